Background: an optimization exercise with open tools, aiming at small area, a short achievable clock period and few clock cycles per item. Do not read the settings as production practice.
Where RTL was checked, it was by simulation tests only, not by an equivalence proof against the original.
Runs are listed by start time; runs that overlapped did not see each other's results, and the first one shown may already differ from the original design.
Not every run is shown, and edits may drop behaviour that the tests do not exercise.
The RTL of runs 2 to 13, 16 to 31, 38, 39, 41 to 46, 48, 51 to 54 and 62 was laid out without a check of its function.

<file path="flow/config.mk">
export PLATFORM = sky130hd
export DESIGN_NAME = mat_ops_controller
export DESIGN_NICKNAME = mat_ops_controller
export VERILOG_FILES = /design/flow/design.v
export SDC_FILE = /design/flow/constraint.sdc
export NUM_CORES = 4
export LEC_CHECK = 0
export CAP_MARGIN = 20
export CORE_MARGIN = 2
export CORE_UTILIZATION = 40
export PLACE_DENSITY = 0.6
export SLEW_MARGIN = 20
</file>
<file path="flow/constraint.sdc">
create_clock -name core_clock -period 5.0 [get_ports {i_clk}]
set_input_delay 1.0000 -clock core_clock [delete_from_list [all_inputs] [get_ports {i_clk}]]
set_output_delay 1.0000 -clock core_clock [all_outputs]
set_load 0.01 [all_outputs]
</file>
<file path="flow/design.v">
`timescale 1ns / 1ns
module mat_ops_controller #(
	parameter DATA_LEN = 8,
	parameter N = 8,
	parameter ADDRESS_SIZE = 4
)
(
	input                         i_clk,
	input                         i_rstn,
	input   [DATA_LEN*N-1:0]      i_read_data_A,
	output  [ADDRESS_SIZE-1:0]    o_address_A,
	output                        o_wr_en_A,
	output  [DATA_LEN*N-1:0]      o_write_data_A,
	input   [DATA_LEN*N-1:0]      i_read_data_B,
	output  [ADDRESS_SIZE-1:0]    o_address_B,
	output                        o_wr_en_B,
	output  [DATA_LEN*N-1:0]      o_write_data_B,
	output                        o_done
);
	reg        run;
	reg  [2:0] r;
	reg  [3:0] s;
	reg  [1:0] tail;
	reg        run_n;
	reg  [2:0] r_n;
	reg  [3:0] s_n;
	reg  [1:0] tail_n;
	wire start = (i_read_data_A[7:0] == 8'd1);
	always @(*) begin
		run_n  = run;
		r_n    = r;
		s_n    = s;
		tail_n = 2'd0;
		if (run) begin
			if (s == 4'd8) begin
				s_n = 4'd0;
				if (r == 3'd7) begin
					run_n  = 1'b0;
					tail_n = 2'd1;
				end else begin
					r_n = r + 3'd1;
				end
			end else if (r == 3'd0 && s == 4'd1) begin
				s_n = 4'd3;
			end else begin
				s_n = s + 4'd1;
			end
		end else if (tail != 2'd0) begin
			tail_n = tail + 2'd1;
		end else if (start) begin
			run_n = 1'b1;
			r_n   = 3'd0;
			s_n   = 4'd0;
		end
	end
	wire       wr_n   = run_n && (s_n == 4'd2) && (r_n != 3'd0);
	wire [3:0] s_m1   = s_n - 4'd1;
	wire [2:0] k_n    = (s_n < 4'd2) ? s_n[2:0] : s_m1[2:0];
	wire       done_n = (tail_n == 2'd3);
	reg  [3:0] addr_a;
	reg  [3:0] addr_b;
	reg        wr_b;
	reg        done;
	reg        v0;
	reg  [2:0] k0;
	reg        f0;
	always @(posedge i_clk, negedge i_rstn) begin
		if (!i_rstn) begin
			run    <= 1'b0;
			r      <= 3'd0;
			s      <= 4'd0;
			tail   <= 2'd0;
			addr_a <= 4'd0;
			addr_b <= 4'd0;
			wr_b   <= 1'b0;
			done   <= 1'b0;
		end else begin
			run    <= run_n;
			r      <= r_n;
			s      <= s_n;
			tail   <= tail_n;
			addr_a <= run_n ? {1'b1, r_n} : 4'd0;
			addr_b <= done_n ? 4'd15 : (wr_n ? {1'b1, r_n - 3'd1} : {1'b0, k_n});
			wr_b   <= wr_n || done_n;
			done   <= done_n;
		end
	end
	always @(posedge i_clk) begin
		v0 <= run_n && !wr_n;
		k0 <= k_n;
		f0 <= run_n && (s_n == 4'd0);
	end
	reg                  v1;
	reg  [2:0]           k1;
	reg                  f1;
	reg                  f2;
	reg  [7:0]           a2;
	reg  [63:0]          b2;
	reg  [63:0]          acc;
	always @(posedge i_clk) begin
		v1 <= v0;
		k1 <= k0;
		f1 <= f0;
		f2 <= f1;
		a2 <= v1 ? i_read_data_A[8*k1 +: 8] : 8'd0;
		b2 <= i_read_data_B;
	end
	genvar j;
	generate
		for (j = 0; j < N; j = j + 1) begin : LANE
			always @(posedge i_clk)
				acc[8*j +: 8] <= (f2 ? 8'd0 : acc[8*j +: 8]) + a2 * b2[8*j +: 8];
		end
	endgenerate
	assign o_address_A    = addr_a;
	assign o_wr_en_A      = done;
	assign o_write_data_A = {(DATA_LEN*N){1'b0}};
	assign o_address_B    = addr_b;
	assign o_wr_en_B      = wr_b;
	assign o_write_data_B = acc;
	assign o_done         = done;
endmodule
</file>
<file path="flow/run.sh">
#!/bin/bash
# synth_recipe.tcl (not shown) runs the flow's synth.tcl, then flattens the netlist and writes it again
# the make line also repeats each setting of config.mk as NAME=value (left out here)
make -C /OpenROAD-flow-scripts/flow DESIGN_CONFIG=/design/flow/config.mk WORK_HOME=/design/flow/orfs CLKGATE_MAP_FILE= SYNTH_SCRIPT=/design/flow/synth_recipe.tcl finish
</file>
==> notes.md, run 1 <==
The aggregate routed wire length came out at 32600 µm. The die footprint is 36400 µm². The mean number of vias per cell came out at 4.53.

The number of resized instances in the post-cts repair step came out at 0. The area share of the largest cell type after synthesis is 0.211. The width of the chip is about 190 µm. The relative slew slack is 0.316. The number of maximum-capacitance constraint violations came out at 0. The critical path is of the register to register type.

The global routing usage summed across all routing layers came out at 0.191. Counting flops and latches in the post-synthesis netlist gives roughly 170. Dividing the final minimum period by the clock period gives 0.840. The arrival time at the worst endpoint came out at 4580 ps. The die outline height came out at roughly 190 µm. The first global-routing pass estimated roughly 54000 µm of wire. The kind of end point of the critical path is a register. The effective utilization at floorplan is 0.406. The final global-route overflow total is 0. The number of port buffers came out at approximately 200. No sink is reached through more buffers than the 2 on the longest clock path. In this run the remaining antenna-violating nets after routing total 0.

The clock tree skew after final layout is 14.0 ps. The class of the worst hold path is register to register. Once detailed placement completed, the half-perimeter wirelength came to between 20000 and 30000 µm. The number of synthesized flops with an enable pin came out at 0. The share of the Yosys chip area taken by registers is 0.243. The routed via count came out at 9618. The buffer count from post-CTS setup fixing came out at 0.

Setup repair after global routing left no endpoint under its margin. The routed wire length per instance is 15.3 µm. The area of the core region is about 34000 µm². The number of H-tree branching levels came out at 4.

The transition time of the tightest slew-check pin is slightly above 1000 ps. The main flop type after synthesis is dfxtp_1. Compared with the post-synthesis result, the final layout area differs by 20.5%.

For this run, the post-layout net count is about 2100. The final-report hold violation count is 0. The number of buffers inserted during clock tree synthesis is 17. The number of remaining DRC errors came out at 0. The post-synthesis average cell area is between 9 and 10 µm². In the post-synthesis netlist, the biggest area contributors are dfxtp_1 (21%), fa_1 (21%), ha_1 (13%), inv_1 (7.4%), xnor2_1 (7.2%).

The total negative slack for setup checks is 0 ps. Derived from the worst setup path, the maximum achievable clock frequency is about 0.24 GHz. After technology mapping, the gate count stands at approximately 1500. The kind of start point of the critical path is a register. Clock latency on the worst-skew pair, taken at its later pin, is roughly 460 ps. The post-route cell area is around 17000 µm². The run finished with no timing, DRC or antenna violations. Entering global routing, the biggest net connects 35 pins. The data required time at the worst endpoint is roughly 5400 ps. The number of sinks handled by clock tree synthesis is around 170. The number of antenna violations at the first check in global routing is 1. Wire segments on met2 add up to approximately 17000 µm in the final route. The first-pass iteration count of the detailed router is 4. The floorplan has 68 rows. In the final layout, the share of cells above drive strength 1 is 0.0468.

The worst hold slack across all endpoints is between 300 and 400 ps. For this run, the number of Yosys warnings is 1. The instance area at placement is ~16000 µm². The clock period minus final worst setup slack is roughly 4200 ps. The number of distinct library cells after synthesis is 47. The async set or reset register ratio after synthesis came out at 0.109. TritonCTS built the clock tree. Clock-pin slew was measured on the worst setup and hold paths at 70 ps. The number of DRC violations after detailed-routing iteration 0 is about 290. The cell area after technology mapping came out at 14000 µm². Routability-driven placement finished with a final weighted congestion of slightly above 0.8. The detailed-route wire length on metal 1 came out at 13700 µm. The I/O pin total is between 200 and 300. The uppermost layer routed is met5. CTS placed an instance of clkbuf_16 at the clock tree root. The number of hold-repair buffers added at the cts stage came out at 0. dfxtp_1 takes more of the synthesized area than any other cell.

The total inserted antenna cells came out at 0. Setup violations remaining at the end of the flow were counted as 0. The maximum fanout encountered on the critical timing path came out at 18. The via count of the first global-routing pass came to between 10000 and 15000. The routed length on met3 came out at 1810 µm. The final max-slew violation count is 0.
routing by layer:
metal,GRT usage,up-vias
li1,-,4649
met1,0.232,4700
met2,0.338,232
met3,0.0439,35
met4,0.0564,2
met5,0,-
logic make-up (layout without fill, tap and decap cells):
group / Yosys count / after routing / synth area share
AOI/OAI and AO/OA: 53 / 53 / 0.0272
and+or+nand+nor: 396 / 396 / 0.143
other: 1 / 64 / 0.000268
muxes: 26 / 26 / 0.0330
xor gates and xnor gates: 147 / 147 / 0.0921
DFF: 165 / 165 / 0.243
buffers and inverters: 387 / 525 / 0.123
adders and majority gates: 292 / 292 / 0.339
registers in the layout, indices dropped and copies added (netlist names), 2 cells and up:
register and count:
acc 64, b2 64, a2 8, addr_b 4, s 4, addr_a 3
k0 3, k1 3, r 3, tail 2
cell usage after synthesis, drive strengths merged (5+ instances only):
library cell	count
dfxtp	147
xor2	32
mux4	16
nor2	7
dfrtp	18
fa	144
mux2i	9
and2	93
inv	276
a21oi	22
ha	148
buf	76
nand2b	45
clkbuf	35
nor2b	28
nand2	206
a21o	18
xnor2	115
nand3	5
worst paths after layout:
| kind | depth (start not counted) | from | to | slack [ps] |
|---|---|---|---|---|
| worst max-delay path | 14 | a2[4]$_SDFF_PN0_ | acc[15]$_DFF_P_ | 800 |
| worst min-delay path | 0 | k0[1]$_DFF_P_ | k1[1]$_DFF_P_ | 330 |
| worst max register to register | 14 | a2[4]$_SDFF_PN0_ | acc[15]$_DFF_P_ | 800 |
| worst min register to register | 0 | k0[1]$_DFF_P_ | k1[1]$_DFF_P_ | 330 |
| max in group asynchronous | 1 | i_rstn | s[1]$_DFF_PN0_ | 3460 |
| min in group asynchronous | 1 | i_rstn | addr_b[0]$_DFF_PN0_ | 1020 |
critical path, stage by stage (launching register included):
cell and delay (ps):
dfxtp_1 700, buf_4 380, nand2_1 110, fa_1 510, inv_1 50, fa_1 450, ha_1 290, inv_1 50
fa_1 520, fa_1 480, inv_1 70, a21o_1 110, a21oi_1 70, xnor2_1 190, xnor2_1 140
layout make-up:
cell class / instances / area (µm²)
Clock inverter: 15 / 149
Fill cell: 3249 / 17600
Tap cell: 455 / 569
Inverter: 276 / 1040
Multi-Input combinational cell: 978 / 9100
Timing Repair Buffer: 217 / 2160
Sequential cell: 165 / 3400
Clock buffer: 17 / 425
per-stage QoR:
stage | std cells | setup WS (ps) | util
floorplan | 1530 | 762 | -
global placement | 2091 | 787 | 0.472
detailed placement | 2091 | 801 | 0.472
CTS | 2123 | 756 | 0.489
global route | 2123 | 471 | 0.489
finish | 2123 | 799 | 0.489
layout by cell type (no fill, tap or decap), types with 2 or more instances in the layout:
cell,count
a21oi_1,22
mux4_2,16
fa_1,144
conb_1,64
inv_6,9
clkbuf_16,17
dfrtp_1,18
xnor2_1,115
inv_1,276
clkinv_8,2
nor2b_1,28
dfxtp_1,142
buf_12,2
nand3_1,5
inv_8,2
clkdlybuf4s50_1,204
mux2i_1,9
and2_1,91
nand2_1,206
nor4b_4,2
a22oi_2,2
a21o_1,18
dfxtp_2,5
nand2b_1,45
xor2_1,32
ha_1,148
buf_4,11
clkinvlp_4,2
a2bb2oi_1,2
nor3_1,2
nor2_1,7
Testbench counts, summed over its fixed seeds: cycles 28,800, jobs 384.
Power of run 1 is not shown: the default activity estimate is doubtful for this run.
--- run 2: outline of the changes from run 1 ---
flow/design.v: 122 -> 265 lines; modules unchanged: 0
  mat_ops_controller: edited, 121 -> 128 lines, not shown
  mac_lane: new, 136 lines, shown in part
==> module mac_lane as of run 2, first 58 of 136 lines <==
module mac_lane (
	input            i_clk,
	input      [7:0] a,
	input      [7:0] b,
	input            first,
	output reg [7:0] acc
);
	wire [20:0] d;
	reg  [20:0] q;
	wire t1;
	wire t2;
	wire t3;
	wire t4;
	wire t5;
	wire t6;
	wire t7;
	wire t8;
	wire t9;
	wire t10;
	wire t11;
	wire t12;
	wire t13;
	wire t14;
	wire t15;
	wire t16;
	wire t17;
	wire t18;
	wire t19;
	wire t20;
	wire t21;
	wire t22;
	wire t23;
	wire t24;
	wire t25;
	assign t1 = (a[0] & b[6]) ^ (a[1] & b[5]);
	assign t2 = (a[0] & b[6]) & (a[1] & b[5]);
	assign t3 = (a[0] & b[7]) ^ (a[1] & b[6]) ^ (a[2] & b[5]);
	assign t4 = (a[3] & b[4]) ^ (a[4] & b[3]);
	assign t5 = (a[0] & b[4]) ^ (a[1] & b[3]);
	assign t6 = (a[0] & b[4]) & (a[1] & b[3]);
	assign t7 = (a[0] & b[5]) ^ (a[1] & b[4]) ^ (a[2] & b[3]);
	assign t8 = ((a[0] & b[5]) & (a[1] & b[4])) | ((a[0] & b[5]) & (a[2] & b[3])) | ((a[1] & b[4]) & (a[2] & b[3]));
	assign t9 = (a[3] & b[2]) ^ (a[4] & b[1]);
	assign t10 = (a[3] & b[2]) & (a[4] & b[1]);
	assign t11 = t1 ^ (a[2] & b[4]) ^ (a[3] & b[3]);
	assign t12 = (t1 & (a[2] & b[4])) | (t1 & (a[3] & b[3])) | ((a[2] & b[4]) & (a[3] & b[3]));
	assign t13 = (a[4] & b[2]) ^ (a[5] & b[1]) ^ (a[6] & b[0]);
	assign t14 = ((a[4] & b[2]) & (a[5] & b[1])) | ((a[4] & b[2]) & (a[6] & b[0])) | ((a[5] & b[1]) & (a[6] & b[0]));
	assign t15 = t2 ^ t3 ^ t4;
	assign t16 = (a[5] & b[2]) ^ (a[6] & b[1]) ^ (a[7] & b[0]);
	assign t17 = (a[0] & b[3]) ^ (a[1] & b[2]);
	assign t18 = (a[0] & b[3]) & (a[1] & b[2]);
	assign t19 = t5 ^ (a[2] & b[2]) ^ (a[3] & b[1]);
	assign t20 = (t5 & (a[2] & b[2])) | (t5 & (a[3] & b[1])) | ((a[2] & b[2]) & (a[3] & b[1]));
	assign t21 = t6 ^ t7 ^ t9;
	assign t22 = (t6 & t7) | (t6 & t9) | (t7 & t9);
	assign t23 = t8 ^ t10 ^ t11;
	assign t24 = (t8 & t10) | (t8 & t11) | (t10 & t11);
==> run 2 against run 1 <==
Against the previous run:
- worst setup slack gained 890 ps
- die area increased by 23%
- critical endpoint is now addr_b[1]$_DFF_PN0_
- flip-flop and latch count increased by 170
- first-iteration DRC count grew 7.6%
- critical path depth is 5 lower
- register-to-register slack gained 960 ps
- count of clock-buffer cells in the layout up 36
- via count is 11% higher
==> notes.md, run 2 <==
The flow ran to the end and the layout has no timing, DRC or antenna violations. The count of buffers added on input and output ports is slightly above 200. The width of the chip is 212 µm. The number of remaining DRC errors came out at 0. For this block, the initial DRC count from the detailed router was ~310. The kind of start point of the critical path is an input pin. The path with the worst hold slack has its endpoint at f1$_DFF_P_.

The number of buffers inserted during clock tree synthesis is 39. Summing all multi-input logic gate instances after layout gives approximately 9200 µm². For the pin with the worst max-slew slack, the measured transition is between 1000 and 1500 ps. At the worst endpoint, the arrival time is 3740 ps. Counting instances in the post-synthesis netlist gives the leading cell types as dfxtp_1 (316), inv_1 (207), and2_1 (202). Setup repair after global routing left no endpoint under its margin. The critical path class is input pin to register. The flip-flop count of the largest register, all copies and words added came out at between 150 and 200. The fraction of the yosys area taken by sequential cells is 0.394.

The number of standard-cell rows in the floorplan is 76. The worst register-to-register path begins at f3$_DFF_P_. The final-report hold violation count came out at 0.

The final HPWL from detailed placement came out at about 26000 µm. In this run the worst hold path is classified as register to register. The I/O pin total came out at approximately 270. The die is around 210 µm tall.

Along the worst path, the maximum fanout reaches 7. The total of flip-flops plus latches after synthesis is approximately 340. The yosys synthesis warning count came out at 2.

Entering global routing, the biggest net connects 57 pins. Leaving out fill and tap cells, the most frequent cells in the layout are dfxtp_1 (310), inv_1 (207), clkdlybuf4s50_1 (204). The final worst-path cycle share came out at 0.661.

The buffer count from post-CTS setup fixing came out at 0. Sorting the synthesized cells by area gives the leading types as dfxtp_1 (37%), fa_1 (15%), ha_1 (8.4%), and2_1 (7.3%), xnor2_1 (5.8%). The post-synthesis instance total is ~1600. The async set or reset register ratio after synthesis came out at 0.0567. The clock latency of the later-clocked register in the worst-skew pair is between 500 and 600 ps. The clock net in this run drives a total of 335 sinks.

The number of synthesized flops with an enable pin came out at 0. The effective utilization at floorplan came out at 0.403. The clock transition at the registers of the reported paths is around 60 ps. The number of instances on the worst hold path is 0. In the final layout, the registers with the most flip-flops are LANE.u_lane.q: 168 flops, LANE.u_lane.acc: 64 flops, b2: 64 flops.

The data required time at the worst endpoint is 5430 ps. The clock period minus final worst setup slack is about 3300 ps. Counting flops per register, the top entry is LANE.u_lane.q.

The final global-route overflow total is 0. The area growth from synthesis to layout came out at 22.1%. The beginning of the critical path is i_read_data_A[6].

The number of antenna violations at the first check in global routing was 5. The number of resized instances in the post-cts repair step came out at 0. The aggregate routed wire length is 36100 µm. The routed wire length per instance is 15.1 µm. The post-synthesis average cell area is between 10 and 15 µm². The total inserted antenna cells is 0.

STA classifies the critical path endpoint as a register. The highest achievable clock rate is around 0.30 GHz. The via count of the first global-routing pass is 11700. The total number of nets in the final design came out at approximately 2200.

The number of hold-repair buffers added at the cts stage is 0. The cell at the root of the clock tree is clkbuf_16. Between clock sinks in the finished design, the worst skew comes to 14.9 ps. The number of nets with antenna violations after routing is 0. In the synthesized netlist the dominant register cell turns out to be dfxtp_1. Using the TritonRoute via totals, the vias-per-cell ratio works out to about 4.5. The number of cell instances on the worst register-to-register path is 10. The number of distinct library cells after synthesis came out at 52. The filler cells instantiated in the layout total roughly 3900. The critical path ends at addr_b[1]$_DFF_PN0_. The total negative slack for setup checks is 0 ps. The first-pass GRT wire length came out at about 59000 µm. In this run the standard cell core region covers ~43000 µm².

The leading cell type by number of instances after synthesis is dfxtp_1. The worst hold path begins at f0$_DFF_P_.
run 2: cell types whose count changed after synthesis, moves of 32 or more:
cell,delta
nand2_1,-113
and2_1,+111
dfxtp_1,+169
inv_1,-69
nand2b_1,-35
nor2b_1,+43
ha_1,-32
run 2: cells by family (layout without fill, tap and decap cells):
family          Yosys count  after routing  share of synthesized area
fa+ha+maj               244            244                      0.233
compound gates           86             86                     0.0371
flops                   335            335                      0.394
buf+inv                 317            488                     0.0839
simple gates            433            433                      0.141
xor+xnor                163            163                     0.0828
other cells               1             64                   0.000217
mux                      27             27                     0.0276
run 2: cell type report:
cell class | count | share of cell area
Clock buffer | 53 | 0.0538
Clock inverter | 17 | 0.0137
Inverter | 207 | 0.0369
Tap cell | 546 | 0.0324
Timing Repair Buffer | 211 | 0.101
Multi-Input combinational cell | 1017 | 0.439
Sequential cell | 335 | 0.323
run 2: per-layer routing:
metal	vias to the layer above	track usage	routed length, µm
li1	5218	-	-
met1	5099	0.197	15100
met2	242	0.303	18000
met3	67	0.0473	2120
met4	10	0.0488	814
met5	-	0	59
run 2: critical path, stage by stage:
cell and delay [ps]:
clkdlybuf4s50_1 460, nor4b_4 420, a31oi_4 180, a22oi_1 420, inv_1 120, ha_1 250, or3b_4 410, mux2i_2 170
a211o_1 320
run 2: through the flow:
stage          instance area [µm²]  setup WS [ps]  hold slack, ps  std cells  utilization
2_1_floorplan                17500           1670             310       1669            -
3_3_place_gp                 19600           1220             311       2316        0.459
3_5_place_dp                 19600           1110             312       2316        0.459
4_1_cts                      21100           1680             326       2386        0.492
5_1_grt                      21100           1520             328       2386        0.492
6_report                     21100           1690             326       2386        0.492
Power of run 2 is not shown: the default activity estimate is doubtful for this run.
==> run 3, diff against run 2 <==
--- a/flow/design.v
+++ b/flow/design.v
@@ -135,6 +135,6 @@
 	output reg [7:0] acc
 );
-	wire [20:0] d;
-	reg  [20:0] q;
+	wire [14:0] d;
+	reg  [14:0] q;
 	wire t1;
 	wire t2;
@@ -162,4 +162,15 @@
 	wire t24;
 	wire t25;
+	wire t26;
+	wire t27;
+	wire t28;
+	wire t29;
+	wire t30;
+	wire t31;
+	wire t32;
+	wire t33;
+	wire t34;
+	wire t35;
+	wire t36;
 	assign t1 = (a[0] & b[6]) ^ (a[1] & b[5]);
 	assign t2 = (a[0] & b[6]) & (a[1] & b[5]);
@@ -187,25 +198,30 @@
 	assign t24 = (t8 & t10) | (t8 & t11) | (t10 & t11);
 	assign t25 = t12 ^ t14 ^ t15;
+	assign t26 = (a[0] & b[2]) ^ (a[1] & b[1]);
+	assign t27 = (a[0] & b[2]) & (a[1] & b[1]);
+	assign t28 = t17 ^ (a[2] & b[1]) ^ (a[3] & b[0]);
+	assign t29 = (t17 & (a[2] & b[1])) | (t17 & (a[3] & b[0])) | ((a[2] & b[1]) & (a[3] & b[0]));
+	assign t30 = t18 ^ t19 ^ (a[4] & b[0]);
+	assign t31 = (t18 & t19) | (t18 & (a[4] & b[0])) | (t19 & (a[4] & b[0]));
+	assign t32 = t20 ^ t21 ^ (a[5] & b[0]);
+	assign t33 = (t20 & t21) | (t20 & (a[5] & b[0])) | (t21 & (a[5] & b[0]));
+	assign t34 = t22 ^ t23 ^ t13;
+	assign t35 = (t22 & t23) | (t22 & t13) | (t23 & t13);
+	assign t36 = t24 ^ t25 ^ t16;
 	assign d[0] = (a[0] & b[0]);
 	assign d[1] = (a[0] & b[1]);
 	assign d[2] = (a[1] & b[0]);
-	assign d[3] = (a[0] & b[2]);
-	assign d[4] = (a[1] & b[1]);
-	assign d[5] = (a[2] & b[0]);
-	assign d[6] = t17;
-	assign d[7] = (a[2] & b[1]);
-	assign d[8] = (a[3] & b[0]);
-	assign d[9] = t18;
-	assign d[10] = t19;
-	assign d[11] = (a[4] & b[0]);
-	assign d[12] = t20;
-	assign d[13] = t21;
-	assign d[14] = (a[5] & b[0]);
-	assign d[15] = t22;
-	assign d[16] = t23;
-	assign d[17] = t13;
-	assign d[18] = t24;
-	assign d[19] = t25;
-	assign d[20] = t16;
+	assign d[3] = t26;
+	assign d[4] = (a[2] & b[0]);
+	assign d[5] = t27;
+	assign d[6] = t28;
+	assign d[7] = t29;
+	assign d[8] = t30;
+	assign d[9] = t31;
+	assign d[10] = t32;
+	assign d[11] = t33;
+	assign d[12] = t34;
+	assign d[13] = t35;
+	assign d[14] = t36;
 	always @(posedge i_clk)
 		q <= d;
@@ -224,41 +240,19 @@
 	wire u12;
 	wire u13;
-	wire u14;
-	wire u15;
-	wire u16;
-	wire u17;
-	wire u18;
-	wire u19;
-	wire u20;
-	wire u21;
-	wire u22;
-	wire u23;
-	wire u24;
-	assign u1 = g[2] ^ q[3];
-	assign u2 = g[2] & q[3];
-	assign u3 = g[3] ^ q[6] ^ q[7];
-	assign u4 = (g[3] & q[6]) | (g[3] & q[7]) | (q[6] & q[7]);
-	assign u5 = g[4] ^ q[9] ^ q[10];
-	assign u6 = (g[4] & q[9]) | (g[4] & q[10]) | (q[9] & q[10]);
-	assign u7 = g[5] ^ q[12] ^ q[13];
-	assign u8 = (g[5] & q[12]) | (g[5] & q[13]) | (q[12] & q[13]);
-	assign u9 = g[6] ^ q[15] ^ q[16];
-	assign u10 = (g[6] & q[15]) | (g[6] & q[16]) | (q[15] & q[16]);
-	assign u11 = g[7] ^ q[18] ^ q[19];
-	assign u12 = g[1] ^ q[1];
-	assign u13 = g[1] & q[1];
-	assign u14 = u1 ^ q[4] ^ q[5];
-	assign u15 = (u1 & q[4]) | (u1 & q[5]) | (q[4] & q[5]);
-	assign u16 = u2 ^ u3 ^ q[8];
-	assign u17 = (u2 & u3) | (u2 & q[8]) | (u3 & q[8]);
-	assign u18 = u4 ^ u5 ^ q[11];
-	assign u19 = (u4 & u5) | (u4 & q[11]) | (u5 & q[11]);
-	assign u20 = u6 ^ u7 ^ q[14];
-	assign u21 = (u6 & u7) | (u6 & q[14]) | (u7 & q[14]);
-	assign u22 = u8 ^ u9 ^ q[17];
-	assign u23 = (u8 & u9) | (u8 & q[17]) | (u9 & q[17]);
-	assign u24 = u10 ^ u11 ^ q[20];
-	wire [7:0] s0 = {u23 , u21 , u19 , u17 , u15 , u13 , u12 , g[0]};
-	wire [7:0] s1 = {u24 , u22 , u20 , u18 , u16 , u14 , q[2] , q[0]};
+	assign u1 = g[1] ^ q[1];
+	assign u2 = g[1] & q[1];
+	assign u3 = g[2] ^ q[3] ^ q[4];
+	assign u4 = (g[2] & q[3]) | (g[2] & q[4]) | (q[3] & q[4]);
+	assign u5 = g[3] ^ q[5] ^ q[6];
+	assign u6 = (g[3] & q[5]) | (g[3] & q[6]) | (q[5] & q[6]);
+	assign u7 = g[4] ^ q[7] ^ q[8];
+	assign u8 = (g[4] & q[7]) | (g[4] & q[8]) | (q[7] & q[8]);
+	assign u9 = g[5] ^ q[9] ^ q[10];
+	assign u10 = (g[5] & q[9]) | (g[5] & q[10]) | (q[9] & q[10]);
+	assign u11 = g[6] ^ q[11] ^ q[12];
+	assign u12 = (g[6] & q[11]) | (g[6] & q[12]) | (q[11] & q[12]);
+	assign u13 = g[7] ^ q[13] ^ q[14];
+	wire [7:0] s0 = {u12 , u10 , u8 , u6 , u4 , u2 , u1 , g[0]};
+	wire [7:0] s1 = {u13 , u11 , u9 , u7 , u5 , u3 , q[2] , q[0]};
 	always @(posedge i_clk)
 		acc <= s0 + s1;
==> run 3 against run 2 <==
Against the previous run:
- still clean
- critical path depth stayed put
- non-clock buffer count up 3
- area after synthesis down 5.6%
- clock skew decreased by 3.1 ps
- via count shrank 2.6%
- count of clock-buffer cells in the layout down 3
- cell count shrank 1.9%
- wire length down 5.3%
- synthesized cell count down 1.3%
- core utilization is 0.46 points higher
- flip-flop and latch count shrank 48
- critical endpoint is now addr_b[0]$_DFF_PN0_
==> notes.md, run 3 <==
The number of maximum-capacitance constraint violations came out at 0. By area the synthesized netlist is led by dfxtp_1 (33%), fa_1 (16%), ha_1 (8.9%), xnor2_1 (7.5%), and2_1 (6.5%). The number of instances on the worst hold path came out at 0.

The area of the core region is 39900 µm². In this run, synthesis inferred 0 flip-flops with an integrated enable. The number of different library cells used by synthesis comes to 50. The aggregate routed wire length is 34200 µm. Using the TritonRoute via totals, the vias-per-cell ratio works out to about 4.4. At the pin with the least slew margin, the transition time is approximately 1000 ps.

The number of resized instances in the post-cts repair step is 0. The cell at the root of the clock tree is clkbuf_16. The die outline height came out at ~210 µm.

The number of remaining DRC errors came out at 0. The fraction of layout instances using a drive strength above 1 came out at 0.0518. In the final layout, the registers with the most flip-flops are LANE.u_lane.q: 120 flops, LANE.u_lane.acc: 64 flops, b2: 64 flops.

The number of cell instances on the worst register-to-register path is 10. The critical path is of the input pin to register type. For this configuration, the core starts out at a cell density of 0.408. The final route contains about 10000 vias. Of the synthesized area, sequential elements account for 0.359. STA classifies the critical path endpoint as a register.

The capturing point of the worst reg2reg path is LANE[2].u_lane.acc[7]$_DFF_P_. For this run, the top clock speed supported by timing is about 0.29 GHz. The final HPWL from detailed placement is around 25000 µm.

The yosys synthesis warning count came out at 2. The library cell used most frequently in the layout, excluding fill and tap cells, is dfxtp_1. Entering global routing, the biggest net connects 46 pins. The worst-case register-to-register setup slack came out at 1640 ps. Of all flip-flops after synthesis, the portion carrying an async set or reset was 0.0662. The flow ran to the end and the layout has no timing, DRC or antenna violations. The final layout contains ~2200 nets.

TritonCTS built the clock tree. The via count of the first global-routing pass is 11300. The first-pass GRT wire length came out at between 50000 and 60000 µm. The cell with the largest stage delay on the worst path is a22oi_1. The hold path endpoint is f2$_DFF_P_. The share of synthesized area in the top cell type comes to 0.329.

The clock tree skew after final layout came out at approximately 12 ps. The tightest min-delay check is of the register to register type. The congestion estimate from routability-driven global placement came to 0.854. The final worst-path cycle share came out at 0.690. The number of endpoints failing setup at the final stage came out at 0. The global routing usage summed across all routing layers is 0.168.

For this design, the CTS-stage hold fixing added 0 buffers. Sorting the synthesized cells by how often they occur yields dfxtp_1 (268), inv_1 (230), and2_1 (170). The flip-flop count of the largest register, all copies and words added is 120. Setup repair after global routing left no endpoint under its margin. The final max-slew violation count was 0. Pin placement for this block handled 269 I/O pins. The leading cell type by number of instances after synthesis is dfxtp_1. The number of buffers inserted during clock tree synthesis is 34. The number of nets with antenna violations after routing is 0. For the worst setup path, the data required time is roughly 5400 ps. Across all setup checks in the final design, the least slack found is about 1600 ps.

Measured against its own limit, the worst slew margin works out to 0.303. The repair_antennas step left the layout with diodes totalling 0. Summed over all layers, the global routing overflow is 0.

The worst hold path begins at f1$_DFF_P_. The number of DRC violations after detailed-routing iteration 0 came out at around 330. The total negative slack for setup checks came out at 0 ps.

The area growth from synthesis to layout is 21.8%. The number of sinks handled by clock tree synthesis is 287. The maximum fanout encountered on the critical timing path came out at 7. The total of flip-flops plus latches after synthesis is 287.

For this run, the share of the core covered by cells in the final layout is 0.497. The maximum cell stage delay along the critical path is roughly 480 ps. The routed wire length per instance is 14.6 µm. The arrival time at the worst endpoint is ~3900 ps. Summed over all instances, the cell type with the most area after synthesis is dfxtp_1. The worst-case setup slack after placement came out at about 1000 ps.

Counting flops per register, the top entry is LANE.u_lane.q.
[run 3: kinds of logic after synthesis]
| logic type | Yosys count | share of synthesized area |
|---|---|---|
| simple gates | 433 | 0.145 |
| buf+inv | 340 | 0.0939 |
| flops | 287 | 0.359 |
| fa+ha+maj | 244 | 0.246 |
| xor+xnor | 165 | 0.0887 |
| compound gates | 89 | 0.0383 |
| mux | 26 | 0.0290 |
| other cells | 1 | 0.000230 |
[run 3: metal layers]
metal | track usage | routed length [µm]
met1 | 0.206 | 14800
met2 | 0.294 | 16800
met3 | 0.0388 | 2010
met4 | 0.0487 | 604
met5 | 0 | 14
[run 3: layout make-up]
cell class / count / share of cell area
timing repair buffer: 214 / 0.107
inverter: 231 / 0.0437
clock inverter: 12 / 0.00719
multi-input combinational: 1021 / 0.462
tap: 525 / 0.0331
sequential: 287 / 0.295
clock buffer: 50 / 0.0527
[run 3: metrics by stage]
step	hold WS (ps)	std cells	area [µm²]
2_1_floorplan	310	1648	16500
3_3_place_gp	311	2278	18600
3_5_place_dp	312	2278	18600
4_1_cts	321	2340	19800
5_1_grt	334	2340	19800
6_report	322	2340	19800
[run 3: worst max-delay path, delay by kind of cell]
family	cells	cell delay (ps)
xor gates and xnor gates	1	180
adders and majority gates	1	230
and+or+nand+nor	2	850
AOI/OAI and AO/OA	3	1000
buffers and inverters	2	580
[run 3: worst max path at each step]
| stage | startpoint | end |
|---|---|---|
| after global placement | i_read_data_A[3] | addr_b[1]$_DFF_PN0_ |
| after global routing | f3$_DFF_P_ | LANE[4].u_lane.acc[7]$_DFF_P_ |
| after detailed placement | i_read_data_A[3] | addr_b[0]$_DFF_PN0_ |
| final | i_read_data_A[3] | addr_b[0]$_DFF_PN0_ |
| after CTS | f3$_DFF_P_ | LANE[2].u_lane.acc[7]$_DFF_P_ |
| after floorplan | i_read_data_A[3] | addr_b[1]$_DFF_PN0_ |
Power of run 3 is not shown: the default activity estimate is doubtful for this run.
==> run 4, diff against run 3 <==
--- a/flow/config.mk
+++ b/flow/config.mk
@@ -10,3 +10,4 @@
 export CORE_UTILIZATION = 40
 export PLACE_DENSITY = 0.6
+export SETUP_SLACK_MARGIN = 2.0
 export SLEW_MARGIN = 20
==> run 4 against run 3 <==
Against the previous run:
- critical path type unchanged
- worst setup slack better by 570 ps
- core utilization up 0.42 points
- global-route usage up 0.084 points
- wire length up 1.0%
- count of clock-buffer cells in the layout up 1
- worst hold slack worse by 4.0 ps
- clock skew up 10 ps
- critical path depth unchanged
- synthesized cell count unchanged
- first-iteration DRC count down 3.3%
- non-clock buffer count up 5
- still clean
==> notes.md, run 4 <==
Clock-pin slew was measured on the worst setup and hold paths at around 60 ps. The most used routing layer in global routing is met2. The routed via count is between 10000 and 15000.

The post-synthesis instance total came out at 1585. The number of cell instances on the worst register-to-register path came out at 10. The async set or reset register ratio after synthesis is 0.0662.

After clock tree synthesis, the flow added hold-fix buffers numbering 0. The total negative slack for setup checks came out at 0 ps. The worst hold slack across all endpoints is 318 ps. The area fraction in compound gates after synthesis came to 0.0383. For met2 alone, demand over resource in global routing was 0.294. Of all nets on the critical path, the largest fanout is 6. For this run the aggregate overflow at the end of global routing stands at 0. The number of buffers on the longest clock path came out at 3.

The relative slew slack came out at 0.322. The number of synthesized flops with an enable pin came out at 0. Among all flip-flop cells after synthesis, the most frequent one is dfxtp_1. The total number of nets in the final design came out at ~2200. After legalization and detailed placement, the total HPWL measured roughly 25000 µm. The total of flip-flops plus latches after synthesis came out at between 200 and 300. The number of placed instances, taps included came out at approximately 2300. In the final layout, the registers with the most flip-flops are LANE.u_lane.q: 120 flops, LANE.u_lane.acc: 64 flops, b2: 64 flops. In the routed design, unresolved DRC markers number 0. The yosys synthesis warning count came out at 2. The fraction of layout instances using a drive strength above 1 came out at 0.0604.

The final-report hold violation count came out at 0. STA classifies the critical path endpoint as a register. The number of standard-cell rows in the floorplan came out at 73. The fraction of synthesized area in multiplexers is 0.0290.

The number of DRC violations after detailed-routing iteration 0 is 320. In the synthesized netlist, the cells that appear most often are dfxtp_1 (268), inv_1 (230), and2_1 (170). The simple-gate area share of the yosys netlist came out at 0.145. The final estimated routing congestion in global placement came out at approximately 0.8. The number of endpoints failing setup at the final stage came out at 0.

The clock latency of the later-clocked register in the worst-skew pair came out at 520 ps. The I/O pin total came out at about 270. The parity-gate share of the synthesized area counting xor and xnor cells is 0.0887. The tree is rooted in a clkbuf_16. The adder-cell share of the synthesized area came out at 0.246. The core region is 39900 µm². The number of instances on the worst hold path came out at 0. The width of the chip came out at roughly 210 µm. Leaving out fill and tap cells, the most frequent cell in the layout is dfxtp_1.

The area share of the largest cell type after synthesis came out at 0.329. The detailed router used layers up to and including met5. The area growth from synthesis to layout came out at 22.8%. The final max-slew violation count is 0. The routed wire length per instance came out at about 15 µm.

STA classifies the critical path startpoint as an input pin. The number of nets with antenna violations after routing came out at 0. The flow ran to the end and the layout has no timing, DRC or antenna violations. The global routing usage on met3 is 0.0442.

The clock tree skew after final layout came out at 21.8 ps. The aggregate routed wire length came out at 34600 µm. The first-pass GRT wire length came out at around 56000 µm. The largest family of logic cells by synthesized area is adder cells.

The detailed-route wire length on metal 1 is around 15000 µm. The met1 usage came out at 0.207. The worst hold path belongs to the class register to register.

After synthesis, the cell types taking the most area are dfxtp_1 (33%), fa_1 (16%), ha_1 (8.9%), xnor2_1 (7.5%), and2_1 (6.5%). TritonCTS built the clock tree. Based on the critical path, the design can be clocked at up to between 0.3 and 0.4 GHz. After detailed routing, the met3 layer carries 2320 µm of wire. The number of distinct library cells after synthesis is 50.

The fill cell instance count of the final layout is 3626. In the layout the commonest cells are dfxtp_1 (263), inv_1 (230), clkdlybuf4s50_1 (198). The data required time at the worst endpoint came out at between 5000 and 6000 ps. The global routing usage summed across all routing layers came out at 0.169.

The arrival time at the worst endpoint is between 3000 and 4000 ps. At the pin with the least slew margin, the transition time is ~1000 ps. The fraction of the yosys area taken by sequential cells came out at 0.359.
run 4: final timing paths:
check,start,endpoint,slack (ps)
max reg2reg,s[0]$_DFF_PN0_,addr_b[2]$_DFF_PN0_,2200
min in group asynchronous,i_rstn,tail[1]$_DFF_PN0_,1000
max,i_read_data_A[5],addr_b[0]$_DFF_PN0_,2120
max in group asynchronous,i_rstn,r[0]$_DFF_PN0_,3420
min reg2reg,f2$_DFF_P_,f3$_DFF_P_,320
min,f2$_DFF_P_,f3$_DFF_P_,320
run 4: through the flow:
step	worst slack (ps)	cell area, µm²	util
final	2120	20000	0.501
after global placement	1300	18700	0.468
after detailed placement	1240	18700	0.468
after floorplan	2010	16500	-
after global routing	1970	20000	0.501
after CTS	1990	19900	0.499
run 4: critical path: stages:
cell and delay [ps]:
clkdlybuf4s50_1 430, nor2_1 320, a31oi_4 200, a22oi_2 250
inv_1 90, ha_2 190, or3_4 420, xor2_1 180
o22a_1 210
run 4: cell type report:
| class | count | area (µm²) | area share |
|---|---|---|---|
| inverters | 231 | 867 | 0.0434 |
| well taps | 525 | 657 | 0.0329 |
| diodes | 2 | 5.00 | 0.000250 |
| multi-input cells | 1021 | 9210 | 0.461 |
| clock inverters | 11 | 124 | 0.00620 |
| repair buffers | 219 | 2200 | 0.110 |
| clock buffers | 51 | 1070 | 0.0535 |
| flip-flops and latches | 287 | 5860 | 0.293 |
run 4: timing repair:
action / CTS / global route
endpoints found under the hold margin: 0 / 0
pin swaps: 3 / 6
endpoints found under the setup margin: 16 / 25
buffers inserted: 3 / 3
resized for setup: 4 / 17
run 4: cell families (layout without fill, tap and decap cells):
family | Yosys count | count (layout)
buffers and inverters | 340 | 512
flip-flops | 287 | 287
XOR/XNOR | 165 | 165
other | 1 | 66
adder cells (fa/ha/maj) | 244 | 244
AO/OA/AOI/OAI | 89 | 89
multiplexers | 26 | 26
AND/OR/NAND/NOR | 433 | 433
Power of run 4 is not shown: the default activity estimate is doubtful for this run.
==> run 5, diff against run 4 <==
--- a/flow/config.mk
+++ b/flow/config.mk
@@ -10,4 +10,4 @@
 export CORE_UTILIZATION = 40
 export PLACE_DENSITY = 0.6
-export SETUP_SLACK_MARGIN = 2.0
+export SETUP_SLACK_MARGIN = 3.0
 export SLEW_MARGIN = 20
==> run 5 against run 4 <==
Against the previous run:
- first-iteration DRC count grew 36%
- synthesized cell count is the same
- count of clock-buffer cells in the layout shrank 3
- clock skew shrank 9.4 ps
- non-clock buffer count grew 110
- sequential share of layout area shrank 2.9 points
- critical path depth shrank 1
- critical path type is now register to register
- largest cell class unchanged
- highest routed layer unchanged
==> notes.md, run 5 <==
The die outline height is approximately 200 µm. At the later pin of the worst-skew pair, clock insertion delay measures roughly 520 ps. The via count of the first global-routing pass came out at about 12000. The cell area after technology mapping is around 16000 µm². The total inserted antenna cells came out at 0. The area share of the largest cell type after synthesis is 0.329.

The number of distinct library cells after synthesis came out at 50. The register with the most flip-flops in the layout has 120 of them. Yosys instantiated no cell more often than dfxtp_1.

Summed over all failing endpoints, the final setup total negative slack is 0 ps. In the synthesized netlist the dominant register cell turns out to be dfxtp_1. The fraction of layout instances using a drive strength above 1 came out at 0.303. The die footprint is about 42000 µm². The H-tree was split into 2 levels. The global routing stage identified its most utilized layer as met2. The mean number of vias per cell is 4.55. TritonCTS built the clock tree.

The number of maximum-capacitance constraint violations came out at 0. The final-report hold violation count was 0. The number of resized instances in the post-cts repair step came out at approximately 500.

In the layout the commonest cells are dfxtp_1 (203), inv_1 (194), and2_1 (134). The first-pass iteration count of the detailed router is 5. The largest registers in the layout are LANE.u_lane.q: 120 flops, LANE.u_lane.acc: 64 flops, b2: 64 flops. The first-pass GRT wire length is between 60000 and 70000 µm. The commonest cells after synthesis are dfxtp_1 (268), inv_1 (230), and2_1 (170). The most common cell after layout, fill and taps aside is dfxtp_1.

Summed over all layers, the routed wires come to a little over 40000 µm. The number of buffers inserted during clock tree synthesis came out at 34. The final worst-path cycle share is 0.512. The async set or reset register ratio after synthesis is 0.0662. The final global-route overflow total is 0.

The number of buffers on the longest clock path is 3. The number of endpoints failing setup at the final stage came out at 0. For the pin with the worst max-slew slack, the measured transition is 945 ps. The number of synthesized flops with an enable pin is 0. The met1 usage came out at 0.232. The worst setup path is captured at a register. The data required time at the worst endpoint came out at approximately 5400 ps. The flow ran to the end and the layout has no timing, DRC or antenna violations.

The number of DRC violations after detailed-routing iteration 0 came out at between 400 and 500. The met2 usage came out at 0.338. The routed wire length per instance came out at approximately 17 µm. By area the synthesized netlist is led by dfxtp_1 (33%), fa_1 (16%), ha_1 (8.9%), xnor2_1 (7.5%), and2_1 (6.5%). Relative to the synthesized area, the layout overhead comes to 38.0%. The effective utilization at floorplan came out at 0.408. The synthesized design spends more area on one cell type than any other, namely dfxtp_1. In this run the worst path has a maximum fanout of 4. The final HPWL from detailed placement is approximately 26000 µm. The final estimated routing congestion in global placement came out at 0.794. After clock tree synthesis, the clock-pin slew on the worst setup and hold paths is approximately 60 ps.

LANE.u_lane.q holds more flip-flops than any other register. CTS saw 287 sinks. The yosys synthesis warning count came out at 2. Setup repair after global routing could not meet its margin everywhere. The total number of nets in the final design is roughly 2300. The detail route stage leaves a number of antenna-violating nets equal to 0.

The post-synthesis average cell area is 10.3 µm². For this run, the total global-route usage over all layers was measured as 0.194. The number of setup buffers added after CTS is approximately 80. The fraction of the yosys area taken by sequential cells came out at 0.359. The clock tree skew after final layout came out at between 10 and 15 ps. The pin count of the biggest net entering global routing is 33. The routed via count is about 11000.

The number of cell instances on the worst register-to-register path is 8. After detailed routing, the number of remaining DRC violations is 0. The clock period minus final worst setup slack is around 2600 ps.

The number of antenna violations at the first check in global routing is 7. The number of instances on the worst hold path is 0. The number of hold buffers added after CTS was 0. Fill cells in the final layout number 3391. The critical path in this run is classified as register to register.

The area of the core region is between 30000 and 40000 µm². The I/O pin total came out at roughly 270. Input and output buffers added on the ports amount to about 200. The class of the worst hold path is register to register. The number of standard-cell rows in the floorplan came out at between 70 and 80.

After technology mapping, the gate count stands at around 1600. The width of the chip came out at 206 µm. The tree is rooted in a clkbuf_16. The arrival time at the worst endpoint is 2950 ps. The total of flip-flops plus latches after synthesis came out at ~290. STA classifies the critical path startpoint as a register. The final max-slew violation count is 0. In the global route stage, met3 resource usage came out at 0.0442.

The relative slew slack came out at 0.369. The highest achievable clock rate is approximately 0.39 GHz.
[run 5: cell families after synthesis]
group / Yosys count / synth area share
AOI/OAI and AO/OA: 89 / 0.0383
xor gates and xnor gates: 165 / 0.0887
adders and majority gates: 244 / 0.246
buffers and inverters: 340 / 0.0939
DFF: 287 / 0.359
muxes: 26 / 0.0290
other: 1 / 0.000230
and+or+nand+nor: 433 / 0.145
[run 5: worst max-delay path, stage by stage, from the launching register on]
cell     delay (ps)
dfxtp_4         370
buf_8           140
and2_4          140
ha_4            260
inv_2            30
fa_1            470
inv_1            50
fa_2            540
fa_2            440
[run 5: final cells by class]
class                           count  area, µm²  area share
Clock buffer                       48       1030      0.0457
Multi-Input combinational cell   1021      10400       0.463
Timing Repair Buffer              329       3360       0.149
Tap cell                          525        657      0.0292
Clock inverter                     14        224     0.00996
Sequential cell                   287       5940       0.264
Inverter                          231        867      0.0386
[run 5: path summary, 6_finish.rpt]
check	start	endpoint	slack, ps
max	a2[1]$_SDFF_PN0_	LANE[0].u_lane.q[12]$_DFF_P_	2440
min	f2$_DFF_P_	f3$_DFF_P_	320
max reg2reg	a2[1]$_SDFF_PN0_	LANE[0].u_lane.q[12]$_DFF_P_	2440
min reg2reg	f2$_DFF_P_	f3$_DFF_P_	320
max in group asynchronous	i_rstn	s[0]$_DFF_PN0_	3410
min in group asynchronous	i_rstn	addr_a[1]$_DFF_PN0_	980
[run 5: per-stage QoR]
stage	std cells	worst slack (ps)	area, µm²	hold slack, ps	util
after floorplan	1648	2110	17500	309	-
after global placement	2279	1440	19400	311	0.487
after detailed placement	2279	1390	19400	312	0.487
after CTS	2422	2460	21800	324	0.546
after global routing	2455	2360	22500	329	0.563
final	2455	2440	22500	324	0.563
[run 5: metal layers]
layer	share of wire	up-vias
met3	0.060	79
met2	0.49	292
met1	0.42	5416
li1	-	5366
met4	0.031	8
met5	0.0011	-
Power of run 5 is not shown: the default activity estimate is doubtful for this run.
==> run 6, diff against run 5 <==
--- a/flow/design.v
+++ b/flow/design.v
@@ -27,6 +27,8 @@
 	reg  [2:0] tail_n;
 	wire start = (i_read_data_A[7:0] == 8'd1);
+	wire last  = (s == 4'd8) && (r == 3'd7);
+	wire idle  = !run && (tail == 3'd0);
 	always @(*) begin
-		run_n  = run;
+		run_n  = run ? !last : (idle && start);
 		r_n    = r;
 		s_n    = s;
@@ -35,10 +37,5 @@
 			if (s == 4'd8) begin
 				s_n = 4'd0;
-				if (r == 3'd7) begin
-					run_n  = 1'b0;
-					tail_n = 3'd1;
-				end else begin
-					r_n = r + 3'd1;
-				end
+				r_n = r + 3'd1;
 			end else if (r == 3'd0 && s == 4'd2) begin
 				s_n = 4'd4;
@@ -46,13 +43,11 @@
 				s_n = s + 4'd1;
 			end
+			if (last)
+				tail_n = 3'd1;
 		end else if (tail != 3'd0) begin
 			tail_n = (tail == 3'd4) ? 3'd0 : tail + 3'd1;
-		end else if (start) begin
-			run_n = 1'b1;
-			r_n   = 3'd0;
-			s_n   = 4'd0;
 		end
 	end
-	wire       wr_n   = run_n && (s_n == 4'd3) && (r_n != 3'd0);
+	wire       wr_n   = run && (s_n == 4'd3) && (r_n != 3'd0);
 	wire [3:0] s_m1   = s_n - 4'd1;
 	wire [2:0] k_n    = (s_n < 4'd3) ? s_n[2:0] : s_m1[2:0];
@@ -80,5 +75,5 @@
 			s      <= s_n;
 			tail   <= tail_n;
-			addr_a <= run_n ? {1'b1, r_n} : 4'd0;
+			addr_a <= {run_n, r_n};
 			addr_b <= done_n ? 4'd15 : (wr_n ? {1'b1, r_n - 3'd1} : {1'b0, k_n});
 			wr_b   <= wr_n || done_n;
@@ -95,5 +90,4 @@
 	reg                  f1;
 	reg                  f2;
-	reg                  f3;
 	reg  [7:0]           a2;
 	reg  [63:0]          b2;
@@ -104,5 +98,4 @@
 		f1 <= f0;
 		f2 <= f1;
-		f3 <= f2;
 		a2 <= v1 ? i_read_data_A[8*k1 +: 8] : 8'd0;
 		b2 <= i_read_data_B;
@@ -115,5 +108,5 @@
 				.a     (a2),
 				.b     (b2[8*j +: 8]),
-				.first (f3),
+				.first (f2),
 				.acc   (acc[8*j +: 8])
 			);
@@ -135,4 +128,5 @@
 	output reg [7:0] acc
 );
+	reg              first_q;
 	wire [14:0] d;
 	reg  [14:0] q;
@@ -224,7 +218,9 @@
 	assign d[13] = t35;
 	assign d[14] = t36;
-	always @(posedge i_clk)
-		q <= d;
-	wire [7:0] g = first ? 8'd0 : acc;
+	always @(posedge i_clk) begin
+		q       <= d;
+		first_q <= first;
+	end
+	wire [7:0] g = first_q ? 8'd0 : acc;
 	wire u1;
 	wire u2;
==> run 6 against run 5 <==
Against the previous run:
- area after synthesis down 0.44%
- wire length grew 4.2%
- global-route usage increased by 0.83 points
- core utilization increased by 1.9 points
- critical endpoint is now LANE[4].u_lane.q[12]$_DFF_P_
- fmax is 0.54% higher
==> notes.md, run 6 <==
After detailed routing, the average wire length per cell comes to roughly 17 µm. At the pin with the least slew margin, the transition time is roughly 830 ps. The tree is rooted in a clkbuf_16.

The total number of nets in the final design came out at roughly 2300. The number of maximum-capacitance constraint violations is 0. The number of antenna diodes in the final layout is 0. The data required time at the worst endpoint is approximately 5400 ps. In the finished design, the share of the clock period the worst path needs comes to 0.509. Entering global routing, the biggest net connects 41 pins.

Synthesis produced 1586 cells. The yosys synthesis warning count came out at 2. The setup slack after layout came out at 2460 ps. For this configuration, the core starts out at a cell density of 0.406. The number of nets with antenna violations after routing is 0. The clock tree skew after final layout came out at about 12 ps. The number of buffers inserted during clock tree synthesis came out at 34. The signal on the critical path passes through buf_12 -> and2_4 -> ha_4 -> inv_2 -> fa_1 -> inv_2 -> fa_2 -> fa_2. The post-synthesis average cell area is between 10 and 15 µm². The number of standard-cell rows in the floorplan came out at 73. The I/O pin total came out at between 200 and 300.

In this run the critical register-to-register path is captured at LANE[4].u_lane.q[12]$_DFF_P_. Ranked by flip-flop count, first place goes to LANE.u_lane.q. The largest single stage delay on the critical path is 530 ps. The total negative slack for setup checks is 0 ps.

Summed over all layers, the routed wires come to ~43000 µm. The class of the worst hold path is register to register. The number of hold-repair buffers added at the cts stage came out at 0.

TritonCTS built the clock tree. The critical path contains buffers and inverters numbering 3 combined. The mean number of vias per cell is around 4.6.

The via count of the first global-routing pass came to ~12000. The worst register-to-register path begins at a2[0]$_SDFF_PN0_. STA classifies the critical path endpoint as a register. The wire-length estimate of the detail-placed layout is between 20000 and 30000 µm. In this run the horizontal extent of the chip is 205 µm. Buffers placed on the I/O ports in this run total 204. The hold path endpoint is LANE[7].u_lane.first_q$_DFF_P_. The final estimated routing congestion in global placement came out at 0.777.

The number of gates on the worst path with buffers counted came out at 8. The die covers 42200 µm². The number of H-tree branching levels is 2. The maximum fanout encountered on the critical timing path is 6. The number of buffers on the longest clock path is 3. Leaving out fill and tap cells, the most frequent cells in the layout are dfxtp_1 (201), inv_1 (175), nand2_1 (139). For this design, the slowest cell found on the critical path is fa_2.

The cell type contributing the most total cell area after synthesis is dfxtp_1. The startpoint identified for the worst hold timing path is f2$_DFF_P_. The fraction of the yosys area taken by sequential cells came out at 0.356. Counting I/O delays and the setup requirement, the final critical path takes approximately 2500 ps. The area of the core region came out at roughly 40000 µm². The critical path ends at LANE[4].u_lane.q[12]$_DFF_P_. The number of instances on the worst hold path came out at 0. The routed via count is around 11000.

Across every metal layer, demand over resource in global routing totals 0.202. The number of sinks handled by clock tree synthesis is roughly 280. The final-report hold violation count came out at 0.

The final non-filler cell total came out at 2478. Leaving out fill and tap cells, the most frequent cell in the layout is dfxtp_1. The critical path class is register to register. The number of distinct library cells after synthesis is 52. The clock latency of the later-clocked register in the worst-skew pair came out at ~520 ps. In the post-synthesis netlist, the biggest area contributors are dfxtp_1 (33%), fa_1 (16%), ha_1 (9.0%), xnor2_1 (7.5%), and2_1 (6.5%).

Clock-pin slew was measured on the worst setup and hold paths at approximately 60 ps. The number of placed instances, taps included came out at between 2000 and 2500. The register with the most flip-flops in the layout has 120 of them. The cell area after technology mapping came out at between 15000 and 20000 µm². The largest registers in the layout are LANE.u_lane.q: 120 flops, LANE.u_lane.acc: 64 flops, b2: 64 flops. The flow ran to the end and the layout has no timing, DRC or antenna violations. The fraction of layout instances using a drive strength above 1 is 0.362. Tracing the worst setup path back leads to its startpoint at a2[0]$_SDFF_PN0_. Sorting the synthesized cells by how often they occur yields dfxtp_1 (268), inv_1 (223), and2_1 (168).
==> run 6: cell types whose count changed in the layout (fill, tap and decap cells not counted), moves of 15 or more <==
cell,change
nand2b_4,+15
inv_1,-19
nand2b_1,-17
buf_4,+22
ha_1,-27
and2_4,+17
and2_1,-19
ha_4,+31
==> run 6: timing repair <==
action	CTS	global route
gates resized for setup	509	171
pin swaps	105	91
cloned	6	2
endpoints found under the setup margin	207	169
buffers inserted	102	34
==> run 6: final cells by class <==
type,count,area [µm²],area share
clock inverter,17,229,0.00986
timing repair buffer,354,3560,0.153
tap,525,657,0.0283
inverter,223,840,0.0361
clock buffer,45,986,0.0424
multi-input combinational,1030,11100,0.476
sequential,284,5890,0.253
==> run 6: per-stage QoR <==
stage / area (µm²) / utilization / hold WS [ps]
floorplan: 17500 / - / 309
global placement: 19400 / 0.486 / 312
detailed placement: 19400 / 0.486 / 312
CTS: 22100 / 0.554 / 315
global route: 23200 / 0.582 / 328
finish: 23200 / 0.582 / 315
==> run 6: routing by layer <==
layer  vias to the layer above  share of wire  routed length [µm]  GRT usage
met1                      5585           0.40               17400      0.237
met4                         8          0.034                1450     0.0748
li1                       5431              -                   -          -
met2                       300           0.50               21400      0.355
met5                         -         0.0010                  44          0
met3                        93          0.065                2800     0.0519
==> run 6: cell families (layout without fill, tap and decap cells) <==
| logic type | count (synthesis) | count (layout) | share of synthesized area |
|---|---|---|---|
| other | 1 | 64 | 0.000231 |
| multiplexers | 28 | 28 | 0.0299 |
| AND/OR/NAND/NOR | 441 | 441 | 0.146 |
| buffers and inverters | 335 | 639 | 0.0942 |
| adder cells (fa/ha/maj) | 245 | 245 | 0.248 |
| AO/OA/AOI/OAI | 88 | 88 | 0.0368 |
| flip-flops | 284 | 284 | 0.356 |
| XOR/XNOR | 164 | 164 | 0.0886 |
Power of run 6 is not shown: the default activity estimate is doubtful for this run.
--- run 7: outline of the changes from run 6 ---
flow/design.v: 255 -> 246 lines; modules unchanged: 1
  mac_lane: edited, 133 -> 124 lines, shown in part
==> module mac_lane, changes in run 7, first 63 of 194 lines <==
@@ -7,6 +7,18 @@
 );
 	reg              first_q;
-	wire [14:0] d;
-	reg  [14:0] q;
+	wire [19:0] d;
+	reg  [19:0] q;
+	wire neg0 = a[1];
+	wire one0 = a[0] ^ 1'b0;
+	wire two0 = (a[1] & ~a[0] & ~1'b0) | (~a[1] & a[0] & 1'b0);
+	wire neg1 = a[3];
+	wire one1 = a[2] ^ a[1];
+	wire two1 = (a[3] & ~a[2] & ~a[1]) | (~a[3] & a[2] & a[1]);
+	wire neg2 = a[5];
+	wire one2 = a[4] ^ a[3];
+	wire two2 = (a[5] & ~a[4] & ~a[3]) | (~a[5] & a[4] & a[3]);
+	wire neg3 = a[7];
+	wire one3 = a[6] ^ a[5];
+	wire two3 = (a[7] & ~a[6] & ~a[5]) | (~a[7] & a[6] & a[5]);
 	wire t1;
 	wire t2;
@@ -19,81 +31,34 @@
 	wire t9;
 	wire t10;
-	wire t11;
-	wire t12;
-	wire t13;
-	wire t14;
-	wire t15;
-	wire t16;
-	wire t17;
-	wire t18;
-	wire t19;
-	wire t20;
-	wire t21;
-	wire t22;
-	wire t23;
-	wire t24;
-	wire t25;
-	wire t26;
-	wire t27;
-	wire t28;
-	wire t29;
-	wire t30;
-	wire t31;
-	wire t32;
-	wire t33;
-	wire t34;
-	wire t35;
-	wire t36;
-	assign t1 = (a[0] & b[6]) ^ (a[1] & b[5]);
-	assign t2 = (a[0] & b[6]) & (a[1] & b[5]);
-	assign t3 = (a[0] & b[7]) ^ (a[1] & b[6]) ^ (a[2] & b[5]);
-	assign t4 = (a[3] & b[4]) ^ (a[4] & b[3]);
-	assign t5 = (a[0] & b[4]) ^ (a[1] & b[3]);
-	assign t6 = (a[0] & b[4]) & (a[1] & b[3]);
-	assign t7 = (a[0] & b[5]) ^ (a[1] & b[4]) ^ (a[2] & b[3]);
-	assign t8 = ((a[0] & b[5]) & (a[1] & b[4])) | ((a[0] & b[5]) & (a[2] & b[3])) | ((a[1] & b[4]) & (a[2] & b[3]));
-	assign t9 = (a[3] & b[2]) ^ (a[4] & b[1]);
-	assign t10 = (a[3] & b[2]) & (a[4] & b[1]);
-	assign t11 = t1 ^ (a[2] & b[4]) ^ (a[3] & b[3]);
-	assign t12 = (t1 & (a[2] & b[4])) | (t1 & (a[3] & b[3])) | ((a[2] & b[4]) & (a[3] & b[3]));
-	assign t13 = (a[4] & b[2]) ^ (a[5] & b[1]) ^ (a[6] & b[0]);
==> run 7 against run 6 <==
Against the previous run:
- worst setup slack worse by 250 ps
- non-clock buffer count decreased by 9
- synthesized cell count grew 32%
- cell area rose by 8.3%
==> notes.md, run 7 <==
The run finished with no timing, DRC or antenna violations. Final hold analysis gives a worst-case slack of 324 ps. Leaving out fill and tap cells, the most frequent cell in the layout is inv_1.

The total of flip-flops plus latches after synthesis is roughly 300. The setup slack after layout came out at between 2000 and 2500 ps. In the synthesized netlist, the number of instances is around 2100. The clock transition at the registers of the reported paths is approximately 60 ps. For the finished layout, the period the worst path requires is around 2800 ps.

CTS placed an instance of clkbuf_16 at the clock tree root. The non-clock inverter instance count of the final layout is 250. The final max-slew violation count came out at 0. The width of the chip came out at about 220 µm. The routed via count is approximately 15000. The number of buffers on the longest clock path is 3. The worst setup path is launched from a register. The die covers ~48000 µm².

For this run, the share of the core covered by cells in the final layout is 0.553. The synthesized design spends more area on one cell type than any other, namely dfxtp_1. Dividing the final minimum period by the clock period gives 0.560. For hold timing, the worst endpoint is LANE[6].u_lane.first_q$_DFF_P_. Data on the critical path is required at its endpoint by about 5500 ps.

TritonCTS built the clock tree. The instance area at placement came out at approximately 21000 µm². The area growth from synthesis to layout came out at 36.1%.

The initialized floorplan defines between 70 and 80 standard-cell rows. The initial utilization of the core area, before any placement, comes to 0.406. At the pin with the least slew margin, the transition time is around 1200 ps.

The I/O pin total is about 270. The total number of nets in the final design is about 2700. The clock latency of the later-clocked register in the worst-skew pair is 550 ps. The number of clock buffers in the layout came out at 47. Of the total standard cell area in the layout, the sequential portion is 0.244. By area the synthesized netlist is led by dfxtp_1 (30%), fa_1 (8.7%), ha_1 (8.5%), xnor2_1 (8.5%), inv_1 (5.1%).

For this run, the register share of the synthesized area comes to 0.325. The number of hold-repair buffers added at the cts stage is 0. Setup violations remaining at the end of the flow were counted as 0.

The leading cell type by number of instances after synthesis is dfxtp_1. The register area is about 6100 µm². The post-synthesis average cell area is 8.83 µm². Headroom to the max-slew limit came out at 0.231. The final HPWL from detailed placement came out at ~35000 µm. The worst-case setup slack after placement came out at between 1500 and 2000 ps. The arrival time at the worst endpoint came out at 3270 ps. The final non-filler cell total is about 3000. After detailed routing, the average wire length per cell comes to 19.0 µm. The number of port buffers is between 200 and 250. The number of DRC violations after detailed-routing iteration 0 is roughly 930. The async set or reset register ratio after synthesis came out at 0.0541. The fill cell instance count of the final layout is approximately 4000.

In this run the most critical hold path is launched from f2$_DFF_P_. In the final layout, the registers with the most flip-flops are LANE.u_lane.q: 132 flops, LANE.u_lane.acc: 64 flops, b2: 64 flops. The number of synthesized flops with an enable pin came out at 0.

The total area of multi-input combinational cells came out at ~12000 µm². Summing all non-filler instances in the final layout gives an area of 25200 µm². The fraction of layout instances using a drive strength above 1 came out at 0.270.

The relative area of non-clock buffer cells in the final design is 0.155. The worst setup path is of the register to register kind. The main flop type after synthesis is dfxtp_1. The fraction of area in clock buffers and inverters came out at 0.0464.

The cell class with the largest area share is multi-input gates. The first-pass GRT wire length came out at a little over 80000 µm. After detailed routing, the number of vias per cell comes to about 5. In this run the vertical extent of the chip is between 200 and 250 µm. The worst setup path is captured at a register. The register with the most flip-flops in the layout has roughly 130 of them. The number of antenna violations at the first check in global routing is 1.

Setup repair after global routing could not meet its margin everywhere. The maximum fanout encountered on the critical timing path is 5. The total number of tap cells is 600. The number of antenna diodes in the final layout is 0. The final layout contains routed wiring with a total length of about 56000 µm.
[run 7: timing repair]
item | in CTS | in global routing
setup endpoints to repair | 215 | 146
gates resized for setup | 549 | 191
pin swaps | 53 | 89
setup buffers | 82 | 23
gates cloned | 9 | 5
[run 7: worst max path at each step]
stage / start / end / slack, ps / cells after the start
final: LANE[6].u_lane.first_q$_DFF_P_ / LANE[3].u_lane.acc[7]$_DFF_P_ / 2200 / 12
after global routing: LANE[6].u_lane.first_q$_DFF_P_ / LANE[3].u_lane.acc[7]$_DFF_P_ / 2100 / 12
after CTS: LANE[6].u_lane.first_q$_DFF_P_ / LANE[1].u_lane.acc[7]$_DFF_P_ / 2260 / 12
after detailed placement: LANE[6].u_lane.first_q$_DFF_P_ / LANE[6].u_lane.acc[6]$_DFF_P_ / 1860 / 13
after global placement: LANE[6].u_lane.first_q$_DFF_P_ / LANE[6].u_lane.acc[6]$_DFF_P_ / 1910 / 13
after floorplan: LANE[6].u_lane.first_q$_DFF_P_ / LANE[5].u_lane.acc[7]$_DFF_P_ / 2330 / 11
[run 7: metal layers]
metal / share of wire / global-route usage
met5: 0.00020 / 0
met3: 0.074 / 0.0488
met1: 0.42 / 0.284
met2: 0.48 / 0.376
met4: 0.030 / 0.0755
[run 7: worst max-delay path, stage by stage (launching register included)]
cell and delay [ps]:
dfxtp_4 360, buf_4 160, clkbuf_16 170, nor2b_1 180, fa_1 450, inv_1 80
fa_1 420, inv_2 80, ha_4 210, nand2_2 80, o21ai_4 70, o41ai_4 320
xnor2_1 150
[run 7: cells by family (layout without fill, tap and decap cells)]
family,count (synthesis),in the layout,share of synthesized area
buffers and inverters,459,659,0.111
and+or+nand+nor,409,409,0.104
adders and majority gates,252,252,0.197
other,1,64,0.000203
AOI/OAI and AO/OA,437,437,0.137
muxes,29,29,0.0269
xor gates and xnor gates,209,209,0.100
DFF,296,296,0.325
Power of run 7 is not shown: the default activity estimate is doubtful for this run.
==> run 8, diff against run 7 <==
--- a/flow/design.v
+++ b/flow/design.v
@@ -129,6 +129,6 @@
 );
 	reg              first_q;
-	wire [19:0] d;
-	reg  [19:0] q;
+	wire [14:0] d;
+	reg  [14:0] q;
 	wire neg0 = a[1];
 	wire one0 = a[0] ^ 1'b0;
@@ -153,4 +153,15 @@
 	wire t9;
 	wire t10;
+	wire t11;
+	wire t12;
+	wire t13;
+	wire t14;
+	wire t15;
+	wire t16;
+	wire t17;
+	wire t18;
+	wire t19;
+	wire t20;
+	wire t21;
 	assign t1 = (((one0 & b[6]) | (two0 & b[5])) ^ neg0) ^ (((one1 & b[4]) | (two1 & b[3])) ^ neg1);
 	assign t2 = (((one0 & b[6]) | (two0 & b[5])) ^ neg0) & (((one1 & b[4]) | (two1 & b[3])) ^ neg1);
@@ -163,24 +174,30 @@
 	assign t9 = (t1 & (((one2 & b[2]) | (two2 & b[1])) ^ neg2)) | (t1 & (((one3 & b[0]) | (two3 & 1'b0)) ^ neg3)) | ((((one2 & b[2]) | (two2 & b[1])) ^ neg2) & (((one3 & b[0]) | (two3 & 1'b0)) ^ neg3));
 	assign t10 = t2 ^ t3 ^ (((one2 & b[3]) | (two2 & b[2])) ^ neg2);
+	assign t11 = (((one0 & b[2]) | (two0 & b[1])) ^ neg0) ^ (((one1 & b[0]) | (two1 & 1'b0)) ^ neg1);
+	assign t12 = (((one0 & b[2]) | (two0 & b[1])) ^ neg0) & (((one1 & b[0]) | (two1 & 1'b0)) ^ neg1);
+	assign t13 = (((one0 & b[3]) | (two0 & b[2])) ^ neg0) ^ (((one1 & b[1]) | (two1 & b[0])) ^ neg1);
+	assign t14 = (((one0 & b[3]) | (two0 & b[2])) ^ neg0) & (((one1 & b[1]) | (two1 & b[0])) ^ neg1);
+	assign t15 = t4 ^ (((one2 & b[0]) | (two2 & 1'b0)) ^ neg2) ^ neg2;
+	assign t16 = (t4 & (((one2 & b[0]) | (two2 & 1'b0)) ^ neg2)) | (t4 & neg2) | ((((one2 & b[0]) | (two2 & 1'b0)) ^ neg2) & neg2);
+	assign t17 = t5 ^ t6 ^ (((one2 & b[1]) | (two2 & b[0])) ^ neg2);
+	assign t18 = (t5 & t6) | (t5 & (((one2 & b[1]) | (two2 & b[0])) ^ neg2)) | (t6 & (((one2 & b[1]) | (two2 & b[0])) ^ neg2));
+	assign t19 = t7 ^ t8 ^ neg3;
+	assign t20 = (t7 & t8) | (t7 & neg3) | (t8 & neg3);
+	assign t21 = t9 ^ t10 ^ (((one3 & b[1]) | (two3 & b[0])) ^ neg3);
 	assign d[0] = (((one0 & b[0]) | (two0 & 1'b0)) ^ neg0);
 	assign d[1] = neg0;
 	assign d[2] = (((one0 & b[1]) | (two0 & b[0])) ^ neg0);
-	assign d[3] = (((one0 & b[2]) | (two0 & b[1])) ^ neg0);
-	assign d[4] = (((one1 & b[0]) | (two1 & 1'b0)) ^ neg1);
-	assign d[5] = neg1;
-	assign d[6] = (((one0 & b[3]) | (two0 & b[2])) ^ neg0);
-	assign d[7] = (((one1 & b[1]) | (two1 & b[0])) ^ neg1);
-	assign d[8] = t4;
-	assign d[9] = (((one2 & b[0]) | (two2 & 1'b0)) ^ neg2);
-	assign d[10] = neg2;
-	assign d[11] = t5;
-	assign d[12] = t6;
-	assign d[13] = (((one2 & b[1]) | (two2 & b[0])) ^ neg2);
-	assign d[14] = t7;
-	assign d[15] = t8;
-	assign d[16] = neg3;
-	assign d[17] = t9;
-	assign d[18] = t10;
-	assign d[19] = (((one3 & b[1]) | (two3 & b[0])) ^ neg3);
+	assign d[3] = t11;
+	assign d[4] = neg1;
+	assign d[5] = t12;
+	assign d[6] = t13;
+	assign d[7] = t14;
+	assign d[8] = t15;
+	assign d[9] = t16;
+	assign d[10] = t17;
+	assign d[11] = t18;
+	assign d[12] = t19;
+	assign d[13] = t20;
+	assign d[14] = t21;
 	always @(posedge i_clk) begin
 		q       <= d;
@@ -203,43 +220,21 @@
 	wire u14;
 	wire u15;
-	wire u16;
-	wire u17;
-	wire u18;
-	wire u19;
-	wire u20;
-	wire u21;
-	wire u22;
-	wire u23;
-	wire u24;
-	wire u25;
-	wire u26;
-	assign u1 = g[2] ^ q[3];
-	assign u2 = g[2] & q[3];
-	assign u3 = g[3] ^ q[6];
-	assign u4 = g[3] & q[6];
-	assign u5 = g[4] ^ q[8] ^ q[9];
-	assign u6 = (g[4] & q[8]) | (g[4] & q[9]) | (q[8] & q[9]);
-	assign u7 = g[5] ^ q[11] ^ q[12];
-	assign u8 = (g[5] & q[11]) | (g[5] & q[12]) | (q[11] & q[12]);
-	assign u9 = g[6] ^ q[14] ^ q[15];
-	assign u10 = (g[6] & q[14]) | (g[6] & q[15]) | (q[14] & q[15]);
-	assign u11 = g[7] ^ q[17] ^ q[18];
-	assign u12 = g[0] ^ q[0];
-	assign u13 = g[0] & q[0];
-	assign u14 = g[1] ^ q[2];
-	assign u15 = g[1] & q[2];
-	assign u16 = u1 ^ q[4] ^ q[5];
-	assign u17 = (u1 & q[4]) | (u1 & q[5]) | (q[4] & q[5]);
-	assign u18 = u2 ^ u3 ^ q[7];
-	assign u19 = (u2 & u3) | (u2 & q[7]) | (u3 & q[7]);
-	assign u20 = u4 ^ u5 ^ q[10];
-	assign u21 = (u4 & u5) | (u4 & q[10]) | (u5 & q[10]);
-	assign u22 = u6 ^ u7 ^ q[13];
-	assign u23 = (u6 & u7) | (u6 & q[13]) | (u7 & q[13]);
-	assign u24 = u8 ^ u9 ^ q[16];
-	assign u25 = (u8 & u9) | (u8 & q[16]) | (u9 & q[16]);
-	assign u26 = u10 ^ u11 ^ q[19];
-	wire [7:0] s0 = {u25 , u23 , u21 , u19 , u17 , u15 , u13 , u12};
-	wire [7:0] s1 = {u26 , u24 , u22 , u20 , u18 , u16 , u14 , q[1]};
+	assign u1 = g[0] ^ q[0];
+	assign u2 = g[0] & q[0];
+	assign u3 = g[1] ^ q[2];
+	assign u4 = g[1] & q[2];
+	assign u5 = g[2] ^ q[3] ^ q[4];
+	assign u6 = (g[2] & q[3]) | (g[2] & q[4]) | (q[3] & q[4]);
+	assign u7 = g[3] ^ q[5] ^ q[6];
+	assign u8 = (g[3] & q[5]) | (g[3] & q[6]) | (q[5] & q[6]);
+	assign u9 = g[4] ^ q[7] ^ q[8];
+	assign u10 = (g[4] & q[7]) | (g[4] & q[8]) | (q[7] & q[8]);
+	assign u11 = g[5] ^ q[9] ^ q[10];
+	assign u12 = (g[5] & q[9]) | (g[5] & q[10]) | (q[9] & q[10]);
+	assign u13 = g[6] ^ q[11] ^ q[12];
+	assign u14 = (g[6] & q[11]) | (g[6] & q[12]) | (q[11] & q[12]);
+	assign u15 = g[7] ^ q[13] ^ q[14];
+	wire [7:0] s0 = {u14 , u12 , u10 , u8 , u6 , u4 , u2 , u1};
+	wire [7:0] s1 = {u15 , u13 , u11 , u9 , u7 , u5 , u3 , q[1]};
 	always @(posedge i_clk)
 		acc <= s0 + s1;
==> run 8 against run 7 <==
Against the previous run:
- clock skew is 4.7 ps lower
- area after synthesis down 3.9%
- global-route usage rose by 0.20 points
- synthesized cell count shrank 1.3%
- largest cell class unchanged
==> notes.md, run 8 <==
The flow ran to the end and the layout has no timing, DRC or antenna violations. The final estimated routing congestion in global placement came out at slightly above 0.8. The worst-case setup slack after placement came out at between 1500 and 2000 ps. The routed wire length per instance is roughly 19 µm. The cell type contributing the most total cell area after synthesis is dfxtp_1.

Buffers inserted to repair hold after CTS numbered 0. The area of the core region came out at 44000 µm². The most used flip-flop cell after synthesis is dfxtp_1.

The final max-slew violation count came to 0. The largest registers in the layout are LANE.u_lane.q: 106 flops, LANE.u_lane.acc: 64 flops, b2: 64 flops. Leaving out fill and tap cells, the most frequent cell in the layout is a21oi_1. The transition time of the tightest slew-check pin came out at about 1100 ps.

The fraction of layout instances using a drive strength above 1 is 0.311. The clock transition at the registers of the reported paths came out at about 60 ps. The TritonCTS clock tree is yes. The instance area at placement came out at around 20000 µm². The capturing point of the worst reg2reg path is LANE[6].u_lane.q[14]$_DFF_P_.

The clock period minus final worst setup slack is about 2700 ps. The final global-route overflow total came out at 0. Clock tree synthesis selected as its root buffer the cell clkbuf_16.

The number of placed instances, taps included is 2714. The longest clock path from root to sink contains 3 buffers. Entering global routing, the biggest net connects between 80 and 90 pins. In this run the most critical hold path is launched from f2$_DFF_P_. The effective utilization at floorplan is 0.403. The number of antenna violations at the first check in global routing is 6. The post-route cell area is roughly 25000 µm². By area, the combinational part of the netlist is dominated by compound AO/OA/AOI/OAI gates. In the synthesized netlist, the cells that appear most often are a21oi_1 (285), inv_1 (258), dfxtp_1 (254). The number of sinks handled by clock tree synthesis came out at between 200 and 300. The HPWL after detailed placement is between 30000 and 40000 µm. The relative slew slack came out at 0.247. The die covers 46100 µm².

In this run the tool buffered the top-level ports with ~200 buffer cells. The first-pass iteration count of the detailed router came out at 6. Setup repair after global routing could not meet its margin everywhere. The async set or reset register ratio after synthesis came out at 0.0593. The setup path with the least slack is of type register to register.

The most common cell in the synthesized netlist is a21oi_1. The number of cell instances on the worst register-to-register path is 13. Setup violations remaining at the end of the flow were counted as 0. The arrival time at the worst endpoint came out at ~3200 ps.

The width of the chip is between 200 and 250 µm. The startpoint identified for the worst register-to-register timing path is a2[2]$_SDFF_PN0_. The number of synthesized flops with an enable pin is 0. Timing would allow up to 0.377 GHz. The total number of nets in the final design came out at 2652.

The hold path endpoint is LANE[6].u_lane.first_q$_DFF_P_. Buffers inserted during clock tree synthesis total 31. The number of DRC violations after detailed-routing iteration 0 came out at roughly 1300. Across all register-to-register paths, the minimum setup slack is around 2300 ps. Of the total synthesized cell area, the portion taken by AND, OR, NAND and NOR gates is 0.0916. The area fraction in compound gates after synthesis was 0.171.

The data required time at the worst endpoint is roughly 5500 ps. The global routing usage summed across all routing layers came out at 0.226. The number of H-tree branching levels came out at 1. The number of nets with antenna violations after routing came out at 0.

The number of standard-cell rows in the floorplan is 77. The post-synthesis average cell area is roughly 8.6 µm². More flip-flops sit in one register than any other, and that register is LANE.u_lane.q. The aggregate routed wire length came out at about 55000 µm.

STA classifies the critical path endpoint as a register. In the routed layout, each cell is associated on average with a via count of about 5.2. The maximum fanout encountered on the critical timing path is 8. The min-delay analysis places its worst path in the category register to register. In the finished design, the share of the clock period the worst path needs comes to 0.531. The area growth from synthesis to layout came out at 39.3%. On the final layout, the worst hold slack is 322 ps. The parity-gate share of the synthesized area counting xor and xnor cells came out at 0.107.

The adder-cell share of the synthesized area came out at 0.170. The final non-filler cell total came out at approximately 3000.
-- run 8: final cells by class --
cell class | instances | area (µm²)
Fill cell | 3818 | 19300
Multi-Input combinational cell | 1373 | 12100
Sequential cell | 270 | 5620
Timing Repair Buffer | 386 | 4210
Inverter | 262 | 1010
Clock buffer | 46 | 922
Tap cell | 592 | 741
Clock inverter | 8 | 93.8
Timing Repair inverter | 1 | 8.76
Antenna cell | 1 | 2.50
-- run 8: worst max-delay path, cell delays in order (launching register included) --
cell and delay (ps):
dfxtp_4 400, buf_12 150, nor2b_4 130, buf_6 150
nand2_2 50, o21ai_1 80, a21oi_1 90, ha_1 330
fa_2 370, xnor2_2 150, xnor2_1 140, xnor2_1 150
xnor2_1 240, xnor2_1 150
-- run 8: repair_timing --
| action | 4_1_cts | 5_1_grt |
|---|---|---|
| gates cloned | 10 | 7 |
| pin swaps | 100 | 111 |
| endpoints found under the setup margin | 235 | 184 |
| buffers inserted | 109 | 44 |
| gates resized for setup | 599 | 154 |
-- run 8: worst max-delay path by stage --
stage                          start                            to  slack, ps  cells past startpoint
CTS                   b2[51]$_DFF_P_  LANE[6].u_lane.q[14]$_DFF_P_       2380                     12
global placement    a2[3]$_SDFF_PN0_  LANE[0].u_lane.q[12]$_DFF_P_       1640                     10
floorplan           a2[1]$_SDFF_PN0_  LANE[0].u_lane.q[12]$_DFF_P_       2350                     13
global route        a2[2]$_SDFF_PN0_  LANE[6].u_lane.q[14]$_DFF_P_       2240                     13
finish              a2[2]$_SDFF_PN0_  LANE[6].u_lane.q[14]$_DFF_P_       2340                     13
detailed placement  a2[3]$_SDFF_PN0_  LANE[0].u_lane.q[14]$_DFF_P_       1530                     12
-- run 8: per-layer routing --
layer	GRT usage	part of all wire	vias to the layer above
met1	0.291	0.41	7354
met2	0.380	0.48	681
li1	-	-	7215
met4	0.0734	0.029	10
met3	0.0433	0.085	107
met5	0	0.0012	-
Power of run 8 is not shown: the default activity estimate is doubtful for this run.
==> run 9, diff against run 8 <==
==> flow/design.v: back to that of run 6 <==
--- a/flow/config.mk
+++ b/flow/config.mk
@@ -10,4 +10,4 @@
 export CORE_UTILIZATION = 40
 export PLACE_DENSITY = 0.6
-export SETUP_SLACK_MARGIN = 3.0
+export SETUP_SLACK_MARGIN = 2.5
 export SLEW_MARGIN = 20
==> run 9 against run 8 <==
Against the previous run:
- still clean
- worst setup slack got worse by 4.3 ps
- clock skew is 4.5 ps lower
- via count down 30%
- area after synthesis shrank 8.7%
- non-clock buffer count shrank 126
- first-iteration DRC count fell by 71%
- register-to-register slack is essentially flat
- critical path depth is 4 lower
- count of clock-buffer cells in the layout rose by 7
- wire length down 32%
- flip-flop and latch count up 14
- worst hold slack gained 0.96 ps
- critical path type unchanged
- largest cell class unchanged
==> notes.md, run 9 <==
The fill cell instance count of the final layout is around 3600. Counting instances, the worst hold path has a depth of 0. STA puts the critical path data arrival time at 3050 ps. The register area came out at approximately 5800 µm². The fraction of standard cell area in multi-input logic is 0.463. The number of DRC violations after detailed-routing iteration 0 came out at between 300 and 400. The via count of the first global-routing pass is between 10000 and 15000. The post-synthesis instance total came out at around 1600. The transition time of the tightest slew-check pin came out at 990 ps. The aggregate routed wire length is 37700 µm. Clock tree synthesis selected as its root buffer the cell clkbuf_16.

The die outline height is between 200 and 250 µm. The number of endpoints failing setup at the final stage came out at 0. The maximum fanout encountered on the critical timing path is 5. In this run the worst hold path is classified as register to register. The main flop type after synthesis is dfxtp_1. Ranked by total area, the top cell class in this layout is multi-input gates. The number of resized instances in the post-cts repair step came out at just over 60.

In the final layout, the share of cells above drive strength 1 is 0.133. The total number of tap cells came out at ~530. The routed via count came out at ~11000. The clock transition at the registers of the reported paths is approximately 60 ps. The most common cell after layout, fill and taps aside is dfxtp_1.

The worst register-to-register path has a depth of 9. The relative area of non-clock buffer cells in the final design is 0.129. The setup slack after layout came out at approximately 2300 ps. The post-synthesis average cell area is a little over 10 µm². In this run the cell area of the synthesized design comes to about 16000 µm². The die is a little over 200 µm wide. The number of antenna violations at the first check in global routing is 2. The commonest cells after synthesis are dfxtp_1 (268), inv_1 (223), and2_1 (168).

The first-pass iteration count of the detailed router is 4. The area fraction in compound gates after synthesis is 0.0368. The kind of start point of the critical path is a register.

The non-clock inverter instance count of the final layout came out at between 200 and 250. The synthesized design contains 0 enable-type register cells. The async set or reset register ratio after synthesis is 0.0563. The Yosys step of the flow raised 2 warnings. The critical path in this run is classified as register to register.

In this run, CTS created clock tree buffers numbering 34. The die footprint came out at roughly 42000 µm². The effective utilization at floorplan came out at 0.406. The area of the core region is about 40000 µm². a little over 1000 cells are multi-input combinational gates.

Summed over all failing endpoints, the final setup total negative slack is 0 ps. Counting stages on the worst path, the most repeated cell is fa_2. The largest registers in the layout are LANE.u_lane.q: 120 flops, LANE.u_lane.acc: 64 flops, b2: 64 flops. The flow ran to the end and the layout has no timing, DRC or antenna violations. The final estimated routing congestion in global placement is approximately 0.8. The total area of multi-input combinational cells came out at between 9000 and 10000 µm². The total of plain and repair buffers excluding clock buffers came out at 260. TritonCTS built the clock tree. The register with the most flip-flops in the layout has 120 of them. The buffer count from post-CTS setup fixing came out at 31. The number of sinks handled by clock tree synthesis is roughly 280.

The final-report hold violation count came out at 0. Setup repair after global routing could not meet its margin everywhere. After layout, the minimum clock period comes to 2660 ps. The fraction of area in clock buffers and inverters came out at 0.0567. The share of the Yosys chip area taken by registers is 0.356. The number of remaining DRC errors is 0. Summed over all layers, the global routing overflow is 0. After detailed routing, the average wire length per cell comes to around 16 µm. The highest achievable clock rate came out at ~0.38 GHz. Once detail routing completed, the nets flagged for antenna violations numbered 0.

Yosys attributes the largest share of cell area to dfxtp_1 (33%), fa_1 (16%), ha_1 (9.0%), xnor2_1 (7.5%), and2_1 (6.5%). The number of maximum-capacitance constraint violations came out at 0. In this run the deepest clock path goes through 3 buffers. Relative to the synthesized area, the layout overhead comes to 28.3%.

Of the total synthesized cell area, the portion taken by XOR and XNOR cells is 0.0886. The area share of the largest cell type after synthesis is 0.331.
[run 9: cell types whose count changed after synthesis, sizes merged, moves of 43 or more]
cell,delta
fa,+56
a21oi,-257
clkbuf,-58
and2,+166
o21ai,-47
nor2,-43
buf,-52
[run 9: per-layer routing]
layer | track usage | up-vias | share of wire
li1 | - | 5243 | -
met1 | 0.229 | 5187 | 0.43
met2 | 0.315 | 265 | 0.49
met3 | 0.0385 | 55 | 0.058
met4 | 0.0527 | 0 | 0.021
met5 | 0 | - | 0
[run 9: stage by stage]
step | utilization | instance area [µm²] | hold WS, ps | cells
global placement | 0.468 | 18700 | 311 | 2279
global route | 0.521 | 20800 | 323 | 2384
detailed placement | 0.468 | 18700 | 312 | 2279
floorplan | - | 16700 | 310 | 1649
CTS | 0.513 | 20500 | 324 | 2372
finish | 0.521 | 20800 | 323 | 2387
[run 9: final timing paths]
kind	end	from	slack, ps
max in group asynchronous	run$_DFF_PN0_	i_rstn	3450
hold reg to reg	LANE[7].u_lane.first_q$_DFF_P_	f2$_DFF_P_	320
min in group asynchronous	addr_b[1]$_DFF_PN0_	i_rstn	960
setup / recovery	LANE[3].u_lane.q[12]$_DFF_P_	a2[0]$_SDFF_PN0_	2340
setup reg to reg	LANE[3].u_lane.q[12]$_DFF_P_	a2[0]$_SDFF_PN0_	2340
hold / removal	LANE[7].u_lane.first_q$_DFF_P_	f2$_DFF_P_	320
[run 9: logic make-up (layout without fill, tap and decap cells)]
kind of cell | after synthesis | count (layout)
AND/OR/NAND/NOR | 441 | 441
buffers and inverters | 335 | 545
flip-flops | 284 | 284
adder cells (fa/ha/maj) | 245 | 245
XOR/XNOR | 164 | 164
AO/OA/AOI/OAI | 88 | 88
multiplexers | 28 | 28
other | 1 | 67
[run 9: critical path, delay by kind of cell, from the launching register on]
family,cells,cell delay [ps]
adder cells (fa/ha/maj),4,1680
buffers and inverters,4,320
flip-flops,1,390
AND/OR/NAND/NOR,1,130
Power of run 9 is not shown: the default activity estimate is doubtful for this run.
==> run 10, diff against run 9 <==
--- a/flow/design.v
+++ b/flow/design.v
@@ -129,6 +129,6 @@
 );
 	reg              first_q;
-	wire [14:0] d;
-	reg  [14:0] q;
+	wire [20:0] d;
+	reg  [20:0] q;
 	wire t1;
 	wire t2;
@@ -156,15 +156,4 @@
 	wire t24;
 	wire t25;
-	wire t26;
-	wire t27;
-	wire t28;
-	wire t29;
-	wire t30;
-	wire t31;
-	wire t32;
-	wire t33;
-	wire t34;
-	wire t35;
-	wire t36;
 	assign t1 = (a[0] & b[6]) ^ (a[1] & b[5]);
 	assign t2 = (a[0] & b[6]) & (a[1] & b[5]);
@@ -192,30 +181,25 @@
 	assign t24 = (t8 & t10) | (t8 & t11) | (t10 & t11);
 	assign t25 = t12 ^ t14 ^ t15;
-	assign t26 = (a[0] & b[2]) ^ (a[1] & b[1]);
-	assign t27 = (a[0] & b[2]) & (a[1] & b[1]);
-	assign t28 = t17 ^ (a[2] & b[1]) ^ (a[3] & b[0]);
-	assign t29 = (t17 & (a[2] & b[1])) | (t17 & (a[3] & b[0])) | ((a[2] & b[1]) & (a[3] & b[0]));
-	assign t30 = t18 ^ t19 ^ (a[4] & b[0]);
-	assign t31 = (t18 & t19) | (t18 & (a[4] & b[0])) | (t19 & (a[4] & b[0]));
-	assign t32 = t20 ^ t21 ^ (a[5] & b[0]);
-	assign t33 = (t20 & t21) | (t20 & (a[5] & b[0])) | (t21 & (a[5] & b[0]));
-	assign t34 = t22 ^ t23 ^ t13;
-	assign t35 = (t22 & t23) | (t22 & t13) | (t23 & t13);
-	assign t36 = t24 ^ t25 ^ t16;
 	assign d[0] = (a[0] & b[0]);
 	assign d[1] = (a[0] & b[1]);
 	assign d[2] = (a[1] & b[0]);
-	assign d[3] = t26;
-	assign d[4] = (a[2] & b[0]);
-	assign d[5] = t27;
-	assign d[6] = t28;
-	assign d[7] = t29;
-	assign d[8] = t30;
-	assign d[9] = t31;
-	assign d[10] = t32;
-	assign d[11] = t33;
-	assign d[12] = t34;
-	assign d[13] = t35;
-	assign d[14] = t36;
+	assign d[3] = (a[0] & b[2]);
+	assign d[4] = (a[1] & b[1]);
+	assign d[5] = (a[2] & b[0]);
+	assign d[6] = t17;
+	assign d[7] = (a[2] & b[1]);
+	assign d[8] = (a[3] & b[0]);
+	assign d[9] = t18;
+	assign d[10] = t19;
+	assign d[11] = (a[4] & b[0]);
+	assign d[12] = t20;
+	assign d[13] = t21;
+	assign d[14] = (a[5] & b[0]);
+	assign d[15] = t22;
+	assign d[16] = t23;
+	assign d[17] = t13;
+	assign d[18] = t24;
+	assign d[19] = t25;
+	assign d[20] = t16;
 	always @(posedge i_clk) begin
 		q       <= d;
@@ -236,19 +220,41 @@
 	wire u12;
 	wire u13;
-	assign u1 = g[1] ^ q[1];
-	assign u2 = g[1] & q[1];
-	assign u3 = g[2] ^ q[3] ^ q[4];
-	assign u4 = (g[2] & q[3]) | (g[2] & q[4]) | (q[3] & q[4]);
-	assign u5 = g[3] ^ q[5] ^ q[6];
-	assign u6 = (g[3] & q[5]) | (g[3] & q[6]) | (q[5] & q[6]);
-	assign u7 = g[4] ^ q[7] ^ q[8];
-	assign u8 = (g[4] & q[7]) | (g[4] & q[8]) | (q[7] & q[8]);
-	assign u9 = g[5] ^ q[9] ^ q[10];
-	assign u10 = (g[5] & q[9]) | (g[5] & q[10]) | (q[9] & q[10]);
-	assign u11 = g[6] ^ q[11] ^ q[12];
-	assign u12 = (g[6] & q[11]) | (g[6] & q[12]) | (q[11] & q[12]);
-	assign u13 = g[7] ^ q[13] ^ q[14];
-	wire [7:0] s0 = {u12 , u10 , u8 , u6 , u4 , u2 , u1 , g[0]};
-	wire [7:0] s1 = {u13 , u11 , u9 , u7 , u5 , u3 , q[2] , q[0]};
+	wire u14;
+	wire u15;
+	wire u16;
+	wire u17;
+	wire u18;
+	wire u19;
+	wire u20;
+	wire u21;
+	wire u22;
+	wire u23;
+	wire u24;
+	assign u1 = g[2] ^ q[3];
+	assign u2 = g[2] & q[3];
+	assign u3 = g[3] ^ q[6] ^ q[7];
+	assign u4 = (g[3] & q[6]) | (g[3] & q[7]) | (q[6] & q[7]);
+	assign u5 = g[4] ^ q[9] ^ q[10];
+	assign u6 = (g[4] & q[9]) | (g[4] & q[10]) | (q[9] & q[10]);
+	assign u7 = g[5] ^ q[12] ^ q[13];
+	assign u8 = (g[5] & q[12]) | (g[5] & q[13]) | (q[12] & q[13]);
+	assign u9 = g[6] ^ q[15] ^ q[16];
+	assign u10 = (g[6] & q[15]) | (g[6] & q[16]) | (q[15] & q[16]);
+	assign u11 = g[7] ^ q[18] ^ q[19];
+	assign u12 = g[1] ^ q[1];
+	assign u13 = g[1] & q[1];
+	assign u14 = u1 ^ q[4] ^ q[5];
+	assign u15 = (u1 & q[4]) | (u1 & q[5]) | (q[4] & q[5]);
+	assign u16 = u2 ^ u3 ^ q[8];
+	assign u17 = (u2 & u3) | (u2 & q[8]) | (u3 & q[8]);
+	assign u18 = u4 ^ u5 ^ q[11];
+	assign u19 = (u4 & u5) | (u4 & q[11]) | (u5 & q[11]);
+	assign u20 = u6 ^ u7 ^ q[14];
+	assign u21 = (u6 & u7) | (u6 & q[14]) | (u7 & q[14]);
+	assign u22 = u8 ^ u9 ^ q[17];
+	assign u23 = (u8 & u9) | (u8 & q[17]) | (u9 & q[17]);
+	assign u24 = u10 ^ u11 ^ q[20];
+	wire [7:0] s0 = {u23 , u21 , u19 , u17 , u15 , u13 , u12 , g[0]};
+	wire [7:0] s1 = {u24 , u22 , u20 , u18 , u16 , u14 , q[2] , q[0]};
 	always @(posedge i_clk)
 		acc <= s0 + s1;
--- a/flow/config.mk
+++ b/flow/config.mk
@@ -10,4 +10,4 @@
 export CORE_UTILIZATION = 40
 export PLACE_DENSITY = 0.6
-export SETUP_SLACK_MARGIN = 2.5
+export SETUP_SLACK_MARGIN = 3.0
 export SLEW_MARGIN = 20
==> run 10 against run 9 <==
Against the previous run:
- non-clock buffer count is 36 higher
- cell area is 11% higher
- clock skew up 16 ps
- flip-flop and latch count rose by 48
- worst setup slack got worse by 65 ps
- cell count is 2.9% higher
- first-iteration DRC count grew 9.7%
- global-route usage increased by 0.33 points
- wire length rose by 10%
- area after synthesis is 5.5% higher
- register-to-register slack lost 70 ps
==> notes.md, run 10 <==
The flow ran to the end and the layout has no timing, DRC or antenna violations. The number of cell instances on the worst register-to-register path is 11. Synthesis instantiated 53 different standard cells from the library. Summing over every cut layer, the via total after detailed routing is roughly 11000.

The final estimated routing congestion in global placement came out at around 0.80. More flip-flops sit in one register than any other, and that register is LANE.u_lane.q. The maximum fanout encountered on the critical timing path came out at 8.

The die outline height is 211 µm. The total number of nets in the final design is 2265. Dividing the final minimum period by the clock period gives 0.545. In this design, the largest share of critical-path delay is due to adder cells. The area of the core region came out at 42000 µm². The share of synthesized area in the top cell type comes to 0.370.

The class of the worst hold path is register to register. For this design, the sink count on the clock tree is around 330. The relative slew slack came out at 0.418. The number of antenna violations at the first check in global routing came out at 2. The utilization of the core after routing came out at 0.548. Entering global routing, the biggest net connects just over 40 pins. The width of the chip came out at around 210 µm. The number of nets with antenna violations after routing came out at 0. The most used flip-flop cell after synthesis is dfxtp_1.

The kind of start point of the critical path is a register. The total of flip-flops plus latches after synthesis came out at around 330. The post-synthesis average cell area is 10.7 µm². The flip-flop count of the largest register, all copies and words added is 168. Summed over all nets, the half-perimeter wirelength after detailed placement is about 27000 µm. The number of buffers inserted during clock tree synthesis is 39. The largest family of logic cells by synthesized area is adder cells. In the synthesized netlist, the cells that appear most often are dfxtp_1 (316), and2_1 (203), inv_1 (193).

The area growth from synthesis to layout is 34.7%. The number of remaining DRC errors came out at 0. The global routing usage summed across all routing layers is 0.186. The post-synthesis instance total is ~1600.

In the final layout, the registers with the most flip-flops are LANE.u_lane.q: 168 flops, LANE.u_lane.acc: 64 flops, b2: 64 flops. Using the TritonRoute via totals, the vias-per-cell ratio works out to around 4.5. The final max-slew violation count is 0. Sorting the synthesized cells by area gives the leading types as dfxtp_1 (37%), fa_1 (15%), ha_1 (8.6%), and2_1 (7.4%), xnor2_1 (6.4%). The number of standard-cell rows in the floorplan is 75. The final non-filler cell total came out at between 2000 and 2500. The via count of the first global-routing pass was between 10000 and 15000. STA classifies the critical path endpoint as a register. STA puts the critical path data required time at 5420 ps. The fill cell instance count of the final layout is roughly 3600. The fraction of synthesized area in multiplexers is 0.0280. The first-pass iteration count of the detailed router came out at 5. The critical path is of the register to register type. The simple-gate area share of the yosys netlist came out at 0.142. The total overflow left after global routing is 0. The aggregate routed wire length is 41500 µm. Input and output buffers added on the ports amount to around 200.

The number of hold-repair buffers added at the cts stage came out at 0. The final-report hold violation count came out at 0. The H-tree was split into 2 levels. The fraction of layout instances using a drive strength above 1 came out at 0.266. The top cell types in the final layout, fill and taps aside, are dfxtp_1 (245), and2_1 (186), inv_1 (163).

The number of placed instances, taps included came out at ~2300. The clock arrives with about 30 ps of skew. For flop-to-flop paths, the worst setup slack is between 2000 and 2500 ps.

The detailed router finished its first iteration with about 410 violations. The beginning of the worst hold path is f2$_DFF_P_. The clock transition at the registers of the reported paths came out at about 60 ps. The worst register-to-register path ends at LANE[6].u_lane.acc[7]$_DFF_P_.

The adder-cell share of the synthesized area came out at 0.235. Traced cell by cell, the critical path runs through clkbuf_16 -> buf_4 -> nand2b_4 -> fa_1 -> inv_1 -> fa_1 -> ha_4 -> nor2_1 -> nor2_1 -> o41ai_2 -> xnor2_1. The worst hold slack across all endpoints is roughly 320 ps.

The maximum cell stage delay along the critical path came out at around 500 ps. The clock latency of the later-clocked register in the worst-skew pair came out at 560 ps. The first-pass GRT wire length is between 60000 and 70000 µm. Of the synthesized area, sequential elements account for 0.393. The TritonCTS clock tree is yes.
-- run 10: cell types whose count changed after synthesis, moves of 15 or more --
| cell | previous run | this run |
|---|---|---|
| and2_1 | 168 | 203 |
| dfxtp_1 | 268 | 316 |
| inv_1 | 223 | 193 |
| nand2_1 | 147 | 109 |
| nand2b_1 | 42 | 11 |
| nor2b_1 | 33 | 62 |
| xor2_1 | 25 | 40 |
-- run 10: timing repair --
action,4_1_cts,5_1_grt
gates resized for setup,504,79
pin swaps,28,58
cloned,1,3
endpoints found under the setup margin,191,139
setup buffers,48,32
-- run 10: worst max path at each step --
stage / endpoint / slack, ps / from
floorplan: LANE[4].u_lane.acc[7]$_DFF_P_ / 2380 / LANE[7].u_lane.first_q$_DFF_P_
global placement: LANE[7].u_lane.acc[7]$_DFF_P_ / 1780 / LANE[7].u_lane.first_q$_DFF_P_
detailed placement: LANE[7].u_lane.acc[7]$_DFF_P_ / 1730 / LANE[7].u_lane.first_q$_DFF_P_
CTS: LANE[4].u_lane.acc[7]$_DFF_P_ / 2290 / LANE[7].u_lane.first_q$_DFF_P_
global route: LANE[7].u_lane.acc[7]$_DFF_P_ / 2170 / LANE[7].u_lane.first_q$_DFF_P_
finish: LANE[6].u_lane.acc[7]$_DFF_P_ / 2280 / LANE[7].u_lane.first_q$_DFF_P_
-- run 10: final cells by class --
class	count	area, µm²	area share
multi-input combinational	1027	10400	0.450
sequential	332	6840	0.297
timing repair buffer	296	3120	0.136
clock buffer	55	1110	0.0481
inverter	194	728	0.0316
tap	539	674	0.0293
clock inverter	12	196	0.00853
antenna	2	5.00	0.000217
-- run 10: routing by layer --
layer	track usage	vias up	share of wire
met5	0	-	0
met4	0.0515	0	0.019
met3	0.0425	51	0.062
met2	0.317	286	0.49
met1	0.236	5428	0.43
li1	-	5390	-
-- run 10: through the flow --
step / instance area, µm² / setup WS (ps)
after global placement: 20200 / 1780
final: 23000 / 2280
after detailed placement: 20200 / 1730
after global routing: 23000 / 2170
after floorplan: 18200 / 2380
after CTS: 22400 / 2290
Power of run 10 is not shown: the default activity estimate is doubtful for this run.
==> run 11, diff against run 10 <==
==> flow/design.v: back to that of run 6 <==
--- a/flow/config.mk
+++ b/flow/config.mk
@@ -9,5 +9,6 @@
 export CORE_MARGIN = 2
 export CORE_UTILIZATION = 40
+export CTS_BUF_LIST = sky130_fd_sc_hd__clkbuf_4 sky130_fd_sc_hd__clkbuf_8
 export PLACE_DENSITY = 0.6
-export SETUP_SLACK_MARGIN = 3.0
+export SETUP_SLACK_MARGIN = 2.5
 export SLEW_MARGIN = 20
==> run 11 against run 10 <==
Against the previous run:
- non-clock buffer count shrank 36
- cell count is 1.5% lower
- via count decreased by 2.6%
- register-to-register slack better by 30 ps
- synthesized cell count down 0.94%
- still clean
- largest cell class unchanged
- flip-flop and latch count is 48 lower
- fmax increased by 1.3%
- cell area decreased by 10%
==> notes.md, run 11 <==
The run finished with no timing, DRC or antenna violations. The placed instances occupy a cell area of between 15000 and 20000 µm². The synthesized design contains 284 register bits.

Excluding fillers, the count of instances in the completed layout stands at about 2400. In this run the count of I/O pins placed on the die edge is ~270. The first-pass iteration count of the detailed router is 4. The transition time of the tightest slew-check pin is 993 ps.

Buffers placed on the I/O ports in this run total slightly above 200. Yosys instantiated no cell more often than dfxtp_1. The final worst-path cycle share came out at 0.538. The final global-route overflow total came out at 0. The cell area after technology mapping came out at roughly 16000 µm².

The final layout contains routed wiring with a total length of roughly 39000 µm. In this run, post-CTS hold repair placed 0 buffers. The floorplan step set the die width to 205 µm. The wire-length estimate of the detail-placed layout is about 26000 µm. Row generation in the floorplan step produced between 70 and 80 rows. The startpoint of the most critical register-to-register path is a2[0]$_SDFF_PN0_. By startpoint and endpoint, the worst setup path is classified as register to register. The area fraction in compound gates after synthesis came out at 0.0368. The largest total area in the synthesized netlist belongs to dfxtp_1. The yosys synthesis warning count came out at 2. The number of cell instances on the worst register-to-register path is 9. The most critical setup path has its startpoint at a2[0]$_SDFF_PN0_.

For this block, the via count after detailed routing is 10900. The number of sinks handled by clock tree synthesis is about 280. STA classifies the critical path endpoint as a register.

No sink is reached through more buffers than the 3 on the longest clock path. The number of distinct library cells after synthesis came out at 52. The number of endpoints failing setup at the final stage is 0. The tool flagged a number of max-cap violations equal to 0.

The area growth from synthesis to layout came out at 28.0%. The data required time at the worst endpoint came out at 5470 ps. The fraction of synthesized area in multiplexers is 0.0299. The largest register by flop count is LANE.u_lane.q. The clock transition at the registers of the reported paths came out at 60 ps. The number of H-tree branching levels is 2. In this run the worst hold path is classified as register to register. In this run, synthesis inferred 0 flip-flops with an integrated enable.

After detailed routing, the number of remaining DRC violations is 0. The mean number of vias per cell is 4.49. By count the netlist is led by dfxtp_1 (268), inv_1 (223), and2_1 (168).

The pin count of the biggest net entering global routing came out at 28. The library cell used most frequently in the layout, excluding fill and tap cells, is dfxtp_1. The die covers roughly 42000 µm².

The setup slack after layout is ~2300 ps. OpenSTA, run right after detailed placement, puts the worst setup slack at roughly 1800 ps. In this run the critical register-to-register path is captured at LANE[3].u_lane.q[12]$_DFF_P_.

The post-synthesis average cell area came out at 10.2 µm². The main flop type after synthesis is dfxtp_1. The number of placed instances, taps included came out at approximately 2300. In the global route stage, overall resource usage came out at 0.183.

The maximum fanout encountered on the critical timing path is 5. The via count of the first global-routing pass came out at approximately 11000. The number of nets with antenna violations after routing is 0. Of the total synthesized cell area, the portion taken by full adders, half adders and majority gates is 0.248. The first-pass GRT wire length is 58900 µm. By area, the combinational part of the netlist is dominated by adder cells. The area share of the largest cell type after synthesis is 0.331. The number of buffers inserted during clock tree synthesis is 52. The library cells used most frequently in the layout, excluding fill and tap cells, are dfxtp_1 (261), inv_1 (210), and2_1 (152). The post-route cell area came out at about 21000 µm². The number of antenna violations at the first check in global routing came out at 1.

The utilization of the core after routing came out at 0.520. The worst hold slack across all endpoints came out at about 330 ps. The final estimated routing congestion in global placement came out at just under 0.8.

In this run the register-to-register setup slack is 2310 ps. Setup repair after global routing could not meet its margin everywhere. The floorplan step set the die height to about 210 µm. By area the synthesized netlist is led by dfxtp_1 (33%), fa_1 (16%), ha_1 (9.0%), xnor2_1 (7.5%), and2_1 (6.5%). The final-report hold violation count came out at 0.
## run 11: changes by cell type after synthesis, moves of 4 or more
| cell | delta |
|---|---|
| inv_1 | +30 |
| xor2_1 | -15 |
| xnor2_1 | +14 |
| o21ai_0 | +9 |
| and2_1 | -35 |
| o21ai_1 | -10 |
| nand2_1 | +38 |
| dfxtp_1 | -48 |
| nor3_1 | -5 |
| a31oi_1 | -4 |
| nor2b_1 | -29 |
| nand2b_1 | +31 |
## run 11: critical path, stage by stage (launching register included)
cell	delay, ps
dfxtp_4	390
buf_12	140
buf_12	110
and2_4	130
ha_4	260
inv_2	30
fa_1	470
inv_1	50
fa_2	520
fa_2	430
## run 11: worst min path at each step
stage	end	slack, ps	startpoint	depth (start not counted)
after floorplan	LANE[7].u_lane.first_q$_DFF_P_	310	f2$_DFF_P_	0
after global placement	LANE[7].u_lane.first_q$_DFF_P_	310	f2$_DFF_P_	0
after detailed placement	k1[2]$_DFF_P_	310	k0[2]$_DFF_P_	0
after CTS	LANE[7].u_lane.first_q$_DFF_P_	330	f2$_DFF_P_	0
after global routing	LANE[7].u_lane.first_q$_DFF_P_	330	f2$_DFF_P_	0
final	LANE[7].u_lane.first_q$_DFF_P_	330	f2$_DFF_P_	0
## run 11: per-layer routing
| metal | GRT usage | share of wire | routed length, µm |
|---|---|---|---|
| met1 | 0.225 | 0.42 | 16100 |
| met2 | 0.318 | 0.50 | 19200 |
| met3 | 0.0405 | 0.066 | 2540 |
| met4 | 0.0586 | 0.021 | 801 |
| met5 | 0 | 0 | 0 |
## run 11: layout make-up
type / count / area [µm²]
Multi-Input combinational cell: 1030 / 9640
Fill cell: 3661 / 19200
Sequential cell: 284 / 5790
Clock inverter: 19 / 201
Tap cell: 525 / 657
Timing Repair Buffer: 260 / 2620
Antenna cell: 2 / 5.00
Clock buffer: 77 / 985
Inverter: 223 / 837
Power of run 11 is not shown: the default activity estimate is doubtful for this run.
==> run 12, diff against run 11 <==
==> flow/flow/run.sh (new file) <==
#!/bin/bash
# The standard layout (standard.sh, standard synthesis unchanged) with
# the port buffers made from the smallest buffer cell instead of the
# clock-delay buffer that buffer_ports picks by default.
set -euo pipefail
bash standard.sh BUFFER_PORTS_ARGS="-buffer_cell sky130_fd_sc_hd__buf_1" finish > make_finish.log 2>&1
==> flow/standard.sh (new file) <==
#!/bin/bash
# synth_recipe.tcl (not shown) runs the flow's synth.tcl, then flattens the netlist and writes it again
# the make line also repeats each setting of config.mk as NAME=value (left out here)
make -C /OpenROAD-flow-scripts/flow DESIGN_CONFIG=/design/flow/config.mk WORK_HOME=/design/flow/orfs CLKGATE_MAP_FILE= SYNTH_SCRIPT=/design/flow/synth_recipe.tcl "${@:-finish}"
--- a/flow/config.mk
+++ b/flow/config.mk
@@ -9,5 +9,4 @@
 export CORE_MARGIN = 2
 export CORE_UTILIZATION = 40
-export CTS_BUF_LIST = sky130_fd_sc_hd__clkbuf_4 sky130_fd_sc_hd__clkbuf_8
 export PLACE_DENSITY = 0.6
 export SETUP_SLACK_MARGIN = 2.5
removed: flow/run.sh
==> run 12 against run 11 <==
Against the previous run:
- worst setup slack improved by 98 ps
- cell area fell by 6.8%
- wire length fell by 3.6%
- die area is the same
- fmax increased by 3.8%
- count of clock-buffer cells in the layout down 24
- clock skew down 13 ps
- worst hold slack lost 1.2 ps
- cell count decreased by 2.3%
- largest cell class unchanged
==> notes.md, run 12 <==
The final max-slew violation count is 0. The initial utilization of the core area, before any placement, comes to 0.406. After floorplanning, the core was divided into 73 placement rows. The number of synthesized flops with an enable pin is 0. The utilization of the core after routing came out at 0.484. The fraction of synthesized area in multiplexers came out at 0.0299. The post-route cell area came out at slightly below 20000 µm². Of the total synthesized cell area, the portion taken by XOR and XNOR cells is 0.0886. The relative slew slack is 0.376. Setup repair after global routing could not meet its margin everywhere. Across the run, the number of max-cap violations was 0. The total negative slack for setup checks came out at 0 ps. The number of endpoints failing setup at the final stage came out at 0. The largest register by flop count is LANE.u_lane.q. The arrival time at the worst endpoint came out at about 3000 ps. The clock transition at the registers of the reported paths came out at around 50 ps.

Across all layers, the routed design uses around 11000 vias. The final HPWL from detailed placement is between 20000 and 30000 µm. TritonCTS built the clock tree. On the critical path the largest part of the delay comes from adder cells. STA classifies the critical path startpoint as a register.

The number of distinct library cells after synthesis came out at 52. Summed over all layers, the global routing overflow is 0. The simple-gate area share of the yosys netlist came out at 0.146.

The pin count of the biggest net entering global routing is 33. The area growth from synthesis to layout came out at 19.3%. The main flop type after synthesis is dfxtp_1. The number of hold-repair buffers added at the cts stage came out at 0. For this design the top-level I/O count stands at 269. The instance area at placement is around 17000 µm².

In the layout the commonest cells are dfxtp_1 (262), inv_1 (216), buf_1 (204). The mean number of vias per cell is between 4 and 5. Of the post-synthesis cell area, the dominant cell type holds 0.331.

Of the cells placed in the final design, the portion with a size suffix greater than 1 is 0.110. For this block, the routed nets add up to roughly 37000 µm of wire. By area, the combinational part of the netlist is dominated by adder cells. Leaving out fill and tap cells, the most frequent cell in the layout is dfxtp_1.

In the final layout, the registers with the most flip-flops are LANE.u_lane.q: 120 flops, LANE.u_lane.acc: 64 flops, b2: 64 flops. The global routing usage summed across all routing layers is 0.181. In this run the standard cell core region covers between 30000 and 40000 µm². The path class of the tightest hold or removal check is register to register. The congestion estimate from routability-driven global placement came to slightly below 0.8. The cell type contributing the most total cell area after synthesis is dfxtp_1.

In this run the tool buffered the top-level ports with approximately 200 buffer cells. Once detail routing completed, the nets flagged for antenna violations numbered 0. Clock skew on the completed layout was measured at around 17 ps.

In the synthesized netlist, the cells that appear most often are dfxtp_1 (268), inv_1 (223), and2_1 (168). The most numerous cell on the critical path is fa_2. In this run the cell area of the synthesized design comes to about 16000 µm². The adder-cell share of the synthesized area is 0.248. CTS placed an instance of clkbuf_16 at the clock tree root. The maximum fanout encountered on the critical timing path is 6. The fraction of the yosys area taken by sequential cells came out at 0.356. The data required time at the worst endpoint came out at around 5400 ps. The first-pass GRT wire length is between 50000 and 60000 µm. For this design, the slowest cell found on the critical path is fa_2.

The H-tree generated during clock tree synthesis spans 2 levels. The flip-flop count of the largest register, all copies and words added came out at between 100 and 150. The die footprint came out at between 40000 and 50000 µm².

After synthesis the netlist holds a flip-flop and latch count of roughly 280. The number of buffers inserted during clock tree synthesis came out at 34. Of the available clock period, the critical path in the final layout requires 0.518. The highest achievable clock rate is approximately 0.39 GHz. The flow ran to the end and the layout has no timing, DRC or antenna violations. Of all flip-flops after synthesis, the portion carrying an async set or reset was 0.0563. The leading cell type by number of instances after synthesis is dfxtp_1. The clock period minus final worst setup slack came out at between 2000 and 3000 ps. The post-synthesis instance total is between 1500 and 2000.

The via count of the first global-routing pass came out at 11400. Yosys attributes the largest share of cell area to dfxtp_1 (33%), fa_1 (16%), ha_1 (9.0%), xnor2_1 (7.5%), and2_1 (6.5%). After the last flow step, the layout net total stands at ~2200.
## run 12: cell counts after synthesis
No cell type changed its count.
## run 12: repair_timing
action,4_1_cts,5_1_grt
gates cloned,1,0
endpoints found under the setup margin,83,49
pin swaps,19,30
resized for setup,35,44
setup buffers,18,11
## run 12: layout make-up
type	count	area, µm²
Clock buffer	53	1100
Sequential cell	284	5790
Timing Repair Buffer	244	1230
Tap cell	525	657
Multi-Input combinational cell	1030	9590
Clock inverter	6	130
Fill cell	3783	20600
Inverter	223	840
## run 12: kinds of logic after synthesis
| group | after synthesis |
|---|---|
| buffers and inverters | 335 |
| flip-flops | 284 |
| multiplexers | 28 |
| AO/OA/AOI/OAI | 88 |
| AND/OR/NAND/NOR | 441 |
| other | 1 |
| adder cells (fa/ha/maj) | 245 |
| XOR/XNOR | 164 |
## run 12: final timing paths
path,startpoint,endpoint,cells after the start
max,a2[0]$_SDFF_PN0_,LANE[5].u_lane.q[12]$_DFF_P_,8
min,v0$_DFF_P_,v1$_DFF_P_,0
max reg2reg,a2[0]$_SDFF_PN0_,LANE[5].u_lane.q[12]$_DFF_P_,8
min reg2reg,v0$_DFF_P_,v1$_DFF_P_,0
max in group asynchronous,i_rstn,run$_DFF_PN0_,1
min in group asynchronous,i_rstn,addr_b[3]$_DFF_PN0_,1
## run 12: through the flow
step / hold WS [ps] / setup slack (ps) / instances
global route: 331 / 2330 / 2365
floorplan: 310 / 2310 / 1649
CTS: 328 / 2410 / 2354
global placement: 313 / 1910 / 2276
finish: 325 / 2410 / 2365
detailed placement: 313 / 1850 / 2276
## run 12: layer usage
metal,share of wire,track usage
met5,0.00043,0
met1,0.41,0.222
met3,0.060,0.0352
met2,0.50,0.320
met4,0.022,0.0570
Power of run 12 is not shown: the default activity estimate is doubtful for this run.
==> run 13, diff against run 12 <==
--- a/flow/design.v
+++ b/flow/design.v
@@ -223,33 +223,5 @@
 	end
 	wire [7:0] g = first_q ? 8'd0 : acc;
-	wire u1;
-	wire u2;
-	wire u3;
-	wire u4;
-	wire u5;
-	wire u6;
-	wire u7;
-	wire u8;
-	wire u9;
-	wire u10;
-	wire u11;
-	wire u12;
-	wire u13;
-	assign u1 = g[1] ^ q[1];
-	assign u2 = g[1] & q[1];
-	assign u3 = g[2] ^ q[3] ^ q[4];
-	assign u4 = (g[2] & q[3]) | (g[2] & q[4]) | (q[3] & q[4]);
-	assign u5 = g[3] ^ q[5] ^ q[6];
-	assign u6 = (g[3] & q[5]) | (g[3] & q[6]) | (q[5] & q[6]);
-	assign u7 = g[4] ^ q[7] ^ q[8];
-	assign u8 = (g[4] & q[7]) | (g[4] & q[8]) | (q[7] & q[8]);
-	assign u9 = g[5] ^ q[9] ^ q[10];
-	assign u10 = (g[5] & q[9]) | (g[5] & q[10]) | (q[9] & q[10]);
-	assign u11 = g[6] ^ q[11] ^ q[12];
-	assign u12 = (g[6] & q[11]) | (g[6] & q[12]) | (q[11] & q[12]);
-	assign u13 = g[7] ^ q[13] ^ q[14];
-	wire [7:0] s0 = {u12 , u10 , u8 , u6 , u4 , u2 , u1 , g[0]};
-	wire [7:0] s1 = {u13 , u11 , u9 , u7 , u5 , u3 , q[2] , q[0]};
 	always @(posedge i_clk)
-		acc <= s0 + s1;
+		acc <= g + {q[13] , q[11] , q[9] , q[7] , q[5] , q[3] , q[1] , q[0]} + {q[14] , q[12] , q[10] , q[8] , q[6] , q[4] , q[2] , 1'b0};
 endmodule
==> run 13 against run 12 <==
Against the previous run:
- critical path depth unchanged
- wire length down 4.5%
- cell area down 3.7%
- critical path type unchanged
==> notes.md, run 13 <==
The final max-slew violation count came to 0. The kind of start point of the critical path is a register. The critical path class is register to register.

Setup repair after global routing could not meet its margin everywhere. Detailed placement finished with a half-perimeter wire length of 24700 µm. The post-synthesis instance total came out at 1435. The clock transition at the registers of the reported paths came out at approximately 60 ps.

Of all cell types, the one taking the most synthesized area is dfxtp_1. Across every metal layer, demand over resource in global routing totals 0.174. The worst-case register-to-register setup slack is between 2000 and 2500 ps.

In this run, CTS created clock tree buffers numbering 34. The routed layout has approximately 10000 vias. In this run the horizontal extent of the chip is around 200 µm. The first-pass iteration count of the detailed router came out at 4.

The min-delay analysis places its worst path in the category register to register. The area growth from synthesis to layout is 19.3%. The flow ran to the end and the layout has no timing, DRC or antenna violations.

The total of flip-flops plus latches after synthesis is ~280. The multi-input combinational cells in the finished layout cover a total of between 9000 and 10000 µm². More flip-flops sit in one register than any other, and that register is LANE.u_lane.q. For the worst-skew pair, the clock arrives at the later sink with an insertion delay of between 500 and 600 ps. For met1 alone, demand over resource in global routing was 0.216. The final-report hold violation count was 0. The data required time at the worst endpoint came out at about 5400 ps.

In the finished design, the share of the clock period the worst path needs comes to 0.513. The number of distinct library cells after synthesis came out at 52. The Yosys step of the flow raised 2 warnings. The relative slew slack is 0.462. The synthesized netlist occupies a cell area of 15600 µm². The first-pass GRT wire length came out at ~55000 µm. The utilization of the core after routing is 0.483. In this run the worst path has a maximum fanout of 7. TritonCTS built the clock tree. For this run, asynchronously set or reset flops after synthesis account for 0.0563. The aggregate routed wire length came out at roughly 36000 µm. The number of H-tree branching levels came out at 2. In the layout the commonest cells are dfxtp_1 (260), buf_1 (204), and2_1 (163). The final global-route overflow total came out at 0. In the final routing, the length of wire on met1 measures roughly 15000 µm. The routed wire length per instance is 16.0 µm. The main flop type after synthesis is dfxtp_1.

The number of endpoints failing setup at the final stage came out at 0. Clock skew on the completed layout was measured at approximately 25 ps. The global routing usage on met3 came out at 0.0373.

The final estimated routing congestion in global placement came out at 0.786. The floorplan step defined a die boundary enclosing slightly above 40000 µm². Based on the critical path, the design can be clocked at up to between 0.3 and 0.4 GHz.

In this run, the number of DRC markers left after iteration 0 of detailed routing was 321. The effective utilization at floorplan came out at 0.405. The largest registers in the layout are LANE.u_lane.q: 120 flops, LANE.u_lane.acc: 64 flops, b2: 64 flops. The via count of the first global-routing pass came to roughly 11000.

The register with the most flip-flops in the layout has 120 of them. Counting every sink on the clock net gives around 280. The die outline height is 202 µm. The uppermost layer routed is met4. The routed length on met3 came out at 1930 µm.

The initialized floorplan defines 72 standard-cell rows. The number of resized instances in the post-cts repair step is 18. For this run, the register share of the synthesized area comes to 0.369. The number of antenna violations at the first check in global routing came out at 2. The total negative slack for setup checks came out at 0 ps. The worst setup path is captured at a register.

Ranked by total cell area, the synthesized netlist is headed by dfxtp_1 (34%), fa_1 (17%), ha_1 (8.5%), xnor2_1 (7.5%), and2_1 (6.8%). The transition time of the tightest slew-check pin came out at 805 ps. Ranked by instance count, the synthesized netlist is headed by dfxtp_1 (268), and2_1 (169), fa_1 (136).

Counting the fill cells in the layout gives 3615. The fraction of layout instances using a drive strength above 1 came out at 0.131. The number of synthesized flops with an enable pin is 0.

The buffer count from post-CTS setup fixing came out at 16. The mean number of vias per cell is roughly 4.5. The met2 routed wirelength came out at between 15000 and 20000 µm.
-- run 13: changes by cell type in the layout (fill, tap and decap cells not counted), moves of 10 or more --
cell / change
nand2_1: -19
nor2_1: -14
ha_4: -10
nand2b_1: -26
xnor2_1: -10
inv_1: -107
nor2b_1: +16
buf_4: +10
-- run 13: worst max-delay path, cell delays in order (launching register included) --
cell,delay (ps)
dfxtp_4,390
buf_6,150
and2_1,160
ha_4,260
inv_2,30
fa_1,470
inv_1,50
fa_2,530
fa_2,420
-- run 13: logic make-up after synthesis --
kind of cell               Yosys count  share of synthesized area
buffers and inverters              230                     0.0726
and+or+nand+nor                    410                      0.143
other                                1                   0.000240
muxes                               31                     0.0334
DFF                                284                      0.369
adders and majority gates          242                      0.259
AOI/OAI and AO/OA                   82                     0.0352
xor gates and xnor gates           155                     0.0870
-- run 13: per-stage QoR --
step	cells	setup WS, ps	hold slack (ps)	cell area [µm²]
3_3_place_gp	2118	1990	312	16800
3_5_place_dp	2118	1960	312	16800
5_1_grt	2216	2340	328	18600
6_report	2217	2440	326	18600
4_1_cts	2191	2390	324	18200
2_1_floorplan	1498	2310	310	16100
-- run 13: worst paths after layout --
kind,from,endpoint,cells past startpoint
max in group asynchronous,i_rstn,tail[0]$_DFF_PN0_,2
setup reg to reg,a2[1]$_SDFF_PN0_,LANE[0].u_lane.q[12]$_DFF_P_,8
hold / removal,v0$_DFF_P_,v1$_DFF_P_,0
min in group asynchronous,i_rstn,addr_a[1]$_DFF_PN0_,1
hold reg to reg,v0$_DFF_P_,v1$_DFF_P_,0
setup / recovery,a2[1]$_SDFF_PN0_,LANE[0].u_lane.q[12]$_DFF_P_,8
-- run 13: cell type report --
type | instances | share of cell area
antenna | 1 | 0.000134
clock buffer | 45 | 0.0534
clock inverter | 12 | 0.00847
inverter | 116 | 0.0234
multi-input combinational | 984 | 0.498
sequential | 284 | 0.311
tap | 518 | 0.0348
timing repair buffer | 257 | 0.0708
Power of run 13 is not shown: the default activity estimate is doubtful for this run.
==> run 14, diff against run 13 <==
--- a/flow/design.v
+++ b/flow/design.v
@@ -18,39 +18,29 @@
 	output                        o_done
 );
-	reg        run;
+	reg        idle;
+	reg  [8:0] S;
+	reg  [3:0] T;
 	reg  [2:0] r;
-	reg  [3:0] s;
-	reg  [2:0] tail;
-	reg        run_n;
-	reg  [2:0] r_n;
-	reg  [3:0] s_n;
-	reg  [2:0] tail_n;
+	reg  [2:0] wrow;      
 	wire start = (i_read_data_A[7:0] == 8'd1);
-	wire last  = (s == 4'd8) && (r == 3'd7);
-	wire idle  = !run && (tail == 3'd0);
-	always @(*) begin
-		run_n  = run ? !last : (idle && start);
-		r_n    = r;
-		s_n    = s;
-		tail_n = 3'd0;
-		if (run) begin
-			if (s == 4'd8) begin
-				s_n = 4'd0;
-				r_n = r + 3'd1;
-			end else if (r == 3'd0 && s == 4'd2) begin
-				s_n = 4'd4;
-			end else begin
-				s_n = s + 4'd1;
-			end
-			if (last)
-				tail_n = 3'd1;
-		end else if (tail != 3'd0) begin
-			tail_n = (tail == 3'd4) ? 3'd0 : tail + 3'd1;
-		end
-	end
-	wire       wr_n   = run && (s_n == 4'd3) && (r_n != 3'd0);
-	wire [3:0] s_m1   = s_n - 4'd1;
-	wire [2:0] k_n    = (s_n < 4'd3) ? s_n[2:0] : s_m1[2:0];
-	wire       done_n = (tail_n == 3'd4);
+	wire go    = idle && start;
+	wire r0    = (r == 3'd0);
+	wire r7    = (r == 3'd7);
+	wire [8:0] S_n;
+	assign S_n[0] = go || (S[8] && !r7);
+	assign S_n[1] = S[0];
+	assign S_n[2] = S[1];
+	assign S_n[3] = S[2] && !r0;
+	assign S_n[4] = (S[2] && r0) || S[3];
+	assign S_n[8:5] = S[7:4];
+	wire [3:0] T_n = {T[2:0], S[8] && r7};
+	wire       idle_n = (idle && !start) || T[3];
+	wire [2:0] r_n    = S[8] ? r + 3'd1 : r;
+	wire [2:0] wrow_n = S[8] ? r : wrow;
+	wire       run_n  = |S_n;
+	wire       wb_n   = S_n[3] || T_n[3];
+	wire [2:0] k_n    = {S_n[5] | S_n[6] | S_n[7] | S_n[8],
+	                     S_n[2] | S_n[4] | S_n[7] | S_n[8],
+	                     S_n[1] | S_n[4] | S_n[6] | S_n[8]};
 	reg  [3:0] addr_a;
 	reg  [3:0] addr_b;
@@ -58,12 +48,12 @@
 	reg        done;
 	reg        v0;
-	reg  [2:0] k0;
 	reg        f0;
 	always @(posedge i_clk, negedge i_rstn) begin
 		if (!i_rstn) begin
-			run    <= 1'b0;
+			idle   <= 1'b1;
+			S      <= 9'd0;
+			T      <= 4'd0;
 			r      <= 3'd0;
-			s      <= 4'd0;
-			tail   <= 3'd0;
+			wrow   <= 3'd0;
 			addr_a <= 4'd0;
 			addr_b <= 4'd0;
@@ -71,18 +61,19 @@
 			done   <= 1'b0;
 		end else begin
-			run    <= run_n;
+			idle   <= idle_n;
+			S      <= S_n;
+			T      <= T_n;
 			r      <= r_n;
-			s      <= s_n;
-			tail   <= tail_n;
+			wrow   <= wrow_n;
 			addr_a <= {run_n, r_n};
-			addr_b <= done_n ? 4'd15 : (wr_n ? {1'b1, r_n - 3'd1} : {1'b0, k_n});
-			wr_b   <= wr_n || done_n;
-			done   <= done_n;
+			addr_b <= wb_n ? {1'b1, wrow_n} : {1'b0, k_n};
+			wr_b   <= wb_n;
+			done   <= T_n[3];
 		end
 	end
+	wire [2:0] k0 = addr_b[2:0];
 	always @(posedge i_clk) begin
-		v0 <= run_n && !wr_n;
-		k0 <= k_n;
-		f0 <= run_n && (s_n == 4'd0);
+		v0 <= run_n && !S_n[3];
+		f0 <= S_n[0];
 	end
 	reg                  v1;
--- a/flow/config.mk
+++ b/flow/config.mk
@@ -10,4 +10,4 @@
 export CORE_UTILIZATION = 40
 export PLACE_DENSITY = 0.6
-export SETUP_SLACK_MARGIN = 2.5
+export SETUP_SLACK_MARGIN = 3.0
 export SLEW_MARGIN = 20
==> run 14 against run 13 <==
Against the previous run:
- still clean
- critical path depth unchanged
- worst setup slack worse by 27 ps
- cell count up 0.95%
- worst hold slack worse by 1.7 ps
- synthesized cell count down 1.7%
- clock skew about the same
- wire length up 9.0%
- flip-flop and latch count up 6
- register-to-register slack worse by 30 ps
==> notes.md, run 14 <==
The arrival time at the worst endpoint is roughly 3000 ps. The number of synthesized flops with an enable pin is 0. Of the total synthesized cell area, the portion taken by full adders, half adders and majority gates is 0.255. The routed via count is about 10000. The post-synthesis instance total is approximately 1400.

The first-pass iteration count of the detailed router came out at 4. The final max-slew violation count is 0. The pin count of the biggest net entering global routing came out at 28.

The post-synthesis average cell area is about 11 µm². After synthesis, the most frequently instantiated cells are dfxtp_1 (265), and2_1 (169), fa_1 (136), inv_1 (136). In this run the worst setup path terminates at LANE[6].u_lane.q[10]$_DFF_P_. The number of endpoints failing setup at the final stage came out at 0. The worst register-to-register path ends at LANE[6].u_lane.q[10]$_DFF_P_.

STA classifies the critical path startpoint as a register. The number of placed instances, taps included came out at between 2000 and 2500. The area of the core region is between 30000 and 40000 µm². The flip-flop count of the largest register, all copies and words added is between 100 and 150. The clock period minus final worst setup slack came out at 2590 ps. TritonCTS built the clock tree. The largest registers in the layout are LANE.u_lane.q: 120 flops, LANE.u_lane.acc: 64 flops, b2: 64 flops.

The flow ran to the end and the layout has no timing, DRC or antenna violations. The total number of nets in the final design is just over 2000. The width of the chip is ~200 µm. The slowest stage of the critical path belongs to the cell fa_2.

Registers take 6050 µm². The clock latency of the later-clocked register in the worst-skew pair is approximately 520 ps. Counting cells, the worst reg-to-reg path comes to 8. The maximum fanout encountered on the critical timing path came out at 7. The share of the Yosys chip area taken by registers is 0.382.

The area fraction in compound gates after synthesis came to 0.0278. The cell area after technology mapping came out at roughly 16000 µm². The number of sinks handled by clock tree synthesis came out at slightly below 300. Tracing the worst setup path back leads to its startpoint at a2[0]$_SDFF_PN0_.

Across all setup checks in the final design, the least slack found is between 2000 and 2500 ps. The total inserted antenna cells came out at 0. The first-pass GRT wire length is a little over 60000 µm. The async set or reset register ratio after synthesis came out at 0.0862. The worst-case register-to-register setup slack came out at 2410 ps. The number of distinct library cells after synthesis came out at 37.

The yosys synthesis warning count came out at 2. Clock tree synthesis selected as its root buffer the cell clkbuf_16. The number of gates on the worst path with buffers counted is 8.

The final non-filler cell total came out at ~2200. The gate family responsible for the most delay along the worst path is adder cells. The top cell types in the final layout, fill and taps aside, are dfxtp_1 (204), and2_1 (135), buf_1 (131). The parity-gate share of the synthesized area counting xor and xnor cells is 0.0893. The effective utilization at floorplan came out at 0.403.

Summed over all nets, the half-perimeter wirelength after detailed placement is approximately 25000 µm. In the synthesized netlist the dominant register cell turns out to be dfxtp_1. The I/O pin total is approximately 270. The critical path contains buffers and inverters numbering 4 combined. The most common cell in the synthesized netlist is dfxtp_1.

The tool flagged a number of max-cap violations equal to 0. The final estimated routing congestion in global placement is around 0.8. The global routing usage summed across all routing layers is 0.195.

The number of buffers inserted during clock tree synthesis came out at 34. Ranked by total cell area, the synthesized netlist is headed by dfxtp_1 (34%), fa_1 (18%), ha_1 (8.0%), xnor2_1 (7.1%), and2_1 (6.8%). By area, the combinational part of the netlist is dominated by adder cells.

The largest register by flop count is LANE.u_lane.q. STA classifies the critical path endpoint as a register. The startpoint of the most critical register-to-register path is a2[0]$_SDFF_PN0_. The number of instances on the worst hold path is 0. By startpoint and endpoint, the worst setup path is classified as register to register.

The highest achievable clock rate came out at 0.386 GHz. The number of antenna violations at the first check in global routing came out at 2. The number of hold-repair buffers added at the cts stage came out at 0. Of the post-synthesis cell area, the dominant cell type holds 0.342. At the worst endpoint, the required time is between 5000 and 6000 ps. Buffers placed on the I/O ports in this run total between 200 and 250. Compared with the post-synthesis result, the final layout area differs by 29.7%. After detailed routing, the average wire length per cell comes to 17.3 µm.
## run 14: cell count changes after synthesis, sizes merged, moves of 6 or more
cell	before	now
and2b	0	10
nor2	19	6
inv	116	136
dfrtp	16	24
clkbuf	37	27
ha	106	99
o21ai	5	11
o21bai	16	8
## run 14: what timing repair did
item | 4_1_cts | 5_1_grt
cloned | 4 | 1
buffers inserted | 63 | 18
pin swaps | 80 | 71
gates resized for setup | 256 | 122
endpoints found under the setup margin | 202 | 162
## run 14: worst min path at each step
stage                                           endpoint
final                                         v1$_DFF_P_
after global routing      LANE[7].u_lane.first_q$_DFF_P_
after CTS                                     v1$_DFF_P_
after detailed placement                      f1$_DFF_P_
after global placement                        v1$_DFF_P_
after floorplan           LANE[7].u_lane.first_q$_DFF_P_
## run 14: per-stage QoR
stage               cell area [µm²]  hold WS (ps)
finish                        20100           324
global route                  20100           336
CTS                           19500           326
detailed placement            16900           312
global placement              16900           311
floorplan                     16200           309
## run 14: kinds of logic (layout without fill, tap and decap cells)
logic type	after synthesis	in the layout
AO/OA/AOI/OAI	73	73
other	1	64
multiplexers	27	27
XOR/XNOR	153	153
flip-flops	290	290
adder cells (fa/ha/maj)	235	235
buffers and inverters	244	490
AND/OR/NAND/NOR	388	388
## run 14: cell type report
class / count / share of cell area
Clock buffer: 53 / 0.0499
Tap cell: 518 / 0.0322
Inverter: 136 / 0.0254
Timing Repair Buffer: 299 / 0.114
Multi-Input combinational cell: 940 / 0.478
Sequential cell: 290 / 0.300
Clock inverter: 2 / 0.000684
## run 14: routing by layer
| metal | GRT usage | up-vias | wire length [µm] |
|---|---|---|---|
| li1 | - | 4792 | - |
| met2 | 0.343 | 264 | 19200 |
| met5 | 0 | - | 25 |
| met1 | 0.240 | 4949 | 16300 |
| met4 | 0.0648 | 4 | 1320 |
| met3 | 0.0360 | 69 | 1870 |
Testbench counts for the RTL of run 14, summed over its fixed seeds: cycles 29,184, jobs 384.
Power of run 14 is not shown: the default activity estimate is doubtful for this run.
==> run 15, diff against run 14 <==
--- a/flow/config.mk
+++ b/flow/config.mk
@@ -10,4 +10,4 @@
 export CORE_UTILIZATION = 40
 export PLACE_DENSITY = 0.6
-export SETUP_SLACK_MARGIN = 3.0
+export SETUP_SLACK_MARGIN = 2.5
 export SLEW_MARGIN = 20
==> run 15 against run 14 <==
Against the previous run:
- first-iteration DRC count rose by 3.8%
- largest cell class unchanged
- fmax rose by 1.6%
- critical endpoint is now LANE[6].u_lane.q[12]$_DFF_P_
- cell count fell by 1.5%
- core utilization fell by 4.1 points
- die area did not move
- flip-flop and latch count did not move
==> notes.md, run 15 <==
The number of placed instances, taps included came out at 2101. The startpoint of the most critical register-to-register path is a2[0]$_SDFF_PN0_. The number of endpoints failing setup at the final stage is 0. The netlist uses 37 different library cells. The number of buffers on the longest clock path came out at 3. The final HPWL from detailed placement is about 25000 µm. The critical path is of the register to register type. The area share of the largest cell type after synthesis is 0.342.

The routed via count is 9762. The library cells used most frequently in the layout, excluding fill and tap cells, are dfxtp_1 (259), buf_1 (204), and2_1 (155). The final worst-path cycle share came out at 0.510. After synthesis, the cell types taking the most area are dfxtp_1 (34%), fa_1 (18%), ha_1 (8.0%), xnor2_1 (7.1%), and2_1 (6.8%). The worst hold path begins at f0$_DFF_P_. TritonCTS built the clock tree. The total of flip-flops plus latches after synthesis is 290.

The die footprint came out at approximately 40000 µm². On the worst path, the slowest cell contributes a delay of ~520 ps. The area growth from synthesis to layout came out at 19.5%. The width of the chip is between 200 and 250 µm. The first-pass iteration count of the detailed router came out at 4. The first-pass GRT wire length came out at about 55000 µm.

The number of synthesized flops with an enable pin came out at 0. Of the cells placed in the final design, the portion with a size suffix greater than 1 is 0.138. Data arrives at the worst endpoint at just under 3000 ps. STA classifies the critical path startpoint as a register. The data required time at the worst endpoint is about 5400 ps. The critical path starts at a2[0]$_SDFF_PN0_. The final max-slew violation count is 0.

The routed design uses between 15000 and 20000 µm of met2 wire. In this run the count of I/O pins placed on the die edge is around 270. The largest individual stage delay along the critical path comes from the cell fa_2. The maximum fanout encountered on the critical timing path came out at 8. The async set or reset register ratio after synthesis is 0.0862. The number of sinks handled by clock tree synthesis came out at 290. Counting flops per register, the top entry is LANE.u_lane.q. The fraction of the yosys area taken by sequential cells is 0.382.

At the later pin of the worst-skew pair, clock insertion delay measures 510 ps. Signal routing reaches up to met4. Hold repair after CTS inserted 0 buffers. By count the netlist is led by dfxtp_1 (265), and2_1 (169), fa_1 (136), inv_1 (136). The library cell used most frequently in the layout, excluding fill and tap cells, is dfxtp_1.

The flip-flop count of the largest register, all copies and words added is between 100 and 150. The pin count of the biggest net entering global routing is 33. The worst setup path is captured at a register. In this run, CTS created clock tree buffers numbering 34. The run finished with no timing, DRC or antenna violations.

The clock tree skew after final layout came out at 15.5 ps. The worst-case setup slack after placement is around 1900 ps. The clock period minus final worst setup slack came out at around 2600 ps. The leading cell type by number of instances after synthesis is dfxtp_1.

The cell area after technology mapping came out at roughly 16000 µm². In this run the clock root is driven by a clkbuf_16. The final non-filler cell total is between 2000 and 2500. The global routing usage on met3 came out at 0.0352. The global routing usage summed across all routing layers came out at 0.173. The core region is roughly 38000 µm². The total number of nets in the final design came out at about 2000.

The min-delay analysis places its worst path in the category register to register. The mean number of vias per cell came out at 4.43. The number of port buffers is about 200. The setup slack after layout is ~2400 ps. The highest achievable clock rate came out at slightly below 0.4 GHz.

For met1 alone, demand over resource in global routing was 0.214. The post-synthesis average cell area came out at 11.0 µm². From bottom edge to top edge, the die measures 201 µm. The post-synthesis instance total came out at around 1400.

The relative slew slack is 0.454. The effective utilization at floorplan came out at 0.403. The most numerous cell on the critical path is fa_1.

The clock transition at the registers of the reported paths came out at roughly 60 ps. The number of remaining DRC errors came out at 0.
-- run 15: cell counts after synthesis --
Identical to the previous run, type by type.
-- run 15: final cells by class --
| class | count | area [µm²] |
|---|---|---|
| diodes | 1 | 2.50 |
| clock buffers | 46 | 1010 |
| clock inverters | 16 | 148 |
| fillers | 3577 | 19900 |
| inverters | 136 | 510 |
| multi-input cells | 940 | 8910 |
| flip-flops and latches | 290 | 5950 |
| well taps | 518 | 648 |
| repair buffers | 258 | 1350 |
-- run 15: metrics by stage --
step / utilization / instance area [µm²]
2_1_floorplan: - / 15900
3_3_place_gp: 0.434 / 16700
3_5_place_dp: 0.434 / 16700
4_1_cts: 0.473 / 18200
5_1_grt: 0.482 / 18500
6_report: 0.482 / 18500
-- run 15: logic make-up (layout without fill, tap and decap cells) --
group	Yosys count	after routing	share of synthesized area
adder cells (fa/ha/maj)	235	235	0.255
multiplexers	27	27	0.0306
AO/OA/AOI/OAI	73	73	0.0278
buffers and inverters	244	456	0.0778
flip-flops	290	290	0.382
XOR/XNOR	153	153	0.0893
AND/OR/NAND/NOR	388	388	0.136
other	1	65	0.000242
-- run 15: critical path, delay by kind of cell (launching register included) --
family                   cells  cell delay (ps)
adder cells (fa/ha/maj)      4             1640
flip-flops                   1              400
buffers and inverters        3              230
AND/OR/NAND/NOR              1              130
-- run 15: what timing repair did --
action,in CTS,in global routing
setup endpoints to repair,89,44
gates resized for setup,40,45
cloned,0,1
pin swaps,19,60
buffers inserted,22,18
-- run 15: worst paths after layout --
check	endpoint	slack, ps	depth (start not counted)
hold / removal	f1$_DFF_P_	320	0
setup reg to reg	LANE[6].u_lane.q[12]$_DFF_P_	2450	8
min in group asynchronous	addr_b[3]$_DFF_PN0_	450	2
hold reg to reg	f1$_DFF_P_	320	0
max in group asynchronous	idle$_DFF_PN1_	4250	2
setup / recovery	LANE[6].u_lane.q[12]$_DFF_P_	2450	8
Power of run 15 is not shown: the default activity estimate is doubtful for this run.
==> run 16, diff against run 15 <==
==> flow/design.v (replaced) <==
`timescale 1ns / 1ns
module mat_ops_controller #(
	parameter DATA_LEN = 8,
	parameter N = 8,
	parameter ADDRESS_SIZE = 4
)
(
	input                         i_clk,
	input                         i_rstn,
	input   [DATA_LEN*N-1:0]      i_read_data_A,
	output  [ADDRESS_SIZE-1:0]    o_address_A,
	output                        o_wr_en_A,
	output  [DATA_LEN*N-1:0]      o_write_data_A,
	input   [DATA_LEN*N-1:0]      i_read_data_B,
	output  [ADDRESS_SIZE-1:0]    o_address_B,
	output                        o_wr_en_B,
	output  [DATA_LEN*N-1:0]      o_write_data_B,
	output                        o_done
);
	reg        idle;
	reg  [8:0] S;
	reg  [3:0] T;
	reg  [2:0] r;
	reg  [2:0] wrow;      
	wire start = (i_read_data_A[7:0] == 8'd1);
	wire go    = idle && start;
	wire r0    = (r == 3'd0);
	wire r7    = (r == 3'd7);
	wire [8:0] S_n;
	assign S_n[0] = go || (S[8] && !r7);
	assign S_n[1] = S[0];
	assign S_n[2] = S[1];
	assign S_n[3] = S[2] && !r0;
	assign S_n[4] = (S[2] && r0) || S[3];
	assign S_n[8:5] = S[7:4];
	wire [3:0] T_n = {T[2:0], S[8] && r7};
	wire       idle_n = (idle && !start) || T[3];
	wire [2:0] r_n    = S[8] ? r + 3'd1 : r;
	wire [2:0] wrow_n = S[8] ? r : wrow;
	wire       run_n  = |S_n;
	wire       wb_n   = S_n[3] || T_n[3];
	wire [2:0] k_n    = {S_n[5] | S_n[6] | S_n[7] | S_n[8],
	                     S_n[2] | S_n[4] | S_n[7] | S_n[8],
	                     S_n[1] | S_n[4] | S_n[6] | S_n[8]};
	reg  [3:0] addr_a;
	reg  [3:0] addr_b;
	reg        wr_b;
	reg        done;
	reg        v0;
	reg        f0;
	always @(posedge i_clk, negedge i_rstn) begin
		if (!i_rstn) begin
			idle   <= 1'b1;
			S      <= 9'd0;
			T      <= 4'd0;
			r      <= 3'd0;
			wrow   <= 3'd0;
			addr_a <= 4'd0;
			addr_b <= 4'd0;
			wr_b   <= 1'b0;
			done   <= 1'b0;
		end else begin
			idle   <= idle_n;
			S      <= S_n;
			T      <= T_n;
			r      <= r_n;
			wrow   <= wrow_n;
			addr_a <= {run_n, r_n};
			addr_b <= wb_n ? {1'b1, wrow_n} : {1'b0, k_n};
			wr_b   <= wb_n;
			done   <= T_n[3];
		end
	end
	wire [2:0] k0 = addr_b[2:0];
	always @(posedge i_clk) begin
		v0 <= run_n && !S_n[3];
		f0 <= S_n[0];
	end
	reg                  v1;
	reg  [2:0]           k1;
	reg                  f1;
	reg                  f2;
	reg  [11:0]          a2;       
	wire [7:0]           a1 = i_read_data_A[8*k1 +: 8];
	wire [11:0]          a1_enc;
	genvar m;
	generate
		for (m = 0; m < 4; m = m + 1) begin : BOOTH
			wire hi = a1[2*m+1];
			wire md = a1[2*m];
			wire lo = (m == 0) ? 1'b0 : a1[2*m-1];
			assign a1_enc[3*m]   = hi;
			assign a1_enc[3*m+1] = md ^ lo;
			assign a1_enc[3*m+2] = (hi & ~md & ~lo) | (~hi & md & lo);
		end
	endgenerate
	reg  [63:0]          b2;
	wire [63:0]          acc;
	always @(posedge i_clk) begin
		v1 <= v0;
		k1 <= k0;
		f1 <= f0;
		f2 <= f1;
		a2 <= v1 ? a1_enc : 12'd0;
		b2 <= i_read_data_B;
	end
	genvar j;
	generate
		for (j = 0; j < N; j = j + 1) begin : LANE
			mac_lane u_lane (
				.i_clk (i_clk),
				.a     (a2),
				.b     (b2[8*j +: 8]),
				.first (f2),
				.acc   (acc[8*j +: 8])
			);
		end
	endgenerate
	assign o_address_A    = addr_a;
	assign o_wr_en_A      = done;
	assign o_write_data_A = {(DATA_LEN*N){1'b0}};
	assign o_address_B    = addr_b;
	assign o_wr_en_B      = wr_b;
	assign o_write_data_B = acc;
	assign o_done         = done;
endmodule
module mac_lane (
	input            i_clk,
	input      [11:0] a,
	input      [7:0] b,
	input            first,
	output reg [7:0] acc
);
	reg              first_q;
	wire [14:0] d;
	reg  [14:0] q;
	wire neg0 = a[0];
	wire one0 = a[1];
	wire two0 = a[2];
	wire neg1 = a[3];
	wire one1 = a[4];
	wire two1 = a[5];
	wire neg2 = a[6];
	wire one2 = a[7];
	wire two2 = a[8];
	wire neg3 = a[9];
	wire one3 = a[10];
	wire two3 = a[11];
	wire t1;
	wire t2;
	wire t3;
	wire t4;
	wire t5;
	wire t6;
	wire t7;
	wire t8;
	wire t9;
	wire t10;
	wire t11;
	wire t12;
	wire t13;
	wire t14;
	wire t15;
	wire t16;
	wire t17;
	wire t18;
	wire t19;
	wire t20;
	wire t21;
	assign t1 = (((one0 & b[6]) | (two0 & b[5])) ^ neg0) ^ (((one1 & b[4]) | (two1 & b[3])) ^ neg1);
	assign t2 = (((one0 & b[6]) | (two0 & b[5])) ^ neg0) & (((one1 & b[4]) | (two1 & b[3])) ^ neg1);
	assign t3 = (((one0 & b[7]) | (two0 & b[6])) ^ neg0) ^ (((one1 & b[5]) | (two1 & b[4])) ^ neg1);
	assign t4 = (((one0 & b[4]) | (two0 & b[3])) ^ neg0) ^ (((one1 & b[2]) | (two1 & b[1])) ^ neg1);
	assign t5 = (((one0 & b[4]) | (two0 & b[3])) ^ neg0) & (((one1 & b[2]) | (two1 & b[1])) ^ neg1);
	assign t6 = (((one0 & b[5]) | (two0 & b[4])) ^ neg0) ^ (((one1 & b[3]) | (two1 & b[2])) ^ neg1);
	assign t7 = (((one0 & b[5]) | (two0 & b[4])) ^ neg0) & (((one1 & b[3]) | (two1 & b[2])) ^ neg1);
	assign t8 = t1 ^ (((one2 & b[2]) | (two2 & b[1])) ^ neg2) ^ (((one3 & b[0]) | (two3 & 1'b0)) ^ neg3);
	assign t9 = (t1 & (((one2 & b[2]) | (two2 & b[1])) ^ neg2)) | (t1 & (((one3 & b[0]) | (two3 & 1'b0)) ^ neg3)) | ((((one2 & b[2]) | (two2 & b[1])) ^ neg2) & (((one3 & b[0]) | (two3 & 1'b0)) ^ neg3));
	assign t10 = t2 ^ t3 ^ (((one2 & b[3]) | (two2 & b[2])) ^ neg2);
	assign t11 = (((one0 & b[2]) | (two0 & b[1])) ^ neg0) ^ (((one1 & b[0]) | (two1 & 1'b0)) ^ neg1);
	assign t12 = (((one0 & b[2]) | (two0 & b[1])) ^ neg0) & (((one1 & b[0]) | (two1 & 1'b0)) ^ neg1);
	assign t13 = (((one0 & b[3]) | (two0 & b[2])) ^ neg0) ^ (((one1 & b[1]) | (two1 & b[0])) ^ neg1);
	assign t14 = (((one0 & b[3]) | (two0 & b[2])) ^ neg0) & (((one1 & b[1]) | (two1 & b[0])) ^ neg1);
	assign t15 = t4 ^ (((one2 & b[0]) | (two2 & 1'b0)) ^ neg2) ^ neg2;
	assign t16 = (t4 & (((one2 & b[0]) | (two2 & 1'b0)) ^ neg2)) | (t4 & neg2) | ((((one2 & b[0]) | (two2 & 1'b0)) ^ neg2) & neg2);
	assign t17 = t5 ^ t6 ^ (((one2 & b[1]) | (two2 & b[0])) ^ neg2);
	assign t18 = (t5 & t6) | (t5 & (((one2 & b[1]) | (two2 & b[0])) ^ neg2)) | (t6 & (((one2 & b[1]) | (two2 & b[0])) ^ neg2));
	assign t19 = t7 ^ t8 ^ neg3;
	assign t20 = (t7 & t8) | (t7 & neg3) | (t8 & neg3);
	assign t21 = t9 ^ t10 ^ (((one3 & b[1]) | (two3 & b[0])) ^ neg3);
	assign d[0] = (((one0 & b[0]) | (two0 & 1'b0)) ^ neg0);
	assign d[1] = neg0;
	assign d[2] = (((one0 & b[1]) | (two0 & b[0])) ^ neg0);
	assign d[3] = t11;
	assign d[4] = neg1;
	assign d[5] = t12;
	assign d[6] = t13;
	assign d[7] = t14;
	assign d[8] = t15;
	assign d[9] = t16;
	assign d[10] = t17;
	assign d[11] = t18;
	assign d[12] = t19;
	assign d[13] = t20;
	assign d[14] = t21;
	always @(posedge i_clk) begin
		q       <= d;
		first_q <= first;
	end
	wire [7:0] g = first_q ? 8'd0 : acc;
	always @(posedge i_clk)
		acc <= g + {q[13] , q[11] , q[9] , q[7] , q[5] , q[3] , q[2] , q[0]} + {q[14] , q[12] , q[10] , q[8] , q[6] , q[4] , 1'b0 , q[1]};
endmodule
==> run 16 against run 15 <==
Against the previous run:
- worst setup slack better by 84 ps
- non-clock buffer count is 10 lower
- critical path type unchanged
- still clean
- area after synthesis is 4.4% lower
- highest routed layer unchanged
==> notes.md, run 16 <==
The flow ran to the end and the layout has no timing, DRC or antenna violations. The startpoint of the most critical register-to-register path is LANE[7].u_lane.first_q$_DFF_P_. The area of the core region is 36500 µm². The flip-flop count of the largest register, all copies and words added came out at ~110. The die outline height came out at 197 µm.

In the final timing run, aggregate negative setup slack is 0 ps. The sum of buffers and inverters on the critical path came out at 3. Counting instances in the post-synthesis netlist gives the leading cell types as dfxtp_1 (255), xnor2_1 (219), a22oi_1 (128). The total of flip-flops plus latches after synthesis came out at 280. The detailed-route wire length on metal 1 is between 15000 and 20000 µm. The number of port buffers came out at around 200. The number of buffers on the longest clock path is 3.

The first-pass GRT wire length came out at 55900 µm. The die covers ~39000 µm². The I/O pin total is roughly 270. The number of antenna violations at the first check in global routing is 0. The fill cell instance count of the final layout came out at between 3000 and 4000.

Counting flops with an async set or reset pin after synthesis yields a share of 0.0893. The min-delay analysis places its worst path in the category register to register. The area growth from synthesis to layout came out at 18.0%. Clock-pin slew was measured on the worst setup and hold paths at around 60 ps. The number of antenna diodes in the final layout is 0. TritonCTS built the clock tree.

The endpoint identified for the worst register-to-register timing path is LANE[5].u_lane.acc[7]$_DFF_P_. The number of nets with antenna violations after routing came out at 0. The pin count of the biggest net entering global routing is 26. Walking the worst path, the cells encountered are buf_6 -> nand2b_1 -> fa_1 -> inv_1 -> ha_2 -> inv_1 -> fa_2 -> nor2b_2 -> nor3_2 -> o21bai_1 -> a21oi_1 -> xnor2_1. The largest register by flop count is LANE.u_lane.q. Across the run, the number of max-cap violations was 0. In this run the worst setup path begins at LANE[7].u_lane.first_q$_DFF_P_. On the critical path, the stage with the largest delay is an instance of dfxtp_4.

In this run the tightest slew margin relative to its limit is 0.415. The width of the chip came out at 197 µm. The global routing usage summed across all routing layers came out at 0.186. The number of H-tree branching levels is 1. After detailed routing, the number of vias per cell comes to 4.87. The total area of multi-input combinational cells is between 8000 and 9000 µm². The share of the Yosys chip area taken by registers is 0.387. The post-synthesis instance total came out at between 1000 and 1500. The number of synthesized flops with an enable pin came out at 0. After clock tree synthesis, the flow added hold-fix buffers numbering 0.

The data required time at the worst endpoint came out at between 5000 and 6000 ps. The initial utilization of the core area, before any placement, comes to 0.406. In this run the cell area of the synthesized design comes to 14800 µm². Yosys attributes the largest share of cell area to dfxtp_1 (34%), xnor2_1 (13%), fa_1 (11%), ha_1 (8.4%), a22oi_1 (6.5%). STA classifies the critical path startpoint as a register. The routed wire length per instance is ~18 µm. The number of buffers inserted during clock tree synthesis came out at 31. The routed design uses ~2400 µm of met3 wire. The number of standard-cell rows in the floorplan is 70. Summing all flip-flop and latch instances after layout gives between 5000 and 6000 µm².

Setup repair after global routing could not meet its margin everywhere. The number of distinct library cells after synthesis came out at 42. Broken down by cell family, the worst path's largest delay share belongs to adder cells.

The smallest clock period supported by the final layout is computed as about 2500 ps. The post-synthesis average cell area is about 11 µm². Counting every sink on the clock net gives 280.

The routed via count is 10100. The transition time of the tightest slew-check pin came out at 874 ps. The total number of nets in the final design is 1886. For flop-to-flop paths, the worst setup slack is between 2000 and 3000 ps. Leaving out fill and tap cells, the most frequent cells in the layout are dfxtp_1 (241), xnor2_1 (219), buf_1 (204). The worst hold path begins at v0$_DFF_P_. The maximum fanout encountered on the critical timing path is 14. The aggregate routed wire length is ~36000 µm.

The worst setup path is captured at a register. Of the cells placed in the final design, the portion with a size suffix greater than 1 is 0.120. The most critical setup path has its endpoint at LANE[5].u_lane.acc[7]$_DFF_P_. The final-report hold violation count was 0. The worst hold path terminates at v1$_DFF_P_. The cell at the root of the clock tree is clkbuf_16.
[run 16: cell count changes after synthesis, moves of 9 or more]
cell      before  now
nor2_1         6   26
inv_1        136  127
nand2_1      126   38
and2_1       169    3
clkbuf_1      26   35
a22oi_1        0  128
and2b_1       10    0
dfxtp_1      265  255
nand2b_1      12   27
buf_1          2   18
mux2_2         3   14
xnor2_1      126  219
fa_1         136   80
[run 16: cell type report]
cell class                      instances  area share
Multi-Input combinational cell        889       0.471
Sequential cell                       280       0.330
Timing Repair Buffer                  248      0.0745
Clock buffer                           37      0.0474
Tap cell                              468      0.0335
Inverter                              127      0.0277
Clock inverter                         21      0.0153
[run 16: metal layers]
metal | vias to the layer above | global-route usage
met1 | 4861 | 0.235
li1 | 4790 | -
met5 | - | 0
met2 | 363 | 0.328
met4 | 0 | 0.0466
met3 | 57 | 0.0341
[run 16: cell families after synthesis]
kind of cell / count (synthesis) / share of synthesized area
flip-flops: 280 / 0.387
buffers and inverters: 259 / 0.0849
XOR/XNOR: 240 / 0.142
AO/OA/AOI/OAI: 211 / 0.0979
adder cells (fa/ha/maj): 179 / 0.192
AND/OR/NAND/NOR: 160 / 0.0559
multiplexers: 35 / 0.0407
other: 1 / 0.000253
[run 16: repair_timing]
item,4_1_cts,5_1_grt
cloned,1,0
endpoints found under the setup margin,63,30
pin swaps,3,30
resized for setup,23,42
setup buffers,20,10
[run 16: per-stage QoR]
| stage | cells | setup slack [ps] | util | cell area, µm² |
|---|---|---|---|---|
| 2_1_floorplan | 1428 | 2470 | - | 15200 |
| 3_3_place_gp | 1981 | 1890 | 0.432 | 15800 |
| 3_5_place_dp | 1981 | 1820 | 0.432 | 15800 |
| 4_1_cts | 2060 | 2500 | 0.472 | 17200 |
| 5_1_grt | 2070 | 2390 | 0.479 | 17500 |
| 6_report | 2070 | 2530 | 0.479 | 17500 |
Power of run 16 is not shown: the default activity estimate is doubtful for this run.
==> run 17, diff against run 16 <==
==> flow/flow/run.sh (replaced) <==
#!/bin/bash
# The standard layout (standard.sh, standard synthesis unchanged) with
# the port buffers made from the smallest buffer cell instead of the
# clock-delay buffer that buffer_ports picks by default.
set -euo pipefail
bash standard.sh BUFFER_PORTS_ARGS="-buffer_cell sky130_fd_sc_hd__buf_1" RECOVER_POWER=100 finish > make_finish.log 2>&1
==> run 17 against run 16 <==
Against the previous run:
- worst hold slack about the same
- cell count is the same
- area after synthesis unchanged
- critical endpoint is now LANE[0].u_lane.acc[7]$_DFF_P_
- wire length decreased by 0.20%
- synthesized cell count unchanged
- critical path depth down 2
- global-route usage unchanged
- flip-flop and latch count is the same
- via count shrank 0.29%
==> notes.md, run 17 <==
The run finished with no timing, DRC or antenna violations. The first global-routing pass estimated between 50000 and 60000 µm of wire. The critical path class is register to register.

The number of buffers on the longest clock path is 3. Setup repair after global routing could not meet its margin everywhere. At the placement stage, the worst setup path has a slack of between 1500 and 2000 ps. For this run, the register share of the synthesized area comes to 0.387. The tree is rooted in a clkbuf_16. The routed wire length per instance came out at between 15 and 20 µm. The routed via count came out at between 10000 and 15000. The number of resized instances in the post-cts repair step came out at 23. The number of distinct library cells after synthesis came out at 42.

Leaving out fill and tap cells, the most frequent cells in the layout are dfxtp_1 (245), xnor2_1 (219), buf_1 (203). The routed design has 36200 µm of wire. STA classifies the critical path startpoint as a register.

The cell family contributing the most delay on the critical path is buffers and inverters. The repair_antennas step left the layout with diodes totalling 0. The final worst-path cycle share came out at 0.627. For this run, the slowest stage of the critical path takes between 700 and 800 ps. The I/O pin total is between 200 and 300. The most common cell in the synthesized netlist is dfxtp_1.

The core region is 36500 µm². The data required time at the worst endpoint came out at approximately 5500 ps. The worst setup path is captured at a register.

For this design, the CTS-stage hold fixing added 0 buffers. The fill cell instance count of the final layout is between 3000 and 4000. The number of remaining DRC errors is 0. The flip-flop count of the largest register, all copies and words added came out at roughly 110. dfxtp_1 takes more of the synthesized area than any other cell.

Setup violations remaining at the end of the flow were counted as 0. The die outline height came out at roughly 200 µm. Counting instances, the worst hold path has a depth of 0.

The floorplan step defined a die boundary enclosing slightly below 40000 µm². The post-synthesis average cell area is 10.9 µm². The final HPWL from detailed placement came out at between 20000 and 25000 µm.

The number of sinks handled by clock tree synthesis is 280. The count of buffers added on input and output ports is just over 200. The routed design could run at a clock period as short as between 3000 and 4000 ps. For this configuration, the core starts out at a cell density of 0.406. The sum of buffers and inverters on the critical path came out at 2. The clock latency of the later-clocked register in the worst-skew pair is 570 ps.

The cell area that synthesis handed to floorplanning was approximately 15000 µm². The number of standard-cell rows in the floorplan is 70. Max-cap violations in this run came to 0. The number of antenna violations at the first check in global routing came to 0.

The pin count of the biggest net entering global routing is 26. TritonCTS built the clock tree. The area share of the largest cell type after synthesis came out at 0.344. The cell that appears most often on the critical path is nor2b_2.

During synthesis, Yosys emitted a total of 2 warnings. The most common cell after layout, fill and taps aside is dfxtp_1. The beginning of the worst hold path is v0$_DFF_P_. The clock transition at the registers of the reported paths came out at ~60 ps. The number of cell instances on the worst register-to-register path is 10. The buffer count from post-CTS setup fixing came out at 20.

Sorting the synthesized cells by area gives the leading types as dfxtp_1 (34%), xnor2_1 (13%), fa_1 (11%), ha_1 (8.4%), a22oi_1 (6.5%). The first-pass iteration count of the detailed router came out at 6. In the final layout, the registers with the most flip-flops are LANE.u_lane.q: 106 flops, LANE.u_lane.acc: 64 flops, b2: 64 flops. The width of the chip is 197 µm. For the pin with the worst max-slew slack, the measured transition is between 1000 and 1500 ps. The final max-slew violation count came out at 0.

The async set or reset register ratio after synthesis came out at 0.0893. In the routed layout, each cell is associated on average with a via count of between 4 and 5. The via count of the first global-routing pass is roughly 10000. The number of DRC violations after detailed-routing iteration 0 came out at 532.

The synthesized design contains 280 register bits. Global routing finished with a remaining overflow of 0. The class of the worst hold path is register to register.

Measured against its own limit, the worst slew margin works out to 0.124. Counting buffers and inverters, the worst setup path is 10 cells deep. The maximum fanout encountered on the critical timing path is 17.
-- run 17: area by class of cell --
class / instances / area [µm²] / area share
Clock inverter: 21 / 268 / 0.0155
Inverter: 127 / 484 / 0.0280
Tap cell: 468 / 586 / 0.0339
Timing Repair Buffer: 248 / 1220 / 0.0706
Sequential cell: 280 / 5760 / 0.334
Clock buffer: 37 / 830 / 0.0480
Multi-Input combinational cell: 889 / 8120 / 0.470
-- run 17: routing by layer --
| layer | part of all wire | routed length [µm] | vias to the layer above | GRT usage |
|---|---|---|---|---|
| met5 | 0 | 0 | - | 0 |
| met4 | 0.023 | 849 | 0 | 0.0466 |
| met3 | 0.060 | 2170 | 59 | 0.0341 |
| met2 | 0.49 | 17900 | 341 | 0.328 |
| met1 | 0.42 | 15300 | 4853 | 0.235 |
| li1 | - | - | 4789 | - |
-- run 17: kinds of logic (layout without fill, tap and decap cells) --
logic type,after synthesis,count (layout),synth area share
XOR/XNOR,240,240,0.142
adder cells (fa/ha/maj),179,179,0.192
AND/OR/NAND/NOR,160,160,0.0559
other,1,64,0.000253
buffers and inverters,259,433,0.0849
multiplexers,35,35,0.0407
AO/OA/AOI/OAI,211,211,0.0979
flip-flops,280,280,0.387
-- run 17: path summary, 6_finish.rpt --
path | endpoint | slack [ps]
hold reg to reg | v1$_DFF_P_ | 330
hold / removal | v1$_DFF_P_ | 330
setup reg to reg | LANE[0].u_lane.acc[7]$_DFF_P_ | 1870
setup / recovery | LANE[0].u_lane.acc[7]$_DFF_P_ | 1870
min in group asynchronous | wrow[2]$_DFF_PN0_ | 800
max in group asynchronous | S[6]$_DFF_PN0_ | 3430
-- run 17: per-stage QoR --
step,hold WS [ps],cells,utilization,instance area [µm²]
finish,327,2070,0.473,17300
global route,331,2070,0.473,17300
detailed placement,315,1981,0.432,15800
floorplan,310,1428,-,15200
CTS,324,2060,0.472,17200
global placement,311,1981,0.432,15800
Power of run 17 is not shown: the default activity estimate is doubtful for this run.
==> run 18, diff against run 17 <==
==> flow/flow/run.sh (replaced) <==
#!/bin/bash
# The standard layout (standard.sh, standard synthesis unchanged) with
# the port buffers made from the smallest buffer cell instead of the
# clock-delay buffer that buffer_ports picks by default.
set -euo pipefail
bash standard.sh BUFFER_PORTS_ARGS="-buffer_cell sky130_fd_sc_hd__buf_1" finish > make_finish.log 2>&1
--- a/flow/config.mk
+++ b/flow/config.mk
@@ -9,4 +9,5 @@
 export CORE_MARGIN = 2
 export CORE_UTILIZATION = 40
+export CTS_BUF_LIST = sky130_fd_sc_hd__clkbuf_8
 export PLACE_DENSITY = 0.6
 export SETUP_SLACK_MARGIN = 2.5
==> run 18 against run 17 <==
Against the previous run:
- still clean
- synthesized cell count did not move
- worst hold slack worse by 3.0 ps
- via count grew 1.0%
- cell area grew 1.3%
- cell count up 1.4%
- critical path type unchanged
- critical endpoint is now LANE[5].u_lane.acc[7]$_DFF_P_
- largest cell class unchanged
==> notes.md, run 18 <==
The leading cell type by number of instances after synthesis is dfxtp_1. At the worst endpoint, the arrival time is around 2900 ps. The most used flip-flop cell after synthesis is dfxtp_1. The total negative slack for setup checks came out at 0 ps. At the end of the flow, the number of nets in the layout was between 1500 and 2000. The worst hold slack across all endpoints came out at 324 ps.

Leaving out fill and tap cells, the most frequent cell in the layout is dfxtp_1. The routed wire length per instance is around 18 µm. Leaving out fill and tap cells, the most frequent cells in the layout are dfxtp_1 (241), xnor2_1 (219), buf_1 (204).

The capturing point of the worst reg2reg path is LANE[5].u_lane.acc[7]$_DFF_P_. The number of DRC violations after detailed-routing iteration 0 is between 400 and 500. The first-pass GRT wire length is 56600 µm. The sum of buffers and inverters on the critical path came out at 3. The total of flip-flops plus latches after synthesis came out at 280. The I/O pin total came out at roughly 270.

The cell area after technology mapping came out at 14800 µm². The first-pass iteration count of the detailed router is 5. The data required time at the worst endpoint came out at around 5500 ps. Setup repair after global routing could not meet its margin everywhere. The die footprint is ~39000 µm². The fraction of layout instances using a drive strength above 1 is 0.134. The global routing usage summed across all routing layers came out at 0.190. The run finished with no timing, DRC or antenna violations. The signal on the critical path passes through buf_8 -> nand2b_1 -> fa_1 -> inv_1 -> ha_2 -> inv_1 -> fa_2 -> nor2b_2 -> nor3_2 -> o21bai_1 -> a21oi_1 -> xnor2_1. The number of sinks handled by clock tree synthesis came out at between 200 and 300. The clock period minus final worst setup slack is about 2500 ps.

Setup violations remaining at the end of the flow were counted as 0. The final estimated routing congestion in global placement came out at ~0.83. After synthesis, the cell types taking the most area are dfxtp_1 (34%), xnor2_1 (13%), fa_1 (11%), ha_1 (8.4%), a22oi_1 (6.5%). In this run the worst setup path begins at LANE[7].u_lane.first_q$_DFF_P_. The worst hold path begins at f1$_DFF_P_.

The maximum cell stage delay along the critical path came out at about 400 ps. The maximum fanout encountered on the critical timing path is 14. Counting flops per register, the top entry is LANE.u_lane.q. The startpoint identified for the worst register-to-register timing path is LANE[7].u_lane.first_q$_DFF_P_. The number of maximum-capacitance constraint violations is 0. The routed via count is 10100. Dividing the detail-routed via count by the number of cells gives roughly 4.8. The number of antenna violations at the first check in global routing is 0. Derived from the worst setup path, the maximum achievable clock frequency is approximately 0.4 GHz. The hold path endpoint is f2$_DFF_P_. In this run, placement finished with an instance count of 1981. In the finished design, the share of the clock period the worst path needs comes to 0.491.

The area of the core region is approximately 37000 µm². The yosys synthesis warning count is 2. Between clock sinks in the finished design, the worst skew comes to between 15 and 20 ps. The flip-flop count of the largest register, all copies and words added came out at roughly 110.

The final non-filler cell total came out at 2100. Buffers inserted during clock tree synthesis total 49. The async set or reset register ratio after synthesis is 0.0893. The number of nets with antenna violations after routing is 0.

The clock transition at the registers of the reported paths is 60 ps. The effective utilization at floorplan is 0.406. The clock latency of the later-clocked register in the worst-skew pair is roughly 590 ps.

The via count of the first global-routing pass is 10400. The total inserted antenna cells came out at 0. The tree is rooted in a clkbuf_8.

The width of the chip is 197 µm. After synthesis, the netlist uses 42 different library cells. The number of remaining DRC errors is 0. The number of standard-cell rows in the floorplan came out at 70. The transition time of the tightest slew-check pin came out at approximately 900 ps. The relative slew slack came out at 0.396.

The worst hold path passes through 0 cells. In this run the tool buffered the top-level ports with a little over 200 buffer cells. TritonCTS built the clock tree.

The area share of the largest cell type after synthesis is 0.344. The largest total area in the synthesized netlist belongs to dfxtp_1. The class of the worst hold path is register to register. Broken down by cell family, the worst path's largest delay share belongs to adder cells. The final max-slew violation count is 0.
[run 18: changes by cell type in the layout (fill, tap and decap cells not counted), sizes merged, moves of 4 or more]
| cell | delta |
|---|---|
| clkbuf | +23 |
| buf | +8 |
| inv | +7 |
| clkinv | -6 |
| bufinv | -4 |
[run 18: layer usage]
metal / global-route usage / share of wire / vias to the layer above
met5: 0 / 0 / -
met4: 0.0626 / 0.023 / 0
met3: 0.0411 / 0.064 / 71
met2: 0.331 / 0.49 / 343
met1: 0.234 / 0.42 / 4891
li1: - / - / 4839
[run 18: through the flow]
step	setup WS, ps	instance area [µm²]	util
2_1_floorplan	2470	15200	-
3_3_place_gp	1890	15800	0.432
3_5_place_dp	1820	15800	0.432
4_1_cts	2490	17200	0.471
5_1_grt	2360	17500	0.479
6_report	2550	17500	0.479
[run 18: layout make-up]
class,count,area (µm²)
clock buffer,67,922
clock inverter,19,143
fill,3449,19000
inverter,127,484
multi-input combinational,889,8270
sequential,280,5780
tap,468,586
timing repair buffer,250,1320
[run 18: kinds of logic (layout without fill, tap and decap cells)]
group | after synthesis | in the layout | synth area share
multiplexers | 35 | 35 | 0.0407
flip-flops | 280 | 280 | 0.387
buffers and inverters | 259 | 463 | 0.0849
adder cells (fa/ha/maj) | 179 | 179 | 0.192
AO/OA/AOI/OAI | 211 | 211 | 0.0979
XOR/XNOR | 240 | 240 | 0.142
other | 1 | 64 | 0.000253
AND/OR/NAND/NOR | 160 | 160 | 0.0559
[run 18: timing repair]
item                                    in CTS  in global routing
endpoints found under the hold margin        0                  0
cloned                                       1                  1
buffers inserted                            17                 14
gates resized for setup                     26                 38
pin swaps                                    1                 30
hold buffers                                 0                  0
endpoints found under the setup margin      64                 28
[run 18: worst reg2reg max path, stage by stage (launching register included)]
cell and delay [ps]:
dfxtp_4 400, buf_8 170, nand2b_1 170, fa_1 360, inv_1 70, ha_2 180, inv_1 60, fa_2 370
nor2b_2 160, nor3_2 60, o21bai_1 130, a21oi_1 90, xnor2_1 130
Power of run 18 is not shown: the default activity estimate is doubtful for this run.
==> run 19, diff against run 18 <==
--- a/flow/config.mk
+++ b/flow/config.mk
@@ -9,5 +9,7 @@
 export CORE_MARGIN = 2
 export CORE_UTILIZATION = 40
-export CTS_BUF_LIST = sky130_fd_sc_hd__clkbuf_8
+export CTS_BUF_LIST = sky130_fd_sc_hd__clkbuf_4 sky130_fd_sc_hd__clkbuf_8 sky130_fd_sc_hd__clkbuf_16
+export CTS_CLUSTER_DIAMETER = 60
+export CTS_CLUSTER_SIZE = 30
 export PLACE_DENSITY = 0.6
 export SETUP_SLACK_MARGIN = 2.5
==> run 19 against run 18 <==
Against the previous run:
- still clean on timing, DRC and antenna
- core utilization is 0.34 points lower
- critical path depth is the same
- area after synthesis unchanged
- flip-flop and latch count unchanged
- worst setup slack is essentially flat
- worst hold slack gained 5.4 ps
- die area did not move
- via count shrank 1.5%
- global-route usage fell by 0.43 points
- clock skew is 4.0 ps lower
- critical path type unchanged
- critical endpoint unchanged
- highest routed layer unchanged
==> notes.md, run 19 <==
Yosys attributes the largest share of cell area to dfxtp_1 (34%), xnor2_1 (13%), fa_1 (11%), ha_1 (8.4%), a22oi_1 (6.5%). The parity-gate share of the synthesized area counting xor and xnor cells came out at 0.142. The most used flip-flop cell after synthesis is dfxtp_1.

The register with the most flip-flops in the final layout is LANE.u_lane.q. The die covers ~39000 µm². The fill cell instance count of the final layout came out at about 3400. The total of flip-flops plus latches after synthesis is 280. The pin count of the biggest net entering global routing came out at 26. The largest family of logic cells by synthesized area is adder cells. The area growth from synthesis to layout is 17.2%.

Dividing the final minimum period by the clock period gives 0.491. The register area came out at 5780 µm². The final global-route overflow total is 0.

The flow ran to the end and the layout has no timing, DRC or antenna violations. Averaged over all synthesized cells, the footprint is 10.9 µm². The area of the core region is between 30000 and 40000 µm². The number of H-tree branching levels is 1.

Ranked by instance count, the synthesized netlist is headed by dfxtp_1 (255), xnor2_1 (219), a22oi_1 (128). The width of the chip came out at 197 µm. The routed wire length per instance came out at roughly 18 µm.

The biggest area contributor in the post-synthesis netlist is dfxtp_1. In this run the remaining antenna-violating nets after routing total 0. The via count of the first global-routing pass came out at between 10000 and 15000. Data on the critical path arrives at its endpoint at 2900 ps.

The Yosys step of the flow raised 2 warnings. The post-synthesis instance total is 1365. After clock tree synthesis, the clock-pin slew on the worst setup and hold paths is approximately 70 ps. After detailed routing, the number of vias per cell comes to between 4 and 5. The aggregate routed wire length is between 30000 and 40000 µm. The later pin in the worst-skew pair is clocked with a latency of around 560 ps. The total negative slack for setup checks is 0 ps. The effective utilization at floorplan came out at 0.406. The number of endpoints failing setup at the final stage is 0. The kind of end point of the critical path is a register. The area share of the largest cell type after synthesis came out at 0.344. The adder-cell share of the synthesized area came out at 0.192. The routed via count is 9990. The critical path in this run is classified as register to register. In the layout the commonest cells are dfxtp_1 (241), xnor2_1 (219), buf_1 (204). The largest registers in the layout are LANE.u_lane.q: 106 flops, LANE.u_lane.acc: 64 flops, b2: 64 flops. After floorplanning, the core was divided into 70 placement rows.

The most common cell after layout, fill and taps aside is dfxtp_1. The number of sinks handled by clock tree synthesis is 280. The utilization of the core after routing is 0.476. The worst pin sits at a relative slew slack of 0.430. Setup repair after global routing could not meet its margin everywhere. The number of maximum-capacitance constraint violations came out at 0. Buffers inserted during clock tree synthesis total 28. The total area of multi-input combinational cells came out at slightly above 8000 µm². The global routing usage summed across all routing layers is 0.186. For the pin with the worst max-slew slack, the measured transition is approximately 850 ps. The area fraction in compound gates after synthesis is 0.0979. The final-report hold violation count was 0.

The number of antenna violations at the first check in global routing is 0. For this run, the post-layout net count is 1878. STA classifies the critical path startpoint as a register.

The tightest min-delay check is of the register to register type. The fraction of layout instances using a drive strength above 1 came out at 0.118. The number of port buffers came out at a little over 200. The data required time at the worst endpoint came out at 5450 ps.

After the first detailed-routing iteration, the DRC count stood at 560. The async set or reset register ratio after synthesis came out at 0.0893. TritonCTS built the clock tree.

The maximum fanout encountered on the critical timing path is 14. The number of distinct library cells after synthesis is 42. The clock period minus final worst setup slack came out at around 2500 ps. The number of remaining DRC errors came out at 0. The fraction of the yosys area taken by sequential cells is 0.387. The total inserted antenna cells came out at 0. The first-pass iteration count of the detailed router came out at 5. The flip-flop count of the largest register, all copies and words added came out at 106.
run 19: cell counts after synthesis:
No cell type changed its count.
run 19: worst paths after layout:
kind / from / slack [ps] / cells after the start / endpoint
worst max register to register: LANE[7].u_lane.first_q$_DFF_P_ / 2550 / 12 / LANE[5].u_lane.acc[7]$_DFF_P_
max in group asynchronous: i_rstn / 4290 / 2 / idle$_DFF_PN1_
worst max-delay path: LANE[7].u_lane.first_q$_DFF_P_ / 2550 / 12 / LANE[5].u_lane.acc[7]$_DFF_P_
worst min-delay path: f2$_DFF_P_ / 330 / 0 / LANE[7].u_lane.first_q$_DFF_P_
worst min register to register: f2$_DFF_P_ / 330 / 0 / LANE[7].u_lane.first_q$_DFF_P_
min in group asynchronous: i_rstn / 420 / 2 / T[3]$_DFF_PN0_
run 19: final cells by class:
type	count	area share
clock inverters	21	0.0163
repair buffers	243	0.0710
well taps	468	0.0337
inverters	127	0.0279
multi-input cells	889	0.476
clock buffers	31	0.0430
flip-flops and latches	280	0.332
run 19: timing repair:
action | in CTS | in global routing
buffers inserted | 17 | 8
pin swaps | 1 | 26
setup endpoints to repair | 64 | 31
resized for setup | 19 | 47
gates cloned | 1 | 0
hold buffers | 0 | 0
run 19: layer usage:
metal	wire, µm	share of wire	GRT usage
met1	15400	0.43	0.235
met2	17700	0.49	0.329
met3	2260	0.063	0.0299
met4	765	0.021	0.0477
met5	0	0	0
run 19: worst max-delay path, cell delays in order, from the launching register on:
cell      delay [ps]
dfxtp_4          380
buf_12           160
nand2b_4         140
fa_1             350
inv_1             80
ha_2             180
inv_1             60
fa_2             370
nor2b_2          130
nor3_1            70
o21bai_1         170
a21oi_1          100
xnor2_1          130
run 19: stage by stage:
stage	hold slack, ps	std cells	cell area, µm²	worst slack, ps
after floorplan	310	1428	15200	2470
after global placement	311	1981	15800	1890
after detailed placement	315	1981	15800	1820
after CTS	331	2051	17100	2500
after global routing	340	2059	17400	2370
final	330	2059	17400	2550
Power of run 19 is not shown: the default activity estimate is doubtful for this run.
==> run 20, diff against run 19 <==
==> flow/config.mk (replaced) <==
export PLATFORM = sky130hd
export DESIGN_NAME = mat_ops_controller
export DESIGN_NICKNAME = mat_ops_controller
export VERILOG_FILES = /design/flow/design.v
export SDC_FILE = /design/flow/constraint.sdc
export NUM_CORES = 4
export LEC_CHECK = 0
export CAP_MARGIN = 20
export CORE_MARGIN = 2
export CORE_UTILIZATION = 60
export PLACE_DENSITY = 0.75
export SETUP_SLACK_MARGIN = 2.5
export SLEW_MARGIN = 20
==> run 20 against run 19 <==
Against the previous run:
- sequential share of layout area about the same
- clock skew decreased by 1.2 ps
- critical path depth unchanged
- die area decreased by 33%
- register-to-register slack got worse by 60 ps
- flip-flop and latch count unchanged
==> notes.md, run 20 <==
By area the synthesized netlist is led by dfxtp_1 (34%), xnor2_1 (13%), fa_1 (11%), ha_1 (8.4%), a22oi_1 (6.5%). The flow ran to the end and the layout has no timing, DRC or antenna violations. The fraction of layout instances using a drive strength above 1 is 0.119. Data arrives at the worst endpoint at around 3000 ps. For the worst flop-to-flop path, the logic depth is 12. Routability-driven placement finished with a final weighted congestion of 0.899. The number of port buffers came out at approximately 200. The final HPWL from detailed placement is 23200 µm. The area share of the largest cell type after synthesis came out at 0.344.

The worst hold slack across all endpoints is around 320 ps. For the worst-skew pair, the clock arrives at the later sink with an insertion delay of 540 ps. Dividing the final minimum period by the clock period gives 0.502.

In this run the worst setup path begins at LANE[7].u_lane.first_q$_DFF_P_. The maximum fanout encountered on the critical timing path came out at 21. The number of synthesized flops with an enable pin came out at 0. In this run the number of H-tree levels came out at 1. The post-route cell area is 17300 µm². The number of distinct library cells after synthesis came out at 42. The fill cell instance count of the final layout is between 1500 and 2000. The routed via count is just over 10000.

The number of buffers inserted during clock tree synthesis is 28. Setup repair after global routing could not meet its margin everywhere. The via count of the first global-routing pass is approximately 10000.

Counting flops with an async set or reset pin after synthesis yields a share of 0.0893. The clock period minus final worst setup slack is approximately 2500 ps. The number of antenna violations at the first check in global routing is 0. The area of the core region is about 24000 µm². Leaving out fill and tap cells, the most frequent cell in the layout is dfxtp_1. The capturing point of the worst reg2reg path is LANE[5].u_lane.acc[7]$_DFF_P_. The global routing usage summed across all routing layers came out at 0.263. The first-pass GRT wire length came out at ~54000 µm.

The fraction of the yosys area taken by sequential cells is 0.387. The highest achievable clock rate came out at between 0.3 and 0.4 GHz. Summed over all nets, wire length on met2 after detailed routing comes to 17800 µm. The biggest area contributor in the post-synthesis netlist is dfxtp_1. The pin count of the biggest net entering global routing came out at 41.

The worst hold path belongs to the class register to register. STA classifies the critical path endpoint as a register. STA classifies the critical path startpoint as a register. In this run the critical register-to-register path is launched from LANE[7].u_lane.first_q$_DFF_P_. The die is around 160 µm wide. The routed wire length per instance is roughly 18 µm.

The final global-route overflow total came out at 0. The data required time at the worst endpoint is about 5400 ps. The library cells used most frequently in the layout, excluding fill and tap cells, are dfxtp_1 (244), xnor2_1 (219), buf_1 (204). The number of hold-repair buffers added at the cts stage is 0. The final-report hold violation count is 0. The clock transition at the registers of the reported paths came out at ~60 ps. The number of maximum-capacitance constraint violations is 0. The area growth from synthesis to layout came out at 16.8%. Setup violations remaining at the end of the flow were counted as 0.

The number of buffers on the longest clock path came out at 3. The critical path class is register to register. The worst-case setup slack after placement came out at 1840 ps. The number of remaining DRC errors is 0.

The routed length on met3 is around 2100 µm. The number of antenna diodes in the final layout is 0. The final max-slew violation count was 0.

The die footprint is approximately 26000 µm². The cell at the root of the clock tree is clkbuf_16. The buffer count from post-CTS setup fixing is 23. In the post-synthesis netlist, the cell with the most instances is dfxtp_1. The TritonCTS clock tree is yes. The transition time of the tightest slew-check pin is between 800 and 900 ps.

The flip-flop count of the largest register, all copies and words added came out at around 110. The total number of nets in the final design came out at ~1900. The number of standard-cell rows in the floorplan is 57. The aggregate routed wire length came out at about 35000 µm. The register area is between 5000 and 6000 µm². After synthesis, the mean cell area works out to about 11 µm². The clock tree skew after final layout is between 10 and 15 ps.
## run 20: metal layers
| metal | track usage | up-vias |
|---|---|---|
| met1 | 0.311 | 4949 |
| met3 | 0.0393 | 97 |
| met4 | 0.106 | 0 |
| met2 | 0.478 | 402 |
| met5 | 0 | - |
| li1 | - | 4802 |
## run 20: layout make-up
cell class,count,area share
Inverter,127,0.0280
Tap cell,324,0.0234
Clock buffer,42,0.0506
Multi-Input combinational cell,889,0.476
Sequential cell,280,0.333
Clock inverter,9,0.0114
Timing Repair Buffer,258,0.0779
## run 20: critical path, stage by stage, from the launching register on
cell,delay [ps]
dfxtp_4,390
buf_12,160
nand2b_1,160
fa_1,360
inv_1,70
ha_1,170
inv_1,60
fa_2,390
nor2b_2,170
nor3_1,80
o21bai_1,140
a21oi_1,100
xnor2_1,130
## run 20: worst min-delay path by stage
stage | start | endpoint | slack (ps) | cells past startpoint
finish | f1$_DFF_P_ | f2$_DFF_P_ | 320 | 0
global route | f1$_DFF_P_ | f2$_DFF_P_ | 330 | 0
CTS | f1$_DFF_P_ | f2$_DFF_P_ | 320 | 0
detailed placement | f1$_DFF_P_ | f2$_DFF_P_ | 310 | 0
global placement | v0$_DFF_P_ | v1$_DFF_P_ | 310 | 0
floorplan | f2$_DFF_P_ | LANE[7].u_lane.first_q$_DFF_P_ | 310 | 0
## run 20: metrics by stage
stage,utilization,std cells
6_report,0.712,1929
5_1_grt,0.712,1929
4_1_cts,0.699,1913
3_5_place_dp,0.642,1839
3_3_place_gp,0.642,1839
2_1_floorplan,-,1428
## run 20: cell families after synthesis
group                    after synthesis  synth area share
flip-flops                           280             0.387
buffers and inverters                259            0.0849
XOR/XNOR                             240             0.142
AO/OA/AOI/OAI                        211            0.0979
adder cells (fa/ha/maj)              179             0.192
AND/OR/NAND/NOR                      160            0.0559
multiplexers                          35            0.0407
other                                  1          0.000253
Power of run 20 is not shown: the default activity estimate is doubtful for this run.
==> run 21, diff against run 20 <==
--- a/flow/config.mk
+++ b/flow/config.mk
@@ -8,6 +8,6 @@
 export CAP_MARGIN = 20
 export CORE_MARGIN = 2
-export CORE_UTILIZATION = 60
-export PLACE_DENSITY = 0.75
-export SETUP_SLACK_MARGIN = 2.5
+export CORE_UTILIZATION = 40
+export PLACE_DENSITY = 0.6
+export SETUP_SLACK_MARGIN = 2.7
 export SLEW_MARGIN = 20
==> run 21 against run 20 <==
Against the previous run:
- core utilization shrank 22 points
- critical path depth shrank 2
- count of clock-buffer cells in the layout shrank 8
- largest cell class unchanged
- cell count grew 9.3%
- flip-flop and latch count is the same
- non-clock buffer count grew 27
- worst setup slack gained 74 ps
- cell area grew 4.2%
- wire length grew 8.1%
- global-route usage shrank 6.7 points
==> notes.md, run 21 <==
The relative slew slack came out at 0.480. The total overflow left after global routing is 0. The routed wire length per instance came out at about 18 µm. After synthesis the netlist holds a flip-flop and latch count of 280.

The die outline height came out at between 150 and 200 µm. The final max-slew violation count is 0. The arrival time at the worst endpoint came out at ~2900 ps.

The flow ran to the end and the layout has no timing, DRC or antenna violations. The number of standard-cell rows in the floorplan came out at 70. The yosys synthesis warning count is 2. The cell at the root of the clock tree is clkbuf_16. In the layout the commonest cells are dfxtp_1 (240), xnor2_1 (217), buf_1 (204). The cell type contributing the most total cell area after synthesis is dfxtp_1. In this run the horizontal extent of the chip is between 150 and 200 µm. TritonCTS built the clock tree.

The number of hold-repair buffers added at the cts stage came out at 0. The global routing usage summed across all routing layers came out at 0.196. Fill cells in the final layout number 3294. The total negative slack for setup checks came out at 0 ps.

The critical path is of the register to register type. The number of nets with antenna violations after routing came out at 0. The via count of the first global-routing pass is around 11000. STA classifies the critical path startpoint as a register. The number of maximum-capacitance constraint violations came out at 0. The main flop type after synthesis is dfxtp_1. The startpoint of the most critical register-to-register path is LANE[7].u_lane.first_q$_DFF_P_.

The final-report hold violation count is 0. At the pin with the least slew margin, the transition time is between 700 and 800 ps. The path class of the tightest hold or removal check is register to register. The number of buffers on the longest clock path came out at 3. The worst-case register-to-register setup slack is 2560 ps. Along the worst path, the maximum fanout reaches 7. The number of antenna violations at the first check in global routing came out at 3. The clock latency of the later-clocked register in the worst-skew pair is 560 ps. The area growth from synthesis to layout is 21.7%. The cell area that synthesis handed to floorplanning was 14800 µm².

Setup repair after global routing could not meet its margin everywhere. The leading cell type by number of instances after synthesis is dfxtp_1. At the worst endpoint, the required time is ~5500 ps. The I/O pin total is around 270. In the synthesized netlist, the cells that appear most often are dfxtp_1 (255), xnor2_1 (219), a22oi_1 (128).

Port buffering added between 200 and 250 buffers. The die covers about 39000 µm². The clock period minus final worst setup slack came out at roughly 2400 ps.

Of all flip-flops after synthesis, the portion carrying an async set or reset was 0.0893. Following the worst setup path forward leads to its endpoint at LANE[7].u_lane.acc[7]$_DFF_P_. The routed via count came out at between 10000 and 15000. TritonCTS created 31 clock buffers. Yosys attributes the largest share of cell area to dfxtp_1 (34%), xnor2_1 (13%), fa_1 (11%), ha_1 (8.4%), a22oi_1 (6.5%). The worst register-to-register path ends at LANE[7].u_lane.acc[7]$_DFF_P_. The number of sinks handled by clock tree synthesis came out at between 200 and 300. Counting flops per register, the top entry is LANE.u_lane.q. The area of the core region is ~37000 µm². The final estimated routing congestion in global placement is ~0.8. The clock transition at the registers of the reported paths came out at about 60 ps. The fraction of layout instances using a drive strength above 1 came out at 0.172.

Yosys mapped a number of flops with a built-in enable equal to 0. The clock arrives with approximately 11 ps of skew. For this configuration, the core starts out at a cell density of 0.406. The number of cell instances on the worst register-to-register path came out at 10.

The mean number of vias per cell is approximately 4.8. The most common cell after layout, fill and taps aside is dfxtp_1. The number of DRC violations after detailed-routing iteration 0 is 406. Static timing analysis puts the maximum clock frequency at about 0.4 GHz. The total number of nets in the final design is between 1500 and 2000.

The worst hold path passes through 0 cells. The final HPWL from detailed placement is between 20000 and 25000 µm. The pin count of the biggest net entering global routing came out at 30. The flip-flop count of the largest register, all copies and words added came out at between 100 and 150. The aggregate routed wire length came out at approximately 38000 µm. The post-synthesis instance total is about 1400.
## run 21: cell counts after synthesis
Identical to the previous run, type by type.
## run 21: repair_timing
action                     CTS  global route
resized for setup           63            42
cloned                       2             0
pin swaps                   31            52
setup endpoints to repair   94            40
setup buffers               57             8
## run 21: per-stage QoR
stage | instance area [µm²] | util | worst slack (ps) | std cells | hold slack, ps
after floorplan | 15400 | - | 2570 | 1428 | 310
after global placement | 15900 | 0.436 | 1970 | 1982 | 310
after detailed placement | 15900 | 0.436 | 1880 | 1982 | 312
after CTS | 17800 | 0.486 | 2530 | 2098 | 326
after global routing | 18000 | 0.494 | 2430 | 2106 | 331
final | 18000 | 0.494 | 2560 | 2108 | 326
## run 21: cells by family after synthesis
family                     share of synthesized area
DFF                                            0.387
buffers and inverters                         0.0849
xor gates and xnor gates                       0.142
AOI/OAI and AO/OA                             0.0979
adders and majority gates                      0.192
and+or+nand+nor                               0.0559
muxes                                         0.0407
other                                       0.000253
## run 21: final cells by class
class | instances | area (µm²) | area share
inverters | 127 | 484 | 0.0268
diodes | 2 | 5.00 | 0.000277
clock buffers | 34 | 807 | 0.0447
multi-input cells | 889 | 8550 | 0.474
clock inverters | 23 | 216 | 0.0120
well taps | 468 | 586 | 0.0325
flip-flops and latches | 280 | 5780 | 0.320
repair buffers | 285 | 1610 | 0.0895
## run 21: critical path, cell delays in order, from the launching register on
cell	delay (ps)
dfxtp_4	420
buf_12	180
nand2b_4	140
fa_1	490
inv_2	50
fa_2	340
a21o_1	200
a21oi_2	170
o21bai_1	100
a21oi_1	160
xnor2_1	130
## run 21: metal layers
metal,part of all wire,wire (µm),track usage
met1,0.42,15800,0.242
met2,0.48,17900,0.331
met3,0.070,2620,0.0440
met4,0.034,1280,0.0783
met5,0.00029,11,0
Power of run 21 is not shown: the default activity estimate is doubtful for this run.
==> run 22, diff against run 21 <==
--- a/flow/design.v
+++ b/flow/design.v
@@ -162,46 +162,34 @@
 	wire t14;
 	wire t15;
-	wire t16;
-	wire t17;
-	wire t18;
-	wire t19;
-	wire t20;
-	wire t21;
-	assign t1 = (((one0 & b[6]) | (two0 & b[5])) ^ neg0) ^ (((one1 & b[4]) | (two1 & b[3])) ^ neg1);
-	assign t2 = (((one0 & b[6]) | (two0 & b[5])) ^ neg0) & (((one1 & b[4]) | (two1 & b[3])) ^ neg1);
-	assign t3 = (((one0 & b[7]) | (two0 & b[6])) ^ neg0) ^ (((one1 & b[5]) | (two1 & b[4])) ^ neg1);
-	assign t4 = (((one0 & b[4]) | (two0 & b[3])) ^ neg0) ^ (((one1 & b[2]) | (two1 & b[1])) ^ neg1);
-	assign t5 = (((one0 & b[4]) | (two0 & b[3])) ^ neg0) & (((one1 & b[2]) | (two1 & b[1])) ^ neg1);
-	assign t6 = (((one0 & b[5]) | (two0 & b[4])) ^ neg0) ^ (((one1 & b[3]) | (two1 & b[2])) ^ neg1);
-	assign t7 = (((one0 & b[5]) | (two0 & b[4])) ^ neg0) & (((one1 & b[3]) | (two1 & b[2])) ^ neg1);
-	assign t8 = t1 ^ (((one2 & b[2]) | (two2 & b[1])) ^ neg2) ^ (((one3 & b[0]) | (two3 & 1'b0)) ^ neg3);
-	assign t9 = (t1 & (((one2 & b[2]) | (two2 & b[1])) ^ neg2)) | (t1 & (((one3 & b[0]) | (two3 & 1'b0)) ^ neg3)) | ((((one2 & b[2]) | (two2 & b[1])) ^ neg2) & (((one3 & b[0]) | (two3 & 1'b0)) ^ neg3));
-	assign t10 = t2 ^ t3 ^ (((one2 & b[3]) | (two2 & b[2])) ^ neg2);
-	assign t11 = (((one0 & b[2]) | (two0 & b[1])) ^ neg0) ^ (((one1 & b[0]) | (two1 & 1'b0)) ^ neg1);
-	assign t12 = (((one0 & b[2]) | (two0 & b[1])) ^ neg0) & (((one1 & b[0]) | (two1 & 1'b0)) ^ neg1);
-	assign t13 = (((one0 & b[3]) | (two0 & b[2])) ^ neg0) ^ (((one1 & b[1]) | (two1 & b[0])) ^ neg1);
-	assign t14 = (((one0 & b[3]) | (two0 & b[2])) ^ neg0) & (((one1 & b[1]) | (two1 & b[0])) ^ neg1);
-	assign t15 = t4 ^ (((one2 & b[0]) | (two2 & 1'b0)) ^ neg2) ^ neg2;
-	assign t16 = (t4 & (((one2 & b[0]) | (two2 & 1'b0)) ^ neg2)) | (t4 & neg2) | ((((one2 & b[0]) | (two2 & 1'b0)) ^ neg2) & neg2);
-	assign t17 = t5 ^ t6 ^ (((one2 & b[1]) | (two2 & b[0])) ^ neg2);
-	assign t18 = (t5 & t6) | (t5 & (((one2 & b[1]) | (two2 & b[0])) ^ neg2)) | (t6 & (((one2 & b[1]) | (two2 & b[0])) ^ neg2));
-	assign t19 = t7 ^ t8 ^ neg3;
-	assign t20 = (t7 & t8) | (t7 & neg3) | (t8 & neg3);
-	assign t21 = t9 ^ t10 ^ (((one3 & b[1]) | (two3 & b[0])) ^ neg3);
-	assign d[0] = (((one0 & b[0]) | (two0 & 1'b0)) ^ neg0);
-	assign d[1] = neg0;
+	assign t1 = (neg1 & ~(one1 & b[0])) ^ (((one0 & b[3]) | (two0 & b[2])) ^ neg0);
+	assign t2 = (neg1 & ~(one1 & b[0])) & (((one0 & b[3]) | (two0 & b[2])) ^ neg0);
+	assign t3 = (one2 & b[0]) ^ (((one0 & b[4]) | (two0 & b[3])) ^ neg0) ^ (((one1 & b[2]) | (two1 & b[1])) ^ neg1);
+	assign t4 = ((one2 & b[0]) & (((one0 & b[4]) | (two0 & b[3])) ^ neg0)) | ((one2 & b[0]) & (((one1 & b[2]) | (two1 & b[1])) ^ neg1)) | ((((one0 & b[4]) | (two0 & b[3])) ^ neg0) & (((one1 & b[2]) | (two1 & b[1])) ^ neg1));
+	assign t5 = (neg2 & ~(one2 & b[0])) ^ (((one0 & b[5]) | (two0 & b[4])) ^ neg0) ^ (((one1 & b[3]) | (two1 & b[2])) ^ neg1);
+	assign t6 = ((neg2 & ~(one2 & b[0])) & (((one0 & b[5]) | (two0 & b[4])) ^ neg0)) | ((neg2 & ~(one2 & b[0])) & (((one1 & b[3]) | (two1 & b[2])) ^ neg1)) | ((((one0 & b[5]) | (two0 & b[4])) ^ neg0) & (((one1 & b[3]) | (two1 & b[2])) ^ neg1));
+	assign t7 = (((one2 & b[1]) | (two2 & b[0])) ^ neg2) ^ t4;
+	assign t8 = (((one2 & b[1]) | (two2 & b[0])) ^ neg2) & t4;
+	assign t9 = (one3 & b[0]) ^ (((one0 & b[6]) | (two0 & b[5])) ^ neg0) ^ (((one1 & b[4]) | (two1 & b[3])) ^ neg1);
+	assign t10 = ((one3 & b[0]) & (((one0 & b[6]) | (two0 & b[5])) ^ neg0)) | ((one3 & b[0]) & (((one1 & b[4]) | (two1 & b[3])) ^ neg1)) | ((((one0 & b[6]) | (two0 & b[5])) ^ neg0) & (((one1 & b[4]) | (two1 & b[3])) ^ neg1));
+	assign t11 = (((one2 & b[2]) | (two2 & b[1])) ^ neg2) ^ t6 ^ t9;
+	assign t12 = ((((one2 & b[2]) | (two2 & b[1])) ^ neg2) & t6) | ((((one2 & b[2]) | (two2 & b[1])) ^ neg2) & t9) | (t6 & t9);
+	assign t13 = (neg3 & ~(one3 & b[0])) ^ (((one0 & b[7]) | (two0 & b[6])) ^ neg0) ^ (((one1 & b[5]) | (two1 & b[4])) ^ neg1);
+	assign t14 = (((one2 & b[3]) | (two2 & b[2])) ^ neg2) ^ (((one3 & b[1]) | (two3 & b[0])) ^ neg3) ^ t10;
+	assign t15 = t13 ^ t14;
+	assign d[0] = (one0 & b[0]);
+	assign d[1] = (neg0 & ~(one0 & b[0]));
 	assign d[2] = (((one0 & b[1]) | (two0 & b[0])) ^ neg0);
-	assign d[3] = t11;
-	assign d[4] = neg1;
-	assign d[5] = t12;
-	assign d[6] = t13;
-	assign d[7] = t14;
-	assign d[8] = t15;
-	assign d[9] = t16;
-	assign d[10] = t17;
-	assign d[11] = t18;
-	assign d[12] = t19;
-	assign d[13] = t20;
-	assign d[14] = t21;
+	assign d[3] = (one1 & b[0]);
+	assign d[4] = (((one0 & b[2]) | (two0 & b[1])) ^ neg0);
+	assign d[5] = (((one1 & b[1]) | (two1 & b[0])) ^ neg1);
+	assign d[6] = t1;
+	assign d[7] = t2;
+	assign d[8] = t3;
+	assign d[9] = t5;
+	assign d[10] = t7;
+	assign d[11] = t8;
+	assign d[12] = t11;
+	assign d[13] = t12;
+	assign d[14] = t15;
 	always @(posedge i_clk) begin
 		q       <= d;
@@ -209,5 +197,31 @@
 	end
 	wire [7:0] g = first_q ? 8'd0 : acc;
+	wire u1;
+	wire u2;
+	wire u3;
+	wire u4;
+	wire u5;
+	wire u6;
+	wire u7;
+	wire u8;
+	wire u9;
+	wire u10;
+	wire u11;
+	wire u12;
+	wire u13;
+	assign u1 = q[1] ^ q[2];
+	assign u2 = q[1] & q[2];
+	assign u3 = q[3] ^ q[4] ^ g[2];
+	assign u4 = (q[3] & q[4]) | (q[3] & g[2]) | (q[4] & g[2]);
+	assign u5 = q[5] ^ q[6] ^ g[3];
+	assign u6 = (q[5] & q[6]) | (q[5] & g[3]) | (q[6] & g[3]);
+	assign u7 = q[7] ^ q[8] ^ g[4];
+	assign u8 = (q[7] & q[8]) | (q[7] & g[4]) | (q[8] & g[4]);
+	assign u9 = q[9] ^ q[10] ^ g[5];
+	assign u10 = (q[9] & q[10]) | (q[9] & g[5]) | (q[10] & g[5]);
+	assign u11 = q[11] ^ q[12] ^ g[6];
+	assign u12 = (q[11] & q[12]) | (q[11] & g[6]) | (q[12] & g[6]);
+	assign u13 = q[13] ^ q[14] ^ g[7];
 	always @(posedge i_clk)
-		acc <= g + {q[13] , q[11] , q[9] , q[7] , q[5] , q[3] , q[2] , q[0]} + {q[14] , q[12] , q[10] , q[8] , q[6] , q[4] , 1'b0 , q[1]};
+		acc <= {u12 , u10 , u8 , u6 , u4 , u2 , g[1] , q[0]} + {u13 , u11 , u9 , u7 , u5 , u3 , u1 , g[0]};
 endmodule
--- a/flow/config.mk
+++ b/flow/config.mk
@@ -10,4 +10,4 @@
 export CORE_UTILIZATION = 40
 export PLACE_DENSITY = 0.6
-export SETUP_SLACK_MARGIN = 2.7
+export SETUP_SLACK_MARGIN = 2.5
 export SLEW_MARGIN = 20
==> run 22 against run 21 <==
Against the previous run:
- fmax is 0.92% lower
- count of clock-buffer cells in the layout is 10 higher
- sequential share of layout area is 1.4 points higher
- register-to-register slack worse by 20 ps
- wire length is 5.7% lower
- flip-flop and latch count is 14 higher
- highest routed layer unchanged
==> notes.md, run 22 <==
The flow ran to the end and the layout has no timing, DRC or antenna violations. The number of standard-cell rows in the floorplan came out at 72. The number of buffers on the longest clock path came out at 3. The async set or reset register ratio after synthesis came out at 0.0850.

The routed via count came out at ~10000. The initial utilization of the core area, before any placement, comes to 0.403. The data required time at the worst endpoint is 5440 ps.

The final-report hold violation count came to 0. The count of nets left with antenna violations once routing finished came out at 0. The maximum cell stage delay along the critical path is about 480 ps. The yosys synthesis warning count came out at 2. The post-synthesis average cell area is ~11 µm². The min-delay analysis places its worst path in the category register to register.

The leading cell type by number of instances after synthesis is dfxtp_1. The die is 201 µm wide. The total negative slack for setup checks came out at 0 ps. By area the synthesized netlist is led by dfxtp_1 (35%), fa_1 (10%), xnor2_1 (9.6%), ha_1 (6.7%), a22oi_1 (6.2%). The routed wire length per instance is between 15 and 20 µm. The number of buffers inserted during clock tree synthesis is 34. The number of port buffers came out at approximately 200. The number of maximum-capacitance constraint violations is 0. The sum of buffers and inverters on the critical path is 2.

The number of H-tree branching levels came out at 2. The number of hold-repair buffers added at the cts stage came out at 0. In this run, distinct cell masters in the synthesized netlist total 52.

The largest registers in the layout are LANE.u_lane.q: 120 flops, LANE.u_lane.acc: 64 flops, b2: 64 flops. Setup repair after global routing could not meet its margin everywhere. The number of antenna violations at the first check in global routing was 4. The pin count of the biggest net entering global routing is 58.

The worst setup path is captured at a register. The final estimated routing congestion in global placement is ~0.84. Synthesis produced a netlist whose cell count is between 1000 and 1500. The TritonCTS clock tree is yes. The final non-filler cell total is approximately 2200. In this run the count of I/O pins placed on the die edge is between 200 and 300. The final global-route overflow total came out at 0. The most common cell after layout, fill and taps aside is dfxtp_1. The final HPWL from detailed placement came out at around 25000 µm. The top cell types in the final layout, fill and taps aside, are dfxtp_1 (261), buf_1 (204), xnor2_1 (169). For this run, the top clock speed supported by timing is 0.407 GHz.

Of the available clock period, the critical path in the final layout requires 0.492. For the pin with the worst max-slew slack, the measured transition is 965 ps. Clock-pin slew was measured on the worst setup and hold paths at roughly 60 ps. The fraction of the yosys area taken by sequential cells is 0.389. The via count of the first global-routing pass is about 11000. The arrival time at the worst endpoint is about 2900 ps. The final max-slew violation count is 0.

In the final design database the tool counted 1938 nets. The critical path goes through buf_8 -> nand2b_4 -> fa_1 -> inv_1 -> ha_4 -> and3_1 -> a221o_1 -> o41ai_2 -> xor2_1. The area of the core region came out at ~38000 µm².

Among all stages on the critical path, the largest delay is contributed by fa_1. The first-pass GRT wire length is 56100 µm. Measured along the y axis, the die boundary spans ~200 µm. The first-pass iteration count of the detailed router came out at 5. The aggregate routed wire length is 35500 µm. The die covers 40200 µm². In the synthesized netlist, the cells that appear most often are dfxtp_1 (269), xnor2_1 (169), inv_1 (162). The cell sitting at the root of the clock tree is a clkbuf_16. The number of placed instances, taps included came out at roughly 2100. The global routing usage summed across all routing layers came out at 0.175. Yosys mapped a number of flops with a built-in enable equal to 0. The flip-flop count of the largest register, all copies and words added came out at between 100 and 150. For this run, the share of the core covered by cells in the final layout is 0.470. The biggest area contributor in the post-synthesis netlist is dfxtp_1. The main flop type after synthesis is dfxtp_1.

The largest register by flop count is LANE.u_lane.q. The clock arrives with ~22 ps of skew. For this design, the sink count on the clock tree is approximately 290.

Synthesis inferred between 200 and 300 register bits. Setup violations remaining at the end of the flow were counted as 0. The mean number of vias per cell is 4.76.
==> run 22: repair_timing <==
item | in CTS | in global routing
setup endpoints to repair | 51 | 37
pin swaps | 1 | 12
resized for setup | 11 | 33
setup buffers | 4 | 3
==> run 22: cell type report <==
class,count,area (µm²)
clock inverter,14,199
inverter,162,608
timing repair buffer,221,950
multi-input combinational,932,8600
antenna,2,5.00
fill,3628,20300
clock buffer,44,992
sequential,294,6040
tap,518,648
==> run 22: metal layers <==
metal	GRT usage	vias to the layer above	routed length (µm)
met4	0.0593	4	858
met3	0.0390	52	2230
met2	0.301	314	17100
li1	-	5060	-
met5	0	-	27
met1	0.217	4973	15300
==> run 22: cell families after synthesis <==
family	synth area share
flip-flops	0.389
buffers and inverters	0.0897
AND/OR/NAND/NOR	0.0915
AO/OA/AOI/OAI	0.103
XOR/XNOR	0.121
adder cells (fa/ha/maj)	0.171
multiplexers	0.0345
other	0.000243
==> run 22: per-stage QoR <==
stage | setup WS (ps) | instance area [µm²] | hold slack (ps)
2_1_floorplan | 2380 | 15800 | 310
5_1_grt | 2400 | 18000 | 329
6_report | 2540 | 18000 | 323
3_3_place_gp | 1950 | 16500 | 313
3_5_place_dp | 1850 | 16500 | 312
4_1_cts | 2440 | 17800 | 324
==> run 22: final timing paths <==
kind	start	slack, ps	depth (start not counted)	endpoint
worst min-delay path	f2$_DFF_P_	320	0	LANE[7].u_lane.first_q$_DFF_P_
worst min register to register	f2$_DFF_P_	320	0	LANE[7].u_lane.first_q$_DFF_P_
max in group asynchronous	i_rstn	4250	2	idle$_DFF_PN1_
worst max-delay path	LANE[7].u_lane.first_q$_DFF_P_	2540	9	LANE[3].u_lane.acc[7]$_DFF_P_
min in group asynchronous	i_rstn	460	2	addr_a[0]$_DFFE_PN0P_
worst max register to register	LANE[7].u_lane.first_q$_DFF_P_	2540	9	LANE[3].u_lane.acc[7]$_DFF_P_
Power of run 22 is not shown: the default activity estimate is doubtful for this run.
==> run 23, diff against run 22 <==
--- a/flow/design.v
+++ b/flow/design.v
@@ -197,31 +197,5 @@
 	end
 	wire [7:0] g = first_q ? 8'd0 : acc;
-	wire u1;
-	wire u2;
-	wire u3;
-	wire u4;
-	wire u5;
-	wire u6;
-	wire u7;
-	wire u8;
-	wire u9;
-	wire u10;
-	wire u11;
-	wire u12;
-	wire u13;
-	assign u1 = q[1] ^ q[2];
-	assign u2 = q[1] & q[2];
-	assign u3 = q[3] ^ q[4] ^ g[2];
-	assign u4 = (q[3] & q[4]) | (q[3] & g[2]) | (q[4] & g[2]);
-	assign u5 = q[5] ^ q[6] ^ g[3];
-	assign u6 = (q[5] & q[6]) | (q[5] & g[3]) | (q[6] & g[3]);
-	assign u7 = q[7] ^ q[8] ^ g[4];
-	assign u8 = (q[7] & q[8]) | (q[7] & g[4]) | (q[8] & g[4]);
-	assign u9 = q[9] ^ q[10] ^ g[5];
-	assign u10 = (q[9] & q[10]) | (q[9] & g[5]) | (q[10] & g[5]);
-	assign u11 = q[11] ^ q[12] ^ g[6];
-	assign u12 = (q[11] & q[12]) | (q[11] & g[6]) | (q[12] & g[6]);
-	assign u13 = q[13] ^ q[14] ^ g[7];
 	always @(posedge i_clk)
-		acc <= {u12 , u10 , u8 , u6 , u4 , u2 , g[1] , q[0]} + {u13 , u11 , u9 , u7 , u5 , u3 , u1 , g[0]};
+		acc <= g + {q[13] , q[11] , q[9] , q[7] , q[5] , q[3] , q[1] , q[0]} + {q[14] , q[12] , q[10] , q[8] , q[6] , q[4] , q[2] , 1'b0};
 endmodule
==> run 23 against run 22 <==
Against the previous run:
- still clean
- flip-flop and latch count is the same
- synthesized cell count shrank 8.9%
- cell count shrank 7.2%
- die area shrank 4.4%
- clock skew grew 1.3 ps
- area after synthesis shrank 4.5%
- count of clock-buffer cells in the layout grew 2
- critical path depth grew 3
- global-route usage is essentially flat
- non-clock buffer count grew 9
- worst hold slack gained 4.3 ps
- largest cell class unchanged
- highest routed layer unchanged
==> notes.md, run 23 <==
The maximum cell stage delay along the critical path came out at between 400 and 500 ps. The die covers slightly below 40000 µm². The number of endpoints failing setup at the final stage came out at 0.

The number of synthesized flops with an enable pin came out at 0. The transition time of the tightest slew-check pin is between 800 and 900 ps. Among all stages on the critical path, the largest delay is contributed by fa_1. The TritonCTS clock tree is yes. The final-report hold violation count came out at 0. The total of flip-flops plus latches after synthesis came out at just under 300.

The register with the most flip-flops in the layout has 120 of them. The library cell used most frequently in the layout, excluding fill and tap cells, is dfxtp_1. The kind of start point of the critical path is a register. The post-synthesis instance total is 1328. The number of buffers on the longest clock path came out at 3.

The top cell types in the final layout, fill and taps aside, are dfxtp_1 (259), buf_1 (204), xnor2_1 (186). The relative slew slack came out at 0.427. Clock tree synthesis inserted a total of 35 buffers. The global routing usage summed across all routing layers came out at 0.175.

The mean number of vias per cell is approximately 4.8. The critical path goes through buf_12 -> nand2b_4 -> fa_1 -> inv_1 -> ha_2 -> inv_1 -> fa_2 -> nor2b_2 -> nor3_1 -> o21bai_1 -> a21oi_2 -> xnor2_1. Routability-driven placement finished with a final weighted congestion of approximately 0.8.

The largest total area in the synthesized netlist belongs to dfxtp_1. The flow ran to the end and the layout has no timing, DRC or antenna violations. STA classifies the critical path endpoint as a register.

Counting flops with an async set or reset pin after synthesis yields a share of 0.0850. In the finished design, the share of the clock period the worst path needs comes to 0.501. The number of nets with antenna violations after routing is 0. The largest register by flop count is LANE.u_lane.q. The path class of the tightest hold or removal check is register to register. The final HPWL from detailed placement is between 20000 and 25000 µm. The cell at the root of the clock tree is clkbuf_16. Of the post-synthesis cell area, the dominant cell type holds 0.365.

The arrival time at the worst endpoint is roughly 2900 ps. The I/O pin total is 269. The sum of buffers and inverters on the critical path came out at 3. Ranked by instance count, the synthesized netlist is headed by dfxtp_1 (269), xnor2_1 (186), a22oi_1 (128). The number of H-tree branching levels is 2. The utilization of the core after routing came out at 0.472. The number of standard-cell rows in the floorplan came out at 70. The number of DRC violations after detailed-routing iteration 0 is 505. The fraction of layout instances using a drive strength above 1 is 0.0955. The number of distinct library cells after synthesis came out at 45.

The highest achievable clock rate is around 0.40 GHz. The pin count of the biggest net entering global routing came out at between 50 and 60. From left edge to right edge, the die measures 196 µm. The first-pass GRT wire length came out at about 53000 µm. The routed design could run at a clock period as short as 2500 ps.

The total inserted antenna cells is 0. Setup repair after global routing could not meet its margin everywhere. The cell area after technology mapping came out at around 15000 µm². For the worst-skew pair, the clock arrives at the later sink with an insertion delay of around 530 ps.

For this run, the number of Yosys warnings is 2. The routed layout has 9776 vias. The data required time at the worst endpoint is approximately 5400 ps. The number of maximum-capacitance constraint violations came out at 0.

On the critical path the largest part of the delay comes from adder cells. The total number of nets in the final design came out at roughly 1800. The filler cells instantiated in the layout total between 3000 and 4000. The number of remaining DRC errors is 0.

The area of the core region is about 36000 µm². The final max-slew violation count came out at 0. The clock drives 294 sinks. In the final layout, the registers with the most flip-flops are LANE.u_lane.q: 120 flops, LANE.u_lane.acc: 64 flops, b2: 64 flops. The number of hold-repair buffers added at the cts stage is 0. The clock transition at the registers of the reported paths came out at about 60 ps.

dfxtp_1 is the most common cell in the netlist. In the synthesized netlist the dominant register cell turns out to be dfxtp_1. The total negative slack for setup checks is 0 ps. The critical path class is register to register. The initial utilization of the core area, before any placement, comes to 0.405. Before antenna repair, the detailed router went through 5 iterations.
==> run 23: per-stage QoR <==
| step | instances | hold WS (ps) | instance area [µm²] | setup WS [ps] |
|---|---|---|---|---|
| finish | 2029 | 328 | 17200 | 2500 |
| global route | 2029 | 333 | 17200 | 2400 |
| CTS | 2013 | 327 | 16900 | 2360 |
| detailed placement | 1952 | 312 | 15700 | 2260 |
| global placement | 1952 | 313 | 15700 | 2280 |
| floorplan | 1391 | 310 | 15100 | 2470 |
==> run 23: cells by family after synthesis <==
kind of cell    share of synthesized area
compound gates                     0.0995
other cells                      0.000254
flops                               0.407
mux                                0.0349
xor+xnor                            0.125
fa+ha+maj                           0.183
simple gates                       0.0743
buf+inv                            0.0760
==> run 23: final timing paths <==
path	end	startpoint	slack, ps	depth (start not counted)
max	LANE[4].u_lane.acc[7]$_DFF_P_	LANE[7].u_lane.first_q$_DFF_P_	2500	12
min	f2$_DFF_P_	f1$_DFF_P_	330	0
max reg2reg	LANE[4].u_lane.acc[7]$_DFF_P_	LANE[7].u_lane.first_q$_DFF_P_	2500	12
min reg2reg	f2$_DFF_P_	f1$_DFF_P_	330	0
max in group asynchronous	idle$_DFF_PN1_	i_rstn	4260	2
min in group asynchronous	S[8]$_DFF_PN0_	i_rstn	450	2
==> run 23: layer usage <==
layer	GRT usage	vias up	share of wire
li1	-	4664	-
met1	0.216	4741	0.42
met2	0.307	309	0.50
met3	0.0390	58	0.063
met4	0.0508	4	0.020
met5	0	-	0.00073
==> run 23: final cells by class <==
class	count	area (µm²)	area share
inverter	109	409	0.0238
clock buffer	46	998	0.0580
sequential	294	6040	0.351
tap	468	586	0.0340
multi-input combinational	868	7980	0.464
clock inverter	14	148	0.00858
timing repair buffer	230	1040	0.0603
==> run 23: what timing repair did <==
| item | 4_1_cts | 5_1_grt |
|---|---|---|
| setup endpoints to repair | 32 | 32 |
| cloned | 0 | 2 |
| pin swaps | 1 | 16 |
| gates resized for setup | 10 | 32 |
| setup buffers | 1 | 14 |
Power of run 23 is not shown: the default activity estimate is doubtful for this run.
==> run 24, diff against run 23 <==
--- a/flow/config.mk
+++ b/flow/config.mk
@@ -10,4 +10,4 @@
 export CORE_UTILIZATION = 40
 export PLACE_DENSITY = 0.6
-export SETUP_SLACK_MARGIN = 2.5
+export SETUP_SLACK_MARGIN = 2.9
 export SLEW_MARGIN = 20
==> run 24 against run 23 <==
Against the previous run:
- synthesized cell count stayed put
- first-iteration DRC count shrank 11%
- flip-flop and latch count unchanged
- global-route usage rose by 1.6 points
- worst hold slack hardly changed
- sequential share of layout area decreased by 2.1 points
- cell count is 2.4% higher
- clock skew is 5.8 ps lower
- core utilization rose by 3.0 points
- largest cell class unchanged
- cell area is 6.5% higher
- die area did not move
- wire length rose by 6.4%
==> notes.md, run 24 <==
The clock period minus final worst setup slack came out at about 2500 ps. The uppermost layer routed is met4. The flip-flop count of the largest register, all copies and words added came out at 120. By area the synthesized netlist is led by dfxtp_1 (36%), fa_1 (12%), xnor2_1 (11%), a22oi_1 (6.5%), ha_1 (6.4%). Setup repair after global routing could not meet its margin everywhere. The pin count of the biggest net entering global routing came out at 33. For this block, the initial DRC count from the detailed router was roughly 450. The total inserted antenna cells came out at 0. The routed wire length per instance came out at 17.5 µm. After synthesis, the mean cell area works out to between 10 and 15 µm². The number of antenna violations at the first check in global routing came out at 0. The total number of nets in the final design is ~1900.

The transition time of the tightest slew-check pin came out at roughly 570 ps. The area share of the largest cell type after synthesis came out at 0.365. At the worst endpoint, the arrival time is slightly below 3000 ps. The utilization of the core after routing came out at 0.503. The number of distinct library cells after synthesis came out at between 40 and 50. Counting flops with a built-in enable in the synthesized netlist gives 0.

The root buffer cell chosen for the clock tree is clkbuf_16. Summed over all instances, the cell type with the most area after synthesis is dfxtp_1. The fraction of layout instances using a drive strength above 1 is 0.193. The pre-antenna-repair detailed-routing pass consisted of 5 iterations. For this block, the routed nets add up to between 30000 and 40000 µm of wire.

The layout has around 3200 filler cells. The signal on the critical path passes through buf_12 -> nand2b_4 -> fa_2 -> inv_2 -> ha_4 -> inv_2 -> fa_2 -> nor2b_4 -> nor3_4 -> o21bai_1 -> a21oi_1 -> xnor2_1. Detailed routing inserted a total of roughly 10000 vias.

By area, the combinational part of the netlist is dominated by adder cells. In this run the vertical extent of the chip is just under 200 µm. For this run, the slowest stage of the critical path takes around 460 ps. The cell area that synthesis handed to floorplanning was between 10000 and 15000 µm². Broken down by cell family, the worst path's largest delay share belongs to adder cells. The clock transition at the registers of the reported paths came out at 60 ps. The maximum fanout encountered on the critical timing path came out at 6. The number of standard-cell rows in the floorplan is 70. The number of endpoints failing setup at the final stage is 0. The adder-cell share of the synthesized area came out at 0.183. The register area is just over 6000 µm².

The detailed-route wire length on metal 1 is about 16000 µm. The flow ran to the end and the layout has no timing, DRC or antenna violations. Port buffering added ~200 buffers. The sum of buffers and inverters on the critical path came out at 3.

The parity-gate share of the synthesized area counting xor and xnor cells is 0.125. The fraction of the yosys area taken by sequential cells came out at 0.407. The async set or reset register ratio after synthesis came out at 0.0850. For this configuration, the core starts out at a cell density of 0.405. The met2 routed wirelength came out at about 18000 µm.

Leaving out fill and tap cells, the most frequent cell in the layout is dfxtp_1. Global routing finished with a remaining overflow of 0. The yosys synthesis warning count came out at 2. The number of hold-repair buffers added at the cts stage is 0. The area growth from synthesis to layout is 24.1%. The final max-slew violation count was 0. The number of maximum-capacitance constraint violations came out at 0.

The clock drives 294 sinks. At the end of routability-driven placement, the weighted congestion stood at 0.800. For this run, the total global-route usage over all layers was measured as 0.191. The TritonCTS clock tree is yes. The class of the worst hold path is register to register.

After routing, the total negative slack on setup checks comes to 0 ps. The portion of synthesized area spent on multiplexers is 0.0349. The largest registers in the layout are LANE.u_lane.q: 120 flops, LANE.u_lane.acc: 64 flops, b2: 64 flops. The area of the core region is roughly 36000 µm². Counting every instance in the synthesized netlist gives approximately 1300. The main flop type after synthesis is dfxtp_1. In the routed design, unresolved DRC markers number 0. The first-pass GRT wire length came out at between 50000 and 60000 µm. The final HPWL from detailed placement is approximately 23000 µm. Static timing analysis puts the maximum clock frequency at between 0.3 and 0.4 GHz. The total area of multi-input combinational cells is between 8000 and 9000 µm².

Dividing the detail-routed via count by the number of cells gives 4.80. The final-report hold violation count came out at 0.
==> run 24: cell types whose count changed in the layout (fill, tap and decap cells not counted), moves of 10 or more <==
| cell | delta |
|---|---|
| inv_2 | +19 |
| inv_1 | -19 |
| ha_4 | +16 |
| nor2b_4 | +12 |
| buf_6 | +21 |
| buf_1 | -27 |
| o21ai_0 | -10 |
| buf_4 | +14 |
| clkbuf_2 | +17 |
| ha_1 | -11 |
==> run 24: repair_timing <==
action | 4_1_cts | 5_1_grt
cloned | 3 | 0
hold endpoints to repair | 0 | 0
setup buffers | 47 | 13
endpoints found under the setup margin | 111 | 77
gates resized for setup | 103 | 93
pin swaps | 45 | 55
==> run 24: layout make-up <==
type | count | share of cell area
multi-input combinational | 868 | 0.460
sequential | 294 | 0.331
timing repair buffer | 278 | 0.0925
clock buffer | 50 | 0.0558
tap | 468 | 0.0320
inverter | 109 | 0.0223
clock inverter | 11 | 0.00636
==> run 24: routing by layer <==
layer / up-vias / GRT usage
met4: 0 / 0.0598
met2: 304 / 0.327
li1: 4779 / -
met1: 4843 / 0.238
met3: 57 / 0.0444
met5: - / 0
==> run 24: worst paths after layout <==
kind,slack (ps),cells after the start,end,start
max in group asynchronous,4270,2,idle$_DFF_PN1_,i_rstn
worst max register to register,2500,12,LANE[6].u_lane.acc[7]$_DFF_P_,LANE[7].u_lane.first_q$_DFF_P_
worst min register to register,330,0,LANE[7].u_lane.first_q$_DFF_P_,f2$_DFF_P_
worst min-delay path,330,0,LANE[7].u_lane.first_q$_DFF_P_,f2$_DFF_P_
worst max-delay path,2500,12,LANE[6].u_lane.acc[7]$_DFF_P_,LANE[7].u_lane.first_q$_DFF_P_
min in group asynchronous,440,2,addr_b[2]$_DFF_PN0_,i_rstn
==> run 24: per-stage QoR <==
step	worst slack (ps)	instances	hold WS, ps	area, µm²
final	2500	2078	327	18300
after global placement	2020	1954	312	15800
after CTS	2500	2065	329	17900
after detailed placement	1940	1954	312	15800
after global routing	2400	2078	331	18300
after floorplan	2480	1391	310	15200
Power of run 24 is not shown: the default activity estimate is doubtful for this run.
==> run 25, diff against run 24 <==
--- a/flow/config.mk
+++ b/flow/config.mk
@@ -10,4 +10,4 @@
 export CORE_UTILIZATION = 40
 export PLACE_DENSITY = 0.6
-export SETUP_SLACK_MARGIN = 2.9
+export SETUP_SLACK_MARGIN = 2.7
 export SLEW_MARGIN = 20
==> run 25 against run 24 <==
Against the previous run:
- core utilization down 1.8 points
- flip-flop and latch count unchanged
- area after synthesis did not move
- fmax is 1.2% lower
- cell count down 1.4%
- via count fell by 1.2%
- synthesized cell count unchanged
- largest cell class unchanged
==> notes.md, run 25 <==
The flow ran to the end and the layout has no timing, DRC or antenna violations. Summing over every cut layer, the via total after detailed routing is 9861. CTS saw a little under 300 sinks.

The floorplan has 70 rows. The final estimated routing congestion in global placement is 0.821. The number of placed instances, taps included came out at between 1500 and 2000.

Dividing the detail-routed wire length by the instance count gives roughly 17 µm. The post-synthesis average cell area is roughly 11 µm². The clock latency of the later-clocked register in the worst-skew pair is approximately 520 ps. The die outline height came out at 196 µm. The final worst-path cycle share came out at 0.506. Yosys printed 2 warnings. The setup slack after layout is approximately 2500 ps. The global routing usage on met3 is 0.0352. The maximum cell stage delay along the critical path came out at about 440 ps.

After floorplanning, the core was sized to cover 36400 µm². The number of antenna violations at the first check in global routing is 0. The via count of the first global-routing pass came out at a little over 10000. dfxtp_1 is the most common cell in the netlist.

The worst-case register-to-register setup slack came out at roughly 2500 ps. In the layout the commonest cells are dfxtp_1 (258), buf_1 (204), xnor2_1 (186). The async set or reset register ratio after synthesis is 0.0850. The first global-routing pass estimated 53900 µm of wire. The final max-slew violation count came to 0. Sorting the synthesized cells by area gives the leading types as dfxtp_1 (36%), fa_1 (12%), xnor2_1 (11%), a22oi_1 (6.5%), ha_1 (6.4%). The number of port buffers is about 200. The post-route cell area is approximately 18000 µm².

The relative slew slack is 0.547. TritonCTS built the clock tree. The cell type contributing the most total cell area after synthesis is dfxtp_1. The effective utilization at floorplan came out at 0.405. The data required time at the worst endpoint came out at approximately 5400 ps.

The clock passes through at most 3 buffers. The I/O pin total came out at 269. The signal on the critical path passes through buf_12 -> buf_8 -> nand2b_4 -> fa_2 -> inv_2 -> ha_4 -> inv_2 -> fa_2 -> nor2b_4 -> nor3_2 -> o21bai_1 -> a21oi_1 -> xnor2_1. The total of flip-flops plus latches after synthesis came out at a little under 300. The number of nets with antenna violations after routing came out at 0.

The met2 usage came out at 0.321. The clock transition at the registers of the reported paths is roughly 60 ps. The most used flip-flop cell after synthesis is dfxtp_1. At the end of the flow, the number of nets in the layout was around 1900. The kind of start point of the critical path is a register.

Entering global routing, the biggest net connects between 40 and 50 pins. In the final layout, the share of cells above drive strength 1 is 0.126. The largest registers in the layout are LANE.u_lane.q: 120 flops, LANE.u_lane.acc: 64 flops, b2: 64 flops. The largest individual stage delay along the critical path comes from the cell fa_2. The die footprint is between 30000 and 40000 µm². The final HPWL from detailed placement came out at roughly 24000 µm. The maximum fanout encountered on the critical timing path is 5. The aggregate routed wire length is between 30000 and 40000 µm. In this run, synthesis inferred 0 flip-flops with an integrated enable.

Hold is met by roughly 320 ps. The post-synthesis instance total is 1328. The worst setup path is captured at a register. The number of maximum-capacitance constraint violations is 0. The number of buffers inserted during clock tree synthesis is 34. The arrival time at the worst endpoint came out at a little under 3000 ps.

The global routing stage identified its most utilized layer as met2. The worst path needs around 2500 ps of the cycle, external delays included. The number of remaining DRC errors is 0. The utilization of the core after routing is 0.485.

For the pin with the worst max-slew slack, the measured transition is just under 700 ps. The final-report hold violation count was 0. Setup violations remaining at the end of the flow were counted as 0. The final non-filler cell total is about 2000. After detailed placement, the total cell area comes to 15800 µm².

The number of DRC violations after detailed-routing iteration 0 came out at 468. The area growth from synthesis to layout is 19.7%. After routing, the total negative slack on setup checks comes to 0 ps.

The commonest cells after synthesis are dfxtp_1 (269), xnor2_1 (186), a22oi_1 (128). The mean number of vias per cell is slightly below 5.
[run 25: repair_timing]
action,CTS,global route
endpoints found under the setup margin,89,48
resized for setup,45,33
pin swaps,27,37
buffers inserted,25,10
[run 25: area by class of cell]
cell class	instances	area, µm²	share of cell area
Antenna cell	1	2.50	0.000142
Clock buffer	47	1020	0.0579
Clock inverter	12	175	0.00992
Inverter	109	409	0.0232
Multi-Input combinational cell	868	8150	0.461
Sequential cell	294	6050	0.343
Tap cell	468	586	0.0331
Timing Repair Buffer	250	1270	0.0718
[run 25: final timing paths]
kind / startpoint / to / depth (start not counted)
max: LANE[7].u_lane.first_q$_DFF_P_ / LANE[4].u_lane.acc[7]$_DFF_P_ / 13
min: f0$_DFF_P_ / f1$_DFF_P_ / 0
max reg2reg: LANE[7].u_lane.first_q$_DFF_P_ / LANE[4].u_lane.acc[7]$_DFF_P_ / 13
min reg2reg: f0$_DFF_P_ / f1$_DFF_P_ / 0
max in group asynchronous: i_rstn / idle$_DFF_PN1_ / 2
min in group asynchronous: i_rstn / S[8]$_DFF_PN0_ / 2
[run 25: logic make-up (layout without fill, tap and decap cells)]
family | after synthesis | count (layout) | share of synthesized area
adder cells (fa/ha/maj) | 163 | 163 | 0.183
AND/OR/NAND/NOR | 193 | 193 | 0.0743
multiplexers | 27 | 27 | 0.0349
AO/OA/AOI/OAI | 214 | 214 | 0.0995
other | 1 | 65 | 0.000254
flip-flops | 294 | 294 | 0.407
XOR/XNOR | 207 | 207 | 0.125
buffers and inverters | 229 | 418 | 0.0760
[run 25: worst max-delay path: cells and delay by family, from the launching register on]
family	cells	cell delay (ps)
fa+ha+maj	3	950
compound gates	2	250
buf+inv	4	390
simple gates	3	320
flops	1	390
xor+xnor	1	120
[run 25: routing by layer]
metal / vias up / routed length, µm
met5: - / 0
met4: 0 / 785
met3: 51 / 2150
met2: 309 / 17800
met1: 4790 / 15000
li1: 4711 / -
Power of run 25 is not shown: the default activity estimate is doubtful for this run.
==> run 26, diff against run 25 <==
--- a/flow/design.v
+++ b/flow/design.v
@@ -81,5 +81,6 @@
 	reg                  f1;
 	reg                  f2;
-	reg  [11:0]          a2;       
+	reg  [11:0]          a2, a2r;
+	reg                  f3, f3r;
 	wire [7:0]           a1 = i_read_data_A[8*k1 +: 8];
 	wire [11:0]          a1_enc;
@@ -102,6 +103,16 @@
 		f1 <= f0;
 		f2 <= f1;
+		f3 <= f2;
 		a2 <= v1 ? a1_enc : 12'd0;
 		b2 <= i_read_data_B;
+	end
+	always @(posedge i_clk, negedge i_rstn) begin
+		if (!i_rstn) begin
+			f3r <= 1'b0;
+			a2r <= 12'd0;
+		end else begin
+			f3r <= f2;
+			a2r <= v1 ? a1_enc : 12'd0;
+		end
 	end
 	genvar j;
@@ -110,7 +121,7 @@
 			mac_lane u_lane (
 				.i_clk (i_clk),
-				.a     (a2),
+				.a     (j < N/2 ? a2 : a2r),
 				.b     (b2[8*j +: 8]),
-				.first (f2),
+				.first (j < N/2 ? f3 : f3r),
 				.acc   (acc[8*j +: 8])
 			);
@@ -132,5 +143,4 @@
 	output reg [7:0] acc
 );
-	reg              first_q;
 	wire [14:0] d;
 	reg  [14:0] q;
@@ -192,8 +202,7 @@
 	assign d[13] = t12;
 	assign d[14] = t15;
-	always @(posedge i_clk) begin
-		q       <= d;
-		first_q <= first;
-	end
+	always @(posedge i_clk)
+		q <= d;
+	wire first_q = first;
 	wire [7:0] g = first_q ? 8'd0 : acc;
 	always @(posedge i_clk)
--- a/flow/config.mk
+++ b/flow/config.mk
@@ -10,4 +10,4 @@
 export CORE_UTILIZATION = 40
 export PLACE_DENSITY = 0.6
-export SETUP_SLACK_MARGIN = 2.7
+export SETUP_SLACK_MARGIN = 2.8
 export SLEW_MARGIN = 20
==> run 26 against run 25 <==
Against the previous run:
- still clean
- via count shrank 1.0%
- first-iteration DRC count grew 8.8%
- flip-flop and latch count grew 13
- worst setup slack gained 3.9 ps
- count of clock-buffer cells in the layout grew 6
==> notes.md, run 26 <==
The flow ran to the end and the layout has no timing, DRC or antenna violations. The global routing usage summed across all routing layers is 0.173. The number of nets with antenna violations after routing came out at 0. The highest achievable clock rate is between 0.3 and 0.4 GHz. The final max-slew violation count came out at 0. The sum of buffers and inverters on the critical path is 4.

The number of gates on the worst path with buffers counted came out at 12. The post-synthesis instance total is between 1000 and 1500. The mean number of vias per cell is 4.74.

The most common cell after layout, fill and taps aside is dfxtp_1. The maximum fanout encountered on the critical timing path is 7. The largest single stage delay on the critical path is roughly 560 ps. The routed wire length per instance came out at 16.6 µm. The post-synthesis average cell area came out at around 11 µm². From synthesis to final layout, the design area changed by 19.8%. The effective utilization at floorplan is 0.408. The die footprint is ~39000 µm².

The tool flagged a number of max-cap violations equal to 0. The worst-case register-to-register setup slack is about 2500 ps. The register with the most flip-flops in the layout has 120 of them. In the final layout, the share of cells above drive strength 1 is 0.148. The cell area after technology mapping came out at approximately 15000 µm². Summed over all instances, the cell type with the most area after synthesis is dfxtp_1.

Once placement completed, the tool counted placed cells totaling between 1500 and 2000. The async set or reset register ratio after synthesis is 0.124. STA classifies the critical path startpoint as a register. The number of sinks handled by clock tree synthesis came out at about 310. The commonest cells after synthesis are dfxtp_1 (269), xnor2_1 (194), a22oi_1 (126). TritonCTS created 36 clock buffers. The startpoint identified for the worst register-to-register timing path is f3r$_DFF_PN0_.

At the pin with the least slew margin, the transition time is 923 ps. The first-pass iteration count of the detailed router came out at 5. The startpoint identified for the worst hold timing path is v0$_DFF_P_. Yosys instantiated no cell more often than dfxtp_1. The final-report hold violation count came out at 0. The number of DRC violations after detailed-routing iteration 0 came out at a little over 500. The arrival time at the worst endpoint came out at just under 3000 ps. The post-route cell area came out at 18000 µm².

On the critical path, the stage with the largest delay is an instance of dfrtp_4. During synthesis, Yosys emitted a total of 2 warnings. Traced cell by cell, the critical path runs through buf_12 -> nand2b_4 -> fa_2 -> inv_2 -> ha_4 -> inv_2 -> fa_2 -> inv_2 -> a21o_1 -> a21oi_2 -> o21ai_1 -> xnor2_1. The pin count of the biggest net entering global routing came out at 39. In this design, the largest share of critical-path delay is due to adder cells. The number of endpoints failing setup at the final stage came out at 0. The largest registers in the layout are LANE.u_lane.q: 120 flops, LANE.u_lane.acc: 64 flops, b2: 64 flops. The floorplan step defined a core boundary enclosing between 30000 and 40000 µm². The aggregate routed wire length came out at 34300 µm. The total of flip-flops plus latches after synthesis is between 300 and 400. Measured along the y axis, the die boundary spans a little under 200 µm.

During placement, the flow inserted port buffers numbering between 200 and 250. The final HPWL from detailed placement is 24000 µm. The number of H-tree branching levels is 2. The clock transition at the registers of the reported paths is ~60 ps. Clock skew on the completed layout was measured at roughly 18 ps.

The fraction of the yosys area taken by sequential cells is 0.422. The clock period minus final worst setup slack is between 2000 and 3000 ps. The library cells used most frequently in the layout, excluding fill and tap cells, are dfxtp_1 (260), buf_1 (203), xnor2_1 (192). The tree is rooted in a clkbuf_16. At the end of the flow the core is filled with cells to 0.489.

The routed via count is 9762. The main flop type after synthesis is dfxtp_1. The final non-filler cell total is between 2000 and 2500. The final global-route overflow total came out at 0. By startpoint and endpoint, the worst setup path is classified as register to register.

The worst setup path is captured at a register. Adding up every negative setup slack in the final design gives 0 ps. The instance area at placement is around 16000 µm². For hold timing, the worst endpoint is v1$_DFF_P_. The final worst-path cycle share came out at 0.506. The number of remaining DRC errors came out at 0. The number of synthesized flops with an enable pin is 0.
-- run 26: per-layer routing --
metal  up-vias  wire length [µm]  global-route usage
met4         0               815              0.0615
met1      4677             15500               0.227
li1       4728                 -                   -
met3        50              1780              0.0341
met5         -                 0                   0
met2       307             16200               0.286
-- run 26: logic make-up after synthesis --
group / synth area share
DFF: 0.422
xor gates and xnor gates: 0.125
AOI/OAI and AO/OA: 0.0952
other: 0.000250
buffers and inverters: 0.0751
and+or+nand+nor: 0.0700
muxes: 0.0326
adders and majority gates: 0.180
-- run 26: final cells by class --
cell class,instances,area [µm²],area share
Multi-Input combinational cell,861,8190,0.455
Tap cell,468,586,0.0325
Clock inverter,13,183,0.0102
Timing Repair Buffer,251,1220,0.0678
Clock buffer,53,1020,0.0565
Sequential cell,307,6390,0.355
Inverter,108,405,0.0225
-- run 26: per-stage QoR --
step	hold slack, ps	worst slack, ps
after floorplan	310	2530
after global placement	312	2230
after detailed placement	315	2170
after CTS	329	2490
after global routing	336	2410
final	327	2470
-- run 26: how the worst max path moves through the flow --
stage | start | to | slack [ps]
after global routing | f3r$_DFF_PN0_ | LANE[4].u_lane.acc[7]$_DFF_P_ | 2410
after CTS | f3r$_DFF_PN0_ | LANE[5].u_lane.acc[7]$_DFF_P_ | 2490
after floorplan | f3r$_DFF_PN0_ | LANE[5].u_lane.acc[7]$_DFF_P_ | 2530
after global placement | f3r$_DFF_PN0_ | LANE[7].u_lane.acc[7]$_DFF_P_ | 2230
final | f3r$_DFF_PN0_ | LANE[4].u_lane.acc[7]$_DFF_P_ | 2470
after detailed placement | f3r$_DFF_PN0_ | LANE[6].u_lane.acc[7]$_DFF_P_ | 2170
-- run 26: what timing repair did --
item                                    4_1_cts  5_1_grt
endpoints found under the setup margin       98       50
setup buffers                                16       22
hold endpoints to repair                      0        0
pin swaps                                    26       35
resized for setup                            43       58
Power of run 26 is not shown: the default activity estimate is doubtful for this run.
==> run 27, diff against run 26 <==
--- a/flow/config.mk
+++ b/flow/config.mk
@@ -10,4 +10,4 @@
 export CORE_UTILIZATION = 40
 export PLACE_DENSITY = 0.6
-export SETUP_SLACK_MARGIN = 2.8
+export SETUP_SLACK_MARGIN = 2.5
 export SLEW_MARGIN = 20
==> run 27 against run 26 <==
Against the previous run:
- cell area shrank 2.2%
- highest routed layer unchanged
- wire length shrank 3.4%
- critical path depth is the same
- clock skew shrank 2.3 ps
- cell count shrank 1.3%
- via count shrank 0.88%
- die area is the same
==> notes.md, run 27 <==
The area of the core region came out at ~37000 µm². The critical path goes through buf_12 -> nand2b_1 -> fa_1 -> inv_1 -> ha_1 -> inv_1 -> fa_1 -> inv_1 -> a21o_1 -> a21oi_2 -> o21ai_1 -> xnor2_1. The critical path starts at f3$_DFF_P_. In this run the most critical hold path is launched from v0$_DFF_P_. In the final routed layout, each cell accounts on average for about 16 µm.

The maximum cell stage delay along the critical path came out at between 400 and 500 ps. Yosys mapped a number of flops with a built-in enable equal to 0. The final global-route overflow total is 0. By instance count, the cell type seen most on the critical path is inv_1. More flip-flops sit in one register than any other, and that register is LANE.u_lane.q. The number of cell instances on the worst register-to-register path is 12. CTS placed an instance of clkbuf_16 at the clock tree root. The class of the worst hold path is register to register. The arrival time at the worst endpoint is between 2000 and 3000 ps. The kind of start point of the critical path is a register. The global routing usage summed across all routing layers came out at 0.171. The cell area after technology mapping came out at around 15000 µm². In the final timing run, aggregate negative setup slack is 0 ps. The final HPWL from detailed placement is 23900 µm. The clock transition at the registers of the reported paths is 60 ps. The register with the most flip-flops in the layout has 120 of them. The width of the chip is about 200 µm. The number of instances on the worst hold path came out at 0. The relative slew slack came out at 0.360.

The number of buffers inserted during clock tree synthesis came out at 36. The worst path needs around 2500 ps of the cycle, external delays included. The highest achievable clock rate came out at approximately 0.4 GHz. The total of flip-flops plus latches after synthesis is between 300 and 400. Of all cell types, the one taking the most synthesized area is dfxtp_1. Setup violations remaining at the end of the flow were counted as 0. The yosys synthesis warning count is 2. The final max-slew violation count is 0. The mean number of vias per cell came out at about 4.8. In the finished design, the share of the clock period the worst path needs comes to 0.502. The number of maximum-capacitance constraint violations came out at 0. The number of port buffers is around 200.

The post-synthesis average cell area is about 11 µm². The flow ran to the end and the layout has no timing, DRC or antenna violations. The final non-filler cell total came out at slightly above 2000. The fraction of the yosys area taken by sequential cells is 0.422. In the layout the commonest cells are dfxtp_1 (263), buf_1 (203), xnor2_1 (194). The number of standard-cell rows in the floorplan came out at 70. At the end of routability-driven placement, the weighted congestion stood at ~0.78. The first global-routing pass estimated 52100 µm of wire. The number of H-tree branching levels is 2. The transition time of the tightest slew-check pin came out at a little under 1000 ps. No sink is reached through more buffers than the 3 on the longest clock path.

The data required time at the worst endpoint is approximately 5400 ps. Among all flip-flop cells after synthesis, the most frequent one is dfxtp_1. The largest registers in the layout are LANE.u_lane.q: 120 flops, LANE.u_lane.acc: 64 flops, b2: 64 flops.

The final-report hold violation count came to 0. In the synthesized netlist, the number of instances is between 1000 and 1500. The area growth from synthesis to layout is 17.1%. TritonCTS built the clock tree. The worst-case register-to-register setup slack came out at around 2500 ps. The fill cell instance count of the final layout is between 3000 and 4000.

The worst setup path is of the register to register kind. The worst setup path is captured at a register. After detailed routing, the total wire length is between 30000 and 40000 µm. The async set or reset register ratio after synthesis came out at 0.124. The total number of nets in the final design is around 1800. The number of antenna violations at the first check in global routing is 0.

The area share of the largest cell type after synthesis is 0.358. The commonest cells after synthesis are dfxtp_1 (269), xnor2_1 (194), a22oi_1 (126). The first-pass iteration count of the detailed router is 5.

In this run, placement finished with an instance count of roughly 2000. The die covers around 39000 µm². Setup repair after global routing could not meet its margin everywhere. The clock latency of the later-clocked register in the worst-skew pair is between 500 and 600 ps. The clock tree skew after final layout came out at ~15 ps.

The fraction of layout instances using a drive strength above 1 is 0.0958.
run 27: cell counts after synthesis:
No cell type changed its count.
run 27: cell type report:
type | count | area (µm²) | area share
clock buffer | 52 | 1070 | 0.0610
multi-input combinational | 861 | 7920 | 0.450
sequential | 307 | 6350 | 0.361
tap | 468 | 586 | 0.0333
clock inverter | 14 | 253 | 0.0144
timing repair buffer | 224 | 997 | 0.0567
inverter | 108 | 405 | 0.0230
run 27: critical path: cells and delay by family (launching register included):
family | cells | cell delay [ps]
adder cells (fa/ha/maj) | 3 | 1050
flip-flops | 1 | 360
AO/OA/AOI/OAI | 3 | 360
buffers and inverters | 4 | 350
AND/OR/NAND/NOR | 1 | 160
XOR/XNOR | 1 | 140
run 27: per-layer routing:
layer / up-vias / GRT usage / routed length (µm)
met5: - / 0 / 0
met4: 0 / 0.0618 / 805
met3: 48 / 0.0313 / 1850
met2: 315 / 0.284 / 15700
met1: 4646 / 0.223 / 14800
li1: 4667 / - / -
run 27: cell families after synthesis:
group | count (synthesis) | synth area share
buffers and inverters | 229 | 0.0751
adders and majority gates | 163 | 0.180
and+or+nand+nor | 183 | 0.0700
DFF | 307 | 0.422
muxes | 27 | 0.0326
xor gates and xnor gates | 215 | 0.125
AOI/OAI and AO/OA | 209 | 0.0952
other | 1 | 0.000250
run 27: stage by stage:
step                      cell area, µm²  worst slack (ps)  utilization  hold slack [ps]
after floorplan                    15300              2460            -              310
after global placement             16000              2160        0.434              311
after detailed placement           16000              2080        0.434              312
after CTS                          17400              2460        0.473              325
after global routing               17600              2340        0.478              337
final                              17600              2490        0.478              324
run 27: what timing repair did:
action	in CTS	in global routing
setup endpoints to repair	42	25
pin swaps	3	19
setup buffers	4	7
resized for setup	19	27
cloned	1	1
hold buffers	0	0
Power of run 27 is not shown: the default activity estimate is doubtful for this run.
==> run 28, diff against run 27 <==
--- a/flow/design.v
+++ b/flow/design.v
@@ -206,5 +206,31 @@
 	wire first_q = first;
 	wire [7:0] g = first_q ? 8'd0 : acc;
+	wire u1;
+	wire u2;
+	wire u3;
+	wire u4;
+	wire u5;
+	wire u6;
+	wire u7;
+	wire u8;
+	wire u9;
+	wire u10;
+	wire u11;
+	wire u12;
+	wire u13;
+	assign u1 = q[1] ^ q[2];
+	assign u2 = q[1] & q[2];
+	assign u3 = q[3] ^ q[4] ^ g[2];
+	assign u4 = (q[3] & q[4]) | (q[3] & g[2]) | (q[4] & g[2]);
+	assign u5 = q[5] ^ q[6] ^ g[3];
+	assign u6 = (q[5] & q[6]) | (q[5] & g[3]) | (q[6] & g[3]);
+	assign u7 = q[7] ^ q[8] ^ g[4];
+	assign u8 = (q[7] & q[8]) | (q[7] & g[4]) | (q[8] & g[4]);
+	assign u9 = q[9] ^ q[10] ^ g[5];
+	assign u10 = (q[9] & q[10]) | (q[9] & g[5]) | (q[10] & g[5]);
+	assign u11 = q[11] ^ q[12] ^ g[6];
+	assign u12 = (q[11] & q[12]) | (q[11] & g[6]) | (q[12] & g[6]);
+	assign u13 = q[13] ^ q[14] ^ g[7];
 	always @(posedge i_clk)
-		acc <= g + {q[13] , q[11] , q[9] , q[7] , q[5] , q[3] , q[1] , q[0]} + {q[14] , q[12] , q[10] , q[8] , q[6] , q[4] , q[2] , 1'b0};
+		acc <= {u12 , u10 , u8 , u6 , u4 , u2 , g[1] , q[0]} + {u13 , u11 , u9 , u7 , u5 , u3 , u1 , g[0]};
 endmodule
--- a/flow/config.mk
+++ b/flow/config.mk
@@ -10,4 +10,4 @@
 export CORE_UTILIZATION = 40
 export PLACE_DENSITY = 0.6
-export SETUP_SLACK_MARGIN = 2.5
+export SETUP_SLACK_MARGIN = 2.8
 export SLEW_MARGIN = 20
==> run 28 against run 27 <==
Against the previous run:
- still clean on timing, DRC and antenna
- flip-flop and latch count is the same
- non-clock buffer count grew 52
- global-route usage grew 1.5 points
- die area grew 4.7%
- worst setup slack gained 74 ps
- critical endpoint is now LANE[1].u_lane.acc[7]$_DFF_P_
==> notes.md, run 28 <==
The global routing usage summed across all routing layers came out at 0.186. The routed design uses around 1800 µm of met3 wire. The final estimated routing congestion in global placement is ~0.8. TritonCTS built the clock tree. Averaged over all synthesized cells, the footprint is ~11 µm². The width of the chip came out at just over 200 µm.

The clock tree skew after final layout is between 15 and 20 ps. The run finished with no timing, DRC or antenna violations. Setup violations remaining at the end of the flow were counted as 0. The beginning of the worst hold path is f0$_DFF_P_. In this run the worst setup path begins at f3$_DFF_P_.

The arrival time at the worst endpoint is about 2900 ps. The adder-cell share of the synthesized area is 0.168. The clock period minus final worst setup slack came out at approximately 2400 ps. After detailed routing, the total wire length is about 38000 µm. Signal routing reaches up to met4.

The class of the worst hold path is register to register. Before antenna repair, the detailed router went through 5 iterations. The final-report hold violation count is 0.

The first-pass GRT wire length is between 60000 and 70000 µm. The kind of end point of the critical path is a register. The mean number of vias per cell is approximately 4.8. Walking the worst path, the cells encountered are buf_6 -> nand2b_4 -> fa_1 -> inv_2 -> ha_4 -> and3_4 -> a221o_1 -> o41ai_2 -> xnor2_1. The number of standard-cell rows in the floorplan is 72. Setup repair after global routing could not meet its margin everywhere. The area fraction in compound gates after synthesis came out at 0.104. The largest registers in the layout are LANE.u_lane.q: 120 flops, LANE.u_lane.acc: 64 flops, b2: 64 flops.

The synthesized design contains 0 enable-type register cells. Clock-pin slew was measured on the worst setup and hold paths at roughly 60 ps. The area growth from synthesis to layout came out at 25.2%. The tool flagged a number of max-cap violations equal to 0. The total inserted antenna cells is 0.

The transition time of the tightest slew-check pin came out at around 890 ps. The simple-gate area share of the yosys netlist came out at 0.0867. The fraction of synthesized area in multiplexers is 0.0339. The relative slew slack is 0.404.

The detailed router placed around 11000 vias in this run. Counting distinct cell types in the post-synthesis netlist gives 55. The number of remaining DRC errors came out at 0.

The H-tree was split into 2 levels. The share of synthesized area in the top cell type comes to 0.342. The maximum fanout encountered on the critical timing path came out at 5.

In this run the critical register-to-register path is captured at LANE[1].u_lane.acc[7]$_DFF_P_. The cell type contributing the most total cell area after synthesis is dfxtp_1. Counting instances in the post-synthesis netlist gives the leading cell types as dfxtp_1 (269), xnor2_1 (177), inv_1 (158). dfxtp_1 is the most common cell in the netlist. The die footprint came out at 41000 µm². The I/O pin total came out at between 200 and 300. The clock latency of the later-clocked register in the worst-skew pair came out at 540 ps.

Summing every instance area after synthesis gives between 15000 and 20000 µm². The total of flip-flops plus latches after synthesis came out at 307. In the layout the commonest cells are dfxtp_1 (261), buf_1 (202), xnor2_1 (175).

The area of the core region is approximately 39000 µm². In the post-synthesis netlist, the biggest area contributors are dfxtp_1 (34%), fa_1 (10%), xnor2_1 (9.8%), ha_1 (6.6%), a22oi_1 (6.1%). The via count of the first global-routing pass came to about 11000. The library cell used most frequently in the layout, excluding fill and tap cells, is dfxtp_1. The async set or reset register ratio after synthesis is 0.124. The number of cell instances on the worst register-to-register path came out at 9. The number of buffers inserted during clock tree synthesis is 36. The cell with the largest stage delay on the worst path is fa_1. The fraction of the yosys area taken by sequential cells came out at 0.402.

The total number of nets in the final design is roughly 2000. The final global-route overflow total is 0. STA classifies the critical path startpoint as a register. In the synthesized netlist the dominant register cell turns out to be dfxtp_1.

The total negative slack for setup checks came out at 0 ps. Following the worst setup path forward leads to its endpoint at LANE[1].u_lane.acc[7]$_DFF_P_. By area, the combinational part of the netlist is dominated by adder cells. The detailed-route wire length on metal 1 is ~17000 µm. The initial utilization of the core area, before any placement, comes to 0.406. The die outline height came out at just over 200 µm.
## run 28: cell types whose count changed after synthesis, sizes merged, moves of 10 or more
| cell | delta |
|---|---|
| xnor2 | -17 |
| nor3 | +15 |
| nor2b | -11 |
| nand2b | +23 |
| nand3 | +11 |
| xor2 | +16 |
| a21oi | -21 |
| inv | +50 |
| nor2 | +10 |
## run 28: cell type report
class                      instances  area [µm²]
clock buffer                      50        1060
timing repair buffer             276        1510
inverter                         158         596
sequential                       307        6370
multi-input combinational        930        9320
tap                              518         648
clock inverter                    15         193
fill                            3506       19000
## run 28: logic make-up after synthesis
| logic type | after synthesis |
|---|---|
| mux | 27 |
| fa+ha+maj | 163 |
| other cells | 1 |
| simple gates | 238 |
| xor+xnor | 214 |
| compound gates | 224 |
| buf+inv | 284 |
| flops | 307 |
## run 28: repair_timing
action / CTS / global route
gates cloned: 2 / 1
gates resized for setup: 108 / 55
endpoints found under the hold margin: 0 / 0
setup buffers: 37 / 23
pin swaps: 65 / 44
setup endpoints to repair: 84 / 57
hold buffers: 0 / 0
## run 28: layer usage
layer,up-vias,GRT usage
met5,-,0
met4,0,0.0534
met3,59,0.0347
met2,276,0.312
met1,5262,0.244
li1,5202,-
## run 28: metrics by stage
step                      setup slack (ps)  std cells  instance area [µm²]  hold WS, ps   util
final                                 2560       2254                19700          329  0.509
after global routing                  2500       2254                19700          336  0.509
after CTS                             2570       2230                19300          329  0.498
after detailed placement              2200       2126                17200          321  0.444
after global placement                2250       2126                17200          316  0.444
after floorplan                       2510       1521                16500          310      -
## run 28: critical path: cells and delay by family, from the launching register on
family	cells	cell delay, ps
fa+ha+maj	2	760
compound gates	2	610
flops	1	370
simple gates	2	270
buf+inv	2	190
xor+xnor	1	120
Power of run 28 is not shown: the default activity estimate is doubtful for this run.
==> run 29, diff against run 28 <==
--- a/flow/design.v
+++ b/flow/design.v
@@ -219,4 +219,47 @@
 	wire u12;
 	wire u13;
+	wire u14;
+	wire u15;
+	wire u16;
+	wire u17;
+	wire u18;
+	wire u19;
+	wire u20;
+	wire u21;
+	wire u22;
+	wire u23;
+	wire u24;
+	wire u25;
+	wire u26;
+	wire u27;
+	wire u28;
+	wire u29;
+	wire u30;
+	wire u31;
+	wire u32;
+	wire u33;
+	wire u34;
+	wire u35;
+	wire u36;
+	wire u37;
+	wire u38;
+	wire u39;
+	wire u40;
+	wire u41;
+	wire u42;
+	wire u43;
+	wire u44;
+	wire u45;
+	wire u46;
+	wire u47;
+	wire u48;
+	wire u49;
+	wire u50;
+	wire u51;
+	wire u52;
+	wire u53;
+	wire u54;
+	wire u55;
+	wire u56;
 	assign u1 = q[1] ^ q[2];
 	assign u2 = q[1] & q[2];
@@ -232,5 +275,48 @@
 	assign u12 = (q[11] & q[12]) | (q[11] & g[6]) | (q[12] & g[6]);
 	assign u13 = q[13] ^ q[14] ^ g[7];
+	assign u14 = (q[0] & g[0]);
+	assign u15 = (q[0] ^ g[0]);
+	assign u16 = (g[1] & u1);
+	assign u17 = (g[1] ^ u1);
+	assign u18 = (u2 & u3);
+	assign u19 = (u2 ^ u3);
+	assign u20 = (u4 & u5);
+	assign u21 = (u4 ^ u5);
+	assign u22 = (u6 & u7);
+	assign u23 = (u6 ^ u7);
+	assign u24 = (u8 & u9);
+	assign u25 = (u8 ^ u9);
+	assign u26 = (u10 & u11);
+	assign u27 = (u10 ^ u11);
+	assign u28 = (u12 & u13);
+	assign u29 = (u12 ^ u13);
+	assign u30 = u16 | (u17 & u14);
+	assign u31 = u18 | (u19 & u16);
+	assign u32 = u19 & u17;
+	assign u33 = u20 | (u21 & u18);
+	assign u34 = u21 & u19;
+	assign u35 = u22 | (u23 & u20);
+	assign u36 = u23 & u21;
+	assign u37 = u24 | (u25 & u22);
+	assign u38 = u25 & u23;
+	assign u39 = u26 | (u27 & u24);
+	assign u40 = u27 & u25;
+	assign u41 = u28 | (u29 & u26);
+	assign u42 = u29 & u27;
+	assign u43 = u31 | (u32 & u14);
+	assign u44 = u33 | (u34 & u30);
+	assign u45 = u35 | (u36 & u31);
+	assign u46 = u36 & u32;
+	assign u47 = u37 | (u38 & u33);
+	assign u48 = u38 & u34;
+	assign u49 = u39 | (u40 & u35);
+	assign u50 = u40 & u36;
+	assign u51 = u41 | (u42 & u37);
+	assign u52 = u42 & u38;
+	assign u53 = u45 | (u46 & u14);
+	assign u54 = u47 | (u48 & u30);
+	assign u55 = u49 | (u50 & u43);
+	assign u56 = u51 | (u52 & u44);
 	always @(posedge i_clk)
-		acc <= {u12 , u10 , u8 , u6 , u4 , u2 , g[1] , q[0]} + {u13 , u11 , u9 , u7 , u5 , u3 , u1 , g[0]};
+		acc <= {(u29 ^ u55) , (u27 ^ u54) , (u25 ^ u53) , (u23 ^ u44) , (u21 ^ u43) , (u19 ^ u30) , (u17 ^ u14) , u15};
 endmodule
==> run 29 against run 28 <==
Against the previous run:
- critical path type unchanged
- count of clock-buffer cells in the layout is 10 lower
- highest routed layer unchanged
- still clean
- flip-flop and latch count unchanged
- largest cell class unchanged
- worst hold slack got worse by 11 ps
==> notes.md, run 29 <==
The run finished with no timing, DRC or antenna violations. The pin count of the biggest net entering global routing came out at 39. The worst hold slack across all endpoints came out at ~320 ps.

The largest registers in the layout are LANE.u_lane.q: 120 flops, LANE.u_lane.acc: 64 flops, b2: 64 flops. Tracing the worst setup path back leads to its startpoint at f3r$_DFF_PN0_. The number of synthesized flops with an enable pin is 0.

For the final database, setup skew stands at between 30 and 40 ps. Once detail routing completed, the nets flagged for antenna violations numbered 0. The endpoint identified for the worst register-to-register timing path is LANE[4].u_lane.acc[7]$_DFF_P_. The first global-routing pass estimated 57800 µm of wire. The number of port buffers is just over 200.

Pin placement for this block handled 269 I/O pins. In this run the most critical hold path is launched from f2$_DFF_P_. By area the synthesized netlist is led by dfxtp_1 (34%), fa_1 (10%), xnor2_1 (9.5%), ha_1 (6.5%), a22oi_1 (6.0%). The final-report hold violation count was 0.

The area of the core region is 39500 µm². The worst-case register-to-register setup slack came out at between 2000 and 2500 ps. The number of cell instances on the worst register-to-register path is 9.

The final layout contains around 2000 nets. The number of buffers inserted during clock tree synthesis came out at 35. Static timing analysis puts the maximum clock frequency at 0.383 GHz. The hold path endpoint is f3r$_DFF_PN0_. For this run, design rule violations remaining after detail routing come to 0. The routed via count came out at between 10000 and 15000.

TritonCTS built the clock tree. The final max-slew violation count is 0. The post-synthesis average cell area is ~11 µm². The number of standard-cell rows in the floorplan came out at 73.

The die outline height came out at approximately 200 µm. The clock transition at the registers of the reported paths is about 60 ps. The final estimated routing congestion in global placement came out at about 0.8.

Measured along the x axis, the die boundary spans 203 µm. The flip-flop count of the largest register, all copies and words added is 120. More flip-flops sit in one register than any other, and that register is LANE.u_lane.q. Setup repair after global routing could not meet its margin everywhere. The total of flip-flops plus latches after synthesis came out at 307.

STA classifies the critical path startpoint as a register. The final global-route overflow total is 0. The area growth from synthesis to layout is 21.9%. The number of DRC violations after detailed-routing iteration 0 is 438. The global routing usage summed across all routing layers is 0.177. In this run the worst setup path terminates at LANE[4].u_lane.acc[7]$_DFF_P_. In the final layout, the share of cells above drive strength 1 is 0.158. Setup violations remaining at the end of the flow were counted as 0. The final worst-path cycle share came out at 0.522. Among all flip-flop cells after synthesis, the most frequent one is dfxtp_1. Among all cell types in the netlist, the one instantiated most often is dfxtp_1.

The area share of the largest cell type after synthesis is 0.338. The worst hold path belongs to the class register to register. The number of sinks handled by clock tree synthesis came out at 307. The number of H-tree branching levels came out at 2. The routed design could run at a clock period as short as approximately 2600 ps. The data required time at the worst endpoint is 5450 ps.

The die footprint is 41400 µm². The worst setup path is captured at a register. The number of antenna violations at the first check in global routing was 0. The post-synthesis instance total is roughly 1500. The startpoint of the most critical register-to-register path is f3r$_DFF_PN0_. Of all flip-flops after synthesis, the portion carrying an async set or reset was 0.124. The yosys synthesis warning count is 2. The clock latency of the later-clocked register in the worst-skew pair came out at 550 ps. The routed wire length per instance is 16.2 µm.

The number of instances on the worst hold path came out at 0. The fill cell instance count of the final layout came out at roughly 3700. The first detailed-routing pass took 7 iterations. Data arrives at the worst endpoint at between 3000 and 4000 ps.

Leaving out fill and tap cells, the most frequent cell in the layout is dfxtp_1. The cell type contributing the most total cell area after synthesis is dfxtp_1. The fraction of the yosys area taken by sequential cells is 0.398.

The final HPWL from detailed placement came out at around 26000 µm. The number of buffers on the longest clock path is 3. The via count of the first global-routing pass was approximately 11000.

The total negative slack for setup checks is 0 ps. The cell area after technology mapping came out at 15900 µm². The transition time of the tightest slew-check pin is 932 ps. For this configuration, the core starts out at a cell density of 0.403.

Counting instances in the post-synthesis netlist gives the leading cell types as dfxtp_1 (269), inv_1 (184), xnor2_1 (172). The relative slew slack is 0.378. The number of maximum-capacitance constraint violations is 0.

The maximum fanout encountered on the critical timing path came out at 8. Dividing the detail-routed via count by the number of cells gives between 4 and 5. The library cells used most frequently in the layout, excluding fill and tap cells, are dfxtp_1 (259), buf_1 (202), xnor2_1 (170). The cell at the root of the clock tree is clkbuf_16. The aggregate routed wire length is 36500 µm.

The worst setup path is of the register to register kind. The number of distinct library cells after synthesis came out at 52.
-- run 29: per-stage QoR --
step	instance area (µm²)	setup WS, ps	cells	util
floorplan	16800	2400	1544	-
global placement	17500	1830	2151	0.442
detailed placement	17500	1750	2151	0.442
CTS	19200	2430	2244	0.487
global route	19400	2290	2250	0.492
finish	19400	2390	2251	0.492
-- run 29: critical path, cell delays in order (launching register included) --
cell and delay [ps]:
dfrtp_4 500, buf_6 180, nand2b_4 150, fa_1 490, inv_2 40, ha_4 220, and3_1 180, a221o_1 330
o41ai_2 260, xor2_1 170
-- run 29: timing repair --
action / in CTS / in global routing
setup buffers: 30 / 6
endpoints found under the setup margin: 99 / 43
hold buffers: 0 / 0
resized for setup: 74 / 30
pin swaps: 36 / 11
-- run 29: cell type report --
cell class | count | area, µm² | share of cell area
timing repair buffer | 245 | 1200 | 0.0620
inverter | 184 | 693 | 0.0357
multi-input combinational | 926 | 9280 | 0.478
clock inverter | 23 | 283 | 0.0146
tap | 525 | 657 | 0.0338
antenna | 1 | 2.50 | 0.000129
clock buffer | 40 | 915 | 0.0471
sequential | 307 | 6370 | 0.328
-- run 29: layer usage --
layer / GRT usage / wire length [µm] / vias to the layer above
li1: - / - / 5189
met1: 0.226 / 16400 / 5175
met2: 0.307 / 17700 / 264
met3: 0.0334 / 1570 / 55
met4: 0.0485 / 798 / 0
met5: 0 / 0 / -
-- run 29: logic make-up after synthesis --
kind of cell,Yosys count,synth area share
mux,28,0.0360
compound gates,211,0.0986
simple gates,242,0.0890
xor+xnor,218,0.121
other cells,1,0.000236
buf+inv,311,0.0912
fa+ha+maj,163,0.166
flops,307,0.398
Power of run 29 is not shown: the default activity estimate is doubtful for this run.
==> run 30, diff against run 29 <==
--- a/flow/design.v
+++ b/flow/design.v
@@ -82,5 +82,5 @@
 	reg                  f2;
 	reg  [11:0]          a2, a2r;
-	reg                  f3, f3r;
+	reg                  f3, keep3;
 	wire [7:0]           a1 = i_read_data_A[8*k1 +: 8];
 	wire [11:0]          a1_enc;
@@ -104,4 +104,5 @@
 		f2 <= f1;
 		f3 <= f2;
+		keep3 <= !f2;
 		a2 <= v1 ? a1_enc : 12'd0;
 		b2 <= i_read_data_B;
@@ -109,8 +110,6 @@
 	always @(posedge i_clk, negedge i_rstn) begin
 		if (!i_rstn) begin
-			f3r <= 1'b0;
 			a2r <= 12'd0;
 		end else begin
-			f3r <= f2;
 			a2r <= v1 ? a1_enc : 12'd0;
 		end
@@ -119,9 +118,9 @@
 	generate
 		for (j = 0; j < N; j = j + 1) begin : LANE
-			mac_lane u_lane (
+			mac_lane #(.KEEP_LOW(j < N/2 ? 0 : 1)) u_lane (
 				.i_clk (i_clk),
 				.a     (j < N/2 ? a2 : a2r),
 				.b     (b2[8*j +: 8]),
-				.first (j < N/2 ? f3 : f3r),
+				.first (j < N/2 ? f3 : keep3),
 				.acc   (acc[8*j +: 8])
 			);
@@ -136,5 +135,7 @@
 	assign o_done         = done;
 endmodule
-module mac_lane (
+module mac_lane #(
+	parameter KEEP_LOW = 0    
+) (
 	input            i_clk,
 	input      [11:0] a,
@@ -205,5 +206,5 @@
 		q <= d;
 	wire first_q = first;
-	wire [7:0] g = first_q ? 8'd0 : acc;
+	wire [7:0] g = (KEEP_LOW ? !first_q : first_q) ? 8'd0 : acc;
 	wire u1;
 	wire u2;
@@ -219,47 +220,4 @@
 	wire u12;
 	wire u13;
-	wire u14;
-	wire u15;
-	wire u16;
-	wire u17;
-	wire u18;
-	wire u19;
-	wire u20;
-	wire u21;
-	wire u22;
-	wire u23;
-	wire u24;
-	wire u25;
-	wire u26;
-	wire u27;
-	wire u28;
-	wire u29;
-	wire u30;
-	wire u31;
-	wire u32;
-	wire u33;
-	wire u34;
-	wire u35;
-	wire u36;
-	wire u37;
-	wire u38;
-	wire u39;
-	wire u40;
-	wire u41;
-	wire u42;
-	wire u43;
-	wire u44;
-	wire u45;
-	wire u46;
-	wire u47;
-	wire u48;
-	wire u49;
-	wire u50;
-	wire u51;
-	wire u52;
-	wire u53;
-	wire u54;
-	wire u55;
-	wire u56;
 	assign u1 = q[1] ^ q[2];
 	assign u2 = q[1] & q[2];
@@ -275,48 +233,5 @@
 	assign u12 = (q[11] & q[12]) | (q[11] & g[6]) | (q[12] & g[6]);
 	assign u13 = q[13] ^ q[14] ^ g[7];
-	assign u14 = (q[0] & g[0]);
-	assign u15 = (q[0] ^ g[0]);
-	assign u16 = (g[1] & u1);
-	assign u17 = (g[1] ^ u1);
-	assign u18 = (u2 & u3);
-	assign u19 = (u2 ^ u3);
-	assign u20 = (u4 & u5);
-	assign u21 = (u4 ^ u5);
-	assign u22 = (u6 & u7);
-	assign u23 = (u6 ^ u7);
-	assign u24 = (u8 & u9);
-	assign u25 = (u8 ^ u9);
-	assign u26 = (u10 & u11);
-	assign u27 = (u10 ^ u11);
-	assign u28 = (u12 & u13);
-	assign u29 = (u12 ^ u13);
-	assign u30 = u16 | (u17 & u14);
-	assign u31 = u18 | (u19 & u16);
-	assign u32 = u19 & u17;
-	assign u33 = u20 | (u21 & u18);
-	assign u34 = u21 & u19;
-	assign u35 = u22 | (u23 & u20);
-	assign u36 = u23 & u21;
-	assign u37 = u24 | (u25 & u22);
-	assign u38 = u25 & u23;
-	assign u39 = u26 | (u27 & u24);
-	assign u40 = u27 & u25;
-	assign u41 = u28 | (u29 & u26);
-	assign u42 = u29 & u27;
-	assign u43 = u31 | (u32 & u14);
-	assign u44 = u33 | (u34 & u30);
-	assign u45 = u35 | (u36 & u31);
-	assign u46 = u36 & u32;
-	assign u47 = u37 | (u38 & u33);
-	assign u48 = u38 & u34;
-	assign u49 = u39 | (u40 & u35);
-	assign u50 = u40 & u36;
-	assign u51 = u41 | (u42 & u37);
-	assign u52 = u42 & u38;
-	assign u53 = u45 | (u46 & u14);
-	assign u54 = u47 | (u48 & u30);
-	assign u55 = u49 | (u50 & u43);
-	assign u56 = u51 | (u52 & u44);
 	always @(posedge i_clk)
-		acc <= {(u29 ^ u55) , (u27 ^ u54) , (u25 ^ u53) , (u23 ^ u44) , (u21 ^ u43) , (u19 ^ u30) , (u17 ^ u14) , u15};
+		acc <= {u12 , u10 , u8 , u6 , u4 , u2 , g[1] , q[0]} + {u13 , u11 , u9 , u7 , u5 , u3 , u1 , g[0]};
 endmodule
--- a/flow/config.mk
+++ b/flow/config.mk
@@ -10,4 +10,4 @@
 export CORE_UTILIZATION = 40
 export PLACE_DENSITY = 0.6
-export SETUP_SLACK_MARGIN = 2.8
+export SETUP_SLACK_MARGIN = 2.5
 export SLEW_MARGIN = 20
==> run 30 against run 29 <==
Against the previous run:
- synthesized cell count shrank 1.4%
- highest routed layer unchanged
- area after synthesis shrank 1.4%
- cell area shrank 5.7%
- global-route usage shrank 0.58 points
- non-clock buffer count shrank 27
- still clean
==> notes.md, run 30 <==
Traced cell by cell, the critical path runs through buf_12 -> nand2b_1 -> fa_1 -> inv_1 -> ha_4 -> and3_1 -> a221o_1 -> o41ai_2 -> xnor2_1. In this run the clock root is driven by a clkbuf_16. The area of the core region came out at slightly below 40000 µm². The routed via count came out at 10400. The global routing usage summed across all routing layers is 0.171. The number of DRC violations after detailed-routing iteration 0 is 416. The async set or reset register ratio after synthesis came out at 0.121. The mapped netlist covers approximately 16000 µm². Hold repair after CTS inserted 0 buffers. Counting the fill cells in the layout gives around 3600. The die outline height came out at slightly above 200 µm. The main flop type after synthesis is dfxtp_1. The largest total area in the synthesized netlist belongs to dfxtp_1. The global routing usage on met3 is 0.0284. The effective utilization at floorplan is 0.406.

The number of synthesized flops with an enable pin came out at 0. The area share of the largest cell type after synthesis is 0.344. The worst setup path is captured at a register. The worst-case register-to-register setup slack is around 2500 ps. In the final layout, the registers with the most flip-flops are LANE.u_lane.q: 120 flops, LANE.u_lane.acc: 64 flops, b2: 64 flops.

The total of flip-flops plus latches after synthesis is 307. The total inserted antenna cells came out at 0. The transition time of the tightest slew-check pin came out at around 900 ps. Entering global routing, the biggest net connects 38 pins. Setup violations remaining at the end of the flow were counted as 0.

For this run, the detailed router's first-pass iteration total came to 5. By count the netlist is led by dfxtp_1 (270), xnor2_1 (175), inv_1 (159). The worst register-to-register path has a depth of 9. The highest achievable clock rate came out at slightly above 0.4 GHz. The final worst-path cycle share is 0.497. The number of buffers inserted during clock tree synthesis is 36. The routed wire length per instance came out at 16.1 µm. The number of distinct library cells after synthesis is 53. The final-report hold violation count came out at 0.

Of the synthesized area, sequential elements account for 0.403. The fraction of layout instances using a drive strength above 1 is 0.0763. The clock period minus final worst setup slack is 2490 ps. The flip-flop count of the largest register, all copies and words added is between 100 and 150. The met2 usage came out at 0.295. The layer flagged by global routing as most heavily used is met2. The cell with the largest stage delay on the worst path is fa_1. The instance area at placement is roughly 17000 µm². Once routing completed, OpenROAD measured the worst setup slack at 2510 ps.

The number of antenna violations at the first check in global routing is 0. The top cell types in the final layout, fill and taps aside, are dfxtp_1 (264), buf_1 (203), xnor2_1 (175). The class of the worst hold path is register to register.

In this run, placement finished with an instance count of 2128. The count of cells in the finished layout, fillers not included, comes to 2196. Routability-driven placement finished with a final weighted congestion of between 0.7 and 0.8. The post-synthesis average cell area is 10.7 µm². The mean number of vias per cell is roughly 4.7. Setup repair after global routing could not meet its margin everywhere. Once layout is complete, the utilization of the core stands at 0.473. The number of port buffers came out at approximately 200. At the worst endpoint, the required time is 5460 ps. The yosys synthesis warning count came out at 3. The number of buffers on the longest clock path came out at 3. TritonCTS built the clock tree. Data arrives at the worst endpoint at roughly 2900 ps. The first-pass GRT wire length came out at around 56000 µm. In this run the count of I/O pins placed on the die edge is between 200 and 300. The run finished with no timing, DRC or antenna violations. The total area of multi-input combinational cells is roughly 8500 µm². The total negative slack for setup checks is 0 ps. The width of the chip is ~200 µm. The maximum cell stage delay along the critical path came out at about 480 ps. The met1 usage is 0.218. The worst hold slack across all endpoints is around 330 ps. The clock latency of the later-clocked register in the worst-skew pair is between 500 and 600 ps. Headroom to the max-slew limit came out at 0.402.

The final global-route overflow total is 0.
[run 30: critical path: cells and delay by family (launching register included)]
family                     cells  cell delay [ps]
DFF                            1              380
buffers and inverters          2              210
xor gates and xnor gates       1              150
adders and majority gates      2              710
AOI/OAI and AO/OA              2              690
and+or+nand+nor                2              290
[run 30: final cells by class]
type,instances,share of cell area
tap,518,0.0354
timing repair buffer,218,0.0513
multi-input combinational,932,0.463
sequential,307,0.347
inverter,159,0.0326
clock inverter,15,0.0118
clock buffer,47,0.0589
[run 30: layer usage]
layer	vias to the layer above	wire (µm)	part of all wire
li1	5103	-	-
met2	259	17100	0.48
met3	56	1640	0.046
met1	4992	15800	0.45
met5	-	0	0
met4	0	847	0.024
[run 30: timing repair]
item	CTS	global route
buffers inserted	0	4
resized for setup	12	25
cloned	0	2
endpoints found under the setup margin	46	41
pin swaps	0	8
[run 30: worst max-delay path by stage]
stage | end | slack [ps] | depth (start not counted)
after detailed placement | LANE[0].u_lane.acc[7]$_DFF_P_ | 2030 | 8
after CTS | LANE[0].u_lane.acc[7]$_DFF_P_ | 2490 | 8
after global routing | LANE[0].u_lane.acc[7]$_DFF_P_ | 2420 | 9
after floorplan | LANE[0].u_lane.acc[7]$_DFF_P_ | 2490 | 10
final | LANE[0].u_lane.acc[7]$_DFF_P_ | 2510 | 9
after global placement | LANE[0].u_lane.acc[7]$_DFF_P_ | 2060 | 8
[run 30: kinds of logic after synthesis]
family | Yosys count | synth area share
flip-flops | 307 | 0.403
buffers and inverters | 285 | 0.0861
AND/OR/NAND/NOR | 242 | 0.0847
AO/OA/AOI/OAI | 222 | 0.104
XOR/XNOR | 214 | 0.119
adder cells (fa/ha/maj) | 163 | 0.168
multiplexers | 27 | 0.0340
other | 1 | 0.000239
Power of run 30 is not shown: the default activity estimate is doubtful for this run.
==> run 31, diff against run 30 <==
--- a/flow/design.v
+++ b/flow/design.v
@@ -207,31 +207,5 @@
 	wire first_q = first;
 	wire [7:0] g = (KEEP_LOW ? !first_q : first_q) ? 8'd0 : acc;
-	wire u1;
-	wire u2;
-	wire u3;
-	wire u4;
-	wire u5;
-	wire u6;
-	wire u7;
-	wire u8;
-	wire u9;
-	wire u10;
-	wire u11;
-	wire u12;
-	wire u13;
-	assign u1 = q[1] ^ q[2];
-	assign u2 = q[1] & q[2];
-	assign u3 = q[3] ^ q[4] ^ g[2];
-	assign u4 = (q[3] & q[4]) | (q[3] & g[2]) | (q[4] & g[2]);
-	assign u5 = q[5] ^ q[6] ^ g[3];
-	assign u6 = (q[5] & q[6]) | (q[5] & g[3]) | (q[6] & g[3]);
-	assign u7 = q[7] ^ q[8] ^ g[4];
-	assign u8 = (q[7] & q[8]) | (q[7] & g[4]) | (q[8] & g[4]);
-	assign u9 = q[9] ^ q[10] ^ g[5];
-	assign u10 = (q[9] & q[10]) | (q[9] & g[5]) | (q[10] & g[5]);
-	assign u11 = q[11] ^ q[12] ^ g[6];
-	assign u12 = (q[11] & q[12]) | (q[11] & g[6]) | (q[12] & g[6]);
-	assign u13 = q[13] ^ q[14] ^ g[7];
 	always @(posedge i_clk)
-		acc <= {u12 , u10 , u8 , u6 , u4 , u2 , g[1] , q[0]} + {u13 , u11 , u9 , u7 , u5 , u3 , u1 , g[0]};
+		acc <= g + {q[13] , q[11] , q[9] , q[7] , q[5] , q[3] , q[1] , q[0]} + {q[14] , q[12] , q[10] , q[8] , q[6] , q[4] , q[2] , 1'b0};
 endmodule
==> run 31 against run 30 <==
Against the previous run:
- first-iteration DRC count increased by 23%
- core utilization barely moved
- highest routed layer unchanged
- register-to-register slack got worse by 50 ps
- largest cell class unchanged
- worst setup slack lost 53 ps
- wire length down 4.3%
- cell area shrank 5.1%
- sequential share of layout area increased by 1.9 points
- non-clock buffer count grew 8
- area after synthesis down 4.6%
- cell count fell by 7.2%
==> notes.md, run 31 <==
The total of flip-flops plus latches after synthesis came out at 307. The library cell used most frequently in the layout, excluding fill and tap cells, is dfxtp_1. The number of synthesized flops with an enable pin came out at 0. The tree is rooted in a clkbuf_16. The clock transition at the registers of the reported paths is approximately 60 ps. The kind of start point of the critical path is a register. The mean number of vias per cell came out at 4.76. The fill cell instance count of the final layout came out at approximately 3400. The most numerous cell on the critical path is buf_4. The first-pass GRT wire length is between 50000 and 60000 µm.

The mapped netlist covers 15000 µm². The number of nets with antenna violations after routing is 0. The flip-flop count of the largest register, all copies and words added came out at between 100 and 150. The beginning of the worst hold path is f1$_DFF_P_.

The floorplan step defined a die boundary enclosing 39000 µm². The final layout contains routed wiring with a total length of 33800 µm. The data required time at the worst endpoint is 5400 ps.

The total negative slack for setup checks is 0 ps. No sink is reached through more buffers than the 3 on the longest clock path. The I/O pin total came out at about 270. The slowest stage of the critical path is the fa_1 cell. The global routing usage summed across all routing layers came out at 0.174.

The yosys synthesis warning count is 3. The path with the worst hold slack has its endpoint at f2$_DFF_P_. The initial utilization of the core area, before any placement, comes to 0.408.

For this run, the register share of the synthesized area comes to 0.423. In this run the vertical extent of the chip is approximately 200 µm. The routed wire length per instance is roughly 17 µm. The class of the worst hold path is register to register. The TritonCTS clock tree is yes. The width of the chip is 197 µm. The number of endpoints failing setup at the final stage is 0.

The area growth from synthesis to layout is 16.0%. In this run the critical register-to-register path is launched from keep3$_DFF_P_. After synthesis, the cell types taking the most area are dfxtp_1 (36%), fa_1 (12%), xnor2_1 (11%), a22oi_1 (6.4%), ha_1 (6.3%). STA classifies the critical path endpoint as a register. The number of DRC violations after detailed-routing iteration 0 came out at a little over 500. In this run the critical register-to-register path is captured at LANE[7].u_lane.acc[7]$_DFF_P_. The area share of the largest cell type after synthesis came out at 0.361. After synthesis, the share of flip-flops with an asynchronous set or reset is 0.121.

The worst hold slack across all endpoints came out at 328 ps. The final max-slew violation count is 0. The number of hold-repair buffers added at the cts stage is 0. Setup repair after global routing could not meet its margin everywhere. The top cell types in the final layout, fill and taps aside, are dfxtp_1 (264), buf_1 (203), xnor2_1 (188). The final HPWL from detailed placement is around 24000 µm. For the worst-skew pair, the clock arrives at the later sink with an insertion delay of between 500 and 600 ps.

The beginning of the critical path is keep3$_DFF_P_. The pin count of the biggest net entering global routing came out at 38. The number of sinks handled by clock tree synthesis came out at ~300.

The post-synthesis instance total came out at 1331. The run finished with no timing, DRC or antenna violations. The leading cell type by number of instances after synthesis is dfxtp_1. The critical path contains buffers and inverters numbering 3 combined. The first-pass iteration count of the detailed router came out at 5. In this run the core area contains 70 standard-cell rows.

Routability-driven placement finished with a final weighted congestion of 0.798. The number of gates on the worst path with buffers counted came out at 11. The transition time of the tightest slew-check pin is approximately 910 ps.

The critical path goes through buf_4 -> buf_4 -> and2_1 -> fa_1 -> inv_1 -> fa_2 -> nor2b_4 -> nor3_2 -> o21bai_1 -> a21oi_2 -> xnor2_1. The setup check on the worst reg-to-reg path leaves a slack of 2460 ps. The final global-route overflow total is 0. In the final layout, the registers with the most flip-flops are LANE.u_lane.q: 120 flops, LANE.u_lane.acc: 64 flops, b2: 64 flops. The number of H-tree branching levels is 2. The number of cell instances on the worst register-to-register path is 11. Derived from the worst setup path, the maximum achievable clock frequency is between 0.3 and 0.4 GHz. The post-synthesis average cell area came out at approximately 11 µm².

The number of remaining DRC errors came out at 0. The relative slew slack came out at 0.395. The total inserted antenna cells is 0. The area of the core region is 36700 µm².
==> run 31: changes by cell type in the layout (fill, tap and decap cells not counted), sizes merged, moves of 10 or more <==
| cell | previous run | this run |
|---|---|---|
| o211ai | 11 | 0 |
| nand2 | 39 | 26 |
| a21oi | 19 | 37 |
| xnor2 | 175 | 190 |
| buf | 214 | 225 |
| inv | 160 | 102 |
| a21boi | 10 | 0 |
| xor2 | 39 | 19 |
| nand3 | 16 | 3 |
| o21ai | 8 | 19 |
==> run 31: repair_timing <==
item	CTS	global route
resized for setup	4	39
setup buffers	5	6
pin swaps	1	16
setup endpoints to repair	36	26
==> run 31: area by class of cell <==
class / instances / area (µm²) / area share
Timing Repair Buffer: 226 / 955 / 0.0550
Sequential cell: 307 / 6350 / 0.366
Tap cell: 468 / 586 / 0.0337
Clock buffer: 53 / 1050 / 0.0603
Multi-Input combinational cell: 871 / 7910 / 0.456
Inverter: 102 / 383 / 0.0221
Clock inverter: 10 / 134 / 0.00771
==> run 31: logic make-up (layout without fill, tap and decap cells) <==
logic type | after synthesis | after routing | share of synthesized area
flip-flops | 307 | 307 | 0.423
buffers and inverters | 216 | 391 | 0.0713
AO/OA/AOI/OAI | 214 | 214 | 0.0981
XOR/XNOR | 209 | 209 | 0.123
AND/OR/NAND/NOR | 194 | 194 | 0.0715
adder cells (fa/ha/maj) | 163 | 163 | 0.180
multiplexers | 27 | 27 | 0.0322
other | 1 | 64 | 0.000251
==> run 31: through the flow <==
stage	area [µm²]	setup slack (ps)	std cells	utilization
finish	17400	2460	2037	0.473
global route	17400	2350	2037	0.473
CTS	17200	2510	2031	0.469
detailed placement	16000	1900	1963	0.435
global placement	16000	1980	1963	0.435
floorplan	15300	2510	1394	-
==> run 31: metal layers <==
layer  share of wire  vias to the layer above  GRT usage
li1                -                     4696          -
met1            0.45                     4646      0.232
met2            0.47                      304      0.287
met3           0.055                       50     0.0302
met4           0.023                        0     0.0602
met5               0                        -          0
Power of run 31 is not shown: the default activity estimate is doubtful for this run.
==> run 32, diff against run 31 <==
--- a/flow/design.v
+++ b/flow/design.v
@@ -19,6 +19,7 @@
 );
 	reg        idle;
+	reg        P;
 	reg  [8:0] S;
-	reg  [3:0] T;
+	reg  [2:0] T;
 	reg  [2:0] r;
 	reg  [2:0] wrow;      
@@ -28,19 +29,19 @@
 	wire r7    = (r == 3'd7);
 	wire [8:0] S_n;
-	assign S_n[0] = go || (S[8] && !r7);
+	assign S_n[0] = P || (S[8] && !r7);
 	assign S_n[1] = S[0];
-	assign S_n[2] = S[1];
-	assign S_n[3] = S[2] && !r0;
-	assign S_n[4] = (S[2] && r0) || S[3];
-	assign S_n[8:5] = S[7:4];
-	wire [3:0] T_n = {T[2:0], S[8] && r7};
-	wire       idle_n = (idle && !start) || T[3];
+	assign S_n[2] = S[1] && !r0;
+	assign S_n[3] = (S[1] && r0) || S[2];
+	assign S_n[8:4] = S[7:3];
+	wire [2:0] T_n = {T[1:0], S[8] && r7};
+	wire       idle_n = (idle && !start) || T[2];
 	wire [2:0] r_n    = S[8] ? r + 3'd1 : r;
 	wire [2:0] wrow_n = S[8] ? r : wrow;
-	wire       run_n  = |S_n;
-	wire       wb_n   = S_n[3] || T_n[3];
+	wire       wb_n   = S_n[2] || T_n[2];
 	wire [2:0] k_n    = {S_n[5] | S_n[6] | S_n[7] | S_n[8],
-	                     S_n[2] | S_n[4] | S_n[7] | S_n[8],
+	                     S_n[3] | S_n[4] | S_n[7] | S_n[8],
 	                     S_n[1] | S_n[4] | S_n[6] | S_n[8]};
+	wire       ra_n   = go || (|S_n[7:0]) || (S_n[8] && !r7);
+	wire [2:0] rowa_n = S_n[8] ? r_n + 3'd1 : r_n;
 	reg  [3:0] addr_a;
 	reg  [3:0] addr_b;
@@ -52,6 +53,7 @@
 		if (!i_rstn) begin
 			idle   <= 1'b1;
+			P      <= 1'b0;
 			S      <= 9'd0;
-			T      <= 4'd0;
+			T      <= 3'd0;
 			r      <= 3'd0;
 			wrow   <= 3'd0;
@@ -62,26 +64,24 @@
 		end else begin
 			idle   <= idle_n;
+			P      <= go;
 			S      <= S_n;
 			T      <= T_n;
 			r      <= r_n;
 			wrow   <= wrow_n;
-			addr_a <= {run_n, r_n};
+			addr_a <= ra_n ? {1'b1, rowa_n} : 4'd0;
 			addr_b <= wb_n ? {1'b1, wrow_n} : {1'b0, k_n};
 			wr_b   <= wb_n;
-			done   <= T_n[3];
+			done   <= T_n[2];
 		end
 	end
 	wire [2:0] k0 = addr_b[2:0];
 	always @(posedge i_clk) begin
-		v0 <= run_n && !S_n[3];
+		v0 <= (|S_n) && !S_n[2];
 		f0 <= S_n[0];
 	end
-	reg                  v1;
-	reg  [2:0]           k1;
 	reg                  f1;
-	reg                  f2;
 	reg  [11:0]          a2, a2r;
-	reg                  f3, keep3;
-	wire [7:0]           a1 = i_read_data_A[8*k1 +: 8];
+	reg                  f2, keep2;
+	wire [7:0]           a1 = i_read_data_A[8*k0 +: 8];
 	wire [11:0]          a1_enc;
 	genvar m;
@@ -96,22 +96,16 @@
 		end
 	endgenerate
-	reg  [63:0]          b2;
 	wire [63:0]          acc;
 	always @(posedge i_clk) begin
-		v1 <= v0;
-		k1 <= k0;
-		f1 <= f0;
-		f2 <= f1;
-		f3 <= f2;
-		keep3 <= !f2;
-		a2 <= v1 ? a1_enc : 12'd0;
-		b2 <= i_read_data_B;
+		f1    <= f0;
+		f2    <= f1;
+		keep2 <= !f1;
+		a2    <= v0 ? a1_enc : 12'd0;
 	end
 	always @(posedge i_clk, negedge i_rstn) begin
-		if (!i_rstn) begin
+		if (!i_rstn)
 			a2r <= 12'd0;
-		end else begin
-			a2r <= v1 ? a1_enc : 12'd0;
-		end
+		else
+			a2r <= v0 ? a1_enc : 12'd0;
 	end
 	genvar j;
@@ -121,6 +115,6 @@
 				.i_clk (i_clk),
 				.a     (j < N/2 ? a2 : a2r),
-				.b     (b2[8*j +: 8]),
-				.first (j < N/2 ? f3 : keep3),
+				.b     (i_read_data_B[8*j +: 8]),
+				.first (j < N/2 ? f2 : keep2),
 				.acc   (acc[8*j +: 8])
 			);
--- a/flow/config.mk
+++ b/flow/config.mk
@@ -10,4 +10,4 @@
 export CORE_UTILIZATION = 40
 export PLACE_DENSITY = 0.6
-export SETUP_SLACK_MARGIN = 2.5
+export SETUP_SLACK_MARGIN = 2.3
 export SLEW_MARGIN = 20
==> run 32 against run 31 <==
Against the previous run:
- cell count is 4.8% lower
- clock skew grew 9.1 ps
- non-clock buffer count shrank 14
- worst setup slack got worse by 40 ps
- cell area is 9.2% lower
- fmax fell by 1.5%
- register-to-register slack got worse by 40 ps
- critical path type unchanged
- critical endpoint is now LANE[1].u_lane.acc[7]$_DFF_P_
==> notes.md, run 32 <==
The run finished with no timing, DRC or antenna violations. Summed over all failing endpoints, the final setup total negative slack is 0 ps. The maximum cell stage delay along the critical path is ~480 ps. The mean number of vias per cell came out at between 4 and 5. The data required time at the worst endpoint came out at approximately 5400 ps. The transition time of the tightest slew-check pin is roughly 870 ps. Counting flops with an async set or reset pin after synthesis yields a share of 0.166. The final-report hold violation count is 0. The clock period minus final worst setup slack came out at 2580 ps.

The worst hold path passes through 0 cells. The number of H-tree branching levels came out at 1. The largest register by flop count is LANE.u_lane.q.

The cell area after technology mapping is 13800 µm². Synthesis instantiated 40 different standard cells from the library. In this design, the largest share of critical-path delay is due to adder cells. The critical path starts at f2$_DFF_P_. The endpoint identified for the worst register-to-register timing path is LANE[1].u_lane.acc[7]$_DFF_P_.

The maximum fanout encountered on the critical timing path is 19. For this run, the top clock speed supported by timing is 0.388 GHz. The arrival time at the worst endpoint is 3010 ps. The number of cell instances on the worst register-to-register path is 11.

The number of antenna violations at the first check in global routing was 1. The post-route cell area came out at roughly 16000 µm². The number of port buffers is between 200 and 250.

In this run the worst hold path is classified as register to register. The post-synthesis average cell area is about 11 µm². No sink is reached through more buffers than the 3 on the longest clock path. On the critical path, the stage with the largest delay is an instance of fa_1. In this run the cell area measured after placement is 14700 µm². The commonest cells after synthesis are dfxtp_1 (201), xnor2_1 (190), a22oi_1 (128).

The critical path goes through buf_8 -> nand2b_1 -> fa_1 -> inv_1 -> ha_1 -> fa_2 -> a21o_1 -> a21oi_2 -> o21bai_1 -> a21oi_2 -> xnor2_1. The most numerous cell type found on the critical path is a21oi_2. The final worst-path cycle share is 0.516. The critical path is of the register to register type. The number of buffers inserted during clock tree synthesis is 28.

The first TritonRoute pass finished after 7 iterations. The final HPWL from detailed placement is 22500 µm. The library cells used most frequently in the layout, excluding fill and tap cells, are buf_1 (203), dfxtp_1 (196), xnor2_1 (190). The beginning of the worst hold path is f0$_DFF_P_. The aggregate routed wire length came out at between 20000 and 30000 µm. The number of buffers and inverters on the critical path is 2. The total number of nets in the final design came out at 1760. dfxtp_1 takes more of the synthesized area than any other cell. The relative slew slack came out at 0.419. Leaving out fill and tap cells, the most frequent cell in the layout is buf_1.

The final global-route overflow total is 0. The leading cell type by number of instances after synthesis is dfxtp_1. After layout, the worst setup slack is about 2400 ps. After clock tree synthesis, the clock-pin slew on the worst setup and hold paths is approximately 60 ps.

Setup repair after global routing could not meet its margin everywhere. The region available for standard cell placement spans between 30000 and 40000 µm². The worst hold path terminates at f1$_DFF_P_. The global routing usage summed across all routing layers is 0.169. The pin count of the biggest net entering global routing is about 40. The via count of the first global-routing pass is a little over 9000. From left edge to right edge, the die measures 189 µm. The number of endpoints failing setup at the final stage came out at 0. In this run, the number of DRC markers left after iteration 0 of detailed routing was 310.

The number of standard-cell rows in the floorplan is 67. The number of synthesized flops with an enable pin is 0. The startpoint of the most critical register-to-register path is f2$_DFF_P_. The effective utilization at floorplan is 0.408. The TritonCTS clock tree is yes.

The area share of the largest cell type after synthesis is 0.293. On the final layout, the worst clock skew is between 20 and 25 ps. The number of nets with antenna violations after routing is 0. In the final layout, the registers with the most flip-flops are LANE.u_lane.q: 120 flops, LANE.u_lane.acc: 64 flops. The number of remaining DRC errors came out at 0. Ranked by total cell area, the synthesized netlist is headed by dfxtp_1 (29%), fa_1 (13%), xnor2_1 (12%), dfrtp_1 (7.1%), a22oi_1 (7.0%). The routed via count came out at about 9100. The kind of end point of the critical path is a register.
==> run 32: changes by cell type in the layout (fill, tap and decap cells not counted), sizes merged, moves of 4 or more <==
| cell | delta |
|---|---|
| dfxtp | -69 |
| clkbuf | -19 |
| buf | -13 |
| inv | +5 |
| diode | +4 |
| o21ai | -4 |
==> run 32: per-layer routing <==
| layer | part of all wire | track usage | vias to the layer above | routed length (µm) |
|---|---|---|---|---|
| met2 | 0.48 | 0.288 | 285 | 14200 |
| met3 | 0.052 | 0.0250 | 55 | 1560 |
| met4 | 0.026 | 0.0593 | 0 | 769 |
| met1 | 0.45 | 0.220 | 4325 | 13300 |
| li1 | - | - | 4484 | - |
| met5 | 0 | 0 | - | 0 |
==> run 32: worst max-delay path by stage <==
stage	end	cells past startpoint
after global routing	LANE[1].u_lane.acc[7]$_DFF_P_	11
after global placement	LANE[2].u_lane.acc[7]$_DFF_P_	12
after CTS	LANE[1].u_lane.acc[7]$_DFF_P_	11
after floorplan	LANE[1].u_lane.acc[7]$_DFF_P_	12
final	LANE[1].u_lane.acc[7]$_DFF_P_	11
after detailed placement	LANE[3].u_lane.acc[7]$_DFF_P_	12
==> run 32: area by class of cell <==
class / count / area [µm²]
Sequential cell: 241 / 5040
Tap cell: 448 / 561
Antenna cell: 4 / 10.0
Multi-Input combinational cell: 877 / 7900
Inverter: 106 / 398
Timing Repair Buffer: 212 / 847
Fill cell: 3227 / 17900
Clock inverter: 17 / 233
Clock buffer: 35 / 778
==> run 32: cells by family (layout without fill, tap and decap cells) <==
family | Yosys count | in the layout | share of synthesized area
AND/OR/NAND/NOR | 198 | 198 | 0.0801
AO/OA/AOI/OAI | 211 | 211 | 0.106
buffers and inverters | 221 | 370 | 0.0791
XOR/XNOR | 212 | 212 | 0.136
adder cells (fa/ha/maj) | 164 | 164 | 0.197
multiplexers | 28 | 28 | 0.0358
other | 1 | 68 | 0.000273
flip-flops | 241 | 241 | 0.365
Testbench counts for the RTL of run 32, summed over its fixed seeds: cycles 29,184, jobs 384.
Power of run 32 is not shown: the default activity estimate is doubtful for this run.
==> run 33, diff against run 32 <==
--- a/flow/config.mk
+++ b/flow/config.mk
@@ -10,4 +10,4 @@
 export CORE_UTILIZATION = 40
 export PLACE_DENSITY = 0.6
-export SETUP_SLACK_MARGIN = 2.3
+export SETUP_SLACK_MARGIN = 2.5
 export SLEW_MARGIN = 20
==> run 33 against run 32 <==
Against the previous run:
- sequential share of layout area fell by 0.53 points
- synthesized cell count did not move
- cell count grew 0.77%
- register-to-register slack gained 120 ps
- fmax is 5.1% higher
- count of clock-buffer cells in the layout increased by 3
- via count rose by 0.40%
- non-clock buffer count grew 18
- global-route usage rose by 0.13 points
- flip-flop and latch count stayed put
- core utilization grew 0.85 points
==> notes.md, run 33 <==
The run finished with no timing, DRC or antenna violations. By count the netlist is led by dfxtp_1 (201), xnor2_1 (190), a22oi_1 (128). The final estimated routing congestion in global placement came out at ~0.82.

TritonCTS created 28 clock buffers. The number of antenna violations at the first check in global routing came out at 1. The clock tree skew after final layout is between 15 and 20 ps.

Entering global routing, the biggest net connects 41 pins. Of the available clock period, the critical path in the final layout requires 0.491. The largest individual stage delay along the critical path comes from the cell fa_1. The beginning of the critical path is keep2$_DFF_P_.

TritonCTS built the clock tree. The worst setup path is launched from a register. The clock latency of the later-clocked register in the worst-skew pair came out at roughly 550 ps. Walking the worst path, the cells encountered are buf_6 -> buf_6 -> and2_4 -> fa_1 -> inv_2 -> fa_2 -> nor2b_2 -> nor3_2 -> o21bai_1 -> a21oi_1 -> xnor2_1. The number of H-tree branching levels is 1. The core region is around 34000 µm². Clock-pin slew was measured on the worst setup and hold paths at roughly 60 ps. The yosys synthesis warning count came out at 3.

Yosys instantiated no cell more often than dfxtp_1. The first-pass GRT wire length is between 40000 and 50000 µm. STA puts the critical path data arrival time at roughly 2900 ps. The root buffer cell chosen for the clock tree is clkbuf_16. The kind of end point of the critical path is a register. The cell type contributing the most total cell area after synthesis is dfxtp_1. In this run the register-to-register setup slack is about 2500 ps.

The number of nets with antenna violations after routing came out at 0. The number of cells on the worst reg-to-reg path is 11. The worst hold path begins at f0$_DFF_P_. In this run, synthesis inferred 0 flip-flops with an integrated enable. The worst hold path terminates at f1$_DFF_P_. The global routing usage summed across all routing layers is 0.170.

The clock period minus final worst setup slack came out at 2450 ps. Across the whole layout, storage elements account for slightly above 5000 µm². The transition time of the tightest slew-check pin came out at 903 ps. The final HPWL from detailed placement came out at 22600 µm. The maximum fanout encountered on the critical timing path came out at 7. The first-pass iteration count of the detailed router is 5.

The number of instances on the worst hold path came out at 0. The total number of nets in the final design came out at between 1500 and 2000. In this run the worst hold path is classified as register to register. The die footprint is about 36000 µm². The highest achievable clock rate is around 0.41 GHz. The die outline height is between 150 and 200 µm. The total area of multi-input combinational cells is 8030 µm². In the synthesized netlist, the number of instances is approximately 1300. The number of remaining DRC errors is 0. Buffers placed on the I/O ports in this run total a little over 200. The routed wire length per instance is roughly 16 µm. In this run, post-CTS hold repair placed 0 buffers. In the synthesized netlist the async set-or-reset flop fraction comes to 0.166.

Post-CTS timing repair inserted 11 buffers for setup. The largest single stage delay on the critical path is ~540 ps. The floorplan step set the die width to 189 µm. In this run the critical register-to-register path is launched from keep2$_DFF_P_.

The final-report hold violation count came out at 0. The flip-flop count of the largest register, all copies and words added is 120. The number of buffers on the longest clock path came out at 3. The worst setup path is of the register to register kind.

The data required time at the worst endpoint came out at approximately 5400 ps. The total negative slack for setup checks came out at 0 ps. The post-synthesis average cell area came out at about 11 µm². Of the cells placed in the final design, the portion with a size suffix greater than 1 is 0.102. In this design, the critical path's most frequently occurring cell is buf_6. The aggregate routed wire length came out at a little over 30000 µm. The final max-slew violation count came to 0. In this run the critical register-to-register path is captured at LANE[7].u_lane.acc[7]$_DFF_P_. Fill cells in the final layout number 3220.

Dividing the detail-routed via count by the number of cells gives about 4.7. The initialized floorplan defines 67 standard-cell rows. Setup repair after global routing could not meet its margin everywhere. Summed over all layers, the global routing overflow is 0.
## run 33: cell types whose count changed in the layout (fill, tap and decap cells not counted), sizes merged
cell,change
clkbuf,+3
diode,-3
bufbuf,+1
bufinv,-1
buf,+17
inv,-1
clkinvlp,-1
## run 33: metrics by stage
step | hold WS [ps] | area (µm²) | instances | setup slack (ps) | util
floorplan | 310 | 14000 | 1339 | 2510 | -
global placement | 317 | 14700 | 1882 | 1930 | 0.436
detailed placement | 325 | 14700 | 1882 | 1830 | 0.436
CTS | 336 | 15900 | 1946 | 2440 | 0.471
global route | 343 | 16100 | 1955 | 2440 | 0.477
finish | 332 | 16100 | 1955 | 2550 | 0.477
## run 33: final cells by class
| type | instances | share of cell area |
|---|---|---|
| diodes | 1 | 0.000156 |
| clock buffers | 38 | 0.0498 |
| repair buffers | 230 | 0.0642 |
| flip-flops and latches | 241 | 0.314 |
| well taps | 448 | 0.0349 |
| clock inverters | 14 | 0.0121 |
| multi-input cells | 877 | 0.500 |
| inverters | 106 | 0.0248 |
## run 33: per-layer routing
metal	vias to the layer above	global-route usage	part of all wire
li1	4515	-	-
met1	4371	0.228	0.45
met2	256	0.286	0.48
met3	44	0.0254	0.048
met4	0	0.0513	0.024
met5	-	0	0
## run 33: critical path: cells and delay by family, from the launching register on
family | cells | cell delay (ps)
adder cells (fa/ha/maj) | 2 | 930
flip-flops | 1 | 380
AND/OR/NAND/NOR | 3 | 340
buffers and inverters | 3 | 310
AO/OA/AOI/OAI | 2 | 220
XOR/XNOR | 1 | 120
## run 33: logic make-up (layout without fill, tap and decap cells)
logic type               count (synthesis)  after routing  synth area share
adder cells (fa/ha/maj)                164            164             0.197
multiplexers                            28             28            0.0358
flip-flops                             241            241             0.365
AO/OA/AOI/OAI                          211            211             0.106
other                                    1             65          0.000273
AND/OR/NAND/NOR                        198            198            0.0801
buffers and inverters                  221            388            0.0791
XOR/XNOR                               212            212             0.136
Power of run 33 is not shown: the default activity estimate is doubtful for this run.
==> run 34, diff against run 33 <==
--- a/flow/design.v
+++ b/flow/design.v
@@ -81,5 +81,5 @@
 	end
 	reg                  f1;
-	reg  [11:0]          a2, a2r;
+	reg  [11:0]          a2;
 	reg                  f2, keep2;
 	wire [7:0]           a1 = i_read_data_A[8*k0 +: 8];
@@ -103,10 +103,4 @@
 		a2    <= v0 ? a1_enc : 12'd0;
 	end
-	always @(posedge i_clk, negedge i_rstn) begin
-		if (!i_rstn)
-			a2r <= 12'd0;
-		else
-			a2r <= v0 ? a1_enc : 12'd0;
-	end
 	genvar j;
 	generate
@@ -114,5 +108,5 @@
 			mac_lane #(.KEEP_LOW(j < N/2 ? 0 : 1)) u_lane (
 				.i_clk (i_clk),
-				.a     (j < N/2 ? a2 : a2r),
+				.a     (a2),
 				.b     (i_read_data_B[8*j +: 8]),
 				.first (j < N/2 ? f2 : keep2),
==> run 34 against run 33 <==
Against the previous run:
- via count grew 1.7%
- critical endpoint is now LANE[1].u_lane.acc[7]$_DFF_P_
- first-iteration DRC count grew 48%
- register-to-register slack gained 50 ps
- worst hold slack lost 3.6 ps
- wire length grew 5.0%
==> notes.md, run 34 <==
The effective utilization at floorplan is 0.406. The gate family responsible for the most delay along the worst path is adder cells. The floorplan has 67 rows. The post-synthesis average cell area is between 10 and 15 µm². Walking the worst path, the cells encountered are buf_8 -> nand2b_1 -> fa_1 -> inv_1 -> ha_2 -> fa_2 -> a21oi_2 -> nor2_1 -> nor2_2 -> o21ai_1 -> xnor2_1. The arrival time at the worst endpoint is approximately 2800 ps. The first-pass iteration count of the detailed router is 5. The total of flip-flops plus latches after synthesis came out at around 230. The mean number of vias per cell is around 4.9. The clock latency of the later-clocked register in the worst-skew pair is 540 ps. The clock tree skew after final layout came out at approximately 24 ps. The area growth from synthesis to layout came out at 14.3%. After clock tree synthesis, the clock-pin slew on the worst setup and hold paths is 60 ps. The fill cell instance count of the final layout is about 3300. CTS built an H-tree with a depth of 1. The number of endpoints failing setup at the final stage came out at 0.

The met1 usage came out at 0.216. The pin count of the biggest net entering global routing is 58. The first-pass GRT wire length came out at 50000 µm. After synthesis, the cell types taking the most area are dfxtp_1 (30%), fa_1 (13%), xnor2_1 (12%), a22oi_1 (7.0%), ha_1 (7.0%). The number of maximum-capacitance constraint violations is 0. The number of gates on the worst path with buffers counted came out at 11. The largest registers in the layout are LANE.u_lane.q: 120 flops, LANE.u_lane.acc: 64 flops, a2: 12 flops.

The data required time at the worst endpoint is around 5400 ps. The routed via count came out at about 9300. The final estimated routing congestion in global placement is 0.790. The floorplan step set the die height to between 150 and 200 µm. The number of placed instances, taps included came out at between 1500 and 2000. The run finished with no timing, DRC or antenna violations. The final non-filler cell total is roughly 1900.

The number of buffers on the longest clock path came out at 3. The transition time of the tightest slew-check pin came out at ~770 ps. The critical path ends at LANE[1].u_lane.acc[7]$_DFF_P_.

The post-synthesis instance total came out at 1266. The capturing point of the worst reg2reg path is LANE[1].u_lane.acc[7]$_DFF_P_. The register with the most flip-flops in the layout has 120 of them. The number of remaining DRC errors is 0. The relative slew slack came out at 0.488. The most common cell after layout, fill and taps aside is buf_1. In the synthesized netlist the async set-or-reset flop fraction comes to 0.122.

The number of cell instances on the worst register-to-register path came out at 11. The cell area after technology mapping came out at about 14000 µm². The final max-slew violation count came out at 0. The path class of the tightest hold or removal check is register to register. In the final layout, the share of cells above drive strength 1 is 0.0740. By count the netlist is led by dfxtp_1 (201), xnor2_1 (189), a22oi_1 (127).

From left edge to right edge, the die measures roughly 190 µm. The number of hold-repair buffers added at the cts stage is 0. The number of synthesized flops with an enable pin came out at 0. The aggregate routed wire length is 32000 µm. Setup repair after global routing could not meet its margin everywhere. The post-route cell area is around 16000 µm².

For hold timing, the worst endpoint is f1$_DFF_P_. The highest achievable clock rate is between 0.4 and 0.5 GHz. The number of distinct library cells after synthesis came out at 45. Across every metal layer, demand over resource in global routing totals 0.177. The cell at the root of the clock tree is clkbuf_16. The yosys synthesis warning count is 3. The critical path class is register to register. Among all flip-flop cells after synthesis, the most frequent one is dfxtp_1. The number of sinks handled by clock tree synthesis is 229. The final global-route overflow total is 0. The number of buffers inserted during clock tree synthesis is 25. The kind of end point of the critical path is a register. The met2 usage is 0.313.

The leading cell type by number of instances after synthesis is dfxtp_1. In the layout the commonest cells are buf_1 (204), dfxtp_1 (192), xnor2_1 (189). In this run the cell area measured after placement is about 14000 µm². At the end of the flow the core is filled with cells to 0.464. The number of antenna violations at the first check in global routing came out at 4. The biggest area contributor in the post-synthesis netlist is dfxtp_1.
run 34: cell count changes in the layout (fill, tap and decap cells not counted), sizes merged, moves of 7 or more:
| cell | before | now |
|---|---|---|
| nor3 | 10 | 3 |
| clkbuf | 38 | 31 |
| nand2 | 23 | 33 |
| dfrtp | 39 | 27 |
| nor2 | 27 | 14 |
| o21bai | 16 | 8 |
run 34: cells by family (layout without fill, tap and decap cells):
group,after synthesis,after routing,share of synthesized area
AND/OR/NAND/NOR,185,185,0.0772
XOR/XNOR,216,216,0.142
AO/OA/AOI/OAI,206,206,0.105
other,1,69,0.000276
multiplexers,28,28,0.0432
adder cells (fa/ha/maj),164,164,0.199
buffers and inverters,237,380,0.0860
flip-flops,229,229,0.347
run 34: area by class of cell:
cell class | instances | area [µm²] | area share
Sequential cell | 229 | 4760 | 0.306
Inverter | 111 | 417 | 0.0268
Clock buffer | 31 | 701 | 0.0450
Tap cell | 448 | 561 | 0.0360
Antenna cell | 5 | 12.5 | 0.000804
Clock inverter | 15 | 154 | 0.00989
Multi-Input combinational cell | 863 | 8000 | 0.514
Timing Repair Buffer | 223 | 947 | 0.0609
run 34: timing repair:
| item | 4_1_cts | 5_1_grt |
|---|---|---|
| resized for setup | 17 | 20 |
| pin swaps | 3 | 13 |
| endpoints found under the setup margin | 63 | 28 |
| buffers inserted | 4 | 6 |
run 34: metrics by stage:
stage          hold WS (ps)  setup WS [ps]
6_report                328           2600
5_1_grt                 336           2460
4_1_cts                 330           2510
3_5_place_dp            316           1950
3_3_place_gp            313           2050
2_1_floorplan           310           2520
run 34: metal layers:
| layer | vias to the layer above | wire length [µm] | share of wire |
|---|---|---|---|
| met4 | 2 | 963 | 0.030 |
| met3 | 62 | 1960 | 0.061 |
| met5 | - | 13 | 0.00041 |
| met2 | 305 | 15800 | 0.49 |
| met1 | 4535 | 13300 | 0.41 |
| li1 | 4440 | - | - |
Testbench counts for the RTL of run 34, summed over its fixed seeds: cycles 29,184, jobs 384.
Power of run 34 is not shown: the default activity estimate is doubtful for this run.
==> run 35, diff against run 34 <==
--- a/flow/config.mk
+++ b/flow/config.mk
@@ -10,4 +10,4 @@
 export CORE_UTILIZATION = 40
 export PLACE_DENSITY = 0.6
-export SETUP_SLACK_MARGIN = 2.5
+export SETUP_SLACK_MARGIN = 2.7
 export SLEW_MARGIN = 20
==> run 35 against run 34 <==
Against the previous run:
- worst setup slack gained 66 ps
- sequential share of layout area is 1.4 points lower
- count of clock-buffer cells in the layout increased by 1
- die area did not move
- clock skew shrank 1.2 ps
- synthesized cell count did not move
- first-iteration DRC count up 0.85%
- non-clock buffer count increased by 24
- area after synthesis did not move
- register-to-register slack gained 70 ps
- critical path type unchanged
- critical endpoint unchanged
- largest cell class unchanged
==> notes.md, run 35 <==
Entering global routing, the biggest net connects between 40 and 50 pins. Routability-driven placement finished with a final weighted congestion of 0.796. Detailed routing inserted a total of between 9000 and 10000 vias. The initialized floorplan defines 67 standard-cell rows.

The class of the worst hold path is register to register. The met2 routed wirelength came out at approximately 16000 µm. In the layout the commonest cells are buf_1 (204), dfxtp_1 (192), xnor2_1 (188). During placement, the flow inserted port buffers numbering 204. The arrival time at the worst endpoint came out at 2760 ps. The final-report hold violation count is 0. Summed over all failing endpoints, the final setup total negative slack is 0 ps. TritonCTS created 26 clock buffers. The number of instances on the worst hold path came out at 0. The Yosys step of the flow raised 3 warnings.

The synthesized design spends more area on one cell type than any other, namely dfxtp_1. After detailed routing, no signal wire sits above met5. For the finished layout, the period the worst path requires is about 2300 ps. Setup slack on the worst reg-to-reg path comes out at between 2000 and 3000 ps. Setup repair after global routing could not meet its margin everywhere. The die is about 190 µm wide. Counting flops and latches in the post-synthesis netlist gives ~230. The via count of the first global-routing pass is 9812.

~270 I/O pins were placed. Measured in cells, the most critical reg-to-reg path has a length of 10. In this run the worst setup path begins at f2$_DFF_P_. The final global-route overflow total came out at 0. By count the netlist is led by dfxtp_1 (201), xnor2_1 (189), a22oi_1 (127). The final max-slew violation count is 0. The register with the most flip-flops in the final layout is LANE.u_lane.q. The sum of buffers and inverters on the critical path came out at 4. After legalization and detailed placement, the total HPWL measured between 20000 and 25000 µm. For this run, the detailed router's first-pass iteration total came to 5.

The number of remaining DRC errors is 0. The final non-filler cell total came out at about 1900. The die outline height is ~190 µm. The fraction of layout instances using a drive strength above 1 is 0.140. The critical path class is register to register. In this design, the stage delay of the slowest critical-path cell is around 480 ps. The number of distinct library cells after synthesis is 45. The number of DRC violations after detailed-routing iteration 0 is 477.

The cell sitting at the root of the clock tree is a clkbuf_16. Once placement finished, the instance area stood at around 15000 µm². For this design, the slowest cell found on the critical path is fa_1. Fill cells in the final layout number between 3000 and 4000. The synthesized design contains 0 enable-type register cells. Of all flip-flops after synthesis, the portion carrying an async set or reset was 0.122.

Following the worst setup path forward leads to its endpoint at LANE[1].u_lane.acc[7]$_DFF_P_. The setup slack after layout is about 2700 ps. The post-synthesis instance total is ~1300. The final worst-path cycle share came out at 0.467.

The effective utilization at floorplan is 0.406. The run finished with no timing, DRC or antenna violations. The post-synthesis average cell area came out at ~11 µm².

Across all hold checks on the routed design, the worst slack comes to 331 ps. The detailed-route wire length on metal 1 came out at about 14000 µm. The area growth from synthesis to layout is 19.9%. The number of antenna violations at the first check in global routing came out at 4. The number of nets with antenna violations after routing came out at 0. The number of sinks handled by clock tree synthesis came out at ~230. OpenSTA, run right after detailed placement, puts the worst setup slack at approximately 2200 ps. The number of maximum-capacitance constraint violations came out at 0. The first-pass GRT wire length is approximately 52000 µm. The maximum fanout encountered on the critical timing path is 16. The routed wire length per instance came out at about 17 µm. The startpoint identified for the worst register-to-register timing path is f2$_DFF_P_.

The data required time at the worst endpoint is between 5000 and 6000 ps. Walking the worst path, the cells encountered are buf_8 -> buf_4 -> buf_12 -> nand2b_1 -> fa_1 -> inv_1 -> ha_1 -> nand2_1 -> o21ai_1 -> xnor2_1. Among all cell types in the netlist, the one instantiated most often is dfxtp_1. The relative slew slack is 0.450.

The number of placed instances, taps included is ~1900. The clock reaches the later pin of the worst-skew pair after ~540 ps.
[run 35: cell counts after synthesis]
No cell type changed its count.
[run 35: what timing repair did]
action	4_1_cts	5_1_grt
setup buffers	16	17
pin swaps	4	48
cloned	0	1
gates resized for setup	30	66
hold buffers	0	0
setup endpoints to repair	71	35
[run 35: worst min-delay path by stage]
stage	from	endpoint	slack [ps]
after floorplan	f0$_DFF_P_	f1$_DFF_P_	310
after global placement	f0$_DFF_P_	f1$_DFF_P_	320
after detailed placement	f0$_DFF_P_	f1$_DFF_P_	310
after CTS	f0$_DFF_P_	f1$_DFF_P_	330
after global routing	f0$_DFF_P_	f1$_DFF_P_	330
final	f0$_DFF_P_	f1$_DFF_P_	330
[run 35: layer usage]
layer  up-vias  GRT usage
li1       4474          -
met1      4563      0.234
met2       342      0.323
met3        55     0.0341
met4         2     0.0553
met5         -          0
[run 35: cell type report]
| type | count | area, µm² | area share |
|---|---|---|---|
| Inverter | 111 | 417 | 0.0256 |
| Clock inverter | 16 | 168 | 0.0103 |
| Antenna cell | 3 | 7.51 | 0.000460 |
| Sequential cell | 229 | 4770 | 0.292 |
| Tap cell | 448 | 561 | 0.0344 |
| Multi-Input combinational cell | 863 | 8420 | 0.516 |
| Timing Repair Buffer | 247 | 1270 | 0.0780 |
| Clock buffer | 32 | 693 | 0.0425 |
[run 35: kinds of logic after synthesis]
family                     count (synthesis)  synth area share
AOI/OAI and AO/OA                        206             0.105
xor gates and xnor gates                 216             0.142
adders and majority gates                164             0.199
buffers and inverters                    237            0.0860
DFF                                      229             0.347
muxes                                     28            0.0432
other                                      1          0.000276
and+or+nand+nor                          185            0.0772
Power of run 35 is not shown: the default activity estimate is doubtful for this run.
==> run 36, diff against run 35 <==
--- a/flow/design.v
+++ b/flow/design.v
@@ -24,10 +24,11 @@
 	reg  [2:0] r;
 	reg  [2:0] wrow;      
+	reg        pa0;       
 	wire start = (i_read_data_A[7:0] == 8'd1);
-	wire go    = idle && start;
+	wire go    = idle && pa0 && start;
 	wire r0    = (r == 3'd0);
 	wire r7    = (r == 3'd7);
 	wire [8:0] S_n;
-	assign S_n[0] = P || (S[8] && !r7);
+	assign S_n[0] = P || (go && addr_a[3]) || (S[8] && !r7);
 	assign S_n[1] = S[0];
 	assign S_n[2] = S[1] && !r0;
@@ -35,5 +36,5 @@
 	assign S_n[8:4] = S[7:3];
 	wire [2:0] T_n = {T[1:0], S[8] && r7};
-	wire       idle_n = (idle && !start) || T[2];
+	wire       idle_n = (idle && !go) || T[2];
 	wire [2:0] r_n    = S[8] ? r + 3'd1 : r;
 	wire [2:0] wrow_n = S[8] ? r : wrow;
@@ -42,5 +43,5 @@
 	                     S_n[3] | S_n[4] | S_n[7] | S_n[8],
 	                     S_n[1] | S_n[4] | S_n[6] | S_n[8]};
-	wire       ra_n   = go || (|S_n[7:0]) || (S_n[8] && !r7);
+	wire       ra_n   = go || (|S_n[7:0]) || (S_n[8] && !r7) || T[2];
 	wire [2:0] rowa_n = S_n[8] ? r_n + 3'd1 : r_n;
 	reg  [3:0] addr_a;
@@ -54,4 +55,5 @@
 			idle   <= 1'b1;
 			P      <= 1'b0;
+			pa0    <= 1'b1;
 			S      <= 9'd0;
 			T      <= 3'd0;
@@ -64,5 +66,6 @@
 		end else begin
 			idle   <= idle_n;
-			P      <= go;
+			P      <= go && !addr_a[3];
+			pa0    <= !addr_a[3];
 			S      <= S_n;
 			T      <= T_n;
--- a/flow/config.mk
+++ b/flow/config.mk
@@ -10,4 +10,4 @@
 export CORE_UTILIZATION = 40
 export PLACE_DENSITY = 0.6
-export SETUP_SLACK_MARGIN = 2.7
+export SETUP_SLACK_MARGIN = 2.5
 export SLEW_MARGIN = 20
==> run 36 against run 35 <==
Against the previous run:
- count of clock-buffer cells in the layout grew 5
- critical path depth is the same
- synthesized cell count shrank 0.87%
- worst hold slack gained 1.0 ps
- wire length shrank 4.7%
- via count shrank 2.0%
- non-clock buffer count shrank 24
==> notes.md, run 36 <==
The global routing usage summed across all routing layers is 0.181. Counting every instance in the synthesized netlist gives 1255. The setup slack after layout is ~2500 ps.

After synthesis, the netlist uses 47 different library cells. The worst-case setup slack after placement came out at around 1900 ps. For this run, the post-layout net count is 1737. The routed layout has around 9200 vias. The fraction of the yosys area taken by sequential cells came out at 0.353.

The kind of end point of the critical path is a register. The data required time at the worst endpoint is between 5000 and 6000 ps. The width of the chip is roughly 190 µm. The final non-filler cell total came out at approximately 1900. The final-report hold violation count came out at 0.

In the synthesized netlist the async set-or-reset flop fraction comes to 0.126. The register area is ~4800 µm². Entering global routing, the biggest net connects 58 pins. From bottom edge to top edge, the die measures approximately 190 µm. The number of standard-cell rows in the floorplan is 67. The fraction of layout instances using a drive strength above 1 came out at 0.0684. In the routed design, unresolved DRC markers number 0.

By area the synthesized netlist is led by dfxtp_1 (30%), fa_1 (13%), xnor2_1 (11%), a22oi_1 (7.1%), ha_1 (7.1%). Among all flip-flop cells after synthesis, the most frequent one is dfxtp_1. For the final routed database, the setup TNS stands at 0 ps. The final max-slew violation count came out at 0. Compared with the post-synthesis result, the final layout area differs by 14.5%.

The final HPWL from detailed placement is about 23000 µm. The total of flip-flops plus latches after synthesis came out at 230. Using the TritonRoute via totals, the vias-per-cell ratio works out to slightly below 5. STA classifies the critical path startpoint as a register. The area share of the largest cell type after synthesis is 0.299.

The tree built by TritonCTS fans out to between 200 and 250 sinks. After clock tree synthesis, the clock-pin slew on the worst setup and hold paths is about 60 ps. The final estimated routing congestion in global placement is 0.818. The largest registers in the layout are LANE.u_lane.q: 120 flops, LANE.u_lane.acc: 64 flops, a2: 12 flops.

The worst path in the final design needs a cycle of 2450 ps, including I/O delays and setup. The first-pass iteration count of the detailed router is 5. The flip-flop count of the largest register, all copies and words added is 120. The total inserted antenna cells came out at 3. The maximum fanout encountered on the critical timing path came out at 8.

The total area of multi-input combinational cells is about 8000 µm². Setup repair after global routing could not meet its margin everywhere. The fraction of area in clock buffers and inverters came out at 0.0575. Measured against its own limit, the worst slew margin works out to 0.498. For this run the aggregate overflow at the end of global routing stands at 0. The non-clock inverter instance count of the final layout came out at 97. The die covers between 30000 and 40000 µm².

The I/O pin total came out at between 200 and 300. For this block, the initial DRC count from the detailed router was ~360. The layout has 37 clock buffers. The transition time of the tightest slew-check pin is 752 ps. The total number of tap cells came out at 448. The highest achievable clock rate is approximately 0.41 GHz. dfxtp_1 takes more of the synthesized area than any other cell.

The cell area that synthesis handed to floorplanning was about 13000 µm². The first-pass GRT wire length is 51100 µm. In this run the clock root is driven by a clkbuf_16.

Of the total standard cell area in the layout, the sequential portion is 0.310. The cell class with the largest area share is multi-input gates. The run finished with no timing, DRC or antenna violations.

The number of port buffers came out at 204. The arrival time at the worst endpoint came out at approximately 2900 ps. The number of antenna violations at the first check in global routing is 5. The number of synthesized flops with an enable pin is 0. The number of buffers inserted during clock tree synthesis came out at 26.

LANE.u_lane.q holds more flip-flops than any other register. Across the run, the number of max-cap violations was 0. At the later pin of the worst-skew pair, clock insertion delay measures 530 ps.

The number of placed instances, taps included is about 1900. The number of endpoints failing setup at the final stage came out at 0. The critical path is of the register to register type.

Measured on the final layout, buffering overhead outside the clock network stands at 0.0620.
-- run 36: cell types whose count changed after synthesis, sizes merged, moves of 5 or more --
cell / before / now
xor2: 24 / 41
inv: 111 / 97
buf: 87 / 82
nand2: 33 / 38
clkbuf: 39 / 44
xnor2: 192 / 175
nand2b: 16 / 11
-- run 36: path summary, 6_finish.rpt --
kind,start,end,slack [ps],cells past startpoint
max,f2$_DFF_P_,LANE[0].u_lane.acc[7]$_DFF_P_,2550,10
min,f0$_DFF_P_,f1$_DFF_P_,330,0
max reg2reg,f2$_DFF_P_,LANE[0].u_lane.acc[7]$_DFF_P_,2550,10
min reg2reg,f0$_DFF_P_,f1$_DFF_P_,330,0
max in group asynchronous,i_rstn,idle$_DFF_PN1_,4230,2
min in group asynchronous,i_rstn,addr_a[2]$_DFF_PN0_,460,2
-- run 36: timing repair --
item                       in CTS  in global routing
pin swaps                       0                  5
hold buffers                    0                  0
buffers inserted                3                  4
gates resized for setup        10                  9
setup endpoints to repair      67                 25
-- run 36: kinds of logic after synthesis --
group                      share of synthesized area
DFF                                            0.353
buffers and inverters                         0.0820
xor gates and xnor gates                       0.142
AOI/OAI and AO/OA                              0.108
and+or+nand+nor                               0.0767
adders and majority gates                      0.202
muxes                                         0.0364
other                                       0.000279
-- run 36: critical path: stages, from the launching register on --
cell and delay [ps]:
dfxtp_4 430, buf_4 220, nor2b_1 80, fa_1 520
inv_1 70, fa_1 450, inv_1 70, a21o_1 110
a21oi_1 100, o21ai_1 190, xnor2_1 90
-- run 36: metrics by stage --
step	util	area (µm²)	hold WS, ps
4_1_cts	0.460	15300	332
3_3_place_gp	0.431	14400	313
3_5_place_dp	0.431	14400	316
5_1_grt	0.462	15400	336
6_report	0.462	15400	332
2_1_floorplan	-	13700	310
-- run 36: layer usage --
metal / track usage / up-vias / part of all wire
met4: 0.0442 / 4 / 0.020
met5: 0 / - / 0.00081
li1: - / 4397 / -
met1: 0.223 / 4472 / 0.41
met3: 0.0379 / 48 / 0.070
met2: 0.325 / 322 / 0.50
Testbench counts for the RTL of run 36, summed over its fixed seeds: cycles 28,808, jobs 384.
Power of run 36 is not shown: the default activity estimate is doubtful for this run.
==> run 37, diff against run 36 <==
--- a/flow/config.mk
+++ b/flow/config.mk
@@ -10,4 +10,4 @@
 export CORE_UTILIZATION = 40
 export PLACE_DENSITY = 0.6
-export SETUP_SLACK_MARGIN = 2.5
+export SETUP_SLACK_MARGIN = 2.4
 export SLEW_MARGIN = 20
==> run 37 against run 36 <==
Against the previous run:
- still clean on timing, DRC and antenna
- register-to-register slack better by 30 ps
- wire length shrank 2.7%
- synthesized cell count is the same
- cell area shrank 0.51%
- count of clock-buffer cells in the layout up 4
- largest cell class unchanged
- flip-flop and latch count stayed put
- via count is 0.14% higher
- die area unchanged
==> notes.md, run 37 <==
The sum of buffers and inverters on the critical path is 1. The number of placed instances, taps included came out at roughly 1900. The run finished with no timing, DRC or antenna violations. The worst setup path is launched from a register. The number of cell instances on the worst register-to-register path is 11. Counting flops with an async set or reset pin after synthesis yields a share of 0.126. The leading cell type by number of instances after synthesis is dfxtp_1. The total of flip-flops plus latches after synthesis is 230.

From left edge to right edge, the die measures between 150 and 200 µm. The largest individual stage delay along the critical path comes from the cell dfrtp_1. The final estimated routing congestion in global placement came out at 0.813.

The maximum fanout encountered on the critical timing path is 16. The sequential fraction of total cell area came out at 0.312. The clock latency of the later-clocked register in the worst-skew pair came out at ~530 ps. A synthesized cell averages between 10 and 15 µm².

The arrival time at the worst endpoint came out at between 1000 and 1500 ps. The first-pass iteration count of the detailed router came out at 5. The clock tree skew after final layout came out at roughly 13 ps.

The fill cell instance count of the final layout came out at between 3000 and 4000. The clock transition at the registers of the reported paths came out at around 60 ps. The largest registers in the layout are LANE.u_lane.q: 120 flops, LANE.u_lane.acc: 64 flops, a2: 12 flops. The final max-slew violation count is 0. The worst-case setup slack after placement came out at around 2000 ps.

The number of endpoints failing setup at the final stage is 0. The detailed router placed slightly above 9000 vias in this run. The maximum cell stage delay along the critical path came out at approximately 720 ps.

The number of port buffers is 204. The register with the most flip-flops in the final layout is LANE.u_lane.q. In the synthesized netlist the dominant register cell turns out to be dfxtp_1. The number of antenna violations at the first check in global routing is 2. Ranked by total cell area, the synthesized netlist is headed by dfxtp_1 (30%), fa_1 (13%), xnor2_1 (11%), a22oi_1 (7.1%), ha_1 (7.1%).

The non-clock inverter instance count of the final layout came out at just under 100. The clock buffers instantiated in the layout total roughly 40. The number of nets with antenna violations after routing came out at 0. After synthesis the cells add up to approximately 13000 µm². The final global-route overflow total came out at 0.

The most common cell after layout, fill and taps aside is buf_1. The first-pass GRT wire length came out at just over 50000 µm. The register area is 4780 µm². The pin count of the biggest net entering global routing came out at 41.

The area growth from synthesis to layout came out at 13.9%. The number of DRC violations after detailed-routing iteration 0 is 470. The fraction of area in clock buffers and inverters came out at 0.0551. The routed wire length per instance is 16.4 µm. The final-report hold violation count came out at 0. The number of standard-cell rows in the floorplan came out at 67. The final non-filler cell total came out at approximately 1900. The kind of end point of the critical path is a primary output.

In this run the critical register-to-register path is captured at LANE[3].u_lane.acc[7]$_DFF_P_. Yosys mapped a number of flops with a built-in enable equal to 0. The total number of sequential cells is 230.

The total number of tap cells is around 450. The die outline height came out at between 150 and 200 µm. The critical path goes through buf_1.

In the layout the commonest cells are buf_1 (204), dfxtp_1 (194), xnor2_1 (173). The aggregate routed wire length is around 31000 µm. The number of buffers on the longest clock path is 3. On the critical path the largest part of the delay comes from flip-flops. The utilization of the core after routing is 0.460. Counting instances in the post-synthesis netlist gives the leading cell types as dfxtp_1 (201), xnor2_1 (173), a22oi_1 (127). The total area of multi-input combinational cells is roughly 7800 µm². The via count of the first global-routing pass is 9855. The fraction of layout instances using a drive strength above 1 came out at 0.0636. The floorplan step defined a core boundary enclosing 33400 µm². The beginning of the worst hold path is f0$_DFF_P_. The total of plain and repair buffers excluding clock buffers came out at roughly 220.

For this run, combinational gates with multiple inputs come to around 870. The number of distinct library cells after synthesis is 47. The number of instances on the worst hold path is 0. The data required time at the worst endpoint is 4000 ps. The global routing usage summed across all routing layers came out at 0.179.
==> run 37: routing by layer <==
| metal | GRT usage | vias to the layer above | wire length, µm |
|---|---|---|---|
| li1 | - | 4394 | - |
| met1 | 0.223 | 4532 | 12900 |
| met2 | 0.326 | 288 | 15800 |
| met3 | 0.0343 | 38 | 2120 |
| met4 | 0.0318 | 4 | 440 |
| met5 | 0 | - | 22 |
==> run 37: how the worst max path moves through the flow <==
stage / start / end / depth (start not counted)
after floorplan: f2$_DFF_P_ / LANE[3].u_lane.acc[7]$_DFF_P_ / 13
after global routing: f2$_DFF_P_ / LANE[1].u_lane.acc[7]$_DFF_P_ / 9
final: addr_b[2]$_DFF_PN0_ / o_address_B[2] / 1
after detailed placement: keep2$_DFF_P_ / LANE[5].u_lane.acc[7]$_DFF_P_ / 10
after CTS: a2[0]$_SDFF_PN0_ / LANE[7].u_lane.q[12]$_DFF_P_ / 4
after global placement: keep2$_DFF_P_ / LANE[7].u_lane.acc[7]$_DFF_P_ / 10
==> run 37: cells by family (layout without fill, tap and decap cells) <==
family | Yosys count | count (layout) | share of synthesized area
AOI/OAI and AO/OA | 208 | 208 | 0.108
adders and majority gates | 164 | 164 | 0.202
buffers and inverters | 223 | 367 | 0.0820
DFF | 230 | 230 | 0.353
and+or+nand+nor | 186 | 186 | 0.0767
muxes | 27 | 27 | 0.0364
xor gates and xnor gates | 216 | 216 | 0.142
other | 1 | 64 | 0.000279
==> run 37: what timing repair did <==
action,CTS,global route
hold buffers,0,0
resized for setup,7,9
setup buffers,0,4
pin swaps,0,0
endpoints found under the setup margin,35,23
endpoints found under the hold margin,0,0
==> run 37: metrics by stage <==
stage	area, µm²	hold slack (ps)
floorplan	13700	310
CTS	15300	333
global placement	14400	314
detailed placement	14400	319
global route	15300	345
finish	15300	330
Power of run 37 is not shown: the default activity estimate is doubtful for this run.
==> run 38, diff against run 37 <==
--- a/flow/design.v
+++ b/flow/design.v
@@ -84,5 +84,5 @@
 	end
 	reg                  f1;
-	reg  [11:0]          a2;
+	reg  [11:0]          a2, a2n;
 	reg                  f2, keep2;
 	wire [7:0]           a1 = i_read_data_A[8*k0 +: 8];
@@ -105,11 +105,12 @@
 		keep2 <= !f1;
 		a2    <= v0 ? a1_enc : 12'd0;
+		a2n   <= v0 ? ~a1_enc : 12'hfff;
 	end
 	genvar j;
 	generate
 		for (j = 0; j < N; j = j + 1) begin : LANE
-			mac_lane #(.KEEP_LOW(j < N/2 ? 0 : 1)) u_lane (
+			mac_lane #(.KEEP_LOW(j < N/2 ? 0 : 1), .A_LOW(j < N/2 ? 0 : 1)) u_lane (
 				.i_clk (i_clk),
-				.a     (a2),
+				.a     (j < N/2 ? a2 : a2n),
 				.b     (i_read_data_B[8*j +: 8]),
 				.first (j < N/2 ? f2 : keep2),
@@ -127,5 +128,6 @@
 endmodule
 module mac_lane #(
-	parameter KEEP_LOW = 0    
+	parameter KEEP_LOW = 0,   
+	parameter A_LOW    = 0    
 ) (
 	input            i_clk,
@@ -137,16 +139,17 @@
 	wire [14:0] d;
 	reg  [14:0] q;
-	wire neg0 = a[0];
-	wire one0 = a[1];
-	wire two0 = a[2];
-	wire neg1 = a[3];
-	wire one1 = a[4];
-	wire two1 = a[5];
-	wire neg2 = a[6];
-	wire one2 = a[7];
-	wire two2 = a[8];
-	wire neg3 = a[9];
-	wire one3 = a[10];
-	wire two3 = a[11];
+	wire [11:0] ad = A_LOW ? ~a : a;
+	wire neg0 = ad[0];
+	wire one0 = ad[1];
+	wire two0 = ad[2];
+	wire neg1 = ad[3];
+	wire one1 = ad[4];
+	wire two1 = ad[5];
+	wire neg2 = ad[6];
+	wire one2 = ad[7];
+	wire two2 = ad[8];
+	wire neg3 = ad[9];
+	wire one3 = ad[10];
+	wire two3 = ad[11];
 	wire t1;
 	wire t2;
--- a/flow/config.mk
+++ b/flow/config.mk
@@ -9,5 +9,8 @@
 export CORE_MARGIN = 2
 export CORE_UTILIZATION = 40
+export CTS_BUF_LIST = sky130_fd_sc_hd__clkbuf_4 sky130_fd_sc_hd__clkbuf_8 sky130_fd_sc_hd__clkbuf_16
+export CTS_CLUSTER_DIAMETER = 60
+export CTS_CLUSTER_SIZE = 30
 export PLACE_DENSITY = 0.6
-export SETUP_SLACK_MARGIN = 2.4
+export SETUP_SLACK_MARGIN = 2.7
 export SLEW_MARGIN = 20
==> run 38 against run 37 <==
Against the previous run:
- core utilization increased by 2.2 points
- flip-flop and latch count is 12 higher
- wire length grew 1.2%
- via count grew 1.8%
- worst hold slack gained 7.1 ps
- cell area is 5.5% higher
- area after synthesis up 1.7%
==> notes.md, run 38 <==
The clock net in this run drives a total of approximately 240 sinks. The instance area at placement came out at approximately 15000 µm². The final HPWL from detailed placement is approximately 23000 µm. The register area came out at ~5000 µm². In the synthesized netlist the dominant register cell turns out to be dfxtp_1. In this run, synthesis inferred 0 flip-flops with an integrated enable. The die outline height is roughly 190 µm. In this run the tool buffered the top-level ports with 204 buffer cells. Setup repair after global routing could not meet its margin everywhere. The cell type contributing the most total cell area after synthesis is dfxtp_1. The number of hold-repair buffers added at the cts stage came out at 0.

The final-report hold violation count is 0. The number of standard-cell rows in the floorplan came out at 67. The maximum fanout encountered on the critical timing path is 6. The data required time at the worst endpoint came out at between 5000 and 6000 ps. The area growth from synthesis to layout came out at 18.2%. Setup total negative slack on the finished layout was measured at 0 ps. The maximum cell stage delay along the critical path is roughly 480 ps. The leading cell type by number of instances after synthesis is dfxtp_1.

The I/O pin total is between 200 and 300. Counting the buffers created by CTS gives 25. Sorting the synthesized cells by area gives the leading types as dfxtp_1 (31%), fa_1 (13%), xnor2_1 (11%), ha_1 (6.9%), dfrtp_1 (4.9%). The worst setup path is captured at a register. The class of the worst hold path is register to register. The fill cell instance count of the final layout came out at between 3000 and 4000. The worst setup path is launched from a register.

The total of flip-flops plus latches after synthesis came out at roughly 240. The number of antenna violations at the first check in global routing was 2. Clock-pin slew was measured on the worst setup and hold paths at 90 ps. The cell area after technology mapping is approximately 14000 µm². The tightest hold path in the finished design has a slack of between 300 and 400 ps. In this run, the number of DRC markers left after iteration 0 of detailed routing was about 360.

The run finished with no timing, DRC or antenna violations. Before antenna repair, the detailed router went through 4 iterations. Routability-driven placement finished with a final weighted congestion of between 0.8 and 0.9.

The yosys synthesis warning count came out at 3. The slowest stage of the critical path is the fa_1 cell. The worst setup path is of the register to register kind. The fraction of layout instances using a drive strength above 1 came out at 0.137. Setup violations remaining at the end of the flow were counted as 0. The effective utilization at floorplan is 0.407. The async set or reset register ratio after synthesis is 0.120.

The number of remaining DRC errors is 0. Static timing analysis puts the maximum clock frequency at approximately 0.42 GHz. Walking the worst path, the cells encountered are buf_12 -> and2_4 -> fa_1 -> ha_2 -> inv_2 -> fa_2 -> inv_2 -> a21o_1 -> a21oi_2 -> o21ai_2 -> xnor2_1. The number of nets with antenna violations after routing is 0. The total area of multi-input combinational cells came out at approximately 8000 µm². The cell count after synthesis came out at roughly 1300. The area of the core region is roughly 34000 µm². Data arrives at the worst endpoint at approximately 2800 ps.

The sum of buffers and inverters on the critical path came out at 3. Dividing the detail-routed wire length by the instance count gives around 16 µm. The final global-route overflow total is 0.

Leaving out fill and tap cells, the most frequent cells in the layout are buf_1 (204), dfxtp_1 (202), xnor2_1 (173). In this run the horizontal extent of the chip is around 190 µm. The final layout contains routed wiring with a total length of 31700 µm. The final max-slew violation count is 0. TritonCTS built the clock tree. The pin count of the biggest net entering global routing came out at 33. Measured in cells, the most critical reg-to-reg path has a length of 11. The number of gates on the worst path with buffers counted came out at 11. The mean number of vias per cell is approximately 4.7.

After layout, the minimum clock period comes to approximately 2400 ps. The share of synthesized area in the top cell type comes to 0.311. The die footprint is about 36000 µm². Between clock sinks in the finished design, the worst skew comes to approximately 18 ps.

The number of H-tree branching levels came out at 1. Yosys mapped the design onto 48 distinct sky130hd cell types. The post-synthesis average cell area came out at around 11 µm². The relative slew slack is 0.545.

The cell at the root of the clock tree is clkbuf_16.
-- run 38: timing repair --
action,CTS,global route
pin swaps,8,36
setup buffers,17,15
endpoints found under the setup margin,86,35
resized for setup,31,45
-- run 38: logic make-up (layout without fill, tap and decap cells) --
| family | count (synthesis) | after routing | share of synthesized area |
|---|---|---|---|
| xor gates and xnor gates | 218 | 218 | 0.140 |
| other | 1 | 66 | 0.000274 |
| DFF | 242 | 242 | 0.365 |
| muxes | 27 | 27 | 0.0358 |
| and+or+nand+nor | 189 | 189 | 0.0729 |
| AOI/OAI and AO/OA | 207 | 207 | 0.0992 |
| adders and majority gates | 164 | 164 | 0.198 |
| buffers and inverters | 253 | 422 | 0.0888 |
-- run 38: final cells by class --
type | instances | share of cell area
multi-input combinational | 869 | 0.495
inverter | 134 | 0.0328
clock buffer | 25 | 0.0387
clock inverter | 20 | 0.0188
antenna | 2 | 0.000309
sequential | 242 | 0.311
tap | 448 | 0.0346
timing repair buffer | 243 | 0.0691
-- run 38: worst paths after layout --
kind | endpoint | startpoint | slack [ps]
hold reg to reg | f1$_DFF_P_ | f0$_DFF_P_ | 340
setup reg to reg | LANE[5].u_lane.acc[7]$_DFF_P_ | keep2$_DFF_P_ | 2640
min in group asynchronous | addr_b[1]$_DFF_PN0_ | i_rstn | 450
hold / removal | f1$_DFF_P_ | f0$_DFF_P_ | 340
setup / recovery | LANE[5].u_lane.acc[7]$_DFF_P_ | keep2$_DFF_P_ | 2640
max in group asynchronous | idle$_DFF_PN1_ | i_rstn | 4240
-- run 38: metrics by stage --
stage / util / cells
after floorplan: - / 1364
after global placement: 0.438 / 1904
after detailed placement: 0.438 / 1904
after CTS: 0.473 / 1966
after global routing: 0.481 / 1982
final: 0.481 / 1983
-- run 38: layer usage --
metal  wire length (µm)  global-route usage  up-vias
met3               1440              0.0200       44
met2              15300               0.313      280
met4                785              0.0490        0
li1                   -                   -     4574
met5                  0                   0        -
met1              14200               0.233     4520
Power of run 38 is not shown: the default activity estimate is doubtful for this run.
==> run 39, diff against run 38 <==
--- a/flow/config.mk
+++ b/flow/config.mk
@@ -13,4 +13,4 @@
 export CTS_CLUSTER_SIZE = 30
 export PLACE_DENSITY = 0.6
-export SETUP_SLACK_MARGIN = 2.7
+export SETUP_SLACK_MARGIN = 2.5
 export SLEW_MARGIN = 20
==> run 39 against run 38 <==
Against the previous run:
- still clean
- cell count down 0.86%
- area after synthesis unchanged
- register-to-register slack worse by 90 ps
- cell area down 2.7%
- fmax down 3.6%
- global-route usage down 0.71 points
- clock skew up 20 ps
- non-clock buffer count down 14
- count of clock-buffer cells in the layout unchanged
- flip-flop and latch count unchanged
- worst setup slack worse by 89 ps
- core utilization down 1.3 points
- critical path type unchanged
==> notes.md, run 39 <==
The relative area of non-clock buffer cells in the final design is 0.0639. The routed via count came out at ~9300. The global routing usage summed across all routing layers came out at 0.171. The library cell used most frequently in the layout, excluding fill and tap cells, is buf_1. The die outline height is between 150 and 200 µm. The area fraction in compound gates after synthesis is 0.0992. The first-pass iteration count of the detailed router is 5. By count the netlist is led by dfxtp_1 (213), xnor2_1 (174), inv_1 (133). The mean number of vias per cell came out at 4.75. From synthesis to final layout, the design area changed by 15.0%.

TritonCTS built the clock tree. The number of DRC violations after detailed-routing iteration 0 is between 400 and 500. The later pin in the worst-skew pair is clocked with a latency of 540 ps.

The fraction of the yosys area taken by sequential cells is 0.365. In the final layout, the registers with the most flip-flops are LANE.u_lane.q: 120 flops, LANE.u_lane.acc: 64 flops. The fraction of layout instances using a drive strength above 1 came out at 0.0856. The kind of end point of the critical path is a register. Counting flops per register, the top entry is LANE.u_lane.q. The parity-gate share of the synthesized area counting xor and xnor cells is 0.140. Averaged over all synthesized cells, the footprint is ~11 µm². The number of antenna diodes in the final layout is 0. The library cells used most frequently in the layout, excluding fill and tap cells, are buf_1 (204), dfxtp_1 (202), xnor2_1 (174). The fraction of standard cell area in multi-input logic is 0.494.

The tightest min-delay check is of the register to register type. The final-report hold violation count came out at 0. The total of plain and repair buffers excluding clock buffers came out at 229. The number of buffers inserted during clock tree synthesis is 24.

The routed wire length per instance is 15.4 µm. In the post-synthesis netlist, the biggest area contributors are dfxtp_1 (31%), fa_1 (13%), xnor2_1 (11%), ha_1 (6.9%), dfrtp_1 (4.9%). The first-pass GRT wire length is 49300 µm. The total area of multi-input combinational cells is between 7000 and 8000 µm².

The effective utilization at floorplan came out at 0.407. The I/O pin total is between 200 and 300. The number of remaining DRC errors came out at 0.

The total number of sequential cells is 242. The critical path is of the register to register type. After synthesis, the largest family of logic cells by area is adder cells.

The number of standard-cell rows in the floorplan is 67. The transition time of the tightest slew-check pin is roughly 780 ps. The cell at the root of the clock tree is clkbuf_16. The fraction of synthesized area in multiplexers is 0.0358.

The flow ran to the end and the layout has no timing, DRC or antenna violations. Of the total synthesized cell area, the portion taken by full adders, half adders and majority gates is 0.198. The total number of tap cells is about 450.

Yosys printed 3 warnings. The leading cell type by number of instances after synthesis is dfxtp_1. Multi-input combinational cells in the finished layout were counted as between 800 and 900. STA puts the critical path data required time at around 5500 ps.

The number of H-tree branching levels is 1. The most used flip-flop cell after synthesis is dfxtp_1. The final global-route overflow total came out at 0. The number of sinks handled by clock tree synthesis came out at about 240. The die is roughly 190 µm wide. The final max-slew violation count is 0.

Timing would allow up to roughly 0.41 GHz. After layout, the inverter instance count without clock inverters stands at 134. The clock tree skew after final layout came out at approximately 38 ps.

The maximum fanout encountered on the critical timing path came out at 10. The fill cell instance count of the final layout is about 3000. The area of the core region is 33600 µm². The relative slew slack is 0.478.

The area share of the largest cell type after synthesis is 0.311. Entering global routing, the biggest net connects 33 pins. The aggregate routed wire length is around 30000 µm.

The final HPWL from detailed placement came out at ~22000 µm. The synthesized design spends more area on one cell type than any other, namely dfxtp_1. The via count of the first global-routing pass is ~9700. Of all flip-flops after synthesis, the portion carrying an async set or reset was 0.120. The number of port buffers came out at 204. The simple-gate area share of the yosys netlist is 0.0729. The fraction of area in clock buffers and inverters is 0.0559.
-- run 39: cell counts after synthesis --
No cell type changed its count.
-- run 39: worst max-delay path, stage by stage, from the launching register on --
cell and delay (ps):
dfxtp_4 410, buf_12 140, nor2b_1 60, fa_1 540
ha_1 190, inv_1 70, fa_1 400, inv_1 70
a21o_1 100, a21oi_1 90, o21ai_1 180, xnor2_1 130
-- run 39: what timing repair did --
| action | 4_1_cts | 5_1_grt |
|---|---|---|
| endpoints found under the hold margin | 0 | 0 |
| setup endpoints to repair | 45 | 38 |
| resized for setup | 17 | 32 |
| gates cloned | 0 | 1 |
| setup buffers | 11 | 6 |
| pin swaps | 3 | 15 |
-- run 39: routing by layer --
layer | vias to the layer above | global-route usage | routed length (µm)
met2 | 311 | 0.297 | 14400
met4 | 0 | 0.0643 | 1050
met5 | - | 0 | 0
li1 | 4539 | - | -
met1 | 4420 | 0.219 | 13100
met3 | 59 | 0.0213 | 1570
-- run 39: worst paths after layout --
path / start / end / slack [ps] / cells after the start
hold reg to reg: f0$_DFF_P_ / f1$_DFF_P_ / 330 / 0
min in group asynchronous: i_rstn / addr_b[1]$_DFF_PN0_ / 440 / 2
setup reg to reg: f2$_DFF_P_ / LANE[0].u_lane.acc[7]$_DFF_P_ / 2550 / 11
hold / removal: f0$_DFF_P_ / f1$_DFF_P_ / 330 / 0
max in group asynchronous: i_rstn / pa0$_DFF_PN1_ / 4250 / 2
setup / recovery: f2$_DFF_P_ / LANE[0].u_lane.acc[7]$_DFF_P_ / 2550 / 11
-- run 39: metrics by stage --
step / instance area (µm²) / util / instances / hold WS, ps / setup slack (ps)
6_report: 15700 / 0.468 / 1966 / 332 / 2550
5_1_grt: 15700 / 0.468 / 1966 / 336 / 2400
4_1_cts: 15600 / 0.464 / 1959 / 334 / 2450
3_5_place_dp: 14600 / 0.434 / 1904 / 314 / 2050
3_3_place_gp: 14600 / 0.434 / 1904 / 310 / 2160
2_1_floorplan: 14000 / - / 1364 / 310 / 2510
Power of run 39 is not shown: the default activity estimate is doubtful for this run.
==> run 40, diff against run 39 <==
--- a/flow/design.v
+++ b/flow/design.v
@@ -84,5 +84,5 @@
 	end
 	reg                  f1;
-	reg  [11:0]          a2, a2n;
+	reg  [11:0]          a2;
 	reg                  f2, keep2;
 	wire [7:0]           a1 = i_read_data_A[8*k0 +: 8];
@@ -105,12 +105,11 @@
 		keep2 <= !f1;
 		a2    <= v0 ? a1_enc : 12'd0;
-		a2n   <= v0 ? ~a1_enc : 12'hfff;
 	end
 	genvar j;
 	generate
 		for (j = 0; j < N; j = j + 1) begin : LANE
-			mac_lane #(.KEEP_LOW(j < N/2 ? 0 : 1), .A_LOW(j < N/2 ? 0 : 1)) u_lane (
+			mac_lane #(.KEEP_LOW(j < N/2 ? 0 : 1)) u_lane (
 				.i_clk (i_clk),
-				.a     (j < N/2 ? a2 : a2n),
+				.a     (a2),
 				.b     (i_read_data_B[8*j +: 8]),
 				.first (j < N/2 ? f2 : keep2),
@@ -128,6 +127,5 @@
 endmodule
 module mac_lane #(
-	parameter KEEP_LOW = 0,   
-	parameter A_LOW    = 0    
+	parameter KEEP_LOW = 0    
 ) (
 	input            i_clk,
@@ -139,17 +137,16 @@
 	wire [14:0] d;
 	reg  [14:0] q;
-	wire [11:0] ad = A_LOW ? ~a : a;
-	wire neg0 = ad[0];
-	wire one0 = ad[1];
-	wire two0 = ad[2];
-	wire neg1 = ad[3];
-	wire one1 = ad[4];
-	wire two1 = ad[5];
-	wire neg2 = ad[6];
-	wire one2 = ad[7];
-	wire two2 = ad[8];
-	wire neg3 = ad[9];
-	wire one3 = ad[10];
-	wire two3 = ad[11];
+	wire neg0 = a[0];
+	wire one0 = a[1];
+	wire two0 = a[2];
+	wire neg1 = a[3];
+	wire one1 = a[4];
+	wire two1 = a[5];
+	wire neg2 = a[6];
+	wire one2 = a[7];
+	wire two2 = a[8];
+	wire neg3 = a[9];
+	wire one3 = a[10];
+	wire two3 = a[11];
 	wire t1;
 	wire t2;
==> run 40 against run 39 <==
Against the previous run:
- still clean on timing, DRC and antenna
- worst hold slack better by 0.84 ps
- wire length up 5.2%
- core utilization shrank 0.99 points
- first-iteration DRC count decreased by 1.0%
- global-route usage increased by 0.79 points
- worst setup slack gained 19 ps
- register-to-register slack improved by 20 ps
- sequential share of layout area down 0.61 points
- area after synthesis is 1.7% lower
- die area shrank 1.7%
- flip-flop and latch count fell by 12
- clock skew shrank 25 ps
- critical path type unchanged
- largest cell class unchanged
- highest routed layer is now met5
==> notes.md, run 40 <==
The flow ran to the end and the layout has no timing, DRC or antenna violations. The tool flagged a number of max-cap violations equal to 0. Walking the worst path, the cells encountered are buf_4 -> nor2b_1 -> fa_1 -> inv_1 -> fa_1 -> inv_1 -> a21o_1 -> a21oi_1 -> o21ai_1 -> xnor2_1.

STA classifies the critical path endpoint as a register. The clock reaches the later pin of the worst-skew pair after 520 ps. The total negative slack for setup checks came out at 0 ps. The worst hold path belongs to the class register to register. The die footprint is ~35000 µm². The die is between 150 and 200 µm wide. Leaving out fill and tap cells, the most frequent cells in the layout are buf_1 (204), dfxtp_1 (193), xnor2_1 (173). The yosys synthesis warning count is 3. Data arrives at the worst endpoint at approximately 2800 ps.

The number of synthesized flops with an enable pin is 0. The fill cell instance count of the final layout is 3200. The net count of the finished layout is roughly 1700. The first-pass GRT wire length came out at ~51000 µm. The critical path in this run is classified as register to register. The maximum fanout encountered on the critical timing path is 8. The async set or reset register ratio after synthesis is 0.126. Counting instances in the post-synthesis netlist gives the leading cell types as dfxtp_1 (201), xnor2_1 (173), a22oi_1 (127). The number of distinct library cells after synthesis came out at between 40 and 50. The flip-flop count of the largest register, all copies and words added is between 100 and 150. The beginning of the critical path is f2$_DFF_P_. The cell type contributing the most total cell area after synthesis is dfxtp_1. The detail route stage leaves a number of antenna-violating nets equal to 0. The cell area after technology mapping is roughly 13000 µm². The number of antenna violations at the first check in global routing is 5. The number of sinks handled by clock tree synthesis came out at 230.

The area growth from synthesis to layout came out at 13.7%. The die outline height came out at around 190 µm. The pin count of the biggest net entering global routing came out at just under 60. The highest achievable clock rate is slightly above 0.4 GHz. The data required time at the worst endpoint came out at around 5400 ps. On the final layout, the worst clock skew is 13.0 ps. The number of buffers on the longest clock path came out at 3.

The clock period minus final worst setup slack is between 2000 and 2500 ps. The final worst-path cycle share came out at 0.487. Measured against its own limit, the worst slew margin works out to 0.512. The main flop type after synthesis is dfxtp_1. Detailed placement finished with a half-perimeter wire length of about 23000 µm. The beginning of the worst hold path is f0$_DFF_P_. The cell with the largest stage delay on the worst path is fa_1. Setup repair after global routing could not meet its margin everywhere. The maximum cell stage delay along the critical path came out at between 500 and 600 ps.

The number of H-tree branching levels is 1. The area share of the largest cell type after synthesis came out at 0.299. The effective utilization at floorplan is 0.403. The routed length on met3 came out at between 2000 and 2500 µm. The first-pass iteration count of the detailed router came out at 5. The kind of start point of the critical path is a register.

The final-report hold violation count is 0. The fraction of layout instances using a drive strength above 1 came out at 0.0680. In the routed layout, each cell is associated on average with a via count of 4.79.

At the pin with the least slew margin, the transition time is 731 ps. The most common cell after layout, fill and taps aside is buf_1. The largest register by flop count is LANE.u_lane.q. The area of the core region came out at 33400 µm².

The final layout contains routed wiring with a total length of ~32000 µm. The final max-slew violation count is 0. The met2 routed wirelength is between 15000 and 20000 µm. The post-synthesis average cell area came out at between 10 and 15 µm².

After technology mapping, the gate count stands at about 1300. After synthesis, the cell types taking the most area are dfxtp_1 (30%), fa_1 (13%), xnor2_1 (11%), a22oi_1 (7.1%), ha_1 (7.1%). The leading cell type by number of instances after synthesis is dfxtp_1. The number of port buffers came out at between 200 and 250. Setup violations remaining at the end of the flow were counted as 0. For this block, wires on met1 add up to between 10000 and 15000 µm. The fraction of the yosys area taken by sequential cells came out at 0.353. The number of DRC violations after detailed-routing iteration 0 came out at a little under 400.

The clock transition at the registers of the reported paths is 70 ps. The number of remaining DRC errors came out at 0.
## run 40: worst paths after layout
path	to	cells past startpoint
worst max-delay path	LANE[0].u_lane.acc[7]$_DFF_P_	10
worst min-delay path	f1$_DFF_P_	0
worst max register to register	LANE[0].u_lane.acc[7]$_DFF_P_	10
worst min register to register	f1$_DFF_P_	0
max in group asynchronous	pa0$_DFF_PN1_	2
min in group asynchronous	addr_a[2]$_DFF_PN0_	2
## run 40: logic make-up after synthesis
| logic type | Yosys count | synth area share |
|---|---|---|
| DFF | 230 | 0.353 |
| buffers and inverters | 223 | 0.0820 |
| xor gates and xnor gates | 216 | 0.142 |
| AOI/OAI and AO/OA | 208 | 0.108 |
| and+or+nand+nor | 186 | 0.0767 |
| adders and majority gates | 164 | 0.202 |
| muxes | 27 | 0.0364 |
| other | 1 | 0.000279 |
## run 40: timing repair
action / in CTS / in global routing
endpoints found under the setup margin: 67 / 24
pin swaps: 0 / 1
buffers inserted: 3 / 4
gates resized for setup: 10 / 7
## run 40: cell type report
type,instances,area (µm²),share of cell area
timing repair buffer,223,956,0.0625
clock inverter,15,156,0.0102
clock buffer,26,622,0.0406
tap,448,561,0.0366
sequential,230,4780,0.313
antenna,4,10.0,0.000654
inverter,97,364,0.0238
multi-input combinational,865,7850,0.513
## run 40: routing by layer
layer / up-vias / global-route usage
li1: 4404 / -
met1: 4401 / 0.222
met2: 289 / 0.320
met3: 43 / 0.0355
met4: 4 / 0.0445
met5: - / 0
## run 40: critical path: cells and delay by family (launching register included)
family,cells,cell delay [ps]
adders and majority gates,2,960
AOI/OAI and AO/OA,3,390
and+or+nand+nor,1,90
xor gates and xnor gates,1,90
buffers and inverters,3,350
DFF,1,430
## run 40: stage by stage
stage	hold WS, ps	util	std cells	area, µm²	setup slack, ps
floorplan	310	-	1318	13700	2470
global placement	313	0.431	1856	14400	1960
detailed placement	316	0.431	1856	14400	1870
CTS	333	0.457	1900	15200	2490
global route	338	0.458	1906	15300	2440
finish	333	0.459	1908	15300	2570
Testbench counts for the RTL of run 40, summed over its fixed seeds: cycles 28,808, jobs 384.
Power of run 40 is not shown: the default activity estimate is doubtful for this run.
==> run 41, diff against run 40 <==
--- a/flow/design.v
+++ b/flow/design.v
@@ -84,6 +84,6 @@
 	end
 	reg                  f1;
-	reg  [11:0]          a2;
-	reg                  f2, keep2;
+	reg  [11:0]          a2, a2n;
+	reg                  f2, keep2, f2r, keep2r;
 	wire [7:0]           a1 = i_read_data_A[8*k0 +: 8];
 	wire [11:0]          a1_enc;
@@ -100,4 +100,13 @@
 	endgenerate
 	wire [63:0]          acc;
+	always @(posedge i_clk, negedge i_rstn) begin
+		if (!i_rstn) begin
+			f2r    <= 1'b0;
+			keep2r <= 1'b1;
+		end else begin
+			f2r    <= f1;
+			keep2r <= !f1;
+		end
+	end
 	always @(posedge i_clk) begin
 		f1    <= f0;
@@ -105,13 +114,14 @@
 		keep2 <= !f1;
 		a2    <= v0 ? a1_enc : 12'd0;
+		a2n   <= v0 ? ~a1_enc : 12'hfff;
 	end
 	genvar j;
 	generate
 		for (j = 0; j < N; j = j + 1) begin : LANE
-			mac_lane #(.KEEP_LOW(j < N/2 ? 0 : 1)) u_lane (
+			mac_lane #(.KEEP_LOW((j / 2) % 2), .A_LOW(j < N/2 ? 0 : 1)) u_lane (
 				.i_clk (i_clk),
-				.a     (a2),
+				.a     (j < N/2 ? a2 : a2n),
 				.b     (i_read_data_B[8*j +: 8]),
-				.first (j < N/2 ? f2 : keep2),
+				.first (j < 2 ? f2 : j < 4 ? keep2 : j < 6 ? f2r : keep2r),
 				.acc   (acc[8*j +: 8])
 			);
@@ -127,5 +137,6 @@
 endmodule
 module mac_lane #(
-	parameter KEEP_LOW = 0    
+	parameter KEEP_LOW = 0,   
+	parameter A_LOW    = 0    
 ) (
 	input            i_clk,
@@ -137,16 +148,17 @@
 	wire [14:0] d;
 	reg  [14:0] q;
-	wire neg0 = a[0];
-	wire one0 = a[1];
-	wire two0 = a[2];
-	wire neg1 = a[3];
-	wire one1 = a[4];
-	wire two1 = a[5];
-	wire neg2 = a[6];
-	wire one2 = a[7];
-	wire two2 = a[8];
-	wire neg3 = a[9];
-	wire one3 = a[10];
-	wire two3 = a[11];
+	wire [11:0] ad = A_LOW ? ~a : a;
+	wire neg0 = ad[0];
+	wire one0 = ad[1];
+	wire two0 = ad[2];
+	wire neg1 = ad[3];
+	wire one1 = ad[4];
+	wire two1 = ad[5];
+	wire neg2 = ad[6];
+	wire one2 = ad[7];
+	wire two2 = ad[8];
+	wire neg3 = ad[9];
+	wire one3 = ad[10];
+	wire two3 = ad[11];
 	wire t1;
 	wire t2;
--- a/flow/config.mk
+++ b/flow/config.mk
@@ -13,4 +13,4 @@
 export CTS_CLUSTER_SIZE = 30
 export PLACE_DENSITY = 0.6
-export SETUP_SLACK_MARGIN = 2.5
+export SETUP_SLACK_MARGIN = 2.7
 export SLEW_MARGIN = 20
==> run 41 against run 40 <==
Against the previous run:
- sequential share of layout area shrank 0.32 points
- critical path depth shrank 1
- register-to-register slack lost 30 ps
==> notes.md, run 41 <==
Timing analysis after detailed placement gives a worst setup slack of 2290 ps. The final-report hold violation count is 0. The number of standard-cell rows in the floorplan is 67. The number of nets with antenna violations after routing came out at 0. The via count of the first global-routing pass came out at between 9000 and 10000. The fraction of layout instances using a drive strength above 1 is 0.157.

Across all hold checks on the routed design, the worst slack comes to 328 ps. TritonCTS built the clock tree. The final worst-path cycle share is 0.492. The synthesized design spends more area on one cell type than any other, namely dfxtp_1. The routed design could run at a clock period as short as 2460 ps. The destination of the critical timing path is LANE[7].u_lane.acc[7]$_DFF_P_. The post-synthesis instance total is about 1300. The async set or reset register ratio after synthesis came out at 0.127.

The number of instances on the worst hold path is 0. The final max-slew violation count is 0. In the synthesized netlist, the cells that appear most often are dfxtp_1 (213), xnor2_1 (170), inv_1 (133).

The number of antenna violations at the first check in global routing came to 0. The library cells used most frequently in the layout, excluding fill and tap cells, are dfxtp_1 (203), buf_1 (203), xnor2_1 (168). In the final layout, the registers with the most flip-flops are LANE.u_lane.q: 120 flops, LANE.u_lane.acc: 64 flops. The first routing iteration left ~480 violations. After synthesis, the cell types taking the most area are dfxtp_1 (31%), fa_1 (13%), xnor2_1 (11%), ha_1 (6.9%), dfrtp_1 (5.1%). Dividing the synthesized area by the synthesized cell count gives 10.5 µm². The flip-flop count of the largest register, all copies and words added came out at between 100 and 150. Setup repair after global routing could not meet its margin everywhere. The worst-case register-to-register setup slack came out at about 2500 ps.

The tree is rooted in a clkbuf_16. The final layout contains ~1800 nets. The maximum fanout encountered on the critical timing path came out at 8.

Between clock sinks in the finished design, the worst skew comes to 18.7 ps. The number of synthesized flops with an enable pin is 0. The data required time at the worst endpoint came out at 5430 ps. The first-pass GRT wire length came out at about 50000 µm. The I/O pin total is 269. The number of endpoints failing setup at the final stage is 0. The pin count of the biggest net entering global routing came out at 33. The width of the chip is between 150 and 200 µm. The worst setup path is launched from a register.

The critical path is of the register to register type. The area of the core region came out at 33700 µm². The run finished with no timing, DRC or antenna violations. The setup slack after layout is ~2500 ps. The number of distinct library cells after synthesis came out at 50.

The mean number of vias per cell is 4.73. The class of the worst hold path is register to register. dfxtp_1 is the most common cell in the netlist.

The main flop type after synthesis is dfxtp_1. The worst register-to-register path ends at LANE[7].u_lane.acc[7]$_DFF_P_. The register with the most flip-flops in the final layout is LANE.u_lane.q. STA puts the critical path data arrival time at roughly 2900 ps.

CTS built an H-tree with a depth of 1. The path with the worst hold slack has its endpoint at f1$_DFF_P_. The total overflow left after global routing is 0. Tracing the worst setup path back leads to its startpoint at keep2r$_DFF_PN1_. The total negative slack for setup checks is 0 ps. For this run, the total global-route usage over all layers was measured as 0.181.

The number of remaining DRC errors came out at 0. The final HPWL from detailed placement is 23500 µm. The post-route cell area came out at roughly 16000 µm². The transition time of the tightest slew-check pin is 804 ps.

The number of cell instances on the worst register-to-register path came out at 9. The fraction of the yosys area taken by sequential cells is 0.366. The clock latency of the later-clocked register in the worst-skew pair is 550 ps. The area share of the largest cell type after synthesis came out at 0.309. The die outline height came out at 190 µm.

The routed layout has approximately 9500 vias. The number of sinks handled by clock tree synthesis is 244. The floorplan step defined a die boundary enclosing 36000 µm². The final layout contains routed wiring with a total length of 32400 µm. The relative slew slack came out at 0.464.

The clock transition at the registers of the reported paths came out at 70 ps.
run 41: cell count changes after synthesis, sizes merged, moves of 7 or more:
| cell | previous run | this run |
|---|---|---|
| a22oi | 127 | 63 |
| and2 | 60 | 41 |
| buf | 82 | 89 |
| clkbuf | 44 | 31 |
| dfxtp | 201 | 213 |
| inv | 97 | 134 |
| nor2 | 14 | 36 |
| o22ai | 1 | 66 |
run 41: layer usage:
| metal | global-route usage | share of wire |
|---|---|---|
| met1 | 0.244 | 0.46 |
| met2 | 0.302 | 0.47 |
| met3 | 0.0242 | 0.051 |
| met4 | 0.0534 | 0.024 |
| met5 | 0 | 0 |
run 41: cell type report:
cell class	count	area, µm²
sequential	244	5090
tap	448	561
fill	3205	17300
clock inverter	22	277
antenna	1	2.50
inverter	134	533
multi-input combinational	876	8080
clock buffer	30	733
timing repair buffer	256	1170
run 41: logic make-up (layout without fill, tap and decap cells):
kind of cell             count (synthesis)  after routing  synth area share
XOR/XNOR                               217            217             0.139
AND/OR/NAND/NOR                        195            195            0.0744
other                                    1             65          0.000272
adder cells (fa/ha/maj)                164            164             0.197
multiplexers                            27             27            0.0356
flip-flops                             244            244             0.366
AO/OA/AOI/OAI                          209            209            0.0990
buffers and inverters                  254            442            0.0885
run 41: worst max-delay path, cell delays in order, from the launching register on:
cell	delay, ps
dfstp_4	690
and2_4	170
fa_1	380
ha_2	200
fa_2	360
a21oi_2	130
nor2_1	50
nor2_1	130
o21ai_1	110
xnor2_1	140
run 41: stage by stage:
step | utilization | instances
after detailed placement | 0.440 | 1912
after global routing | 0.488 | 2010
final | 0.488 | 2011
after global placement | 0.440 | 1912
after floorplan | - | 1374
after CTS | 0.477 | 1982
run 41: what timing repair did:
| action | CTS | global route |
|---|---|---|
| setup buffers | 18 | 28 |
| resized for setup | 38 | 48 |
| pin swaps | 9 | 40 |
| hold buffers | 0 | 0 |
| cloned | 0 | 0 |
| endpoints found under the setup margin | 73 | 33 |
Power of run 41 is not shown: the default activity estimate is doubtful for this run.
==> run 42, diff against run 41 <==
--- a/flow/design.v
+++ b/flow/design.v
@@ -79,11 +79,14 @@
 	end
 	wire [2:0] k0 = addr_b[2:0];
+	reg        h0;
 	always @(posedge i_clk) begin
 		v0 <= (|S_n) && !S_n[2];
 		f0 <= S_n[0];
+		h0 <= (|S_n) && !wb_n && (k_n == 3'd0);
 	end
 	reg                  f1;
 	reg  [11:0]          a2, a2n;
-	reg                  f2, keep2, f2r, keep2r;
+	reg                  f2, keep2;
+	reg                  h1, h2, hkeep2;
 	wire [7:0]           a1 = i_read_data_A[8*k0 +: 8];
 	wire [11:0]          a1_enc;
@@ -100,17 +103,11 @@
 	endgenerate
 	wire [63:0]          acc;
-	always @(posedge i_clk, negedge i_rstn) begin
-		if (!i_rstn) begin
-			f2r    <= 1'b0;
-			keep2r <= 1'b1;
-		end else begin
-			f2r    <= f1;
-			keep2r <= !f1;
-		end
-	end
 	always @(posedge i_clk) begin
 		f1    <= f0;
 		f2    <= f1;
 		keep2 <= !f1;
+		h1    <= h0;
+		h2    <= h1;
+		hkeep2 <= !h1;
 		a2    <= v0 ? a1_enc : 12'd0;
 		a2n   <= v0 ? ~a1_enc : 12'hfff;
@@ -123,5 +120,5 @@
 				.a     (j < N/2 ? a2 : a2n),
 				.b     (i_read_data_B[8*j +: 8]),
-				.first (j < 2 ? f2 : j < 4 ? keep2 : j < 6 ? f2r : keep2r),
+				.first (j < 2 ? f2 : j < 4 ? keep2 : j < 6 ? h2 : hkeep2),
 				.acc   (acc[8*j +: 8])
 			);
==> run 42 against run 41 <==
Against the previous run:
- die area is 0.41% higher
- sequential share of layout area rose by 0.52 points
- critical path depth rose by 1
- still clean on timing, DRC and antenna
- worst setup slack better by 140 ps
- register-to-register slack gained 140 ps
- critical endpoint is now LANE[0].u_lane.acc[7]$_DFF_P_
- non-clock buffer count shrank 5
- cell area down 0.91%
- cell count barely moved
==> notes.md, run 42 <==
The relative slew slack came out at 0.525. The number of distinct library cells after synthesis is 48. The adder-cell share of the synthesized area came out at 0.196. Traced cell by cell, the critical path runs through nor2b_1 -> fa_1 -> ha_1 -> inv_1 -> fa_2 -> inv_1 -> a21o_1 -> a21oi_1 -> o21ai_1 -> xnor2_1.

The parity-gate share of the synthesized area counting xor and xnor cells came out at 0.138. The total number of nets in the final design is between 1500 and 2000. The clock period minus final worst setup slack came out at 2320 ps. In the final layout, the registers with the most flip-flops are LANE.u_lane.q: 120 flops, LANE.u_lane.acc: 64 flops. The number of hold-repair buffers added at the cts stage is 0. The gate family responsible for the most delay along the worst path is adder cells. The number of buffers and inverters on the critical path is 2. The first-pass iteration count of the detailed router is 5. The fraction of the yosys area taken by sequential cells came out at 0.366. The maximum fanout encountered on the critical timing path is 8. In this run the post-CTS setup repair buffer count came out at 24. STA classifies the critical path endpoint as a register. The routed via count came out at 9494. During synthesis, Yosys emitted a total of 5 warnings.

The number of endpoints failing setup at the final stage is 0. The die footprint came out at roughly 36000 µm². Counting stages on the worst path, the most repeated cell is inv_1. The area growth from synthesis to layout came out at 17.7%. The number of antenna violations at the first check in global routing came out at 1. After synthesis the cells add up to roughly 14000 µm². In the post-synthesis netlist, the biggest area contributors are dfxtp_1 (31%), fa_1 (13%), xnor2_1 (11%), ha_1 (6.9%), dfrtp_1 (4.9%). TritonCTS built the clock tree.

0 antenna diodes ended up in the layout. The clock latency of the later-clocked register in the worst-skew pair is 520 ps. The area of the core region came out at 34300 µm².

The pin count of the biggest net entering global routing came out at 33. The number of remaining DRC errors is 0. The cell with the largest stage delay on the worst path is fa_1. Setup repair after global routing could not meet its margin everywhere. In the post-synthesis netlist, the cell with the most instances is dfxtp_1. The final-report hold violation count came out at 0.

Of the total synthesized cell area, the portion taken by AND, OR, NAND and NOR gates is 0.0730. The flow ran to the end and the layout has no timing, DRC or antenna violations. At the pin with the least slew margin, the transition time is between 700 and 800 ps. The number of maximum-capacitance constraint violations came out at 0. Counting every sink on the clock net gives roughly 250. The min-delay analysis places its worst path in the category register to register. The area share of the largest cell type after synthesis is 0.314. Measured against the total synthesized area, the mux share comes to 0.0375. The number of gates resized after CTS was 49. Row generation in the floorplan step produced 68 rows. The maximum cell stage delay along the critical path came out at approximately 480 ps.

The final global-route overflow total came out at 0. The detail route stage leaves a number of antenna-violating nets equal to 0. The number of buffers on the longest clock path is 3. The effective utilization at floorplan came out at 0.404. The cell type contributing the most total cell area after synthesis is dfxtp_1. The clock transition at the registers of the reported paths came out at roughly 80 ps. Yosys mapped a number of flops with a built-in enable equal to 0. For the worst setup path, the data arrival time is approximately 2700 ps. From left edge to right edge, the die measures 190 µm. The post-synthesis average cell area is approximately 10 µm². The area fraction in compound gates after synthesis is 0.0997. The flip-flop count of the largest register, all copies and words added came out at 120.

STA classifies the critical path startpoint as a register. Detailed placement finished with a half-perimeter wire length of about 23000 µm. In the final routed layout, each cell accounts on average for 15.9 µm. The post-synthesis instance total is between 1000 and 1500. Leaving out fill and tap cells, the most frequent cell in the layout is buf_1. For this run, the leading register cell type out of synthesis is dfxtp_1. The total of flip-flops plus latches after synthesis is about 250. The number of DRC violations after detailed-routing iteration 0 is between 300 and 400. The total negative slack for setup checks came out at 0 ps. The via count of the first global-routing pass is 9482.

The worst setup path is of the register to register kind. The final worst-path cycle share is 0.464. The highest achievable clock rate came out at 0.431 GHz.
==> run 42: changes by cell type in the layout (fill, tap and decap cells not counted), sizes merged, moves of 2 or more <==
cell | previous run | this run
a21oi | 36 | 39
nor3 | 3 | 1
clkbuf | 31 | 24
nor2b | 43 | 45
buf | 255 | 250
inv | 144 | 147
clkinvlp | 3 | 0
nor2 | 36 | 39
dfxtp | 213 | 217
==> run 42: path summary, 6_finish.rpt <==
check | slack, ps | cells past startpoint | start | end
max | 2680 | 10 | f2$_DFF_P_ | LANE[0].u_lane.acc[7]$_DFF_P_
min | 340 | 0 | f1$_DFF_P_ | f2$_DFF_P_
max reg2reg | 2680 | 10 | f2$_DFF_P_ | LANE[0].u_lane.acc[7]$_DFF_P_
min reg2reg | 340 | 0 | f1$_DFF_P_ | f2$_DFF_P_
max in group asynchronous | 4220 | 2 | i_rstn | addr_b[1]$_DFF_PN0_
min in group asynchronous | 460 | 2 | i_rstn | addr_a[2]$_DFF_PN0_
==> run 42: metrics by stage <==
step | hold WS (ps) | cells | util | setup WS (ps) | cell area, µm²
2_1_floorplan | 310 | 1382 | - | 2610 | 14300
3_3_place_gp | 320 | 1928 | 0.435 | 2170 | 14900
3_5_place_dp | 333 | 1928 | 0.435 | 2090 | 14900
4_1_cts | 348 | 1993 | 0.468 | 2560 | 16000
5_1_grt | 349 | 2009 | 0.475 | 2570 | 16300
6_report | 344 | 2009 | 0.475 | 2680 | 16300
==> run 42: cell type report <==
cell class	count	area (µm²)
clock inverter	18	256
timing repair buffer	251	1130
multi-input combinational	878	8080
tap	455	569
inverter	138	559
sequential	246	5120
fill	3239	18000
clock buffer	23	576
==> run 42: routing by layer <==
layer	share of wire	track usage	vias up
met5	0.00041	0	-
met4	0.026	0.0483	2
met3	0.053	0.0264	53
met2	0.49	0.307	287
met1	0.44	0.230	4520
li1	-	-	4632
Power of run 42 is not shown: the default activity estimate is doubtful for this run.
==> run 43, diff against run 42 <==
--- a/flow/config.mk
+++ b/flow/config.mk
@@ -13,4 +13,4 @@
 export CTS_CLUSTER_SIZE = 30
 export PLACE_DENSITY = 0.6
-export SETUP_SLACK_MARGIN = 2.7
+export SETUP_SLACK_MARGIN = 2.5
 export SLEW_MARGIN = 20
==> run 43 against run 42 <==
Against the previous run:
- cell area shrank 3.6%
- still clean
- sequential share of layout area grew 1.0 points
- worst setup slack lost 62 ps
- cell count down 1.4%
- area after synthesis did not move
- synthesized cell count unchanged
- die area unchanged
- highest routed layer is now met4
- via count decreased by 1.9%
- largest cell class unchanged
- global-route usage shrank 0.82 points
- register-to-register slack worse by 60 ps
- critical endpoint is now o_address_B[2]
==> notes.md, run 43 <==
The final worst-path cycle share came out at 0.477. The maximum fanout encountered on the critical timing path is 17. The number of H-tree branching levels is 1. The worst setup path is launched from a register. In the final design database the tool counted approximately 1800 nets.

The number of hold-repair buffers added at the cts stage came out at 0. The yosys synthesis warning count came out at 5. The number of instances on the worst hold path came out at 0.

The number of remaining DRC errors came out at 0. The total area of multi-input combinational cells is around 8000 µm². The final-report hold violation count is 0. The final non-filler cell total is around 2000.

The number of antenna violations at the first check in global routing is 0. The register with the most flip-flops in the layout has 120 of them. The most common cell after layout, fill and taps aside is dfxtp_1. The routed via count is ~9300.

Leaving out fill and tap cells, the most frequent cells in the layout are dfxtp_1 (206), buf_1 (204), xnor2_1 (172). The transition time of the tightest slew-check pin is approximately 840 ps. Synthesis produced a netlist whose cell count is 1319. The highest achievable clock rate is approximately 0.42 GHz.

By area, the combinational part of the netlist is dominated by adder cells. The area of the core region came out at between 30000 and 40000 µm². The fill cell instance count of the final layout came out at between 3000 and 4000.

The worst setup path is of the register to primary output kind. The routed wire length per instance is roughly 15 µm. The final max-slew violation count is 0. The most critical setup path has its startpoint at addr_b[2]$_DFF_PN0_. The register with the most flip-flops in the final layout is LANE.u_lane.q.

The number of gates on the worst path with buffers counted came out at 1. The cell type contributing the most total cell area after synthesis is dfxtp_1. The width of the chip came out at 190 µm.

The area share of the largest cell type after synthesis came out at 0.314. The die outline height came out at between 150 and 200 µm. The cell area after technology mapping is ~14000 µm². The maximum cell stage delay along the critical path came out at 650 ps. In this run the remaining antenna-violating nets after routing total 0. The fraction of the yosys area taken by sequential cells is 0.366. In this run, CTS created clock tree buffers numbering 24. The relative slew slack is 0.442. The run finished with no timing, DRC or antenna violations. The first-pass iteration count of the detailed router is 6. The commonest cells after synthesis are dfxtp_1 (217), xnor2_1 (172), inv_1 (137). The I/O pin total came out at between 200 and 300. The initial utilization of the core area, before any placement, comes to 0.404. dfxtp_1 is the most common cell in the netlist. The critical path goes through buf_1. The clock latency of the later-clocked register in the worst-skew pair is about 540 ps. The worst-case register-to-register setup slack is between 2000 and 3000 ps. The cell at the root of the clock tree is clkbuf_16. Summed over all layers, the routed wires come to 30400 µm. The fraction of synthesized area in multiplexers came out at 0.0375. The number of synthesized flops with an enable pin came out at 0.

The number of endpoints failing setup at the final stage is 0. The first global-routing pass estimated 48900 µm of wire. On the critical path the largest part of the delay comes from flip-flops. Of the total synthesized cell area, the portion taken by full adders, half adders and majority gates is 0.196.

The global routing usage summed across all routing layers is 0.169. The number of port buffers came out at roughly 200. The mean number of vias per cell is 4.71. In this run the worst setup path terminates at o_address_B[2].

The fraction of layout instances using a drive strength above 1 is 0.0675. STA classifies the critical path endpoint as a primary output. The total overflow left after global routing is 0. The startpoint identified for the worst register-to-register timing path is keep2$_DFF_P_.

Of the total synthesized cell area, the portion taken by XOR and XNOR cells is 0.138. Subtracting the final worst setup slack from the clock period gives between 2000 and 2500 ps. In the post-synthesis netlist, the biggest area contributors are dfxtp_1 (31%), fa_1 (13%), xnor2_1 (11%), ha_1 (6.9%), dfrtp_1 (4.9%).

The total negative slack for setup checks is 0 ps. Setup repair after global routing could not meet its margin everywhere. The largest registers in the layout are LANE.u_lane.q: 120 flops, LANE.u_lane.acc: 64 flops. The slowest stage of the critical path is the dfrtp_2 cell.
==> run 43: cell counts after synthesis <==
No cell type changed its count.
==> run 43: how the worst min path moves through the flow <==
stage / start / to / slack [ps]
floorplan: f0$_DFF_P_ / f1$_DFF_P_ / 310
global placement: f0$_DFF_P_ / f1$_DFF_P_ / 310
detailed placement: f0$_DFF_P_ / f1$_DFF_P_ / 310
CTS: f0$_DFF_P_ / f1$_DFF_P_ / 330
global route: f0$_DFF_P_ / f1$_DFF_P_ / 340
finish: f0$_DFF_P_ / f1$_DFF_P_ / 330
==> run 43: final cells by class <==
class,instances,area share
Inverter,138,0.0330
Multi-Input combinational cell,878,0.496
Clock buffer,26,0.0403
Timing Repair Buffer,220,0.0564
Clock inverter,17,0.0134
Tap cell,455,0.0362
Sequential cell,246,0.325
==> run 43: stage by stage <==
| stage | area (µm²) | worst slack [ps] | hold slack (ps) |
|---|---|---|---|
| 2_1_floorplan | 14100 | 2540 | 310 |
| 3_3_place_gp | 14800 | 2330 | 313 |
| 3_5_place_dp | 14800 | 2190 | 312 |
| 4_1_cts | 15600 | 2470 | 332 |
| 5_1_grt | 15700 | 2400 | 337 |
| 6_report | 15700 | 2620 | 331 |
==> run 43: kinds of logic after synthesis <==
group / count (synthesis)
buf+inv: 258
flops: 246
xor+xnor: 217
compound gates: 211
simple gates: 193
fa+ha+maj: 164
mux: 29
other cells: 1
==> run 43: metal layers <==
layer / vias up / wire length [µm] / global-route usage
met5: - / 0 / 0
met4: 0 / 935 / 0.0558
met3: 53 / 1690 / 0.0221
met2: 313 / 14200 / 0.284
met1: 4380 / 13500 / 0.224
li1: 4570 / - / -
==> run 43: what timing repair did <==
action                     in CTS  in global routing
setup endpoints to repair      54                 20
hold endpoints to repair        0                  0
pin swaps                       0                  3
buffers inserted                0                  9
resized for setup              17                 12
Power of run 43 is not shown: the default activity estimate is doubtful for this run.
==> run 44, diff against run 43 <==
--- a/flow/config.mk
+++ b/flow/config.mk
@@ -13,4 +13,4 @@
 export CTS_CLUSTER_SIZE = 30
 export PLACE_DENSITY = 0.6
-export SETUP_SLACK_MARGIN = 2.5
+export SETUP_SLACK_MARGIN = 2.6
 export SLEW_MARGIN = 20
==> run 44 against run 43 <==
Against the previous run:
- cell area is 1.7% higher
- global-route usage rose by 0.50 points
- via count is 2.0% higher
- cell count grew 0.86%
- fmax is 0.21% lower
- area after synthesis did not move
- non-clock buffer count rose by 15
- worst setup slack worse by 5.1 ps
- critical path depth rose by 9
- first-iteration DRC count is 10% higher
- still clean on timing, DRC and antenna
- largest cell class unchanged
==> notes.md, run 44 <==
The transition time of the tightest slew-check pin is ~750 ps. The routed length on met3 is about 1800 µm. In the routed design, unresolved DRC markers number 0. The fraction of the yosys area taken by sequential cells came out at 0.366. The clock period minus final worst setup slack came out at roughly 2400 ps. The detailed router placed ~9500 vias in this run. Using the TritonRoute via totals, the vias-per-cell ratio works out to around 4.8.

The biggest area contributor in the post-synthesis netlist is dfxtp_1. For flop-to-flop paths, the worst setup slack is between 2000 and 3000 ps. The number of DRC violations after detailed-routing iteration 0 came out at 444. The main flop type after synthesis is dfxtp_1. Yosys instantiated no cell more often than dfxtp_1. The library cells used most frequently in the layout, excluding fill and tap cells, are dfxtp_1 (206), buf_1 (204), xnor2_1 (172). The buffer count from post-CTS setup fixing came out at 15. The number of standard-cell rows in the floorplan came out at between 60 and 70.

The number of antenna violations at the first check in global routing is 0. The kind of start point of the critical path is a register. The highest achievable clock rate is between 0.4 and 0.5 GHz. The data required time at the worst endpoint came out at 5430 ps.

For this run, the detailed router's first-pass iteration total came to 5. Leaving out fill and tap cells, the most frequent cell in the layout is dfxtp_1. The most used routing layer in global routing is met2. The register with the most flip-flops in the layout has 120 of them. The yosys synthesis warning count came out at 5. The number of port buffers is around 200. In the global route stage, overall resource usage came out at 0.174.

The final max-slew violation count came out at 0. The number of buffers on the longest clock path came out at 3. In this run the vertical extent of the chip is 190 µm. The detail route stage leaves a number of antenna-violating nets equal to 0. The cell area after technology mapping is about 14000 µm².

The met2 usage came out at 0.292. The final worst-path cycle share is 0.478. The fraction of layout instances using a drive strength above 1 came out at 0.0967. The run finished with no timing, DRC or antenna violations. The largest register by flop count is LANE.u_lane.q. The number of endpoints failing setup at the final stage came out at 0. Clock tree synthesis inserted a total of 24 buffers. The number of hold-repair buffers added at the cts stage is 0. TritonCTS built the clock tree.

The tool flagged a number of max-cap violations equal to 0. CTS placed an instance of clkbuf_16 at the clock tree root. In the post-synthesis netlist, the biggest area contributors are dfxtp_1 (31%), fa_1 (13%), xnor2_1 (11%), ha_1 (6.9%), dfrtp_1 (4.9%). Along the worst path, the maximum fanout reaches 6. The aggregate routed wire length is between 30000 and 40000 µm. The largest registers in the layout are LANE.u_lane.q: 120 flops, LANE.u_lane.acc: 64 flops.

Synthesis inferred approximately 250 register bits. The total negative slack for setup checks came out at 0 ps. The width of the chip came out at 190 µm. The arrival time at the worst endpoint came out at 2820 ps. In this run the count of I/O pins placed on the die edge is around 270. The number of synthesized flops with an enable pin came out at 0. The final estimated routing congestion in global placement is between 0.8 and 0.9. In this run, distinct cell masters in the synthesized netlist total 48. The async set or reset register ratio after synthesis is 0.118. The clock latency of the later-clocked register in the worst-skew pair is approximately 540 ps. The wire-length estimate of the detail-placed layout is 22800 µm.

The multi-input combinational cells in the finished layout cover a total of 7890 µm². The global routing usage on met3 is 0.0271. The die footprint is about 36000 µm².

The number of H-tree branching levels is 1. The final-report hold violation count was 0. Counting cells, the worst reg-to-reg path comes to 10. The capturing point of the worst reg2reg path is LANE[0].u_lane.acc[7]$_DFF_P_. The via count of the first global-routing pass is 9615. In the final layout, flip-flops and latches occupy 5110 µm². The beginning of the worst hold path is f0$_DFF_P_. On the final layout, the worst clock skew is about 22 ps. The number of resized instances in the post-cts repair step came out at 24. The relative slew slack is 0.500.

The total number of nets in the final design came out at between 1500 and 2000.
## run 44: cell counts after synthesis
Identical to the previous run, type by type.
## run 44: critical path: stages, from the launching register on
cell and delay [ps]:
dfxtp_4 400, nor2b_1 80, fa_1 550, ha_1 190, inv_1 70, fa_1 410, inv_1 90, a21o_1 130
a21oi_2 80, o21ai_0 200, xnor2_1 90
## run 44: cells by family after synthesis
kind of cell    synth area share
compound gates            0.0997
xor+xnor                   0.138
fa+ha+maj                  0.196
buf+inv                   0.0888
flops                      0.366
mux                       0.0375
other cells             0.000271
simple gates              0.0730
## run 44: stage by stage
stage          hold WS, ps  utilization  setup WS (ps)  instances  cell area [µm²]
3_5_place_dp           313        0.430           2140       1928            14800
3_3_place_gp           313        0.430           2220       1928            14800
2_1_floorplan          310            -           2570       1382            14100
5_1_grt                337        0.466           2470       1996            16000
4_1_cts                333        0.461           2580       1987            15800
6_report               334        0.466           2610       1997            16000
## run 44: worst max path at each step
stage / from / endpoint / slack, ps / cells past startpoint
2_1_floorplan: f2$_DFF_P_ / LANE[1].u_lane.acc[7]$_DFF_P_ / 2570 / 11
6_report: f2$_DFF_P_ / LANE[0].u_lane.acc[7]$_DFF_P_ / 2610 / 10
3_5_place_dp: f2$_DFF_P_ / LANE[0].u_lane.acc[7]$_DFF_P_ / 2140 / 10
3_3_place_gp: hkeep2$_DFF_P_ / LANE[7].u_lane.acc[7]$_DFF_P_ / 2220 / 9
4_1_cts: f2$_DFF_P_ / LANE[0].u_lane.acc[7]$_DFF_P_ / 2580 / 9
5_1_grt: f2$_DFF_P_ / LANE[0].u_lane.acc[7]$_DFF_P_ / 2470 / 10
## run 44: area by class of cell
cell class | instances | area share
clock buffers | 26 | 0.0396
flip-flops and latches | 246 | 0.320
repair buffers | 235 | 0.0633
inverters | 138 | 0.0324
multi-input cells | 878 | 0.493
well taps | 455 | 0.0356
diodes | 1 | 0.000157
clock inverters | 18 | 0.0160
Power of run 44 is not shown: the default activity estimate is doubtful for this run.
==> run 45, diff against run 44 <==
--- a/flow/design.v
+++ b/flow/design.v
@@ -23,5 +23,4 @@
 	reg  [2:0] T;
 	reg  [2:0] r;
-	reg  [2:0] wrow;      
 	reg        pa0;       
 	wire start = (i_read_data_A[7:0] == 8'd1);
@@ -38,5 +37,5 @@
 	wire       idle_n = (idle && !go) || T[2];
 	wire [2:0] r_n    = S[8] ? r + 3'd1 : r;
-	wire [2:0] wrow_n = S[8] ? r : wrow;
+	wire [2:0] wrow_n = r_n - 3'd1;     
 	wire       wb_n   = S_n[2] || T_n[2];
 	wire [2:0] k_n    = {S_n[5] | S_n[6] | S_n[7] | S_n[8],
@@ -59,5 +58,4 @@
 			T      <= 3'd0;
 			r      <= 3'd0;
-			wrow   <= 3'd0;
 			addr_a <= 4'd0;
 			addr_b <= 4'd0;
@@ -71,5 +69,4 @@
 			T      <= T_n;
 			r      <= r_n;
-			wrow   <= wrow_n;
 			addr_a <= ra_n ? {1'b1, rowa_n} : 4'd0;
 			addr_b <= wb_n ? {1'b1, wrow_n} : {1'b0, k_n};
@@ -78,15 +75,13 @@
 		end
 	end
-	wire [2:0] k0 = addr_b[2:0];
-	reg        h0;
+	reg  [2:0] k0;
 	always @(posedge i_clk) begin
+		k0 <= k_n;
 		v0 <= (|S_n) && !S_n[2];
 		f0 <= S_n[0];
-		h0 <= (|S_n) && !wb_n && (k_n == 3'd0);
 	end
 	reg                  f1;
-	reg  [11:0]          a2, a2n;
+	reg  [11:0]          a2;
 	reg                  f2, keep2;
-	reg                  h1, h2, hkeep2;
 	wire [7:0]           a1 = i_read_data_A[8*k0 +: 8];
 	wire [11:0]          a1_enc;
@@ -107,18 +102,14 @@
 		f2    <= f1;
 		keep2 <= !f1;
-		h1    <= h0;
-		h2    <= h1;
-		hkeep2 <= !h1;
 		a2    <= v0 ? a1_enc : 12'd0;
-		a2n   <= v0 ? ~a1_enc : 12'hfff;
 	end
 	genvar j;
 	generate
 		for (j = 0; j < N; j = j + 1) begin : LANE
-			mac_lane #(.KEEP_LOW((j / 2) % 2), .A_LOW(j < N/2 ? 0 : 1)) u_lane (
+			mac_lane #(.KEEP_LOW(j < N/2 ? 0 : 1)) u_lane (
 				.i_clk (i_clk),
-				.a     (j < N/2 ? a2 : a2n),
+				.a     (a2),
 				.b     (i_read_data_B[8*j +: 8]),
-				.first (j < 2 ? f2 : j < 4 ? keep2 : j < 6 ? h2 : hkeep2),
+				.first (j < N/2 ? f2 : keep2),
 				.acc   (acc[8*j +: 8])
 			);
--- a/flow/config.mk
+++ b/flow/config.mk
@@ -13,4 +13,4 @@
 export CTS_CLUSTER_SIZE = 30
 export PLACE_DENSITY = 0.6
-export SETUP_SLACK_MARGIN = 2.6
+export SETUP_SLACK_MARGIN = 2.5
 export SLEW_MARGIN = 20
==> run 45 against run 44 <==
Against the previous run:
- still clean
- first-iteration DRC count down 9.7%
- fmax decreased by 3.9%
- flip-flop and latch count fell by 16
- clock skew fell by 8.1 ps
- worst hold slack better by 2.6 ps
- cell area down 2.7%
- sequential share of layout area down 1.3 points
==> notes.md, run 45 <==
The run finished with no timing, DRC or antenna violations. In this run, the number of DRC markers left after iteration 0 of detailed routing was 401. The routed wire length per instance is about 17 µm. The die outline height is between 150 and 200 µm. The largest register by flop count is LANE.u_lane.q. The parity-gate share of the synthesized area counting xor and xnor cells came out at 0.139.

The final global-route overflow total is 0. The clock period minus final worst setup slack is 2490 ps. Derived from the worst setup path, the maximum achievable clock frequency is roughly 0.40 GHz. Clock tree synthesis inserted a total of 26 buffers. Of the post-synthesis cell area, the dominant cell type holds 0.304. The clock transition at the registers of the reported paths is around 60 ps.

The area fraction in compound gates after synthesis came out at 0.110. The routed via count is 9165. The final estimated routing congestion in global placement came out at about 0.81. The number of antenna violations at the first check in global routing came out at 1. The total number of nets in the final design came out at about 1700. The flip-flop count of the largest register, all copies and words added came out at 120. The TritonCTS clock tree is yes. The adder-cell share of the synthesized area came out at 0.203. The library cells used most frequently in the layout, excluding fill and tap cells, are buf_1 (204), dfxtp_1 (194), xnor2_1 (172). The async set or reset register ratio after synthesis is 0.113.

In the routed design, unresolved DRC markers number 0. The maximum fanout encountered on the critical timing path is 6. The first global-routing pass estimated between 40000 and 50000 µm of wire. The cell type contributing the most total cell area after synthesis is dfxtp_1.

For the worst setup path, the data required time is ~5400 ps. At the pin with the least slew margin, the transition time is ~760 ps. The final max-slew violation count is 0. The worst-case setup slack after placement is between 1500 and 2000 ps. Setup repair after global routing could not meet its margin everywhere.

The worst setup path is of the register to register kind. The number of placed instances, taps included is 1853. Buffers inserted to repair hold after CTS numbered 0.

The worst setup path is launched from a register. In the routed layout, each cell is associated on average with a via count of 4.80. The relative slew slack came out at 0.490. The most used routing layer in global routing is met2.

The longest clock path from root to sink contains 3 buffers. The number of synthesized flops with an enable pin is 0. After synthesis, the largest family of logic cells by area is adder cells. For the final routed database, the setup TNS stands at 0 ps. The clock tree skew after final layout came out at roughly 14 ps.

The number of distinct library cells after synthesis is 50. The HPWL after detailed placement is approximately 22000 µm. Setup violations remaining at the end of the flow were counted as 0. The leading cell type by number of instances after synthesis is dfxtp_1. The total of flip-flops plus latches after synthesis came out at between 200 and 250. The number of maximum-capacitance constraint violations came out at 0. Ranked by instance count, the synthesized netlist is headed by dfxtp_1 (204), xnor2_1 (172), a22oi_1 (128).

The global routing usage on met3 is 0.0289. The global routing usage summed across all routing layers is 0.178. Clock latency on the worst-skew pair, taken at its later pin, is about 530 ps.

The floorplan step defined a core boundary enclosing 33400 µm². The I/O pin total is between 200 and 300. In the synthesized netlist the dominant register cell turns out to be dfxtp_1. After floorplanning, the core was divided into 67 placement rows. In this run the horizontal extent of the chip is ~190 µm. After routing the design area is around 16000 µm². The number of H-tree branching levels came out at 1. The post-synthesis average cell area is roughly 11 µm². The number of nets with antenna violations after routing is 0. Sorting the synthesized cells by area gives the leading types as dfxtp_1 (30%), fa_1 (13%), xnor2_1 (11%), ha_1 (7.2%), a22oi_1 (7.1%).

The via count of the first global-routing pass came out at 9321. Dividing the final minimum period by the clock period gives 0.497. The number of port buffers is roughly 200.

The routed design has 31700 µm of wire. The yosys synthesis warning count came out at 3. The number of resized instances in the post-cts repair step came out at 12. The met1 usage is 0.233. The largest registers in the layout are LANE.u_lane.q: 120 flops, LANE.u_lane.acc: 64 flops, a2: 12 flops.
## run 45: changes by cell type in the layout (fill, tap and decap cells not counted), moves of 8 or more
cell      change
o22ai_1      -65
a22oi_1      +64
inv_1        -48
nand2_1      -16
and2_1       +15
nor2_1       -14
buf_4        -13
dfxtp_1      -12
a21oi_2      -11
a21oi_1       +9
o21ai_0       +8
o21bai_1      +8
## run 45: critical path: stages, from the launching register on
cell,delay [ps]
dfxtp_4,390
buf_4,150
and2_1,150
fa_1,570
inv_1,70
fa_1,460
nor2b_1,160
nor3_1,80
o21bai_1,140
a21oi_1,90
xnor2_1,120
## run 45: kinds of logic after synthesis
logic type               after synthesis
multiplexers                          28
adder cells (fa/ha/maj)              165
flip-flops                           230
buffers and inverters                210
AO/OA/AOI/OAI                        214
other                                  1
XOR/XNOR                             211
AND/OR/NAND/NOR                      187
## run 45: final cells by class
| cell class | instances | area (µm²) |
|---|---|---|
| fillers | 3218 | 17800 |
| clock inverters | 14 | 140 |
| flip-flops and latches | 230 | 4760 |
| inverters | 91 | 342 |
| clock buffers | 33 | 746 |
| multi-input cells | 869 | 8000 |
| well taps | 448 | 561 |
| repair buffers | 226 | 992 |
## run 45: path summary, 6_finish.rpt
check                                                 to  slack [ps]           from  cells past startpoint
max                        LANE[4].u_lane.acc[7]$_DFF_P_        2510  keep2$_DFF_P_                     10
min                                           f1$_DFF_P_         340     f0$_DFF_P_                      0
max reg2reg                LANE[4].u_lane.acc[7]$_DFF_P_        2510  keep2$_DFF_P_                     10
min reg2reg                                   f1$_DFF_P_         340     f0$_DFF_P_                      0
max in group asynchronous                 idle$_DFF_PN1_        4240         i_rstn                      2
min in group asynchronous            addr_a[1]$_DFF_PN0_         440         i_rstn                      2
## run 45: routing by layer
| layer | routed length, µm | part of all wire |
|---|---|---|
| met3 | 1980 | 0.062 |
| met2 | 15200 | 0.48 |
| met5 | 0 | 0 |
| met1 | 14000 | 0.44 |
| met4 | 552 | 0.017 |
Power of run 45 is not shown: the default activity estimate is doubtful for this run.
==> run 46, diff against run 45 <==
--- a/flow/config.mk
+++ b/flow/config.mk
@@ -6,4 +6,5 @@
 export NUM_CORES = 4
 export LEC_CHECK = 0
+export ABC_AREA = 1
 export CAP_MARGIN = 20
 export CORE_MARGIN = 2
==> run 46 against run 45 <==
Against the previous run:
- worst setup slack improved by 59 ps
- critical path depth decreased by 4
- core utilization decreased by 1.5 points
- wire length increased by 24%
- cell area increased by 8.5%
- first-iteration DRC count increased by 89%
- largest cell class unchanged
- highest routed layer is now met5
- critical path type unchanged
- still clean
- global-route usage increased by 2.0 points
- count of clock-buffer cells in the layout decreased by 3
==> notes.md, run 46 <==
The synthesized design contains 230 register bits. The cell at the root of the clock tree is clkbuf_16. The simple-gate area share of the yosys netlist is 0.187. The critical path class is register to register. Summed over all nets, the half-perimeter wirelength after detailed placement is 28800 µm. The later pin in the worst-skew pair is clocked with a latency of ~550 ps. In this run, CTS created clock tree buffers numbering 25. By area the synthesized netlist is led by dfxtp_1 (27%), nand2_1 (12%), fa_1 (12%), xor2_1 (8.6%), inv_1 (8.5%).

Of the cells placed in the final design, the portion with a size suffix greater than 1 is 0.0493. By instance count, the cell type seen most on the critical path is fa_1. The kind of end point of the critical path is a register.

The mean number of vias per cell is between 4 and 5. The number of remaining DRC errors is 0. The met1 usage came out at 0.246. The global routing usage summed across all routing layers is 0.198.

Across the run, the number of max-cap violations was 0. The arrival time at the worst endpoint came out at between 2000 and 3000 ps. The number of placed instances, taps included is between 2000 and 3000. On the critical path, the stage with the largest delay is an instance of fa_1. The congestion estimate from routability-driven global placement came to ~0.86.

The final max-slew violation count came out at 0. The sum of buffers and inverters on the critical path came out at 3. Of the available clock period, the critical path in the final layout requires 0.485.

The number of H-tree branching levels came out at 1. After global routing, the most crowded layer is met2. The routed length on met3 is 3200 µm. The kind of cell with the highest combined delay along the critical path is buffers and inverters. The area fraction in compound gates after synthesis is 0.0631. The fraction of synthesized area in multiplexers came out at 0. The run finished with no timing, DRC or antenna violations. The utilization of the core after routing came out at 0.451. The final global-route overflow total came out at 0. The fill cell instance count of the final layout is 3807. The total number of nets in the final design is around 2400. The async set or reset register ratio after synthesis came out at 0.113.

The share of synthesized area in the top cell type comes to 0.270. The worst hold slack across all endpoints came out at about 350 ps. The aggregate routed wire length came out at 39200 µm. The parity-gate share of the synthesized area counting xor and xnor cells is 0.105. The share of the Yosys chip area taken by registers is 0.314. The die is around 200 µm wide.

The number of buffers on the longest clock path came out at 3. The highest achievable clock rate is between 0.4 and 0.5 GHz. Relative to the synthesized area, the layout overhead comes to 11.6%.

The clock transition at the registers of the reported paths came out at around 70 ps. Setup violations remaining at the end of the flow were counted as 0. The final-report hold violation count came to 0. The yosys synthesis warning count is 3.

The relative slew slack came out at 0.458. Buffers placed on the I/O ports in this run total just over 200. The total negative slack for setup checks is 0 ps.

Across the routed clock network, the largest skew measured is 33.6 ps. The global routing usage on met3 came out at 0.0414. The met2 usage came out at 0.336. In the post-synthesis netlist, the cell with the most instances is nand2_1. By count the netlist is led by nand2_1 (487), inv_1 (344), dfxtp_1 (204). The number of antenna violations at the first check in global routing was 13. The detailed-route wire length on metal 1 is approximately 16000 µm.

In this run the worst hold path is classified as register to register. After detailed routing, no signal wire sits above met5. The largest registers in the layout are LANE.u_lane.q: 120 flops, LANE.u_lane.acc: 64 flops, a2: 12 flops. The post-synthesis instance total came out at between 1500 and 2000.

The floorplan step defined a die boundary enclosing between 30000 and 40000 µm². The area of the core region is 37400 µm². The largest family of logic cells by synthesized area is simple AND/OR/NAND/NOR gates.

The data required time at the worst endpoint is ~5400 ps. The via count of the first global-routing pass was 12000. The effective utilization at floorplan came out at 0.404. Wire segments on met2 add up to 18200 µm in the final route.

The number of sinks handled by clock tree synthesis is 230. The clock period minus final worst setup slack came out at 2430 ps.
## run 46: cell types whose count changed in the layout (fill, tap and decap cells not counted), moves of 88 or more
cell	change
o22ai_1	+88
nand3_1	+101
xnor2_1	-146
nand2_1	+462
xor2_1	+112
inv_1	+253
a22oi_1	-128
## run 46: cell families after synthesis
kind of cell / Yosys count
adders and majority gates: 165
other: 1
DFF: 230
AOI/OAI and AO/OA: 158
and+or+nand+nor: 691
buffers and inverters: 486
xor gates and xnor gates: 178
## run 46: area by class of cell
cell class,instances,area [µm²],area share
Antenna cell,5,12.5,0.000742
Clock buffer,30,676,0.0401
Clock inverter,16,165,0.00979
Inverter,353,1350,0.0799
Multi-Input combinational cell,1256,8330,0.494
Sequential cell,230,4750,0.282
Tap cell,511,639,0.0379
Timing Repair Buffer,223,923,0.0548
Timing Repair inverter,2,15.0,0.000890
## run 46: worst paths after layout
kind                                   from                      endpoint  slack [ps]  cells past startpoint
setup / recovery           a2[3]$_SDFF_PN0_  LANE[6].u_lane.q[12]$_DFF_P_        2570                      6
hold / removal                   f0$_DFF_P_                    f1$_DFF_P_         350                      0
setup reg to reg           a2[3]$_SDFF_PN0_  LANE[6].u_lane.q[12]$_DFF_P_        2570                      6
hold reg to reg                  f0$_DFF_P_                    f1$_DFF_P_         350                      0
max in group asynchronous            i_rstn                 pa0$_DFF_PN1_        4290                      2
min in group asynchronous            i_rstn                S[5]$_DFF_PN0_         420                      2
## run 46: through the flow
| step | cell area (µm²) | setup WS (ps) |
|---|---|---|
| 6_report | 16900 | 2570 |
| 5_1_grt | 16900 | 2470 |
| 4_1_cts | 16800 | 2510 |
| 3_5_place_dp | 15900 | 2030 |
| 3_3_place_gp | 15900 | 2180 |
| 2_1_floorplan | 15300 | 2530 |
## run 46: what timing repair did
action	CTS	global route
setup endpoints to repair	67	26
cloned	2	0
hold buffers	0	0
buffers inserted	4	5
resized for setup	16	7
Power of run 46 is not shown: the default activity estimate is doubtful for this run.
==> run 47, diff against run 46 <==
--- a/flow/design.v
+++ b/flow/design.v
@@ -23,4 +23,5 @@
 	reg  [2:0] T;
 	reg  [2:0] r;
+	reg  [2:0] wrow;      
 	reg        pa0;       
 	wire start = (i_read_data_A[7:0] == 8'd1);
@@ -37,5 +38,5 @@
 	wire       idle_n = (idle && !go) || T[2];
 	wire [2:0] r_n    = S[8] ? r + 3'd1 : r;
-	wire [2:0] wrow_n = r_n - 3'd1;     
+	wire [2:0] wrow_n = S[8] ? r : wrow;
 	wire       wb_n   = S_n[2] || T_n[2];
 	wire [2:0] k_n    = {S_n[5] | S_n[6] | S_n[7] | S_n[8],
@@ -58,4 +59,5 @@
 			T      <= 3'd0;
 			r      <= 3'd0;
+			wrow   <= 3'd0;
 			addr_a <= 4'd0;
 			addr_b <= 4'd0;
@@ -69,4 +71,5 @@
 			T      <= T_n;
 			r      <= r_n;
+			wrow   <= wrow_n;
 			addr_a <= ra_n ? {1'b1, rowa_n} : 4'd0;
 			addr_b <= wb_n ? {1'b1, wrow_n} : {1'b0, k_n};
@@ -75,7 +78,6 @@
 		end
 	end
-	reg  [2:0] k0;
+	wire [2:0] k0 = addr_b[2:0];
 	always @(posedge i_clk) begin
-		k0 <= k_n;
 		v0 <= (|S_n) && !S_n[2];
 		f0 <= S_n[0];
@@ -125,6 +127,5 @@
 endmodule
 module mac_lane #(
-	parameter KEEP_LOW = 0,   
-	parameter A_LOW    = 0    
+	parameter KEEP_LOW = 0    
 ) (
 	input            i_clk,
@@ -136,17 +137,16 @@
 	wire [14:0] d;
 	reg  [14:0] q;
-	wire [11:0] ad = A_LOW ? ~a : a;
-	wire neg0 = ad[0];
-	wire one0 = ad[1];
-	wire two0 = ad[2];
-	wire neg1 = ad[3];
-	wire one1 = ad[4];
-	wire two1 = ad[5];
-	wire neg2 = ad[6];
-	wire one2 = ad[7];
-	wire two2 = ad[8];
-	wire neg3 = ad[9];
-	wire one3 = ad[10];
-	wire two3 = ad[11];
+	wire neg0 = a[0];
+	wire one0 = a[1];
+	wire two0 = a[2];
+	wire neg1 = a[3];
+	wire one1 = a[4];
+	wire two1 = a[5];
+	wire neg2 = a[6];
+	wire one2 = a[7];
+	wire two2 = a[8];
+	wire neg3 = a[9];
+	wire one3 = a[10];
+	wire two3 = a[11];
 	wire t1;
 	wire t2;
--- a/flow/config.mk
+++ b/flow/config.mk
@@ -6,6 +6,5 @@
 export NUM_CORES = 4
 export LEC_CHECK = 0
-export ABC_AREA = 1
-export CAP_MARGIN = 20
+export CAP_MARGIN = 0
 export CORE_MARGIN = 2
 export CORE_UTILIZATION = 40
@@ -15,3 +14,3 @@
 export PLACE_DENSITY = 0.6
 export SETUP_SLACK_MARGIN = 2.5
-export SLEW_MARGIN = 20
+export SLEW_MARGIN = 0
==> run 47 against run 46 <==
Against the previous run:
- flip-flop and latch count unchanged
- cell area down 9.3%
- critical path depth rose by 4
- critical path type unchanged
- largest cell class unchanged
==> notes.md, run 47 <==
The run finished with no timing, DRC or antenna violations. The clock latency of the later-clocked register in the worst-skew pair is roughly 520 ps. The sequential fraction of total cell area came out at 0.313. The number of clock buffers in the layout is 26.

The clock period minus final worst setup slack came out at roughly 2400 ps. In the layout the commonest cells are buf_1 (204), dfxtp_1 (193), xnor2_1 (173). The die is 187 µm tall. The net count of the finished layout is approximately 1700. Among all flip-flop cells after synthesis, the most frequent one is dfxtp_1. The final worst-path cycle share is 0.487. During placement, the flow inserted port buffers numbering 204. The pin count of the biggest net entering global routing came out at 58. The number of maximum-capacitance constraint violations came out at 0. The final max-slew violation count is 0. After synthesis, the cell types taking the most area are dfxtp_1 (30%), fa_1 (13%), xnor2_1 (11%), a22oi_1 (7.1%), ha_1 (7.1%). The number of buffers on the longest clock path came out at 3. The relative area of non-clock buffer cells in the final design came out at 0.0625. Counting every instance in the synthesized netlist gives 1255. The first TritonRoute pass finished after 5 iterations. The routed design has 31800 µm of wire. The arrival time at the worst endpoint came out at 2840 ps.

The met1 usage came out at 0.222. The fraction of layout instances using a drive strength above 1 came out at 0.0680. The final HPWL from detailed placement came out at around 23000 µm. The cell area after technology mapping came out at around 13000 µm².

Ranked by instance count, the synthesized netlist is headed by dfxtp_1 (201), xnor2_1 (173), a22oi_1 (127). Setup repair after global routing could not meet its margin everywhere. The number of antenna violations at the first check in global routing is 5. The routed wire length per instance is about 17 µm. The kind of start point of the critical path is a register. The biggest slice of the area belongs to multi-input gates.

The relative slew slack is 0.512. The register area is ~4800 µm². The clock transition at the registers of the reported paths is around 70 ps. The floorplan step defined a die boundary enclosing between 30000 and 40000 µm². The most common cell after layout, fill and taps aside is buf_1. The register with the most flip-flops in the layout has 120 of them. The multi-input logic cell count is between 800 and 900.

The number of distinct library cells after synthesis is 47. The total area of multi-input combinational cells is roughly 7900 µm². The fraction of standard cell area in multi-input logic came out at 0.513. The final-report hold violation count came out at 0. The area share of the largest cell type after synthesis is 0.299. The fraction of area in clock buffers and inverters is 0.0509. Summed over all layers, the global routing overflow is 0.

For this floorplan the total number of well-tap instances is around 450. In this run the worst path has a maximum fanout of 8. Setup violations remaining at the end of the flow were counted as 0.

The met2 usage is 0.320. The area of the core region came out at about 33000 µm². The floorplan has 67 rows. Using the TritonRoute via totals, the vias-per-cell ratio works out to 4.79. The highest achievable clock rate is ~0.41 GHz. The number of remaining DRC errors is 0. The number of buffers inserted during clock tree synthesis is 23. The clock arrives with 13.0 ps of skew. More flip-flops sit in one register than any other, and that register is LANE.u_lane.q. The number of hold-repair buffers added at the cts stage is 0.

The total inserted antenna cells is 4. The number of H-tree branching levels is 1. The min-delay analysis places its worst path in the category register to register. The global routing usage on met3 is 0.0355. The number of sinks handled by clock tree synthesis came out at 230. The largest registers in the layout are LANE.u_lane.q: 120 flops, LANE.u_lane.acc: 64 flops, a2: 12 flops. In this run the register-to-register setup slack is approximately 2600 ps. In this run the mean area of a mapped cell was roughly 11 µm². The total negative slack for setup checks is 0 ps. The total number of sequential cells came out at 230. Of all cell types, the one taking the most synthesized area is dfxtp_1. The plain and repair buffers instantiated in the layout total approximately 220. The cell at the root of the clock tree is clkbuf_16.
-- run 47: through the flow --
step                      cells  instance area (µm²)  hold WS, ps  utilization  setup WS, ps
final                      1908                15300          333        0.459          2570
after global routing       1906                15300          338        0.458          2440
after CTS                  1900                15200          333        0.457          2490
after detailed placement   1856                14400          316        0.431          1870
after global placement     1856                14400          313        0.431          1960
after floorplan            1318                13700          310            -          2470
-- run 47: cells by family after synthesis --
family	count (synthesis)	synth area share
xor+xnor	216	0.142
mux	27	0.0364
simple gates	186	0.0767
compound gates	208	0.108
buf+inv	223	0.0820
fa+ha+maj	164	0.202
flops	230	0.353
other cells	1	0.000279
-- run 47: worst paths after layout --
check                      startpoint                       endpoint  cells past startpoint
max                        f2$_DFF_P_  LANE[0].u_lane.acc[7]$_DFF_P_                     10
min reg2reg                f0$_DFF_P_                     f1$_DFF_P_                      0
min in group asynchronous      i_rstn            addr_a[2]$_DFF_PN0_                      2
min                        f0$_DFF_P_                     f1$_DFF_P_                      0
max reg2reg                f2$_DFF_P_  LANE[0].u_lane.acc[7]$_DFF_P_                     10
max in group asynchronous      i_rstn                  pa0$_DFF_PN1_                      2
-- run 47: timing repair --
item                                    4_1_cts  5_1_grt
endpoints found under the setup margin       67       24
setup buffers                                 3        4
pin swaps                                     0        1
resized for setup                            10        7
-- run 47: worst max-delay path, stage by stage, from the launching register on --
cell and delay (ps):
dfxtp_4 430, buf_4 220, nor2b_1 90, fa_1 510
inv_1 60, fa_1 450, inv_1 70, a21o_1 110
a21oi_1 100, o21ai_1 180, xnor2_1 90
-- run 47: per-layer routing --
layer | vias to the layer above | routed length [µm] | share of wire
met2 | 289 | 15700 | 0.49
met1 | 4401 | 13400 | 0.42
met5 | - | 26 | 0.00082
met4 | 4 | 646 | 0.020
met3 | 43 | 2010 | 0.063
li1 | 4404 | - | -
Testbench counts for the RTL of run 47, summed over its fixed seeds: cycles 28,808, jobs 384.
Power of run 47 is not shown: the default activity estimate is doubtful for this run.
==> run 48, diff against run 47 <==
--- a/flow/design.v
+++ b/flow/design.v
@@ -23,5 +23,4 @@
 	reg  [2:0] T;
 	reg  [2:0] r;
-	reg  [2:0] wrow;      
 	reg        pa0;       
 	wire start = (i_read_data_A[7:0] == 8'd1);
@@ -38,5 +37,5 @@
 	wire       idle_n = (idle && !go) || T[2];
 	wire [2:0] r_n    = S[8] ? r + 3'd1 : r;
-	wire [2:0] wrow_n = S[8] ? r : wrow;
+	wire [2:0] wrow_n = r_n - 3'd1;     
 	wire       wb_n   = S_n[2] || T_n[2];
 	wire [2:0] k_n    = {S_n[5] | S_n[6] | S_n[7] | S_n[8],
@@ -59,5 +58,4 @@
 			T      <= 3'd0;
 			r      <= 3'd0;
-			wrow   <= 3'd0;
 			addr_a <= 4'd0;
 			addr_b <= 4'd0;
@@ -71,5 +69,4 @@
 			T      <= T_n;
 			r      <= r_n;
-			wrow   <= wrow_n;
 			addr_a <= ra_n ? {1'b1, rowa_n} : 4'd0;
 			addr_b <= wb_n ? {1'b1, wrow_n} : {1'b0, k_n};
@@ -78,12 +75,16 @@
 		end
 	end
-	wire [2:0] k0 = addr_b[2:0];
+	reg  [2:0] k0;
+	reg        h0;
 	always @(posedge i_clk) begin
+		k0 <= k_n;
 		v0 <= (|S_n) && !S_n[2];
 		f0 <= S_n[0];
+		h0 <= (|S_n) && !wb_n && (k_n == 3'd0);
 	end
 	reg                  f1;
-	reg  [11:0]          a2;
+	reg  [11:0]          a2, a2n;
 	reg                  f2, keep2;
+	reg                  h1, h2, hkeep2;
 	wire [7:0]           a1 = i_read_data_A[8*k0 +: 8];
 	wire [11:0]          a1_enc;
@@ -104,14 +105,18 @@
 		f2    <= f1;
 		keep2 <= !f1;
+		h1    <= h0;
+		h2    <= h1;
+		hkeep2 <= !h1;
 		a2    <= v0 ? a1_enc : 12'd0;
+		a2n   <= v0 ? ~a1_enc : 12'hfff;
 	end
 	genvar j;
 	generate
 		for (j = 0; j < N; j = j + 1) begin : LANE
-			mac_lane #(.KEEP_LOW(j < N/2 ? 0 : 1)) u_lane (
+			mac_lane #(.KEEP_LOW((j / 2) % 2), .A_LOW(j < N/2 ? 0 : 1)) u_lane (
 				.i_clk (i_clk),
-				.a     (a2),
+				.a     (j < N/2 ? a2 : a2n),
 				.b     (i_read_data_B[8*j +: 8]),
-				.first (j < N/2 ? f2 : keep2),
+				.first (j < 2 ? f2 : j < 4 ? keep2 : j < 6 ? h2 : hkeep2),
 				.acc   (acc[8*j +: 8])
 			);
@@ -127,5 +132,6 @@
 endmodule
 module mac_lane #(
-	parameter KEEP_LOW = 0    
+	parameter KEEP_LOW = 0,   
+	parameter A_LOW    = 0    
 ) (
 	input            i_clk,
@@ -137,16 +143,17 @@
 	wire [14:0] d;
 	reg  [14:0] q;
-	wire neg0 = a[0];
-	wire one0 = a[1];
-	wire two0 = a[2];
-	wire neg1 = a[3];
-	wire one1 = a[4];
-	wire two1 = a[5];
-	wire neg2 = a[6];
-	wire one2 = a[7];
-	wire two2 = a[8];
-	wire neg3 = a[9];
-	wire one3 = a[10];
-	wire two3 = a[11];
+	wire [11:0] ad = A_LOW ? ~a : a;
+	wire neg0 = ad[0];
+	wire one0 = ad[1];
+	wire two0 = ad[2];
+	wire neg1 = ad[3];
+	wire one1 = ad[4];
+	wire two1 = ad[5];
+	wire neg2 = ad[6];
+	wire one2 = ad[7];
+	wire two2 = ad[8];
+	wire neg3 = ad[9];
+	wire one3 = ad[10];
+	wire two3 = ad[11];
 	wire t1;
 	wire t2;
--- a/flow/config.mk
+++ b/flow/config.mk
@@ -6,5 +6,5 @@
 export NUM_CORES = 4
 export LEC_CHECK = 0
-export CAP_MARGIN = 0
+export CAP_MARGIN = 20
 export CORE_MARGIN = 2
 export CORE_UTILIZATION = 40
@@ -13,4 +13,4 @@
 export CTS_CLUSTER_SIZE = 30
 export PLACE_DENSITY = 0.6
-export SETUP_SLACK_MARGIN = 2.5
-export SLEW_MARGIN = 0
+export SETUP_SLACK_MARGIN = 2.6
+export SLEW_MARGIN = 20
==> run 48 against run 47 <==
Against the previous run:
- still clean
- critical path depth decreased by 1
- non-clock buffer count grew 6
- fmax grew 3.5%
- area after synthesis rose by 2.7%
- register-to-register slack better by 80 ps
- sequential share of layout area is 0.90 points higher
- critical path type unchanged
==> notes.md, run 48 <==
The relative slew slack came out at 0.478. The routed length on met3 is between 1500 and 2000 µm. The first-pass iteration count of the detailed router came out at 5. The data required time at the worst endpoint is about 5400 ps. The cell at the root of the clock tree is clkbuf_16. The clock period minus final worst setup slack came out at 2350 ps. The global routing usage on met3 is 0.0266. The pin count of the biggest net entering global routing came out at 33. The main flop type after synthesis is dfxtp_1.

In the layout the commonest cells are dfxtp_1 (204), buf_1 (204), xnor2_1 (176). Grouping stages by cell kind, the critical path spends the most delay in adder cells. The first-pass GRT wire length is between 40000 and 50000 µm. The beginning of the critical path is keep2$_DFF_P_.

The routed wire length per instance came out at between 15 and 20 µm. The clock latency of the later-clocked register in the worst-skew pair came out at approximately 520 ps. Ranked by flip-flop count, first place goes to LANE.u_lane.q. The final HPWL from detailed placement came out at about 23000 µm. The final max-slew violation count is 0. The area growth from synthesis to layout is 14.5%. TritonCTS built the clock tree.

The width of the chip came out at around 190 µm. The die is about 190 µm tall. The number of distinct library cells after synthesis is between 40 and 50. The worst path meets setup with between 2000 and 3000 ps of slack. The leading cell type by number of instances after synthesis is dfxtp_1. Setup slack on the worst reg-to-reg path comes out at ~2600 ps. In the post-synthesis netlist, the biggest area contributors are dfxtp_1 (32%), fa_1 (13%), xnor2_1 (11%), ha_1 (7.0%), dfrtp_1 (4.3%).

The flip-flop count of the largest register, all copies and words added came out at 120. The startpoint of the most critical register-to-register path is keep2$_DFF_P_. The total of flip-flops plus latches after synthesis came out at 246. The maximum fanout encountered on the critical timing path is 9. The fraction of the yosys area taken by sequential cells is 0.366.

STA classifies the critical path startpoint as a register. The via count of the first global-routing pass came out at between 9000 and 10000. The worst setup path is of the register to register kind. Setup violations remaining at the end of the flow were counted as 0. The number of cell instances on the worst register-to-register path is 9.

The flow ran to the end and the layout has no timing, DRC or antenna violations. Max-cap violations in this run came to 0. The number of remaining DRC errors is 0. Summed over all failing endpoints, the final setup total negative slack is 0 ps. The number of port buffers is between 200 and 250.

The destination of the critical timing path is LANE[2].u_lane.acc[7]$_DFF_P_. Data on the critical path arrives at its endpoint at ~2800 ps. The fill cell instance count of the final layout is about 3300. After synthesis the cells add up to around 14000 µm².

The number of antenna violations at the first check in global routing is 0. The area share of the largest cell type after synthesis is 0.319. The most used routing layer in global routing is met2. The initial utilization of the core area, before any placement, comes to 0.403. In this run, synthesis inferred 0 flip-flops with an integrated enable. For this block, the routed nets add up to roughly 31000 µm of wire. The largest registers in the layout are LANE.u_lane.q: 120 flops, LANE.u_lane.acc: 64 flops. Counting every instance in the synthesized netlist gives roughly 1300.

The fraction of layout instances using a drive strength above 1 is 0.0955. Dividing the synthesized area by the synthesized cell count gives between 10 and 15 µm². The number of gates on the worst path with buffers counted is 9. The final route contains 9459 vias. The maximum cell stage delay along the critical path is 480 ps.

The transition time of the tightest slew-check pin is ~800 ps. The final-report hold violation count came to 0. The commonest cells after synthesis are dfxtp_1 (220), xnor2_1 (177), inv_1 (127). The number of DRC violations after detailed-routing iteration 0 is ~420. The async set or reset register ratio after synthesis came out at 0.106.

The worst setup path is captured at a register. The highest achievable clock rate is between 0.4 and 0.5 GHz. The number of hold-repair buffers added at the cts stage came out at 0. The number of standard-cell rows in the floorplan came out at a little under 70. The instance area at placement is ~15000 µm². dfxtp_1 takes more of the synthesized area than any other cell. The clock transition at the registers of the reported paths came out at 80 ps.
[run 48: changes by cell type after synthesis, moves of 7 or more]
cell      delta
o22ai_1     +65
o21bai_1     +7
clkbuf_1    -16
nor2_1      +26
dfxtp_1     +19
a22oi_1     -63
inv_1       +30
and2_1      -15
nand2b_1    +10
nand2_1     -11
[run 48: what timing repair did]
action	4_1_cts	5_1_grt
pin swaps	1	28
setup endpoints to repair	54	22
gates resized for setup	25	44
setup buffers	12	7
[run 48: cells by family after synthesis]
group | after synthesis | synth area share
flip-flops | 246 | 0.366
buffers and inverters | 243 | 0.0861
AO/OA/AOI/OAI | 221 | 0.105
XOR/XNOR | 214 | 0.136
AND/OR/NAND/NOR | 197 | 0.0767
adder cells (fa/ha/maj) | 165 | 0.197
multiplexers | 27 | 0.0330
other | 1 | 0.000271
[run 48: how the worst min path moves through the flow]
stage,start,endpoint,slack (ps),cells past startpoint
2_1_floorplan,f0$_DFF_P_,f1$_DFF_P_,310,0
3_3_place_gp,f0$_DFF_P_,f1$_DFF_P_,310,0
6_report,f0$_DFF_P_,f1$_DFF_P_,350,0
5_1_grt,T[0]$_DFF_PN0_,T[1]$_DFF_PN0_,370,0
3_5_place_dp,f0$_DFF_P_,f1$_DFF_P_,320,0
4_1_cts,f0$_DFF_P_,f1$_DFF_P_,350,0
[run 48: through the flow]
| step | hold slack [ps] | instances |
|---|---|---|
| 3_3_place_gp | 313 | 1926 |
| 2_1_floorplan | 310 | 1377 |
| 6_report | 348 | 1984 |
| 4_1_cts | 353 | 1977 |
| 5_1_grt | 366 | 1984 |
| 3_5_place_dp | 324 | 1926 |
[run 48: cell type report]
class | instances | area [µm²] | area share
Inverter | 127 | 477 | 0.0301
Sequential cell | 246 | 5090 | 0.322
Multi-Input combinational cell | 888 | 7960 | 0.503
Clock buffer | 23 | 576 | 0.0364
Timing Repair Buffer | 229 | 951 | 0.0601
Tap cell | 455 | 569 | 0.0360
Clock inverter | 16 | 200 | 0.0127
Power of run 48 is not shown: the default activity estimate is doubtful for this run.
==> run 49, diff against run 48 <==
==> flow/design.v: back to that of run 36 <==
--- a/flow/config.mk
+++ b/flow/config.mk
@@ -10,7 +10,7 @@
 export CORE_UTILIZATION = 40
 export CTS_BUF_LIST = sky130_fd_sc_hd__clkbuf_4 sky130_fd_sc_hd__clkbuf_8 sky130_fd_sc_hd__clkbuf_16
-export CTS_CLUSTER_DIAMETER = 60
-export CTS_CLUSTER_SIZE = 30
+export CTS_CLUSTER_DIAMETER = 80
+export CTS_CLUSTER_SIZE = 40
 export PLACE_DENSITY = 0.6
-export SETUP_SLACK_MARGIN = 2.6
+export SETUP_SLACK_MARGIN = 2.5
 export SLEW_MARGIN = 20
==> run 49 against run 48 <==
Against the previous run:
- register-to-register slack lost 50 ps
- count of clock-buffer cells in the layout shrank 7
- via count shrank 3.9%
- first-iteration DRC count shrank 14%
- cell area shrank 5.3%
- die area shrank 2.6%
- non-clock buffer count shrank 6
- sequential share of layout area shrank 0.24 points
- synthesized cell count shrank 4.5%
- worst setup slack lost 53 ps
- cell count shrank 4.7%
- largest cell class unchanged
==> notes.md, run 49 <==
The run finished with no timing, DRC or antenna violations. The via count of the first global-routing pass is 9334. CTS saw 230 sinks. The clock tree skew after final layout came out at about 26 ps. The number of endpoints failing setup at the final stage is 0.

By count the netlist is led by dfxtp_1 (201), xnor2_1 (173), a22oi_1 (127). The first-pass iteration count of the detailed router is 5. The arrival time at the worst endpoint came out at 2820 ps. The area share of the largest cell type after synthesis is 0.299. The TritonCTS clock tree is yes. Leaving out fill and tap cells, the most frequent cell in the layout is buf_1. Yosys attributes the largest share of cell area to dfxtp_1 (30%), fa_1 (13%), xnor2_1 (11%), a22oi_1 (7.1%), ha_1 (7.1%). At the end of routability-driven placement, the weighted congestion stood at 0.818. The post-synthesis average cell area is 10.7 µm². The final-report hold violation count came out at 0. Of the cells placed in the final design, the portion with a size suffix greater than 1 is 0.0563.

After clock tree synthesis, the clock-pin slew on the worst setup and hold paths is approximately 90 ps. The first-pass GRT wire length is between 40000 and 50000 µm. The total negative slack for setup checks is 0 ps. The floorplan has 67 rows. The die outline height is between 150 and 200 µm. The pin count of the biggest net entering global routing is 58. The number of buffers on the longest clock path is 3. CTS built an H-tree with a depth of 1. The routed wire length per instance is about 17 µm. The data required time at the worst endpoint came out at between 5000 and 6000 ps.

The number of maximum-capacitance constraint violations came out at 0. The worst hold path was traced through 0 stages. In the final layout, the registers with the most flip-flops are LANE.u_lane.q: 120 flops, LANE.u_lane.acc: 64 flops, a2: 12 flops.

Detailed placement ended at an HPWL of approximately 23000 µm. In this run, synthesis inferred 0 flip-flops with an integrated enable. The area growth from synthesis to layout came out at 11.3%. The startpoint identified for the worst hold timing path is f0$_DFF_P_.

dfxtp_1 is the most common cell in the netlist. The final max-slew violation count came out at 0. The number of distinct library cells after synthesis came out at 47.

The worst-case register-to-register setup slack is approximately 2600 ps. The number of cell instances on the worst register-to-register path is 9. The I/O pin total came out at 269. The critical path class is register to register.

The buffer count from post-CTS setup fixing is 1. In this run the critical register-to-register path is captured at LANE[7].u_lane.acc[6]$_DFF_P_. The final worst-path cycle share is 0.481. The tightest min-delay check is of the register to register type. The hold path endpoint is f1$_DFF_P_. The number of clock buffers added by TritonCTS is 14. The aggregate routed wire length is approximately 31000 µm. The async set or reset register ratio after synthesis came out at 0.126.

The total number of nets in the final design came out at 1725. The flip-flop count of the largest register, all copies and words added is 120. For this run, design rule violations remaining after detail routing come to 0. The largest register by flop count is LANE.u_lane.q. The clock period minus final worst setup slack is about 2400 ps. The number of nets with antenna violations after routing came out at 0. The cell at the root of the clock tree is clkbuf_16. The highest achievable clock rate came out at ~0.42 GHz.

The relative slew slack came out at 0.504. The number of DRC violations after detailed-routing iteration 0 is 360. Setup repair after global routing could not meet its margin everywhere. The kind of start point of the critical path is a register. The cell type contributing the most total cell area after synthesis is dfxtp_1. After filler insertion, the fill cell instance count of the layout stands at approximately 3200. The total of flip-flops plus latches after synthesis came out at 230. After technology mapping, the gate count stands at 1255. In the final layout, the multi-input gates occupy a little under 8000 µm². In this run the critical register-to-register path is launched from keep2$_DFF_P_. Across the whole layout, storage elements account for between 4000 and 5000 µm².

In this run the worst setup path begins at keep2$_DFF_P_. The number of antenna violations at the first check in global routing was 5. The die footprint came out at roughly 35000 µm². For this configuration, the core starts out at a cell density of 0.403.
==> run 49: changes by cell type after synthesis, sizes merged, moves of 5 or more <==
cell,before,now
a22oi,64,127
nor2,40,14
o22ai,66,1
buf,87,82
nand2b,21,11
o21ai,16,11
inv,127,97
clkbuf,29,44
o21bai,16,9
dfxtp,220,201
a21o,10,15
and2,45,60
nand2,27,38
mux2i,10,4
==> run 49: cell families (layout without fill, tap and decap cells) <==
logic type / count (synthesis) / count (layout) / synth area share
compound gates: 208 / 208 / 0.108
simple gates: 186 / 186 / 0.0767
other cells: 1 / 68 / 0.000279
xor+xnor: 216 / 216 / 0.142
mux: 27 / 27 / 0.0364
buf+inv: 223 / 344 / 0.0820
flops: 230 / 230 / 0.353
fa+ha+maj: 164 / 164 / 0.202
==> run 49: layout make-up <==
cell class | instances | area share
sequential | 230 | 0.319
antenna | 4 | 0.000668
tap | 448 | 0.0374
inverter | 97 | 0.0243
multi-input combinational | 865 | 0.524
timing repair buffer | 223 | 0.0638
clock buffer | 16 | 0.0255
clock inverter | 8 | 0.00551
==> run 49: worst max-delay path, cell delays in order (launching register included) <==
cell and delay [ps]:
dfxtp_4 440, buf_4 210, and2_1 160, fa_1 430, ha_1 280, a21o_1 190, a21oi_1 230, o21bai_1 90
a21oi_1 170, xnor2_1 130
==> run 49: per-layer routing <==
metal,up-vias,GRT usage,routed length [µm]
met4,4,0.0382,590
li1,4369,-,-
met5,-,0,27
met1,4408,0.218,13200
met3,36,0.0330,1870
met2,276,0.316,15700
==> run 49: stage by stage <==
| stage | instances | util | setup WS, ps | hold WS (ps) |
|---|---|---|---|---|
| after floorplan | 1318 | - | 2470 | 310 |
| after detailed placement | 1856 | 0.431 | 1870 | 316 |
| after global placement | 1856 | 0.431 | 1960 | 313 |
| after CTS | 1881 | 0.447 | 2440 | 336 |
| final | 1891 | 0.449 | 2600 | 336 |
| after global routing | 1889 | 0.449 | 2480 | 341 |
Testbench counts for the RTL of run 49, summed over its fixed seeds: cycles 28,808, jobs 384.
Power of run 49 is not shown: the default activity estimate is doubtful for this run.
==> run 50, diff against run 49 <==
--- a/flow/config.mk
+++ b/flow/config.mk
@@ -11,5 +11,5 @@
 export CTS_BUF_LIST = sky130_fd_sc_hd__clkbuf_4 sky130_fd_sc_hd__clkbuf_8 sky130_fd_sc_hd__clkbuf_16
 export CTS_CLUSTER_DIAMETER = 80
-export CTS_CLUSTER_SIZE = 40
+export CTS_CLUSTER_SIZE = 60
 export PLACE_DENSITY = 0.6
 export SETUP_SLACK_MARGIN = 2.5
==> run 50 against run 49 <==
Against the previous run:
- still clean
- flip-flop and latch count unchanged
- synthesized cell count unchanged
- first-iteration DRC count unchanged
- via count did not move
- critical path depth did not move
- critical endpoint unchanged
- highest routed layer unchanged
==> notes.md, run 50 <==
The run finished with no timing, DRC or antenna violations. The fraction of layout instances using a drive strength above 1 is 0.0563. The flip-flop count of the largest register, all copies and words added came out at 120. The pin count of the biggest net entering global routing is between 50 and 60. The critical path class is register to register. The final max-slew violation count is 0. The die covers 35100 µm². In this run the tightest slew margin relative to its limit is 0.504. The maximum fanout encountered on the critical timing path came out at 10.

Sorting the synthesized cells by area gives the leading types as dfxtp_1 (30%), fa_1 (13%), xnor2_1 (11%), a22oi_1 (7.1%), ha_1 (7.1%). The first-pass GRT wire length came out at 49600 µm. The worst hold path belongs to the class register to register. The number of antenna violations at the first check in global routing came to 5. The number of port buffers is 204. The number of H-tree branching levels came out at 1. By count the netlist is led by dfxtp_1 (201), xnor2_1 (173), a22oi_1 (127). The total area of multi-input combinational cells is 7850 µm². The total of flip-flops plus latches after synthesis came out at 230. The post-synthesis average cell area is approximately 11 µm². The final-report hold violation count came to 0. In the routed design, unresolved DRC markers number 0. In the final layout, the registers with the most flip-flops are LANE.u_lane.q: 120 flops, LANE.u_lane.acc: 64 flops, a2: 12 flops.

The clock period minus final worst setup slack is 2400 ps. The highest achievable clock rate came out at about 0.42 GHz. The biggest area contributor in the post-synthesis netlist is dfxtp_1. During synthesis, Yosys emitted a total of 3 warnings. In this run the standard cell core region covers roughly 33000 µm². The clock transition at the registers of the reported paths came out at approximately 90 ps.

Counting the fill cells in the layout gives about 3200. After detailed placement, the total cell area comes to 14400 µm². The most common cell after layout, fill and taps aside is buf_1.

Setup violations remaining at the end of the flow were counted as 0. The mean number of vias per cell is 4.81. The share of the Yosys chip area taken by registers is 0.353.

The number of buffers on the longest clock path came out at 3. The post-route cell area is about 15000 µm². Between clock sinks in the finished design, the worst skew comes to 25.5 ps.

The I/O pin total is ~270. The number of maximum-capacitance constraint violations came out at 0. The number of distinct library cells after synthesis came out at 47. The cell area after technology mapping came out at 13500 µm². The final estimated routing congestion in global placement is 0.818. In the synthesized netlist the dominant register cell turns out to be dfxtp_1.

TritonCTS built the clock tree. The number of buffers inserted during clock tree synthesis came out at 14. Clock tree synthesis selected as its root buffer the cell clkbuf_16. Compared with the post-synthesis result, the final layout area differs by 11.3%. Buffers inserted to repair hold after CTS numbered 0.

In the final layout, flip-flops and latches occupy 4780 µm². The final global-route overflow total came out at 0. In the layout the commonest cells are buf_1 (204), dfxtp_1 (193), xnor2_1 (173). The utilization of the core after routing came out at 0.449. The global routing usage summed across all routing layers came out at 0.176. The number of standard-cell rows in the floorplan came out at 67.

The total number of nets in the final design is ~1700. The data required time at the worst endpoint came out at ~5400 ps. STA classifies the critical path startpoint as a register.

The number of resized instances in the post-cts repair step came out at 11. The width of the chip is 187 µm. The final worst-path cycle share is 0.481. LANE.u_lane.q holds more flip-flops than any other register. The first-pass iteration count of the detailed router came out at 5. The routed via count is around 9100.

The worst hold slack across all endpoints is 336 ps. The total negative slack for setup checks came out at 0 ps. Counting flops with an async set or reset pin after synthesis yields a share of 0.126. At the worst endpoint, the arrival time is roughly 2800 ps.

The worst setup path is captured at a register. The effective utilization at floorplan is 0.403. Measured along the y axis, the die boundary spans about 190 µm. The via count of the first global-routing pass came out at just over 9000.

Setup repair after global routing could not meet its margin everywhere. At the pin with the least slew margin, the transition time is roughly 740 ps. The buffer count from post-CTS setup fixing is 1. After the first detailed-routing iteration, the DRC count stood at between 300 and 400.

The number of synthesized flops with an enable pin is 0. The later pin in the worst-skew pair is clocked with a latency of about 500 ps. The routed wire length per instance is 16.6 µm.

The final HPWL from detailed placement is 22600 µm. The count of nets left with antenna violations once routing finished came out at 0. The post-synthesis instance total is ~1300. The number of sinks handled by clock tree synthesis came out at 230. The aggregate routed wire length came out at 31400 µm. The leading cell type by number of instances after synthesis is dfxtp_1. Of the post-synthesis cell area, the dominant cell type holds 0.299.
run 50: cell counts after synthesis:
No cell type changed its count.
run 50: logic make-up after synthesis:
kind of cell,share of synthesized area
AO/OA/AOI/OAI,0.108
XOR/XNOR,0.142
adder cells (fa/ha/maj),0.202
buffers and inverters,0.0820
flip-flops,0.353
multiplexers,0.0364
other,0.000279
AND/OR/NAND/NOR,0.0767
run 50: per-layer routing:
layer | GRT usage | up-vias | part of all wire
li1 | - | 4369 | -
met1 | 0.218 | 4408 | 0.42
met2 | 0.316 | 276 | 0.50
met3 | 0.0330 | 36 | 0.059
met4 | 0.0382 | 4 | 0.019
met5 | 0 | - | 0.00086
run 50: final timing paths:
check                              startpoint                            end  slack [ps]  depth (start not counted)
worst max register to register  keep2$_DFF_P_  LANE[7].u_lane.acc[6]$_DFF_P_        2600                          9
worst min register to register     f0$_DFF_P_                     f1$_DFF_P_         340                          0
max in group asynchronous              i_rstn                 idle$_DFF_PN1_        4180                          2
min in group asynchronous              i_rstn            addr_a[2]$_DFF_PN0_         510                          2
worst min-delay path               f0$_DFF_P_                     f1$_DFF_P_         340                          0
worst max-delay path            keep2$_DFF_P_  LANE[7].u_lane.acc[6]$_DFF_P_        2600                          9
run 50: worst max-delay path, stage by stage (launching register included):
cell and delay, ps:
dfxtp_4 440, buf_4 210, and2_1 160, fa_1 430, ha_1 280, a21o_1 190
a21oi_1 230, o21bai_1 90, a21oi_1 170, xnor2_1 130
run 50: area by class of cell:
cell class,count,share of cell area
clock inverter,8,0.00551
timing repair buffer,223,0.0638
inverter,97,0.0243
clock buffer,16,0.0255
tap,448,0.0374
sequential,230,0.319
antenna,4,0.000668
multi-input combinational,865,0.524
run 50: metrics by stage:
step / worst slack [ps] / instances
finish: 2600 / 1891
global route: 2480 / 1889
CTS: 2440 / 1881
detailed placement: 1870 / 1856
global placement: 1960 / 1856
floorplan: 2470 / 1318
Power of run 50 is not shown: the default activity estimate is doubtful for this run.
--- run 51: outline of the changes from run 50 ---
flow/design.v: 202 -> 222 lines; modules unchanged: 0
  mat_ops_controller: edited, 126 -> 131 lines, not shown
  mac_lane: edited, 75 -> 90 lines, not shown
--- a/flow/config.mk
+++ b/flow/config.mk
@@ -10,7 +10,7 @@
 export CORE_UTILIZATION = 40
 export CTS_BUF_LIST = sky130_fd_sc_hd__clkbuf_4 sky130_fd_sc_hd__clkbuf_8 sky130_fd_sc_hd__clkbuf_16
-export CTS_CLUSTER_DIAMETER = 80
-export CTS_CLUSTER_SIZE = 60
+export CTS_CLUSTER_DIAMETER = 60
+export CTS_CLUSTER_SIZE = 30
 export PLACE_DENSITY = 0.6
-export SETUP_SLACK_MARGIN = 2.5
+export SETUP_SLACK_MARGIN = 2.6
 export SLEW_MARGIN = 20
==> run 51 against run 50 <==
Against the previous run:
- still clean
- critical path depth grew 1
- area after synthesis is 1.7% higher
- cell count increased by 4.0%
- flip-flop and latch count fell by 8
- highest routed layer unchanged
==> notes.md, run 51 <==
The kind of end point of the critical path is a register. The area share of the largest cell type after synthesis came out at 0.286. The transition time of the tightest slew-check pin is between 700 and 800 ps. The number of buffers inserted during clock tree synthesis is 25. The share of the Yosys chip area taken by registers is 0.334. The number of standard-cell rows in the floorplan is 67.

Each instance of the synthesized netlist takes up on average 10.4 µm². In the post-synthesis netlist, the cell with the most instances is dfxtp_1. The root buffer cell chosen for the clock tree is clkbuf_16. The most numerous cell on the critical path is ha_1. Before CTS, the worst setup slack after placement is ~2200 ps. The TritonCTS clock tree is yes.

By count the netlist is led by dfxtp_1 (196), xnor2_1 (185), inv_1 (120). Of the total synthesized cell area, the portion taken by XOR and XNOR cells is 0.140. STA classifies the critical path startpoint as a register.

The number of buffers on the longest clock path came out at 3. The post-synthesis instance total is about 1300. The post-route cell area is between 15000 and 20000 µm².

The flow ran to the end and the layout has no timing, DRC or antenna violations. The most common cell after layout, fill and taps aside is buf_1. The area growth from synthesis to layout is 13.9%. Setup repair after global routing could not meet its margin everywhere. For this run, the number of standard cells in the final layout without fillers is between 1500 and 2000. The largest single stage delay on the critical path is about 400 ps. In the global route stage, overall resource usage came out at 0.172.

The die outline height came out at ~190 µm. The worst hold slack across all endpoints came out at 329 ps. For this run, the detailed router's first-pass iteration total came to 6. Data on the critical path is required at its endpoint by about 5400 ps. The netlist uses 49 different library cells.

The floorplan step defined a core boundary enclosing ~34000 µm². The arrival time at the worst endpoint came out at around 2800 ps. Traced cell by cell, the critical path runs through buf_4 -> and2_1 -> ha_1 -> ha_1 -> fa_2 -> a21oi_1 -> nor2_1 -> nor2_2 -> o21ai_0 -> xnor2_1. The effective utilization at floorplan is 0.407. In this run the cell area of the synthesized design comes to roughly 14000 µm². The setup slack after layout is 2670 ps. The final-report hold violation count is 0.

The mean number of vias per cell is ~4.8. LANE.u_lane.q holds more flip-flops than any other register. Of the total synthesized cell area, the portion taken by full adders, half adders and majority gates is 0.228. The die footprint is roughly 36000 µm². The number of antenna violations at the first check in global routing came out at 1. Including well taps, the total number of placed cells is 1919. The pin count of the biggest net entering global routing is 33. The min-delay analysis places its worst path in the category register to register. The number of synthesized flops with an enable pin is 0. The slowest stage of the critical path belongs to the cell dfxtp_4. For this run, the top clock speed supported by timing is 0.430 GHz.

In this run, post-CTS hold repair placed 0 buffers. The number of endpoints failing setup at the final stage came out at 0. The synthesized design contains between 200 and 250 register bits. The total number of nets in the final design is 1827. The flip-flop count of the largest register, all copies and words added came out at between 90 and 100.

The width of the chip is ~190 µm. The final HPWL from detailed placement came out at 23100 µm. During I/O placement, the number of pins put on the boundary was roughly 270. After synthesis, the share of flip-flops with an asynchronous set or reset is 0.117.

The number of antenna diodes in the final layout is 0. In the layout the commonest cells are buf_1 (204), xnor2_1 (185), dfxtp_1 (180). At the end of the flow the core is filled with cells to 0.464. The final global-route overflow total is 0. The final worst-path cycle share came out at 0.465. The first-pass GRT wire length is approximately 50000 µm.

The placed instances occupy a cell area of ~15000 µm². The number of sinks handled by clock tree synthesis came out at around 220. The yosys synthesis warning count came out at 5. After synthesis, the share of cell area in mux cells is 0.0361. The final max-slew violation count came out at 0.

Yosys attributes the largest share of cell area to dfxtp_1 (29%), fa_1 (13%), xnor2_1 (12%), ha_1 (10%), dfrtp_1 (4.4%). Once detail routing completed, the nets flagged for antenna violations numbered 0. Among all flip-flop cells after synthesis, the most frequent one is dfxtp_1.
[run 51: cell types whose count changed after synthesis, sizes merged, moves of 9 or more]
| cell | previous run | this run |
|---|---|---|
| clkbuf | 44 | 32 |
| inv | 97 | 121 |
| xnor2 | 175 | 186 |
| xor2 | 41 | 27 |
| o22ai | 1 | 64 |
| and2 | 60 | 44 |
| ha | 76 | 109 |
| nor2b | 48 | 39 |
| a22oi | 127 | 64 |
| nor2 | 14 | 49 |
[run 51: area by class of cell]
class                           count  area, µm²
Inverter                          121        454
Clock buffer                       27        647
Sequential cell                   222       4610
Multi-Input combinational cell    920       8220
Timing Repair Buffer              210        823
Clock inverter                     19        287
Tap cell                          448        561
Fill cell                        3171      18000
[run 51: what timing repair did]
action                                  4_1_cts  5_1_grt
buffers inserted                              0        2
endpoints found under the setup margin       81       32
pin swaps                                     0        1
resized for setup                            14       15
[run 51: final timing paths]
check | cells past startpoint | startpoint | end | slack, ps
max | 10 | hkeep2$_DFF_P_ | LANE[7].u_lane.acc[7]$_DFF_P_ | 2670
min reg2reg | 0 | f0$_DFF_P_ | f1$_DFF_P_ | 330
max reg2reg | 10 | hkeep2$_DFF_P_ | LANE[7].u_lane.acc[7]$_DFF_P_ | 2670
min | 0 | f0$_DFF_P_ | f1$_DFF_P_ | 330
min in group asynchronous | 2 | i_rstn | addr_a[2]$_DFF_PN0_ | 430
max in group asynchronous | 2 | i_rstn | idle$_DFF_PN1_ | 4260
[run 51: per-layer routing]
| metal | vias to the layer above | GRT usage | part of all wire |
|---|---|---|---|
| met2 | 319 | 0.301 | 0.48 |
| li1 | 4600 | - | - |
| met4 | 2 | 0.0448 | 0.021 |
| met5 | - | 0 | 0.00042 |
| met3 | 46 | 0.0256 | 0.057 |
| met1 | 4555 | 0.223 | 0.44 |
[run 51: critical path, delay by kind of cell (launching register included)]
family	cells	cell delay [ps]
fa+ha+maj	3	770
flops	1	400
simple gates	3	370
compound gates	2	310
buf+inv	1	190
xor+xnor	1	150
Power of run 51 is not shown: the default activity estimate is doubtful for this run.
==> run 52, diff against run 51 <==
--- a/flow/design.v
+++ b/flow/design.v
@@ -76,15 +76,12 @@
 	end
 	reg  [2:0] k0;
-	reg        h0;
 	always @(posedge i_clk) begin
 		k0 <= k_n;
 		v0 <= (|S_n) && !S_n[2];
 		f0 <= S_n[0];
-		h0 <= (|S_n) && !wb_n && (k_n == 3'd0);
 	end
 	reg                  f1;
-	reg  [11:0]          a2, a2n;
+	reg  [11:0]          a2;
 	reg                  f2, keep2;
-	reg                  h1, h2, hkeep2;
 	wire [7:0]           a1 = i_read_data_A[8*k0 +: 8];
 	wire [11:0]          a1_enc;
@@ -105,18 +102,14 @@
 		f2    <= f1;
 		keep2 <= !f1;
-		h1    <= h0;
-		h2    <= h1;
-		hkeep2 <= !h1;
 		a2    <= v0 ? a1_enc : 12'd0;
-		a2n   <= v0 ? ~a1_enc : 12'hfff;
 	end
 	genvar j;
 	generate
 		for (j = 0; j < N; j = j + 1) begin : LANE
-			mac_lane #(.KEEP_LOW((j / 2) % 2), .A_LOW(j < N/2 ? 0 : 1)) u_lane (
+			mac_lane #(.KEEP_LOW(j < N/2 ? 0 : 1)) u_lane (
 				.i_clk (i_clk),
-				.a     (j < N/2 ? a2 : a2n),
+				.a     (a2),
 				.b     (i_read_data_B[8*j +: 8]),
-				.first (j < 2 ? f2 : j < 4 ? keep2 : j < 6 ? h2 : hkeep2),
+				.first (j < N/2 ? f2 : keep2),
 				.acc   (acc[8*j +: 8])
 			);
--- a/flow/config.mk
+++ b/flow/config.mk
@@ -10,7 +10,7 @@
 export CORE_UTILIZATION = 40
 export CTS_BUF_LIST = sky130_fd_sc_hd__clkbuf_4 sky130_fd_sc_hd__clkbuf_8 sky130_fd_sc_hd__clkbuf_16
-export CTS_CLUSTER_DIAMETER = 60
-export CTS_CLUSTER_SIZE = 30
+export CTS_CLUSTER_DIAMETER = 80
+export CTS_CLUSTER_SIZE = 40
 export PLACE_DENSITY = 0.6
-export SETUP_SLACK_MARGIN = 2.6
+export SETUP_SLACK_MARGIN = 2.5
 export SLEW_MARGIN = 20
==> run 52 against run 51 <==
Against the previous run:
- cell count fell by 4.6%
- first-iteration DRC count rose by 9.9%
- via count fell by 2.9%
- non-clock buffer count rose by 5
- critical path type unchanged
- critical path depth fell by 1
- cell area fell by 4.0%
- clock skew rose by 9.0 ps
- fmax fell by 4.1%
- core utilization fell by 1.6 points
- worst hold slack improved by 14 ps
- flip-flop and latch count fell by 16
- wire length rose by 0.82%
- largest cell class unchanged
==> notes.md, run 52 <==
The cell with the largest stage delay on the worst path is dfxtp_4. The total of flip-flops plus latches after synthesis came out at slightly above 200. The fill cell instance count of the final layout is roughly 3200. The number of DRC violations after detailed-routing iteration 0 is 443.

Sorting the synthesized cells by area gives the leading types as dfxtp_1 (27%), fa_1 (13%), xnor2_1 (10%), ha_1 (10%), a22oi_1 (7.0%). The average instance in the mapped netlist occupies 10.7 µm². The startpoint identified for the worst register-to-register timing path is f2$_DFF_P_. Across every metal layer, demand over resource in global routing totals 0.172.

The first-pass GRT wire length came out at around 50000 µm. In this run the worst hold path is classified as register to register. The main flop type after synthesis is dfxtp_1.

TritonCTS built the clock tree. The setup slack after layout came out at approximately 2600 ps. The congestion estimate from routability-driven global placement came to about 0.8. Counting stages on the worst path, the most repeated cell is ha_1. The largest register by flop count is LANE.u_lane.q. In this run the cell area measured after placement is roughly 14000 µm².

Port buffering added 204 buffers. The number of cell instances on the worst register-to-register path came out at 9. The worst-case setup slack after placement is 2030 ps. The effective utilization at floorplan came out at 0.406. The final HPWL from detailed placement is 22200 µm. STA puts the critical path data required time at roughly 5400 ps. The number of endpoints failing setup at the final stage is 0. In this design, the largest share of critical-path delay is due to adder cells. The async set or reset register ratio after synthesis is 0.126. The cell area after technology mapping came out at about 14000 µm². The share of synthesized area in the top cell type comes to 0.266.

In the post-synthesis netlist, the cell with the most instances is dfxtp_1. The total number of nets in the final design is between 1500 and 2000. Before antenna repair, the detailed router went through 5 iterations. The sum of buffers and inverters on the critical path came out at 1. In this run the vertical extent of the chip is about 190 µm. The number of sinks handled by clock tree synthesis is a little over 200.

In the final layout, flip-flops and latches occupy roughly 4300 µm². The die footprint is 35400 µm². The fraction of layout instances using a drive strength above 1 is 0.0518. The met2 usage is 0.296.

Entering global routing, the biggest net connects 49 pins. In the synthesized netlist, the cells that appear most often are dfxtp_1 (180), xnor2_1 (159), a22oi_1 (126). Leaving out fill and tap cells, the most frequent cells in the layout are buf_1 (204), dfxtp_1 (170), xnor2_1 (159).

The routed wire length per instance came out at 16.5 µm. The global routing stage identified its most utilized layer as met2. The maximum cell stage delay along the critical path came out at between 400 and 500 ps. In the final layout, the registers with the most flip-flops are LANE.u_lane.q: 96 flops, LANE.u_lane.acc: 64 flops, a2: 12 flops.

The post-synthesis instance total is around 1300. The number of standard-cell rows in the floorplan is 67. The signal on the critical path passes through buf_12 -> nor2b_1 -> ha_1 -> ha_1 -> fa_1 -> a21o_1 -> a21oi_2 -> o31ai_1 -> xor2_1. The region available for standard cell placement spans 33400 µm². The final-report hold violation count came out at 0. The run finished with no timing, DRC or antenna violations. Headroom to the max-slew limit came out at 0.322. The met1 usage came out at 0.225. The aggregate routed wire length is 31000 µm. Leaving out fill and tap cells, the most frequent cell in the layout is buf_1. The number of buffers on the longest clock path came out at 3.

The total negative slack for setup checks is 0 ps. Setup repair after global routing could not meet its margin everywhere. The number of buffers inserted during clock tree synthesis came out at 13. The worst setup path is captured at a register.

Timing would allow up to about 0.41 GHz. The global routing usage on met3 came out at 0.0324. The tree is rooted in a clkbuf_16.

Compared with the post-synthesis result, the final layout area differs by 10.4%. Pin placement for this block handled between 200 and 300 I/O pins. The clock transition at the registers of the reported paths is 90 ps.

The final worst-path cycle share came out at 0.485. The maximum fanout encountered on the critical timing path came out at 15. The routed design could run at a clock period as short as 2430 ps.

The arrival time at the worst endpoint came out at between 2000 and 3000 ps. The clock latency of the later-clocked register in the worst-skew pair came out at 500 ps.
==> run 52: timing repair <==
item,in CTS,in global routing
buffers inserted,2,2
resized for setup,13,11
setup endpoints to repair,77,15
gates cloned,0,1
pin swaps,1,0
==> run 52: logic make-up (layout without fill, tap and decap cells) <==
family                     after synthesis  count (layout)  share of synthesized area
AOI/OAI and AO/OA                      232             232                      0.123
buffers and inverters                  218             319                     0.0810
xor gates and xnor gates               206             206                      0.137
DFF                                    206             206                      0.314
adders and majority gates              197             197                      0.230
and+or+nand+nor                        174             174                     0.0751
muxes                                   30              30                     0.0388
other                                    1              64                   0.000276
==> run 52: cell type report <==
cell class                      count  share of cell area
Clock inverter                      5             0.00301
Tap cell                          448              0.0374
Inverter                           83              0.0208
Clock buffer                       16              0.0245
Multi-Input combinational cell    903               0.566
Timing Repair Buffer              215              0.0621
Sequential cell                   206               0.286
==> run 52: metrics by stage <==
step / cells / hold WS [ps] / utilization
floorplan: 1327 / 310 / -
global placement: 1850 / 316 / 0.431
global route: 1876 / 364 / 0.448
detailed placement: 1850 / 316 / 0.431
finish: 1876 / 342 / 0.448
CTS: 1873 / 339 / 0.445
==> run 52: routing by layer <==
metal	vias to the layer above	share of wire
met2	280	0.48
met1	4442	0.44
met3	33	0.064
li1	4491	-
met4	2	0.016
met5	-	0.00029
==> run 52: how the worst min path moves through the flow <==
stage | start | endpoint | slack, ps | cells past startpoint
after floorplan | f0$_DFF_P_ | f1$_DFF_P_ | 310 | 0
after global placement | f0$_DFF_P_ | f1$_DFF_P_ | 320 | 0
after detailed placement | f0$_DFF_P_ | f1$_DFF_P_ | 320 | 0
after CTS | f0$_DFF_P_ | f1$_DFF_P_ | 340 | 0
after global routing | f0$_DFF_P_ | f1$_DFF_P_ | 360 | 0
final | f0$_DFF_P_ | f1$_DFF_P_ | 340 | 0
Power of run 52 is not shown: the default activity estimate is doubtful for this run.
==> run 53, diff against run 52 <==
--- a/flow/design.v
+++ b/flow/design.v
@@ -76,12 +76,15 @@
 	end
 	reg  [2:0] k0;
+	reg        h0;
 	always @(posedge i_clk) begin
 		k0 <= k_n;
 		v0 <= (|S_n) && !S_n[2];
 		f0 <= S_n[0];
+		h0 <= (|S_n) && !wb_n && (k_n == 3'd0);
 	end
 	reg                  f1;
-	reg  [11:0]          a2;
+	reg  [11:0]          a2, a2n;
 	reg                  f2, keep2;
+	reg                  h1, h2, hkeep2;
 	wire [7:0]           a1 = i_read_data_A[8*k0 +: 8];
 	wire [11:0]          a1_enc;
@@ -102,14 +105,18 @@
 		f2    <= f1;
 		keep2 <= !f1;
+		h1    <= h0;
+		h2    <= h1;
+		hkeep2 <= !h1;
 		a2    <= v0 ? a1_enc : 12'd0;
+		a2n   <= v0 ? ~a1_enc : 12'hfff;
 	end
 	genvar j;
 	generate
 		for (j = 0; j < N; j = j + 1) begin : LANE
-			mac_lane #(.KEEP_LOW(j < N/2 ? 0 : 1)) u_lane (
+			mac_lane #(.KEEP_LOW((j / 2) % 2), .A_LOW(j < N/2 ? 0 : 1)) u_lane (
 				.i_clk (i_clk),
-				.a     (a2),
+				.a     (j < N/2 ? a2 : a2n),
 				.b     (i_read_data_B[8*j +: 8]),
-				.first (j < N/2 ? f2 : keep2),
+				.first (j < 2 ? f2 : j < 4 ? keep2 : j < 6 ? h2 : hkeep2),
 				.acc   (acc[8*j +: 8])
 			);
--- a/flow/config.mk
+++ b/flow/config.mk
@@ -10,7 +10,7 @@
 export CORE_UTILIZATION = 40
 export CTS_BUF_LIST = sky130_fd_sc_hd__clkbuf_4 sky130_fd_sc_hd__clkbuf_8 sky130_fd_sc_hd__clkbuf_16
-export CTS_CLUSTER_DIAMETER = 80
-export CTS_CLUSTER_SIZE = 40
+export CTS_CLUSTER_DIAMETER = 60
+export CTS_CLUSTER_SIZE = 30
 export PLACE_DENSITY = 0.6
-export SETUP_SLACK_MARGIN = 2.5
+export SETUP_SLACK_MARGIN = 2.75
 export SLEW_MARGIN = 20
==> run 53 against run 52 <==
Against the previous run:
- global-route usage barely moved
- first-iteration DRC count rose by 3.8%
- flip-flop and latch count rose by 16
- worst hold slack got worse by 12 ps
- synthesized cell count rose by 4.3%
- clock skew fell by 8.9 ps
- cell count rose by 6.1%
- critical path depth did not move
- still clean on timing, DRC and antenna
- non-clock buffer count rose by 16
==> notes.md, run 53 <==
The flow ran to the end and the layout has no timing, DRC or antenna violations. The routed via count is between 9000 and 10000. The worst setup path is launched from a register. The width of the chip came out at ~190 µm. The library cell used most frequently in the layout, excluding fill and tap cells, is buf_1. The data required time at the worst endpoint is ~5400 ps. The worst setup path is captured at a register.

For the pin with the worst max-slew slack, the measured transition is slightly above 700 ps. dfxtp_1 is the most common cell in the netlist. Max-cap violations in this run came to 0. The clock period minus final worst setup slack is approximately 2200 ps. In the final design database the tool counted 1849 nets.

The initialized floorplan defines between 60 and 70 standard-cell rows. The final worst-path cycle share is 0.441. The number of antenna violations at the first check in global routing is 0. The worst setup path is of the register to register kind. In the final timing run, aggregate negative setup slack is 0 ps. In this run the worst setup path begins at keep2$_DFF_P_. The relative slew slack came out at 0.517. In the routed layout, each cell is associated on average with a via count of roughly 4.8. The floorplan step defined a die boundary enclosing between 30000 and 40000 µm². The final global-route overflow total came out at 0. The global routing usage summed across all routing layers is 0.172. The top cell types in the final layout, fill and taps aside, are buf_1 (201), dfxtp_1 (184), xnor2_1 (184).

Synthesis produced between 1000 and 1500 cells. The destination of the critical timing path is LANE[2].u_lane.acc[7]$_DFF_P_. Counting flops and latches in the post-synthesis netlist gives 222. The number of buffers on the longest clock path is 3. Of the cells placed in the final design, the portion with a size suffix greater than 1 is 0.142. The number of endpoints failing setup at the final stage came out at 0. In this run the critical register-to-register path is launched from keep2$_DFF_P_. The maximum fanout encountered on the critical timing path is 13. The worst-case register-to-register setup slack is ~2800 ps. For this run, the top clock speed supported by timing is between 0.4 and 0.5 GHz.

The number of nets with antenna violations after routing is 0. The startpoint identified for the worst hold timing path is h0$_DFF_P_. Yosys printed 5 warnings. The final-report hold violation count is 0. The routed wire length per instance came out at 15.5 µm.

Hold repair after CTS inserted 0 buffers. The post-synthesis average cell area is 10.4 µm². After synthesis, the cell types taking the most area are dfxtp_1 (29%), fa_1 (13%), xnor2_1 (12%), ha_1 (10%), dfrtp_1 (4.4%).

The number of sinks handled by clock tree synthesis came out at around 220. The worst register-to-register path ends at LANE[2].u_lane.acc[7]$_DFF_P_. In the synthesized netlist the dominant register cell turns out to be dfxtp_1. The synthesized netlist contains between 40 and 50 unique library cells. The largest registers in the layout are LANE.u_lane.q: 96 flops, LANE.u_lane.acc: 64 flops. The I/O pin total came out at between 200 and 300.

The path class of the tightest hold or removal check is register to register. The worst hold path was traced through 0 stages. The hold path endpoint is h1$_DFF_P_. The number of DRC violations after detailed-routing iteration 0 came out at 460. Wires add up to slightly above 30000 µm.

The first detailed-routing pass took 5 iterations. Setup repair after global routing could not meet its margin everywhere. The flip-flop count of the largest register, all copies and words added is 96. The number of synthesized flops with an enable pin is 0. After synthesis, the most frequently instantiated cells are dfxtp_1 (196), xnor2_1 (185), inv_1 (120). The total inserted antenna cells is 0. The arrival time at the worst endpoint is approximately 2600 ps.

The register with the most flip-flops in the final layout is LANE.u_lane.q. Entering global routing, the biggest net connects 33 pins. The final estimated routing congestion in global placement came out at roughly 0.79. The clock transition at the registers of the reported paths is 80 ps. The number of remaining DRC errors came out at 0. In this run the vertical extent of the chip is between 150 and 200 µm. The effective utilization at floorplan is 0.407. The fraction of the yosys area taken by sequential cells is 0.334. Relative to the synthesized area, the layout overhead comes to 18.0%. The synthesized netlist occupies a cell area of roughly 14000 µm². The TritonCTS clock tree is yes.
[run 53: changes by cell type after synthesis, sizes merged, moves of 13 or more]
cell   previous run  this run
inv              83       121
dfxtp           180       196
a22oi           126        64
o21ai             3        16
nor2             15        49
o22ai             0        64
and2             60        44
xor2             42        27
a21o             26         9
nand2            18        40
xnor2           162       186
[run 53: per-stage QoR]
step                      hold slack [ps]  utilization  instance area (µm²)  worst slack, ps  instances
final                                 330        0.481                16200             2790       1990
after global routing                  345        0.481                16200             2660       1990
after CTS                             330        0.476                16000             2760       1982
after detailed placement              312        0.444                14900             2190       1925
after global placement                315        0.444                14900             2230       1925
after floorplan                       310            -                14300             2630       1381
[run 53: final cells by class]
class | count | area (µm²)
Clock buffer | 29 | 697
Clock inverter | 19 | 245
Fill cell | 3126 | 17500
Inverter | 121 | 531
Multi-Input combinational cell | 920 | 8530
Sequential cell | 222 | 4610
Tap cell | 448 | 561
Timing Repair Buffer | 231 | 983
[run 53: logic make-up (layout without fill, tap and decap cells)]
family	count (synthesis)	in the layout	share of synthesized area
buf+inv	239	400	0.0850
flops	222	222	0.334
xor+xnor	215	215	0.140
compound gates	209	209	0.0978
simple gates	207	207	0.0784
fa+ha+maj	197	197	0.228
mux	28	28	0.0361
other cells	1	64	0.000274
[run 53: worst max-delay path, cell delays in order (launching register included)]
cell and delay [ps]:
dfxtp_4 390, and2_1 150, ha_1 290, ha_1 230
fa_1 410, a21oi_1 160, nor2_1 70, nor2_2 120
o21ai_0 130, xnor2_1 140
[run 53: metal layers]
| layer | GRT usage | share of wire | vias up |
|---|---|---|---|
| li1 | - | - | 4656 |
| met1 | 0.229 | 0.44 | 4492 |
| met2 | 0.297 | 0.48 | 315 |
| met3 | 0.0230 | 0.062 | 45 |
| met4 | 0.0424 | 0.020 | 0 |
| met5 | 0 | 0 | - |
[run 53: timing repair]
item / 4_1_cts / 5_1_grt
resized for setup: 23 / 42
setup endpoints to repair: 94 / 37
setup buffers: 9 / 8
endpoints found under the hold margin: 0 / 0
pin swaps: 3 / 7
Power of run 53 is not shown: the default activity estimate is doubtful for this run.
==> run 54, diff against run 53 <==
--- a/flow/design.v
+++ b/flow/design.v
@@ -76,15 +76,12 @@
 	end
 	reg  [2:0] k0;
-	reg        h0;
 	always @(posedge i_clk) begin
 		k0 <= k_n;
 		v0 <= (|S_n) && !S_n[2];
 		f0 <= S_n[0];
-		h0 <= (|S_n) && !wb_n && (k_n == 3'd0);
 	end
 	reg                  f1;
-	reg  [11:0]          a2, a2n;
+	reg  [11:0]          a2;
 	reg                  f2, keep2;
-	reg                  h1, h2, hkeep2;
 	wire [7:0]           a1 = i_read_data_A[8*k0 +: 8];
 	wire [11:0]          a1_enc;
@@ -105,18 +102,14 @@
 		f2    <= f1;
 		keep2 <= !f1;
-		h1    <= h0;
-		h2    <= h1;
-		hkeep2 <= !h1;
 		a2    <= v0 ? a1_enc : 12'd0;
-		a2n   <= v0 ? ~a1_enc : 12'hfff;
 	end
 	genvar j;
 	generate
 		for (j = 0; j < N; j = j + 1) begin : LANE
-			mac_lane #(.KEEP_LOW((j / 2) % 2), .A_LOW(j < N/2 ? 0 : 1)) u_lane (
+			mac_lane #(.KEEP_LOW(j < N/2 ? 0 : 1)) u_lane (
 				.i_clk (i_clk),
-				.a     (j < N/2 ? a2 : a2n),
+				.a     (a2),
 				.b     (i_read_data_B[8*j +: 8]),
-				.first (j < 2 ? f2 : j < 4 ? keep2 : j < 6 ? h2 : hkeep2),
+				.first (j < N/2 ? f2 : keep2),
 				.acc   (acc[8*j +: 8])
 			);
--- a/flow/config.mk
+++ b/flow/config.mk
@@ -10,7 +10,7 @@
 export CORE_UTILIZATION = 40
 export CTS_BUF_LIST = sky130_fd_sc_hd__clkbuf_4 sky130_fd_sc_hd__clkbuf_8 sky130_fd_sc_hd__clkbuf_16
-export CTS_CLUSTER_DIAMETER = 60
-export CTS_CLUSTER_SIZE = 30
+export CTS_CLUSTER_DIAMETER = 80
+export CTS_CLUSTER_SIZE = 40
 export PLACE_DENSITY = 0.6
-export SETUP_SLACK_MARGIN = 2.75
+export SETUP_SLACK_MARGIN = 2.4
 export SLEW_MARGIN = 20
==> run 54 against run 53 <==
Against the previous run:
- worst setup slack got worse by 240 ps
- via count decreased by 3.0%
- critical endpoint is now LANE[7].u_lane.q[9]$_DFF_P_
- area after synthesis decreased by 0.92%
- wire length decreased by 0.73%
- clock skew increased by 8.6 ps
- register-to-register slack got worse by 240 ps
- critical path depth decreased by 4
- sequential share of layout area increased by 0.33 points
- worst hold slack improved by 9.4 ps
- flip-flop and latch count decreased by 16
- cell count decreased by 5.8%
- core utilization decreased by 3.6 points
==> notes.md, run 54 <==
The run finished with no timing, DRC or antenna violations. The number of port buffers came out at roughly 200. The die is between 150 and 200 µm tall. STA classifies the critical path endpoint as a register. Max-cap violations in this run came to 0. The effective utilization at floorplan came out at 0.406. The setup slack after layout came out at roughly 2600 ps.

The register with the most flip-flops in the final layout is LANE.u_lane.q. The clock transition at the registers of the reported paths came out at ~100 ps. In the finished design, the share of the clock period the worst path needs comes to 0.488.

The number of synthesized flops with an enable pin is 0. The number of buffers on the longest clock path came out at 3. The final global-route overflow total came out at 0. The async set or reset register ratio after synthesis is 0.126. The I/O pin total came out at between 200 and 300.

The number of buffers inserted during clock tree synthesis came out at 13. The clock tree skew after final layout came out at 28.7 ps. The final-report hold violation count is 0. The width of the chip came out at between 150 and 200 µm. The kind of start point of the critical path is a register. The post-synthesis average cell area came out at 10.7 µm². The relative slew slack is 0.283. The number of antenna violations at the first check in global routing came out at 0. The register with the most flip-flops in the layout has 96 of them. The fraction of the yosys area taken by sequential cells came out at 0.314.

In this run the standard cell core region covers between 30000 and 40000 µm². The most used flip-flop cell after synthesis is dfxtp_1. The number of distinct library cells after synthesis came out at 50. Data on the critical path arrives at its endpoint at 2820 ps. Yosys printed 3 warnings. The mean number of vias per cell is 4.92. In the layout the commonest cells are buf_1 (204), dfxtp_1 (171), xnor2_1 (159). For the worst-skew pair, the clock arrives at the later sink with an insertion delay of 490 ps. The largest registers in the layout are LANE.u_lane.q: 96 flops, LANE.u_lane.acc: 64 flops, a2: 12 flops. The final max-slew violation count came out at 0. The mapped netlist covers 13600 µm². The final estimated routing congestion in global placement is slightly below 0.8. The global routing usage summed across all routing layers came out at 0.174. Yosys attributes the largest share of cell area to dfxtp_1 (27%), fa_1 (13%), xnor2_1 (10%), ha_1 (10%), a22oi_1 (7.0%). Leaving out fill and tap cells, the most frequent cell in the layout is buf_1. Prior to clock tree synthesis, the placed netlist has a worst setup slack of roughly 2000 ps. For the worst setup path, the data required time is about 5400 ps. The area growth from synthesis to layout came out at 9.53%. Setup repair after global routing left no endpoint under its margin. The number of remaining DRC errors came out at 0. The first-pass GRT wire length came out at between 40000 and 50000 µm.

After detailed routing, the average wire length per cell comes to ~16 µm. The clock period minus final worst setup slack is roughly 2400 ps. The first-pass iteration count of the detailed router came out at 5. The via count of the first global-routing pass is a little under 10000. The highest achievable clock rate came out at a little over 0.4 GHz. The worst hold path belongs to the class register to register. The die footprint came out at around 35000 µm². The critical path in this run is classified as register to register. The final HPWL from detailed placement is between 20000 and 25000 µm.

The detailed router placed between 9000 and 10000 vias in this run. dfxtp_1 takes more of the synthesized area than any other cell. The leading cell type by number of instances after synthesis is dfxtp_1.

The number of DRC violations after detailed-routing iteration 0 is approximately 430. The number of nets with antenna violations after routing is 0. The number of H-tree branching levels is 1. The instance area at placement came out at 14400 µm². The total of flip-flops plus latches after synthesis is 206. The total negative slack for setup checks is 0 ps. The number of sinks handled by clock tree synthesis came out at 206. Entering global routing, the biggest net connects slightly below 60 pins. The post-route cell area is roughly 15000 µm².

By count the netlist is led by dfxtp_1 (180), xnor2_1 (159), a22oi_1 (126). The aggregate routed wire length came out at ~31000 µm. TritonCTS built the clock tree. For this run, the post-layout net count is roughly 1700.
run 54: worst max-delay path, stage by stage, from the launching register on:
cell and delay [ps]:
dfxtp_4 670, buf_4 350, a22oi_1 150, xnor2_1 170, fa_1 570, fa_1 420
run 54: cell families (layout without fill, tap and decap cells):
group           Yosys count  count (layout)  synth area share
mux                      30              30            0.0388
other cells               1              65          0.000276
simple gates            174             174            0.0751
compound gates          232             232             0.123
buf+inv                 218             316            0.0810
xor+xnor                206             206             0.137
flops                   206             206             0.314
fa+ha+maj               197             197             0.230
run 54: final cells by class:
type,count,area [µm²]
Tap cell,448,561
Multi-Input combinational cell,903,8450
Sequential cell,206,4290
Clock buffer,13,325
Timing Repair Buffer,211,835
Fill cell,3207,18600
Inverter,83,312
Clock inverter,9,88.8
Antenna cell,1,2.50
run 54: worst paths after layout:
path	start	to	slack [ps]	depth (start not counted)
worst max-delay path	a2[2]$_SDFF_PN0_	LANE[7].u_lane.q[9]$_DFF_P_	2560	5
worst min-delay path	f0$_DFF_P_	f1$_DFF_P_	340	0
worst max register to register	a2[2]$_SDFF_PN0_	LANE[7].u_lane.q[9]$_DFF_P_	2560	5
worst min register to register	f0$_DFF_P_	f1$_DFF_P_	340	0
max in group asynchronous	i_rstn	pa0$_DFF_PN1_	4210	2
min in group asynchronous	i_rstn	S[6]$_DFF_PN0_	480	2
run 54: repair_timing:
action | in CTS | in global routing
buffers inserted | 0 | 1
endpoints found under the setup margin | 47 | 15
gates resized for setup | 8 | 2
cloned | 0 | 0
run 54: routing by layer:
layer | GRT usage | vias up | part of all wire
li1 | - | 4484 | -
met1 | 0.222 | 4429 | 0.43
met2 | 0.307 | 279 | 0.49
met3 | 0.0307 | 34 | 0.063
met4 | 0.0360 | 0 | 0.015
met5 | 0 | - | 0
run 54: metrics by stage:
stage	std cells	hold WS, ps	util
5_1_grt	1873	342	0.444
3_5_place_dp	1850	316	0.431
6_report	1874	340	0.444
4_1_cts	1872	340	0.443
2_1_floorplan	1327	310	-
3_3_place_gp	1850	314	0.431
Power of run 54 is not shown: the default activity estimate is doubtful for this run.
==> run 55, diff against run 54 <==
--- a/flow/design.v
+++ b/flow/design.v
@@ -24,4 +24,10 @@
 	reg  [2:0] r;
 	reg        pa0;       
+	reg  [3:0] addr_a;
+	reg  [3:0] addr_b;
+	reg        wr_b;
+	reg        done;
+	reg        v0;
+	reg        f0;
 	wire start = (i_read_data_A[7:0] == 8'd1);
 	wire go    = idle && pa0 && start;
@@ -44,10 +50,4 @@
 	wire       ra_n   = go || (|S_n[7:0]) || (S_n[8] && !r7) || T[2];
 	wire [2:0] rowa_n = S_n[8] ? r_n + 3'd1 : r_n;
-	reg  [3:0] addr_a;
-	reg  [3:0] addr_b;
-	reg        wr_b;
-	reg        done;
-	reg        v0;
-	reg        f0;
 	always @(posedge i_clk, negedge i_rstn) begin
 		if (!i_rstn) begin
@@ -76,12 +76,15 @@
 	end
 	reg  [2:0] k0;
+	reg        h0;
 	always @(posedge i_clk) begin
 		k0 <= k_n;
 		v0 <= (|S_n) && !S_n[2];
 		f0 <= S_n[0];
+		h0 <= (|S_n) && !wb_n && (k_n == 3'd0);
 	end
 	reg                  f1;
-	reg  [11:0]          a2;
+	reg  [11:0]          a2, a2n;
 	reg                  f2, keep2;
+	reg                  h1, h2, hkeep2;
 	wire [7:0]           a1 = i_read_data_A[8*k0 +: 8];
 	wire [11:0]          a1_enc;
@@ -102,14 +105,18 @@
 		f2    <= f1;
 		keep2 <= !f1;
+		h1    <= h0;
+		h2    <= h1;
+		hkeep2 <= !h1;
 		a2    <= v0 ? a1_enc : 12'd0;
+		a2n   <= v0 ? ~a1_enc : 12'hfff;
 	end
 	genvar j;
 	generate
 		for (j = 0; j < N; j = j + 1) begin : LANE
-			mac_lane #(.KEEP_LOW(j < N/2 ? 0 : 1)) u_lane (
+			mac_lane #(.KEEP_LOW((j / 2) % 2), .A_LOW(j < N/2 ? 0 : 1)) u_lane (
 				.i_clk (i_clk),
-				.a     (a2),
+				.a     (j < N/2 ? a2 : a2n),
 				.b     (i_read_data_B[8*j +: 8]),
-				.first (j < N/2 ? f2 : keep2),
+				.first (j < 2 ? f2 : j < 4 ? keep2 : j < 6 ? h2 : hkeep2),
 				.acc   (acc[8*j +: 8])
 			);
--- a/flow/config.mk
+++ b/flow/config.mk
@@ -10,7 +10,7 @@
 export CORE_UTILIZATION = 40
 export CTS_BUF_LIST = sky130_fd_sc_hd__clkbuf_4 sky130_fd_sc_hd__clkbuf_8 sky130_fd_sc_hd__clkbuf_16
-export CTS_CLUSTER_DIAMETER = 80
-export CTS_CLUSTER_SIZE = 40
+export CTS_CLUSTER_DIAMETER = 60
+export CTS_CLUSTER_SIZE = 30
 export PLACE_DENSITY = 0.6
-export SETUP_SLACK_MARGIN = 2.4
+export SETUP_SLACK_MARGIN = 2.75
 export SLEW_MARGIN = 20
==> run 55 against run 54 <==
Against the previous run:
- cell area increased by 8.7%
- die area increased by 0.92%
- sequential share of layout area is 0.33 points lower
- critical path depth increased by 4
- still clean on timing, DRC and antenna
- global-route usage fell by 0.12 points
- clock skew fell by 8.6 ps
- area after synthesis up 0.93%
- core utilization up 3.6 points
- critical endpoint is now LANE[2].u_lane.acc[7]$_DFF_P_
==> notes.md, run 55 <==
The run finished with no timing, DRC or antenna violations. The final HPWL from detailed placement came out at between 20000 and 25000 µm. The cell at the root of the clock tree is clkbuf_16. Tracing the worst setup path back leads to its startpoint at keep2$_DFF_P_.

The cell area after technology mapping came out at between 10000 and 15000 µm². The number of placed instances, taps included came out at roughly 1900. Of the total synthesized cell area, the portion taken by XOR and XNOR cells is 0.140. The flip-flop count of the largest register, all copies and words added is 96.

Setup violations remaining at the end of the flow were counted as 0. The number of DRC violations after detailed-routing iteration 0 came out at 460. The clock transition at the registers of the reported paths came out at about 80 ps. Among the stages of the critical path, the cell type that occurs most often is ha_1. Global routing finished with a remaining overflow of 0.

The instance area at placement is around 15000 µm². The largest individual stage delay along the critical path comes from the cell fa_1. The transition time of the tightest slew-check pin is a little over 700 ps. The clock drives approximately 220 sinks. The number of antenna violations at the first check in global routing came out at 0. The final max-slew violation count is 0. The critical path goes through and2_1 -> ha_1 -> ha_1 -> fa_1 -> a21oi_1 -> nor2_1 -> nor2_2 -> o21ai_0 -> xnor2_1.

The TritonCTS clock tree is yes. Entering global routing, the biggest net connects 33 pins. The number of maximum-capacitance constraint violations came out at 0.

The worst setup path is of the register to register kind. In this run the number of cells on the critical path is 9. The area fraction in compound gates after synthesis is 0.0978. The number of nets with antenna violations after routing came out at 0. The endpoint identified for the worst register-to-register timing path is LANE[2].u_lane.acc[7]$_DFF_P_.

The highest achievable clock rate came out at between 0.4 and 0.5 GHz. For this configuration, the core starts out at a cell density of 0.407. The die outline height came out at 189 µm. Ranked by instance count, the synthesized netlist is headed by dfxtp_1 (196), xnor2_1 (185), inv_1 (120). The aggregate routed wire length came out at just over 30000 µm. The worst-case register-to-register setup slack came out at 2790 ps. The total inserted antenna cells came out at 0.

The global routing usage summed across all routing layers came out at 0.172. Counting flops with a built-in enable in the synthesized netlist gives 0. The arrival time at the worst endpoint is about 2600 ps. Of the total synthesized cell area, the portion taken by full adders, half adders and majority gates is 0.228. The data required time at the worst endpoint is ~5400 ps. The first-pass iteration count of the detailed router came out at 5. The post-synthesis instance total came out at 1318. The worst hold slack across all endpoints came out at 330 ps. The most common cell after layout, fill and taps aside is buf_1.

The clock period minus final worst setup slack is about 2200 ps. The main flop type after synthesis is dfxtp_1. Counting flops with an async set or reset pin after synthesis yields a share of 0.117. The via count of the first global-routing pass was 9783. By area the synthesized netlist is led by dfxtp_1 (29%), fa_1 (13%), xnor2_1 (12%), ha_1 (10%), dfrtp_1 (4.4%). The destination of the critical timing path is LANE[2].u_lane.acc[7]$_DFF_P_. The clock latency of the later-clocked register in the worst-skew pair is between 500 and 600 ps.

Grouping stages by cell kind, the critical path spends the most delay in adder cells. The startpoint of the most critical register-to-register path is keep2$_DFF_P_. Setup repair after global routing could not meet its margin everywhere. Summed over all instances, the cell type with the most area after synthesis is dfxtp_1.

The maximum fanout encountered on the critical timing path came out at 13. The die covers 35700 µm². The mean number of vias per cell is about 4.8.

After synthesis, the largest family of logic cells by area is adder cells. In the routed design, unresolved DRC markers number 0. STA classifies the critical path startpoint as a register. LANE.u_lane.q holds more flip-flops than any other register. The simple-gate area share of the yosys netlist came out at 0.0784.

After synthesis, the share of cell area in mux cells is 0.0361. The number of hold-repair buffers added at the cts stage is 0. The area growth from synthesis to layout is 18.0%.

The fraction of the yosys area taken by sequential cells came out at 0.334. In this run, CTS created clock tree buffers numbering 26. For the worst flop-to-flop path, the logic depth is 9. Of the available clock period, the critical path in the final layout requires 0.441. The post-synthesis average cell area came out at between 10 and 15 µm².
run 55: changes by cell type in the layout (fill, tap and decap cells not counted), moves of 17 or more:
cell | previous run | this run
nand2_1 | 18 | 39
a21o_1 | 26 | 9
buf_4 | 5 | 24
xnor2_1 | 159 | 184
a22oi_1 | 126 | 48
and2_1 | 60 | 42
o22ai_1 | 0 | 51
nor2_1 | 15 | 37
run 55: layout make-up:
type                       instances  area [µm²]
timing repair buffer             231         983
fill                            3126       17500
multi-input combinational        920        8530
sequential                       222        4610
clock buffer                      29         697
tap                              448         561
inverter                         121         531
clock inverter                    19         245
run 55: kinds of logic (layout without fill, tap and decap cells):
| group | count (synthesis) | after routing |
|---|---|---|
| adders and majority gates | 197 | 197 |
| other | 1 | 64 |
| buffers and inverters | 239 | 400 |
| AOI/OAI and AO/OA | 209 | 209 |
| DFF | 222 | 222 |
| muxes | 28 | 28 |
| and+or+nand+nor | 207 | 207 |
| xor gates and xnor gates | 215 | 215 |
run 55: how the worst min path moves through the flow:
stage / startpoint / to / slack (ps)
6_report: h0$_DFF_P_ / h1$_DFF_P_ / 330
4_1_cts: h0$_DFF_P_ / h1$_DFF_P_ / 330
3_5_place_dp: h0$_DFF_P_ / h1$_DFF_P_ / 310
3_3_place_gp: h0$_DFF_P_ / h1$_DFF_P_ / 310
5_1_grt: f0$_DFF_P_ / f1$_DFF_P_ / 340
2_1_floorplan: f0$_DFF_P_ / f1$_DFF_P_ / 310
run 55: layer usage:
layer,vias up,part of all wire,track usage
met4,0,0.020,0.0424
met1,4492,0.44,0.229
met2,315,0.48,0.297
met5,-,0,0
li1,4656,-,-
met3,45,0.062,0.0230
run 55: repair_timing:
action,4_1_cts,5_1_grt
endpoints found under the setup margin,94,37
pin swaps,3,7
gates resized for setup,23,42
setup buffers,9,8
Testbench counts for the RTL of run 55, summed over its fixed seeds: cycles 28,808, jobs 384.
Power of run 55 is not shown: the default activity estimate is doubtful for this run.
==> run 56, diff against run 55 <==
--- a/flow/config.mk
+++ b/flow/config.mk
@@ -13,4 +13,4 @@
 export CTS_CLUSTER_SIZE = 30
 export PLACE_DENSITY = 0.6
-export SETUP_SLACK_MARGIN = 2.75
+export SETUP_SLACK_MARGIN = 2.9
 export SLEW_MARGIN = 20
==> run 56 against run 55 <==
Against the previous run:
- still clean on timing, DRC and antenna
- sequential share of layout area down 1.9 points
- first-iteration DRC count fell by 35%
- cell count rose by 1.5%
==> notes.md, run 56 <==
The post-route cell area is about 17000 µm². The number of synthesized flops with an enable pin came out at 0. The number of different library cells used by synthesis comes to just under 50. The beginning of the worst hold path is h0$_DFF_P_. The fraction of the yosys area taken by sequential cells came out at 0.334. The highest achievable clock rate is roughly 0.47 GHz. The post-synthesis instance total is roughly 1300. The effective utilization at floorplan came out at 0.407.

Subtracting the final worst setup slack from the clock period gives about 2100 ps. The fill cell instance count of the final layout is slightly below 3000. In the final layout, the share of cells above drive strength 1 is 0.287. The number of instances on the worst hold path came out at 0. The worst setup path is launched from a register. The global routing usage summed across all routing layers came out at 0.180. Yosys attributes the largest share of cell area to dfxtp_1 (29%), fa_1 (13%), xnor2_1 (12%), ha_1 (10%), dfrtp_1 (4.4%). After clock tree synthesis, the flow added hold-fix buffers numbering 0. The aggregate routed wire length came out at between 30000 and 40000 µm. The setup path with the least slack is of type register to primary output.

The cell type contributing the most total cell area after synthesis is dfxtp_1. Dividing the final minimum period by the clock period gives 0.425. The final-report hold violation count was 0. The floorplan step defined a core boundary enclosing about 34000 µm². The pin count of the biggest net entering global routing came out at 33. A synthesized cell averages 10.4 µm². The relative slew slack came out at 0.599.

The number of antenna violations at the first check in global routing is 0. The run finished with no timing, DRC or antenna violations. In the final layout, the registers with the most flip-flops are LANE.u_lane.q: 96 flops, LANE.u_lane.acc: 64 flops.

Counting both buffers and inverters, the worst setup path holds a total of 1. The flip-flop count of the largest register, all copies and words added is 96. STA puts the critical path data required time at about 4000 ps. The worst-case register-to-register setup slack is slightly below 3000 ps.

The area share of the largest cell type after synthesis is 0.286. The library cells used most frequently in the layout, excluding fill and tap cells, are xnor2_1 (171), dfxtp_1 (169), buf_1 (146). The final HPWL from detailed placement is ~23000 µm. The transition time of the tightest slew-check pin came out at about 600 ps.

The number of DRC violations after detailed-routing iteration 0 came out at slightly below 300. The area growth from synthesis to layout is 27.4%. The clock transition at the registers of the reported paths is 80 ps.

The leading cell type by number of instances after synthesis is dfxtp_1. Broken down by cell family, the worst path's largest delay share belongs to flip-flops. The routed via count came out at 9779. The instance area at placement is about 15000 µm². The final estimated routing congestion in global placement is 0.828. The total number of nets in the final design came out at 1882. The number of remaining DRC errors is 0. After synthesis the cells add up to around 14000 µm². Summed over all layers, the global routing overflow is 0. The number of buffers inserted during clock tree synthesis came out at 23. The first global-routing pass estimated ~52000 µm of wire. For hold timing, the worst endpoint is h1$_DFF_P_. The total negative slack for setup checks is 0 ps. The async set or reset register ratio after synthesis came out at 0.117. The worst register-to-register path ends at LANE[2].u_lane.acc[7]$_DFF_P_.

The yosys synthesis warning count came out at 5. The clock latency of the later-clocked register in the worst-skew pair is ~530 ps. The via count of the first global-routing pass is between 9000 and 10000. The width of the chip came out at between 150 and 200 µm. The number of standard-cell rows in the floorplan is between 60 and 70.

The tightest min-delay check is of the register to register type. The number of buffers on the longest clock path is 3. The number of sinks handled by clock tree synthesis came out at 222. The mean number of vias per cell came out at roughly 4.8. The die covers between 30000 and 40000 µm². The main flop type after synthesis is dfxtp_1. Before antenna repair, the detailed router went through 4 iterations. The maximum fanout encountered on the critical timing path is 4. The arrival time at the worst endpoint came out at 1120 ps. Ranked by instance count, the synthesized netlist is headed by dfxtp_1 (196), xnor2_1 (185), inv_1 (120). The number of cell instances on the worst register-to-register path came out at 8. Synthesis inferred about 220 register bits.
-- run 56: cell counts after synthesis --
Identical to the previous run, type by type.
-- run 56: area by class of cell --
| type | count | area share |
|---|---|---|
| inverter | 121 | 0.0326 |
| tap | 448 | 0.0321 |
| clock inverter | 18 | 0.0147 |
| timing repair buffer | 267 | 0.0836 |
| clock buffer | 24 | 0.0334 |
| multi-input combinational | 920 | 0.537 |
| sequential | 222 | 0.266 |
-- run 56: timing repair --
item	CTS	global route
gates resized for setup	121	161
setup buffers	32	23
endpoints found under the setup margin	134	74
pin swaps	38	83
-- run 56: stage by stage --
stage	setup WS (ps)	hold WS, ps	instances
2_1_floorplan	2630	310	1381
3_3_place_gp	2230	316	1923
3_5_place_dp	2160	313	1923
4_1_cts	2840	319	1997
5_1_grt	2800	326	2020
6_report	2880	316	2020
-- run 56: cell families after synthesis --
kind of cell,count (synthesis),synth area share
mux,28,0.0361
compound gates,209,0.0978
other cells,1,0.000274
buf+inv,239,0.0850
xor+xnor,215,0.140
fa+ha+maj,197,0.228
flops,222,0.334
simple gates,207,0.0784
-- run 56: worst max-delay path by stage --
stage / endpoint / slack, ps / cells after the start
floorplan: LANE[2].u_lane.q[7]$_DFF_P_ / 2630 / 5
global placement: LANE[6].u_lane.q[9]$_DFF_P_ / 2230 / 6
detailed placement: LANE[5].u_lane.q[7]$_DFF_P_ / 2160 / 6
CTS: o_wr_en_A / 2840 / 1
global route: LANE[2].u_lane.acc[7]$_DFF_P_ / 2800 / 9
finish: o_wr_en_A / 2880 / 1
-- run 56: routing by layer --
| layer | global-route usage | part of all wire | up-vias | wire, µm |
|---|---|---|---|---|
| li1 | - | - | 4722 | - |
| met3 | 0.0239 | 0.047 | 37 | 1550 |
| met1 | 0.236 | 0.44 | 4765 | 14400 |
| met2 | 0.315 | 0.50 | 255 | 16400 |
| met5 | 0 | 0 | - | 0 |
| met4 | 0.0412 | 0.018 | 0 | 582 |
Power of run 56 is not shown: the default activity estimate is doubtful for this run.
==> run 57, diff against run 56 <==
--- a/flow/config.mk
+++ b/flow/config.mk
@@ -10,7 +10,7 @@
 export CORE_UTILIZATION = 40
 export CTS_BUF_LIST = sky130_fd_sc_hd__clkbuf_4 sky130_fd_sc_hd__clkbuf_8 sky130_fd_sc_hd__clkbuf_16
-export CTS_CLUSTER_DIAMETER = 60
-export CTS_CLUSTER_SIZE = 30
+export CTS_CLUSTER_DIAMETER = 70
+export CTS_CLUSTER_SIZE = 35
 export PLACE_DENSITY = 0.6
-export SETUP_SLACK_MARGIN = 2.9
+export SETUP_SLACK_MARGIN = 2.75
 export SLEW_MARGIN = 20
==> run 57 against run 56 <==
Against the previous run:
- register-to-register slack got worse by 80 ps
- via count shrank 3.3%
- first-iteration DRC count is 58% higher
- core utilization is 4.3 points lower
- wire length is 5.5% lower
- critical path depth up 4
==> notes.md, run 57 <==
The flow ran to the end and the layout has no timing, DRC or antenna violations. The arrival time at the worst endpoint came out at roughly 2600 ps. By count the netlist is led by dfxtp_1 (196), xnor2_1 (185), inv_1 (120). The longest clock path from root to sink contains 3 buffers. The worst hold path terminates at h1$_DFF_P_. The number of maximum-capacitance constraint violations came out at 0. The startpoint identified for the worst hold timing path is h0$_DFF_P_. In the synthesized netlist the dominant register cell turns out to be dfxtp_1. Grouping stages by cell kind, the critical path spends the most delay in adder cells. The total inserted antenna cells is 0. The fraction of layout instances using a drive strength above 1 came out at 0.140. In this run the critical register-to-register path is captured at LANE[6].u_lane.q[9]$_DFF_P_. The number of hold-repair buffers added at the cts stage came out at 0. The cell with the largest stage delay on the worst path is fa_1. The clock transition at the registers of the reported paths is about 90 ps. Of all nets on the critical path, the largest fanout is 8. The final-report hold violation count came out at 0. The library cells used most frequently in the layout, excluding fill and tap cells, are buf_1 (199), xnor2_1 (184), dfxtp_1 (183). The number of placed instances, taps included came out at ~1900.

The worst path in the final design needs a cycle of about 2200 ps, including I/O delays and setup. The instance area at placement came out at roughly 15000 µm². The die footprint came out at about 36000 µm².

The startpoint identified for the worst register-to-register timing path is a2n[5]$_SDFF_PN1_. The via count of the first global-routing pass was 9732. The pin count of the biggest net entering global routing is 33. The number of DRC violations after detailed-routing iteration 0 came out at between 400 and 500.

The first-pass iteration count of the detailed router is 5. The routed wire length per instance is between 15 and 20 µm. The largest register by flop count is LANE.u_lane.q. The global routing usage on met3 came out at 0.0219. The total negative slack for setup checks is 0 ps. Sorting the synthesized cells by area gives the leading types as dfxtp_1 (29%), fa_1 (13%), xnor2_1 (12%), ha_1 (10%), dfrtp_1 (4.4%). In the synthesized netlist, the number of instances is approximately 1300. The critical path class is input pin to register. In this run the most used layer during global routing was met2.

The relative slew slack came out at 0.508. The filler cells instantiated in the layout total 3135. The final non-filler cell total is about 2000. The sum of buffers and inverters on the critical path is 1.

The tightest min-delay check is of the register to register type. The transition time of the tightest slew-check pin is about 740 ps. The post-route cell area came out at approximately 16000 µm². The number of antenna violations at the first check in global routing is 0. The number of distinct library cells after synthesis came out at 49.

The number of instances on the worst hold path came out at 0. The final HPWL from detailed placement is roughly 23000 µm. STA classifies the critical path startpoint as an input pin.

Across the whole layout, storage elements account for around 4600 µm². Yosys instantiated no cell more often than dfxtp_1. The number of sinks handled by clock tree synthesis came out at 222. The total number of nets in the final design came out at around 1800. The clock tree skew after final layout came out at approximately 27 ps. The yosys synthesis warning count came out at 5.

Detailed routing inserted a total of roughly 9500 vias. The worst-case register-to-register setup slack came out at around 2800 ps. For the worst flop-to-flop path, the logic depth is 4.

The critical path goes through buf_1 -> and2_1 -> nor2b_1 -> fa_1 -> fa_2. The die outline height came out at between 150 and 200 µm. The clock latency of the later-clocked register in the worst-skew pair came out at around 530 ps. The total of flip-flops plus latches after synthesis came out at roughly 220.

In the final layout, the registers with the most flip-flops are LANE.u_lane.q: 96 flops, LANE.u_lane.acc: 64 flops. In the routed design, unresolved DRC markers number 0. The total area of multi-input combinational cells is around 8500 µm². The effective utilization at floorplan came out at 0.407. After floorplanning, the core was divided into 67 placement rows. Setup repair after global routing could not meet its margin everywhere. For the worst setup path, the data required time is 5390 ps. The met2 routed wirelength is about 15000 µm.

Buffers placed on the I/O ports in this run total ~200. The global routing usage summed across all routing layers is 0.172. Signal routing reaches up to met4.
[run 57: how the worst max path moves through the flow]
stage               depth (start not counted)  slack, ps              start                             to
finish                                      5       2820   i_read_data_B[0]    LANE[0].u_lane.q[7]$_DFF_P_
global route                                9       2690         h2$_DFF_P_  LANE[4].u_lane.acc[6]$_DFF_P_
CTS                                         9       2760      keep2$_DFF_P_  LANE[2].u_lane.acc[7]$_DFF_P_
detailed placement                          5       2190  i_read_data_B[16]    LANE[2].u_lane.q[7]$_DFF_P_
global placement                            6       2230  i_read_data_B[60]    LANE[7].u_lane.q[7]$_DFF_P_
floorplan                                   5       2630  i_read_data_B[16]    LANE[2].u_lane.q[7]$_DFF_P_
[run 57: area by class of cell]
class	count	share of cell area
Clock buffer	19	0.0297
Clock inverter	15	0.0173
Inverter	121	0.0331
Multi-Input combinational cell	920	0.533
Sequential cell	222	0.288
Tap cell	448	0.0350
Timing Repair Buffer	234	0.0632
[run 57: through the flow]
stage	hold slack [ps]	util	worst slack [ps]
3_3_place_gp	315	0.444	2230
4_1_cts	332	0.470	2760
3_5_place_dp	312	0.444	2190
5_1_grt	349	0.476	2690
2_1_floorplan	310	-	2630
6_report	336	0.476	2820
[run 57: repair_timing]
item	in CTS	in global routing
gates resized for setup	24	52
pin swaps	3	11
setup endpoints to repair	96	32
buffers inserted	10	10
[run 57: cell families (layout without fill, tap and decap cells)]
group | Yosys count | after routing | synth area share
and+or+nand+nor | 207 | 207 | 0.0784
xor gates and xnor gates | 215 | 215 | 0.140
buffers and inverters | 239 | 389 | 0.0850
muxes | 28 | 28 | 0.0361
other | 1 | 64 | 0.000274
adders and majority gates | 197 | 197 | 0.228
DFF | 222 | 222 | 0.334
AOI/OAI and AO/OA | 209 | 209 | 0.0978
Power of run 57 is not shown: the default activity estimate is doubtful for this run.
==> run 58, diff against run 57 <==
--- a/flow/config.mk
+++ b/flow/config.mk
@@ -10,6 +10,6 @@
 export CORE_UTILIZATION = 40
 export CTS_BUF_LIST = sky130_fd_sc_hd__clkbuf_4 sky130_fd_sc_hd__clkbuf_8 sky130_fd_sc_hd__clkbuf_16
-export CTS_CLUSTER_DIAMETER = 70
-export CTS_CLUSTER_SIZE = 35
+export CTS_CLUSTER_DIAMETER = 80
+export CTS_CLUSTER_SIZE = 40
 export PLACE_DENSITY = 0.6
 export SETUP_SLACK_MARGIN = 2.75
==> run 58 against run 57 <==
Against the previous run:
- worst hold slack improved by 3.4 ps
- die area did not move
- via count fell by 0.20%
- flip-flop and latch count is the same
- wire length about the same
- critical path depth rose by 2
- register-to-register slack lost 20 ps
- clock skew grew 4.1 ps
- area after synthesis is the same
- critical path type unchanged
- largest cell class unchanged
- highest routed layer unchanged
==> notes.md, run 58 <==
The flow ran to the end and the layout has no timing, DRC or antenna violations. Leaving out fill and tap cells, the most frequent cells in the layout are buf_1 (198), xnor2_1 (184), dfxtp_1 (182). The die outline height is 189 µm. Leaving out fill and tap cells, the most frequent cell in the layout is buf_1.

The total number of tap cells is 448. Counting flops and latches in the post-synthesis netlist gives 222. In the final layout, the multi-input gates occupy about 8600 µm². The number of buffers inserted during clock tree synthesis is 15.

The number of antenna violations at the first check in global routing came out at 0. The TritonCTS clock tree is yes. The commonest cells after synthesis are dfxtp_1 (196), xnor2_1 (185), inv_1 (120). The number of remaining DRC errors is 0. For the worst setup path, the data required time is between 5000 and 6000 ps.

The number of buffers on the longest clock path is 3. The fraction of layout instances using a drive strength above 1 came out at 0.138. The instance area at placement is 14900 µm². The highest achievable clock rate is roughly 0.45 GHz.

Of all the cell area in the finished design, the clock network holds 0.0342. The mean number of vias per cell is about 4.8. The maximum fanout encountered on the critical timing path is 5. The total inserted antenna cells came out at 0.

For this block, the initial DRC count from the detailed router was between 400 and 500. The class of the worst hold path is register to register. The final layout contains routed wiring with a total length of 31000 µm. Clock latency on the worst-skew pair, taken at its later pin, is about 510 ps. CTS built an H-tree with a depth of 1. The final max-slew violation count is 0.

The area of the core region is approximately 34000 µm². The synthesized design spends more area on one cell type than any other, namely dfxtp_1. The cell class with the largest area share is multi-input gates. The total number of sequential cells is roughly 220. In this run the remaining antenna-violating nets after routing total 0.

The cell sitting at the root of the clock tree is a clkbuf_16. The effective utilization at floorplan is 0.407. The post-synthesis average cell area is approximately 10 µm².

around 270 I/O pins were placed. Compared with the post-synthesis result, the final layout area differs by 15.6%. The layout contains a multi-input combinational cell count of between 900 and 1000. The width of the chip came out at between 150 and 200 µm. The fraction of standard cell area in multi-input logic came out at 0.541. The final worst-path cycle share came out at 0.441.

Measured on the final layout, buffering overhead outside the clock network stands at 0.0642. In this run, synthesis inferred 0 flip-flops with an integrated enable. The relative slew slack came out at 0.520. Non-clock buffers in the final layout number 233. The transition time of the tightest slew-check pin is 719 ps. The final estimated routing congestion in global placement came out at roughly 0.79. The total negative slack for setup checks is 0 ps.

The async set or reset register ratio after synthesis came out at 0.117. The routed wire length per instance is between 15 and 20 µm. STA classifies the critical path startpoint as an input pin. The die footprint came out at 35700 µm². The detailed router placed between 9000 and 10000 vias in this run. The post-synthesis instance total is around 1300. The fill cell instance count of the final layout is roughly 3200. The first detailed-routing pass ran for 5 iterations. The number of sinks handled by clock tree synthesis came out at around 220. In the final design database the tool counted ~1800 nets. The number of cell instances on the worst register-to-register path came out at 8.

Of the synthesized area, sequential elements account for 0.334. The worst setup path is captured at a register. The clock tree skew after final layout came out at between 30 and 40 ps. The number of maximum-capacitance constraint violations came out at 0.

In this run the cell area of the synthesized design comes to approximately 14000 µm². The register with the most flip-flops in the layout has 96 of them. The final global-route overflow total is 0. In this run the most critical hold path is launched from h0$_DFF_P_. The number of clock buffers in the layout is 15. Of the total standard cell area in the layout, the sequential portion is 0.291. The largest registers in the layout are LANE.u_lane.q: 96 flops, LANE.u_lane.acc: 64 flops. The number of hold-repair buffers added at the cts stage came out at 0.
run 58: changes by cell type in the layout (fill, tap and decap cells not counted), sizes merged:
cell,previous run,this run
bufinv,2,0
clkinvlp,5,4
inv,124,125
clkbuf,24,20
clkinv,5,3
buf,229,228
run 58: what timing repair did:
item                       CTS  global route
hold endpoints to repair     0             0
setup endpoints to repair   98            38
pin swaps                    2             9
cloned                       0             0
resized for setup           23            63
setup buffers                9            10
run 58: cell families (layout without fill, tap and decap cells):
group / Yosys count / count (layout) / synth area share
simple gates: 207 / 207 / 0.0784
mux: 28 / 28 / 0.0361
other cells: 1 / 64 / 0.000274
xor+xnor: 215 / 215 / 0.140
flops: 222 / 222 / 0.334
buf+inv: 239 / 380 / 0.0850
fa+ha+maj: 197 / 197 / 0.228
compound gates: 209 / 209 / 0.0978
run 58: metal layers:
metal,GRT usage,routed length [µm]
met2,0.299,15000
met3,0.0200,1450
met4,0.0382,510
met5,0,0
met1,0.230,14000
run 58: worst paths after layout:
| path | endpoint | slack (ps) |
|---|---|---|
| worst max-delay path | LANE[5].u_lane.q[3]$_DFF_P_ | 2790 |
| worst max register to register | LANE[6].u_lane.acc[7]$_DFF_P_ | 2800 |
| worst min-delay path | h1$_DFF_P_ | 340 |
| min in group asynchronous | S[7]$_DFF_PN0_ | 460 |
| worst min register to register | h1$_DFF_P_ | 340 |
| max in group asynchronous | pa0$_DFF_PN1_ | 4230 |
run 58: worst max-delay path, cell delays in order:
cell and delay [ps]:
buf_1 180, clkinvlp_4 180, buf_4 160, o22ai_1 150, xnor2_1 160, fa_1 470, ha_1 310
run 58: stage by stage:
step / hold slack, ps / utilization / worst slack, ps / instances
2_1_floorplan: 310 / - / 2630 / 1381
3_3_place_gp: 315 / 0.444 / 2230 / 1925
3_5_place_dp: 312 / 0.444 / 2190 / 1925
4_1_cts: 340 / 0.463 / 2660 / 1960
5_1_grt: 352 / 0.471 / 2680 / 1970
6_report: 340 / 0.471 / 2790 / 1970
Power of run 58 is not shown: the default activity estimate is doubtful for this run.
==> run 59, diff against run 58 <==
--- a/flow/config.mk
+++ b/flow/config.mk
@@ -13,4 +13,4 @@
 export CTS_CLUSTER_SIZE = 40
 export PLACE_DENSITY = 0.6
-export SETUP_SLACK_MARGIN = 2.75
+export SETUP_SLACK_MARGIN = 2.85
 export SLEW_MARGIN = 20
==> run 59 against run 58 <==
Against the previous run:
- flip-flop and latch count stayed put
- die area stayed put
- still clean on timing, DRC and antenna
- count of clock-buffer cells in the layout stayed put
- global-route usage is 0.35 points higher
- largest cell class unchanged
- non-clock buffer count is 19 higher
==> notes.md, run 59 <==
The number of buffers on the longest clock path came out at 3. For met2 alone, demand over resource in global routing was 0.302. The kind of start point of the critical path is a register. The class of the worst hold path is register to register.

The clock transition at the registers of the reported paths is roughly 110 ps. The number of endpoints failing setup at the final stage is 0. The leading cell type by number of instances after synthesis is dfxtp_1. The clock drives between 200 and 250 sinks. The first-pass GRT wire length came out at 50600 µm. The cell at the root of the clock tree is clkbuf_16.

The maximum fanout encountered on the critical timing path is 3. The number of port buffers is approximately 200. The commonest cells after synthesis are dfxtp_1 (196), xnor2_1 (185), inv_1 (120). The setup path with the least slack is of type register to primary output. The final layout contains routed wiring with a total length of around 32000 µm. The post-route cell area is 16700 µm². In the post-synthesis netlist, the biggest area contributors are dfxtp_1 (29%), fa_1 (13%), xnor2_1 (12%), ha_1 (10%), dfrtp_1 (4.4%).

The number of maximum-capacitance constraint violations came out at 0. The final global-route overflow total is 0. On the critical path, the stage with the largest delay is an instance of dfrtp_1.

The number of DRC violations after detailed-routing iteration 0 is between 300 and 400. The final max-slew violation count was 0. The main flop type after synthesis is dfxtp_1. The total of flip-flops plus latches after synthesis is around 220. The number of synthesized flops with an enable pin is 0. Leaving out fill and tap cells, the most frequent cell in the layout is dfxtp_1. The mean number of vias per cell is approximately 4.8. The layer flagged by global routing as most heavily used is met2.

The cell area after technology mapping came out at about 14000 µm². The flow ran to the end and the layout has no timing, DRC or antenna violations. Of the post-synthesis cell area, the dominant cell type holds 0.286. The number of antenna violations at the first check in global routing came to 2. Data on the critical path is required at its endpoint by around 4000 ps. In the final routing, the length of wire on met1 measures ~14000 µm.

The effective utilization at floorplan is 0.407. The final-report hold violation count came out at 0. The worst hold slack across all endpoints came out at 343 ps. Broken down by cell family, the worst path's largest delay share belongs to flip-flops. The cell type contributing the most total cell area after synthesis is dfxtp_1. Traced cell by cell, the critical path runs through buf_2. The final HPWL from detailed placement came out at roughly 23000 µm. Headroom to the max-slew limit came out at 0.599. The number of standard-cell rows in the floorplan is 67.

269 I/O pins were placed. The yosys synthesis warning count is 5. The die footprint came out at 35700 µm². The clock latency of the later-clocked register in the worst-skew pair came out at approximately 520 ps. After layout, the minimum clock period comes to ~2100 ps. The width of the chip is ~190 µm. The final worst-path cycle share came out at 0.427. The instance area at placement came out at 15100 µm². In the global route stage, met1 resource usage came out at 0.233. The die outline height came out at 189 µm.

The clock tree skew after final layout is approximately 44 ps. The post-synthesis average cell area is between 10 and 15 µm². The post-synthesis instance total is between 1000 and 1500. The number of H-tree branching levels came out at 1. After the last flow step, the layout net total stands at 1859. The pin count of the biggest net entering global routing came out at 35. Once detail routing completed, the nets flagged for antenna violations numbered 0. The routed wire length per instance is 16.0 µm. In the layout the commonest cells are dfxtp_1 (182), xnor2_1 (177), buf_1 (177). The routed length on met3 came out at ~1600 µm.

The fraction of layout instances using a drive strength above 1 came out at 0.223. The first-pass iteration count of the detailed router is 5. TritonCTS built the clock tree. The async set or reset register ratio after synthesis came out at 0.117. The number of remaining DRC errors is 0.

The number of hold-repair buffers added at the cts stage came out at 0. The global routing usage on met3 is 0.0237. Together, buffers and inverters on the worst path number 1.
[run 59: cell counts after synthesis]
Identical to the previous run, type by type.
[run 59: logic make-up (layout without fill, tap and decap cells)]
family / Yosys count / in the layout / synth area share
adders and majority gates: 197 / 197 / 0.228
and+or+nand+nor: 207 / 207 / 0.0784
AOI/OAI and AO/OA: 209 / 209 / 0.0978
muxes: 28 / 28 / 0.0361
DFF: 222 / 222 / 0.334
buffers and inverters: 239 / 399 / 0.0850
xor gates and xnor gates: 215 / 215 / 0.140
other: 1 / 66 / 0.000274
[run 59: worst paths after layout]
| kind | from | to | slack (ps) | cells after the start |
|---|---|---|---|---|
| setup / recovery | T[2]$_DFF_PN0_ | o_done | 2860 | 1 |
| hold / removal | f0$_DFF_P_ | f1$_DFF_P_ | 340 | 0 |
| setup reg to reg | h2$_DFF_P_ | LANE[4].u_lane.acc[7]$_DFF_P_ | 2880 | 10 |
| hold reg to reg | f0$_DFF_P_ | f1$_DFF_P_ | 340 | 0 |
| max in group asynchronous | i_rstn | pa0$_DFF_PN1_ | 4250 | 2 |
| min in group asynchronous | i_rstn | addr_b[2]$_DFF_PN0_ | 450 | 2 |
[run 59: repair_timing]
| item | 4_1_cts | 5_1_grt |
|---|---|---|
| endpoints found under the setup margin | 121 | 47 |
| gates resized for setup | 51 | 139 |
| pin swaps | 9 | 53 |
| buffers inserted | 17 | 21 |
[run 59: cell type report]
| cell class | count | area [µm²] |
|---|---|---|
| fill | 3115 | 16900 |
| multi-input combinational | 920 | 9080 |
| sequential | 222 | 4620 |
| timing repair buffer | 252 | 1270 |
| inverter | 121 | 564 |
| tap | 448 | 561 |
| clock buffer | 15 | 375 |
| clock inverter | 11 | 189 |
| antenna | 2 | 5.00 |
[run 59: per-stage QoR]
step	instances	setup slack [ps]
after CTS	1968	2750
after detailed placement	1925	2150
after global routing	1990	2750
after floorplan	1381	2630
final	1991	2860
after global placement	1925	2220
Power of run 59 is not shown: the default activity estimate is doubtful for this run.
==> run 60, diff against run 59 <==
--- a/flow/config.mk
+++ b/flow/config.mk
@@ -13,4 +13,4 @@
 export CTS_CLUSTER_SIZE = 40
 export PLACE_DENSITY = 0.6
-export SETUP_SLACK_MARGIN = 2.85
+export SETUP_SLACK_MARGIN = 2.65
 export SLEW_MARGIN = 20
==> run 60 against run 59 <==
Against the previous run:
- worst setup slack got worse by 110 ps
- core utilization fell by 3.9 points
- wire length down 4.7%
- via count shrank 2.7%
- clock skew fell by 18 ps
- area after synthesis unchanged
- critical path depth up 4
- worst hold slack gained 10 ps
- non-clock buffer count is 32 lower
==> notes.md, run 60 <==
The run finished with no timing, DRC or antenna violations. The post-route cell area came out at 15400 µm². Across all register-to-register paths, the minimum setup slack is 2780 ps. The number of maximum-capacitance constraint violations is 0. In this run the critical register-to-register path is captured at LANE[1].u_lane.acc[7]$_DFF_P_. Hold is met by around 350 ps. The maximum cell stage delay along the critical path came out at ~500 ps. The routed via count came out at 9357.

The floorplan has 67 rows. The kind of end point of the critical path is a register. Detailed placement finished with a half-perimeter wire length of ~23000 µm.

Counting flops per register, the top entry is LANE.u_lane.q. The number of buffers inserted during clock tree synthesis came out at 14. The number of buffers on the longest clock path is 3.

The highest achievable clock rate came out at between 0.4 and 0.5 GHz. The total number of nets in the final design is 1826. In the post-synthesis netlist, the biggest area contributors are dfxtp_1 (29%), fa_1 (13%), xnor2_1 (12%), ha_1 (10%), dfrtp_1 (4.4%). The global routing usage summed across all routing layers came out at 0.173. The aggregate routed wire length came out at between 30000 and 40000 µm. Traced cell by cell, the critical path runs through buf_1 -> and2_4 -> nor2b_2 -> fa_1 -> fa_1. The total inserted antenna cells came out at 0. In the final layout, the multi-input gates occupy approximately 8300 µm². The number of endpoints failing setup at the final stage came out at 0. The top cell types in the final layout, fill and taps aside, are buf_1 (203), dfxtp_1 (184), xnor2_1 (184). The clock tree skew after final layout is between 20 and 30 ps. In the finished design, the share of the clock period the worst path needs comes to 0.448. The register with the most flip-flops in the layout has 96 of them. In this run, the number of DRC markers left after iteration 0 of detailed routing was between 500 and 600.

The area share of the largest cell type after synthesis is 0.286. In this run the critical register-to-register path is launched from f2$_DFF_P_. The clock latency of the later-clocked register in the worst-skew pair is between 400 and 500 ps. Global routing finished with a remaining overflow of 0.

TritonCTS built the clock tree. The final-report hold violation count came to 0. The final non-filler cell total came out at just under 2000. The die covers 35700 µm².

The mean number of vias per cell came out at ~4.8. The area growth from synthesis to layout came out at 12.2%. Dividing the detail-routed wire length by the instance count gives between 15 and 20 µm. The most common cell after layout, fill and taps aside is buf_1. Sorting the synthesized cells by how often they occur yields dfxtp_1 (196), xnor2_1 (185), inv_1 (120). The clock transition at the registers of the reported paths came out at ~110 ps. Including well taps, the total number of placed cells is 1923.

The simple-gate area share of the yosys netlist is 0.0784. Fill cells in the final layout number between 3000 and 4000. The async set or reset register ratio after synthesis came out at 0.117.

For this run, design rule violations remaining after detail routing come to 0. For this configuration, the core starts out at a cell density of 0.407. The number of H-tree branching levels came out at 1. The tightest min-delay check is of the register to register type. In this run the horizontal extent of the chip is about 190 µm. At the end of routability-driven placement, the weighted congestion stood at 0.822. Along the worst hold path, the cell count comes to 0.

The worst setup path is of the input pin to register kind. The path with the worst hold slack has its endpoint at h1$_DFF_P_. The via count of the first global-routing pass is 9619.

The clock net in this run drives a total of approximately 220 sinks. For the worst flop-to-flop path, the logic depth is 9. The adder-cell share of the synthesized area is 0.228. Of the post-synthesis cell area, the part taken by muxes is 0.0361. In the synthesized netlist, the number of instances is 1318. The cell sitting at the root of the clock tree is a clkbuf_16. The synthesized design spends more area on one cell type than any other, namely dfxtp_1.

After routing, the total negative slack on setup checks comes to 0 ps. Setup repair after global routing left no endpoint under its margin. Among the stages of the critical path, the cell type that occurs most often is fa_1. The die outline height came out at approximately 190 µm. After synthesis the cells add up to around 14000 µm². The number of synthesized flops with an enable pin came out at 0. The post-synthesis average cell area is just over 10 µm².

The final max-slew violation count came out at 0.
## run 60: cell count changes in the layout (fill, tap and decap cells not counted), moves of 16 or more
cell     previous run  this run
fa_1               65        84
a21oi_2            20         0
buf_1             177       203
fa_2               23         4
a21oi_1            24        44
inv_1              87       103
a22oi_1            38        60
a22oi_2            26         4
buf_4              34        15
ha_4               22         1
ha_1               76       107
## run 60: cells by family after synthesis
family,after synthesis
buffers and inverters,239
muxes,28
adders and majority gates,197
AOI/OAI and AO/OA,209
xor gates and xnor gates,215
and+or+nand+nor,207
other,1
DFF,222
## run 60: final cells by class
class                   count  area share
repair buffers            220      0.0580
well taps                 448      0.0365
clock inverters             7     0.00684
flip-flops and latches    222       0.300
clock buffers              16      0.0249
inverters                 121      0.0321
multi-input cells         920       0.542
## run 60: worst max path at each step
stage | startpoint | endpoint | cells after the start
detailed placement | i_read_data_B[37] | LANE[4].u_lane.q[9]$_DFF_P_ | 6
global route | hkeep2$_DFF_P_ | LANE[6].u_lane.acc[7]$_DFF_P_ | 9
finish | i_read_data_B[16] | LANE[2].u_lane.q[7]$_DFF_P_ | 5
floorplan | i_read_data_B[16] | LANE[2].u_lane.q[7]$_DFF_P_ | 5
CTS | f2$_DFF_P_ | LANE[0].u_lane.acc[7]$_DFF_P_ | 9
global placement | i_read_data_B[37] | LANE[4].u_lane.q[9]$_DFF_P_ | 6
## run 60: per-layer routing
| layer | wire length, µm | up-vias | global-route usage |
|---|---|---|---|
| met4 | 450 | 0 | 0.0352 |
| met1 | 14100 | 4460 | 0.236 |
| met5 | 0 | - | 0 |
| met2 | 14400 | 276 | 0.296 |
| met3 | 1460 | 29 | 0.0215 |
| li1 | - | 4592 | - |
## run 60: repair_timing
item	in CTS	in global routing
pin swaps	0	2
hold buffers	0	0
setup buffers	0	8
resized for setup	15	19
setup endpoints to repair	91	23
## run 60: critical path, delay by kind of cell
| kind | cells | cell delay [ps] |
|---|---|---|
| fa+ha+maj | 2 | 910 |
| buf+inv | 1 | 390 |
| simple gates | 2 | 300 |
Power of run 60 is not shown: the default activity estimate is doubtful for this run.
==> run 61, diff against run 60 <==
--- a/flow/config.mk
+++ b/flow/config.mk
@@ -13,4 +13,4 @@
 export CTS_CLUSTER_SIZE = 40
 export PLACE_DENSITY = 0.6
-export SETUP_SLACK_MARGIN = 2.65
+export SETUP_SLACK_MARGIN = 2.55
 export SLEW_MARGIN = 20
==> run 61 against run 60 <==
Against the previous run:
- cell area shrank 0.55%
- critical path type is now register to register
- still clean
- core utilization shrank 0.25 points
- flip-flop and latch count is the same
- area after synthesis is the same
- first-iteration DRC count shrank 38%
- worst setup slack lost 110 ps
- count of clock-buffer cells in the layout grew 1
- critical path depth grew 5
- die area is the same
- sequential share of layout area grew 0.13 points
==> notes.md, run 61 <==
The final HPWL from detailed placement came out at 23000 µm. The class of the worst hold path is register to register. The clock transition at the registers of the reported paths is approximately 100 ps. The fraction of the yosys area taken by sequential cells is 0.334. The relative slew slack is 0.476. The first global-routing pass estimated between 40000 and 50000 µm of wire. The worst setup path is captured at a register. The routed via count is 9375. The die footprint came out at 35700 µm². The total number of nets in the final design came out at 1822. The number of DRC violations after detailed-routing iteration 0 is 345. The cell sitting at the root of the clock tree is a clkbuf_16. The number of H-tree branching levels came out at 1. The area share of the largest cell type after synthesis came out at 0.286. For this run, the leading register cell type out of synthesis is dfxtp_1. The clock tree skew after final layout is roughly 36 ps. In the final layout, the registers with the most flip-flops are LANE.u_lane.q: 96 flops, LANE.u_lane.acc: 64 flops.

The final-report hold violation count came to 0. The final worst-path cycle share is 0.470. For this run, the slowest stage of the critical path takes between 400 and 500 ps. The pin count of the biggest net entering global routing is 33. STA classifies the critical path startpoint as a register. Relative to the synthesized area, the layout overhead comes to 11.5%.

The final max-slew violation count is 0. In this run, synthesis produced a sequential element count of between 200 and 250. The number of port buffers is between 200 and 250.

For the pin with the worst max-slew slack, the measured transition is around 790 ps. By instance count, the leading cell after synthesis is dfxtp_1. In the final timing run, aggregate negative setup slack is 0 ps. Ranked by total cell area, the synthesized netlist is headed by dfxtp_1 (29%), fa_1 (13%), xnor2_1 (12%), ha_1 (10%), dfrtp_1 (4.4%).

Leaving out fill and tap cells, the most frequent cell in the layout is buf_1. The via count of the first global-routing pass is between 9000 and 10000. The post-synthesis average cell area came out at 10.4 µm². The flip-flop count of the largest register, all copies and words added came out at between 90 and 100.

Based on the critical path, the design can be clocked at up to ~0.43 GHz. From bottom edge to top edge, the die measures 189 µm. The run finished with no timing, DRC or antenna violations. In this run the worst path has a maximum fanout of 9.

The aggregate routed wire length is between 20000 and 30000 µm. Of the cells placed in the final design, the portion with a size suffix greater than 1 is 0.0505. On the critical path, the stage with the largest delay is an instance of fa_1.

The number of remaining DRC errors is 0. The number of antenna violations at the first check in global routing is 0. The width of the chip came out at 189 µm. At the worst endpoint, the arrival time is 2750 ps. The signal on the critical path passes through buf_4 -> and2_1 -> ha_1 -> ha_1 -> fa_1 -> a21oi_1 -> nor2_1 -> nor2_1 -> o21ai_0 -> xnor2_1.

Together, buffers and inverters on the worst path number 1. dfxtp_1 takes more of the synthesized area than any other cell. At the worst endpoint, the required time is 5400 ps. The I/O pin total came out at 269.

The number of buffers inserted during clock tree synthesis came out at 17. The async set or reset register ratio after synthesis is 0.117. The critical path class is register to register. The global routing usage summed across all routing layers came out at 0.169. Synthesis instantiated 49 different standard cells from the library. The number of buffers on the longest clock path came out at 3. The effective utilization at floorplan came out at 0.407. The TritonCTS clock tree is yes. The final estimated routing congestion in global placement is between 0.8 and 0.9. Setup violations remaining at the end of the flow were counted as 0. During synthesis, Yosys emitted a total of 5 warnings.

The total inserted antenna cells came out at 0. Setup repair after global routing could not meet its margin everywhere. The mean number of vias per cell is between 4 and 5.

The area of the core region came out at roughly 34000 µm². The number of nets with antenna violations after routing is 0. The first-pass iteration count of the detailed router came out at 5. The number of hold-repair buffers added at the cts stage came out at 0.

The kind of cell with the highest combined delay along the critical path is adder cells. The library cells used most frequently in the layout, excluding fill and tap cells, are buf_1 (204), xnor2_1 (185), dfxtp_1 (184). The number of maximum-capacitance constraint violations is 0.
-- run 61: cell type report --
cell class,instances,area (µm²)
Tap cell,448,561
Inverter,121,454
Multi-Input combinational cell,920,8190
Clock inverter,13,204
Fill cell,3206,18300
Clock buffer,17,425
Sequential cell,222,4600
Timing Repair Buffer,213,833
-- run 61: what timing repair did --
item	in CTS	in global routing
resized for setup	10	9
setup endpoints to repair	68	26
setup buffers	0	3
-- run 61: path summary, 6_finish.rpt --
path / cells past startpoint / startpoint / slack (ps) / endpoint
min in group asynchronous: 2 / i_rstn / 440 / S[7]$_DFF_PN0_
worst max-delay path: 10 / hkeep2$_DFF_P_ / 2650 / LANE[6].u_lane.acc[7]$_DFF_P_
worst max register to register: 10 / hkeep2$_DFF_P_ / 2650 / LANE[6].u_lane.acc[7]$_DFF_P_
max in group asynchronous: 2 / i_rstn / 4260 / idle$_DFF_PN1_
worst min register to register: 0 / f0$_DFF_P_ / 340 / f1$_DFF_P_
worst min-delay path: 0 / f0$_DFF_P_ / 340 / f1$_DFF_P_
-- run 61: logic make-up after synthesis --
family / Yosys count / share of synthesized area
xor+xnor: 215 / 0.140
flops: 222 / 0.334
fa+ha+maj: 197 / 0.228
simple gates: 207 / 0.0784
mux: 28 / 0.0361
compound gates: 209 / 0.0978
other cells: 1 / 0.000274
buf+inv: 239 / 0.0850
-- run 61: metrics by stage --
step	setup WS (ps)	std cells	util	cell area, µm²	hold slack (ps)
global route	2440	1954	0.454	15300	349
floorplan	2530	1381	-	13900	310
global placement	2280	1921	0.434	14600	318
finish	2650	1954	0.454	15300	340
CTS	2560	1951	0.453	15200	344
detailed placement	2210	1921	0.434	14600	323
-- run 61: metal layers --
metal  GRT usage  up-vias  wire [µm]
met3      0.0259       40       1870
met4      0.0388        0        556
met1       0.223     4452      13200
li1            -     4578          -
met2       0.291      305      14300
met5           0        -          0
Power of run 61 is not shown: the default activity estimate is doubtful for this run.
==> run 62, diff against run 61 <==
--- a/flow/design.v
+++ b/flow/design.v
@@ -18,8 +18,6 @@
 	output                        o_done
 );
-	reg        idle;
-	reg        P;
-	reg  [8:0] S;
-	reg  [2:0] T;
+	localparam [3:0] ST_T1 = 4'd9, ST_T3 = 4'd11, ST_P = 4'd12, ST_IDLE = 4'd15;
+	reg  [3:0] st;
 	reg  [2:0] r;
 	reg        pa0;       
@@ -31,30 +29,44 @@
 	reg        f0;
 	wire start = (i_read_data_A[7:0] == 8'd1);
+	wire idle  = (st == ST_IDLE);
 	wire go    = idle && pa0 && start;
 	wire r0    = (r == 3'd0);
 	wire r7    = (r == 3'd7);
+	wire last  = (st == 4'd8);
+	reg  [3:0] st_n;
+	always @(*) begin
+		if (st == ST_IDLE)
+			st_n = go ? (addr_a[3] ? 4'd0 : ST_P) : ST_IDLE;
+		else if (st == ST_P)
+			st_n = 4'd0;
+		else if (last)
+			st_n = r7 ? ST_T1 : 4'd0;
+		else if (st == 4'd1 && r0)
+			st_n = 4'd3;
+		else if (st == ST_T3 || st > ST_P)
+			st_n = ST_IDLE;
+		else
+			st_n = st + 4'd1;
+	end
 	wire [8:0] S_n;
-	assign S_n[0] = P || (go && addr_a[3]) || (S[8] && !r7);
-	assign S_n[1] = S[0];
-	assign S_n[2] = S[1] && !r0;
-	assign S_n[3] = (S[1] && r0) || S[2];
-	assign S_n[8:4] = S[7:3];
-	wire [2:0] T_n = {T[1:0], S[8] && r7};
-	wire       idle_n = (idle && !go) || T[2];
-	wire [2:0] r_n    = S[8] ? r + 3'd1 : r;
+	genvar si;
+	generate
+		for (si = 0; si < 9; si = si + 1) begin : SLOT
+			assign S_n[si] = (st_n == si);
+		end
+	endgenerate
+	wire       done_n = (st_n == ST_T3);
+	wire [2:0] r_n    = last ? r + 3'd1 : r;
 	wire [2:0] wrow_n = r_n - 3'd1;     
-	wire       wb_n   = S_n[2] || T_n[2];
+	wire       wb_n   = S_n[2] || done_n;
 	wire [2:0] k_n    = {S_n[5] | S_n[6] | S_n[7] | S_n[8],
 	                     S_n[3] | S_n[4] | S_n[7] | S_n[8],
 	                     S_n[1] | S_n[4] | S_n[6] | S_n[8]};
-	wire       ra_n   = go || (|S_n[7:0]) || (S_n[8] && !r7) || T[2];
+	wire       ra_n   = go || (|S_n[7:0]) || (S_n[8] && !r7) || (st == ST_T3);
 	wire [2:0] rowa_n = S_n[8] ? r_n + 3'd1 : r_n;
 	always @(posedge i_clk, negedge i_rstn) begin
 		if (!i_rstn) begin
-			idle   <= 1'b1;
-			P      <= 1'b0;
+			st     <= ST_IDLE;
 			pa0    <= 1'b1;
-			S      <= 9'd0;
-			T      <= 3'd0;
 			r      <= 3'd0;
 			addr_a <= 4'd0;
@@ -63,14 +75,11 @@
 			done   <= 1'b0;
 		end else begin
-			idle   <= idle_n;
-			P      <= go && !addr_a[3];
+			st     <= st_n;
 			pa0    <= !addr_a[3];
-			S      <= S_n;
-			T      <= T_n;
 			r      <= r_n;
 			addr_a <= ra_n ? {1'b1, rowa_n} : 4'd0;
 			addr_b <= wb_n ? {1'b1, wrow_n} : {1'b0, k_n};
 			wr_b   <= wb_n;
-			done   <= T_n[2];
+			done   <= done_n;
 		end
 	end
--- a/flow/config.mk
+++ b/flow/config.mk
@@ -13,4 +13,4 @@
 export CTS_CLUSTER_SIZE = 40
 export PLACE_DENSITY = 0.6
-export SETUP_SLACK_MARGIN = 2.55
+export SETUP_SLACK_MARGIN = 2.65
 export SLEW_MARGIN = 20
==> run 62 against run 61 <==
Against the previous run:
- area after synthesis fell by 0.43%
- worst setup slack improved by 73 ps
- critical path depth fell by 2
- first-iteration DRC count rose by 20%
- count of clock-buffer cells in the layout did not move
- die area fell by 0.42%
- critical endpoint is now addr_b[1]$_DFF_PN0_
- sequential share of layout area fell by 1.7 points
- highest routed layer unchanged
- register-to-register slack improved by 70 ps
==> notes.md, run 62 <==
The post-synthesis average cell area is 10.4 µm². Before CTS, the worst setup slack after placement is 2190 ps. The routed wire length per instance is between 15 and 20 µm.

The run finished with no timing, DRC or antenna violations. The count of buffers added on input and output ports is between 200 and 250. The maximum fanout encountered on the critical timing path is 8. The cell type contributing the most total cell area after synthesis is dfxtp_1. The first-pass iteration count of the detailed router is 7. The repair_antennas step left the layout with diodes totalling 0.

The sum of buffers and inverters on the critical path came out at 0. For this run, the slowest stage of the critical path takes between 400 and 500 ps. The global routing usage summed across all routing layers is 0.167. The largest register by flop count is LANE.u_lane.q. The worst hold path begins at h0$_DFF_P_.

The number of H-tree branching levels came out at 1. The number of synthesized flops with an enable pin is 0. The first routing iteration left between 400 and 500 violations. The final HPWL from detailed placement is between 20000 and 25000 µm.

The flip-flop count of the largest register, all copies and words added is 96. The gate family responsible for the most delay along the worst path is simple AND/OR/NAND/NOR gates. The number of buffers on the longest clock path is 3. The total negative slack for setup checks came out at 0 ps. The clock latency of the later-clocked register in the worst-skew pair came out at between 500 and 600 ps. In the final design database the tool counted 1820 nets. The total of flip-flops plus latches after synthesis is 213. At the worst endpoint, the required time is around 5400 ps. By area the synthesized netlist is led by dfxtp_1 (29%), fa_1 (13%), xnor2_1 (13%), ha_1 (10%), buf_4 (3.7%). The critical path in this run is classified as register to register. The class of the worst hold path is register to register. The clock period minus final worst setup slack came out at about 2300 ps. The number of endpoints failing setup at the final stage is 0.

The final worst-path cycle share is 0.456. The die outline height came out at 189 µm. The number of maximum-capacitance constraint violations is 0. Once routing completed, OpenROAD measured the worst setup slack at between 2000 and 3000 ps. The worst hold slack across all endpoints came out at ~350 ps.

TritonCTS built the clock tree. The effective utilization at floorplan came out at 0.407. The final estimated routing congestion in global placement came out at 0.811.

After detailed routing, the number of remaining DRC violations is 0. In the synthesized netlist, the number of instances is 1308. The final-report hold violation count came out at 0. The number of distinct library cells after synthesis is between 50 and 60. The first global-routing pass estimated 48500 µm of wire. The number of standard-cell rows in the floorplan is 67. The area growth from synthesis to layout is 13.3%.

The area share of the largest cell type after synthesis came out at 0.288. The transition time of the tightest slew-check pin came out at about 950 ps. The number of nets with antenna violations after routing came out at 0. The cell area after technology mapping came out at about 14000 µm². The kind of start point of the critical path is a register.

Setup repair after global routing could not meet its margin everywhere. Tracing the worst setup path back leads to its startpoint at r[0]$_DFF_PN0_. The cell at the root of the clock tree is clkbuf_16.

The top cell types in the final layout, fill and taps aside, are buf_1 (203), xnor2_1 (195), dfxtp_1 (180). The floorplan step set the die width to about 190 µm. Buffers inserted to repair hold after CTS numbered 0.

The mean number of vias per cell is between 4 and 5. The highest achievable clock rate is about 0.44 GHz. The fraction of the yosys area taken by sequential cells is 0.319. The clock tree skew after final layout came out at around 34 ps. The largest individual stage delay along the critical path comes from the cell dfrtp_1. The number of buffers inserted during clock tree synthesis came out at 15.

The relative slew slack is 0.365. The largest registers in the layout are LANE.u_lane.q: 96 flops, LANE.u_lane.acc: 64 flops. The number of antenna violations at the first check in global routing was 0.

In this run the standard cell core region covers 33500 µm². The final max-slew violation count is 0. The kind of end point of the critical path is a register.

The fill cell instance count of the final layout came out at roughly 3300. The routed layout has approximately 9500 vias.
run 62: changes by cell type after synthesis, sizes merged, moves of 5 or more:
| cell | previous run | this run |
|---|---|---|
| nand2 | 40 | 30 |
| o21bai | 9 | 17 |
| dfrtp | 24 | 12 |
| xnor2 | 186 | 196 |
| inv | 121 | 98 |
| clkbuf | 32 | 37 |
run 62: path summary, 6_finish.rpt:
path / endpoint / slack [ps] / depth (start not counted)
max in group asynchronous: addr_a[3]$_DFF_PN0_ / 3790 / 1
setup / recovery: addr_b[1]$_DFF_PN0_ / 2720 / 8
min in group asynchronous: addr_b[0]$_DFF_PN0_ / 610 / 1
hold reg to reg: h1$_DFF_P_ / 350 / 0
hold / removal: h1$_DFF_P_ / 350 / 0
setup reg to reg: addr_b[1]$_DFF_PN0_ / 2720 / 8
run 62: stage by stage:
step / util / cell area [µm²]
6_report: 0.461 / 15400
5_1_grt: 0.461 / 15400
4_1_cts: 0.454 / 15200
3_5_place_dp: 0.437 / 14700
3_3_place_gp: 0.437 / 14700
2_1_floorplan: - / 14100
run 62: layout make-up:
class | instances | area, µm² | area share
clock buffer | 17 | 408 | 0.0264
clock inverter | 8 | 101 | 0.00656
inverter | 98 | 390 | 0.0253
multi-input combinational | 936 | 8660 | 0.560
sequential | 213 | 4400 | 0.285
tap | 448 | 561 | 0.0363
timing repair buffer | 226 | 932 | 0.0603
run 62: cell families after synthesis:
family	count (synthesis)	synth area share
compound gates	225	0.111
buf+inv	222	0.0809
xor+xnor	219	0.141
flops	213	0.319
simple gates	202	0.0820
fa+ha+maj	200	0.232
mux	26	0.0339
other cells	1	0.000275
run 62: per-layer routing:
layer,GRT usage,part of all wire,wire length (µm)
met2,0.290,0.48,14500
met1,0.221,0.45,13500
met3,0.0229,0.051,1530
met5,0,0,0
met4,0.0364,0.017,497
run 62: repair_timing:
item                       CTS  global route
setup endpoints to repair  104            29
pin swaps                    3            13
resized for setup           27            34
setup buffers                2            14
Power of run 62 is not shown: the default activity estimate is doubtful for this run.

re-timing with driven ports:
The flow's constraints put no driver on any port. The routed layouts listed below were extracted and timed again, unchanged, in two steps. Step 1 (the two cells are an assumption about what drives the block):
set clk [get_ports {i_clk}]
set_driving_cell -lib_cell sky130_fd_sc_hd__clkbuf_16 $clk
set_driving_cell -lib_cell sky130_fd_sc_hd__buf_2 [delete_from_list [all_inputs] $clk]
Step 2 also shifts input and output timing later by t, the mid clock arrival at the registers, as if the neighbouring blocks saw the same clock. a / b / c = ideal ports / drivers / drivers and shift; a / b = the first two.
run	t (ns)	setup WS [ns]	worst hold slack (ns)	latest minus earliest clock arrival (ns)	worst slew at a driven data input, ns
run 1	0.504	0.799 / 0.799 / 0.799	0.328 / 0.328 / 0.328	0.015 / 0.015	0.07
run 2	0.600	1.694 / 1.727 / 1.127	0.326 / 0.326 / 0.326	0.016 / 0.016	0.08
run 3	0.568	1.551 / 1.584 / 1.016	0.322 / 0.322 / 0.322	0.014 / 0.014	0.09
run 4	0.562	2.121 / 2.152 / 1.590	0.318 / 0.318 / 0.318	0.023 / 0.022	0.08
run 5	0.567	2.441 / 2.441 / 1.911	0.324 / 0.324 / 0.324	0.013 / 0.013	0.11
run 6	0.570	2.455 / 2.455 / 2.455	0.315 / 0.315 / 0.315	0.014 / 0.014	0.08
run 7	0.591	2.202 / 2.202 / 2.202	0.324 / 0.324 / 0.324	0.029 / 0.029	0.07
run 8	0.631	2.345 / 2.345 / 2.345	0.322 / 0.322 / 0.322	0.021 / 0.021	0.08
run 9	0.560	2.340 / 2.340 / 2.340	0.323 / 0.323 / 0.323	0.019 / 0.019	0.11
run 10	0.597	2.275 / 2.275 / 2.275	0.324 / 0.324 / 0.324	0.031 / 0.031	0.07
run 11	0.657	2.310 / 2.310 / 2.310	0.326 / 0.326 / 0.326	0.037 / 0.037	0.11
run 12	0.575	2.408 / 2.408 / 2.142	0.325 / 0.325 / 0.325	0.017 / 0.017	0.08
run 13	0.570	2.436 / 2.436 / 2.436	0.326 / 0.326 / 0.326	0.026 / 0.027	0.05
run 14	0.562	2.409 / 2.409 / 2.409	0.324 / 0.324 / 0.324	0.026 / 0.025	0.07
run 15	0.558	2.449 / 2.449 / 2.449	0.324 / 0.324 / 0.324	0.017 / 0.017	0.09
run 16	0.613	2.533 / 2.533 / 2.463	0.327 / 0.327 / 0.327	0.013 / 0.013	0.05
run 17	0.613	1.867 / 1.867 / 1.867	0.327 / 0.327 / 0.327	0.014 / 0.014	0.05
run 18	0.629	2.547 / 2.547 / 2.485	0.324 / 0.324 / 0.324	0.022 / 0.021	0.06
run 19	0.603	2.547 / 2.547 / 2.478	0.330 / 0.330 / 0.330	0.019 / 0.019	0.06
run 20	0.585	2.490 / 2.490 / 2.488	0.320 / 0.320 / 0.320	0.015 / 0.015	0.04
run 21	0.607	2.563 / 2.563 / 2.446	0.326 / 0.326 / 0.326	0.012 / 0.013	0.08
run 22	0.559	2.541 / 2.541 / 2.541	0.323 / 0.323 / 0.323	0.023 / 0.023	0.10
run 23	0.564	2.497 / 2.497 / 2.478	0.328 / 0.328 / 0.328	0.024 / 0.025	0.08
run 24	0.573	2.499 / 2.499 / 2.499	0.327 / 0.327 / 0.327	0.019 / 0.019	0.06
run 25	0.567	2.469 / 2.469 / 2.378	0.325 / 0.325 / 0.325	0.022 / 0.021	0.05
run 26	0.583	2.472 / 2.472 / 2.418	0.327 / 0.327 / 0.327	0.018 / 0.018	0.05
run 27	0.577	2.489 / 2.489 / 2.383	0.324 / 0.324 / 0.324	0.016 / 0.016	0.05
run 28	0.582	2.563 / 2.563 / 2.521	0.329 / 0.329 / 0.329	0.020 / 0.020	0.07
run 29	0.583	2.392 / 2.392 / 2.392	0.318 / 0.318 / 0.318	0.037 / 0.037	0.04
run 30	0.571	2.514 / 2.514 / 2.514	0.326 / 0.326 / 0.326	0.013 / 0.013	0.04
run 31	0.568	2.461 / 2.461 / 2.311	0.328 / 0.328 / 0.328	0.019 / 0.019	0.05
run 32	0.595	2.421 / 2.404 / 2.205	0.333 / 0.333 / 0.333	0.031 / 0.031	0.08
run 33	0.583	2.545 / 2.545 / 2.254	0.332 / 0.332 / 0.332	0.023 / 0.023	0.08
run 34	0.577	2.597 / 2.593 / 2.192	0.328 / 0.328 / 0.328	0.026 / 0.026	0.10
run 35	0.581	2.663 / 2.663 / 2.275	0.331 / 0.331 / 0.331	0.023 / 0.023	0.09
run 36	0.571	2.547 / 2.541 / 2.272	0.332 / 0.332 / 0.332	0.017 / 0.017	0.09
run 37	0.575	2.546 / 2.496 / 2.256	0.330 / 0.330 / 0.330	0.013 / 0.013	0.09
run 38	0.575	2.636 / 2.636 / 2.303	0.337 / 0.337 / 0.337	0.018 / 0.019	0.08
run 39	0.575	2.547 / 2.547 / 2.346	0.332 / 0.332 / 0.332	0.039 / 0.040	0.07
run 40	0.560	2.567 / 2.554 / 2.307	0.333 / 0.333 / 0.333	0.016 / 0.016	0.09
run 41	0.589	2.540 / 2.540 / 2.336	0.328 / 0.328 / 0.328	0.019 / 0.019	0.06
run 42	0.563	2.678 / 2.678 / 2.315	0.344 / 0.344 / 0.344	0.025 / 0.024	0.07
run 43	0.570	2.617 / 2.566 / 2.318	0.331 / 0.331 / 0.331	0.035 / 0.035	0.07
run 44	0.575	2.612 / 2.612 / 2.321	0.334 / 0.334 / 0.334	0.026 / 0.026	0.07
run 45	0.574	2.514 / 2.514 / 2.301	0.337 / 0.337 / 0.337	0.020 / 0.020	0.08
run 46	0.586	2.573 / 2.573 / 2.237	0.349 / 0.349 / 0.349	0.035 / 0.034	0.09
run 47	0.560	2.567 / 2.554 / 2.307	0.333 / 0.333 / 0.333	0.016 / 0.016	0.09
run 48	0.562	2.649 / 2.649 / 2.342	0.348 / 0.348 / 0.348	0.020 / 0.020	0.06
run 49	0.535	2.597 / 2.583 / 2.286	0.336 / 0.336 / 0.336	0.028 / 0.028	0.09
run 50	0.535	2.597 / 2.583 / 2.286	0.336 / 0.336 / 0.336	0.028 / 0.028	0.09
run 51	0.581	2.675 / 2.675 / 2.164	0.329 / 0.329 / 0.329	0.022 / 0.022	0.07
run 52	0.528	2.575 / 2.575 / 2.162	0.342 / 0.342 / 0.342	0.029 / 0.029	0.08
run 53	0.576	2.795 / 2.795 / 2.248	0.330 / 0.330 / 0.330	0.021 / 0.020	0.07
run 54	0.530	2.558 / 2.558 / 2.179	0.340 / 0.340 / 0.340	0.029 / 0.029	0.08
run 55	0.576	2.795 / 2.795 / 2.248	0.330 / 0.330 / 0.330	0.021 / 0.020	0.07
run 56	0.573	2.876 / 2.829 / 2.330	0.316 / 0.316 / 0.316	0.021 / 0.021	0.08
run 57	0.556	2.815 / 2.816 / 2.262	0.336 / 0.336 / 0.336	0.033 / 0.033	0.07
run 58	0.540	2.794 / 2.797 / 2.278	0.340 / 0.340 / 0.340	0.032 / 0.031	0.07
run 59	0.552	2.865 / 2.812 / 2.348	0.343 / 0.343 / 0.343	0.044 / 0.044	0.08
run 60	0.528	2.758 / 2.764 / 2.236	0.353 / 0.353 / 0.353	0.027 / 0.027	0.06
run 61	0.558	2.648 / 2.648 / 2.166	0.340 / 0.340 / 0.340	0.044 / 0.045	0.08
run 62	0.538	2.720 / 2.720 / 2.250	0.345 / 0.345 / 0.345	0.036 / 0.037	0.06
After both steps every run listed still meets setup and hold. For run 2, which loses most, drivers alone change the setup slack by +0.033 ns; drivers and shift together by -0.567 ns.
